This design comes from an exercise in tuning for small area, a short achievable clock period and few clock cycles on the open sky130 flow, not from production work. At most, simulation tests tie the RTL to the original design; equivalence was not proved. Order is by start time. A run may have started before the one above it ended, and the first run may already hold edits. Not every run is shown, and edits may drop behaviour that the tests do not exercise. Function not checked in runs 2 to 8, 11, 12, 18 to 29, 34 to 38, 43, 52, 54, 55, 57 to 59, 64, 81 and 82: the RTL went through the layout flow alone. The clock cells of runs 35 to 50 come from the design's own scripts or RTL, not from TritonCTS. The clock input has no modelled driver; a real chip could not lean on it and would need a root buffer or a full tree. Power and IR drop assume default switching activity.

<file path="flow/run.sh">
#!/bin/bash
# synth_recipe.tcl (not shown) runs the flow's synth.tcl, then flattens the netlist and writes it again
# the make line also repeats each setting of config.mk as NAME=value (left out here)
make -C /OpenROAD-flow-scripts/flow DESIGN_CONFIG=/design/flow/config.mk WORK_HOME=/design/flow/orfs CLKGATE_MAP_FILE= SYNTH_SCRIPT=/design/flow/synth_recipe.tcl finish
</file>
<file path="flow/constraint.sdc">
create_clock -name core_clock -period 5.5 [get_ports {clk}]
set_input_delay 1.1000 -clock core_clock [delete_from_list [all_inputs] [get_ports {clk}]]
set_output_delay 1.1000 -clock core_clock [all_outputs]
set_load 0.01 [all_outputs]
</file>
<file path="flow/design.v">
module ME(
	clk,
	rst_n,
    block_valid,
	area_valid,
    in_data,
    out_valid,
    out_vector
);
input clk, rst_n, block_valid, area_valid;
input [7:0] in_data;
output logic out_valid;
output logic signed [2:0] out_vector;
logic [7:0] curr_block[0:15];
logic [11:0] sum_array[0:63];
logic out_cnt;
logic IsInvalid;
logic signed [2:0] min_x, min_y;
logic signed [2:0] min_x_t, min_y_t;
logic [11:0] min_num;
logic [3:0] in_cnt;
logic [5:0] abs_cnt;
assign min_x_t = (min_num > sum_array[27])? 2: min_x;
assign min_y_t = (min_num > sum_array[27])? -2: min_y;
assign out_vector = (rst_n && out_valid)? ((out_cnt)? min_y_t: min_x_t): 0;
logic [0:2] x_cnt, y_cnt;
always @(posedge clk) begin
    if(block_valid) begin
        min_num <= 12'b111111111111;
        x_cnt <= 0;
        y_cnt <= 0;
    end
    if(abs_cnt >= 28 && (abs_cnt - 28) % 8 < 5) begin
        if(x_cnt == 4) begin
            y_cnt <= y_cnt + 1;
            x_cnt <= 0;
        end
        else
            x_cnt <= x_cnt + 1;
        if(min_num > sum_array[27]) begin
            min_x <=  x_cnt - 2;
            min_y <=  2 - y_cnt;
            min_num <= sum_array[27];
        end
    end
end
always @(posedge clk, negedge rst_n) begin
    if(!rst_n) begin
        out_valid <= 0;
        IsInvalid <= 0;
        in_cnt <= 0; 
        abs_cnt <= 0;
    end
    else begin
        if(block_valid) begin
            curr_block[in_cnt] <= in_data;
            in_cnt <= in_cnt + 1;
            IsInvalid <= 1;
            sum_array[0] <= 0;
            sum_array[1] <= 0;
            sum_array[2] <= 0;
            sum_array[3] <= 0;
            sum_array[4] <= 0;
            sum_array[5] <= 0;
            sum_array[6] <= 0;
            sum_array[7] <= 0;
            sum_array[8] <= 0;
            sum_array[9] <= 0;
            sum_array[10] <= 0;
            sum_array[11] <= 0;
            sum_array[12] <= 0;
            sum_array[13] <= 0;
            sum_array[14] <= 0;
            sum_array[15] <= 0;
            sum_array[16] <= 0;
            sum_array[17] <= 0;
            sum_array[18] <= 0;
            sum_array[19] <= 0;
            sum_array[20] <= 0;
            sum_array[21] <= 0;
            sum_array[22] <= 0;
            sum_array[23] <= 0;
            sum_array[24] <= 0;
            sum_array[25] <= 0;
            sum_array[26] <= 0;
            sum_array[27] <= 0;
            sum_array[28] <= 0;
            sum_array[29] <= 0;
            sum_array[30] <= 0;
            sum_array[31] <= 0;
            sum_array[32] <= 0;
            sum_array[33] <= 0;
            sum_array[34] <= 0;
            sum_array[35] <= 0;
            sum_array[36] <= 0;
            sum_array[37] <= 0;
            sum_array[38] <= 0;
            sum_array[39] <= 0;
            sum_array[40] <= 0;
            sum_array[41] <= 0;
            sum_array[42] <= 0;
            sum_array[43] <= 0;
            sum_array[44] <= 0;
            sum_array[45] <= 0;
            sum_array[46] <= 0;
            sum_array[47] <= 0;
            sum_array[48] <= 0;
            sum_array[49] <= 0;
            sum_array[50] <= 0;
            sum_array[51] <= 0;
            sum_array[52] <= 0;
            sum_array[53] <= 0;
            sum_array[54] <= 0;
            sum_array[55] <= 0;
            sum_array[56] <= 0;
            sum_array[57] <= 0;
            sum_array[58] <= 0;
            sum_array[59] <= 0;
            sum_array[60] <= 0;
            sum_array[61] <= 0;
            sum_array[62] <= 0;
            sum_array[63] <= 0;
        end
        if(area_valid)begin
            abs_cnt <= abs_cnt + 1;
            sum_array[0] <= (in_data > curr_block[0])? in_data - curr_block[0]: curr_block[0] - in_data;
            sum_array[1] <= sum_array[0] + ((in_data > curr_block[1])? in_data - curr_block[1]: curr_block[1] - in_data);
            sum_array[2] <= sum_array[1] + ((in_data > curr_block[2])? in_data - curr_block[2]: curr_block[2] - in_data);
            sum_array[3] <= sum_array[2] + ((in_data > curr_block[3])? in_data - curr_block[3]: curr_block[3] - in_data);
            sum_array[4] <= sum_array[3];
            sum_array[5] <= sum_array[4];
            sum_array[6] <= sum_array[5];
            sum_array[7] <= sum_array[6];
            sum_array[8] <= sum_array[7] + ((in_data > curr_block[4])? in_data - curr_block[4]: curr_block[4] - in_data);
            sum_array[9] <= sum_array[8] + ((in_data > curr_block[5])? in_data - curr_block[5]: curr_block[5] - in_data);
            sum_array[10] <= sum_array[9] + ((in_data > curr_block[6])? in_data - curr_block[6]: curr_block[6] - in_data);
            sum_array[11] <= sum_array[10] + ((in_data > curr_block[7])? in_data - curr_block[7]: curr_block[7] - in_data);
            sum_array[12] <= sum_array[11];
            sum_array[13] <= sum_array[12];
            sum_array[14] <= sum_array[13];
            sum_array[15] <= sum_array[14];
            sum_array[16] <= sum_array[15] + ((in_data > curr_block[8])? in_data - curr_block[8]: curr_block[8] - in_data);
            sum_array[17] <= sum_array[16] + ((in_data > curr_block[9])? in_data - curr_block[9]: curr_block[9] - in_data);
            sum_array[18] <= sum_array[17] + ((in_data > curr_block[10])? in_data - curr_block[10]: curr_block[10] - in_data);
            sum_array[19] <= sum_array[18] + ((in_data > curr_block[11])? in_data - curr_block[11]: curr_block[11] - in_data);
            sum_array[20] <= sum_array[19];
            sum_array[21] <= sum_array[20];
            sum_array[22] <= sum_array[21];
            sum_array[23] <= sum_array[22];
            sum_array[24] <= sum_array[23] + ((in_data > curr_block[12])? in_data - curr_block[12]: curr_block[12] - in_data);
            sum_array[25] <= sum_array[24] + ((in_data > curr_block[13])? in_data - curr_block[13]: curr_block[13] - in_data);
            sum_array[26] <= sum_array[25] + ((in_data > curr_block[14])? in_data - curr_block[14]: curr_block[14] - in_data);
            sum_array[27] <= sum_array[26] + ((in_data > curr_block[15])? in_data - curr_block[15]: curr_block[15] - in_data);
            sum_array[28] <= sum_array[27];
            sum_array[29] <= sum_array[28];
            sum_array[30] <= sum_array[29];
            sum_array[31] <= sum_array[30];
            sum_array[32] <= sum_array[31];
            sum_array[33] <= sum_array[32];
            sum_array[34] <= sum_array[33];
            sum_array[35] <= sum_array[34];
            sum_array[36] <= sum_array[35];
            sum_array[37] <= sum_array[36];
            sum_array[38] <= sum_array[37];
            sum_array[39] <= sum_array[38];
            sum_array[40] <= sum_array[39];
            sum_array[41] <= sum_array[40];
            sum_array[42] <= sum_array[41];
            sum_array[43] <= sum_array[42];
            sum_array[44] <= sum_array[43];
            sum_array[45] <= sum_array[44];
            sum_array[46] <= sum_array[45];
            sum_array[47] <= sum_array[46];
            sum_array[48] <= sum_array[47];
            sum_array[49] <= sum_array[48];
            sum_array[50] <= sum_array[49];
            sum_array[51] <= sum_array[50];
            sum_array[52] <= sum_array[51];
            sum_array[53] <= sum_array[52];
            sum_array[54] <= sum_array[53];
            sum_array[55] <= sum_array[54];
            sum_array[56] <= sum_array[55];
            sum_array[57] <= sum_array[56];
            sum_array[58] <= sum_array[57];
            sum_array[59] <= sum_array[58];
            sum_array[60] <= sum_array[59];
            sum_array[61] <= sum_array[60];
            sum_array[62] <= sum_array[61];
            sum_array[63] <= sum_array[62];
        end
        if(IsInvalid && !area_valid && !block_valid) begin
            out_valid <= 1;
        end
        if(out_valid) begin
            out_cnt <= out_cnt + 1;
        end
        else begin
            out_cnt <= 0;
        end
        if(out_cnt == 1) begin
            out_valid <= 0;
            IsInvalid <= 0;
        end
    end
end
endmodule
</file>
<file path="flow/config.mk">
export PLATFORM = sky130hd
export DESIGN_NAME = ME
export DESIGN_NICKNAME = ME
export VERILOG_FILES = /design/flow/design.v
export SDC_FILE = /design/flow/constraint.sdc
export NUM_CORES = 8
export LEC_CHECK = 0
export CAP_MARGIN = 20
export CORE_MARGIN = 2
export CORE_UTILIZATION = 40
export SLEW_MARGIN = 20
</file>
==> impl_metrics.json, run 1 <==
{
  "outcome": "finished clean",
  "hold_violations": 0,
  "slowest_delay_ps": 520,
  "first_pass_iters": 5,
  "drive_gt1_frac": 0.0821,
  "start_util": 0.405,
  "synth_top_family_by_area": "adder cells",
  "yosys-top-cells-area": "edfxtp_1 40%, ha_1 16%, and2_1 3.8%, a21o_1 3.1%, a21oi_1 3.1%",
  "min_path_type": "flop to flop",
  "drt.antenna.violating_nets": 0,
  "track_usage": 0.170,
  "syn_area_per_cell_um2": 10.6,
  "synth-simple-area-share": 0.127,
  "fmax_mhz": 205,
  "place.gp.congestion": 0.831,
  "cts.sinks": 498,
  "dp_hpwl_um": 53700,
  "synth_seq_cells": 498,
  "synth_xor_area_frac": 0.0507,
  "ys_warn_count": 3,
  "cap_violations": 0,
  "powerDensity_mw_per_mm2": 335,
  "root_buffer": "clkbuf_16",
  "grt_pass1_vias": 23500,
  "tritoncts": "built",
  "ys_async_sr_fraction": 0.0241,
  "cts_buffers": 59,
  "port_buffers": 15,
  "clock_path_buffers": 3,
  "required_ps": 5880,
  "rsz0062_at_grt": "false",
  "synthAdderAreaFrac": 0.183,
  "grt_pass1_wl_um": 125000,
  "utilization": 0.452,
  "fin_area_mm2": 0.0394,
  "die_x_um": 301,
  "cp.arrival_ps": 5260,
  "vias_per_cell": 5.22,
  "worstSetupPathType": "primary input to flop",
  "vias": 24100,
  "slew_headroom": 0.309,
  "fill_cells": 8142,
  "grt_start_max_net_pins": 130,
  "die_y_um": 301,
  "drtIter0Drc": 1332,
  "synth_nets": 3817,
  "overflow": 0,
  "htreeDepth": 2,
  "area_delta_synth_final_pct": 11.7,
  "fp.coreArea_mm2": 0.0872,
  "path_max_fanout": 13,
  "wire_per_inst_um": 16.6,
  "dp_cells": 4502,
  "syn_area_mm2": 0.0353,
  "num_rows": 108,
  "post_dp_cell_area_mm2": 0.0375,
  "instances_no_fill": 4615,
  "end_kind": "flop",
  "synth_cells": 3317,
  "hold_buffers": 0,
  "ys_seq_area_frac": 0.418,
  "synth_top_cell_area_share": 0.401,
  "final_common_cell": "edfxtp_1",
  "synth_ff_type": "edfxtp_1",
  "clk_latency_ps": 640,
  "postCtsSetupBuffers": 0,
  "synthMuxAreaShare": 0.0299,
  "timing.final.crit_share": 0.886,
  "io_pins": 16,
  "nNetsFinal": 3908,
  "ys_types": 92,
  "worst_ir_drop_vdd_uv": 218,
  "tightest_slew_ps": 1030,
  "finalSetupViolations": 0,
  "crit_chain": "buf_2, clkinvlp_4, buf_12, buf_4, ha_1, nor2b_1, o21ai_0, o21ai_1, a21oi_4, mux2_2, ha_1, a21o_1, a21o_1, a2111oi_0, buf_4, o21a_1, a21oi_1, xor2_1, mux2i_1",
  "slew_violations": 0,
  "yosysTopAreaCell": "edfxtp_1",
  "die_area_mm2": 0.0906,
  "cts.clk_slew.worst_paths_ps": 60,
  "synth-edff-count": 471,
  "cp-start-kind": "primary input",
  "leakage_nw": 16.9,
  "drc": 0,
  "finalWirelength_um": 76800,
  "antenna_found_initial": 0,
  "cts_resized": 0,
  "layout_min_cycle_time_ps": 4870,
  "slowest_stage": "a2111oi_0",
  "mostFrequentLayoutCells": "471 x edfxtp_1, 440 x ha_1, 258 x nor2_1",
  "synth_compound_area_frac": 0.154,
  "finClkSkew_ps": 29.2
}
-- cells in the mapped netlist, types with 7 or more instances --
cell type,instances
inv_1,255
or2_2,9
dfxtp_1,15
mux2i_1,77
clkbuf_1,53
a211oi_1,44
a21o_1,146
o221ai_1,10
o31ai_1,11
edfxtp_1,471
nand2_1,88
nand3b_1,7
a21oi_1,218
xor2_1,85
nor3_1,81
dfrtp_1,12
a211o_1,13
xnor2_1,106
o21ai_0,169
or3_1,12
mux2_2,21
nor2b_1,40
nor3b_1,14
a31oi_1,24
fa_1,47
ha_1,441
or4_1,7
and2_1,214
buf_2,25
o211ai_1,12
clkbuf_2,8
nand2b_1,38
nor2_1,259
nand3_1,22
nand4_1,34
o21bai_1,25
o21a_1,57
a31o_2,8
and3_1,16
-- worst paths after layout --
check                      cells past startpoint               from  slack [ps]                end
max                                           19         in_data[1]         630   sum_array[2][11]
max in group asynchronous                      2              rst_n        4430         abs_cnt[1]
max reg2reg                                   14  curr_block[13][2]        1170  sum_array[25][10]
min reg2reg                                    1         abs_cnt[5]         460         abs_cnt[5]
min                                            1         abs_cnt[5]         460         abs_cnt[5]
min in group asynchronous                      2              rst_n         830          in_cnt[2]
-- cell families after synthesis --
| group | count (synthesis) |
|---|---|
| mux | 101 |
| simple gates | 863 |
| fa+ha+maj | 488 |
| xor+xnor | 196 |
| flops | 498 |
| compound gates | 826 |
| buf+inv | 345 |
-- power breakdown --
| group | total (mW) | internal (mW) | switching [mW] |
|---|---|---|---|
| combinational | 4.35 | 1.93 | 2.42 |
| clock | 3.88 | 2.26 | 1.62 |
| sequential | 4.97 | 4.76 | 0.210 |
| total | 13.2 | 8.96 | 4.24 |
-- cell type report --
| type | instances | area (um2) | area share |
|---|---|---|---|
| Multi-Input combinational cell | 2474 | 19200 | 0.488 |
| Sequential cell | 498 | 14700 | 0.374 |
| Clock buffer | 72 | 1570 | 0.0397 |
| Tap cell | 1155 | 1450 | 0.0367 |
| Timing Repair Buffer | 119 | 1090 | 0.0277 |
| Inverter | 256 | 967 | 0.0245 |
| Clock inverter | 40 | 359 | 0.00911 |
| Antenna cell | 1 | 2.50 | 0.0000635 |
-- state kept, by name, indices dropped and copies added, names as in the netlist --
name / cells
out_cnt: 1
in_cnt: 4
y_cnt: 3
abs_cnt: 6
x_cnt: 3
curr_block: 128
IsInvalid: 1
min_x: 3
sum_array: 333
min_y: 3
out_valid: 1
min_num: 12
-- worst max-delay path: cells and delay by family --
| kind | cells | cell delay (ps) |
|---|---|---|
| buffers and inverters | 5 | 830 |
| xor gates and xnor gates | 1 | 200 |
| muxes | 2 | 510 |
| adders and majority gates | 2 | 630 |
| and+or+nand+nor | 1 | 140 |
| AOI/OAI and AO/OA | 8 | 1820 |
-- metrics by stage --
| step | hold slack (ps) | power [mW] | setup TNS (ps) | setup slack [ps] |
|---|---|---|---|---|
| 6_report | 455 | 13.2 | 0 | 626 |
| 5_1_grt | 496 | 14.1 | 0 | 299 |
| 4_1_cts | 465 | 13.4 | 0 | 614 |
| 3_5_place_dp | 453 | 9.38 | -90.3 | -55.7 |
| 3_3_place_gp | 452 | 9.36 | 0 | 29.4 |
| 2_1_floorplan | 433 | 8.35 | -418520 | -1260 |
-- layer usage --
metal  part of all wire  track usage  wire [um]
met5                  0            0          0
met4              0.022       0.0448       1670
met3              0.036       0.0205       2740
met2               0.46        0.277      35100
met1               0.49        0.239      37300
Testbench counts, summed over its fixed seeds: cycles 42,496.
==> run 2: changes to the inputs <==
==> flow/design.v (replaced) <==
module ME(
    input clk,
    input rst_n,
    input block_valid,
    input area_valid,
    input [7:0] in_data,
    output logic out_valid,
    output logic signed [2:0] out_vector
);
logic [7:0] blk [0:15];
always_ff @(posedge clk)
    if (block_valid) begin
        for (int k = 0; k < 15; k++) blk[k] <= blk[k+1];
        blk[15] <= in_data;
    end
logic [7:0] pix [0:24];
always_ff @(posedge clk) begin
    pix[0] <= in_data;
    for (int d = 1; d < 25; d++) pix[d] <= pix[d-1];
end
function automatic [7:0] absdiff(input [7:0] a, input [7:0] b);
    absdiff = (a > b) ? a - b : b - a;
endfunction
logic [9:0] col [0:3];
always_comb
    for (int j = 0; j < 4; j++)
        col[j] = {2'b0, absdiff(pix[24], blk[j])}    + {2'b0, absdiff(pix[16], blk[4+j])}
               + {2'b0, absdiff(pix[8],  blk[8+j])}  + {2'b0, absdiff(pix[0],  blk[12+j])};
logic [9:0]  colr [0:3];
logic [9:0]  h0;
logic [10:0] h1;
logic [11:0] h2;
always_ff @(posedge clk) begin
    for (int j = 0; j < 4; j++) colr[j] <= col[j];
    h0 <= colr[0];
    h1 <= {1'b0, h0} + {1'b0, colr[1]};
    h2 <= {1'b0, h1} + {2'b0, colr[2]};
end
wire [11:0] sad = h2 + {2'b0, colr[3]};
logic [5:0] idx0, idx1;
logic v0, v1;
always_ff @(posedge clk, negedge rst_n)
    if (!rst_n) begin
        v0 <= 1'b0;
        v1 <= 1'b0;
    end else begin
        v0 <= area_valid;
        v1 <= v0;
    end
always_ff @(posedge clk) begin
    idx0 <= block_valid ? 6'd0 : idx0 + {5'd0, v0};
    idx1 <= idx0;
end
wire win_ok = v1 && idx1[5:3] >= 3'd3 && idx1[2:0] >= 3'd3;
wire first  = idx1 == 6'd27;
wire better = first || sad < min_sad;
logic [11:0] min_sad;
logic signed [2:0] min_x, min_y;
wire [2:0] cur_x = idx1[2:0] - 3'd5;    
wire [2:0] cur_y = 3'd5 - idx1[5:3];    
always_ff @(posedge clk)
    if (win_ok && better) begin
        min_sad <= sad;
        min_x   <= cur_x;
        min_y   <= cur_y;
    end
wire last = v1 && idx1 == 6'd63;
logic second;
always_ff @(posedge clk, negedge rst_n)
    if (!rst_n) begin
        out_valid  <= 1'b0;
        second     <= 1'b0;
        out_vector <= 3'd0;
    end else begin
        second <= 1'b0;
        if (last) begin
            out_valid  <= 1'b1;
            out_vector <= better ? cur_x : min_x;
            second     <= 1'b1;
        end else if (second) begin
            out_vector <= min_y;
        end else begin
            out_valid  <= 1'b0;
            out_vector <= 3'd0;
        end
    end
endmodule
==> run 2 against run 1 <==
Compared with the run above:
- die area down 29%
- combinational power up 53%
- clock skew rose by 6.8 ps
- power up 6.6%
- via count is 32% lower
- critical endpoint is now colr[1][9]
- routed wire length fell by 24%
- first-iteration DRC count fell by 22%
- setup slack worse by 360 ps
- non-clock buffer count decreased by 72
- critical path depth up 1
- maximum frequency decreased by 6.9%
- area after synthesis fell by 29%
- still clean
==> impl_metrics.json, run 2 <==
{
  "outcome": "finished clean",
  "io_pins": 16,
  "buffer_area_frac": 0.0140,
  "slew_headroom": 0.424,
  "finalSetupViolations": 0,
  "synth_commonest_cells": "379 x inv_1, 323 x ha_1, 285 x dfxtp_1",
  "mostFrequentLayoutCells": "379 x inv_1, 323 x ha_1, 284 x dfxtp_1",
  "timing.rr.end": "colr[1][9]",
  "path_max_fanout": 14,
  "hold_end": "pix[16][2]",
  "required_ps": 5950,
  "top_usage_layer": "met2",
  "combinationalPower_mw": 6.65,
  "crit_end": "colr[1][9]",
  "inverters": 379,
  "port_buffers": 15,
  "postCtsSetupBuffers": 0,
  "syn_area_mm2": 0.0250,
  "root_buffer": "clkbuf_16",
  "cts_buffers": 48,
  "cp.arrival_ps": 5690,
  "timing.final.ws_setup_ps": 265,
  "multi_input_area_mm2": 0.0131,
  "synth_seq_cells": 438,
  "crit_buf_inv": 3,
  "reg2reg_setup_slack_ps": 260,
  "hold_violations": 0,
  "leakage_nw": 13.0,
  "final_common_cell": "inv_1",
  "r2r-start": "blk[1][4]",
  "use_met3": 0.0262,
  "yosys-top-cells-area": "dfxtp_1 23%, edfxtp_1 18%, ha_1 16%, fa_1 7.9%, inv_1 5.7%",
  "nClkBuffers": 65,
  "finalSetupTns_ps": 0,
  "p_int_mw": 8.78,
  "use_met1": 0.247,
  "ys_async_sr_fraction": 0.0160,
  "tightest_slew_ps": 859,
  "synth_cells": 2277,
  "timing.final.crit_share": 0.952,
  "nNetsFinal": 2785,
  "pwr-share-seq": 0.294,
  "pwr.group.clock_mw": 3.28,
  "topRoutingLayerUsed": "met4",
  "clockPowerShare": 0.233,
  "drive_gt1_frac": 0.0851,
  "cap_violations": 0,
  "start_util": 0.405,
  "seq_share": 0.368
}
run 2: cell types whose count changed after synthesis, sizes merged, moves of 58 or more:
cell / change
edfxtp: -325
dfxtp: +270
nor2: -217
and2: -197
inv: +124
ha: -118
o21ai: -98
a21oi: -69
a21o: -59
clkbuf: -58
run 2: kinds of logic (layout without fill, tap and decap cells):
kind of cell | after synthesis | count (layout) | synth area share
AOI/OAI and AO/OA | 486 | 486 | 0.131
DFF | 438 | 438 | 0.411
adders and majority gates | 422 | 422 | 0.241
buffers and inverters | 402 | 511 | 0.0639
and+or+nand+nor | 275 | 275 | 0.0541
xor gates and xnor gates | 141 | 141 | 0.0494
muxes | 113 | 113 | 0.0496
run 2: per-stage QoR:
step	instances	total power [mW]
6_report	3223	14.1
5_1_grt	3223	15.1
4_1_cts	3223	14.2
3_5_place_dp	3138	10.8
3_3_place_gp	3138	10.7
2_1_floorplan	2277	9.11
run 2: timing repair:
action | CTS | global route
setup endpoints to repair | 0 | 3
resized for setup | 0 | 4
hold buffers | 0 | 0
==> run 3: changes to the inputs <==
--- a/flow/design.v
+++ b/flow/design.v
@@ -14,28 +14,22 @@
         blk[15] <= in_data;
     end
-logic [7:0] pix [0:24];
-always_ff @(posedge clk) begin
-    pix[0] <= in_data;
-    for (int d = 1; d < 25; d++) pix[d] <= pix[d-1];
-end
+logic [7:0] pix;
+always_ff @(posedge clk) pix <= in_data;
 function automatic [7:0] absdiff(input [7:0] a, input [7:0] b);
     absdiff = (a > b) ? a - b : b - a;
 endfunction
-logic [9:0] col [0:3];
-always_comb
-    for (int j = 0; j < 4; j++)
-        col[j] = {2'b0, absdiff(pix[24], blk[j])}    + {2'b0, absdiff(pix[16], blk[4+j])}
-               + {2'b0, absdiff(pix[8],  blk[8+j])}  + {2'b0, absdiff(pix[0],  blk[12+j])};
-logic [9:0]  colr [0:3];
-logic [9:0]  h0;
-logic [10:0] h1;
-logic [11:0] h2;
-always_ff @(posedge clk) begin
-    for (int j = 0; j < 4; j++) colr[j] <= col[j];
-    h0 <= colr[0];
-    h1 <= {1'b0, h0} + {1'b0, colr[1]};
-    h2 <= {1'b0, h1} + {2'b0, colr[2]};
-end
-wire [11:0] sad = h2 + {2'b0, colr[3]};
+function automatic [11:0] psmask(input integer s);
+    integer n;
+    n = (s / 8) * 4 + ((s % 8) < 3 ? (s % 8) : 3) + 1;    
+    psmask = n == 1 ? 12'h0ff : n == 2 ? 12'h1ff : n <= 4 ? 12'h3ff : n <= 8 ? 12'h7ff : 12'hfff;
+endfunction
+logic [11:0] ps [0:27];
+always_ff @(posedge clk)
+    for (int s = 0; s < 28; s++)
+        if (s % 8 < 4)
+            ps[s] <= ((s == 0 ? 12'd0 : ps[s-1]) + {4'd0, absdiff(pix, blk[(s/8)*4 + s%8])}) & psmask(s);
+        else
+            ps[s] <= ps[s-1];
+wire [11:0] sad = ps[27];
 logic [5:0] idx0, idx1;
 logic v0, v1;
@@ -54,7 +48,7 @@
 wire win_ok = v1 && idx1[5:3] >= 3'd3 && idx1[2:0] >= 3'd3;
 wire first  = idx1 == 6'd27;
+logic [11:0] min_sad;
 wire better = first || sad < min_sad;
-logic [11:0] min_sad;
-logic signed [2:0] min_x, min_y;
+logic [2:0] min_x, min_y;
 wire [2:0] cur_x = idx1[2:0] - 3'd5;    
 wire [2:0] cur_y = 3'd5 - idx1[5:3];    
==> run 3 against run 2 <==
Compared with the run above:
- still clean on timing, DRC and antenna
- sequential power increased by 35%
- synthesized cell count rose by 14%
- flip-flop and latch count rose by 44
- setup slack improved by 630 ps
- largest cell class unchanged
==> impl_metrics.json, run 3 <==
{
  "outcome": "finished clean",
  "multi_input_area_mm2": 0.0150,
  "top_usage_layer": "met2",
  "cap_violations": 0,
  "synth_compound_area_frac": 0.143,
  "nNetsFinal": 3099,
  "cts_resized": 0,
  "postCtsSetupBuffers": 0,
  "timing.rr.end": "ps[10][10]",
  "root_buffer": "clkbuf_16",
  "drc": 0,
  "start_util": 0.405,
  "reg2reg_setup_slack_ps": 900,
  "met3WireLength_um": 2190,
  "use_met3": 0.0202,
  "die_area_mm2": 0.0703,
  "port_buffers": 15,
  "r2r-start": "pix[4]",
  "slew_headroom": 0.363,
  "hold_end": "ps[12][3]",
  "syn_area_mm2": 0.0273,
  "synth_top_family_by_area": "adder cells",
  "hold_buffers": 0,
  "synthAdderAreaFrac": 0.208,
  "cts_buffers": 53,
  "hold_violations": 0,
  "top_register": "ps",
  "leakage_nw": 13.7,
  "required_ps": 5980,
  "final_common_cell": "ha_1",
  "drive_gt1_frac": 0.0747,
  "use_met1": 0.243,
  "crit_buf_inv": 1,
  "crit_start": "pix[4]",
  "io_pins": 16,
  "wire_per_inst_um": 17.1,
  "topRoutingLayerUsed": "met4",
  "ys_async_sr_fraction": 0.0145,
  "synth_commonest_cells": "378 x ha_1, 329 x dfxtp_1, 251 x inv_1",
  "finalSetupViolations": 0,
  "synth_cells": 2598,
  "tightest_slew_ps": 955,
  "synth-simple-area-share": 0.0826,
  "crit_end": "ps[10][10]",
  "synth_seq_cells": 482,
  "yosys-top-cells-area": "dfxtp_1 24%, ha_1 17%, edfxtp_1 16%, xnor2_1 4.8%, a21oi_1 3.9%",
  "path_max_fanout": 16,
  "timing.final.crit_share": 0.837,
  "cp.arrival_ps": 5080
}
-- run 3: changes by cell type after synthesis, moves of 27 or more --
cell     delta
a21oi_1    +63
dfxtp_1    +44
fa_1       -52
ha_1       +55
inv_1     -128
nand2_1    +95
nor2_1     +49
nor2b_1    +27
xnor2_1    +48
xor2_1     +37
-- run 3: power by group --
group          switching, mW  total (mW)  internal [mW]
Clock                   1.51        3.57           2.06
Combinational           3.01        5.61           2.60
Sequential             0.588        5.60           5.01
Total                   5.11        14.8           9.68
-- run 3: layout make-up --
class	count	share of cell area
clock buffers	69	0.0488
clock inverters	29	0.00967
inverters	251	0.0311
multi-input cells	1837	0.495
flip-flops and latches	482	0.368
well taps	873	0.0361
repair buffers	37	0.0109
-- run 3: stage by stage --
| step | std cells | total power [mW] | util |
|---|---|---|---|
| CTS | 3578 | 15.0 | 0.450 |
| global route | 3578 | 15.9 | 0.450 |
| detailed placement | 3480 | 11.3 | 0.424 |
| floorplan | 2598 | 9.90 | - |
| global placement | 3480 | 11.2 | 0.424 |
| finish | 3578 | 14.8 | 0.450 |
==> run 4: changes to the inputs <==
--- a/flow/config.mk
+++ b/flow/config.mk
@@ -6,6 +6,9 @@
 export NUM_CORES = 8
 export LEC_CHECK = 0
+export ABC_CLOCK_PERIOD_IN_PS = 3000
 export CAP_MARGIN = 20
 export CORE_MARGIN = 2
 export CORE_UTILIZATION = 40
+export SETUP_SLACK_MARGIN = 2.5
 export SLEW_MARGIN = 20
+export TNS_END_PERCENT = 100
==> run 4 against run 3 <==
Compared with the run above:
- still clean on timing, DRC and antenna
- area after synthesis unchanged
- non-clock buffer count up 286
- synthesized cell count unchanged
- die area is the same
- clock power about the same
- cell count is 8.0% higher
- power is 22% higher
- utilization up 9.5 points
- via count is 8.9% higher
- clock-buffer cell count down 6
- critical path type unchanged
- largest power group unchanged
- highest routed layer unchanged
==> impl_metrics.json, run 4 <==
{
  "synth_commonest_cells": "378 x ha_1, 329 x dfxtp_1, 251 x inv_1",
  "crit_end": "ps[16][10]",
  "die_area_mm2": 0.0703,
  "drive_gt1_frac": 0.332,
  "slew_headroom": 0.442,
  "cts.clk_slew.worst_paths_ps": 60,
  "cts_buffers": 52,
  "p_total_mw": 18.0,
  "root_buffer": "clkbuf_16",
  "crit_start": "pix[5]",
  "timing.rr.end": "ps[16][10]",
  "syn_area_mm2": 0.0273,
  "port_buffers": 15,
  "reg2reg_setup_slack_ps": 1720,
  "start_util": 0.405,
  "cp.arrival_ps": 4310,
  "ys_async_sr_fraction": 0.0145,
  "post_dp_cell_area_mm2": 0.0290,
  "drt.antenna.violating_nets": 0,
  "synth_top_cell_area_share": 0.242,
  "dp_cells": 3475,
  "hold_end": "ps[14][10]",
  "synth_cells": 2598,
  "grt_start_max_net_pins": 59,
  "cap_violations": 0,
  "num_rows": 95,
  "yosys-top-cells-area": "dfxtp_1 24%, ha_1 17%, edfxtp_1 16%, xnor2_1 4.8%, a21oi_1 3.9%",
  "cts.sinks": 482,
  "synth_seq_cells": 482,
  "outcome": "finished clean",
  "instances_no_fill": 3865,
  "top_register": "ps",
  "leakage_nw": 15.9,
  "tightest_slew_ps": 832,
  "r2r-start": "pix[5]",
  "hold_buffers": 0,
  "tritoncts": "built",
  "path_max_fanout": 5,
  "timing.final.crit_share": 0.688,
  "wire_per_inst_um": 18.6,
  "final_common_cell": "dfxtp_1",
  "hold_violations": 0,
  "cts_resized": 352,
  "required_ps": 6020,
  "nNetsFinal": 3388,
  "finalSetupViolations": 0,
  "postCtsSetupBuffers": 173,
  "io_pins": 16,
  "utilization": 0.545
}
-- run 4: cell counts after synthesis --
No cell type changed its count.
-- run 4: report_power, final --
group          internal (mW)  leakage [nW]  switching (mW)  total, mW
Clock                   2.02         0.855            1.51       3.54
Sequential              5.02          4.28           0.694       5.71
Combinational           4.59          10.8            4.16       8.75
-- run 4: area by class of cell --
cell class	instances	area [um2]
fill	5671	30600
multi-input combinational	1841	18700
sequential	482	11200
timing repair buffer	323	3050
clock buffer	63	1440
tap	873	1090
inverter	251	981
clock inverter	32	285
-- run 4: routing by layer --
metal / global-route usage / vias to the layer above / share of wire
met3: 0.0226 / 143 / 0.028
li1: - / 9841 / -
met4: 0.0709 / 0 / 0.033
met5: 0 / - / 0
met1: 0.248 / 9840 / 0.44
met2: 0.335 / 325 / 0.50
-- run 4: cell families after synthesis --
group                      synth area share
DFF                                   0.409
muxes                                0.0445
and+or+nand+nor                      0.0826
AOI/OAI and AO/OA                     0.143
xor gates and xnor gates             0.0726
adders and majority gates             0.208
buffers and inverters                0.0412
==> run 5: changes to the inputs <==
--- a/flow/design.v
+++ b/flow/design.v
@@ -16,7 +16,13 @@
 logic [7:0] pix;
 always_ff @(posedge clk) pix <= in_data;
-function automatic [7:0] absdiff(input [7:0] a, input [7:0] b);
-    absdiff = (a > b) ? a - b : b - a;
-endfunction
+logic [7:0] adv [0:15];
+logic       adc [0:15];
+always_ff @(posedge clk)
+    for (int k = 0; k < 16; k++) begin
+        logic [8:0] e;
+        e = {1'b0, pix} + {1'b0, ~blk[k]};
+        adv[k] <= e[7:0] ^ {8{~e[8]}};
+        adc[k] <= e[8];
+    end
 function automatic [11:0] psmask(input integer s);
     integer n;
@@ -28,29 +34,33 @@
     for (int s = 0; s < 28; s++)
         if (s % 8 < 4)
-            ps[s] <= ((s == 0 ? 12'd0 : ps[s-1]) + {4'd0, absdiff(pix, blk[(s/8)*4 + s%8])}) & psmask(s);
+            ps[s] <= ((s == 0 ? 12'd0 : ps[s-1]) + {4'd0, adv[(s/8)*4 + s%8]}
+                      + {11'd0, adc[(s/8)*4 + s%8]}) & psmask(s);
         else
             ps[s] <= ps[s-1];
 wire [11:0] sad = ps[27];
-logic [5:0] idx0, idx1;
-logic v0, v1;
+logic [5:0] idx0, idx1, idx2;
+logic v0, v1, v2;
 always_ff @(posedge clk, negedge rst_n)
     if (!rst_n) begin
         v0 <= 1'b0;
         v1 <= 1'b0;
+        v2 <= 1'b0;
     end else begin
         v0 <= area_valid;
         v1 <= v0;
+        v2 <= v1;
     end
 always_ff @(posedge clk) begin
     idx0 <= block_valid ? 6'd0 : idx0 + {5'd0, v0};
     idx1 <= idx0;
+    idx2 <= idx1;
 end
-wire win_ok = v1 && idx1[5:3] >= 3'd3 && idx1[2:0] >= 3'd3;
-wire first  = idx1 == 6'd27;
+wire win_ok = v2 && idx2[5:3] >= 3'd3 && idx2[2:0] >= 3'd3;
+wire first  = idx2 == 6'd27;
 logic [11:0] min_sad;
 wire better = first || sad < min_sad;
 logic [2:0] min_x, min_y;
-wire [2:0] cur_x = idx1[2:0] - 3'd5;    
-wire [2:0] cur_y = 3'd5 - idx1[5:3];    
+wire [2:0] cur_x = idx2[2:0] - 3'd5;    
+wire [2:0] cur_y = 3'd5 - idx2[5:3];    
 always_ff @(posedge clk)
     if (win_ok && better) begin
@@ -59,5 +69,5 @@
         min_y   <= cur_y;
     end
-wire last = v1 && idx1 == 6'd63;
+wire last = v2 && idx2 == 6'd63;
 logic second;
 always_ff @(posedge clk, negedge rst_n)
--- a/flow/config.mk
+++ b/flow/config.mk
@@ -6,9 +6,9 @@
 export NUM_CORES = 8
 export LEC_CHECK = 0
-export ABC_CLOCK_PERIOD_IN_PS = 3000
+export ABC_CLOCK_PERIOD_IN_PS = 2500
 export CAP_MARGIN = 20
 export CORE_MARGIN = 2
 export CORE_UTILIZATION = 40
-export SETUP_SLACK_MARGIN = 2.5
+export SETUP_SLACK_MARGIN = 3.0
 export SLEW_MARGIN = 20
 export TNS_END_PERCENT = 100
==> run 5 against run 4 <==
Compared with the run above:
- worst hold slack got worse by 6.5 ps
- sequential power increased by 25%
- utilization decreased by 8.2 points
- cell count decreased by 8.8%
- routed wire length decreased by 28%
- combinational power decreased by 33%
- flip-flop and latch count increased by 151
- largest power group is now sequential cells
- setup slack improved by 1300 ps
- final area decreased by 13%
- clock-buffer cell count increased by 30
- maximum frequency increased by 53%
- critical path depth decreased by 8
==> impl_metrics.json, run 5 <==
{
  "outcome": "finished clean",
  "top_register": "ps",
  "hold_buffers": 0,
  "synth-simple-area-share": 0.0610,
  "synth_commonest_cells": "479 x dfxtp_1, 287 x inv_1, 252 x ha_1",
  "cp.arrival_ps": 2970,
  "use_met3": 0.0288,
  "ys_async_sr_fraction": 0.0126,
  "io_pins": 16,
  "cts_resized": 14,
  "synth_top_cell_area_share": 0.346,
  "synthAdderAreaFrac": 0.147,
  "required_ps": 6000,
  "path_max_fanout": 8,
  "post_dp_cell_area_mm2": 0.0291,
  "multi_input_area_mm2": 0.0127,
  "synth_top_family_by_area": "adder cells",
  "use_met1": 0.192,
  "fill_cells": 6189,
  "hold_violations": 0,
  "tritoncts": "built",
  "syn_area_mm2": 0.0277,
  "tightest_slew_ps": 994,
  "p_total_mw": 17.6,
  "timing.rr.end": "adv[8][7]",
  "met2_usage": 0.249,
  "start_util": 0.404,
  "topRoutingLayerUsed": "met4",
  "top_usage_layer": "met2",
  "reg2reg_setup_slack_ps": 3030,
  "final_common_cell": "dfxtp_1",
  "nNetsFinal": 2851,
  "cts_buffers": 68,
  "synth_seq_cells": 633,
  "synth_cells": 2435,
  "synth_xor_area_frac": 0.104,
  "root_buffer": "clkbuf_16",
  "cts.sinks": 633,
  "synthMuxAreaShare": 0.00813,
  "dr_wl_met2_um": 24000,
  "hold_end": "ps[14][0]",
  "synth_compound_area_frac": 0.130,
  "cap_violations": 0,
  "met3WireLength_um": 1590,
  "drt.antenna.violating_nets": 0,
  "cts.clk_slew.worst_paths_ps": 60,
  "drive_gt1_frac": 0.0921,
  "die_area_mm2": 0.0714,
  "slew_headroom": 0.337
}
run 5: per-stage QoR:
stage,util,cells
final,0.463,3526
after floorplan,-,2435
after CTS,0.459,3519
after global placement,0.424,3387
after detailed placement,0.424,3387
after global routing,0.463,3526
run 5: how the worst max path moves through the flow:
stage	start	to	slack [ps]
floorplan	min_sad[10]	min_sad[0]	3030
global placement	block_valid	blk[11][4]	2640
detailed placement	min_sad[2]	min_sad[10]	2590
CTS	pix[0]	adv[7][7]	2960
global route	pix[0]	adv[4][7]	2950
finish	pix[0]	adv[8][7]	3030
run 5: power by group:
group / switching [mW] / internal [mW]
logic: 3.07 / 2.81
registers: 0.681 / 6.43
clock network: 1.82 / 2.82
total: 5.58 / 12.1
run 5: area by class of cell:
cell class	instances	area share
well taps	931	0.0367
clock buffers	93	0.0624
multi-input cells	1515	0.399
repair buffers	36	0.0104
inverters	287	0.0339
flip-flops and latches	633	0.447
clock inverters	31	0.0108
run 5: worst reg2reg max path, stage by stage (launching register included):
cell      delay [ps]
dfxtp_4          360
buf_6            160
ha_1             250
fa_2             380
a211o_1          330
nand2_1           70
a21oi_1           90
a211o_1          270
mux2_2           260
o311ai_1         210
==> run 6: changes to the inputs <==
--- a/flow/config.mk
+++ b/flow/config.mk
@@ -6,9 +6,9 @@
 export NUM_CORES = 8
 export LEC_CHECK = 0
-export ABC_CLOCK_PERIOD_IN_PS = 2500
+export ABC_CLOCK_PERIOD_IN_PS = 3000
 export CAP_MARGIN = 20
 export CORE_MARGIN = 2
 export CORE_UTILIZATION = 40
-export SETUP_SLACK_MARGIN = 3.0
+export SETUP_SLACK_MARGIN = 2.5
 export SLEW_MARGIN = 20
 export TNS_END_PERCENT = 100
==> run 6 against run 5 <==
Compared with the run above:
- synthesized cell count unchanged
- first-iteration DRC count increased by 9.5%
- clock skew decreased by 6.6 ps
- die area unchanged
- via count decreased by 0.40%
- worst hold slack improved by 0.52 ps
- maximum frequency decreased by 10%
- flip-flop and latch count unchanged
- non-clock buffer count decreased by 14
- sequential power about the same
- setup slack got worse by 270 ps
- critical endpoint is now adv[5][7]
- largest power group unchanged
==> impl_metrics.json, run 6 <==
{
  "topRoutingLayerUsed": "met4",
  "synth_cells": 2435,
  "pg_seq_mw": 7.13,
  "utilization": 0.458,
  "cp.arrival_ps": 3240,
  "reg2reg_setup_slack_ps": 2750,
  "use_met3": 0.0271,
  "dp_cells": 3388,
  "cap_violations": 0,
  "combinationalPower_mw": 5.80,
  "power.group.top": "sequential cells",
  "outcome": "finished clean",
  "cts_buffers": 68,
  "cts_resized": 1,
  "fill_cells": 6215,
  "synth_seq_cells": 633,
  "nNetsFinal": 2837,
  "hold_end": "ps[21][0]",
  "combPwrFrac": 0.330,
  "p_sw_mw": 5.55,
  "timing.rr.end": "adv[5][7]",
  "pwr.group.clock_mw": 4.64,
  "io_pins": 16,
  "slew_headroom": 0.267,
  "p_sw_frac": 0.316,
  "synth_top_cell_area_share": 0.346,
  "cts.clk_slew.worst_paths_ps": 60,
  "met3WireLength_um": 1700,
  "die_area_mm2": 0.0714,
  "final_common_cell": "dfxtp_1",
  "tightest_slew_ps": 1100,
  "required_ps": 5990,
  "post_dp_cell_area_mm2": 0.0291,
  "hold_violations": 0,
  "instances_no_fill": 3510,
  "met2_usage": 0.244,
  "p_total_mw": 17.6,
  "drive_gt1_frac": 0.0741,
  "p_int_mw": 12.0,
  "root_buffer": "clkbuf_16",
  "drt.antenna.violating_nets": 0,
  "syn_area_mm2": 0.0277,
  "top_usage_layer": "met2",
  "hold_buffers": 0,
  "path_max_fanout": 16,
  "dr_wl_met2_um": 23500,
  "rsz0062_at_grt": "false",
  "pwr-share-seq": 0.406,
  "ys_async_sr_fraction": 0.0126
}
## run 6: cell counts after synthesis
No cell type changed its count.
## run 6: cell type report
cell class                      instances  area [um2]  area share
Clock buffer                           99        2110      0.0672
Clock inverter                         23         228     0.00725
Inverter                              287        1080      0.0343
Multi-Input combinational cell       1515       12500       0.397
Sequential cell                       633       14200       0.451
Tap cell                              931        1160      0.0371
Timing Repair Buffer                   22         200     0.00637
## run 6: cells by family after synthesis
kind of cell / Yosys count / synth area share
fa+ha+maj: 298 / 0.147
buf+inv: 287 / 0.0389
mux: 18 / 0.00813
flops: 633 / 0.511
simple gates: 324 / 0.0610
compound gates: 547 / 0.130
xor+xnor: 328 / 0.104
## run 6: how the worst max path moves through the flow
stage,startpoint,to,depth (start not counted)
3_3_place_gp,pix[0],adv[1][1],9
2_1_floorplan,pix[1],adv[1][1],8
6_report,pix[3],adv[5][7],7
5_1_grt,pix[4],adv[1][7],4
3_5_place_dp,pix[0],adv[1][4],9
4_1_cts,pix[2],adv[3][7],7
## run 6: worst max-delay path, delay by kind of cell (launching register included)
kind	cells	cell delay [ps]
compound gates	4	830
flops	1	1050
simple gates	1	70
mux	1	260
fa+ha+maj	1	420
==> run 7: changes to the inputs <==
--- a/flow/config.mk
+++ b/flow/config.mk
@@ -6,9 +6,9 @@
 export NUM_CORES = 8
 export LEC_CHECK = 0
-export ABC_CLOCK_PERIOD_IN_PS = 3000
+export ABC_CLOCK_PERIOD_IN_PS = 2000
 export CAP_MARGIN = 20
 export CORE_MARGIN = 2
 export CORE_UTILIZATION = 40
-export SETUP_SLACK_MARGIN = 2.5
+export SETUP_SLACK_MARGIN = 3.5
 export SLEW_MARGIN = 20
 export TNS_END_PERCENT = 100
==> run 7 against run 6 <==
Compared with the run above:
- still clean on timing, DRC and antenna
- setup slack improved by 320 ps
- synthesized cell count unchanged
- critical path depth increased by 2
- first-iteration DRC count decreased by 19%
- power increased by 8.8%
- cell count increased by 3.7%
- largest cell class unchanged
- largest power group unchanged
==> impl_metrics.json, run 7 <==
{
  "outcome": "finished clean",
  "cp.arrival_ps": 2910,
  "synth_seq_cells": 633,
  "utilization": 0.501,
  "rsz0062_at_grt": "true",
  "met2_usage": 0.270,
  "final_common_cell": "dfxtp_1",
  "synth_top_cell_area_share": 0.346,
  "ys_async_sr_fraction": 0.0126,
  "dr_wl_met2_um": 27000,
  "slew_headroom": 0.437,
  "antenna_found_initial": 0,
  "die_area_mm2": 0.0714,
  "instances_no_fill": 3641,
  "cts.clk_slew.worst_paths_ps": 60,
  "crit_start": "pix[0]",
  "port_buffers": 15,
  "timing.rr.end": "adv[3][7]",
  "layout_min_cycle_time_ps": 2420,
  "path_max_fanout": 7,
  "dp_cells": 3383,
  "multi_input_area_mm2": 0.0140,
  "syn_area_mm2": 0.0277,
  "min_path_type": "flop to flop",
  "vias_per_cell": 4.78,
  "use_met3": 0.0266,
  "tightest_slew_ps": 834,
  "hold_buffers": 0,
  "hold_violations": 0,
  "post_dp_cell_area_mm2": 0.0292,
  "cap_violations": 0,
  "cts_buffers": 68,
  "seq_area_mm2": 0.0142,
  "hold_end": "ps[20][9]",
  "crit_end": "adv[3][7]",
  "p_total_mw": 19.1,
  "nNetsFinal": 2967,
  "required_ps": 5980,
  "yosys-top-cells-area": "dfxtp_1 35%, edfxtp_1 16%, ha_1 11%, xnor2_1 7.3%, inv_1 3.9%",
  "met3WireLength_um": 1590,
  "io_pins": 16,
  "root_buffer": "clkbuf_16",
  "drive_gt1_frac": 0.230,
  "timing.final.ws_setup_ps": 3080,
  "reg2reg_setup_slack_ps": 3080,
  "fill_cells": 5943,
  "drt.antenna.violating_nets": 0,
  "topRoutingLayerUsed": "met4",
  "top_usage_layer": "met2"
}
==> run 7: final cells by class <==
type,instances,share of cell area
tap,931,0.0339
sequential,633,0.414
multi-input combinational,1515,0.409
clock buffer,91,0.0578
timing repair buffer,152,0.0419
clock inverter,32,0.0128
inverter,287,0.0314
==> run 7: where the power goes <==
part / leakage [nW] / total (mW) / internal [mW] / switching [mW]
Sequential: 5.55 / 7.15 / 6.43 / 0.719
Clock: 1.19 / 4.86 / 3.02 / 1.84
Combinational: 8.07 / 7.10 / 3.57 / 3.53
Total: 14.8 / 19.1 / 13.0 / 6.09
==> run 7: repair_timing <==
item	CTS	global route
gates resized for setup	196	143
endpoints found under the setup margin	248	284
endpoints found under the hold margin	0	0
cloned	0	1
pin swaps	199	164
buffers inserted	87	47
==> run 7: kinds of logic after synthesis <==
logic type	synth area share
flip-flops	0.511
AO/OA/AOI/OAI	0.130
XOR/XNOR	0.104
AND/OR/NAND/NOR	0.0610
adder cells (fa/ha/maj)	0.147
buffers and inverters	0.0389
multiplexers	0.00813
==> run 7: worst max-delay path, stage by stage, from the launching register on <==
cell	delay [ps]
dfxtp_4	370
buf_12	160
ha_4	170
fa_2	350
a211o_1	330
nand2_1	90
a21oi_2	70
a211o_1	230
mux2_4	280
o311ai_4	260
==> run 8: changes to the inputs <==
--- a/flow/config.mk
+++ b/flow/config.mk
@@ -6,9 +6,9 @@
 export NUM_CORES = 8
 export LEC_CHECK = 0
-export ABC_CLOCK_PERIOD_IN_PS = 2000
+export ABC_CLOCK_PERIOD_IN_PS = 2200
 export CAP_MARGIN = 20
 export CORE_MARGIN = 2
 export CORE_UTILIZATION = 40
-export SETUP_SLACK_MARGIN = 3.5
+export SETUP_SLACK_MARGIN = 3.3
 export SLEW_MARGIN = 20
 export TNS_END_PERCENT = 100
==> run 8 against run 7 <==
Compared with the run above:
- clock-buffer cell count down 3
- first-iteration DRC count increased by 37%
- maximum frequency down 0.75%
- die area did not move
- synthesized cell count is the same
- utilization fell by 0.95 points
- area after synthesis unchanged
- via count fell by 0.24%
- sequential power barely moved
- critical path type unchanged
- critical endpoint is now adv[7][7]
- largest power group unchanged
==> impl_metrics.json, run 8 <==
{
  "crit_family": "compound AO/OA/AOI/OAI gates",
  "timing.rr.end": "adv[7][7]",
  "met3WireLength_um": 1770,
  "synth_top_cell_area_share": 0.346,
  "use_met3": 0.0288,
  "path_max_fanout": 7,
  "root_buffer": "clkbuf_16",
  "yosys-top-cells-area": "dfxtp_1 35%, edfxtp_1 16%, ha_1 11%, xnor2_1 7.3%, inv_1 3.9%",
  "min_path_type": "flop to flop",
  "required_ps": 6010,
  "combinationalPower_mw": 6.60,
  "top_usage_layer": "met2",
  "cp.arrival_ps": 2950,
  "cts_resized": 109,
  "p_int_mw": 12.5,
  "vias_per_cell": 4.80,
  "hold_end": "ps[13][2]",
  "cts_buffers": 69,
  "reg2reg_setup_slack_ps": 3060,
  "port_buffers": 15,
  "cp.depth": 10,
  "instances_no_fill": 3617,
  "nNetsFinal": 2941,
  "slowest_delay_ps": 410,
  "slew_headroom": 0.418,
  "crit_buf_inv": 2,
  "outcome": "finished clean",
  "met2_usage": 0.251,
  "postCtsSetupBuffers": 59,
  "combPwrFrac": 0.358,
  "crit_start": "pix[0]",
  "syn_area_mm2": 0.0277,
  "io_pins": 16,
  "pg_seq_mw": 7.13,
  "p_sw_frac": 0.321,
  "dr_wl_met2_um": 25500,
  "crit_chain": "buf_12, buf_6, ha_4, fa_2, a211o_1, nand2_1, a21oi_2, a211o_1, mux2_4, o311ai_2",
  "antenna_found_initial": 0,
  "hold_violations": 0,
  "pwr-share-seq": 0.387,
  "post_dp_cell_area_mm2": 0.0291,
  "tightest_slew_ps": 873,
  "crit_end": "adv[7][7]",
  "layout_min_cycle_time_ps": 2440,
  "path_common_cell": "a211o_1",
  "power.group.top": "sequential cells",
  "hold_buffers": 0,
  "final_common_cell": "dfxtp_1",
  "p_sw_mw": 5.92
}
-- run 8: changes by cell type in the layout (fill, tap and decap cells not counted), sizes merged --
cell	change
inv	+1
clkinv	+2
buf	-27
bufinv	-4
clkinvlp	+7
clkbuf	-3
-- run 8: metrics by stage --
| stage | hold slack, ps | power (mW) | utilization |
|---|---|---|---|
| detailed placement | 312 | 13.1 | 0.425 |
| finish | 317 | 18.4 | 0.492 |
| global placement | 311 | 12.9 | 0.425 |
| CTS | 318 | 18.2 | 0.475 |
| floorplan | 310 | 11.7 | - |
| global route | 322 | 19.7 | 0.492 |
-- run 8: cell type report --
class,instances,area [um2],area share
clock buffers,88,1950,0.0579
clock inverters,38,400,0.0119
inverters,287,1080,0.0319
multi-input cells,1515,13700,0.406
flip-flops and latches,633,14200,0.421
well taps,931,1160,0.0345
repair buffers,125,1250,0.0371
-- run 8: cells by family after synthesis --
group,share of synthesized area
flip-flops,0.511
adder cells (fa/ha/maj),0.147
multiplexers,0.00813
XOR/XNOR,0.104
AND/OR/NAND/NOR,0.0610
AO/OA/AOI/OAI,0.130
buffers and inverters,0.0389
==> run 9: changes to the inputs <==
--- a/flow/design.v
+++ b/flow/design.v
@@ -19,10 +19,6 @@
 logic       adc [0:15];
 always_ff @(posedge clk)
-    for (int k = 0; k < 16; k++) begin
-        logic [8:0] e;
-        e = {1'b0, pix} + {1'b0, ~blk[k]};
-        adv[k] <= e[7:0] ^ {8{~e[8]}};
-        adc[k] <= e[8];
-    end
+    for (int k = 0; k < 16; k++)
+        {adc[k], adv[k]} <= {1'b0, pix} + {1'b0, ~blk[k]};
 function automatic [11:0] psmask(input integer s);
     integer n;
@@ -34,5 +30,6 @@
     for (int s = 0; s < 28; s++)
         if (s % 8 < 4)
-            ps[s] <= ((s == 0 ? 12'd0 : ps[s-1]) + {4'd0, adv[(s/8)*4 + s%8]}
+            ps[s] <= ((s == 0 ? 12'd0 : ps[s-1])
+                      + {4'd0, adv[(s/8)*4 + s%8] ^ {8{~adc[(s/8)*4 + s%8]}}}
                       + {11'd0, adc[(s/8)*4 + s%8]}) & psmask(s);
         else
==> run 9 against run 8 <==
Compared with the run above:
- still clean on timing, DRC and antenna
- global-route usage down 1.1 points
- non-clock buffer count down 88
- routed wire length down 11%
- via count down 8.4%
- sequential power about the same
- synthesized cell count down 3.8%
- sequential share of layout area up 4.2 points
- clock-buffer cell count up 4
==> impl_metrics.json, run 9 <==
{
  "multi_input_gates": 1462,
  "final_common_cell": "dfxtp_1",
  "met2_usage": 0.236,
  "holdWs_ps": 320,
  "cp.arrival_ps": 1110,
  "root_buffer": "clkbuf_16",
  "crit_start": "out_valid",
  "combPwrFrac": 0.354,
  "crit_buf_inv": 1,
  "min_path_type": "flop to flop",
  "tightest_slew_ps": 799,
  "use_met3": 0.0300,
  "multi_input_area_share": 0.387,
  "met3WireLength_um": 1640,
  "hold_violations": 0,
  "io_pins": 16,
  "synth-simple-area-share": 0.0713,
  "layout.cells.largest_class": "registers",
  "utilization": 0.460,
  "seq_share": 0.463,
  "reg2reg_setup_slack_ps": 3390,
  "p_int_mw": 12.3,
  "slowest_delay_ps": 380,
  "top_usage_layer": "met2",
  "cp.depth": 1,
  "dr_wl_met2_um": 22400,
  "nClkBuffers": 92,
  "synth_xor_area_frac": 0.113,
  "timing.rr.end": "ps[11][10]",
  "inverters": 230,
  "synth_compound_area_frac": 0.0999,
  "outcome": "finished clean",
  "synthMuxAreaShare": 0.00917,
  "p_total_mw": 18.2,
  "multi_input_area_mm2": 0.0119,
  "instances_no_fill": 3357,
  "required_ps": 4400,
  "slew_headroom": 0.468,
  "vias_per_cell": 4.74,
  "seq_cells": 633,
  "crit_chain": "buf_2",
  "hold_end": "ps[14][0]",
  "pwr-share-seq": 0.392,
  "seq_area_mm2": 0.0142,
  "p_sw_mw": 5.87,
  "n_tap_cell": 873,
  "crit_family": "flip-flops",
  "buffers": 37,
  "synth_top_family_by_area": "adder cells"
}
-- run 9: changes by cell type after synthesis, sizes merged, moves of 15 or more --
| cell | previous run | this run |
|---|---|---|
| inv | 287 | 230 |
| o21ai | 135 | 111 |
| o41ai | 3 | 19 |
| fa | 46 | 31 |
| xor2 | 97 | 55 |
| o21a | 60 | 19 |
| xnor2 | 231 | 293 |
| nor2b | 58 | 37 |
| nor2 | 98 | 128 |
| nand2 | 78 | 122 |
| buf | 0 | 16 |
| o311ai | 18 | 1 |
| a211o | 31 | 0 |
-- run 9: power by group through the flow --
stage               registers (mW)  logic [mW]  clock network [mW]
detailed placement            7.23        6.16                   0
global placement              7.21        6.05                   0
CTS                           7.15        6.31                4.76
global route                  7.30        7.28                4.96
floorplan                     6.91        5.12                   0
finish                        7.12        6.42                4.62
-- run 9: timing repair --
| action | CTS | global route |
|---|---|---|
| pin swaps | 8 | 19 |
| hold buffers | 0 | 0 |
| setup endpoints to repair | 148 | 145 |
| gates resized for setup | 57 | 59 |
| buffers inserted | 11 | 7 |
-- run 9: worst max path at each step --
stage	end	slack, ps
final	out_valid	3290
after global routing	ps[19][10]	3170
after floorplan	adv[0][6]	3320
after global placement	blk[2][7]	2690
after detailed placement	blk[2][6]	2650
after CTS	out_valid	3250
Testbench counts for the RTL of run 9, summed over its fixed seeds: cycles 43,520.
==> run 10: changes to the inputs <==
--- a/flow/config.mk
+++ b/flow/config.mk
@@ -6,9 +6,9 @@
 export NUM_CORES = 8
 export LEC_CHECK = 0
-export ABC_CLOCK_PERIOD_IN_PS = 2200
+export ABC_CLOCK_PERIOD_IN_PS = 2500
 export CAP_MARGIN = 20
 export CORE_MARGIN = 2
 export CORE_UTILIZATION = 40
-export SETUP_SLACK_MARGIN = 3.3
+export SETUP_SLACK_MARGIN = 3.0
 export SLEW_MARGIN = 20
 export TNS_END_PERCENT = 100
==> run 10 against run 9 <==
Compared with the run above:
- global-route usage rose by 0.064 points
- area after synthesis did not move
- sequential share of layout area rose by 0.37 points
- register-to-register slack got worse by 270 ps
- largest cell class unchanged
- first-iteration DRC count rose by 3.9%
- still clean
- maximum frequency fell by 7.4%
- clock power rose by 0.9%
- sequential power barely moved
- via count fell by 0.46%
- setup slack got worse by 180 ps
- critical endpoint is now ps[17][10]
- power fell by 1.2%
- final area fell by 1.1%
==> impl_metrics.json, run 10 <==
{
  "outcome": "finished clean",
  "tightest_slew_ps": 919,
  "met2_usage": 0.236,
  "grt_pass1_vias": 16300,
  "p_total_mw": 18.0,
  "cp.arrival_ps": 2910,
  "r2r-start": "adc[9]",
  "grt_pass1_wl_um": 81200,
  "slowest_delay_ps": 580,
  "io_pins": 16,
  "vias_per_cell": 4.73,
  "track_usage": 0.144,
  "hold_end": "ps[12][4]",
  "crit_buf_inv": 1,
  "crit_end": "ps[17][10]",
  "met3WireLength_um": 1520,
  "slew_headroom": 0.388,
  "worstSetupPathType": "flop to flop",
  "fmax_mhz": 420,
  "final_common_cell": "dfxtp_1",
  "crit_chain": "xnor2_1, inv_1, fa_1, nor2b_1, o21ai_0, a21boi_0, o21ai_0, nor2_1, xor2_1",
  "use_met3": 0.0267,
  "crit_family": "compound AO/OA/AOI/OAI gates",
  "synth-simple-area-share": 0.0713,
  "worstHoldStart": "ps[11][4]",
  "timing.rr.end": "ps[17][10]",
  "synth_compound_area_frac": 0.0999,
  "crit_start": "adc[9]",
  "synth_xor_area_frac": 0.113,
  "synth_top_family_by_area": "adder cells",
  "required_ps": 6030,
  "start_util": 0.402,
  "reg2reg_setup_slack_ps": 3120,
  "ys_async_sr_fraction": 0.0126,
  "synthMuxAreaShare": 0.00917,
  "multi_input_area_mm2": 0.0117,
  "antenna_found_initial": 0,
  "root_buffer": "clkbuf_16",
  "cp.depth": 9,
  "overflow": 0,
  "synth_nets": 2637,
  "min_path_type": "flop to flop",
  "top_usage_layer": "met2",
  "cts_buffers": 67,
  "hold_buffers": 0,
  "dr_wl_met2_um": 22200,
  "hold_violations": 0,
  "seq_area_mm2": 0.0142,
  "path_max_fanout": 8
}
==> run 10: cell count changes in the layout (fill, tap and decap cells not counted), sizes merged <==
cell         change
buf             -16
bufinv           -1
clkinv           +5
clkbuf           -5
inv              +2
dlygate4sd2      +4
==> run 10: layout make-up <==
class | instances | area share
multi-input combinational | 1462 | 0.385
timing repair buffer | 25 | 0.00729
clock inverter | 36 | 0.0135
tap | 873 | 0.0359
clock buffer | 87 | 0.0631
inverter | 230 | 0.0284
sequential | 633 | 0.467
==> run 10: where the power goes <==
part | switching [mW] | internal, mW
clock network | 1.84 | 2.82
registers | 0.751 | 6.36
logic | 3.22 | 2.96
==> run 10: stage by stage <==
| step | setup slack, ps | hold WS, ps | utilization | cells |
|---|---|---|---|---|
| 6_report | 3120 | 313 | 0.455 | 3346 |
| 5_1_grt | 2950 | 322 | 0.455 | 3346 |
| 4_1_cts | 3030 | 318 | 0.454 | 3342 |
| 3_5_place_dp | 2720 | 312 | 0.419 | 3219 |
| 3_3_place_gp | 2760 | 310 | 0.419 | 3219 |
| 2_1_floorplan | 3010 | 310 | - | 2342 |
==> run 10: what timing repair did <==
action                     4_1_cts  5_1_grt
gates resized for setup          8       16
pin swaps                        0        2
setup endpoints to repair       76       57
setup buffers                    0        4
==> run 11: changes to the inputs <==
--- a/flow/design.v
+++ b/flow/design.v
@@ -15,10 +15,14 @@
     end
 logic [7:0] pix;
-always_ff @(posedge clk) pix <= in_data;
-logic [7:0] adv [0:15];
-logic       adc [0:15];
-always_ff @(posedge clk)
-    for (int k = 0; k < 16; k++)
-        {adc[k], adv[k]} <= {1'b0, pix} + {1'b0, ~blk[k]};
+logic [15:0] gt;
+always_ff @(posedge clk) begin
+    pix <= in_data;
+    for (int k = 0; k < 16; k++) gt[k] <= in_data > blk[k];
+end
+function automatic [11:0] addabs(input [11:0] p, input [7:0] a, input [7:0] b, input g);
+    logic [7:0] m;
+    m = {8{~g}};
+    addabs = p + {4'hf, a ^ m} + {4'h0, ~b ^ m} + 12'd1;
+endfunction
 function automatic [11:0] psmask(input integer s);
     integer n;
@@ -30,34 +34,30 @@
     for (int s = 0; s < 28; s++)
         if (s % 8 < 4)
-            ps[s] <= ((s == 0 ? 12'd0 : ps[s-1])
-                      + {4'd0, adv[(s/8)*4 + s%8] ^ {8{~adc[(s/8)*4 + s%8]}}}
-                      + {11'd0, adc[(s/8)*4 + s%8]}) & psmask(s);
+            ps[s] <= addabs(s == 0 ? 12'd0 : ps[s-1], pix, blk[(s/8)*4 + s%8], gt[(s/8)*4 + s%8])
+                     & psmask(s);
         else
             ps[s] <= ps[s-1];
 wire [11:0] sad = ps[27];
-logic [5:0] idx0, idx1, idx2;
-logic v0, v1, v2;
+logic [5:0] idx0, idx1;
+logic v0, v1;
 always_ff @(posedge clk, negedge rst_n)
     if (!rst_n) begin
         v0 <= 1'b0;
         v1 <= 1'b0;
-        v2 <= 1'b0;
     end else begin
         v0 <= area_valid;
         v1 <= v0;
-        v2 <= v1;
     end
 always_ff @(posedge clk) begin
     idx0 <= block_valid ? 6'd0 : idx0 + {5'd0, v0};
     idx1 <= idx0;
-    idx2 <= idx1;
 end
-wire win_ok = v2 && idx2[5:3] >= 3'd3 && idx2[2:0] >= 3'd3;
-wire first  = idx2 == 6'd27;
+wire win_ok = v1 && idx1[5:3] >= 3'd3 && idx1[2:0] >= 3'd3;
+wire first  = idx1 == 6'd27;
 logic [11:0] min_sad;
 wire better = first || sad < min_sad;
 logic [2:0] min_x, min_y;
-wire [2:0] cur_x = idx2[2:0] - 3'd5;    
-wire [2:0] cur_y = 3'd5 - idx2[5:3];    
+wire [2:0] cur_x = idx1[2:0] - 3'd5;    
+wire [2:0] cur_y = 3'd5 - idx1[5:3];    
 always_ff @(posedge clk)
     if (win_ok && better) begin
@@ -66,5 +66,5 @@
         min_y   <= cur_y;
     end
-wire last = v2 && idx2 == 6'd63;
+wire last = v1 && idx1 == 6'd63;
 logic second;
 always_ff @(posedge clk, negedge rst_n)
==> run 11 against run 10 <==
Compared with the run above:
- still clean on timing, DRC and antenna
- setup slack got worse by 750 ps
- via count rose by 11%
- synthesized cell count rose by 9.8%
- clock skew rose by 1.5 ps
- combinational power rose by 150%
- cell count rose by 11%
- power rose by 38%
- non-clock buffer count rose by 208
- worst hold slack improved by 7.1 ps
- critical path type unchanged
==> impl_metrics.json, run 11 <==
{
  "outcome": "finished clean",
  "hold_buffers": 0,
  "crit_end": "ps[19][9]",
  "io_pins": 16,
  "cts_resized": 189,
  "ys_async_sr_fraction": 0.0141,
  "preCtsSetupSlack_ps": 1840,
  "power.group.top": "combinational logic",
  "pg_seq_mw": 5.89,
  "synth_nets": 3019,
  "p_sw_mw": 9.17,
  "clockNetworkAreaShare": 0.0533,
  "crit_buf_inv": 4,
  "seq_cells": 498,
  "n_tap_cell": 882,
  "p_sw_frac": 0.369,
  "start_util": 0.402,
  "pwr-share-seq": 0.237,
  "fmax_mhz": 319,
  "nClkBuffers": 72,
  "buffers": 233,
  "inverters": 554,
  "grt_pass1_wl_um": 94500,
  "seq_share": 0.340,
  "utilization": 0.498,
  "crit_chain": "buf_12, buf_12, xor2_4, fa_1, inv_2, ha_4, a21o_1, a21oi_2, nor2b_1, o21a_1, o41ai_4, buf_4, o21bai_1, xor2_1",
  "seq_area_mm2": 0.0115,
  "holdWs_ps": 320,
  "buffer_area_frac": 0.0655,
  "layout.cells.largest_class": "multi-input gates",
  "combinationalPower_mw": 15.3,
  "multi_input_area_share": 0.447,
  "cp.arrival_ps": 3600,
  "crit_start": "pix[1]",
  "final_common_cell": "inv_1",
  "overflow": 0,
  "crit_family": "compound AO/OA/AOI/OAI gates",
  "multi_input_area_mm2": 0.0152,
  "cp.depth": 14,
  "dp_cells": 3432,
  "antenna_found_initial": 0,
  "root_buffer": "clkbuf_16",
  "grt_pass1_vias": 18800,
  "slowest_delay_ps": 520,
  "r2r-start": "pix[1]",
  "postCtsSetupBuffers": 153,
  "clockPowerShare": 0.148,
  "p_total_mw": 24.8,
  "vias_per_cell": 4.73
}
run 11: worst reg2reg max path: stages, from the launching register on:
cell and delay, ps:
dfxtp_4 400, buf_12 160, buf_12 130, xor2_4 150
fa_1 520, inv_2 50, ha_4 210, a21o_1 170
a21oi_2 130, nor2b_1 70, o21a_1 230, o41ai_4 400
buf_4 180, o21bai_1 70, xor2_1 140
run 11: per-layer routing:
| layer | vias up | GRT usage | routed length [um] |
|---|---|---|---|
| met3 | 105 | 0.0247 | 2210 |
| li1 | 8698 | - | - |
| met5 | - | 0 | 0 |
| met1 | 8572 | 0.210 | 25900 |
| met4 | 0 | 0.0510 | 1470 |
| met2 | 284 | 0.294 | 29000 |
run 11: cell families after synthesis:
| logic type | count (synthesis) | share of synthesized area |
|---|---|---|
| DFF | 498 | 0.418 |
| and+or+nand+nor | 216 | 0.0425 |
| adders and majority gates | 437 | 0.232 |
| xor gates and xnor gates | 403 | 0.129 |
| muxes | 5 | 0.00182 |
| AOI/OAI and AO/OA | 406 | 0.0918 |
| buffers and inverters | 607 | 0.0859 |
==> run 12: changes to the inputs <==
--- a/flow/config.mk
+++ b/flow/config.mk
@@ -6,9 +6,9 @@
 export NUM_CORES = 8
 export LEC_CHECK = 0
-export ABC_CLOCK_PERIOD_IN_PS = 2500
+export ABC_CLOCK_PERIOD_IN_PS = 2200
 export CAP_MARGIN = 20
 export CORE_MARGIN = 2
 export CORE_UTILIZATION = 40
-export SETUP_SLACK_MARGIN = 3.0
+export SETUP_SLACK_MARGIN = 3.3
 export SLEW_MARGIN = 20
 export TNS_END_PERCENT = 100
==> run 12 against run 11 <==
Compared with the run above:
- still clean on timing, DRC and antenna
- power is 3.2% lower
- sequential power hardly changed
- clock power is 4% higher
- routed wire length is 1.1% lower
- die area stayed put
- critical endpoint is now ps[26][11]
==> impl_metrics.json, run 12 <==
{
  "outcome": "finished clean",
  "p_total_mw": 24.0,
  "synth-simple-area-share": 0.0425,
  "grt_pass1_vias": 18400,
  "io_pins": 16,
  "timing.rr.end": "ps[26][11]",
  "slew_headroom": 0.286,
  "grt_start_max_net_pins": 72,
  "start_util": 0.402,
  "crit_family": "compound AO/OA/AOI/OAI gates",
  "synthMuxAreaShare": 0.00182,
  "ys_async_sr_fraction": 0.0141,
  "finalSetupViolations": 0,
  "overflow": 0,
  "clockPowerShare": 0.159,
  "root_buffer": "clkbuf_16",
  "synth_compound_area_frac": 0.0918,
  "drtIter0Drc": 756,
  "crit_start": "blk[14][1]",
  "p_sw_mw": 8.89,
  "synth_top_family_by_area": "adder cells",
  "timing.final.crit_share": 0.570,
  "p_sw_frac": 0.370,
  "crit_buf_inv": 1,
  "pwr-share-seq": 0.246,
  "slew_violations": 0,
  "vias_per_cell": 4.72,
  "antenna_found_initial": 0,
  "multi_input_area_mm2": 0.0150,
  "fmax_mhz": 319,
  "hold_buffers": 0,
  "seq_area_mm2": 0.0115,
  "combPwrFrac": 0.596,
  "cp.arrival_ps": 3670,
  "crit_chain": "xnor2_2, fa_1, inv_2, ha_4, a21o_1, a21oi_2, nor2b_1, o21a_1, o41a_1, a221o_1, a21oi_2, xnor2_1",
  "preCtsSetupSlack_ps": 1820,
  "first_pass_iters": 5,
  "dp_cells": 3433,
  "crit_end": "ps[26][11]",
  "r2r-start": "blk[14][1]",
  "final_common_cell": "inv_1",
  "holdWs_ps": 321,
  "post_dp_cell_area_mm2": 0.0292,
  "synth_xor_area_frac": 0.129,
  "synthAdderAreaFrac": 0.232,
  "cp.depth": 12,
  "grt_pass1_wl_um": 93200,
  "utilization": 0.496,
  "slowest_delay_ps": 500
}
[run 12: cell counts after synthesis]
No cell type changed its count.
[run 12: power by group through the flow]
stage                     clock network [mW]  logic [mW]  registers, mW
after CTS                               3.91        13.2           5.92
after floorplan                            0        9.14           5.68
after detailed placement                   0        10.8           5.99
after global routing                    4.05        16.0           6.04
final                                   3.81        14.3           5.90
after global placement                     0        10.5           5.98
[run 12: per-layer routing]
| metal | vias up | global-route usage | share of wire |
|---|---|---|---|
| li1 | 8690 | - | - |
| met4 | 0 | 0.0486 | 0.028 |
| met5 | - | 0 | 0 |
| met3 | 117 | 0.0260 | 0.035 |
| met1 | 8491 | 0.210 | 0.45 |
| met2 | 235 | 0.288 | 0.49 |
[run 12: timing repair]
action / 4_1_cts / 5_1_grt
setup buffers: 139 / 39
cloned: 1 / 2
endpoints found under the setup margin: 196 / 175
pin swaps: 131 / 99
gates resized for setup: 205 / 99
[run 12: layout make-up]
cell class	instances	share of cell area
tap	882	0.0326
clock buffer	79	0.0511
clock inverter	22	0.00573
multi-input combinational	1467	0.445
sequential	498	0.341
inverter	554	0.0616
timing repair buffer	213	0.0630
==> run 13: changes to the inputs <==
--- a/flow/design.v
+++ b/flow/design.v
@@ -15,14 +15,10 @@
     end
 logic [7:0] pix;
-logic [15:0] gt;
-always_ff @(posedge clk) begin
-    pix <= in_data;
-    for (int k = 0; k < 16; k++) gt[k] <= in_data > blk[k];
-end
-function automatic [11:0] addabs(input [11:0] p, input [7:0] a, input [7:0] b, input g);
-    logic [7:0] m;
-    m = {8{~g}};
-    addabs = p + {4'hf, a ^ m} + {4'h0, ~b ^ m} + 12'd1;
-endfunction
+always_ff @(posedge clk) pix <= in_data;
+logic [7:0] adv [0:15];
+logic       adc [0:15];
+always_ff @(posedge clk)
+    for (int k = 0; k < 16; k++)
+        {adc[k], adv[k]} <= {1'b0, pix} + {1'b0, ~blk[k]};
 function automatic [11:0] psmask(input integer s);
     integer n;
@@ -34,30 +30,34 @@
     for (int s = 0; s < 28; s++)
         if (s % 8 < 4)
-            ps[s] <= addabs(s == 0 ? 12'd0 : ps[s-1], pix, blk[(s/8)*4 + s%8], gt[(s/8)*4 + s%8])
-                     & psmask(s);
+            ps[s] <= ((s == 0 ? 12'd0 : ps[s-1])
+                      + {4'd0, adv[(s/8)*4 + s%8] ^ {8{~adc[(s/8)*4 + s%8]}}}
+                      + {11'd0, adc[(s/8)*4 + s%8]}) & psmask(s);
         else
             ps[s] <= ps[s-1];
 wire [11:0] sad = ps[27];
-logic [5:0] idx0, idx1;
-logic v0, v1;
+logic [5:0] idx0, idx1, idx2;
+logic v0, v1, v2;
 always_ff @(posedge clk, negedge rst_n)
     if (!rst_n) begin
         v0 <= 1'b0;
         v1 <= 1'b0;
+        v2 <= 1'b0;
     end else begin
         v0 <= area_valid;
         v1 <= v0;
+        v2 <= v1;
     end
 always_ff @(posedge clk) begin
     idx0 <= block_valid ? 6'd0 : idx0 + {5'd0, v0};
     idx1 <= idx0;
+    idx2 <= idx1;
 end
-wire win_ok = v1 && idx1[5:3] >= 3'd3 && idx1[2:0] >= 3'd3;
-wire first  = idx1 == 6'd27;
+wire win_ok = v2 && idx2[5:3] >= 3'd3 && idx2[2:0] >= 3'd3;
+wire first  = idx2 == 6'd27;
 logic [11:0] min_sad;
 wire better = first || sad < min_sad;
 logic [2:0] min_x, min_y;
-wire [2:0] cur_x = idx1[2:0] - 3'd5;    
-wire [2:0] cur_y = 3'd5 - idx1[5:3];    
+wire [2:0] cur_x = idx2[2:0] - 3'd5;    
+wire [2:0] cur_y = 3'd5 - idx2[5:3];    
 always_ff @(posedge clk)
     if (win_ok && better) begin
@@ -66,5 +66,5 @@
         min_y   <= cur_y;
     end
-wire last = v1 && idx1 == 6'd63;
+wire last = v2 && idx2 == 6'd63;
 logic second;
 always_ff @(posedge clk, negedge rst_n)
--- a/flow/config.mk
+++ b/flow/config.mk
@@ -6,9 +6,9 @@
 export NUM_CORES = 8
 export LEC_CHECK = 0
-export ABC_CLOCK_PERIOD_IN_PS = 2200
+export ABC_CLOCK_PERIOD_IN_PS = 2000
 export CAP_MARGIN = 20
 export CORE_MARGIN = 2
 export CORE_UTILIZATION = 40
-export SETUP_SLACK_MARGIN = 3.3
+export SETUP_SLACK_MARGIN = 3.5
 export SLEW_MARGIN = 20
 export TNS_END_PERCENT = 100
==> run 13 against run 12 <==
Compared with the run above:
- clock-buffer cell count grew 10
- non-clock buffer count shrank 71
- clock skew grew 7.3 ps
- register-to-register slack gained 1000 ps
- largest cell class is now registers
- highest routed layer unchanged
==> impl_metrics.json, run 13 <==
{
  "root_buffer": "clkbuf_16",
  "die_area_mm2": 0.0693,
  "area_delta_synth_final_pct": 22.3,
  "crit_chain": "buf_6",
  "synth_xor_area_frac": 0.113,
  "seq_cells": 633,
  "synth_top_family_by_area": "adder cells",
  "postCtsSetupBuffers": 56,
  "cts_resized": 120,
  "outcome": "finished clean",
  "clockNetworkAreaShare": 0.0718,
  "met1Wirelength_um": 24000,
  "preCtsSetupSlack_ps": 2700,
  "slew_violations": 0,
  "multi_input_area_share": 0.395,
  "timing.final.crit_share": 0.400,
  "n_tap_cell": 873,
  "inverters": 230,
  "met2_usage": 0.247,
  "hold_buffers": 0,
  "slew_headroom": 0.531,
  "cp.arrival_ps": 1100,
  "synth-simple-area-share": 0.0713,
  "dr_wl_met2_um": 25300,
  "nClkBuffers": 89,
  "port_buffers": 15,
  "vias_per_cell": 4.77,
  "buffers": 142,
  "use_met1": 0.190,
  "ys_types": 67,
  "grt_pass1_wl_um": 82900,
  "grt_pass1_vias": 16700,
  "track_usage": 0.147,
  "io_pins": 16,
  "multi_input_gates": 1462,
  "buffer_area_frac": 0.0395,
  "start_util": 0.402,
  "ys_async_sr_fraction": 0.0126,
  "fmax_mhz": 455,
  "met3WireLength_um": 1540,
  "grt_start_max_net_pins": 109,
  "antenna_found_initial": 0,
  "top_usage_layer": "met2",
  "seq_area_mm2": 0.0143,
  "multi_input_area_mm2": 0.0130,
  "drtIter0Drc": 730,
  "use_met3": 0.0262,
  "slowest_delay_ps": 380,
  "topRoutingLayerUsed": "met4"
}
-- run 13: metrics by stage --
stage                      util  instance area [um2]  hold WS, ps  power (mW)  std cells
after floorplan               -                27000          310        12.1       2342
after global placement    0.421                28100          310        13.3       3216
after detailed placement  0.421                28100          312        13.5       3216
after CTS                 0.469                31300          325        18.8       3396
after global routing      0.492                32900          330        20.9       3464
final                     0.492                32900          320        19.6       3464
-- run 13: worst paths after layout --
path | startpoint | to | slack, ps | cells after the start
min in group asynchronous | rst_n | v2 | 780 | 1
hold / removal | ps[21][1] | ps[22][1] | 320 | 0
hold reg to reg | ps[21][1] | ps[22][1] | 320 | 0
setup reg to reg | min_sad[7] | min_sad[8] | 3390 | 9
max in group asynchronous | rst_n | out_valid | 4460 | 1
setup / recovery | out_valid | out_valid | 3300 | 1
-- run 13: power by group --
part	total, mW	internal [mW]	switching, mW
clock	4.72	2.84	1.88
sequential	7.18	6.37	0.816
combinational	7.65	3.91	3.74
total	19.6	13.1	6.43
-- run 13: cell families (layout without fill, tap and decap cells) --
logic type               after synthesis  in the layout
flip-flops                           633            633
adder cells (fa/ha/maj)              283            283
buffers and inverters                247            496
AO/OA/AOI/OAI                        408            408
AND/OR/NAND/NOR                      404            404
XOR/XNOR                             348            348
multiplexers                          19             19
Testbench counts for the RTL of run 13, summed over its fixed seeds: cycles 43,520.
==> run 14: changes to the inputs <==
--- a/flow/config.mk
+++ b/flow/config.mk
@@ -6,9 +6,10 @@
 export NUM_CORES = 8
 export LEC_CHECK = 0
-export ABC_CLOCK_PERIOD_IN_PS = 2000
+export ABC_CLOCK_PERIOD_IN_PS = 2200
 export CAP_MARGIN = 20
 export CORE_MARGIN = 2
 export CORE_UTILIZATION = 40
-export SETUP_SLACK_MARGIN = 3.5
+export CTS_BUF_LIST = sky130_fd_sc_hd__clkbuf_8
+export SETUP_SLACK_MARGIN = 3.3
 export SLEW_MARGIN = 20
 export TNS_END_PERCENT = 100
==> run 14 against run 13 <==
Compared with the run above:
- global-route usage down 0.31 points
- utilization down 3.2 points
- critical path depth unchanged
- clock power down 7.0%
- setup slack worse by 90 ps
- power down 8.2%
- worst hold slack worse by 1.5 ps
- final area down 6.5%
- area after synthesis unchanged
- clock skew about the same
- register-to-register slack about the same
- cell count down 0.98%
- critical path type unchanged
- largest cell class unchanged
==> impl_metrics.json, run 14 <==
{
  "outcome": "finished clean",
  "clockPowerShare": 0.244,
  "area_delta_synth_final_pct": 14.4,
  "utilization": 0.460,
  "port_buffers": 15,
  "combPwrFrac": 0.359,
  "syn_area_mm2": 0.0269,
  "timing.final.crit_share": 0.416,
  "die_area_mm2": 0.0693,
  "p_sw_mw": 5.91,
  "vias_per_cell": 4.70,
  "yosysTopAreaCell": "dfxtp_1",
  "io_pins": 16,
  "drtIter0Drc": 688,
  "slew_headroom": 0.463,
  "synth_cells": 2342,
  "hold_buffers": 0,
  "p_int_mw": 12.0,
  "cts_buffers": 103,
  "dp_cells": 3217,
  "synth-simple-area-share": 0.0713,
  "crit_chain": "buf_2",
  "preCtsSetupSlack_ps": 2650,
  "pwr.group.clock_mw": 4.39,
  "ys_types": 67,
  "reg2reg_setup_slack_ps": 3390,
  "combinationalPower_mw": 6.44,
  "fmax_mhz": 437,
  "r2r_cells": 9,
  "holdPathStages": 0,
  "p_sw_frac": 0.329,
  "power.group.top": "sequential cells",
  "post_dp_cell_area_mm2": 0.0280,
  "grt_pass1_wl_um": 81400,
  "pg_seq_mw": 7.13,
  "root_buffer": "clkbuf_8",
  "yosys-top-cells-area": "dfxtp_1 36%, edfxtp_1 16%, ha_1 12%, xnor2_1 9.5%, inv_1 3.2%",
  "instances_no_fill": 3430,
  "synth_top_family_by_area": "adder cells",
  "slew_violations": 0,
  "holdWs_ps": 318,
  "grt_pass1_vias": 16700,
  "cp.arrival_ps": 1190,
  "fin_area_mm2": 0.0307,
  "ys_async_sr_fraction": 0.0126,
  "antenna_found_initial": 0,
  "p_total_mw": 18.0,
  "grt_start_max_net_pins": 81,
  "pwr-share-seq": 0.397
}
-- run 14: cell counts after synthesis --
No cell type changed its count.
-- run 14: cell type report --
| class | count | area [um2] |
|---|---|---|
| flip-flops and latches | 633 | 14200 |
| repair buffers | 38 | 334 |
| fillers | 6124 | 36100 |
| inverters | 230 | 867 |
| clock inverters | 67 | 556 |
| well taps | 873 | 1090 |
| clock buffers | 127 | 1750 |
| multi-input cells | 1462 | 11900 |
-- run 14: path summary, 6_finish.rpt --
check,start,end
worst min register to register,ps[13][2],ps[14][2]
worst max-delay path,out_valid,out_valid
worst min-delay path,ps[13][2],ps[14][2]
worst max register to register,adv[7][0],ps[11][10]
max in group asynchronous,rst_n,second
min in group asynchronous,rst_n,v0
-- run 14: metal layers --
metal	track usage	vias up	wire length, um
li1	-	8216	-
met1	0.186	7568	23400
met2	0.235	222	22600
met3	0.0311	105	1720
met4	0.0519	0	1300
met5	0	-	0
-- run 14: repair_timing --
item	in CTS	in global routing
pin swaps	7	19
setup endpoints to repair	147	89
gates resized for setup	60	56
buffers inserted	10	9
==> run 15: changes to the inputs <==
--- a/flow/config.mk
+++ b/flow/config.mk
@@ -10,5 +10,6 @@
 export CORE_MARGIN = 2
 export CORE_UTILIZATION = 40
-export CTS_BUF_LIST = sky130_fd_sc_hd__clkbuf_8
+export CTS_BUF_LIST = sky130_fd_sc_hd__clkbuf_4
+export CTS_CLUSTER_SIZE = 30
 export SETUP_SLACK_MARGIN = 3.3
 export SLEW_MARGIN = 20
==> run 15 against run 14 <==
Compared with the run above:
- cell count grew 3.1%
- synthesized cell count unchanged
- sequential power about the same
- clock power down 5.0%
- utilization down 0.14 points
- flip-flop and latch count unchanged
- clock skew is 36 ps higher
- via count up 2.5%
- combinational power is essentially flat
- critical path type unchanged
- highest routed layer unchanged
- global-route usage grew 0.47 points
- routed wire length is 2.1% higher
- power is 1.3% lower
==> impl_metrics.json, run 15 <==
{
  "worstHoldStart": "ps[11][4]",
  "met2_usage": 0.239,
  "synth_top_family_by_area": "adder cells",
  "instances_no_fill": 3535,
  "ys_types": 67,
  "yosysTopAreaCell": "dfxtp_1",
  "hold_buffers": 0,
  "cp.arrival_ps": 1490,
  "io_pins": 16,
  "port_buffers": 15,
  "dp_cells": 3217,
  "hold_end": "ps[12][4]",
  "drtIter0Drc": 622,
  "vias_per_cell": 4.67,
  "slew_headroom": 0.461,
  "yosys-top-cells-area": "dfxtp_1 36%, edfxtp_1 16%, ha_1 12%, xnor2_1 9.5%, inv_1 3.2%",
  "antenna_found_initial": 2,
  "pwr.group.clock_mw": 4.17,
  "grt_start_max_net_pins": 81,
  "topRoutingLayerUsed": "met4",
  "pg_seq_mw": 7.12,
  "combPwrFrac": 0.363,
  "pwr-share-seq": 0.402,
  "r2r-start": "adv[4][0]",
  "fmax_mhz": 386,
  "timing.rr.end": "ps[8][10]",
  "p_sw_frac": 0.336,
  "use_met1": 0.185,
  "crit_chain": "buf_2",
  "ys_async_sr_fraction": 0.0126,
  "met3WireLength_um": 2050,
  "outcome": "finished clean",
  "powerDensity_mw_per_mm2": 578,
  "area_delta_synth_final_pct": 14.0,
  "slew_violations": 0,
  "dr_wl_met2_um": 23100,
  "p_int_mw": 11.8,
  "grt_pass1_vias": 17300,
  "timing.final.crit_share": 0.471,
  "crit_start": "out_valid",
  "p_sw_mw": 5.95,
  "grt_pass1_wl_um": 83100,
  "syn_area_mm2": 0.0269,
  "synth_cells": 2342,
  "holdPathStages": 0,
  "use_met3": 0.0414,
  "clockPowerShare": 0.235,
  "power.group.top": "sequential cells",
  "cts_buffers": 160
}
[run 15: cell counts after synthesis]
Identical to the previous run, type by type.
[run 15: what timing repair did]
item | in CTS | in global routing
buffers inserted | 11 | 9
gates resized for setup | 63 | 52
pin swaps | 9 | 21
endpoints found under the setup margin | 150 | 86
[run 15: worst max-delay path by stage]
stage / to / slack (ps)
after floorplan: adv[0][6] / 3320
after global placement: blk[2][7] / 2690
after detailed placement: blk[2][6] / 2650
after CTS: out_valid / 2760
after global routing: out_valid / 2780
final: out_valid / 2910
[run 15: layout make-up]
cell class              instances  area [um2]
fillers                      6193       36200
flip-flops and latches        633       14200
multi-input cells            1462       11900
clock buffers                 242        1820
well taps                     873        1090
inverters                     230         867
clock inverters                50         362
repair buffers                 39         354
diodes                          6        15.0
[run 15: per-stage QoR]
stage / hold WS [ps] / cell area (um2) / util / power, mW / worst slack, ps
after floorplan: 310 / 26900 / - / 12.0 / 3320
after global placement: 310 / 28000 / 0.419 / 13.3 / 2690
after detailed placement: 312 / 28000 / 0.419 / 13.4 / 2650
after CTS: 256 / 30400 / 0.454 / 17.8 / 2760
after global routing: 311 / 30600 / 0.459 / 19.2 / 2780
final: 310 / 30600 / 0.459 / 17.7 / 2910
==> run 16: changes to the inputs <==
--- a/flow/config.mk
+++ b/flow/config.mk
@@ -9,7 +9,5 @@
 export CAP_MARGIN = 20
 export CORE_MARGIN = 2
-export CORE_UTILIZATION = 40
-export CTS_BUF_LIST = sky130_fd_sc_hd__clkbuf_4
-export CTS_CLUSTER_SIZE = 30
+export CORE_UTILIZATION = 60
 export SETUP_SLACK_MARGIN = 3.3
 export SLEW_MARGIN = 20
==> run 16 against run 15 <==
Compared with the run above:
- first-iteration DRC count increased by 41%
- power grew 2.5%
- worst hold slack better by 12 ps
- clock power is 8.9% higher
- synthesized cell count stayed put
- sequential power about the same
- final area fell by 0.65%
- via count is 3.6% lower
- global-route usage increased by 6.8 points
- combinational power about the same
- die area is 33% lower
- still clean
- register-to-register slack got worse by 20 ps
==> impl_metrics.json, run 16 <==
{
  "instances_no_fill": 3085,
  "timing.final.crit_share": 0.397,
  "synth_top_family_by_area": "adder cells",
  "cts_buffers": 67,
  "n_antenna_cell": 0,
  "fill_cells": 3294,
  "clockPowerShare": 0.250,
  "synth_top_cell_area_share": 0.357,
  "timing.final.ws_setup_ps": 3320,
  "crit_end": "out_valid",
  "pg_seq_mw": 7.15,
  "combPwrFrac": 0.356,
  "hold_buffers": 0,
  "grt_pass1_vias": 16000,
  "drtIter0Drc": 877,
  "vias_per_cell": 5.16,
  "clock_path_buffers": 3,
  "port_buffers": 15,
  "p_sw_frac": 0.324,
  "powerDensity_mw_per_mm2": 597,
  "dp_cells": 2937,
  "crit_start": "out_valid",
  "holdWs_ps": 321,
  "yosys-top-cells-area": "dfxtp_1 36%, edfxtp_1 16%, ha_1 12%, xnor2_1 9.5%, inv_1 3.2%",
  "grt_start_max_net_pins": 60,
  "grt_pass1_wl_um": 80900,
  "pwr.group.clock_mw": 4.54,
  "synth_cells": 2342,
  "post_dp_cell_area_mm2": 0.0277,
  "syn_area_mm2": 0.0269,
  "area_delta_synth_final_pct": 13.3,
  "ys_async_sr_fraction": 0.0126,
  "io_pins": 16,
  "antenna_found_initial": 0,
  "p_total_mw": 18.2,
  "pwr-share-seq": 0.394,
  "timing.rr.end": "ps[8][10]",
  "outcome": "finished clean",
  "yosysTopAreaCell": "dfxtp_1",
  "synth_compound_area_frac": 0.0999,
  "power.group.top": "sequential cells",
  "p_int_mw": 12.3,
  "fmax_mhz": 459,
  "r2r-start": "adv[4][0]",
  "fin_area_mm2": 0.0304,
  "slew_headroom": 0.509,
  "p_sw_mw": 5.89,
  "ys_types": 67,
  "cp.arrival_ps": 1080
}
## run 16: repair_timing
item	4_1_cts	5_1_grt
buffers inserted	13	13
pin swaps	8	18
gates resized for setup	65	46
endpoints found under the setup margin	140	94
## run 16: routing by layer
metal | part of all wire | up-vias | track usage
met5 | 0 | - | 0
li1 | - | 8141 | -
met2 | 0.44 | 215 | 0.337
met1 | 0.50 | 7478 | 0.306
met4 | 0.025 | 0 | 0.0738
met3 | 0.035 | 88 | 0.0364
## run 16: layout make-up
type,count,area [um2],area share
Sequential cell,633,14300,0.468
Multi-Input combinational cell,1462,11900,0.391
Clock buffer,100,2080,0.0683
Inverter,230,867,0.0285
Tap cell,592,741,0.0243
Timing Repair Buffer,46,417,0.0137
Clock inverter,22,195,0.00641
## run 16: worst min path at each step
stage / slack, ps / to / startpoint / cells past startpoint
after floorplan: 310 / idx2[0] / idx1[0] / 0
after global placement: 310 / ps[14][0] / ps[13][0] / 0
after detailed placement: 310 / ps[12][8] / ps[11][8] / 0
after CTS: 330 / ps[14][0] / ps[13][0] / 0
after global routing: 330 / ps[23][9] / ps[22][9] / 0
final: 320 / ps[5][3] / ps[4][3] / 0
==> run 17: changes to the inputs <==
--- a/flow/config.mk
+++ b/flow/config.mk
@@ -10,4 +10,6 @@
 export CORE_MARGIN = 2
 export CORE_UTILIZATION = 60
+export CTS_CLUSTER_DIAMETER = 100
+export CTS_CLUSTER_SIZE = 30
 export SETUP_SLACK_MARGIN = 3.3
 export SLEW_MARGIN = 20
==> run 17 against run 16 <==
Compared with the run above:
- still clean on timing, DRC and antenna
- sequential power is essentially flat
- first-iteration DRC count down 4.6%
- power is 13% lower
- register-to-register slack got worse by 20 ps
- die area unchanged
- area after synthesis did not move
- sequential share of layout area rose by 2.4 points
- via count shrank 2.4%
- critical path depth is the same
- critical endpoint unchanged
- largest cell class unchanged
==> impl_metrics.json, run 17 <==
{
  "combPwrFrac": 0.409,
  "use_met1": 0.308,
  "fin_area_mm2": 0.0290,
  "met1Wirelength_um": 24300,
  "tightest_slew_ps": 735,
  "instances_no_fill": 3012,
  "pwr.group.clock_mw": 2.22,
  "clockPowerShare": 0.140,
  "p_sw_mw": 5.45,
  "yosys-top-cells-area": "dfxtp_1 36%, edfxtp_1 16%, ha_1 12%, xnor2_1 9.5%, inv_1 3.2%",
  "powerDensity_mw_per_mm2": 547,
  "antenna_found_initial": 0,
  "synth_top_family_by_area": "adder cells",
  "holdPathStages": 0,
  "cp.arrival_ps": 1110,
  "path_max_fanout": 2,
  "p_sw_frac": 0.344,
  "hold_buffers": 0,
  "port_buffers": 15,
  "met2_usage": 0.328,
  "met3WireLength_um": 1060,
  "die_x_um": 216,
  "timing.final.ws_setup_ps": 3290,
  "grt_pass1_wl_um": 78600,
  "use_met3": 0.0195,
  "slew_headroom": 0.510,
  "dp_cells": 2937,
  "syn_area_mm2": 0.0269,
  "p_total_mw": 15.8,
  "area_delta_synth_final_pct": 7.82,
  "io_pins": 16,
  "dr_wl_met2_um": 21200,
  "ys_types": 67,
  "grt_pass1_vias": 15400,
  "drtIter0Drc": 837,
  "power.group.top": "sequential cells",
  "top_usage_layer": "met2",
  "clock_path_buffers": 3,
  "pwr-share-seq": 0.450,
  "n_antenna_cell": 0,
  "vias_per_cell": 5.16,
  "outcome": "finished clean",
  "ys_async_sr_fraction": 0.0126,
  "p_int_mw": 10.4,
  "timing.final.crit_share": 0.401,
  "pg_seq_mw": 7.13,
  "cts_buffers": 25,
  "post_dp_cell_area_mm2": 0.0277,
  "fmax_mhz": 453
}
-- run 17: final timing paths --
kind	start	to	slack (ps)
min	ps[13][5]	ps[14][5]	330
max reg2reg	adv[3][0]	ps[3][8]	3350
max	out_valid	out_valid	3290
max in group asynchronous	rst_n	out_valid	4470
min in group asynchronous	rst_n	out_vector[1]	780
min reg2reg	ps[13][5]	ps[14][5]	330
-- run 17: cells by family (layout without fill, tap and decap cells) --
logic type | Yosys count | count (layout)
xor gates and xnor gates | 348 | 348
and+or+nand+nor | 404 | 404
adders and majority gates | 283 | 283
muxes | 19 | 19
DFF | 633 | 633
buffers and inverters | 247 | 325
AOI/OAI and AO/OA | 408 | 408
-- run 17: cell type report --
type	count	area (um2)
fillers	3492	15200
flip-flops and latches	633	14300
multi-input cells	1462	11900
inverters	230	867
well taps	592	741
clock buffers	38	674
repair buffers	54	472
clock inverters	3	33.8
-- run 17: repair_timing --
| item | in CTS | in global routing |
|---|---|---|
| pin swaps | 10 | 17 |
| endpoints found under the setup margin | 152 | 98 |
| setup buffers | 18 | 16 |
| gates resized for setup | 70 | 51 |
==> run 18: changes to the inputs <==
==> flow/design.v (replaced) <==
module ME(
    input clk,
    input rst_n,
    input block_valid,
    input area_valid,
    input [7:0] in_data,
    output logic out_valid,
    output logic signed [2:0] out_vector
);
logic [7:0] nblk [0:15];
always_ff @(posedge clk)
    if (block_valid) begin
        for (int k = 0; k < 15; k++) nblk[k] <= nblk[k+1];
        nblk[15] <= ~in_data;
    end
logic [7:0] pix;
always_ff @(posedge clk) pix <= in_data;
logic [7:0] adv [0:15];
logic       adc [0:15];
always_ff @(posedge clk)
    for (int k = 0; k < 16; k++)
        {adc[k], adv[k]} <= {1'b0, pix} + {1'b0, nblk[k]};
function automatic [11:0] psmask(input integer s);
    integer n;
    n = (s / 8) * 4 + ((s % 8) < 3 ? (s % 8) : 3) + 1;    
    psmask = n == 1 ? 12'h0ff : n == 2 ? 12'h1ff : n <= 4 ? 12'h3ff : n <= 8 ? 12'h7ff : 12'hfff;
endfunction
logic [11:0] ps [0:27];
always_ff @(posedge clk)
    for (int s = 0; s < 28; s++)
        if (s % 8 < 4)
            ps[s] <= ((s == 0 ? 12'd0 : ps[s-1])
                      + {4'd0, adv[(s/8)*4 + s%8] ^ {8{~adc[(s/8)*4 + s%8]}}}
                      + {11'd0, adc[(s/8)*4 + s%8]}) & psmask(s);
        else
            ps[s] <= ps[s-1];
wire [11:0] sad = ps[27];
logic [5:0] idx;
logic v0, v1, v2;
always_ff @(posedge clk, negedge rst_n)
    if (!rst_n) begin
        v0 <= 1'b0;
        v1 <= 1'b0;
        v2 <= 1'b0;
    end else begin
        v0 <= area_valid;
        v1 <= v0;
        v2 <= v1;
    end
always_ff @(posedge clk)
    idx <= block_valid ? 6'd0 : idx + {5'd0, v2};
wire win_ok = v2 && idx[5:3] >= 3'd3 && idx[2:0] >= 3'd3;
wire first  = idx == 6'd27;
logic [11:0] nmin;    
wire better = first || sad < ~nmin;
logic [2:0] min_x, min_y;
wire [2:0] cur_x = idx[2:0] - 3'd5;    
wire [2:0] cur_y = 3'd5 - idx[5:3];    
always_ff @(posedge clk)
    if (win_ok && better) begin
        nmin    <= ~sad;
        min_x   <= cur_x;
        min_y   <= cur_y;
    end
wire last = v2 && idx == 6'd63;
logic second;
always_ff @(posedge clk, negedge rst_n)
    if (!rst_n) begin
        out_valid  <= 1'b0;
        second     <= 1'b0;
        out_vector <= 3'd0;
    end else begin
        second    <= last;
        out_valid <= last || second;
        if (last)
            out_vector <= better ? cur_x : min_x;
        else if (second)
            out_vector <= min_y;
        else
            out_vector <= 3'd0;
    end
endmodule
==> run 18 against run 17 <==
Compared with the run above:
- die area shrank 2.0%
- critical path depth is the same
- clock-buffer cell count grew 1
- critical path type unchanged
- final area shrank 1.8%
- non-clock buffer count shrank 10
- combinational power shrank 2%
- clock power shrank 3%
- utilization grew 0.38 points
- still clean on timing, DRC and antenna
- highest routed layer unchanged
==> impl_metrics.json, run 18 <==
{
  "outcome": "finished clean",
  "n_antenna_cell": 0,
  "n_tap_cell": 585,
  "slew_headroom": 0.323,
  "die_x_um": 214,
  "nClkBuffers": 39,
  "combPwrFrac": 0.410,
  "buffers": 44,
  "p_sw_frac": 0.346,
  "multi_input_area_share": 0.431,
  "hold_buffers": 0,
  "p_int_mw": 10.1,
  "top_usage_layer": "met2",
  "port_buffers": 15,
  "seq_cells": 621,
  "powerDensity_mw_per_mm2": 544,
  "vias_per_cell": 5.43,
  "hold_end": "ps[6][5]",
  "timing.rr.end": "adv[14][6]",
  "yosys-top-cells-area": "dfxtp_1 35%, edfxtp_1 17%, ha_1 12%, xnor2_1 8.6%, a21oi_1 2.6%",
  "grt_pass1_vias": 15500,
  "buffer_area_frac": 0.0149,
  "seq_share": 0.492,
  "tightest_slew_ps": 1020,
  "p_total_mw": 15.5,
  "met3WireLength_um": 1160,
  "dp_cells": 2806,
  "use_met3": 0.0215,
  "ys_types": 76,
  "r2r-start": "pix[0]",
  "pwr.group.clock_mw": 2.16,
  "holdPathStages": 0,
  "dr_wl_met2_um": 22600,
  "power.group.top": "sequential cells",
  "path_max_fanout": 1,
  "p_sw_mw": 5.36,
  "clock_path_buffers": 3,
  "met2_usage": 0.362,
  "clockPowerShare": 0.140,
  "antenna_found_initial": 0,
  "timing.final.crit_share": 0.396,
  "timing.final.ws_setup_ps": 3320,
  "multi_input_gates": 1483,
  "ys_async_sr_fraction": 0.0129,
  "cts_buffers": 24,
  "seq_area_mm2": 0.0140,
  "fin_area_mm2": 0.0285,
  "post_dp_cell_area_mm2": 0.0272,
  "fill_cells": 3397
}
run 18: changes by cell type in the layout (fill, tap and decap cells not counted), moves of 16 or more:
| cell | delta |
|---|---|
| inv_1 | -134 |
| a211oi_1 | +16 |
| o21bai_1 | +19 |
| xnor2_1 | -27 |
| o21ai_0 | -43 |
| nand2_1 | -67 |
| a21o_1 | +32 |
| o21ai_1 | +21 |
run 18: repair_timing:
action | 4_1_cts | 5_1_grt
gates resized for setup | 58 | 65
buffers inserted | 4 | 15
endpoints found under the setup margin | 102 | 98
cloned | 0 | 3
pin swaps | 5 | 24
run 18: kinds of logic after synthesis:
family / share of synthesized area
AOI/OAI and AO/OA: 0.124
adders and majority gates: 0.143
xor gates and xnor gates: 0.108
buffers and inverters: 0.0178
muxes: 0.00907
DFF: 0.529
and+or+nand+nor: 0.0687
run 18: worst max-delay path by stage:
stage	startpoint	end	slack [ps]	depth (start not counted)
2_1_floorplan	nmin[6]	min_x[0]	3250	6
3_3_place_gp	block_valid	nblk[8][0]	2870	2
3_5_place_dp	block_valid	nblk[8][1]	2830	2
4_1_cts	out_vector[1]	out_vector[1]	3270	1
5_1_grt	nmin[2]	min_y[1]	3230	8
6_report	out_vector[2]	out_vector[2]	3320	1
==> run 19: changes to the inputs <==
--- a/flow/design.v
+++ b/flow/design.v
@@ -14,26 +14,23 @@
         nblk[15] <= ~in_data;
     end
-logic [7:0] pix;
-always_ff @(posedge clk) pix <= in_data;
+logic [7:0] pix [0:12];
+always_ff @(posedge clk) begin
+    pix[0] <= in_data;
+    for (int d = 1; d < 13; d++) pix[d] <= pix[d-1];
+end
 logic [7:0] adv [0:15];
 logic       adc [0:15];
 always_ff @(posedge clk)
     for (int k = 0; k < 16; k++)
-        {adc[k], adv[k]} <= {1'b0, pix} + {1'b0, nblk[k]};
+        {adc[k], adv[k]} <= {1'b0, pix[12 - 4*(k/4)]} + {1'b0, nblk[k]};
 function automatic [11:0] psmask(input integer s);
-    integer n;
-    n = (s / 8) * 4 + ((s % 8) < 3 ? (s % 8) : 3) + 1;    
-    psmask = n == 1 ? 12'h0ff : n == 2 ? 12'h1ff : n <= 4 ? 12'h3ff : n <= 8 ? 12'h7ff : 12'hfff;
+    psmask = s == 0 ? 12'h0ff : s == 1 ? 12'h1ff : s <= 3 ? 12'h3ff : s <= 7 ? 12'h7ff : 12'hfff;
 endfunction
-logic [11:0] ps [0:27];
+logic [11:0] ps [0:15];
 always_ff @(posedge clk)
-    for (int s = 0; s < 28; s++)
-        if (s % 8 < 4)
-            ps[s] <= ((s == 0 ? 12'd0 : ps[s-1])
-                      + {4'd0, adv[(s/8)*4 + s%8] ^ {8{~adc[(s/8)*4 + s%8]}}}
-                      + {11'd0, adc[(s/8)*4 + s%8]}) & psmask(s);
-        else
-            ps[s] <= ps[s-1];
-wire [11:0] sad = ps[27];
+    for (int s = 0; s < 16; s++)
+        ps[s] <= ((s == 0 ? 12'd0 : ps[s-1])
+                  + {4'd0, adv[s] ^ {8{~adc[s]}}} + {11'd0, adc[s]}) & psmask(s);
+wire [11:0] sad = ps[15];
 logic [5:0] idx;
 logic v0, v1, v2;
==> run 19 against run 18 <==
Compared with the run above:
- still clean on timing, DRC and antenna
- synthesized cell count down 3.2%
- area after synthesis down 4.6%
- sequential share of layout area down 0.40 points
- maximum frequency down 1.5%
- combinational power up 2%
- critical endpoint is now out_vector[1]
- largest cell class unchanged
- cell count down 4.5%
==> impl_metrics.json, run 19 <==
{
  "rsz0062_at_grt": "true",
  "overflow": 0,
  "vias_per_cell": 5.40,
  "nClkBuffers": 39,
  "n_antenna_cell": 0,
  "seq_share": 0.488,
  "seq_area_mm2": 0.0133,
  "crit_start": "out_vector[1]",
  "synth-simple-area-share": 0.0690,
  "seq_cells": 585,
  "slew_headroom": 0.386,
  "n_tap_cell": 532,
  "fill_cells": 3195,
  "yosys-top-cells-area": "dfxtp_1 34%, edfxtp_1 17%, ha_1 13%, xnor2_1 10%, fa_1 2.5%",
  "final_common_cell": "dfxtp_1",
  "synthAdderAreaFrac": 0.150,
  "finalSetupTns_ps": 0,
  "ys_types": 65,
  "mostFrequentLayoutCells": "401 x dfxtp_1, 284 x xnor2_1, 250 x ha_1",
  "tightest_slew_ps": 922,
  "cts_buffers": 23,
  "buffers": 42,
  "layout.cells.largest_class": "registers",
  "top_usage_layer": "met2",
  "postCtsSetupBuffers": 18,
  "die_x_um": 209,
  "buffer_area_frac": 0.0144,
  "met3WireLength_um": 1160,
  "antenna_found_initial": 0,
  "synthMuxAreaShare": 0.00842,
  "synth_ff_type": "dfxtp_1",
  "multi_input_gates": 1443,
  "clock_path_buffers": 3,
  "use_met3": 0.0218,
  "root_buffer": "clkbuf_16",
  "timing.final.ws_setup_ps": 3290,
  "outcome": "finished clean",
  "met2_usage": 0.343,
  "dr_wl_met2_um": 20900,
  "cts_resized": 65,
  "end_kind": "output port",
  "r2r-start": "nmin[8]",
  "synth_xor_area_frac": 0.119,
  "dp_hpwl_um": 33300,
  "path_max_fanout": 1,
  "worst_ir_drop_vdd_uv": 355,
  "synth_top_family_by_area": "adder cells",
  "hold_buffers": 0,
  "grt_pass1_vias": 14600
}
-- run 19: cell types whose count changed after synthesis, sizes merged, moves of 21 or more --
| cell | change |
|---|---|
| dfxtp | -36 |
| o41ai | +25 |
| o21ai | +29 |
| nand2 | +41 |
| xnor2 | +35 |
| xor2 | -21 |
| a21o | -32 |
-- run 19: through the flow --
step           cell area (um2)  instances   util  hold WS, ps  power (mW)
5_1_grt                  27200       2741  0.663          340        15.9
3_5_place_dp             25900       2674  0.630          312        12.3
4_1_cts                  26800       2733  0.653          328        14.6
6_report                 27200       2741  0.663          329        14.8
2_1_floorplan            25200       2146      -          310        11.0
3_3_place_gp             25900       2674  0.630          310        12.2
-- run 19: path summary, 6_finish.rpt --
kind / cells past startpoint / to / slack [ps]
worst max register to register: 7 / nmin[5] / 3350
max in group asynchronous: 1 / v2 / 4450
min in group asynchronous: 1 / out_vector[0] / 790
worst max-delay path: 1 / out_vector[1] / 3290
worst min-delay path: 0 / pix[10][5] / 330
worst min register to register: 0 / pix[10][5] / 330
-- run 19: report_power, final --
part           leakage (nW)  internal (mW)  total, mW  switching [mW]
Combinational          5.68           3.16       6.46            3.30
Clock                 0.314          0.812       2.05            1.24
Sequential             5.16           5.54       6.26           0.720
==> run 20: changes to the inputs <==
--- a/flow/design.v
+++ b/flow/design.v
@@ -14,14 +14,17 @@
         nblk[15] <= ~in_data;
     end
-logic [7:0] pix [0:12];
+logic [7:0] pix [0:11];
 always_ff @(posedge clk) begin
     pix[0] <= in_data;
-    for (int d = 1; d < 13; d++) pix[d] <= pix[d-1];
+    for (int d = 1; d < 12; d++) pix[d] <= pix[d-1];
 end
+function automatic [7:0] pixd(input integer i);
+    pixd = i == 0 ? pix[11] : i == 1 ? pix[7] : i == 2 ? pix[3] : in_data;
+endfunction
 logic [7:0] adv [0:15];
 logic       adc [0:15];
 always_ff @(posedge clk)
     for (int k = 0; k < 16; k++)
-        {adc[k], adv[k]} <= {1'b0, pix[12 - 4*(k/4)]} + {1'b0, nblk[k]};
+        {adc[k], adv[k]} <= {1'b0, pixd(k/4)} + {1'b0, nblk[k]};
 function automatic [11:0] psmask(input integer s);
     psmask = s == 0 ? 12'h0ff : s == 1 ? 12'h1ff : s <= 3 ? 12'h3ff : s <= 7 ? 12'h7ff : 12'hfff;
@@ -34,13 +37,11 @@
 wire [11:0] sad = ps[15];
 logic [5:0] idx;
-logic v0, v1, v2;
+logic v1, v2;
 always_ff @(posedge clk, negedge rst_n)
     if (!rst_n) begin
-        v0 <= 1'b0;
         v1 <= 1'b0;
         v2 <= 1'b0;
     end else begin
-        v0 <= area_valid;
-        v1 <= v0;
+        v1 <= area_valid;
         v2 <= v1;
     end
==> run 20 against run 19 <==
Compared with the run above:
- sequential power shrank 2%
- maximum frequency down 2.6%
- area after synthesis up 0.75%
- utilization is 0.33 points lower
- sequential share of layout area shrank 1.2 points
- synthesized cell count rose by 0.75%
- first-iteration DRC count increased by 8.0%
- final area is 1.1% higher
- power decreased by 1.1%
- non-clock buffer count rose by 3
- critical path type is now flop to flop
==> impl_metrics.json, run 20 <==
{
  "reg2reg_setup_slack_ps": 3230,
  "timing.rr.end": "ps[7][9]",
  "fin_area_mm2": 0.0275,
  "utilization": 0.659,
  "vias_per_cell": 5.50,
  "synth_ff_type": "dfxtp_1",
  "synthMuxAreaShare": 0.00742,
  "multi_input_gates": 1470,
  "finalSetupTns_ps": 0,
  "hold_end": "pix[11][3]",
  "post_dp_cell_area_mm2": 0.0261,
  "buffer_area_frac": 0.0148,
  "slew_headroom": 0.546,
  "nClkBuffers": 39,
  "buffers": 45,
  "overflow": 0,
  "dp_hpwl_um": 34300,
  "yosys-top-cells-area": "dfxtp_1 33%, edfxtp_1 17%, ha_1 12%, xnor2_1 9.0%, a21oi_1 2.7%",
  "worstHoldStart": "pix[10][3]",
  "holdWs_ps": 326,
  "instances_no_fill": 2768,
  "slowest_stage": "dfxtp_4",
  "n_antenna_cell": 0,
  "outcome": "finished clean",
  "r2r_cells": 7,
  "worst_ir_drop_vdd_uv": 304,
  "timing.final.ws_setup_ps": 3230,
  "dp_cells": 2700,
  "ys_types": 70,
  "final_common_cell": "dfxtp_1",
  "hold_buffers": 0,
  "synth_xor_area_frac": 0.113,
  "seq_area_mm2": 0.0131,
  "synth_compound_area_frac": 0.125,
  "root_buffer": "clkbuf_16",
  "r2r-start": "adc[7]",
  "synth_top_family_by_area": "adder cells",
  "mostFrequentLayoutCells": "401 x dfxtp_1, 252 x xnor2_1, 244 x ha_1",
  "p_total_mw": 14.6,
  "layout.cells.largest_class": "registers",
  "fill_cells": 3210,
  "synthAdderAreaFrac": 0.149,
  "synth-simple-area-share": 0.0714,
  "antenna_found_initial": 0,
  "clock_path_buffers": 3,
  "grt_pass1_vias": 15000,
  "cp-start-kind": "flop",
  "tightest_slew_ps": 681,
  "ys_warn_count": 6
}
==> run 20: changes by cell type in the layout (fill, tap and decap cells not counted), sizes merged, moves of 22 or more <==
cell   delta
o41ai    -24
a21o     +28
xor2     +22
o21ai    -35
xnor2    -35
nand2    -51
==> run 20: how the worst max path moves through the flow <==
stage | start | end | slack (ps) | cells past startpoint
after floorplan | in_data[0] | adc[12] | 3020 | 7
after global placement | in_data[0] | adc[12] | 2080 | 8
after detailed placement | in_data[0] | adv[14][6] | 2030 | 8
after CTS | adv[7][0] | ps[7][10] | 3190 | 7
after global routing | adc[7] | ps[7][10] | 3140 | 8
final | adc[7] | ps[7][9] | 3230 | 7
==> run 20: repair_timing <==
action                                  CTS  global route
endpoints found under the setup margin   85            88
setup buffers                             9            17
cloned                                    0             2
resized for setup                        81            90
pin swaps                                19            29
==> run 20: power breakdown <==
group	switching [mW]	internal, mW	total, mW	leakage [nW]
registers	0.655	5.46	6.12	5.08
clock network	1.24	0.811	2.05	0.314
logic	3.34	3.10	6.44	6.15
==> run 20: metal layers <==
metal	vias to the layer above	wire (um)	global-route usage
li1	7748	-	-
met1	7241	22100	0.288
met2	169	22300	0.369
met3	53	920	0.0195
met4	0	876	0.0421
met5	-	0	0
==> run 21: changes to the inputs <==
--- a/flow/design.v
+++ b/flow/design.v
@@ -14,17 +14,14 @@
         nblk[15] <= ~in_data;
     end
-logic [7:0] pix [0:11];
+logic [7:0] pix [0:12];
 always_ff @(posedge clk) begin
     pix[0] <= in_data;
-    for (int d = 1; d < 12; d++) pix[d] <= pix[d-1];
+    for (int d = 1; d < 13; d++) pix[d] <= pix[d-1];
 end
-function automatic [7:0] pixd(input integer i);
-    pixd = i == 0 ? pix[11] : i == 1 ? pix[7] : i == 2 ? pix[3] : in_data;
-endfunction
 logic [7:0] adv [0:15];
 logic       adc [0:15];
 always_ff @(posedge clk)
     for (int k = 0; k < 16; k++)
-        {adc[k], adv[k]} <= {1'b0, pixd(k/4)} + {1'b0, nblk[k]};
+        {adc[k], adv[k]} <= {1'b0, pix[12 - 4*(k/4)]} + {1'b0, nblk[k]};
 function automatic [11:0] psmask(input integer s);
     psmask = s == 0 ? 12'h0ff : s == 1 ? 12'h1ff : s <= 3 ? 12'h3ff : s <= 7 ? 12'h7ff : 12'hfff;
@@ -37,11 +34,13 @@
 wire [11:0] sad = ps[15];
 logic [5:0] idx;
-logic v1, v2;
+logic v0, v1, v2;
 always_ff @(posedge clk, negedge rst_n)
     if (!rst_n) begin
+        v0 <= 1'b0;
         v1 <= 1'b0;
         v2 <= 1'b0;
     end else begin
-        v1 <= area_valid;
+        v0 <= area_valid;
+        v1 <= v0;
         v2 <= v1;
     end
--- a/flow/config.mk
+++ b/flow/config.mk
@@ -9,5 +9,5 @@
 export CAP_MARGIN = 20
 export CORE_MARGIN = 2
-export CORE_UTILIZATION = 60
+export CORE_UTILIZATION = 75
 export CTS_CLUSTER_DIAMETER = 100
 export CTS_CLUSTER_SIZE = 30
==> run 21 against run 20 <==
Compared with the run above:
- worst hold slack improved by 7.5 ps
- flip-flop and latch count rose by 9
- via count rose by 1.5%
- utilization rose by 16 points
- clock skew fell by 10 ps
- area after synthesis fell by 0.75%
- highest routed layer unchanged
==> impl_metrics.json, run 21 <==
{
  "outcome": "finished clean",
  "instances_no_fill": 2676,
  "synth_ff_type": "dfxtp_1",
  "finalSetupTns_ps": 0,
  "pg_seq_mw": 6.25,
  "tightest_slew_ps": 601,
  "clock_path_buffers": 3,
  "synth_commonest_cells": "431 x dfxtp_1, 295 x xnor2_1, 252 x ha_1",
  "n_antenna_cell": 0,
  "dp_hpwl_um": 33500,
  "grt_pass1_vias": 15500,
  "post_dp_cell_area_mm2": 0.0258,
  "slowest_stage": "dfxtp_4",
  "worst_ir_drop_vdd_uv": 375,
  "die_x_um": 187,
  "pwr-share-seq": 0.416,
  "r2r-start": "adc[13]",
  "p_total_mw": 15.0,
  "final_common_cell": "dfxtp_1",
  "ys_types": 65,
  "p_sw_frac": 0.361,
  "cts_resized": 76,
  "fin_area_mm2": 0.0273,
  "utilization": 0.821,
  "yosys-top-cells-area": "dfxtp_1 34%, edfxtp_1 17%, ha_1 13%, xnor2_1 10%, fa_1 2.5%",
  "cts_buffers": 23,
  "dp_cells": 2591,
  "vias_per_cell": 5.77,
  "overflow": 0,
  "timing.rr.end": "ps[13][10]",
  "pwr.group.clock_mw": 2.05,
  "p_int_mw": 9.60,
  "combinationalPower_mw": 6.71,
  "postCtsSetupBuffers": 27,
  "combPwrFrac": 0.447,
  "rsz0062_at_grt": "true",
  "worstHoldStart": "pix[5][7]",
  "drc": 0,
  "antenna_found_initial": 0,
  "timing.final.ws_setup_ps": 3280,
  "reg2reg_setup_slack_ps": 3280,
  "root_buffer": "clkbuf_16",
  "slew_headroom": 0.599,
  "power.group.top": "combinational logic",
  "clockPowerShare": 0.137,
  "cp-start-kind": "flop",
  "p_sw_mw": 5.41,
  "mostFrequentLayoutCells": "403 x dfxtp_1, 279 x xnor2_1, 249 x ha_1",
  "hold_end": "pix[6][7]"
}
[run 21: worst max-delay path by stage]
stage / from / to / slack [ps] / cells past startpoint
2_1_floorplan: adc[13] / ps[13][10] / 3300 / 9
3_3_place_gp: block_valid / nblk[1][1] / 2820 / 2
3_5_place_dp: block_valid / nblk[0][1] / 2760 / 2
4_1_cts: out_valid / out_valid / 3190 / 1
5_1_grt: adc[13] / ps[13][10] / 3200 / 8
6_report: adc[13] / ps[13][10] / 3280 / 8
[run 21: cell families after synthesis]
group / share of synthesized area
AO/OA/AOI/OAI: 0.109
XOR/XNOR: 0.119
adder cells (fa/ha/maj): 0.150
buffers and inverters: 0.0187
flip-flops: 0.526
multiplexers: 0.00842
AND/OR/NAND/NOR: 0.0690
[run 21: per-layer routing]
layer  global-route usage  routed length (um)  vias to the layer above
met5                    0                   0                        -
met4               0.0641                1010                        0
met3               0.0231                1480                       75
met2                0.475               23600                      274
met1                0.349               20700                     7452
li1                     -                   -                     7638
[run 21: area by class of cell]
class / count / area [um2]
Sequential cell: 585 / 13300
Clock inverter: 2 / 25.0
Multi-Input combinational cell: 1443 / 11900
Inverter: 98 / 368
Timing Repair Buffer: 61 / 519
Tap cell: 448 / 561
Clock buffer: 39 / 636
Fill cell: 1908 / 5950
==> run 22: changes to the inputs <==
--- a/flow/config.mk
+++ b/flow/config.mk
@@ -9,7 +9,7 @@
 export CAP_MARGIN = 20
 export CORE_MARGIN = 2
-export CORE_UTILIZATION = 75
-export CTS_CLUSTER_DIAMETER = 100
-export CTS_CLUSTER_SIZE = 30
+export CORE_UTILIZATION = 60
+export CTS_CLUSTER_DIAMETER = 60
+export CTS_CLUSTER_SIZE = 40
 export SETUP_SLACK_MARGIN = 3.3
 export SLEW_MARGIN = 20
==> run 22 against run 21 <==
Compared with the run above:
- still clean
- critical path type is now flop to output port
- via count is 3.5% lower
- synthesized cell count unchanged
- power is 6.8% higher
- critical path depth decreased by 7
- clock-buffer cell count rose by 6
==> impl_metrics.json, run 22 <==
{
  "outcome": "finished clean",
  "cp-start-kind": "flop",
  "crit_start": "out_vector[1]",
  "met1Wirelength_um": 22300,
  "r2r-start": "nmin[8]",
  "root_buffer": "clkbuf_16",
  "utilization": 0.683,
  "ys_types": 65,
  "power.group.top": "combinational logic",
  "mostFrequentLayoutCells": "403 x dfxtp_1, 282 x xnor2_1, 250 x ha_1",
  "clock_path_buffers": 3,
  "p_sw_frac": 0.354,
  "post_dp_cell_area_mm2": 0.0259,
  "rsz0062_at_grt": "true",
  "combPwrFrac": 0.408,
  "pwr.group.clock_mw": 3.23,
  "slowest_stage": "dfrtp_1",
  "cp.depth": 1,
  "synth_top_cell_area_share": 0.343,
  "synth_commonest_cells": "431 x dfxtp_1, 295 x xnor2_1, 252 x ha_1",
  "antenna_found_initial": 0,
  "topRoutingLayerUsed": "met4",
  "p_int_mw": 10.4,
  "dp_cells": 2674,
  "final_common_cell": "dfxtp_1",
  "vias_per_cell": 5.36,
  "yosys-top-cells-area": "dfxtp_1 34%, edfxtp_1 17%, ha_1 13%, xnor2_1 10%, fa_1 2.5%",
  "crit_family": "flip-flops",
  "overflow": 0,
  "slew_headroom": 0.404,
  "crit_buf_inv": 1,
  "instances_no_fill": 2781,
  "die_x_um": 209,
  "timing.final.ws_setup_ps": 3290,
  "finalSetupTns_ps": 0,
  "grt_pass1_vias": 14700,
  "fin_area_mm2": 0.0281,
  "dp_hpwl_um": 33300,
  "pwr-share-seq": 0.391,
  "tightest_slew_ps": 895,
  "combinationalPower_mw": 6.55,
  "worst_ir_drop_vdd_uv": 357,
  "clockPowerShare": 0.201,
  "drc": 0,
  "synth_ff_type": "dfxtp_1",
  "dr_wl_met2_um": 21100,
  "p_total_mw": 16.0,
  "p_sw_mw": 5.68,
  "worstHoldStart": "pix[3][4]"
}
## run 22: cell counts after synthesis
Identical to the previous run, type by type.
## run 22: kinds of logic after synthesis
group | count (synthesis) | share of synthesized area
xor gates and xnor gates | 340 | 0.119
and+or+nand+nor | 373 | 0.0690
DFF | 585 | 0.526
adders and majority gates | 283 | 0.150
AOI/OAI and AO/OA | 427 | 0.109
muxes | 20 | 0.00842
buffers and inverters | 118 | 0.0187
## run 22: final cells by class
cell class	instances	area (um2)
Tap cell	532	666
Multi-Input combinational cell	1443	11900
Clock buffer	45	1060
Fill cell	3075	13000
Sequential cell	585	13300
Inverter	98	368
Clock inverter	25	374
Timing Repair Buffer	53	478
## run 22: final timing paths
path	slack, ps	endpoint
worst max-delay path	3290	out_vector[1]
worst min-delay path	320	pix[4][4]
worst max register to register	3320	out_vector[2]
worst min register to register	320	pix[4][4]
max in group asynchronous	4440	second
min in group asynchronous	800	out_vector[0]
## run 22: what timing repair did
action                                  CTS  global route
pin swaps                                14            30
endpoints found under the setup margin   61            89
gates resized for setup                  61            82
cloned                                    0             1
setup buffers                            25            11
## run 22: metal layers
metal,vias up,global-route usage
met5,-,0
met2,142,0.344
met4,0,0.0589
li1,7674,-
met1,7010,0.295
met3,70,0.0316
==> run 23: changes to the inputs <==
--- a/flow/config.mk
+++ b/flow/config.mk
@@ -10,6 +10,6 @@
 export CORE_MARGIN = 2
 export CORE_UTILIZATION = 60
-export CTS_CLUSTER_DIAMETER = 60
-export CTS_CLUSTER_SIZE = 40
+export CTS_CLUSTER_DIAMETER = 80
+export CTS_CLUSTER_SIZE = 35
 export SETUP_SLACK_MARGIN = 3.3
 export SLEW_MARGIN = 20
==> run 23 against run 22 <==
Compared with the run above:
- area after synthesis unchanged
- flip-flop and latch count unchanged
- sequential share of layout area increased by 0.92 points
- via count down 0.42%
- register-to-register slack improved by 20 ps
- cell count fell by 0.93%
- routed wire length is 1.0% lower
- clock-buffer cell count fell by 17
- utilization shrank 1.3 points
- combinational power hardly changed
- critical path type unchanged
- largest power group unchanged
==> impl_metrics.json, run 23 <==
{
  "outcome": "finished clean",
  "synth-simple-area-share": 0.0690,
  "timing.final.ws_setup_ps": 3260,
  "dp_cells": 2674,
  "top_usage_layer": "met2",
  "yosys-top-cells-area": "dfxtp_1 34%, edfxtp_1 17%, ha_1 13%, xnor2_1 10%, fa_1 2.5%",
  "crit_buf_inv": 1,
  "worst_ir_drop_vdd_uv": 366,
  "p_sw_frac": 0.360,
  "synth_cells": 2146,
  "topRoutingLayerUsed": "met4",
  "dp_hpwl_um": 33300,
  "clockPowerShare": 0.156,
  "use_met1": 0.292,
  "synth_compound_area_frac": 0.109,
  "power.group.top": "combinational logic",
  "final_common_cell": "dfxtp_1",
  "use_met3": 0.0218,
  "instances_no_fill": 2755,
  "post_dp_cell_area_mm2": 0.0259,
  "synth_ff_type": "dfxtp_1",
  "tightest_slew_ps": 892,
  "p_sw_mw": 5.47,
  "cp-start-kind": "flop",
  "ys_types": 65,
  "drc": 0,
  "vias_per_cell": 5.38,
  "met2_usage": 0.346,
  "pwr.group.clock_mw": 2.36,
  "area_delta_synth_final_pct": 9.73,
  "met1Wirelength_um": 22100,
  "die_x_um": 209,
  "first_pass_iters": 5,
  "slowest_stage": "dfrtp_1",
  "hold_buffers": 0,
  "p_total_mw": 15.2,
  "rsz0062_at_grt": "true",
  "antenna_found_initial": 0,
  "pwr-share-seq": 0.413,
  "grt_pass1_vias": 14600,
  "synth_top_family_by_area": "adder cells",
  "synthAdderAreaFrac": 0.150,
  "combPwrFrac": 0.432,
  "seq_area_mm2": 0.0133,
  "dr_wl_met2_um": 21100,
  "p_int_mw": 9.72,
  "fin_area_mm2": 0.0276,
  "root_buffer": "clkbuf_16",
  "synth_commonest_cells": "431 x dfxtp_1, 295 x xnor2_1, 252 x ha_1"
}
run 23: cell counts after synthesis:
No cell type changed its count.
run 23: worst paths after layout:
kind	startpoint	endpoint	slack, ps	cells after the start
min in group asynchronous	rst_n	v1	770	1
hold reg to reg	pix[2][6]	pix[3][6]	330	0
max in group asynchronous	rst_n	v0	4470	1
hold / removal	pix[2][6]	pix[3][6]	330	0
setup reg to reg	adc[13]	ps[13][8]	3340	8
setup / recovery	out_vector[1]	out_vector[1]	3260	1
run 23: per-stage QoR:
step                       util  hold slack (ps)
after floorplan               -              310
after global placement    0.630              310
after detailed placement  0.630              312
after CTS                 0.659              335
after global routing      0.671              343
final                     0.671              332
run 23: layout make-up:
class,count,share of cell area
clock buffers,28,0.0238
clock inverters,18,0.00831
inverters,98,0.0133
multi-input cells,1443,0.431
flip-flops and latches,585,0.482
well taps,532,0.0241
repair buffers,51,0.0172
run 23: what timing repair did:
item | in CTS | in global routing
resized for setup | 65 | 89
cloned | 0 | 1
pin swaps | 15 | 31
endpoints found under the setup margin | 64 | 93
buffers inserted | 22 | 12
==> run 24: changes to the inputs <==
==> flow/flow/run.sh (new file) <==
#!/bin/bash
# Standard layout, with yosys's own carry-lookahead mapping instead of the
# Kogge-Stone one (SYNTH_OPERATIONS_ARGS replaces the default -extra-map).
set -euo pipefail
bash standard.sh SYNTH_OPERATIONS_ARGS=-booth finish > standard_make.log 2>&1
==> flow/standard.sh (new file) <==
#!/bin/bash
# synth_recipe.tcl (not shown) runs the flow's synth.tcl, then flattens the netlist and writes it again
# the make line also repeats each setting of config.mk as NAME=value (left out here)
make -C /OpenROAD-flow-scripts/flow DESIGN_CONFIG=/design/flow/config.mk WORK_HOME=/design/flow/orfs CLKGATE_MAP_FILE= SYNTH_SCRIPT=/design/flow/synth_recipe.tcl "${@:-finish}"
--- a/flow/config.mk
+++ b/flow/config.mk
@@ -10,6 +10,6 @@
 export CORE_MARGIN = 2
 export CORE_UTILIZATION = 60
-export CTS_CLUSTER_DIAMETER = 80
-export CTS_CLUSTER_SIZE = 35
+export CTS_CLUSTER_DIAMETER = 100
+export CTS_CLUSTER_SIZE = 30
 export SETUP_SLACK_MARGIN = 3.3
 export SLEW_MARGIN = 20
removed: flow/run.sh
==> run 24 against run 23 <==
Compared with the run above:
- clock-buffer cell count increased by 12
- clock power fell by 13%
- still clean on timing, DRC and antenna
- via count down 22%
- critical endpoint is now adv[8][7]
- worst hold slack lost 20 ps
==> impl_metrics.json, run 24 <==
{
  "p_total_mw": 13.2,
  "die_x_um": 202,
  "cp-start-kind": "flop",
  "outcome": "finished clean",
  "use_met1": 0.276,
  "hold_buffers": 0,
  "first_pass_iters": 4,
  "timing.final.ws_setup_ps": 3160,
  "multi_input_area_share": 0.406,
  "antenna_found_initial": 0,
  "n_tap_cell": 518,
  "ys_types": 35,
  "vias_per_cell": 4.97,
  "dr_wl_met2_um": 18600,
  "synth_cells": 1691,
  "post_dp_cell_area_mm2": 0.0246,
  "r2r-start": "nblk[8][0]",
  "rsz0062_at_grt": "true",
  "nClkBuffers": 40,
  "crit_buf_inv": 0,
  "root_buffer": "clkbuf_16",
  "seq_area_mm2": 0.0133,
  "cp.depth": 8,
  "met2_usage": 0.325,
  "die_area_mm2": 0.0410,
  "buffers": 107,
  "multi_input_gates": 948,
  "buffer_area_frac": 0.0325,
  "final_common_cell": "dfxtp_1",
  "holdWs_ps": 312,
  "tightest_slew_ps": 816,
  "drc": 0,
  "use_met3": 0.0181,
  "reg2reg_setup_slack_ps": 3160,
  "top_usage_layer": "met2",
  "dp_hpwl_um": 28100,
  "layout.cells.largest_class": "registers",
  "crit_end": "adv[8][7]",
  "fin_area_mm2": 0.0270,
  "utilization": 0.696,
  "synth_ff_type": "dfxtp_1",
  "area_delta_synth_final_pct": 14.2,
  "dp_cells": 2210,
  "yosys-top-cells-area": "dfxtp_1 37%, edfxtp_1 19%, ha_1 13%, fa_1 11%, xnor2_1 5.1%",
  "inverters": 142,
  "timing.rr.end": "adv[8][7]",
  "postCtsSetupBuffers": 44,
  "met1Wirelength_um": 18400,
  "seq_cells": 585
}
## run 24: changes by cell type after synthesis, sizes merged, moves of 25 or more
cell   before  now
a21o       52   77
a21oi     119   34
fa         31  124
inv        98  142
nand2      97   29
nor2      127   15
o21ai     111   33
o41ai      27    0
xnor2     295  137
xor2       45  113
## run 24: report_power, final
part	leakage, nW	internal, mW	total, mW	switching [mW]
registers	5.16	5.52	6.25	0.732
clock network	0.311	0.813	2.06	1.25
logic	6.36	2.51	4.85	2.34
## run 24: cells by family after synthesis
logic type | Yosys count | synth area share
DFF | 585 | 0.559
adders and majority gates | 372 | 0.237
xor gates and xnor gates | 250 | 0.0927
AOI/OAI and AO/OA | 178 | 0.0504
buffers and inverters | 158 | 0.0252
and+or+nand+nor | 130 | 0.0281
muxes | 18 | 0.00763
## run 24: worst min-delay path by stage
stage | from | endpoint | slack (ps) | depth (start not counted)
floorplan | pix[9][0] | pix[10][0] | 310 | 0
global placement | pix[6][5] | pix[7][5] | 310 | 0
detailed placement | pix[10][0] | pix[11][0] | 310 | 0
CTS | pix[7][4] | pix[8][4] | 320 | 0
global route | pix[7][4] | pix[8][4] | 310 | 0
finish | pix[7][4] | pix[8][4] | 310 | 0
==> run 25: changes to the inputs <==
--- a/flow/design.v
+++ b/flow/design.v
@@ -24,15 +24,34 @@
     for (int k = 0; k < 16; k++)
         {adc[k], adv[k]} <= {1'b0, pix[12 - 4*(k/4)]} + {1'b0, nblk[k]};
-function automatic [11:0] psmask(input integer s);
-    psmask = s == 0 ? 12'h0ff : s == 1 ? 12'h1ff : s <= 3 ? 12'h3ff : s <= 7 ? 12'h7ff : 12'hfff;
+logic [3:0] plo [0:15], pmid [0:15], phi [0:15];
+logic       kc1 [0:15], kc2 [0:15];
+function automatic [3:0] himask(input integer s);
+    himask = s == 0 ? 4'h0 : s == 1 ? 4'h1 : s <= 3 ? 4'h3 : s <= 7 ? 4'h7 : 4'hf;
 endfunction
-logic [11:0] ps [0:15];
 always_ff @(posedge clk)
-    for (int s = 0; s < 16; s++)
-        ps[s] <= ((s == 0 ? 12'd0 : ps[s-1])
-                  + {4'd0, adv[s] ^ {8{~adc[s]}}} + {11'd0, adc[s]}) & psmask(s);
-wire [11:0] sad = ps[15];
+    for (int s = 0; s < 16; s++) begin
+        logic [7:0] t;
+        logic [4:0] lo, mid;
+        t = adv[s] ^ {8{~adc[s]}};
+        if (s == 0) begin
+            lo  = {1'b0, t[3:0]} + {4'd0, adc[s]};
+            mid = {1'b0, t[7:4]};
+            phi[s] <= 4'd0;
+            kc2[s] <= 1'b0;
+        end else begin
+            lo  = {1'b0, plo[s-1]}  + {1'b0, t[3:0]} + {4'd0, adc[s]};
+            mid = {1'b0, pmid[s-1]} + {1'b0, t[7:4]} + {4'd0, kc1[s-1]};
+            phi[s] <= (phi[s-1] + {3'd0, kc2[s-1]}) & himask(s);
+            kc2[s] <= mid[4];
+        end
+        plo[s]  <= lo[3:0];
+        kc1[s]  <= lo[4];
+        pmid[s] <= mid[3:0];
+    end
+logic [11:0] sad;
+always_ff @(posedge clk)
+    sad <= {phi[15], pmid[15], plo[15]} + {3'd0, kc2[15], 3'd0, kc1[15], 4'd0};
 logic [5:0] idx;
-logic v0, v1, v2;
+logic v0, v1, v2, v3;
 always_ff @(posedge clk, negedge rst_n)
     if (!rst_n) begin
@@ -40,12 +59,14 @@
         v1 <= 1'b0;
         v2 <= 1'b0;
+        v3 <= 1'b0;
     end else begin
         v0 <= area_valid;
         v1 <= v0;
         v2 <= v1;
+        v3 <= v2;
     end
 always_ff @(posedge clk)
-    idx <= block_valid ? 6'd0 : idx + {5'd0, v2};
-wire win_ok = v2 && idx[5:3] >= 3'd3 && idx[2:0] >= 3'd3;
+    idx <= block_valid ? 6'd0 : idx + {5'd0, v3};
+wire win_ok = v3 && idx[5:3] >= 3'd3 && idx[2:0] >= 3'd3;
 wire first  = idx == 6'd27;
 logic [11:0] nmin;    
@@ -60,5 +81,5 @@
         min_y   <= cur_y;
     end
-wire last = v2 && idx == 6'd63;
+wire last = v3 && idx == 6'd63;
 logic second;
 always_ff @(posedge clk, negedge rst_n)
==> flow/run.sh (new file) <==
#!/bin/bash
# synth_recipe.tcl (not shown) runs the flow's synth.tcl, then flattens the netlist and writes it again
# the make line also repeats each setting of config.mk as NAME=value (left out here)
make -C /OpenROAD-flow-scripts/flow DESIGN_CONFIG=/design/flow/config.mk WORK_HOME=/design/flow/orfs CLKGATE_MAP_FILE= SYNTH_SCRIPT=/design/flow/synth_recipe.tcl finish
removed: flow/flow/run.sh
removed: flow/standard.sh
==> run 25 against run 24 <==
Compared with the run above:
- still clean
- global-route usage decreased by 0.51 points
- setup slack gained 160 ps
- register-to-register slack better by 170 ps
- power shrank 1.2%
- critical path depth down 7
- maximum frequency increased by 7.2%
- highest routed layer unchanged
==> impl_metrics.json, run 25 <==
{
  "outcome": "finished clean",
  "seq_area_mm2": 0.0141,
  "clockPowerShare": 0.168,
  "hold_buffers": 0,
  "num_rows": 74,
  "yosys-top-cells-area": "dfxtp_1 38%, edfxtp_1 18%, ha_1 13%, xnor2_1 8.9%, fa_1 5.0%",
  "fin_area_mm2": 0.0262,
  "die_x_um": 207,
  "root_buffer": "clkbuf_16",
  "pwr.group.clock_mw": 2.18,
  "combPwrFrac": 0.322,
  "utilization": 0.646,
  "power.group.top": "sequential cells",
  "combinationalPower_mw": 4.18,
  "p_total_mw": 13.0,
  "area_delta_synth_final_pct": 6.69,
  "synth_ff_type": "dfxtp_1",
  "final_common_cell": "dfxtp_1",
  "cp-start-kind": "flop",
  "met1Wirelength_um": 18600,
  "timing.rr.end": "out_vector[1]",
  "tightest_slew_ps": 656,
  "holdWs_ps": 329,
  "holdPathStages": 0,
  "reg2reg_setup_slack_ps": 3330,
  "die_area_mm2": 0.0426,
  "slowest_stage": "dfrtp_1",
  "pwr-share-seq": 0.510,
  "r2r-start": "nmin[9]",
  "drc": 0,
  "use_met3": 0.0222,
  "p_int_mw": 9.01,
  "post_dp_cell_area_mm2": 0.0254,
  "worstHoldStart": "pix[6][7]",
  "crit_buf_inv": 1,
  "synth_cells": 1870,
  "p_sw_frac": 0.307,
  "postCtsSetupBuffers": 5,
  "dp_hpwl_um": 28900,
  "antenna_found_initial": 0,
  "hold_end": "pix[7][7]",
  "timing.final.ws_setup_ps": 3320,
  "pg_seq_mw": 6.63,
  "top_usage_layer": "met2",
  "use_met1": 0.256,
  "vias_per_cell": 5.10,
  "rsz0062_at_grt": "true",
  "ys_types": 32,
  "dp_cells": 2402
}
[run 25: cell types whose count changed in the layout (fill, tap and decap cells not counted), moves of 46 or more]
cell	change
a21oi_1	+76
dfxtp_1	+63
buf_4	-79
ha_1	+46
fa_2	-60
xnor2_1	+146
[run 25: final cells by class]
cell class,instances,area share
Clock buffer,43,0.0268
Multi-Input combinational cell,1124,0.388
Timing Repair Buffer,25,0.00853
Sequential cell,627,0.536
Inverter,102,0.0146
Tap cell,532,0.0254
[run 25: worst max-delay path by stage]
| stage | slack, ps | to | depth (start not counted) |
|---|---|---|---|
| detailed placement | 2870 | nblk[0][0] | 2 |
| global route | 3250 | out_vector[1] | 8 |
| finish | 3320 | out_vector[2] | 1 |
| floorplan | 3370 | min_x[0] | 6 |
| CTS | 3270 | out_vector[2] | 1 |
| global placement | 2900 | nblk[1][1] | 2 |
[run 25: cell families (layout without fill, tap and decap cells)]
family                   count (synthesis)  count (layout)  share of synthesized area
AO/OA/AOI/OAI                          298             298                     0.0765
XOR/XNOR                               314             314                      0.112
adder cells (fa/ha/maj)                326             326                      0.184
buffers and inverters                  119             170                     0.0185
flip-flops                             627             627                      0.571
multiplexers                            18              18                    0.00778
AND/OR/NAND/NOR                        168             168                     0.0296
==> run 26: changes to the inputs <==
--- a/flow/design.v
+++ b/flow/design.v
@@ -24,11 +24,11 @@
     for (int k = 0; k < 16; k++)
         {adc[k], adv[k]} <= {1'b0, pix[12 - 4*(k/4)]} + {1'b0, nblk[k]};
-logic [3:0] plo [0:15], pmid [0:15], phi [0:15];
-logic       kc1 [0:15], kc2 [0:15];
+logic [3:0] plo [0:14], pmid [0:14], phi [0:14];
+logic       kc1 [0:14], kc2 [0:14];
 function automatic [3:0] himask(input integer s);
     himask = s == 0 ? 4'h0 : s == 1 ? 4'h1 : s <= 3 ? 4'h3 : s <= 7 ? 4'h7 : 4'hf;
 endfunction
 always_ff @(posedge clk)
-    for (int s = 0; s < 16; s++) begin
+    for (int s = 0; s < 15; s++) begin
         logic [7:0] t;
         logic [4:0] lo, mid;
@@ -51,7 +51,8 @@
 logic [11:0] sad;
 always_ff @(posedge clk)
-    sad <= {phi[15], pmid[15], plo[15]} + {3'd0, kc2[15], 3'd0, kc1[15], 4'd0};
+    sad <= {phi[14], pmid[14], plo[14]} + {3'd0, kc2[14], 3'd0, kc1[14], 4'd0}
+           + {4'd0, adv[15] ^ {8{~adc[15]}}} + {11'd0, adc[15]};
 logic [5:0] idx;
-logic v0, v1, v2, v3;
+logic v0, v1, v2;
 always_ff @(posedge clk, negedge rst_n)
     if (!rst_n) begin
@@ -59,14 +60,12 @@
         v1 <= 1'b0;
         v2 <= 1'b0;
-        v3 <= 1'b0;
     end else begin
         v0 <= area_valid;
         v1 <= v0;
         v2 <= v1;
-        v3 <= v2;
     end
 always_ff @(posedge clk)
-    idx <= block_valid ? 6'd0 : idx + {5'd0, v3};
-wire win_ok = v3 && idx[5:3] >= 3'd3 && idx[2:0] >= 3'd3;
+    idx <= block_valid ? 6'd0 : idx + {5'd0, v2};
+wire win_ok = v2 && idx[5:3] >= 3'd3 && idx[2:0] >= 3'd3;
 wire first  = idx == 6'd27;
 logic [11:0] nmin;    
@@ -81,5 +80,5 @@
         min_y   <= cur_y;
     end
-wire last = v3 && idx == 6'd63;
+wire last = v2 && idx == 6'd63;
 logic second;
 always_ff @(posedge clk, negedge rst_n)
==> run 26 against run 25 <==
Compared with the run above:
- critical path type is now flop to flop
- power is 1.4% higher
- highest routed layer unchanged
- synthesized cell count is 0.96% higher
- still clean
- area after synthesis is 0.66% lower
- maximum frequency is 2.3% lower
- die area is 0.65% lower
==> impl_metrics.json, run 26 <==
{
  "cp-start-kind": "flop",
  "synth_top_family_by_area": "adder cells",
  "synth_compound_area_frac": 0.0769,
  "synth_cells": 1888,
  "combPwrFrac": 0.347,
  "outcome": "finished clean",
  "seq_area_mm2": 0.0138,
  "leakage_nw": 11.3,
  "utilization": 0.654,
  "antenna_found_initial": 0,
  "root_buffer": "clkbuf_16",
  "grt_pass1_wl_um": 64600,
  "n_tap_cell": 525,
  "tightest_slew_ps": 797,
  "die_area_mm2": 0.0424,
  "fin_area_mm2": 0.0262,
  "clockPowerShare": 0.164,
  "num_rows": 73,
  "layout.cells.largest_class": "registers",
  "synthAdderAreaFrac": 0.187,
  "p_total_mw": 13.2,
  "holdWs_ps": 333,
  "vias_per_cell": 5.13,
  "post_dp_cell_area_mm2": 0.0252,
  "yosys-top-cells-area": "dfxtp_1 38%, edfxtp_1 18%, ha_1 14%, xnor2_1 9.2%, fa_1 4.9%",
  "dp_cells": 2413,
  "dp_hpwl_um": 29600,
  "worstHoldStart": "pix[11][3]",
  "buffer_area_frac": 0.00985,
  "hold_buffers": 0,
  "nClkBuffers": 41,
  "clockNetworkAreaShare": 0.0270,
  "n_antenna_cell": 1,
  "synth_ff_type": "dfxtp_1",
  "r2r-start": "adc[15]",
  "p_int_mw": 9.03,
  "die_x_um": 206,
  "seq_cells": 612,
  "p_sw_frac": 0.315,
  "ys_types": 32,
  "final_common_cell": "dfxtp_1",
  "postCtsSetupBuffers": 4,
  "pwr-share-seq": 0.488,
  "rsz0062_at_grt": "true",
  "multi_input_gates": 1143,
  "synth-simple-area-share": 0.0331,
  "synthMuxAreaShare": 0.00773,
  "timing.final.ws_setup_ps": 3270,
  "multi_input_area_share": 0.395
}
-- run 26: routing by layer --
metal / share of wire / global-route usage / up-vias
li1: - / - / 6476
met5: 0 / 0 / -
met4: 0.017 / 0.0342 / 0
met1: 0.47 / 0.259 / 6001
met2: 0.48 / 0.340 / 110
met3: 0.024 / 0.0217 / 37
-- run 26: power by group through the flow --
stage / sequential [mW] / clock (mW) / combinational, mW
4_1_cts: 6.45 / 2.25 / 4.60
3_5_place_dp: 6.54 / 0 / 4.48
5_1_grt: 6.58 / 2.40 / 5.29
6_report: 6.43 / 2.17 / 4.58
3_3_place_gp: 6.54 / 0 / 4.42
2_1_floorplan: 6.30 / 0 / 3.58
-- run 26: path summary, 6_finish.rpt --
kind / endpoint / slack [ps] / cells after the start
max: sad[9] / 3270 / 9
min: pix[12][3] / 330 / 0
max reg2reg: sad[9] / 3270 / 9
min reg2reg: pix[12][3] / 330 / 0
max in group asynchronous: second / 4440 / 1
min in group asynchronous: out_vector[2] / 800 / 1
-- run 26: worst max-delay path, cell delays in order, from the launching register on --
cell and delay (ps):
dfxtp_4 380, xnor2_1 130, ha_1 280, ha_2 190, fa_2 330, a21o_1 170
a21oi_2 180, o21ai_2 110, o41ai_2 230, xnor2_1 160
==> run 27: changes to the inputs <==
--- a/flow/design.v
+++ b/flow/design.v
@@ -24,32 +24,29 @@
     for (int k = 0; k < 16; k++)
         {adc[k], adv[k]} <= {1'b0, pix[12 - 4*(k/4)]} + {1'b0, nblk[k]};
-logic [3:0] plo [0:14], pmid [0:14], phi [0:14];
-logic       kc1 [0:14], kc2 [0:14];
-function automatic [3:0] himask(input integer s);
-    himask = s == 0 ? 4'h0 : s == 1 ? 4'h1 : s <= 3 ? 4'h3 : s <= 7 ? 4'h7 : 4'hf;
+logic [5:0] pd0 [0:14];
+logic [5:0] pd1 [0:14];
+logic       kc1 [0:14];
+function automatic [5:0] topmask(input integer s);
+    integer m, k;
+    m = (255 * (s + 1)) >> 6;
+    k = 0;
+    while (k < m) k = 2 * k + 1;
+    topmask = k;
 endfunction
 always_ff @(posedge clk)
     for (int s = 0; s < 15; s++) begin
-        logic [7:0] t;
-        logic [4:0] lo, mid;
-        t = adv[s] ^ {8{~adc[s]}};
-        if (s == 0) begin
-            lo  = {1'b0, t[3:0]} + {4'd0, adc[s]};
-            mid = {1'b0, t[7:4]};
-            phi[s] <= 4'd0;
-            kc2[s] <= 1'b0;
-        end else begin
-            lo  = {1'b0, plo[s-1]}  + {1'b0, t[3:0]} + {4'd0, adc[s]};
-            mid = {1'b0, pmid[s-1]} + {1'b0, t[7:4]} + {4'd0, kc1[s-1]};
-            phi[s] <= (phi[s-1] + {3'd0, kc2[s-1]}) & himask(s);
-            kc2[s] <= mid[4];
-        end
-        plo[s]  <= lo[3:0];
-        kc1[s]  <= lo[4];
-        pmid[s] <= mid[3:0];
+        logic [11:0] t;
+        logic [6:0] q0;
+        logic [6:0] q1;
+        t = {4'd0, adv[s] ^ {8{~adc[s]}}};
+        q0 = {1'b0, (s == 0 ? 6'd0 : pd0[s-1])} + {1'b0, t[5:0]} + {6'd0, adc[s]};
+        q1 = {1'b0, (s == 0 ? 6'd0 : pd1[s-1])} + {1'b0, t[11:6]} + {6'd0, (s == 0 ? 1'b0 : kc1[s-1])};
+        pd0[s] <= q0[5:0];
+        kc1[s] <= q0[6];
+        pd1[s] <= q1[5:0] & topmask(s);
     end
 logic [11:0] sad;
 always_ff @(posedge clk)
-    sad <= {phi[14], pmid[14], plo[14]} + {3'd0, kc2[14], 3'd0, kc1[14], 4'd0}
+    sad <= {pd1[14], pd0[14]} + ({11'd0, kc1[14]} << 6)
            + {4'd0, adv[15] ^ {8{~adc[15]}}} + {11'd0, adc[15]};
 logic [5:0] idx;
==> run 27 against run 26 <==
Compared with the run above:
- utilization decreased by 1.1 points
- area after synthesis increased by 0.61%
- sequential power decreased by 0.6%
- clock skew decreased by 16 ps
- maximum frequency increased by 0.77%
- final area about the same
- via count increased by 2.1%
- register-to-register slack improved by 20 ps
- non-clock buffer count decreased by 1
- flip-flop and latch count decreased by 12
- critical endpoint is now sad[10]
- highest routed layer unchanged
==> impl_metrics.json, run 27 <==
{
  "pwr-share-seq": 0.473,
  "pwr.group.clock_mw": 2.06,
  "fin_area_mm2": 0.0261,
  "met1Wirelength_um": 19800,
  "topRoutingLayerUsed": "met4",
  "buffer_area_frac": 0.00790,
  "drt.antenna.violating_nets": 0,
  "p_total_mw": 13.5,
  "die_area_mm2": 0.0426,
  "tightest_slew_ps": 884,
  "multi_input_gates": 1189,
  "slowest_delay_ps": 410,
  "use_met3": 0.0216,
  "nClkBuffers": 41,
  "holdWs_ps": 332,
  "root_buffer": "clkbuf_16",
  "seq_cells": 600,
  "n_antenna_cell": 0,
  "antenna_found_initial": 1,
  "clockNetworkAreaShare": 0.0246,
  "die_x_um": 206,
  "dp_hpwl_um": 30700,
  "layout.cells.largest_class": "registers",
  "pg_seq_mw": 6.39,
  "final_common_cell": "dfxtp_1",
  "clockPowerShare": 0.153,
  "post_dp_cell_area_mm2": 0.0253,
  "power.group.top": "sequential cells",
  "vias_per_cell": 5.07,
  "n_tap_cell": 532,
  "utilization": 0.643,
  "use_met1": 0.272,
  "leakage_nw": 11.1,
  "synth_ff_type": "dfxtp_1",
  "met2_usage": 0.335,
  "crit_chain": "xnor2_2, ha_1, ha_1, a21o_1, a21oi_2, nand2b_4, a21oi_2, or4_1, nand4_1",
  "outcome": "finished clean",
  "rsz0062_at_grt": "true",
  "p_sw_frac": 0.332,
  "top_usage_layer": "met2",
  "num_rows": 74,
  "multi_input_area_share": 0.402,
  "slowest_stage": "dfxtp_4",
  "crit_buf_inv": 0,
  "dr_wl_met2_um": 19100,
  "combinationalPower_mw": 5.06,
  "timing.final.ws_setup_ps": 3280,
  "dp_cells": 2493,
  "yosys-top-cells-area": "dfxtp_1 36%, edfxtp_1 18%, ha_1 12%, xnor2_1 10%, fa_1 4.9%"
}
[run 27: cell types whose count changed after synthesis, sizes merged, moves of 14 or more]
cell    change
a21o       -34
a21oi      +16
buf        +14
clkbuf     -14
ha         -26
inv        +40
nor2       +16
o21bai     +18
xnor2      +28
[run 27: kinds of logic after synthesis]
| family | count (synthesis) | synth area share |
|---|---|---|
| fa+ha+maj | 304 | 0.173 |
| xor+xnor | 335 | 0.119 |
| compound gates | 307 | 0.0782 |
| mux | 18 | 0.00880 |
| simple gates | 225 | 0.0423 |
| flops | 600 | 0.550 |
| buf+inv | 173 | 0.0289 |
[run 27: what timing repair did]
item | CTS | global route
hold buffers | 0 | 0
buffers inserted | 6 | 1
setup endpoints to repair | 29 | 74
resized for setup | 28 | 18
cloned | 0 | 0
pin swaps | 10 | 7
[run 27: path summary, 6_finish.rpt]
path	from	endpoint	slack, ps	cells after the start
worst max-delay path	adc[15]	sad[10]	3280	9
worst min register to register	pix[9][1]	pix[10][1]	330	0
worst max register to register	adc[15]	sad[10]	3280	9
min in group asynchronous	rst_n	out_vector[0]	790	1
max in group asynchronous	rst_n	v2	4450	1
worst min-delay path	pix[9][1]	pix[10][1]	330	0
==> run 28: changes to the inputs <==
--- a/flow/design.v
+++ b/flow/design.v
@@ -24,10 +24,10 @@
     for (int k = 0; k < 16; k++)
         {adc[k], adv[k]} <= {1'b0, pix[12 - 4*(k/4)]} + {1'b0, nblk[k]};
-logic [5:0] pd0 [0:14];
-logic [5:0] pd1 [0:14];
+logic [7:0] pd0 [0:14];
+logic [3:0] pd1 [0:14];
 logic       kc1 [0:14];
-function automatic [5:0] topmask(input integer s);
+function automatic [3:0] topmask(input integer s);
     integer m, k;
-    m = (255 * (s + 1)) >> 6;
+    m = (255 * (s + 1)) >> 8;
     k = 0;
     while (k < m) k = 2 * k + 1;
@@ -37,16 +37,16 @@
     for (int s = 0; s < 15; s++) begin
         logic [11:0] t;
-        logic [6:0] q0;
-        logic [6:0] q1;
+        logic [8:0] q0;
+        logic [4:0] q1;
         t = {4'd0, adv[s] ^ {8{~adc[s]}}};
-        q0 = {1'b0, (s == 0 ? 6'd0 : pd0[s-1])} + {1'b0, t[5:0]} + {6'd0, adc[s]};
-        q1 = {1'b0, (s == 0 ? 6'd0 : pd1[s-1])} + {1'b0, t[11:6]} + {6'd0, (s == 0 ? 1'b0 : kc1[s-1])};
-        pd0[s] <= q0[5:0];
-        kc1[s] <= q0[6];
-        pd1[s] <= q1[5:0] & topmask(s);
+        q0 = {1'b0, (s == 0 ? 8'd0 : pd0[s-1])} + {1'b0, t[7:0]} + {8'd0, adc[s]};
+        q1 = {1'b0, (s == 0 ? 4'd0 : pd1[s-1])} + {1'b0, t[11:8]} + {4'd0, (s == 0 ? 1'b0 : kc1[s-1])};
+        pd0[s] <= q0[7:0];
+        kc1[s] <= q0[8];
+        pd1[s] <= q1[3:0] & topmask(s);
     end
 logic [11:0] sad;
 always_ff @(posedge clk)
-    sad <= {pd1[14], pd0[14]} + ({11'd0, kc1[14]} << 6)
+    sad <= {pd1[14], pd0[14]} + ({11'd0, kc1[14]} << 8)
            + {4'd0, adv[15] ^ {8{~adc[15]}}} + {11'd0, adc[15]};
 logic [5:0] idx;
==> run 28 against run 27 <==
Compared with the run above:
- global-route usage decreased by 0.088 points
- clock skew increased by 3.6 ps
- clock power about the same
- clock-buffer cell count unchanged
- final area increased by 1.3%
- synthesized cell count increased by 3.8%
- utilization increased by 0.54 points
- via count increased by 6.2%
- largest cell class unchanged
- worst hold slack improved by 0.60 ps
- combinational power increased by 7.5%
- area after synthesis increased by 1.0%
- critical path depth decreased by 1
==> impl_metrics.json, run 28 <==
{
  "hold_buffers": 0,
  "cts.clk_slew.worst_paths_ps": 110,
  "crit_buf_inv": 2,
  "holdWs_ps": 333,
  "dr_wl_met2_um": 19200,
  "crit_chain": "ha_4, nand2_4, nor2_4, or4b_4, o22ai_4, a211oi_4, buf_12, clkbuf_16",
  "outcome": "finished clean",
  "timing.final.ws_setup_ps": 3220,
  "met1Wirelength_um": 21300,
  "top_usage_layer": "met2",
  "fin_area_mm2": 0.0265,
  "n_antenna_cell": 0,
  "synth_top_family_by_area": "adder cells",
  "hold_end": "pix[8][0]",
  "final_common_cell": "dfxtp_1",
  "p_total_mw": 13.8,
  "topRoutingLayerUsed": "met4",
  "post_dp_cell_area_mm2": 0.0256,
  "r2r_cells": 8,
  "yosys-top-cells-area": "dfxtp_1 36%, edfxtp_1 18%, ha_1 14%, xnor2_1 9.8%, a21oi_1 3.0%",
  "num_rows": 74,
  "use_met3": 0.0233,
  "timing.rr.end": "min_x[0]",
  "worstHoldStart": "pix[7][0]",
  "reg2reg_setup_slack_ps": 3220,
  "use_met1": 0.284,
  "die_x_um": 207,
  "r2r-start": "nmin[9]",
  "slowest_stage": "or4b_4",
  "finalSetupViolations": 0,
  "vias_per_cell": 5.23,
  "synth-simple-area-share": 0.0412,
  "fill_cells": 3169,
  "dp_cells": 2568,
  "synth_xor_area_frac": 0.115,
  "synthMuxAreaShare": 0.00876,
  "holdPathStages": 0,
  "root_buffer": "clkbuf_16",
  "cp.depth": 8,
  "die_area_mm2": 0.0431,
  "vias": 13700,
  "tightest_slew_ps": 874,
  "met2_usage": 0.321,
  "clock_path_buffers": 3,
  "leakage_nw": 11.1,
  "utilization": 0.649,
  "rsz0062_at_grt": "true",
  "slowest_delay_ps": 480,
  "antenna_found_initial": 0
}
## run 28: cell type report
| cell class | instances | share of cell area |
|---|---|---|
| Clock buffer | 41 | 0.0243 |
| Inverter | 105 | 0.0149 |
| Multi-Input combinational cell | 1315 | 0.414 |
| Sequential cell | 600 | 0.511 |
| Tap cell | 532 | 0.0251 |
| Timing Repair Buffer | 24 | 0.0108 |
## run 28: repair_timing
item / CTS / global route
cloned: 0 / 3
endpoints found under the setup margin: 41 / 70
buffers inserted: 1 / 4
gates resized for setup: 25 / 43
pin swaps: 1 / 7
## run 28: worst max-delay path by stage
stage	start	endpoint	slack, ps
final	nmin[9]	min_x[0]	3220
after global routing	nmin[9]	nmin[7]	3160
after CTS	out_vector[0]	out_vector[0]	3220
after detailed placement	block_valid	nblk[3][0]	2870
after global placement	block_valid	nblk[3][0]	2890
after floorplan	nmin[1]	min_x[0]	3370
## run 28: report_power, final
part / switching, mW / total [mW] / internal, mW / leakage, nW
registers: 0.609 / 6.29 / 5.68 / 5.28
clock network: 1.26 / 2.06 / 0.807 / 0.305
logic: 2.83 / 5.44 / 2.61 / 5.53
total: 4.70 / 13.8 / 9.10 / 11.1
==> run 29: changes to the inputs <==
--- a/flow/design.v
+++ b/flow/design.v
@@ -14,20 +14,23 @@
         nblk[15] <= ~in_data;
     end
-logic [7:0] pix [0:12];
+logic [7:0] pix [0:11];
 always_ff @(posedge clk) begin
     pix[0] <= in_data;
-    for (int d = 1; d < 13; d++) pix[d] <= pix[d-1];
+    for (int d = 1; d < 12; d++) pix[d] <= pix[d-1];
 end
+function automatic [7:0] pixd(input integer i);
+    pixd = i == 0 ? pix[11] : i == 1 ? pix[7] : i == 2 ? pix[3] : in_data;
+endfunction
 logic [7:0] adv [0:15];
 logic       adc [0:15];
 always_ff @(posedge clk)
     for (int k = 0; k < 16; k++)
-        {adc[k], adv[k]} <= {1'b0, pix[12 - 4*(k/4)]} + {1'b0, nblk[k]};
-logic [7:0] pd0 [0:14];
-logic [3:0] pd1 [0:14];
+        {adc[k], adv[k]} <= {1'b0, pixd(k/4)} + {1'b0, nblk[k]};
+logic [5:0] pd0 [0:14];
+logic [5:0] pd1 [0:14];
 logic       kc1 [0:14];
-function automatic [3:0] topmask(input integer s);
+function automatic [5:0] topmask(input integer s);
     integer m, k;
-    m = (255 * (s + 1)) >> 8;
+    m = (255 * (s + 1)) >> 6;
     k = 0;
     while (k < m) k = 2 * k + 1;
@@ -37,27 +40,25 @@
     for (int s = 0; s < 15; s++) begin
         logic [11:0] t;
-        logic [8:0] q0;
-        logic [4:0] q1;
+        logic [6:0] q0;
+        logic [6:0] q1;
         t = {4'd0, adv[s] ^ {8{~adc[s]}}};
-        q0 = {1'b0, (s == 0 ? 8'd0 : pd0[s-1])} + {1'b0, t[7:0]} + {8'd0, adc[s]};
-        q1 = {1'b0, (s == 0 ? 4'd0 : pd1[s-1])} + {1'b0, t[11:8]} + {4'd0, (s == 0 ? 1'b0 : kc1[s-1])};
-        pd0[s] <= q0[7:0];
-        kc1[s] <= q0[8];
-        pd1[s] <= q1[3:0] & topmask(s);
+        q0 = {1'b0, (s == 0 ? 6'd0 : pd0[s-1])} + {1'b0, t[5:0]} + {6'd0, adc[s]};
+        q1 = {1'b0, (s == 0 ? 6'd0 : pd1[s-1])} + {1'b0, t[11:6]} + {6'd0, (s == 0 ? 1'b0 : kc1[s-1])};
+        pd0[s] <= q0[5:0];
+        kc1[s] <= q0[6];
+        pd1[s] <= q1[5:0] & topmask(s);
     end
 logic [11:0] sad;
 always_ff @(posedge clk)
-    sad <= {pd1[14], pd0[14]} + ({11'd0, kc1[14]} << 8)
+    sad <= {pd1[14], pd0[14]} + ({11'd0, kc1[14]} << 6)
            + {4'd0, adv[15] ^ {8{~adc[15]}}} + {11'd0, adc[15]};
 logic [5:0] idx;
-logic v0, v1, v2;
+logic v1, v2;
 always_ff @(posedge clk, negedge rst_n)
     if (!rst_n) begin
-        v0 <= 1'b0;
         v1 <= 1'b0;
         v2 <= 1'b0;
     end else begin
-        v0 <= area_valid;
-        v1 <= v0;
+        v1 <= area_valid;
         v2 <= v1;
     end
==> run 29 against run 28 <==
Compared with the run above:
- register-to-register slack better by 60 ps
- still clean on timing, DRC and antenna
- critical path type unchanged
- area after synthesis down 2.3%
- non-clock buffer count up 2
- routed wire length down 5.2%
==> impl_metrics.json, run 29 <==
{
  "outcome": "finished clean",
  "hold_end": "pix[9][6]",
  "die_area_mm2": 0.0421,
  "vias": 13000,
  "p_total_mw": 13.3,
  "slowest_delay_ps": 520,
  "cts.clk_slew.worst_paths_ps": 110,
  "pg_seq_mw": 6.29,
  "worstHoldStart": "pix[8][6]",
  "r2r_cells": 10,
  "synth_top_family_by_area": "adder cells",
  "combPwrFrac": 0.368,
  "synth-simple-area-share": 0.0422,
  "final_common_cell": "dfxtp_1",
  "crit_buf_inv": 1,
  "synthMuxAreaShare": 0.00784,
  "root_buffer": "clkbuf_16",
  "fill_cells": 3128,
  "tightest_slew_ps": 681,
  "rsz0062_at_grt": "true",
  "timing.rr.end": "sad[10]",
  "pwr.group.clock_mw": 2.08,
  "combinationalPower_mw": 4.88,
  "synth_cells": 1955,
  "synth_seq_cells": 591,
  "clockPowerShare": 0.157,
  "yosys-top-cells-area": "dfxtp_1 36%, edfxtp_1 18%, ha_1 13%, xnor2_1 10%, fa_1 4.9%",
  "synth_compound_area_frac": 0.0778,
  "ys_seq_area_frac": 0.549,
  "num_rows": 73,
  "p_sw_frac": 0.329,
  "postCtsSetupBuffers": 4,
  "dp_cells": 2480,
  "p_int_mw": 8.90,
  "cts_resized": 47,
  "slowest_stage": "fa_1",
  "hold_buffers": 0,
  "r2r-start": "adc[15]",
  "pwr-share-seq": 0.475,
  "antenna_found_initial": 2,
  "timing.final.ws_setup_ps": 3280,
  "synth_xor_area_frac": 0.121,
  "holdPathStages": 0,
  "finalSetupViolations": 0,
  "vias_per_cell": 5.12,
  "clock_path_buffers": 3,
  "fin_area_mm2": 0.0261,
  "power.group.top": "sequential cells",
  "p_sw_mw": 4.36
}
## run 29: changes by cell type after synthesis, moves of 15 or more
cell / delta
inv_1: +51
o21ai_0: -39
ha_1: -33
fa_1: +29
a211oi_1: -27
a21oi_1: -19
clkbuf_1: +15
## run 29: area by class of cell
cell class	count	area [um2]	share of cell area
clock buffers	40	639	0.0245
inverters	155	582	0.0223
diodes	1	2.50	0.0000959
well taps	525	657	0.0252
repair buffers	26	215	0.00825
flip-flops and latches	591	13300	0.512
multi-input cells	1192	10600	0.407
clock inverters	2	17.5	0.000671
## run 29: worst max-delay path by stage
stage	startpoint	endpoint	slack [ps]	cells after the start
2_1_floorplan	in_data[0]	adv[13][6]	3110	7
3_3_place_gp	in_data[0]	adv[14][6]	2170	8
3_5_place_dp	in_data[0]	adv[15][6]	2110	8
4_1_cts	adc[15]	sad[11]	3200	10
5_1_grt	adc[15]	sad[11]	3180	9
6_report	adc[15]	sad[10]	3280	10
## run 29: metal layers
metal	up-vias	part of all wire	global-route usage
met2	100	0.48	0.350
met4	0	0.020	0.0424
met1	6160	0.48	0.273
li1	6642	-	-
met3	52	0.023	0.0218
met5	-	0	0
==> run 30: changes to the inputs <==
--- a/flow/design.v
+++ b/flow/design.v
@@ -27,10 +27,12 @@
     for (int k = 0; k < 16; k++)
         {adc[k], adv[k]} <= {1'b0, pixd(k/4)} + {1'b0, nblk[k]};
-logic [5:0] pd0 [0:14];
-logic [5:0] pd1 [0:14];
+logic [3:0] pd0 [0:14];
+logic [3:0] pd1 [0:14];
+logic [3:0] pd2 [0:14];
 logic       kc1 [0:14];
-function automatic [5:0] topmask(input integer s);
+logic       kc2 [0:14];
+function automatic [3:0] topmask(input integer s);
     integer m, k;
-    m = (255 * (s + 1)) >> 6;
+    m = (255 * (s + 1)) >> 8;
     k = 0;
     while (k < m) k = 2 * k + 1;
@@ -40,16 +42,20 @@
     for (int s = 0; s < 15; s++) begin
         logic [11:0] t;
-        logic [6:0] q0;
-        logic [6:0] q1;
+        logic [4:0] q0;
+        logic [4:0] q1;
+        logic [4:0] q2;
         t = {4'd0, adv[s] ^ {8{~adc[s]}}};
-        q0 = {1'b0, (s == 0 ? 6'd0 : pd0[s-1])} + {1'b0, t[5:0]} + {6'd0, adc[s]};
-        q1 = {1'b0, (s == 0 ? 6'd0 : pd1[s-1])} + {1'b0, t[11:6]} + {6'd0, (s == 0 ? 1'b0 : kc1[s-1])};
-        pd0[s] <= q0[5:0];
-        kc1[s] <= q0[6];
-        pd1[s] <= q1[5:0] & topmask(s);
+        q0 = {1'b0, (s == 0 ? 4'd0 : pd0[s-1])} + {1'b0, t[3:0]} + {4'd0, adc[s]};
+        q1 = {1'b0, (s == 0 ? 4'd0 : pd1[s-1])} + {1'b0, t[7:4]} + {4'd0, (s == 0 ? 1'b0 : kc1[s-1])};
+        q2 = {1'b0, (s == 0 ? 4'd0 : pd2[s-1])} + {1'b0, t[11:8]} + {4'd0, (s == 0 ? 1'b0 : kc2[s-1])};
+        pd0[s] <= q0[3:0];
+        kc1[s] <= q0[4];
+        pd1[s] <= q1[3:0];
+        kc2[s] <= q1[4];
+        pd2[s] <= q2[3:0] & topmask(s);
     end
 logic [11:0] sad;
 always_ff @(posedge clk)
-    sad <= {pd1[14], pd0[14]} + ({11'd0, kc1[14]} << 6)
+    sad <= {pd2[14], pd1[14], pd0[14]} + ({11'd0, kc1[14]} << 4) + ({11'd0, kc2[14]} << 8)
            + {4'd0, adv[15] ^ {8{~adc[15]}}} + {11'd0, adc[15]};
 logic [5:0] idx;
==> run 30 against run 29 <==
Compared with the run above:
- still clean
- sequential power is 1% higher
- die area is 0.60% higher
- combinational power is 6.4% lower
- first-iteration DRC count is 4.8% lower
- register-to-register slack hardly changed
- clock-buffer cell count is 3 higher
- area after synthesis is 0.61% higher
- critical endpoint is now sad[7]
- largest power group unchanged
==> impl_metrics.json, run 30 <==
{
  "crit_start": "adc[15]",
  "rsz0062_at_grt": "true",
  "holdPathStages": 0,
  "outcome": "finished clean",
  "antenna_found_initial": 0,
  "postCtsSetupBuffers": 3,
  "met1Wirelength_um": 18700,
  "clock_path_buffers": 3,
  "use_met3": 0.0192,
  "met2_usage": 0.348,
  "r2r-start": "adc[15]",
  "vias": 12500,
  "tightest_slew_ps": 810,
  "topRoutingLayerUsed": "met4",
  "layout_min_cycle_time_ps": 2210,
  "synth_cells": 1873,
  "nNetsFinal": 2244,
  "hold_buffers": 0,
  "crit_end": "sad[7]",
  "finalSetupViolations": 0,
  "top_usage_layer": "met2",
  "min_path_type": "flop to flop",
  "die_area_mm2": 0.0423,
  "timing.final.ws_setup_ps": 3290,
  "fin_area_mm2": 0.0261,
  "final_common_cell": "dfxtp_1",
  "p_total_mw": 13.1,
  "root_buffer": "clkbuf_16",
  "synth_seq_cells": 603,
  "fp.coreArea_mm2": 0.0399,
  "drt.antenna.violating_nets": 0,
  "timing.rr.end": "sad[7]",
  "vias_per_cell": 5.13,
  "num_rows": 73,
  "worstHoldStart": "pix[0][7]",
  "fill_cells": 3053,
  "slowest_delay_ps": 480,
  "use_met1": 0.258,
  "yosys-top-cells-area": "dfxtp_1 37%, edfxtp_1 18%, ha_1 14%, xnor2_1 9.2%, fa_1 4.9%",
  "cts_resized": 45,
  "wire_per_inst_um": 16.0,
  "timing.final.crit_share": 0.402,
  "dp_cells": 2398,
  "n_antenna_cell": 0,
  "utilization": 0.655,
  "ys_seq_area_frac": 0.556,
  "r2r_cells": 9,
  "slowest_stage": "fa_1",
  "hold_end": "pix[1][7]"
}
## run 30: cell count changes in the layout (fill, tap and decap cells not counted), sizes merged, moves of 26 or more
cell | previous run | this run
inv | 157 | 115
a21o | 55 | 94
xnor2 | 284 | 256
ha | 244 | 270
a21oi | 132 | 103
## run 30: worst max-delay path: cells and delay by family (launching register included)
kind / cells / cell delay [ps]
simple gates: 1 / 110
flops: 1 / 420
compound gates: 3 / 490
buf+inv: 1 / 60
fa+ha+maj: 2 / 730
xor+xnor: 2 / 310
## run 30: power by group
part	switching, mW	total (mW)	internal (mW)
Sequential	0.635	6.38	5.75
Clock	1.30	2.17	0.879
Combinational	2.24	4.57	2.33
## run 30: cells by family after synthesis
logic type	after synthesis	synth area share
flip-flops	603	0.556
adder cells (fa/ha/maj)	330	0.188
XOR/XNOR	311	0.112
AO/OA/AOI/OAI	294	0.0821
AND/OR/NAND/NOR	187	0.0339
buffers and inverters	132	0.0224
multiplexers	16	0.00697
## run 30: area by class of cell
cell class	count	area [um2]	share of cell area
tap	525	657	0.0251
inverter	115	432	0.0165
multi-input combinational	1138	10500	0.403
timing repair buffer	20	199	0.00761
sequential	603	13600	0.520
clock inverter	1	30.0	0.00115
clock buffer	43	693	0.0265
Testbench counts for the RTL of run 30, summed over its fixed seeds: cycles 43,008.
==> run 31: changes to the inputs <==
--- a/flow/config.mk
+++ b/flow/config.mk
@@ -12,5 +12,5 @@
 export CTS_CLUSTER_DIAMETER = 100
 export CTS_CLUSTER_SIZE = 30
-export SETUP_SLACK_MARGIN = 3.3
+export SETUP_SLACK_MARGIN = 3.35
 export SLEW_MARGIN = 20
 export TNS_END_PERCENT = 100
==> run 31 against run 30 <==
Compared with the run above:
- global-route usage down 0.11 points
- area after synthesis unchanged
- largest cell class unchanged
- worst hold slack improved by 3.3 ps
- power grew 1.2%
- routed wire length shrank 0.10%
- critical endpoint is now sad[11]
- final area is 0.69% higher
==> impl_metrics.json, run 31 <==
{
  "clockPowerShare": 0.163,
  "pwr-share-seq": 0.481,
  "cts_resized": 52,
  "yosys-top-cells-area": "dfxtp_1 37%, edfxtp_1 18%, ha_1 14%, xnor2_1 9.2%, fa_1 4.9%",
  "wire_per_inst_um": 15.9,
  "timing.rr.end": "sad[11]",
  "slowest_stage": "dfxtp_4",
  "clock_path_buffers": 3,
  "combinationalPower_mw": 4.73,
  "worstHoldStart": "pix[10][7]",
  "fill_cells": 2979,
  "p_sw_frac": 0.319,
  "vias_per_cell": 5.10,
  "pg_seq_mw": 6.39,
  "tightest_slew_ps": 813,
  "synth_top_cell_area_share": 0.369,
  "root_buffer": "clkbuf_16",
  "timing.final.crit_share": 0.410,
  "r2r_cells": 11,
  "slowest_delay_ps": 420,
  "finalSetupViolations": 0,
  "p_total_mw": 13.3,
  "p_sw_mw": 4.23,
  "synth_xor_area_frac": 0.112,
  "ys_seq_area_frac": 0.556,
  "postCtsSetupBuffers": 3,
  "num_rows": 73,
  "nNetsFinal": 2250,
  "synthAdderAreaFrac": 0.188,
  "drt.antenna.violating_nets": 0,
  "synthMuxAreaShare": 0.00697,
  "hold_buffers": 0,
  "outcome": "finished clean",
  "holdPathStages": 0,
  "synth_top_family_by_area": "adder cells",
  "synth_seq_cells": 603,
  "synth-simple-area-share": 0.0339,
  "timing.final.ws_setup_ps": 3240,
  "power.group.top": "sequential cells",
  "die_area_mm2": 0.0423,
  "fin_area_mm2": 0.0263,
  "synth_compound_area_frac": 0.0821,
  "vias": 12500,
  "antenna_found_initial": 0,
  "pwr.group.clock_mw": 2.17,
  "hold_end": "pix[11][7]",
  "min_path_type": "flop to flop",
  "synth_cells": 1873,
  "synth_commonest_cells": "450 x dfxtp_1, 270 x ha_1, 256 x xnor2_1"
}
run 31: per-layer routing:
metal  GRT usage  share of wire
met2       0.342           0.49
met5           0              0
met4      0.0373          0.018
met3      0.0215          0.020
met1       0.261           0.47
run 31: worst max-delay path by stage:
stage | start | end | slack [ps]
2_1_floorplan | in_data[0] | adv[13][6] | 3110
3_3_place_gp | in_data[0] | adv[13][6] | 2190
3_5_place_dp | in_data[0] | adv[14][6] | 2090
4_1_cts | out_vector[1] | out_vector[1] | 3250
5_1_grt | adc[15] | sad[9] | 3140
6_report | adc[15] | sad[11] | 3240
run 31: final cells by class:
| class | instances | area (um2) | share of cell area |
|---|---|---|---|
| clock buffers | 43 | 693 | 0.0263 |
| multi-input cells | 1138 | 10700 | 0.406 |
| repair buffers | 26 | 241 | 0.00918 |
| inverters | 115 | 432 | 0.0164 |
| clock inverters | 1 | 30.0 | 0.00114 |
| well taps | 525 | 657 | 0.0250 |
| flip-flops and latches | 603 | 13600 | 0.516 |
run 31: critical path: cells and delay by family (launching register included):
family                     cells  cell delay [ps]
DFF                            1              420
xor gates and xnor gates       2              280
adders and majority gates      3              810
and+or+nand+nor                1              130
buffers and inverters          1               40
AOI/OAI and AO/OA              4              460
==> run 32: changes to the inputs <==
--- a/flow/config.mk
+++ b/flow/config.mk
@@ -9,8 +9,8 @@
 export CAP_MARGIN = 20
 export CORE_MARGIN = 2
-export CORE_UTILIZATION = 60
+export CORE_UTILIZATION = 70
 export CTS_CLUSTER_DIAMETER = 100
 export CTS_CLUSTER_SIZE = 30
-export SETUP_SLACK_MARGIN = 3.35
+export SETUP_SLACK_MARGIN = 3.3
 export SLEW_MARGIN = 20
 export TNS_END_PERCENT = 100
==> run 32 against run 31 <==
Compared with the run above:
- maximum frequency up 0.65%
- final area down 1.3%
- still clean on timing, DRC and antenna
- global-route usage up 3.2 points
- highest routed layer unchanged
- area after synthesis unchanged
- critical path depth unchanged
- synthesized cell count unchanged
==> impl_metrics.json, run 32 <==
{
  "slowest_delay_ps": 400,
  "die_y_um": 191,
  "slowest_stage": "dfxtp_4",
  "clockPowerShare": 0.165,
  "tightest_slew_ps": 790,
  "synth_compound_area_frac": 0.0821,
  "synth_seq_cells": 603,
  "antenna_found_initial": 0,
  "min_path_type": "flop to flop",
  "synth_commonest_cells": "450 x dfxtp_1, 270 x ha_1, 256 x xnor2_1",
  "crit_buf_inv": 1,
  "synth_top_family_by_area": "adder cells",
  "nNetsFinal": 2245,
  "slew_violations": 0,
  "preCtsSetupSlack_ps": 2140,
  "pg_seq_mw": 6.39,
  "synth_xor_area_frac": 0.112,
  "wire_per_inst_um": 16.6,
  "die_area_mm2": 0.0364,
  "p_sw_mw": 4.17,
  "finalWirelength_um": 39400,
  "synth_top_cell_area_share": 0.369,
  "timing.final.ws_setup_ps": 3260,
  "vias": 12600,
  "fill_cells": 2242,
  "synth_cells": 1873,
  "combinationalPower_mw": 4.55,
  "fin_area_mm2": 0.0260,
  "timing.final.crit_share": 0.407,
  "slew_headroom": 0.473,
  "pwr.group.clock_mw": 2.17,
  "outcome": "finished clean",
  "synth-simple-area-share": 0.0339,
  "synthAdderAreaFrac": 0.188,
  "synthMuxAreaShare": 0.00697,
  "clock_path_buffers": 3,
  "p_total_mw": 13.1,
  "port_buffers": 15,
  "crit_family": "adder cells",
  "drt.antenna.violating_nets": 0,
  "power.group.top": "sequential cells",
  "hold_buffers": 0,
  "ys_seq_area_frac": 0.556,
  "root_buffer": "clkbuf_16",
  "num_rows": 68,
  "yosys-top-cells-area": "dfxtp_1 37%, edfxtp_1 18%, ha_1 14%, xnor2_1 9.2%, fa_1 4.9%",
  "p_sw_frac": 0.318,
  "finalSetupViolations": 0,
  "vias_per_cell": 5.32
}
## run 32: cell counts after synthesis
No cell type changed its count.
## run 32: path summary, 6_finish.rpt
| path | start | endpoint | cells after the start |
|---|---|---|---|
| max | adc[15] | sad[11] | 11 |
| min | pix[9][6] | pix[10][6] | 0 |
| max reg2reg | adc[15] | sad[11] | 11 |
| min reg2reg | pix[9][6] | pix[10][6] | 0 |
| max in group asynchronous | rst_n | v2 | 1 |
| min in group asynchronous | rst_n | out_valid | 1 |
## run 32: cell type report
| type | count | area, um2 | area share |
|---|---|---|---|
| Clock buffer | 43 | 693 | 0.0267 |
| Clock inverter | 1 | 30.0 | 0.00116 |
| Inverter | 115 | 432 | 0.0166 |
| Multi-Input combinational cell | 1138 | 10500 | 0.404 |
| Sequential cell | 603 | 13600 | 0.523 |
| Tap cell | 455 | 569 | 0.0219 |
| Timing Repair Buffer | 21 | 174 | 0.00670 |
## run 32: layer usage
layer / GRT usage / wire, um
met5: 0 / 0
met1: 0.293 / 18100
met4: 0.0408 / 670
met2: 0.415 / 19900
met3: 0.0228 / 735
## run 32: what timing repair did
action,in CTS,in global routing
cloned,0,0
gates resized for setup,36,20
pin swaps,8,6
setup endpoints to repair,54,37
buffers inserted,3,1
==> run 33: changes to the inputs <==
--- a/flow/config.mk
+++ b/flow/config.mk
@@ -9,5 +9,5 @@
 export CAP_MARGIN = 20
 export CORE_MARGIN = 2
-export CORE_UTILIZATION = 70
+export CORE_UTILIZATION = 50
 export CTS_CLUSTER_DIAMETER = 100
 export CTS_CLUSTER_SIZE = 30
==> run 33 against run 32 <==
Compared with the run above:
- still clean
- routed wire length grew 0.97%
- cell count grew 6.6%
- power grew 0.56%
- clock power grew 3%
- non-clock buffer count shrank 2
- utilization shrank 21 points
- clock skew shrank 8.9 ps
- synthesized cell count is the same
- critical endpoint unchanged
==> impl_metrics.json, run 33 <==
{
  "outcome": "finished clean",
  "met2_usage": 0.295,
  "holdPathStages": 0,
  "synthMuxAreaShare": 0.00697,
  "num_rows": 80,
  "min_path_type": "flop to flop",
  "postCtsSetupBuffers": 3,
  "multi_input_gates": 1138,
  "buffer_area_frac": 0.00663,
  "buffers": 19,
  "drt.antenna.violating_nets": 0,
  "p_sw_mw": 4.22,
  "yosys-top-cells-area": "dfxtp_1 37%, edfxtp_1 18%, ha_1 14%, xnor2_1 9.2%, fa_1 4.9%",
  "nNetsFinal": 2243,
  "port_buffers": 15,
  "hold_buffers": 0,
  "fill_cells": 4035,
  "clock_path_buffers": 3,
  "inverters": 115,
  "synth_commonest_cells": "450 x dfxtp_1, 270 x ha_1, 256 x xnor2_1",
  "seq_cells": 603,
  "r2r_cells": 11,
  "finalSetupViolations": 0,
  "r2r-start": "adc[15]",
  "layout.cells.largest_class": "registers",
  "crit_start": "adc[15]",
  "seq_area_mm2": 0.0136,
  "p_sw_frac": 0.320,
  "finalWirelength_um": 39800,
  "ys_seq_area_frac": 0.556,
  "antenna_found_initial": 0,
  "dr_wl_met2_um": 19500,
  "synth-simple-area-share": 0.0339,
  "met3WireLength_um": 617,
  "synthAdderAreaFrac": 0.188,
  "top_usage_layer": "met2",
  "wire_per_inst_um": 15.7,
  "synth_compound_area_frac": 0.0821,
  "synth_cells": 1873,
  "slew_violations": 0,
  "multi_input_area_share": 0.402,
  "timing.rr.end": "sad[11]",
  "use_met3": 0.0172,
  "vias_per_cell": 4.93,
  "slew_headroom": 0.417,
  "crit_end": "sad[11]",
  "topRoutingLayerUsed": "met4",
  "synth_top_family_by_area": "adder cells",
  "hold_end": "pix[10][4]"
}
## run 33: cell counts after synthesis
Identical to the previous run, type by type.
## run 33: logic make-up (layout without fill, tap and decap cells)
kind of cell,after synthesis,count (layout)
flip-flops,603,603
adder cells (fa/ha/maj),330,330
XOR/XNOR,311,311
AO/OA/AOI/OAI,294,294
AND/OR/NAND/NOR,187,187
buffers and inverters,132,177
multiplexers,16,16
## run 33: critical path, cell delays in order, from the launching register on
cell and delay, ps:
dfxtp_4 420, xnor2_2 140, ha_1 280, ha_2 170, inv_2 40, fa_2 340, nor2b_1 120, o21a_1 190
o21ai_4 100, a21oi_2 170, a211oi_2 50, xnor2_1 120
## run 33: stage by stage
step                setup WS (ps)   util  hold slack [ps]  total power, mW
floorplan                    3110      -              310             9.86
global placement             2180  0.529              310             11.0
detailed placement           2160  0.529              312             11.0
CTS                          3220  0.545              327             13.4
global route                 3120  0.547              327             14.3
finish                       3220  0.547              329             13.2
## run 33: power groups by stage
stage / logic (mW) / registers, mW / clock network (mW)
after global routing: 5.30 / 6.52 / 2.47
after floorplan: 3.63 / 6.23 / 0
after detailed placement: 4.54 / 6.49 / 0
after global placement: 4.47 / 6.51 / 0
after CTS: 4.64 / 6.41 / 2.33
final: 4.56 / 6.39 / 2.24
==> run 34: changes to the inputs <==
--- a/flow/design.v
+++ b/flow/design.v
@@ -14,17 +14,29 @@
         nblk[15] <= ~in_data;
     end
-logic [7:0] pix [0:11];
+logic [7:0] pix [0:12];
 always_ff @(posedge clk) begin
     pix[0] <= in_data;
-    for (int d = 1; d < 12; d++) pix[d] <= pix[d-1];
+    for (int d = 1; d < 13; d++) pix[d] <= pix[d-1];
 end
-function automatic [7:0] pixd(input integer i);
-    pixd = i == 0 ? pix[11] : i == 1 ? pix[7] : i == 2 ? pix[3] : in_data;
+function automatic [7:0] cmppix(input integer i);
+    cmppix = i == 0 ? pix[11] : i == 1 ? pix[7] : i == 2 ? pix[3] : in_data;
 endfunction
-logic [7:0] adv [0:15];
-logic       adc [0:15];
+function automatic [7:0] addpix(input integer i);
+    addpix = pix[12 - 4*i];
+endfunction
+logic [15:0] gt, c4;
+logic [7:0]  e15;
 always_ff @(posedge clk)
-    for (int k = 0; k < 16; k++)
-        {adc[k], adv[k]} <= {1'b0, pixd(k/4)} + {1'b0, nblk[k]};
+    for (int k = 0; k < 16; k++) begin
+        logic [7:0] a;
+        logic [8:0] e;
+        logic [4:0] lo;
+        a  = cmppix(k/4);
+        e  = {1'b0, a} + {1'b0, nblk[k]};
+        lo = {1'b0, a[3:0]} + {1'b0, nblk[k][3:0]};
+        gt[k] <= e[8];
+        c4[k] <= lo[4];
+        if (k == 15) e15 <= e[7:0];
+    end
 logic [3:0] pd0 [0:14];
 logic [3:0] pd1 [0:14];
@@ -45,6 +57,11 @@
         logic [4:0] q1;
         logic [4:0] q2;
-        t = {4'd0, adv[s] ^ {8{~adc[s]}}};
-        q0 = {1'b0, (s == 0 ? 4'd0 : pd0[s-1])} + {1'b0, t[3:0]} + {4'd0, adc[s]};
+        logic [7:0] a;
+        logic [3:0] elo, ehi;
+        a = addpix(s/4);
+        elo = a[3:0] + nblk[s][3:0];
+        ehi = a[7:4] + nblk[s][7:4] + {3'd0, c4[s]};
+        t = {4'd0, {ehi, elo} ^ {8{~gt[s]}}};
+        q0 = {1'b0, (s == 0 ? 4'd0 : pd0[s-1])} + {1'b0, t[3:0]} + {4'd0, gt[s]};
         q1 = {1'b0, (s == 0 ? 4'd0 : pd1[s-1])} + {1'b0, t[7:4]} + {4'd0, (s == 0 ? 1'b0 : kc1[s-1])};
         q2 = {1'b0, (s == 0 ? 4'd0 : pd2[s-1])} + {1'b0, t[11:8]} + {4'd0, (s == 0 ? 1'b0 : kc2[s-1])};
@@ -58,5 +75,5 @@
 always_ff @(posedge clk)
     sad <= {pd2[14], pd1[14], pd0[14]} + ({11'd0, kc1[14]} << 4) + ({11'd0, kc2[14]} << 8)
-           + {4'd0, adv[15] ^ {8{~adc[15]}}} + {11'd0, adc[15]};
+           + {4'd0, e15 ^ {8{~gt[15]}}} + {11'd0, gt[15]};
 logic [5:0] idx;
 logic v1, v2;
--- a/flow/config.mk
+++ b/flow/config.mk
@@ -9,5 +9,5 @@
 export CAP_MARGIN = 20
 export CORE_MARGIN = 2
-export CORE_UTILIZATION = 50
+export CORE_UTILIZATION = 60
 export CTS_CLUSTER_DIAMETER = 100
 export CTS_CLUSTER_SIZE = 30
==> run 34 against run 33 <==
Compared with the run above:
- clock skew decreased by 7.2 ps
- final area decreased by 0.25%
- largest power group unchanged
- flip-flop and latch count decreased by 97
- synthesized cell count decreased by 5.4%
- critical endpoint is now kc2[10]
- sequential power decreased by 14%
- critical path depth decreased by 4
- die area decreased by 20%
- highest routed layer unchanged
- setup slack got worse by 51 ps
- routed wire length increased by 1.2%
==> impl_metrics.json, run 34 <==
{
  "port_buffers": 15,
  "yosys-top-cells-area": "dfxtp_1 30%, edfxtp_1 19%, ha_1 18%, fa_1 7.7%, xnor2_1 7.6%",
  "slew_headroom": 0.490,
  "r2r_cells": 7,
  "inverters": 102,
  "utilization": 0.677,
  "finalWirelength_um": 40300,
  "crit_chain": "fa_2, inv_2, fa_1, xor2_2, fa_2, a21o_1, a21o_1",
  "finalSetupViolations": 0,
  "crit_buf_inv": 1,
  "buffer_area_frac": 0.0240,
  "p_total_mw": 12.5,
  "timing.rr.end": "kc2[10]",
  "layout.cells.largest_class": "multi-input gates",
  "multi_input_gates": 1147,
  "seq_area_mm2": 0.0117,
  "clock_path_buffers": 3,
  "pwr.group.clock_mw": 1.88,
  "crit_end": "kc2[10]",
  "combinationalPower_mw": 5.11,
  "top_usage_layer": "met2",
  "p_sw_frac": 0.332,
  "cp.depth": 7,
  "met3WireLength_um": 686,
  "outcome": "finished clean",
  "synth_cells": 1771,
  "nNetsFinal": 2291,
  "p_sw_mw": 4.15,
  "crit_family": "adder cells",
  "slew_violations": 0,
  "power.group.top": "sequential cells",
  "pg_seq_mw": 5.51,
  "holdPathStages": 0,
  "r2r-start": "nblk[10][4]",
  "synth_commonest_cells": "353 x dfxtp_1, 332 x ha_1, 204 x xnor2_1",
  "wire_per_inst_um": 16.9,
  "ys_seq_area_frac": 0.496,
  "timing.final.ws_setup_ps": 3170,
  "hold_buffers": 0,
  "crit_start": "nblk[10][4]",
  "drt.antenna.violating_nets": 0,
  "met2_usage": 0.359,
  "slowest_delay_ps": 440,
  "buffers": 80,
  "seq_cells": 506,
  "postCtsSetupBuffers": 33,
  "dr_wl_met2_um": 19700,
  "vias_per_cell": 5.17,
  "min_path_type": "flop to flop"
}
-- run 34: cell count changes after synthesis, sizes merged, moves of 47 or more --
cell	before	now
a21o	94	156
dfxtp	450	353
ha	270	332
nor2	59	12
xnor2	256	204
xor2	55	108
-- run 34: worst register-to-register path, stage by stage, from the launching register on --
cell	delay (ps)
edfxtp_1	440
fa_2	410
inv_2	80
fa_1	420
xor2_2	180
fa_2	380
a21o_1	170
a21o_1	160
-- run 34: cell families (layout without fill, tap and decap cells) --
group / after synthesis / in the layout / share of synthesized area
mux: 18 / 18 / 0.00837
xor+xnor: 312 / 312 / 0.116
flops: 506 / 506 / 0.496
simple gates: 79 / 80 / 0.0171
fa+ha+maj: 422 / 422 / 0.254
compound gates: 315 / 315 / 0.0884
buf+inv: 119 / 218 / 0.0203
-- run 34: worst min path at each step --
| stage | start | end | slack (ps) |
|---|---|---|---|
| floorplan | kc2[1] | pd2[2] | 310 |
| global placement | kc2[1] | pd2[2] | 310 |
| detailed placement | pix[9][2] | pix[10][2] | 310 |
| CTS | pix[6][2] | pix[7][2] | 330 |
| global route | pix[6][2] | pix[7][2] | 330 |
| finish | pix[6][2] | pix[7][2] | 320 |
==> run 35: changes to the inputs <==
--- a/flow/design.v
+++ b/flow/design.v
@@ -8,10 +8,4 @@
     output logic signed [2:0] out_vector
 );
-logic [7:0] nblk [0:15];
-always_ff @(posedge clk)
-    if (block_valid) begin
-        for (int k = 0; k < 15; k++) nblk[k] <= nblk[k+1];
-        nblk[15] <= ~in_data;
-    end
 logic [7:0] pix [0:12];
 always_ff @(posedge clk) begin
@@ -19,24 +13,17 @@
     for (int d = 1; d < 13; d++) pix[d] <= pix[d-1];
 end
-function automatic [7:0] cmppix(input integer i);
-    cmppix = i == 0 ? pix[11] : i == 1 ? pix[7] : i == 2 ? pix[3] : in_data;
-endfunction
-function automatic [7:0] addpix(input integer i);
-    addpix = pix[12 - 4*i];
-endfunction
-logic [15:0] gt, c4;
-logic [7:0]  e15;
+logic bv;
+always_ff @(posedge clk) bv <= block_valid;
+logic [7:0] nblk [0:15];
 always_ff @(posedge clk)
-    for (int k = 0; k < 16; k++) begin
-        logic [7:0] a;
-        logic [8:0] e;
-        logic [4:0] lo;
-        a  = cmppix(k/4);
-        e  = {1'b0, a} + {1'b0, nblk[k]};
-        lo = {1'b0, a[3:0]} + {1'b0, nblk[k][3:0]};
-        gt[k] <= e[8];
-        c4[k] <= lo[4];
-        if (k == 15) e15 <= e[7:0];
+    if (bv) begin
+        for (int k = 0; k < 15; k++) nblk[k] <= nblk[k+1];
+        nblk[15] <= ~pix[0];
     end
+logic [7:0] adv [0:15];
+logic       adc [0:15];
+always_ff @(posedge clk)
+    for (int k = 0; k < 16; k++)
+        {adc[k], adv[k]} <= {1'b0, pix[12 - 4*(k/4)]} + {1'b0, nblk[k]};
 logic [3:0] pd0 [0:14];
 logic [3:0] pd1 [0:14];
@@ -57,11 +44,6 @@
         logic [4:0] q1;
         logic [4:0] q2;
-        logic [7:0] a;
-        logic [3:0] elo, ehi;
-        a = addpix(s/4);
-        elo = a[3:0] + nblk[s][3:0];
-        ehi = a[7:4] + nblk[s][7:4] + {3'd0, c4[s]};
-        t = {4'd0, {ehi, elo} ^ {8{~gt[s]}}};
-        q0 = {1'b0, (s == 0 ? 4'd0 : pd0[s-1])} + {1'b0, t[3:0]} + {4'd0, gt[s]};
+        t = {4'd0, adv[s] ^ {8{~adc[s]}}};
+        q0 = {1'b0, (s == 0 ? 4'd0 : pd0[s-1])} + {1'b0, t[3:0]} + {4'd0, adc[s]};
         q1 = {1'b0, (s == 0 ? 4'd0 : pd1[s-1])} + {1'b0, t[7:4]} + {4'd0, (s == 0 ? 1'b0 : kc1[s-1])};
         q2 = {1'b0, (s == 0 ? 4'd0 : pd2[s-1])} + {1'b0, t[11:8]} + {4'd0, (s == 0 ? 1'b0 : kc2[s-1])};
@@ -75,17 +57,19 @@
 always_ff @(posedge clk)
     sad <= {pd2[14], pd1[14], pd0[14]} + ({11'd0, kc1[14]} << 4) + ({11'd0, kc2[14]} << 8)
-           + {4'd0, e15 ^ {8{~gt[15]}}} + {11'd0, gt[15]};
+           + {4'd0, adv[15] ^ {8{~adc[15]}}} + {11'd0, adc[15]};
 logic [5:0] idx;
-logic v1, v2;
+logic v0, v1, v2;
 always_ff @(posedge clk, negedge rst_n)
     if (!rst_n) begin
+        v0 <= 1'b0;
         v1 <= 1'b0;
         v2 <= 1'b0;
     end else begin
-        v1 <= area_valid;
+        v0 <= area_valid;
+        v1 <= v0;
         v2 <= v1;
     end
 always_ff @(posedge clk)
-    idx <= block_valid ? 6'd0 : idx + {5'd0, v2};
+    idx <= bv ? 6'd0 : idx + {5'd0, v2};
 wire win_ok = v2 && idx[5:3] >= 3'd3 && idx[2:0] >= 3'd3;
 wire first  = idx == 6'd27;
==> flow/flow/run.sh (new file) <==
#!/bin/bash
# The standard layout, except for clock tree synthesis: after placement
# flow/cts_manual.tcl builds the clock tree (see mcts.tcl), then the
# standard flow continues from it. Each step's output goes to its own log.
set -euo pipefail
here=$(pwd)
bash standard.sh place > make_place.log 2>&1
bash standard.sh run RUN_SCRIPT="$here/flow/cts_manual.tcl" RUN_LOG_NAME_STEM=4_1_cts_manual \
    MCTS_LEAVES=24 MCTS_ROOT=clkinv_16 MCTS_LEAF=clkinv_8 > make_cts.log 2>&1
bash standard.sh finish > make_finish.log 2>&1
==> flow/flow/cts_manual.tcl (new file) <==
# The CTS step of ORFS's cts.tcl, with a two-level clock tree built by
# mcts.tcl in place of TritonCTS: the clock port drives four root
# inverters, each root drives a group of leaf inverters, and each leaf
# drives a cluster of flip-flops. Every flip-flop sees two inversions.
utl::set_metrics_stage "cts__{}"
source $::env(SCRIPTS_DIR)/load.tcl
erase_non_stage_variables cts
load_design 3_place.odb 3_place.sdc

source [file join [file dirname [info script]] mcts.tcl]
set_dont_use $::env(DONT_USE_CELLS)
manual_cts $::env(MCTS_LEAVES) sky130_fd_sc_hd__$::env(MCTS_ROOT) sky130_fd_sc_hd__$::env(MCTS_LEAF) 4
set_propagated_clock [all_clocks]

log_cmd estimate_parasitics -placement
report_clock_latency
set_placement_padding -global \
  -left $::env(CELL_PAD_IN_SITES_DETAIL_PLACEMENT) \
  -right $::env(CELL_PAD_IN_SITES_DETAIL_PLACEMENT)
detailed_placement
log_cmd estimate_parasitics -placement

repair_timing_helper
detailed_placement
check_placement -verbose
report_clock_latency

report_metrics 4 "cts final"
orfs_write_db $::env(RESULTS_DIR)/4_1_cts.odb
orfs_write_sdc $::env(RESULTS_DIR)/4_cts.sdc
==> flow/flow/mcts.tcl (new file) <==
proc outpin {inst} {
  foreach it [$inst getITerms] {
    if {[$it isOutputSignal]} { return $it }
  }
}
# manual two-level clock tree: clk -> root buffer -> K leaf buffers -> flops
proc manual_cts {K rootcell leafcell {R 1}} {
  set db [ord::get_db]
  set block [ord::get_db_block]
  set clknet [$block findNet clk]
  set sinks {}
  foreach it [$clknet getITerms] {
    lappend sinks $it
  }
  # sink locations
  set pts {}
  foreach it $sinks {
    set inst [$it getInst]
    set bb [$inst getBBox]
    lappend pts [list [expr {([$bb xMin]+[$bb xMax])/2}] [expr {([$bb yMin]+[$bb yMax])/2}]]
  }
  set n [llength $pts]
  # k-means init: spread over sorted-by-x/y grid
  set cx {}; set cy {}
  for {set k 0} {$k < $K} {incr k} {
    set p [lindex $pts [expr {($k * $n) / $K}]]
    lappend cx [lindex $p 0]; lappend cy [lindex $p 1]
  }
  # balanced-ish kmeans with capacity
  set cap [expr {int(ceil(double($n) / $K * 1.15))}]
  for {set iter 0} {$iter < 30} {incr iter} {
    set assign {}
    set cnt [lrepeat $K 0]
    # order points by distance to nearest center to make capacity fair
    set order {}
    for {set i 0} {$i < $n} {incr i} {
      set p [lindex $pts $i]
      set best 1e18
      for {set k 0} {$k < $K} {incr k} {
        set d [expr {abs([lindex $p 0]-[lindex $cx $k]) + abs([lindex $p 1]-[lindex $cy $k])}]
        if {$d < $best} {set best $d}
      }
      lappend order [list $i $best]
    }
    set order [lsort -real -index 1 $order]
    set assign [lrepeat $n -1]
    foreach o $order {
      set i [lindex $o 0]
      set p [lindex $pts $i]
      set ds {}
      for {set k 0} {$k < $K} {incr k} {
        lappend ds [list $k [expr {abs([lindex $p 0]-[lindex $cx $k]) + abs([lindex $p 1]-[lindex $cy $k])}]]
      }
      foreach kd [lsort -real -index 1 $ds] {
        set k [lindex $kd 0]
        if {[lindex $cnt $k] < $cap} {
          lset assign $i $k
          lset cnt $k [expr {[lindex $cnt $k] + 1}]
          break
        }
      }
    }
    set sx [lrepeat $K 0.0]; set sy [lrepeat $K 0.0]
    for {set i 0} {$i < $n} {incr i} {
      set k [lindex $assign $i]; set p [lindex $pts $i]
      lset sx $k [expr {[lindex $sx $k] + [lindex $p 0]}]
      lset sy $k [expr {[lindex $sy $k] + [lindex $p 1]}]
    }
    for {set k 0} {$k < $K} {incr k} {
      if {[lindex $cnt $k] > 0} {
        lset cx $k [expr {int([lindex $sx $k] / [lindex $cnt $k])}]
        lset cy $k [expr {int([lindex $sy $k] / [lindex $cnt $k])}]
      }
    }
  }
  puts "manual_cts: $n sinks, $K clusters, sizes $cnt"
  # root buffer at the clock port
  set bterm [$block findBTerm clk]
  set bb [$bterm getBBox]
  set px [expr {([$bb xMin]+[$bb xMax])/2}]; set py [expr {([$bb yMin]+[$bb yMax])/2}]
  # centroid of leaf centers
  set mx 0; set my 0
  for {set k 0} {$k < $K} {incr k} { set mx [expr {$mx + [lindex $cx $k]}]; set my [expr {$my + [lindex $cy $k]}] }
  set mx [expr {$mx / $K}]; set my [expr {$my / $K}]
  set rootm [$db findMaster $rootcell]
  set leafm [$db findMaster $leafcell]
  # group the leaf centers into R groups by angle around their centroid
  set grp {}
  for {set k 0} {$k < $K} {incr k} {
    set ang [expr {atan2([lindex $cy $k]-$my, [lindex $cx $k]-$mx)}]
    lappend grp [list $k $ang]
  }
  set grp [lsort -real -index 1 $grp]
  for {set r 0} {$r < $R} {incr r} { set members($r) {} }
  set idx 0
  foreach g $grp {
    set r [expr {($idx * $R) / $K}]
    lappend members($r) [lindex $g 0]
    incr idx
  }
  for {set r 0} {$r < $R} {incr r} {
    set sx 0; set sy 0
    foreach k $members($r) { set sx [expr {$sx + [lindex $cx $k]}]; set sy [expr {$sy + [lindex $cy $k]}] }
    set nm [llength $members($r)]
    # root sits between the group's centroid and the die centroid
    set rx [expr {($sx / $nm + $mx) / 2}]; set ry [expr {($sy / $nm + $my) / 2}]
    set root [odb::dbInst_create $block $rootm "mcts_root_$r"]
    $root setLocation [expr {int($rx)}] [expr {int($ry)}]
    $root setPlacementStatus PLACED
    set rootnet [odb::dbNet_create $block "mcts_root_net_$r"]
    $rootnet setSigType CLOCK
    [$root findITerm A] connect $clknet
    [outpin $root] connect $rootnet
    foreach k $members($r) {
      set lb [odb::dbInst_create $block $leafm "mcts_leaf_$k"]
      $lb setLocation [lindex $cx $k] [lindex $cy $k]
      $lb setPlacementStatus PLACED
      set ln [odb::dbNet_create $block "mcts_leaf_net_$k"]
      $ln setSigType CLOCK
      [$lb findITerm A] connect $rootnet
      [outpin $lb] connect $ln
      set leafnets($k) $ln
    }
  }
  for {set i 0} {$i < $n} {incr i} {
    set it [lindex $sinks $i]
    $it disconnect
    $it connect $leafnets([lindex $assign $i])
  }
}
==> flow/standard.sh (new file) <==
#!/bin/bash
# synth_recipe.tcl (not shown) runs the flow's synth.tcl, then flattens the netlist and writes it again
# the make line also repeats each setting of config.mk as NAME=value (left out here)
make -C /OpenROAD-flow-scripts/flow DESIGN_CONFIG=/design/flow/config.mk WORK_HOME=/design/flow/orfs CLKGATE_MAP_FILE= SYNTH_SCRIPT=/design/flow/synth_recipe.tcl "${@:-finish}"
==> flow/config.mk (replaced) <==
export PLATFORM = sky130hd
export DESIGN_NAME = ME
export DESIGN_NICKNAME = ME
export VERILOG_FILES = /design/flow/design.v
export SDC_FILE = /design/flow/constraint.sdc
export NUM_CORES = 8
export LEC_CHECK = 0
export ABC_CLOCK_PERIOD_IN_PS = 1900
export CAP_MARGIN = 20
export CORE_MARGIN = 2
export CORE_UTILIZATION = 60
export SETUP_SLACK_MARGIN = 3.6
export SLEW_MARGIN = 20
export TNS_END_PERCENT = 100
removed: flow/run.sh
==> run 35 against run 34 <==
Compared with the run above:
- utilization shrank 0.59 points
- routed wire length grew 3.0%
- flip-flop and latch count grew 107
- critical path depth grew 2
- first-iteration DRC count grew 23%
- die area grew 4.2%
- area after synthesis grew 4.2%
- sequential share of layout area grew 7.1 points
- clock skew grew 30 ps
- global-route usage shrank 1.0 points
- sequential power grew 18%
- maximum frequency grew 0.31%
- critical path type unchanged
- critical endpoint is now sad[10]
- largest cell class is now registers
- largest power group unchanged
==> impl_metrics.json, run 35 <==
{
  "outcome": "finished clean",
  "ys_warn_count": 10,
  "slew_headroom": 0.421,
  "syn_area_mm2": 0.0245,
  "synthMuxAreaShare": 0.00773,
  "holdPathStages": 0,
  "drtIter0Drc": 532,
  "synth_compound_area_frac": 0.0783,
  "synth-simple-area-share": 0.0310,
  "yosys-top-cells-area": "dfxtp_1 38%, edfxtp_1 18%, ha_1 14%, xnor2_1 9.2%, fa_1 4.9%",
  "synth_top_family_by_area": "adder cells",
  "synth_xor_area_frac": 0.111,
  "worstHoldStart": "pix[3][2]",
  "timing.rr.end": "sad[10]",
  "area_delta_synth_final_pct": 9.77,
  "finalWirelength_um": 41500,
  "port_buffers": 15,
  "ys_seq_area_frac": 0.563,
  "die_y_um": 206,
  "crit_start": "adc[15]",
  "synth_cells": 1887,
  "hold_end": "pix[4][2]",
  "crit_end": "sad[10]",
  "end_kind": "flop",
  "min_path_type": "flop to flop",
  "drt.antenna.violating_nets": 0,
  "r2r_cells": 9,
  "r2r-start": "adc[15]",
  "rsz0062_at_grt": "true",
  "slew_violations": 0,
  "cp.arrival_ps": 2490,
  "timing.final.ws_setup_ps": 3180,
  "synth_commonest_cells": "459 x dfxtp_1, 270 x ha_1, 256 x xnor2_1",
  "synth_nets": 2229,
  "p_total_mw": 13.0,
  "vias_per_cell": 5.15,
  "utilization": 0.671,
  "wire_per_inst_um": 16.6,
  "overflow": 0,
  "place.gp.congestion": 0.789,
  "ys_async_sr_fraction": 0.0131,
  "cp-start-kind": "flop",
  "finalSetupViolations": 0,
  "cts.clk_slew.worst_paths_ps": 110,
  "synth-edff-count": 146,
  "nNetsFinal": 2318,
  "yosysTopAreaCell": "dfxtp_1",
  "synth_top_cell_area_share": 0.376,
  "synthAdderAreaFrac": 0.187
}
==> run 35: cell count changes in the layout (fill, tap and decap cells not counted), sizes merged, moves of 17 or more <==
cell	before	now
a21o	156	93
clkbuf	38	0
clkinv	0	28
dfxtp	353	459
fa	90	60
ha	332	270
inv	102	122
nand2	28	59
nor2	12	57
o21ai	32	49
o21bai	3	26
xnor2	204	256
xor2	108	54
==> run 35: worst max-delay path, cell delays in order (launching register included) <==
cell	delay (ps)
dfxtp_4	380
xor2_2	150
fa_1	490
inv_2	50
ha_4	210
o21a_4	210
a2111oi_4	360
o21bai_1	100
a21oi_1	180
xnor2_1	140
==> run 35: where the power goes <==
part           switching (mW)  internal, mW
clock                    1.42         0.245
combinational            2.36          2.48
sequential              0.652          5.83
==> run 35: metal layers <==
layer / global-route usage / vias to the layer above / routed length, um
met2: 0.334 / 91 / 19500
met3: 0.0136 / 40 / 832
met5: 0 / - / 0
met1: 0.280 / 6174 / 20400
met4: 0.0304 / 0 / 672
li1: - / 6555 / -
==> run 35: final cells by class <==
type                            instances  area [um2]
Multi-Input combinational cell       1135       10700
Timing Repair Buffer                   76         656
Inverter                              150         968
Fill cell                            2952       13200
Sequential cell                       613       13900
Tap cell                              525         657
==> run 36: changes to the inputs <==
--- a/flow/design.v
+++ b/flow/design.v
@@ -26,9 +26,9 @@
     for (int k = 0; k < 16; k++)
         {adc[k], adv[k]} <= {1'b0, pix[12 - 4*(k/4)]} + {1'b0, nblk[k]};
-logic [3:0] pd0 [0:14];
-logic [3:0] pd1 [0:14];
-logic [3:0] pd2 [0:14];
-logic       kc1 [0:14];
-logic       kc2 [0:14];
+logic [3:0] pd0 [0:15];
+logic [3:0] pd1 [0:15];
+logic [3:0] pd2 [0:15];
+logic       kc1 [0:15];
+logic       kc2 [0:15];
 function automatic [3:0] topmask(input integer s);
     integer m, k;
@@ -39,5 +39,5 @@
 endfunction
 always_ff @(posedge clk)
-    for (int s = 0; s < 15; s++) begin
+    for (int s = 0; s < 16; s++) begin
         logic [11:0] t;
         logic [4:0] q0;
@@ -54,8 +54,6 @@
         pd2[s] <= q2[3:0] & topmask(s);
     end
-logic [11:0] sad;
-always_ff @(posedge clk)
-    sad <= {pd2[14], pd1[14], pd0[14]} + ({11'd0, kc1[14]} << 4) + ({11'd0, kc2[14]} << 8)
-           + {4'd0, adv[15] ^ {8{~adc[15]}}} + {11'd0, adc[15]};
+wire [11:0] sad_d = {pd2[15], pd1[15], pd0[15]};
+wire [11:0] sad_k = {3'd0, kc2[15], 3'd0, kc1[15], 4'd0};
 logic [5:0] idx;
 logic v0, v1, v2;
@@ -73,16 +71,25 @@
     idx <= bv ? 6'd0 : idx + {5'd0, v2};
 wire win_ok = v2 && idx[5:3] >= 3'd3 && idx[2:0] >= 3'd3;
-wire first  = idx == 6'd27;
-logic [11:0] nmin;    
-wire better = first || sad < ~nmin;
-logic [2:0] min_x, min_y;
 wire [2:0] cur_x = idx[2:0] - 3'd5;    
 wire [2:0] cur_y = 3'd5 - idx[5:3];    
-always_ff @(posedge clk)
-    if (win_ok && better) begin
-        nmin    <= ~sad;
-        min_x   <= cur_x;
-        min_y   <= cur_y;
+logic [11:0] mlag, prev;
+logic        prev_ok, prev_better;
+logic [2:0]  lag_x, lag_y, prev_x, prev_y;
+wire better = win_ok && {1'b0, sad_d} + {1'b0, sad_k} < {1'b0, mlag}
+                     && (!prev_ok || {1'b0, sad_d} + {1'b0, sad_k} < {1'b0, prev});
+always_ff @(posedge clk) begin
+    prev        <= sad_d + sad_k;
+    prev_ok     <= win_ok;
+    prev_better <= better;
+    prev_x      <= cur_x;
+    prev_y      <= cur_y;
+    if (bv)
+        mlag <= 12'hfff;    
+    else if (prev_better) begin
+        mlag  <= prev;
+        lag_x <= prev_x;
+        lag_y <= prev_y;
     end
+end
 wire last = v2 && idx == 6'd63;
 logic second;
@@ -96,7 +103,7 @@
         out_valid <= last || second;
         if (last)
-            out_vector <= better ? cur_x : min_x;
+            out_vector <= better ? cur_x : prev_better ? prev_x : lag_x;
         else if (second)
-            out_vector <= min_y;
+            out_vector <= prev_better ? prev_y : lag_y;
         else
             out_vector <= 3'd0;
==> run 36 against run 35 <==
Compared with the run above:
- utilization shrank 1.6 points
- clock power grew 2%
- setup slack lost 250 ps
- global-route usage grew 0.52 points
- flip-flop and latch count grew 22
- final area grew 2.8%
- highest routed layer unchanged
==> impl_metrics.json, run 36 <==
{
  "outcome": "finished clean",
  "p_sw_frac": 0.349,
  "multi_input_area_share": 0.403,
  "synth_nets": 2399,
  "cp.arrival_ps": 2670,
  "wire_per_inst_um": 16.4,
  "met2_usage": 0.361,
  "met1Wirelength_um": 20300,
  "utilization": 0.655,
  "place.gp.congestion": 0.820,
  "crit_buf_inv": 0,
  "slew_headroom": 0.293,
  "vias_per_cell": 5.07,
  "dr_wl_met2_um": 21400,
  "slowest_delay_ps": 350,
  "n_tap_cell": 539,
  "top_usage_layer": "met2",
  "yosys-top-cells-area": "dfxtp_1 38%, edfxtp_1 16%, ha_1 13%, xnor2_1 9.5%, fa_1 4.8%",
  "inverters": 220,
  "combPwrFrac": 0.365,
  "die_y_um": 211,
  "seq_area_mm2": 0.0142,
  "use_met1": 0.270,
  "use_met3": 0.0159,
  "fill_cells": 3190,
  "met3WireLength_um": 921,
  "syn_area_mm2": 0.0257,
  "rsz0062_at_grt": "true",
  "r2r-start": "pd2[15][0]",
  "p_sw_mw": 4.65,
  "multi_input_area_mm2": 0.0111,
  "crit_chain": "ha_4, and3_4, a31oi_4, xnor2_2, ha_1, a211o_1, o211ai_2, o2111a_2, nand4_4, mux2i_1, o21ai_1",
  "port_buffers": 15,
  "yosysTopAreaCell": "dfxtp_1",
  "synth_cells": 2050,
  "nNetsFinal": 2457,
  "seq_share": 0.513,
  "area_delta_synth_final_pct": 7.43,
  "ys_warn_count": 10,
  "drtIter0Drc": 539,
  "crit_family": "compound AO/OA/AOI/OAI gates",
  "layout.cells.largest_class": "registers",
  "finalWirelength_um": 43400,
  "synth_commonest_cells": "493 x dfxtp_1, 280 x xnor2_1, 276 x ha_1",
  "drt.antenna.violating_nets": 0,
  "ys_seq_area_frac": 0.549,
  "ys_async_sr_fraction": 0.0126,
  "cts.clk_slew.worst_paths_ps": 100,
  "finalSetupViolations": 0
}
-- run 36: cells by family after synthesis --
| family | Yosys count | share of synthesized area |
|---|---|---|
| flops | 635 | 0.549 |
| fa+ha+maj | 337 | 0.182 |
| xor+xnor | 314 | 0.107 |
| compound gates | 287 | 0.0746 |
| simple gates | 240 | 0.0456 |
| buf+inv | 212 | 0.0318 |
| mux | 25 | 0.0104 |
-- run 36: how the worst max path moves through the flow --
stage	from	endpoint	slack (ps)	depth (start not counted)
after global routing	kc1[15]	out_vector[0]	2810	12
after CTS	pd1[15][0]	out_vector[0]	2910	12
after detailed placement	kc1[15]	out_vector[0]	2880	12
after floorplan	pd2[15][0]	out_vector[0]	3120	11
after global placement	pd2[15][0]	out_vector[0]	2930	12
final	pd2[15][0]	out_vector[0]	2930	11
-- run 36: metrics by stage --
stage	hold WS, ps	cells	total power, mW
global placement	310	2585	11.5
floorplan	310	2050	10.1
finish	323	2645	13.3
detailed placement	312	2585	11.6
global route	336	2645	14.5
-- run 36: power by group through the flow --
stage               registers [mW]  logic (mW)  clock network, mW
floorplan                     6.55        3.55                  0
global placement              6.86        4.66                  0
detailed placement            6.85        4.76                  0
CTS                           6.78        4.91               1.79
global route                  6.89        5.61               1.96
finish                        6.75        4.87               1.71
==> run 37: changes to the inputs <==
--- a/flow/design.v
+++ b/flow/design.v
@@ -56,6 +56,8 @@
 wire [11:0] sad_d = {pd2[15], pd1[15], pd0[15]};
 wire [11:0] sad_k = {3'd0, kc2[15], 3'd0, kc1[15], 4'd0};
+logic [11:0] sad;
+always_ff @(posedge clk) sad <= sad_d + sad_k;
 logic [5:0] idx;
-logic v0, v1, v2;
+logic v0, v1, v2, v3;
 always_ff @(posedge clk, negedge rst_n)
     if (!rst_n) begin
@@ -63,12 +65,14 @@
         v1 <= 1'b0;
         v2 <= 1'b0;
+        v3 <= 1'b0;
     end else begin
         v0 <= area_valid;
         v1 <= v0;
         v2 <= v1;
+        v3 <= v2;
     end
 always_ff @(posedge clk)
-    idx <= bv ? 6'd0 : idx + {5'd0, v2};
-wire win_ok = v2 && idx[5:3] >= 3'd3 && idx[2:0] >= 3'd3;
+    idx <= bv ? 6'd0 : idx + {5'd0, v3};
+wire win_ok = v3 && idx[5:3] >= 3'd3 && idx[2:0] >= 3'd3;
 wire [2:0] cur_x = idx[2:0] - 3'd5;    
 wire [2:0] cur_y = 3'd5 - idx[5:3];    
@@ -76,8 +80,7 @@
 logic        prev_ok, prev_better;
 logic [2:0]  lag_x, lag_y, prev_x, prev_y;
-wire better = win_ok && {1'b0, sad_d} + {1'b0, sad_k} < {1'b0, mlag}
-                     && (!prev_ok || {1'b0, sad_d} + {1'b0, sad_k} < {1'b0, prev});
+wire better = win_ok && sad < mlag && (!prev_ok || sad < prev);
 always_ff @(posedge clk) begin
-    prev        <= sad_d + sad_k;
+    prev        <= sad;
     prev_ok     <= win_ok;
     prev_better <= better;
@@ -92,5 +95,5 @@
     end
 end
-wire last = v2 && idx == 6'd63;
+wire last = v3 && idx == 6'd63;
 logic second;
 always_ff @(posedge clk, negedge rst_n)
==> run 37 against run 36 <==
Compared with the run above:
- still clean on timing, DRC and antenna
- first-iteration DRC count fell by 1.9%
- utilization rose by 0.25 points
- setup slack improved by 150 ps
- global-route usage fell by 0.97 points
- sequential power rose by 2%
- area after synthesis barely moved
- highest routed layer unchanged
==> impl_metrics.json, run 37 <==
{
  "ys_seq_area_frac": 0.559,
  "synth_commonest_cells": "505 x dfxtp_1, 276 x ha_1, 269 x xnor2_1",
  "holdWs_ps": 318,
  "synth_ff_type": "dfxtp_1",
  "die_y_um": 211,
  "slew_headroom": 0.456,
  "yosys-top-cells-area": "dfxtp_1 39%, edfxtp_1 16%, ha_1 13%, xnor2_1 9.2%, fa_1 4.8%",
  "drtIter0Drc": 529,
  "mostFrequentLayoutCells": "473 x dfxtp_1, 266 x xnor2_1, 262 x ha_1",
  "cts.clk_slew.worst_paths_ps": 110,
  "place.gp.congestion": 0.768,
  "utilization": 0.657,
  "area_delta_synth_final_pct": 7.92,
  "synthAdderAreaFrac": 0.182,
  "fill_cells": 3204,
  "ys_async_sr_fraction": 0.0139,
  "nNetsFinal": 2439,
  "crit_family": "simple AND/OR/NAND/NOR gates",
  "wire_per_inst_um": 16.0,
  "clk_latency_ps": 240,
  "seq_area_mm2": 0.0144,
  "synthMuxAreaShare": 0.00926,
  "synth_xor_area_frac": 0.107,
  "port_buffers": 15,
  "ys_warn_count": 10,
  "crit_chain": "ha_4, a211oi_2, o21ai_1, or4b_4, or4_4, o31ai_2, o21ai_1",
  "synth_cells": 2025,
  "finClkSkew_ps": 29.4,
  "vias_per_cell": 5.09,
  "finalSetupViolations": 0,
  "path_common_cell": "o21ai_1",
  "synth-simple-area-share": 0.0440,
  "synth_nets": 2374,
  "outcome": "finished clean",
  "cp.arrival_ps": 2530,
  "instances_no_fill": 2627,
  "cp.depth": 7,
  "synth_seq_cells": 648,
  "overflow": 0,
  "synth_compound_area_frac": 0.0727,
  "drt.antenna.violating_nets": 0,
  "syn_area_mm2": 0.0257,
  "rsz0062_at_grt": "true",
  "dp_cells": 2560,
  "finalWirelength_um": 42000,
  "yosysTopAreaCell": "dfxtp_1",
  "crit_buf_inv": 0,
  "multi_input_area_mm2": 0.0111,
  "synth_top_family_by_area": "adder cells"
}
-- run 37: worst paths after layout --
kind | to | slack, ps | start
min in group asynchronous | v3 | 1140 | rst_n
max in group asynchronous | out_vector[2] | 4080 | rst_n
min | pix[12][3] | 320 | pix[11][3]
max reg2reg | out_vector[2] | 3080 | sad[9]
min reg2reg | pix[12][3] | 320 | pix[11][3]
max | out_vector[2] | 3080 | sad[9]
-- run 37: report_power, final --
| group | switching [mW] | total, mW | internal, mW |
|---|---|---|---|
| logic | 2.13 | 4.39 | 2.26 |
| registers | 0.720 | 6.88 | 6.16 |
| clock network | 1.49 | 1.74 | 0.246 |
-- run 37: area by class of cell --
| class | instances | area share |
|---|---|---|
| tap | 539 | 0.0243 |
| multi-input combinational | 1205 | 0.400 |
| timing repair buffer | 56 | 0.0158 |
| sequential | 648 | 0.521 |
| inverter | 179 | 0.0390 |
-- run 37: routing by layer --
layer / share of wire / vias up / track usage
li1: - / 6930 / -
met1: 0.51 / 6277 / 0.284
met2: 0.46 / 113 / 0.314
met3: 0.021 / 41 / 0.0123
met4: 0.018 / 0 / 0.0306
met5: 0 / - / 0
==> run 38: changes to the inputs <==
--- a/flow/flow/run.sh
+++ b/flow/flow/run.sh
@@ -5,5 +5,5 @@
 set -euo pipefail
 here=$(pwd)
-bash standard.sh place > make_place.log 2>&1
+bash standard.sh ADDER_MAP_FILE= place > make_place.log 2>&1
 bash standard.sh run RUN_SCRIPT="$here/flow/cts_manual.tcl" RUN_LOG_NAME_STEM=4_1_cts_manual \
     MCTS_LEAVES=24 MCTS_ROOT=clkinv_16 MCTS_LEAF=clkinv_8 > make_cts.log 2>&1
==> run 38 against run 37 <==
Compared with the run above:
- cell count is 9.6% higher
- highest routed layer unchanged
- first-iteration DRC count up 22%
- final area is 3.1% higher
- critical endpoint is now adc[0]
- critical path type unchanged
- largest power group unchanged
- setup slack lost 99 ps
- worst hold slack better by 9.7 ps
==> impl_metrics.json, run 38 <==
{
  "multi_input_area_mm2": 0.0111,
  "synth_compound_area_frac": 0.0696,
  "synth_ff_type": "dfxtp_1",
  "cts.clk_slew.worst_paths_ps": 110,
  "synth_nets": 2210,
  "syn_area_mm2": 0.0254,
  "utilization": 0.681,
  "synth_xor_area_frac": 0.221,
  "ys_async_sr_fraction": 0.0139,
  "finalWirelength_um": 42300,
  "vias_per_cell": 5.19,
  "ys_warn_count": 10,
  "multi_input_gates": 1413,
  "outcome": "finished clean",
  "ys_seq_area_frac": 0.564,
  "clk_latency_ps": 230,
  "combPwrFrac": 0.321,
  "met3WireLength_um": 866,
  "synthMuxAreaShare": 0.00541,
  "wire_per_inst_um": 14.7,
  "dr_wl_met2_um": 20400,
  "overflow": 0,
  "dp_cells": 2694,
  "instances_no_fill": 2880,
  "multi_input_area_share": 0.390,
  "n_tap_cell": 539,
  "nNetsFinal": 2355,
  "seq_share": 0.508,
  "top_usage_layer": "met2",
  "synthAdderAreaFrac": 0.0583,
  "yosysTopAreaCell": "dfxtp_1",
  "crit_family": "adder cells",
  "crit_buf_inv": 0,
  "rsz0062_at_grt": "true",
  "met1Wirelength_um": 20100,
  "holdWs_ps": 328,
  "finClkSkew_ps": 33.3,
  "layout.cells.largest_class": "registers",
  "drtIter0Drc": 644,
  "drt.antenna.violating_nets": 0,
  "synth_cells": 2198,
  "path_common_cell": "maj3_2",
  "synth_commonest_cells": "534 x xnor2_1, 505 x dfxtp_1, 137 x nand2_1",
  "die_y_um": 210,
  "p_sw_frac": 0.335,
  "clockPowerShare": 0.130,
  "fill_cells": 3194,
  "topRoutingLayerUsed": "met4",
  "slew_headroom": 0.500
}
[run 38: changes by cell type in the layout (fill, tap and decap cells not counted), moves of 44 or more]
| cell | previous run | this run |
|---|---|---|
| a21o_1 | 88 | 4 |
| buf_4 | 41 | 138 |
| fa_1 | 44 | 0 |
| ha_1 | 262 | 0 |
| inv_1 | 145 | 76 |
| maj3_1 | 0 | 74 |
| maj3_2 | 0 | 72 |
| nand2_1 | 67 | 136 |
| xnor2_1 | 266 | 525 |
| xor2_1 | 45 | 108 |
[run 38: power by group through the flow]
stage	combinational, mW	sequential, mW	clock (mW)
after CTS	4.23	7.34	1.82
after global placement	3.96	7.39	0
after global routing	4.81	7.53	1.98
after floorplan	3.57	7.07	0
final	4.29	7.35	1.73
after detailed placement	4.03	7.44	0
[run 38: final timing paths]
path | to | cells after the start | startpoint
max | adc[0] | 7 | nblk[0][0]
min | pix[4][2] | 0 | pix[3][2]
max reg2reg | adc[0] | 7 | nblk[0][0]
min reg2reg | pix[4][2] | 0 | pix[3][2]
max in group asynchronous | second | 1 | rst_n
min in group asynchronous | out_vector[0] | 1 | rst_n
==> run 39: changes to the inputs <==
--- a/flow/design.v
+++ b/flow/design.v
@@ -74,26 +74,29 @@
 always_ff @(posedge clk)
     idx <= bv ? 6'd0 : idx + {5'd0, v3};
-wire win_ok = v3 && idx[5:3] >= 3'd3 && idx[2:0] >= 3'd3;
 wire [2:0] cur_x = idx[2:0] - 3'd5;    
 wire [2:0] cur_y = 3'd5 - idx[5:3];    
-logic [11:0] mlag, prev;
+logic wok, wlast;
+always_ff @(posedge clk) begin
+    wok   <= v2 && (idx + {5'd0, v3}) >= 6'd27 && (idx[2:0] + {2'd0, v3}) >= 3'd3;
+    wlast <= v2 && (idx + {5'd0, v3}) == 6'd63;
+end
+logic [11:0] nmlag, nprev;
 logic        prev_ok, prev_better;
 logic [2:0]  lag_x, lag_y, prev_x, prev_y;
-wire better = win_ok && sad < mlag && (!prev_ok || sad < prev);
+wire better = wok && sad < ~nmlag && (!prev_ok || sad < ~nprev);
 always_ff @(posedge clk) begin
-    prev        <= sad;
-    prev_ok     <= win_ok;
+    nprev       <= ~sad;
+    prev_ok     <= wok;
     prev_better <= better;
     prev_x      <= cur_x;
     prev_y      <= cur_y;
     if (bv)
-        mlag <= 12'hfff;    
+        nmlag <= 12'h000;    
     else if (prev_better) begin
-        mlag  <= prev;
+        nmlag <= nprev;
         lag_x <= prev_x;
         lag_y <= prev_y;
     end
 end
-wire last = v3 && idx == 6'd63;
 logic second;
 always_ff @(posedge clk, negedge rst_n)
@@ -103,7 +106,7 @@
         out_vector <= 3'd0;
     end else begin
-        second    <= last;
-        out_valid <= last || second;
-        if (last)
+        second    <= wlast;
+        out_valid <= wlast || second;
+        if (wlast)
             out_vector <= better ? cur_x : prev_better ? prev_x : lag_x;
         else if (second)
==> run 39 against run 38 <==
Compared with the run above:
- still clean on timing, DRC and antenna
- power up 1.7%
- critical path depth did not move
- cell count rose by 2.6%
- final area up 3.5%
- global-route usage increased by 0.95 points
- synthesized cell count up 2.7%
- worst hold slack worse by 12 ps
- area after synthesis is 1.4% higher
- clock skew decreased by 12 ps
- sequential power up 0.8%
- critical path type unchanged
- critical endpoint unchanged
- largest power group unchanged
==> impl_metrics.json, run 39 <==
{
  "clk_latency_ps": 230,
  "outcome": "finished clean",
  "worstHoldStart": "pix[7][7]",
  "clockPowerShare": 0.128,
  "finalWirelength_um": 45500,
  "multi_input_gates": 1480,
  "synth_nets": 2269,
  "top_usage_layer": "met2",
  "r2r_cells": 7,
  "vias_per_cell": 5.31,
  "combPwrFrac": 0.327,
  "ys_async_sr_fraction": 0.0138,
  "yosys-top-cells-area": "dfxtp_1 39%, xnor2_1 18%, edfxtp_1 16%, maj3_1 5.2%, xor2_1 3.2%",
  "rsz0062_at_grt": "true",
  "utilization": 0.700,
  "met3WireLength_um": 956,
  "crit_buf_inv": 1,
  "met1Wirelength_um": 21600,
  "p_int_mw": 8.99,
  "dr_wl_met2_um": 22200,
  "fill_cells": 3123,
  "synth_ff_type": "dfxtp_1",
  "wire_per_inst_um": 15.4,
  "hold_end": "pix[8][7]",
  "syn_area_mm2": 0.0258,
  "ys_warn_count": 10,
  "synth_cells": 2257,
  "holdPathStages": 0,
  "nNetsFinal": 2431,
  "slew_headroom": 0.327,
  "post_dp_cell_area_mm2": 0.0265,
  "multi_input_area_share": 0.403,
  "timing.rr.end": "adc[0]",
  "ys_seq_area_frac": 0.558,
  "crit_start": "nblk[0][1]",
  "drtIter0Drc": 781,
  "layout.cells.largest_class": "registers",
  "crit_end": "adc[0]",
  "die_y_um": 211,
  "seq_share": 0.493,
  "drt.antenna.violating_nets": 0,
  "path_common_cell": "maj3_2",
  "r2r-start": "nblk[0][1]",
  "yosysTopAreaCell": "dfxtp_1",
  "overflow": 0,
  "dp_hpwl_um": 29300,
  "worst_ir_drop_vdd_uv": 272,
  "cts.clk_slew.worst_paths_ps": 100,
  "cp.depth": 7
}
-- run 39: cell types whose count changed after synthesis, sizes merged, moves of 11 or more --
cell and delta:
inv -17, nor2 +22, o21ai +17, xnor2 +11, xor2 -15, a21oi -25
-- run 39: power groups by stage --
stage | Combinational [mW] | Clock, mW | Sequential, mW
final | 4.45 | 1.74 | 7.41
after global routing | 4.96 | 1.98 | 7.60
after CTS | 4.33 | 1.81 | 7.39
after detailed placement | 4.07 | 0 | 7.50
after global placement | 4.00 | 0 | 7.46
after floorplan | 3.59 | 0 | 7.10
-- run 39: through the flow --
| stage | hold WS, ps | std cells |
|---|---|---|
| after global routing | 324 | 2956 |
| after detailed placement | 312 | 2745 |
| after global placement | 311 | 2745 |
| after floorplan | 310 | 2257 |
| final | 316 | 2956 |
-- run 39: logic make-up after synthesis --
group / count (synthesis) / share of synthesized area
fa+ha+maj: 136 / 0.0529
buf+inv: 127 / 0.0197
compound gates: 294 / 0.0752
mux: 18 / 0.00727
flops: 650 / 0.558
simple gates: 392 / 0.0685
xor+xnor: 640 / 0.218
Testbench counts for the RTL of run 39, summed over its fixed seeds: cycles 44,032.
==> run 40: changes to the inputs <==
--- a/flow/flow/run.sh
+++ b/flow/flow/run.sh
@@ -5,5 +5,5 @@
 set -euo pipefail
 here=$(pwd)
-bash standard.sh ADDER_MAP_FILE= place > make_place.log 2>&1
+bash standard.sh place > make_place.log 2>&1
 bash standard.sh run RUN_SCRIPT="$here/flow/cts_manual.tcl" RUN_LOG_NAME_STEM=4_1_cts_manual \
     MCTS_LEAVES=24 MCTS_ROOT=clkinv_16 MCTS_LEAF=clkinv_8 > make_cts.log 2>&1
==> run 40 against run 39 <==
Compared with the run above:
- global-route usage decreased by 1.2 points
- final area decreased by 6.0%
- die area increased by 0.11%
- via count decreased by 16%
- sequential share of layout area increased by 2.9 points
- setup slack improved by 400 ps
- worst hold slack about the same
- utilization decreased by 5.0 points
- maximum frequency increased by 21%
- clock power about the same
- routed wire length decreased by 10%
- largest power group unchanged
==> impl_metrics.json, run 40 <==
{
  "synth-simple-area-share": 0.0431,
  "r2r-start": "nblk[15][1]",
  "instances_no_fill": 2608,
  "multi_input_gates": 1190,
  "ys_async_sr_fraction": 0.0138,
  "wire_per_inst_um": 15.7,
  "layout.cells.largest_class": "registers",
  "holdWs_ps": 316,
  "clk_latency_ps": 230,
  "utilization": 0.649,
  "worst_ir_drop_vdd_uv": 267,
  "outcome": "finished clean",
  "nNetsFinal": 2410,
  "combPwrFrac": 0.334,
  "met3WireLength_um": 895,
  "drt.antenna.violating_nets": 0,
  "crit_start": "nblk[15][1]",
  "top_usage_layer": "met2",
  "synth_top_family_by_area": "adder cells",
  "yosysTopAreaCell": "dfxtp_1",
  "cts.clk_slew.worst_paths_ps": 110,
  "ys_seq_area_frac": 0.557,
  "synth_ff_type": "dfxtp_1",
  "met1Wirelength_um": 20500,
  "yosys-top-cells-area": "dfxtp_1 39%, edfxtp_1 16%, ha_1 13%, xnor2_1 9.2%, fa_1 4.7%",
  "synth_nets": 2354,
  "clockPowerShare": 0.135,
  "vias_per_cell": 5.04,
  "syn_area_mm2": 0.0258,
  "overflow": 0,
  "p_int_mw": 8.70,
  "die_y_um": 211,
  "slew_headroom": 0.395,
  "r2r_cells": 7,
  "multi_input_area_share": 0.402,
  "rsz0062_at_grt": "true",
  "drtIter0Drc": 452,
  "post_dp_cell_area_mm2": 0.0266,
  "crit_end": "adv[15][7]",
  "cp-start-kind": "flop",
  "synth_xor_area_frac": 0.107,
  "timing.rr.end": "adv[15][7]",
  "synth_cells": 2008,
  "synth_seq_cells": 650,
  "synthMuxAreaShare": 0.0134,
  "dp_cells": 2549,
  "synthAdderAreaFrac": 0.180,
  "dp_hpwl_um": 30500,
  "seq_share": 0.521
}
## run 40: cell count changes in the layout (fill, tap and decap cells not counted), sizes merged, moves of 29 or more
cell,change
a21oi,+29
xnor2,-275
maj3,-136
xor2,-48
nor2b,+42
inv,+85
nand2,-111
a21o,+84
buf,-151
nor2,-39
fa,+61
ha,+273
## run 40: power groups by stage
stage                     sequential [mW]  combinational [mW]  clock, mW
after floorplan                      6.73                3.39          0
after global placement               7.01                4.14          0
after detailed placement             7.01                4.24          0
after CTS                            6.92                4.32       1.83
after global routing                 7.07                5.05       2.00
final                                6.91                4.34       1.76
## run 40: worst min path at each step
stage | from | end | cells past startpoint
6_report | pix[7][2] | pix[8][2] | 0
2_1_floorplan | kc2[1] | pd2[2] | 0
4_1_cts | pix[6][6] | pix[7][6] | 0
5_1_grt | pix[7][2] | pix[8][2] | 0
3_3_place_gp | pix[6][7] | pix[7][7] | 0
3_5_place_dp | pix[10][7] | pix[11][7] | 0
## run 40: critical path: stages (launching register included)
cell and delay [ps]:
edfxtp_1 430, ha_1 290, a21o_1 190, a21oi_2 180
nor2b_1 60, o21a_1 210, o41ai_2 270, xnor2_1 180
==> run 41: changes to the inputs <==
--- a/flow/config.mk
+++ b/flow/config.mk
@@ -10,5 +10,5 @@
 export CORE_MARGIN = 2
 export CORE_UTILIZATION = 60
-export SETUP_SLACK_MARGIN = 3.6
+export SETUP_SLACK_MARGIN = 3.65
 export SLEW_MARGIN = 20
 export TNS_END_PERCENT = 100
==> run 41 against run 40 <==
Compared with the run above:
- first-iteration DRC count increased by 32%
- setup slack got worse by 41 ps
- area after synthesis unchanged
- register-to-register slack got worse by 40 ps
- synthesized cell count unchanged
- die area unchanged
- routed wire length increased by 1.7%
- power about the same
- global-route usage increased by 0.42 points
- maximum frequency decreased by 2.1%
- largest power group unchanged
==> impl_metrics.json, run 41 <==
{
  "outcome": "finished clean",
  "ys_seq_area_frac": 0.557,
  "synth_top_cell_area_share": 0.393,
  "syn_area_mm2": 0.0258,
  "pwr.group.clock_mw": 1.74,
  "tightest_slew_ps": 990,
  "dp_hpwl_um": 30400,
  "p_total_mw": 13.0,
  "hold_end": "pix[7][6]",
  "clk_latency_ps": 230,
  "track_usage": 0.190,
  "rsz0062_at_grt": "true",
  "utilization": 0.655,
  "yosys-top-cells-area": "dfxtp_1 39%, edfxtp_1 16%, ha_1 13%, xnor2_1 9.2%, fa_1 4.7%",
  "slew_violations": 0,
  "end_kind": "flop",
  "nNetsFinal": 2441,
  "r2r-start": "nblk[11][0]",
  "pg_seq_mw": 6.91,
  "drt.antenna.violating_nets": 0,
  "worstHoldStart": "pix[6][6]",
  "post_dp_cell_area_mm2": 0.0266,
  "holdWs_ps": 312,
  "cp-start-kind": "flop",
  "fill_cells": 3265,
  "power.group.top": "sequential cells",
  "wire_per_inst_um": 15.7,
  "holdPathStages": 0,
  "p_int_mw": 8.71,
  "ys_async_sr_fraction": 0.0138,
  "layout_min_cycle_time_ps": 1920,
  "worst_ir_drop_vdd_uv": 257,
  "r2r_cells": 8,
  "crit_end": "adv[11][7]",
  "crit_start": "nblk[11][0]",
  "synth_ff_type": "dfxtp_1",
  "yosysTopAreaCell": "dfxtp_1",
  "clockPowerShare": 0.134,
  "vias_per_cell": 5.07,
  "die_y_um": 211,
  "multi_input_area_mm2": 0.0112,
  "combinationalPower_mw": 4.35,
  "synth_nets": 2354,
  "slew_headroom": 0.339,
  "finClkSkew_ps": 23.5,
  "synth_seq_cells": 650,
  "overflow": 0,
  "drtIter0Drc": 597,
  "timing.rr.end": "adv[11][7]"
}
==> run 41: critical path, cell delays in order, from the launching register on <==
cell and delay (ps):
edfxtp_1 470, ha_2 230, buf_4 130, a21o_1 160
a21oi_2 170, nor2b_1 60, o21a_1 190, o41ai_2 280
xnor2_1 160
==> run 41: cells by family after synthesis <==
group           after synthesis  synth area share
xor+xnor                    315             0.107
fa+ha+maj                   334             0.180
simple gates                223            0.0431
buf+inv                     168            0.0252
mux                          33            0.0134
flops                       650             0.557
compound gates              285            0.0746
==> run 41: metal layers <==
layer,track usage,vias to the layer above,routed length [um]
met5,0,-,0
met4,0.0350,0,954
met3,0.0148,63,1040
met2,0.320,98,19000
met1,0.273,6319,20500
li1,-,6910,-
==> run 41: through the flow <==
| stage | setup WS, ps | instances |
|---|---|---|
| 3_3_place_gp | 3310 | 2549 |
| 6_report | 3580 | 2639 |
| 5_1_grt | 3470 | 2639 |
| 3_5_place_dp | 3300 | 2549 |
| 2_1_floorplan | 3570 | 2008 |
==> run 41: cell type report <==
class                           instances  area share
Timing Repair Buffer                   79      0.0227
Multi-Input combinational cell       1190       0.398
Tap cell                              546      0.0244
Inverter                              174      0.0379
Sequential cell                       650       0.517
==> run 42: changes to the inputs <==
--- a/flow/config.mk
+++ b/flow/config.mk
@@ -10,5 +10,5 @@
 export CORE_MARGIN = 2
 export CORE_UTILIZATION = 60
-export SETUP_SLACK_MARGIN = 3.65
+export SETUP_SLACK_MARGIN = 3.75
 export SLEW_MARGIN = 20
 export TNS_END_PERCENT = 100
==> run 42 against run 41 <==
Compared with the run above:
- critical path type unchanged
- worst hold slack got worse by 8.2 ps
- clock power about the same
- largest power group unchanged
- maximum frequency decreased by 0.49%
- die area unchanged
- highest routed layer unchanged
- power increased by 1.8%
- cell count increased by 2.0%
- clock skew increased by 6.4 ps
==> impl_metrics.json, run 42 <==
{
  "synth_seq_cells": 650,
  "met1Wirelength_um": 20900,
  "finClkSkew_ps": 29.9,
  "timing.final.ws_setup_ps": 3570,
  "die_y_um": 211,
  "top_usage_layer": "met2",
  "ys_seq_area_frac": 0.557,
  "rsz0062_at_grt": "true",
  "tightest_slew_ps": 598,
  "vias_per_cell": 5.06,
  "ys_async_sr_fraction": 0.0138,
  "syn_area_mm2": 0.0258,
  "final_common_cell": "dfxtp_1",
  "end_kind": "flop",
  "hold_end": "pix[6][5]",
  "synth_ff_type": "dfxtp_1",
  "clk_latency_ps": 240,
  "r2r_cells": 7,
  "track_usage": 0.194,
  "post_dp_cell_area_mm2": 0.0266,
  "grt_start_max_net_pins": 60,
  "min_path_type": "flop to flop",
  "area_delta_synth_final_pct": 11.7,
  "utilization": 0.675,
  "fin_area_mm2": 0.0289,
  "dp_hpwl_um": 30900,
  "yosys-top-cells-area": "dfxtp_1 39%, edfxtp_1 16%, ha_1 13%, xnor2_1 9.2%, fa_1 4.7%",
  "slew_headroom": 0.601,
  "synth_top_cell_area_share": 0.393,
  "worst_ir_drop_vdd_uv": 302,
  "yosysTopAreaCell": "dfxtp_1",
  "cp-start-kind": "flop",
  "preCtsSetupSlack_ps": 3460,
  "instances_no_fill": 2692,
  "r2r-start": "nblk[11][1]",
  "dr_wl_met2_um": 20500,
  "wire_per_inst_um": 16.0,
  "dp_cells": 2549,
  "holdWs_ps": 304,
  "layout_min_cycle_time_ps": 1930,
  "met3WireLength_um": 1060,
  "slew_violations": 0,
  "drt.antenna.violating_nets": 0,
  "overflow": 0,
  "p_total_mw": 13.2,
  "outcome": "finished clean",
  "met2_usage": 0.335,
  "ys_warn_count": 10,
  "timing.rr.end": "adv[11][7]"
}
run 42: cell families after synthesis:
kind of cell,after synthesis,share of synthesized area
adders and majority gates,334,0.180
xor gates and xnor gates,315,0.107
buffers and inverters,168,0.0252
AOI/OAI and AO/OA,285,0.0746
muxes,33,0.0134
and+or+nand+nor,223,0.0431
DFF,650,0.557
run 42: worst max-delay path, stage by stage (launching register included):
cell	delay [ps]
edfxtp_1	480
ha_1	320
a21o_1	200
a21oi_2	170
nor2b_1	70
o21a_1	190
o41ai_2	270
xnor2_1	170
run 42: worst max path at each step:
stage                 from          end  slack, ps  depth (start not counted)
6_report       nblk[11][1]   adv[11][7]       3570                          7
5_1_grt        nblk[11][1]   adv[11][7]       3480                          7
4_1_cts        nblk[11][1]   adv[11][7]       3560                          7
3_5_place_dp            bv  nblk[15][3]       3460                          1
3_3_place_gp            bv  nblk[14][5]       3480                          1
2_1_floorplan           bv     lag_x[0]       3570                          3
run 42: power breakdown:
| group | internal, mW | switching, mW |
|---|---|---|
| combinational | 2.43 | 2.13 |
| clock | 0.245 | 1.49 |
| sequential | 6.18 | 0.749 |
run 42: cell type report:
class,count,area [um2]
fill,3175,13900
inverter,174,1070
multi-input combinational,1190,11500
sequential,650,14500
tap,546,683
timing repair buffer,132,1080
==> run 43: changes to the inputs <==
--- a/flow/design.v
+++ b/flow/design.v
@@ -26,12 +26,10 @@
     for (int k = 0; k < 16; k++)
         {adc[k], adv[k]} <= {1'b0, pix[12 - 4*(k/4)]} + {1'b0, nblk[k]};
-logic [3:0] pd0 [0:15];
-logic [3:0] pd1 [0:15];
-logic [3:0] pd2 [0:15];
+logic [5:0] pd0 [0:15];
+logic [5:0] pd1 [0:15];
 logic       kc1 [0:15];
-logic       kc2 [0:15];
-function automatic [3:0] topmask(input integer s);
+function automatic [5:0] topmask(input integer s);
     integer m, k;
-    m = (255 * (s + 1)) >> 8;
+    m = (255 * (s + 1)) >> 6;
     k = 0;
     while (k < m) k = 2 * k + 1;
@@ -41,19 +39,15 @@
     for (int s = 0; s < 16; s++) begin
         logic [11:0] t;
-        logic [4:0] q0;
-        logic [4:0] q1;
-        logic [4:0] q2;
+        logic [6:0] q0;
+        logic [6:0] q1;
         t = {4'd0, adv[s] ^ {8{~adc[s]}}};
-        q0 = {1'b0, (s == 0 ? 4'd0 : pd0[s-1])} + {1'b0, t[3:0]} + {4'd0, adc[s]};
-        q1 = {1'b0, (s == 0 ? 4'd0 : pd1[s-1])} + {1'b0, t[7:4]} + {4'd0, (s == 0 ? 1'b0 : kc1[s-1])};
-        q2 = {1'b0, (s == 0 ? 4'd0 : pd2[s-1])} + {1'b0, t[11:8]} + {4'd0, (s == 0 ? 1'b0 : kc2[s-1])};
-        pd0[s] <= q0[3:0];
-        kc1[s] <= q0[4];
-        pd1[s] <= q1[3:0];
-        kc2[s] <= q1[4];
-        pd2[s] <= q2[3:0] & topmask(s);
+        q0 = {1'b0, (s == 0 ? 6'd0 : pd0[s-1])} + {1'b0, t[5:0]} + {6'd0, adc[s]};
+        q1 = {1'b0, (s == 0 ? 6'd0 : pd1[s-1])} + {1'b0, t[11:6]} + {6'd0, (s == 0 ? 1'b0 : kc1[s-1])};
+        pd0[s] <= q0[5:0];
+        kc1[s] <= q0[6];
+        pd1[s] <= q1[5:0] & topmask(s);
     end
-wire [11:0] sad_d = {pd2[15], pd1[15], pd0[15]};
-wire [11:0] sad_k = {3'd0, kc2[15], 3'd0, kc1[15], 4'd0};
+wire [11:0] sad_d = {pd1[15], pd0[15]};
+wire [11:0] sad_k = {5'd0, kc1[15], 6'd0};
 logic [11:0] sad;
 always_ff @(posedge clk) sad <= sad_d + sad_k;
--- a/flow/config.mk
+++ b/flow/config.mk
@@ -10,5 +10,5 @@
 export CORE_MARGIN = 2
 export CORE_UTILIZATION = 60
-export SETUP_SLACK_MARGIN = 3.75
+export SETUP_SLACK_MARGIN = 3.6
 export SLEW_MARGIN = 20
 export TNS_END_PERCENT = 100
==> run 43 against run 42 <==
Compared with the run above:
- combinational power is 9.8% higher
- utilization is 1.9 points lower
- clock power hardly changed
- routed wire length is 0.33% lower
- cell count is 0.74% higher
- die area hardly changed
- first-iteration DRC count is 21% higher
- area after synthesis hardly changed
- global-route usage hardly changed
==> impl_metrics.json, run 43 <==
{
  "ys_types": 45,
  "crit_buf_inv": 0,
  "hold_end": "pix[7][3]",
  "overflow": 0,
  "crit_family": "compound AO/OA/AOI/OAI gates",
  "outcome": "finished clean",
  "instances_no_fill": 2712,
  "ys_seq_area_frac": 0.548,
  "clk_latency_ps": 220,
  "cp.depth": 7,
  "min_path_type": "flop to flop",
  "drt.antenna.violating_nets": 0,
  "ys_warn_count": 8,
  "fill_cells": 3274,
  "crit_end": "out_vector[2]",
  "synth_seq_cells": 637,
  "crit_start": "sad[11]",
  "cap_violations": 0,
  "holdWs_ps": 325,
  "slew_headroom": 0.568,
  "r2r-start": "sad[11]",
  "grt_start_max_net_pins": 64,
  "vias_per_cell": 5.09,
  "wire_per_inst_um": 15.8,
  "timing.rr.end": "out_vector[2]",
  "dp_cells": 2641,
  "yosysTopAreaCell": "dfxtp_1",
  "layout_min_cycle_time_ps": 1910,
  "end_kind": "flop",
  "first_pass_iters": 6,
  "crit_chain": "ha_4, nand4_4, o21bai_4, a2111oi_4, o31ai_4, o31a_1, o2bb2ai_1",
  "fin_area_mm2": 0.0280,
  "p_total_mw": 13.6,
  "finClkSkew_ps": 28.6,
  "cp-start-kind": "flop",
  "slew_violations": 0,
  "slowest_stage": "dfxtp_4",
  "yosys-top-cells-area": "dfxtp_1 38%, edfxtp_1 16%, ha_1 12%, xnor2_1 10%, fa_1 4.7%",
  "slowest_delay_ps": 380,
  "nNetsFinal": 2487,
  "area_delta_synth_final_pct": 8.60,
  "synth_ff_type": "dfxtp_1",
  "ys_async_sr_fraction": 0.0141,
  "post_dp_cell_area_mm2": 0.0265,
  "dp_hpwl_um": 32200,
  "preCtsSetupSlack_ps": 3400,
  "utilization": 0.655,
  "r2r_cells": 7,
  "worst_ir_drop_vdd_uv": 317
}
## run 43: cell count changes after synthesis, moves of 18 or more
cell | before | now
a21o_1 | 85 | 64
nor2b_1 | 48 | 30
nand2_1 | 35 | 78
inv_1 | 146 | 188
o21bai_1 | 11 | 37
ha_1 | 273 | 246
xnor2_1 | 270 | 295
## run 43: where the power goes
part	switching, mW	internal (mW)
sequential	0.797	6.05
clock	1.48	0.246
combinational	2.45	2.57
## run 43: area by class of cell
class / instances / area, um2 / share of cell area
sequential: 637 / 14300 / 0.508
tap: 546 / 683 / 0.0244
inverter: 216 / 1220 / 0.0436
multi-input combinational: 1253 / 11400 / 0.407
timing repair buffer: 60 / 472 / 0.0168
## run 43: cells by family after synthesis
kind of cell / count (synthesis) / share of synthesized area
flops: 637 / 0.548
xor+xnor: 340 / 0.115
fa+ha+maj: 307 / 0.167
compound gates: 303 / 0.0758
simple gates: 270 / 0.0487
buf+inv: 210 / 0.0328
mux: 33 / 0.0134
## run 43: layer usage
metal  global-route usage  part of all wire  vias to the layer above
met5                    0                 0                        -
li1                     -                 -                     7118
met4               0.0401             0.024                        0
met2                0.334              0.48                       90
met1                0.269              0.48                     6544
met3               0.0147             0.020                       62
==> run 44: changes to the inputs <==
--- a/flow/design.v
+++ b/flow/design.v
@@ -26,10 +26,12 @@
     for (int k = 0; k < 16; k++)
         {adc[k], adv[k]} <= {1'b0, pix[12 - 4*(k/4)]} + {1'b0, nblk[k]};
-logic [5:0] pd0 [0:15];
-logic [5:0] pd1 [0:15];
+logic [3:0] pd0 [0:15];
+logic [3:0] pd1 [0:15];
+logic [3:0] pd2 [0:15];
 logic       kc1 [0:15];
-function automatic [5:0] topmask(input integer s);
+logic       kc2 [0:15];
+function automatic [3:0] topmask(input integer s);
     integer m, k;
-    m = (255 * (s + 1)) >> 6;
+    m = (255 * (s + 1)) >> 8;
     k = 0;
     while (k < m) k = 2 * k + 1;
@@ -39,15 +41,19 @@
     for (int s = 0; s < 16; s++) begin
         logic [11:0] t;
-        logic [6:0] q0;
-        logic [6:0] q1;
+        logic [4:0] q0;
+        logic [4:0] q1;
+        logic [4:0] q2;
         t = {4'd0, adv[s] ^ {8{~adc[s]}}};
-        q0 = {1'b0, (s == 0 ? 6'd0 : pd0[s-1])} + {1'b0, t[5:0]} + {6'd0, adc[s]};
-        q1 = {1'b0, (s == 0 ? 6'd0 : pd1[s-1])} + {1'b0, t[11:6]} + {6'd0, (s == 0 ? 1'b0 : kc1[s-1])};
-        pd0[s] <= q0[5:0];
-        kc1[s] <= q0[6];
-        pd1[s] <= q1[5:0] & topmask(s);
+        q0 = {1'b0, (s == 0 ? 4'd0 : pd0[s-1])} + {1'b0, t[3:0]} + {4'd0, adc[s]};
+        q1 = {1'b0, (s == 0 ? 4'd0 : pd1[s-1])} + {1'b0, t[7:4]} + {4'd0, (s == 0 ? 1'b0 : kc1[s-1])};
+        q2 = {1'b0, (s == 0 ? 4'd0 : pd2[s-1])} + {1'b0, t[11:8]} + {4'd0, (s == 0 ? 1'b0 : kc2[s-1])};
+        pd0[s] <= q0[3:0];
+        kc1[s] <= q0[4];
+        pd1[s] <= q1[3:0];
+        kc2[s] <= q1[4];
+        pd2[s] <= q2[3:0] & topmask(s);
     end
-wire [11:0] sad_d = {pd1[15], pd0[15]};
-wire [11:0] sad_k = {5'd0, kc1[15], 6'd0};
+wire [11:0] sad_d = {pd2[15], pd1[15], pd0[15]};
+wire [11:0] sad_k = {3'd0, kc2[15], 3'd0, kc1[15], 4'd0};
 logic [11:0] sad;
 always_ff @(posedge clk) sad <= sad_d + sad_k;
--- a/flow/config.mk
+++ b/flow/config.mk
@@ -6,4 +6,5 @@
 export NUM_CORES = 8
 export LEC_CHECK = 0
+export ABC_AREA = 1
 export ABC_CLOCK_PERIOD_IN_PS = 1900
 export CAP_MARGIN = 20
==> run 44 against run 43 <==
Compared with the run above:
- register-to-register slack gained 90 ps
- utilization shrank 0.63 points
- flip-flop and latch count grew 13
- sequential share of layout area grew 0.75 points
- clock skew grew 16 ps
- routed wire length grew 0.29%
==> impl_metrics.json, run 44 <==
{
  "met3WireLength_um": 1110,
  "crit_chain": "clkbuf_2",
  "slowest_stage": "dfrtp_1",
  "synth_seq_cells": 650,
  "dp_cells": 2861,
  "slowest_delay_ps": 380,
  "dp_hpwl_um": 32600,
  "grt_start_max_net_pins": 102,
  "area_delta_synth_final_pct": 6.52,
  "slew_violations": 0,
  "hold_end": "pix[7][5]",
  "cp-start-kind": "flop",
  "ys_warn_count": 10,
  "pwr-share-seq": 0.536,
  "combPwrFrac": 0.329,
  "preCtsSetupSlack_ps": 3390,
  "layout_min_cycle_time_ps": 1830,
  "ys_seq_area_frac": 0.547,
  "outcome": "finished clean",
  "worst_ir_drop_vdd_uv": 281,
  "ys_types": 33,
  "synth_ff_type": "dfxtp_1",
  "pg_seq_mw": 6.91,
  "clockPowerShare": 0.134,
  "crit_start": "out_vector[1]",
  "combinationalPower_mw": 4.25,
  "pwr.group.clock_mw": 1.73,
  "p_int_mw": 8.42,
  "wire_per_inst_um": 14.8,
  "yosys-top-cells-area": "dfxtp_1 39%, edfxtp_1 15%, ha_1 13%, xnor2_1 6.2%, xor2_1 4.8%",
  "p_sw_mw": 4.47,
  "first_pass_iters": 5,
  "cp.depth": 1,
  "slew_headroom": 0.574,
  "yosysTopAreaCell": "dfxtp_1",
  "r2r_cells": 8,
  "crit_family": "flip-flops",
  "cap_violations": 0,
  "met1Wirelength_um": 21200,
  "topRoutingLayerUsed": "met4",
  "timing.rr.end": "adv[12][6]",
  "p_sw_frac": 0.346,
  "finClkSkew_ps": 44.9,
  "vias_per_cell": 4.98,
  "overflow": 0,
  "ys_async_sr_fraction": 0.0138,
  "dr_wl_met2_um": 19700,
  "drt.antenna.violating_nets": 0,
  "min_path_type": "flop to flop"
}
==> run 44: cell types whose count changed after synthesis, moves of 36 or more <==
cell      before  now
nand2_1       78  289
inv_1        188  249
xor2_1        45  143
o21bai_1      37    1
a21o_1        64   12
a21oi_1       97  140
nor2_1        85   38
nand3_1       13   86
xnor2_1      295  186
==> run 44: metrics by stage <==
stage	hold slack [ps]	power [mW]	util	cell area [um2]
after floorplan	310	10.1	-	26300
after global placement	310	11.1	0.627	27100
after detailed placement	312	11.2	0.627	27100
after global routing	331	14.0	0.649	28000
final	315	12.9	0.649	28000
==> run 44: cell families after synthesis <==
kind of cell	count (synthesis)	synth area share
adders and majority gates	334	0.176
AOI/OAI and AO/OA	234	0.0480
muxes	15	0.00604
DFF	650	0.547
buffers and inverters	270	0.0409
xor gates and xnor gates	329	0.110
and+or+nand+nor	448	0.0718
==> run 44: area by class of cell <==
type                    instances  area (um2)
fillers                      3455       15200
inverters                     278        1450
multi-input cells            1360       11100
flip-flops and latches        650       14500
well taps                     585         732
repair buffers                 34         285
==> run 44: routing by layer <==
layer / global-route usage / vias up
met5: 0 / -
met4: 0.0424 / 0
met3: 0.0151 / 69
met2: 0.320 / 125
met1: 0.274 / 6783
li1: - / 7510
Testbench counts for the RTL of run 44, summed over its fixed seeds: cycles 44,032.
==> run 45: changes to the inputs <==
--- a/flow/config.mk
+++ b/flow/config.mk
@@ -11,5 +11,5 @@
 export CORE_MARGIN = 2
 export CORE_UTILIZATION = 60
-export SETUP_SLACK_MARGIN = 3.6
+export SETUP_SLACK_MARGIN = 3.7
 export SLEW_MARGIN = 20
 export TNS_END_PERCENT = 100
==> run 45 against run 44 <==
Compared with the run above:
- still clean on timing, DRC and antenna
- global-route usage grew 0.060 points
- area after synthesis is the same
- routed wire length grew 0.87%
- sequential power is essentially flat
- first-iteration DRC count grew 40%
- maximum frequency shrank 0.52%
- cell count grew 0.93%
- power grew 0.93%
- clock power is essentially flat
- final area grew 1.8%
==> impl_metrics.json, run 45 <==
{
  "synth_seq_cells": 650,
  "fill_cells": 3380,
  "wire_per_inst_um": 14.8,
  "slowest_delay_ps": 390,
  "yosysTopAreaCell": "dfxtp_1",
  "layout_min_cycle_time_ps": 1840,
  "outcome": "finished clean",
  "dp_hpwl_um": 32200,
  "ys_seq_area_frac": 0.547,
  "vias_per_cell": 4.98,
  "inverters": 278,
  "multi_input_area_mm2": 0.0113,
  "post_dp_cell_area_mm2": 0.0271,
  "multi_input_gates": 1360,
  "seq_area_mm2": 0.0145,
  "utilization": 0.661,
  "worst_ir_drop_vdd_uv": 244,
  "drt.antenna.violating_nets": 0,
  "drc": 0,
  "ys_warn_count": 10,
  "crit_start": "out_vector[1]",
  "multi_input_area_share": 0.397,
  "slew_violations": 0,
  "finClkSkew_ps": 33.2,
  "io_pins": 16,
  "crit_chain": "buf_6",
  "holdWs_ps": 304,
  "preCtsSetupSlack_ps": 3430,
  "cp-start-kind": "flop",
  "min_path_type": "flop to flop",
  "fin_area_mm2": 0.0285,
  "cap_violations": 0,
  "r2r-start": "pix[0][0]",
  "p_total_mw": 13.0,
  "n_tap_cell": 585,
  "ys_async_sr_fraction": 0.0138,
  "grt_start_max_net_pins": 74,
  "mostFrequentLayoutCells": "474 x dfxtp_1, 276 x nand2_1, 251 x ha_1",
  "seq_cells": 650,
  "layout.cells.largest_class": "registers",
  "seq_share": 0.508,
  "dp_cells": 2862,
  "first_pass_iters": 5,
  "yosys-top-cells-area": "dfxtp_1 39%, edfxtp_1 15%, ha_1 13%, xnor2_1 6.2%, xor2_1 4.8%",
  "ys_types": 33,
  "crit_family": "flip-flops",
  "overflow": 0,
  "slew_headroom": 0.612,
  "slowest_stage": "dfrtp_1"
}
[run 45: power by group]
part / internal [mW] / total (mW) / switching (mW)
clock network: 0.245 / 1.74 / 1.50
registers: 6.17 / 6.90 / 0.728
logic: 2.06 / 4.37 / 2.31
total: 8.47 / 13.0 / 4.53
[run 45: cell families after synthesis]
kind of cell,after synthesis,synth area share
AO/OA/AOI/OAI,234,0.0480
adder cells (fa/ha/maj),334,0.176
buffers and inverters,270,0.0409
AND/OR/NAND/NOR,448,0.0718
flip-flops,650,0.547
XOR/XNOR,329,0.110
multiplexers,15,0.00604
[run 45: per-layer routing]
metal	vias up	part of all wire	global-route usage
met5	-	0	0
met4	0	0.018	0.0287
met3	55	0.022	0.0142
met2	117	0.46	0.327
met1	6877	0.50	0.276
li1	7550	-	-
[run 45: final timing paths]
check	slack, ps	to	cells after the start
worst max-delay path	3660	out_vector[1]	1
worst min-delay path	300	pix[6][3]	0
worst max register to register	3670	adv[15][4]	10
worst min register to register	300	pix[6][3]	0
max in group asynchronous	4090	v3	1
min in group asynchronous	1140	out_vector[0]	1
==> run 46: changes to the inputs <==
--- a/flow/config.mk
+++ b/flow/config.mk
@@ -11,5 +11,5 @@
 export CORE_MARGIN = 2
 export CORE_UTILIZATION = 60
-export SETUP_SLACK_MARGIN = 3.7
+export SETUP_SLACK_MARGIN = 3.55
 export SLEW_MARGIN = 20
 export TNS_END_PERCENT = 100
==> run 46 against run 45 <==
Compared with the run above:
- setup slack lost 88 ps
- final area decreased by 2.9%
- maximum frequency decreased by 4.6%
- routed wire length is 2.3% lower
- critical path type is now flop to flop
- largest power group unchanged
==> impl_metrics.json, run 46 <==
{
  "grt_start_max_net_pins": 81,
  "power.group.top": "sequential cells",
  "slew_violations": 0,
  "hold_end": "pix[12][2]",
  "ys_warn_count": 10,
  "r2r_cells": 4,
  "ys_seq_area_frac": 0.547,
  "mostFrequentLayoutCells": "481 x dfxtp_1, 286 x nand2_1, 270 x ha_1",
  "dp_hpwl_um": 32300,
  "p_sw_frac": 0.346,
  "io_pins": 16,
  "seq_area_mm2": 0.0144,
  "pwr.group.clock_mw": 1.71,
  "synth_seq_cells": 650,
  "yosys-top-cells-area": "dfxtp_1 39%, edfxtp_1 15%, ha_1 13%, xnor2_1 6.2%, xor2_1 4.8%",
  "drc": 0,
  "outcome": "finished clean",
  "synth_cells": 2280,
  "ys_types": 33,
  "powerDensity_mw_per_mm2": 465,
  "fill_cells": 3507,
  "crit_end": "pd1[5][2]",
  "timing.final.crit_share": 0.350,
  "crit_chain": "xnor2_1, fa_1, fa_1, xor2_1",
  "timing.rr.end": "pd1[5][2]",
  "num_rows": 76,
  "clockPowerShare": 0.133,
  "ys_async_sr_fraction": 0.0138,
  "slowest_stage": "dfxtp_1",
  "cp-start-kind": "flop",
  "multi_input_area_mm2": 0.0109,
  "cp.depth": 4,
  "p_int_mw": 8.41,
  "r2r-start": "adc[5]",
  "utilization": 0.642,
  "first_pass_iters": 5,
  "min_path_type": "flop to flop",
  "reg2reg_setup_slack_ps": 3580,
  "slew_headroom": 0.624,
  "pwr-share-seq": 0.537,
  "crit_start": "adc[5]",
  "yosysTopAreaCell": "dfxtp_1",
  "worst_ir_drop_vdd_uv": 234,
  "layout_min_cycle_time_ps": 1920,
  "combinationalPower_mw": 4.24,
  "wire_per_inst_um": 14.7,
  "cap_violations": 0,
  "slowest_delay_ps": 650,
  "tightest_slew_ps": 563
}
==> run 46: cell families after synthesis <==
group / count (synthesis) / synth area share
compound gates: 234 / 0.0480
xor+xnor: 329 / 0.110
fa+ha+maj: 334 / 0.176
buf+inv: 270 / 0.0409
flops: 650 / 0.547
mux: 15 / 0.00604
simple gates: 448 / 0.0718
==> run 46: layer usage <==
metal	track usage	part of all wire	vias to the layer above
met4	0.0352	0.021	0
li1	-	-	7463
met2	0.329	0.46	142
met3	0.0173	0.028	56
met1	0.273	0.49	6705
met5	0	0	-
==> run 46: cell type report <==
type | count | area share
inverters | 278 | 0.0523
repair buffers | 20 | 0.00696
well taps | 585 | 0.0264
multi-input cells | 1360 | 0.393
flip-flops and latches | 650 | 0.521
==> run 46: worst reg2reg max path, cell delays in order, from the launching register on <==
cell     delay (ps)
dfxtp_1         650
xnor2_1         180
fa_1            430
fa_1            420
xor2_1          170
==> run 46: per-stage QoR <==
stage	power, mW	cells	hold WS (ps)	cell area [um2]
2_1_floorplan	10.1	2280	310	26300
3_3_place_gp	11.1	2861	310	27100
3_5_place_dp	11.3	2861	312	27100
5_1_grt	14.0	2893	318	27700
6_report	12.9	2893	311	27700
==> run 47: changes to the inputs <==
--- a/flow/config.mk
+++ b/flow/config.mk
@@ -10,6 +10,6 @@
 export CAP_MARGIN = 20
 export CORE_MARGIN = 2
-export CORE_UTILIZATION = 60
-export SETUP_SLACK_MARGIN = 3.55
+export CORE_UTILIZATION = 50
+export SETUP_SLACK_MARGIN = 3.6
 export SLEW_MARGIN = 20
 export TNS_END_PERCENT = 100
==> run 47 against run 46 <==
Compared with the run above:
- sequential share of layout area down 0.68 points
- flip-flop and latch count unchanged
- area after synthesis unchanged
- clock skew up 10 ps
- clock power up 3%
- maximum frequency down 0.64%
- cell count up 3.9%
- die area up 20%
- power up 1.7%
- critical endpoint is now out_vector[1]
==> impl_metrics.json, run 47 <==
{
  "outcome": "finished clean",
  "yosysTopAreaCell": "dfxtp_1",
  "dp_cells": 2965,
  "cp.depth": 1,
  "worst_ir_drop_vdd_uv": 239,
  "ys_async_sr_fraction": 0.0138,
  "drc": 0,
  "clockPowerShare": 0.134,
  "crit_chain": "buf_2",
  "p_total_mw": 13.1,
  "reg2reg_setup_slack_ps": 3660,
  "slew_violations": 0,
  "power.group.top": "sequential cells",
  "synth_seq_cells": 650,
  "pwr.group.clock_mw": 1.76,
  "slew_headroom": 0.422,
  "timing.final.crit_share": 0.352,
  "min_path_type": "flop to flop",
  "dp_hpwl_um": 36200,
  "hold_violations": 0,
  "slowest_stage": "dfrtp_1",
  "num_rows": 84,
  "dr_wl_met2_um": 22700,
  "met3WireLength_um": 1070,
  "cp-start-kind": "flop",
  "drive_gt1_frac": 0.0664,
  "mostFrequentLayoutCells": "480 x dfxtp_1, 282 x nand2_1, 263 x ha_1",
  "ys_warn_count": 10,
  "p_sw_frac": 0.355,
  "met1Wirelength_um": 21700,
  "io_pins": 16,
  "timing.rr.end": "adc[14]",
  "first_pass_iters": 5,
  "combinationalPower_mw": 4.31,
  "holdWs_ps": 331,
  "yosys-top-cells-area": "dfxtp_1 39%, edfxtp_1 15%, ha_1 13%, xnor2_1 6.2%, xor2_1 4.8%",
  "crit_start": "out_vector[1]",
  "topRoutingLayerUsed": "met4",
  "cap_violations": 0,
  "post_dp_cell_area_mm2": 0.0272,
  "powerDensity_mw_per_mm2": 466,
  "pwr-share-seq": 0.536,
  "wire_per_inst_um": 15.6,
  "r2r_cells": 11,
  "layout_min_cycle_time_ps": 1940,
  "synth_cells": 2280,
  "ys_types": 33,
  "fill_cells": 4447,
  "fin_area_mm2": 0.0281
}
==> run 47: cell counts after synthesis <==
Identical to the previous run, type by type.
==> run 47: layout make-up <==
class                           count  area, um2  share of cell area
Sequential cell                   650      14500               0.515
Multi-Input combinational cell   1360      11100               0.394
Timing Repair Buffer               31        263             0.00935
Inverter                          278       1450              0.0517
Tap cell                          688        861              0.0306
==> run 47: worst min-delay path by stage <==
stage                     startpoint          to  slack [ps]  cells after the start
after global placement     pix[7][6]   pix[8][6]         310                      0
after detailed placement  pix[10][5]  pix[11][5]         310                      0
after global routing      pix[11][0]  pix[12][0]         340                      0
after floorplan               kc2[1]      pd2[2]         310                      0
final                      pix[7][0]   pix[8][0]         330                      0
after CTS                  pix[7][0]   pix[8][0]         330                      0
==> run 47: cell families after synthesis <==
family	count (synthesis)	synth area share
flip-flops	650	0.547
AO/OA/AOI/OAI	234	0.0480
buffers and inverters	270	0.0409
adder cells (fa/ha/maj)	334	0.176
XOR/XNOR	329	0.110
AND/OR/NAND/NOR	448	0.0718
multiplexers	15	0.00604
==> run 47: layer usage <==
metal / track usage / up-vias
met5: 0 / -
met3: 0.0127 / 51
met1: 0.232 / 6762
met2: 0.300 / 126
li1: - / 7488
met4: 0.0452 / 0
==> run 48: changes to the inputs <==
--- a/flow/config.mk
+++ b/flow/config.mk
@@ -10,5 +10,5 @@
 export CAP_MARGIN = 20
 export CORE_MARGIN = 2
-export CORE_UTILIZATION = 50
+export CORE_UTILIZATION = 70
 export SETUP_SLACK_MARGIN = 3.6
 export SLEW_MARGIN = 20
==> run 48 against run 47 <==
Compared with the run above:
- still clean on timing, DRC and antenna
- sequential share of layout area increased by 0.43 points
- utilization rose by 21 points
- combinational power shrank 2%
- first-iteration DRC count is 10% higher
- final area down 0.82%
- die area is 28% lower
==> impl_metrics.json, run 48 <==
{
  "synth_compound_area_frac": 0.0480,
  "hold_end": "pix[3][6]",
  "multi_input_area_mm2": 0.0110,
  "clockPowerShare": 0.133,
  "powerDensity_mw_per_mm2": 461,
  "synthAdderAreaFrac": 0.176,
  "worst_ir_drop_vdd_uv": 293,
  "synth_seq_cells": 650,
  "ys_seq_area_frac": 0.547,
  "r2r_cells": 9,
  "timing.final.crit_share": 0.354,
  "synthMuxAreaShare": 0.00604,
  "pwr-share-seq": 0.539,
  "post_dp_cell_area_mm2": 0.0269,
  "outcome": "finished clean",
  "synth_cells": 2280,
  "p_sw_frac": 0.345,
  "crit_start": "pix[0][0]",
  "slew_headroom": 0.613,
  "ys_async_sr_fraction": 0.0138,
  "num_rows": 71,
  "slew_violations": 0,
  "synth_top_family_by_area": "adder cells",
  "yosysTopAreaCell": "dfxtp_1",
  "cap_violations": 0,
  "dp_hpwl_um": 32800,
  "hold_violations": 0,
  "cp-start-kind": "flop",
  "ys_types": 33,
  "worstHoldStart": "pix[2][6]",
  "min_path_type": "flop to flop",
  "ys_warn_count": 10,
  "synth-simple-area-share": 0.0718,
  "holdPathStages": 0,
  "dp_cells": 2750,
  "io_pins": 16,
  "layout_min_cycle_time_ps": 1950,
  "mostFrequentLayoutCells": "479 x dfxtp_1, 281 x nand2_1, 261 x ha_1",
  "fmax_mhz": 513,
  "area_delta_synth_final_pct": 5.90,
  "p_total_mw": 12.9,
  "seq_area_mm2": 0.0145,
  "drc": 0,
  "fin_area_mm2": 0.0279,
  "antenna_found_initial": 0,
  "fill_cells": 2498,
  "timing.rr.end": "adv[12][6]",
  "synth_xor_area_frac": 0.110,
  "reg2reg_setup_slack_ps": 3550
}
==> run 48: layer usage <==
metal | global-route usage | part of all wire
met1 | 0.306 | 0.47
met2 | 0.391 | 0.48
met3 | 0.0162 | 0.028
met4 | 0.0443 | 0.023
met5 | 0 | 0
==> run 48: area by class of cell <==
type | count | share of cell area
inverters | 278 | 0.0521
multi-input cells | 1360 | 0.396
flip-flops and latches | 650 | 0.519
well taps | 474 | 0.0213
repair buffers | 38 | 0.0113
==> run 48: critical path, stage by stage, from the launching register on <==
cell and delay, ps:
dfxtp_4 390, buf_4 130, ha_4 130, inv_1 50
fa_2 340, nand3b_1 160, nand2_1 90, a21oi_1 70
o21ai_1 220, xor2_1 270
==> run 48: power groups by stage <==
stage | Combinational, mW | Clock (mW) | Sequential, mW
global placement | 4.00 | 0 | 7.01
CTS | 4.25 | 1.77 | 6.94
global route | 4.91 | 1.94 | 7.06
detailed placement | 4.19 | 0 | 7.03
finish | 4.22 | 1.71 | 6.92
floorplan | 3.36 | 0 | 6.73
==> run 49: changes to the inputs <==
--- a/flow/flow/run.sh
+++ b/flow/flow/run.sh
@@ -7,4 +7,4 @@
 bash standard.sh place > make_place.log 2>&1
 bash standard.sh run RUN_SCRIPT="$here/flow/cts_manual.tcl" RUN_LOG_NAME_STEM=4_1_cts_manual \
-    MCTS_LEAVES=24 MCTS_ROOT=clkinv_16 MCTS_LEAF=clkinv_8 > make_cts.log 2>&1
+    MCTS_LEAVES=20 MCTS_ROOT=clkinv_16 MCTS_LEAF=clkinv_16 > make_cts.log 2>&1
 bash standard.sh finish > make_finish.log 2>&1
--- a/flow/config.mk
+++ b/flow/config.mk
@@ -10,5 +10,5 @@
 export CAP_MARGIN = 20
 export CORE_MARGIN = 2
-export CORE_UTILIZATION = 70
+export CORE_UTILIZATION = 60
 export SETUP_SLACK_MARGIN = 3.6
 export SLEW_MARGIN = 20
==> run 49 against run 48 <==
Compared with the run above:
- synthesized cell count did not move
- global-route usage fell by 3.1 points
- flip-flop and latch count did not move
- critical path depth fell by 1
- still clean
- clock power rose by 15%
==> impl_metrics.json, run 49 <==
{
  "r2r_cells": 8,
  "layout_min_cycle_time_ps": 1850,
  "timing.final.crit_share": 0.337,
  "timing.rr.end": "adv[3][6]",
  "hold_end": "pix[2][2]",
  "met1Wirelength_um": 21200,
  "p_int_mw": 8.50,
  "area_delta_synth_final_pct": 6.68,
  "r2r-start": "pix[12][0]",
  "hold_violations": 0,
  "reg2reg_setup_slack_ps": 3650,
  "worstHoldStart": "pix[1][2]",
  "mostFrequentLayoutCells": "478 x dfxtp_1, 279 x nand2_1, 263 x ha_1",
  "met2_usage": 0.322,
  "powerDensity_mw_per_mm2": 467,
  "crit_family": "adder cells",
  "cap_violations": 0,
  "synth_top_family_by_area": "adder cells",
  "fmax_mhz": 540,
  "slew_violations": 0,
  "top_usage_layer": "met2",
  "crit_chain": "ha_1, inv_1, fa_1, o211ai_2, nand2_1, a21oi_2, nor2_1, xnor2_1",
  "drc": 0,
  "yosysTopAreaCell": "dfxtp_1",
  "pwr-share-seq": 0.527,
  "synth_compound_area_frac": 0.0480,
  "use_met1": 0.275,
  "crit_buf_inv": 1,
  "io_pins": 16,
  "synthMuxAreaShare": 0.00604,
  "ys_async_sr_fraction": 0.0138,
  "slew_headroom": 0.573,
  "synth_cells": 2280,
  "antenna_found_initial": 0,
  "p_total_mw": 13.1,
  "outcome": "finished clean",
  "min_path_type": "flop to flop",
  "dp_hpwl_um": 32600,
  "slowest_delay_ps": 410,
  "synthAdderAreaFrac": 0.176,
  "synth_xor_area_frac": 0.110,
  "dr_wl_met2_um": 19700,
  "num_rows": 76,
  "holdPathStages": 0,
  "topRoutingLayerUsed": "met4",
  "synth_seq_cells": 650,
  "ys_seq_area_frac": 0.547,
  "worst_ir_drop_vdd_uv": 271,
  "slowest_stage": "fa_1"
}
-- run 49: cell counts after synthesis --
No cell type changed its count.
-- run 49: cell type report --
class                      count  area (um2)
fill                        3452       15100
inverter                     274        1660
multi-input combinational   1360       11000
sequential                   650       14500
tap                          585         732
timing repair buffer          25         218
-- run 49: power by group through the flow --
stage	Combinational, mW	Sequential, mW	Clock [mW]
after global placement	4.08	7.02	0
after CTS	4.27	6.94	2.06
final	4.23	6.91	1.97
after global routing	4.95	7.06	2.25
after floorplan	3.36	6.73	0
after detailed placement	4.20	7.02	0
-- run 49: worst max path at each step --
stage	start	endpoint	cells past startpoint
floorplan	bv	lag_x[0]	2
global placement	pix[0][1]	adv[12][6]	7
detailed placement	pix[0][1]	adv[15][6]	7
CTS	out_vector[1]	out_vector[1]	1
global route	nblk[10][0]	adc[10]	11
finish	pix[12][0]	adv[3][6]	8
-- run 49: metrics by stage --
| step | instance area, um2 | cells | setup slack [ps] |
|---|---|---|---|
| floorplan | 26300 | 2280 | 3610 |
| global placement | 27100 | 2861 | 3450 |
| detailed placement | 27100 | 2861 | 3390 |
| global route | 28100 | 2894 | 3530 |
| finish | 28100 | 2894 | 3650 |
==> run 50: changes to the inputs <==
--- a/flow/flow/run.sh
+++ b/flow/flow/run.sh
@@ -7,4 +7,4 @@
 bash standard.sh place > make_place.log 2>&1
 bash standard.sh run RUN_SCRIPT="$here/flow/cts_manual.tcl" RUN_LOG_NAME_STEM=4_1_cts_manual \
-    MCTS_LEAVES=20 MCTS_ROOT=clkinv_16 MCTS_LEAF=clkinv_16 > make_cts.log 2>&1
+    MCTS_LEAVES=28 MCTS_ROOT=clkinv_16 MCTS_LEAF=clkinv_8 > make_cts.log 2>&1
 bash standard.sh finish > make_finish.log 2>&1
==> run 50 against run 49 <==
Compared with the run above:
- synthesized cell count did not move
- sequential power barely moved
- area after synthesis did not move
- clock skew fell by 13 ps
- flip-flop and latch count did not move
- worst hold slack got worse by 25 ps
- die area did not move
- power fell by 1.3%
- final area fell by 0.32%
- cell count rose by 0.38%
- global-route usage barely moved
- routed wire length barely moved
- critical endpoint unchanged
- largest cell class unchanged
- largest power group unchanged
==> impl_metrics.json, run 50 <==
{
  "outcome": "finished clean",
  "instances_no_fill": 2905,
  "mostFrequentLayoutCells": "478 x dfxtp_1, 280 x nand2_1, 262 x ha_1",
  "hold_violations": 0,
  "multi_input_gates": 1360,
  "crit_buf_inv": 1,
  "antenna_found_initial": 0,
  "drc": 0,
  "crit_chain": "ha_1, inv_1, fa_1, o211ai_2, nand2_1, a21oi_2, nor2_1, xnor2_1",
  "preCtsSetupSlack_ps": 3390,
  "holdPathStages": 0,
  "cap_violations": 0,
  "yosysTopAreaCell": "dfxtp_1",
  "synth_compound_area_frac": 0.0480,
  "fin_area_mm2": 0.0280,
  "synth_cells": 2280,
  "fmax_mhz": 539,
  "timing.rr.end": "adv[3][6]",
  "ys_seq_area_frac": 0.547,
  "synthAdderAreaFrac": 0.176,
  "hold_end": "pix[10][7]",
  "min_path_type": "flop to flop",
  "multi_input_area_mm2": 0.0110,
  "synth_xor_area_frac": 0.110,
  "layout.cells.largest_class": "registers",
  "p_total_mw": 12.9,
  "timing.final.crit_share": 0.337,
  "io_pins": 16,
  "pwr.group.clock_mw": 1.80,
  "synth_seq_cells": 650,
  "combinationalPower_mw": 4.23,
  "post_dp_cell_area_mm2": 0.0271,
  "multi_input_area_share": 0.394,
  "crit_family": "adder cells",
  "ys_async_sr_fraction": 0.0138,
  "n_tap_cell": 585,
  "dp_hpwl_um": 32600,
  "p_int_mw": 8.44,
  "worst_ir_drop_vdd_uv": 247,
  "timing.final.ws_setup_ps": 3640,
  "layout_min_cycle_time_ps": 1860,
  "powerDensity_mw_per_mm2": 463,
  "slowest_stage": "fa_1",
  "seq_cells": 650,
  "num_rows": 76,
  "r2r-start": "pix[12][0]",
  "worstHoldStart": "pix[9][7]",
  "seq_share": 0.517,
  "synthMuxAreaShare": 0.00604
}
[run 50: cell families (layout without fill, tap and decap cells)]
family / count (synthesis) / count (layout)
buffers and inverters: 270 / 310
flip-flops: 650 / 650
multiplexers: 15 / 15
AO/OA/AOI/OAI: 234 / 234
adder cells (fa/ha/maj): 334 / 334
XOR/XNOR: 329 / 329
AND/OR/NAND/NOR: 448 / 448
[run 50: routing by layer]
| layer | up-vias | GRT usage | share of wire |
|---|---|---|---|
| met2 | 113 | 0.322 | 0.46 |
| li1 | 7503 | - | - |
| met4 | 0 | 0.0421 | 0.025 |
| met3 | 62 | 0.0145 | 0.023 |
| met1 | 6747 | 0.273 | 0.49 |
| met5 | - | 0 | 0 |
[run 50: stage by stage]
step,utilization,hold WS (ps)
floorplan,-,310
global placement,0.627,310
detailed placement,0.627,312
global route,0.648,303
finish,0.648,303
[run 50: worst max-delay path by stage]
stage / start / endpoint / slack, ps / depth (start not counted)
final: pix[12][0] / adv[3][6] / 3640 / 8
after global placement: pix[0][1] / adv[12][6] / 3450 / 7
after global routing: pix[12][0] / adc[1] / 3500 / 11
after CTS: out_vector[1] / out_vector[1] / 3520 / 1
after detailed placement: pix[0][1] / adv[15][6] / 3390 / 7
after floorplan: bv / lag_x[0] / 3610 / 2
==> run 51: changes to the inputs <==
==> flow/design.v: back to that of run 30 <==
==> flow/run.sh (new file) <==
#!/bin/bash
# synth_recipe.tcl (not shown) runs the flow's synth.tcl, then flattens the netlist and writes it again
# the make line also repeats each setting of config.mk as NAME=value (left out here)
make -C /OpenROAD-flow-scripts/flow DESIGN_CONFIG=/design/flow/config.mk WORK_HOME=/design/flow/orfs CLKGATE_MAP_FILE= SYNTH_SCRIPT=/design/flow/synth_recipe.tcl finish
--- a/flow/config.mk
+++ b/flow/config.mk
@@ -7,9 +7,11 @@
 export LEC_CHECK = 0
 export ABC_AREA = 1
-export ABC_CLOCK_PERIOD_IN_PS = 1900
+export ABC_CLOCK_PERIOD_IN_PS = 2200
 export CAP_MARGIN = 20
 export CORE_MARGIN = 2
 export CORE_UTILIZATION = 60
-export SETUP_SLACK_MARGIN = 3.6
+export CTS_CLUSTER_DIAMETER = 100
+export CTS_CLUSTER_SIZE = 30
+export SETUP_SLACK_MARGIN = 3.3
 export SLEW_MARGIN = 20
 export TNS_END_PERCENT = 100
removed: flow/flow/run.sh
removed: flow/flow/cts_manual.tcl
removed: flow/flow/mcts.tcl
removed: flow/standard.sh
==> run 51 against run 50 <==
Compared with the run above:
- critical path depth shrank 7
- power is 2.6% higher
- first-iteration DRC count up 8.3%
- cell count decreased by 7.8%
- sequential share of layout area decreased by 0.78 points
- highest routed layer unchanged
==> impl_metrics.json, run 51 <==
{
  "dr_wl_met2_um": 20200,
  "io_pins": 16,
  "synth_seq_cells": 603,
  "outcome": "finished clean",
  "antenna_found_initial": 0,
  "cap_violations": 0,
  "topRoutingLayerUsed": "met4",
  "crit_buf_inv": 1,
  "crit_chain": "buf_2",
  "crit_start": "out_valid",
  "met2_usage": 0.346,
  "overflow": 0,
  "r2r-start": "adc[15]",
  "instances_no_fill": 2679,
  "met1Wirelength_um": 20200,
  "drc": 0,
  "min_path_type": "flop to flop",
  "powerDensity_mw_per_mm2": 498,
  "crit_family": "flip-flops",
  "multi_input_gates": 1312,
  "met3WireLength_um": 1060,
  "p_total_mw": 13.3,
  "hold_end": "pix[11][7]",
  "seq_cells": 603,
  "hold_violations": 0,
  "crit_end": "out_valid",
  "layout_min_cycle_time_ps": 2190,
  "cp.depth": 1,
  "num_rows": 74,
  "dp_hpwl_um": 31900,
  "timing.rr.end": "sad[9]",
  "ys_seq_area_frac": 0.542,
  "worstHoldStart": "pix[10][7]",
  "multi_input_area_share": 0.409,
  "timing.final.crit_share": 0.397,
  "ys_async_sr_fraction": 0.0116,
  "yosysTopAreaCell": "dfxtp_1",
  "n_tap_cell": 532,
  "top_usage_layer": "met2",
  "layout.cells.largest_class": "registers",
  "use_met3": 0.0210,
  "synth_cells": 2097,
  "holdWs_ps": 335,
  "utilization": 0.650,
  "worst_ir_drop_vdd_uv": 327,
  "mostFrequentLayoutCells": "448 x dfxtp_1, 260 x ha_1, 179 x a21oi_1",
  "slowest_stage": "dfrtp_1",
  "use_met1": 0.272,
  "nClkBuffers": 42
}
-- run 51: cell types whose count changed after synthesis, sizes merged, moves of 23 or more --
| cell | previous run | this run |
|---|---|---|
| nand2 | 291 | 171 |
| nand4 | 6 | 29 |
| dfxtp | 507 | 450 |
| a21oi | 141 | 184 |
| inv | 250 | 165 |
| o21ai | 70 | 31 |
| nand3 | 86 | 129 |
-- run 51: metrics by stage --
step | instance area, um2 | setup slack, ps
2_1_floorplan | 25100 | 3250
4_1_cts | 26600 | 3280
3_3_place_gp | 25900 | 2230
6_report | 26700 | 3310
5_1_grt | 26700 | 3240
3_5_place_dp | 25900 | 2230
-- run 51: report_power, final --
group          total [mW]  switching, mW  leakage [nW]  internal [mW]
registers            6.41          0.647          5.30           5.76
logic                4.71           2.53          6.04           2.18
clock network        2.16           1.31         0.335          0.855
-- run 51: logic make-up after synthesis --
kind of cell    Yosys count  synth area share
xor+xnor                337             0.118
flops                   603             0.542
buf+inv                 182            0.0296
simple gates            384            0.0689
compound gates          246            0.0527
mux                      15           0.00639
fa+ha+maj               330             0.183
-- run 51: timing repair --
item | 4_1_cts | 5_1_grt
gates cloned | 0 | 0
setup endpoints to repair | 54 | 37
pin swaps | 0 | 9
resized for setup | 27 | 20
setup buffers | 2 | 4
Testbench counts for the RTL of run 51, summed over its fixed seeds: cycles 43,008.
==> run 52: changes to the inputs <==
--- a/flow/design.v
+++ b/flow/design.v
@@ -27,12 +27,10 @@
     for (int k = 0; k < 16; k++)
         {adc[k], adv[k]} <= {1'b0, pixd(k/4)} + {1'b0, nblk[k]};
-logic [3:0] pd0 [0:14];
-logic [3:0] pd1 [0:14];
-logic [3:0] pd2 [0:14];
+logic [5:0] pd0 [0:14];
+logic [5:0] pd1 [0:14];
 logic       kc1 [0:14];
-logic       kc2 [0:14];
-function automatic [3:0] topmask(input integer s);
+function automatic [5:0] topmask(input integer s);
     integer m, k;
-    m = (255 * (s + 1)) >> 8;
+    m = (255 * (s + 1)) >> 6;
     k = 0;
     while (k < m) k = 2 * k + 1;
@@ -42,20 +40,16 @@
     for (int s = 0; s < 15; s++) begin
         logic [11:0] t;
-        logic [4:0] q0;
-        logic [4:0] q1;
-        logic [4:0] q2;
+        logic [6:0] q0;
+        logic [6:0] q1;
         t = {4'd0, adv[s] ^ {8{~adc[s]}}};
-        q0 = {1'b0, (s == 0 ? 4'd0 : pd0[s-1])} + {1'b0, t[3:0]} + {4'd0, adc[s]};
-        q1 = {1'b0, (s == 0 ? 4'd0 : pd1[s-1])} + {1'b0, t[7:4]} + {4'd0, (s == 0 ? 1'b0 : kc1[s-1])};
-        q2 = {1'b0, (s == 0 ? 4'd0 : pd2[s-1])} + {1'b0, t[11:8]} + {4'd0, (s == 0 ? 1'b0 : kc2[s-1])};
-        pd0[s] <= q0[3:0];
-        kc1[s] <= q0[4];
-        pd1[s] <= q1[3:0];
-        kc2[s] <= q1[4];
-        pd2[s] <= q2[3:0] & topmask(s);
+        q0 = {1'b0, (s == 0 ? 6'd0 : pd0[s-1])} + {1'b0, t[5:0]} + {6'd0, adc[s]};
+        q1 = {1'b0, (s == 0 ? 6'd0 : pd1[s-1])} + {1'b0, t[11:6]} + {6'd0, (s == 0 ? 1'b0 : kc1[s-1])};
+        pd0[s] <= q0[5:0];
+        kc1[s] <= q0[6];
+        pd1[s] <= q1[5:0] & topmask(s);
     end
 logic [11:0] sad;
 always_ff @(posedge clk)
-    sad <= {pd2[14], pd1[14], pd0[14]} + ({11'd0, kc1[14]} << 4) + ({11'd0, kc2[14]} << 8)
+    sad <= {pd1[14], pd0[14]} + ({11'd0, kc1[14]} << 6)
            + {4'd0, adv[15] ^ {8{~adc[15]}}} + {11'd0, adc[15]};
 logic [5:0] idx;
==> run 52 against run 51 <==
Compared with the run above:
- still clean
- area after synthesis grew 1.1%
- die area grew 1.1%
- synthesized cell count grew 5.6%
- first-iteration DRC count grew 21%
- cell count grew 4.5%
- register-to-register slack gained 60 ps
- clock skew shrank 23 ps
- flip-flop and latch count shrank 12
- clock-buffer cell count shrank 3
- combinational power grew 11%
- sequential power shrank 1%
- largest power group unchanged
==> impl_metrics.json, run 52 <==
{
  "outcome": "finished clean",
  "cts_resized": 31,
  "hold_violations": 0,
  "worst_ir_drop_vdd_uv": 271,
  "timing.final.crit_share": 0.395,
  "utilization": 0.645,
  "timing.rr.end": "sad[10]",
  "cap_violations": 0,
  "grt_start_max_net_pins": 135,
  "layout.cells.largest_class": "registers",
  "multi_input_gates": 1370,
  "yosysTopAreaCell": "dfxtp_1",
  "ys_async_sr_fraction": 0.0118,
  "instances_no_fill": 2800,
  "n_tap_cell": 539,
  "crit_buf_inv": 1,
  "nClkBuffers": 39,
  "fin_area_mm2": 0.0269,
  "seq_cells": 591,
  "path_max_fanout": 1,
  "tritoncts": "built",
  "dp_hpwl_um": 32600,
  "synth_seq_cells": 591,
  "multi_input_area_share": 0.415,
  "final_common_cell": "dfxtp_1",
  "holdWs_ps": 328,
  "cp.depth": 1,
  "mostFrequentLayoutCells": "426 x dfxtp_1, 236 x inv_1, 236 x ha_1",
  "layout_min_cycle_time_ps": 2180,
  "slowest_stage": "dfrtp_1",
  "worstHoldStart": "pix[9][5]",
  "preCtsSetupSlack_ps": 2280,
  "crit_family": "flip-flops",
  "r2r-start": "adc[15]",
  "ys_seq_area_frac": 0.526,
  "crit_start": "out_vector[2]",
  "die_area_mm2": 0.0439,
  "fmax_mhz": 460,
  "first_pass_iters": 5,
  "timing.final.ws_setup_ps": 3320,
  "min_path_type": "flop to flop",
  "crit_chain": "buf_2",
  "drc": 0,
  "antenna_found_initial": 0,
  "synth_commonest_cells": "438 x dfxtp_1, 244 x ha_1, 238 x inv_1",
  "num_rows": 75,
  "post_dp_cell_area_mm2": 0.0261,
  "powerDensity_mw_per_mm2": 506,
  "crit_end": "out_vector[2]"
}
## run 52: cell count changes after synthesis, sizes merged, moves of 18 or more
cell / change
a21o: +29
a21oi: -21
ha: -26
inv: +73
nand3: -18
nor2: +23
## run 52: worst reg2reg max path, cell delays in order, from the launching register on
cell and delay, ps:
dfxtp_4 410, buf_6 140, xnor2_2 180, ha_1 270, ha_1 350, a21o_1 190, a22oi_1 160, nand3_1 130
xor2_1 150
## run 52: kinds of logic (layout without fill, tap and decap cells)
group	count (synthesis)	after routing	synth area share
compound gates	278	278	0.0642
xor+xnor	363	363	0.127
fa+ha+maj	304	304	0.168
buf+inv	254	299	0.0401
flops	591	591	0.526
mux	1	1	0.000445
other cells	0	1	0
simple gates	424	424	0.0739
## run 52: routing by layer
layer  routed length [um]  GRT usage  vias up  share of wire
li1                     -          -     7442              -
met2                19700      0.339      141           0.46
met3                  983     0.0205       42          0.023
met5                    0          0        -              0
met1                21700      0.295     6753           0.50
met4                  750     0.0382        0          0.017
## run 52: power breakdown
group | switching (mW) | internal [mW]
clock | 1.26 | 0.807
combinational | 2.80 | 2.44
sequential | 0.699 | 5.63
==> run 53: changes to the inputs <==
--- a/flow/design.v
+++ b/flow/design.v
@@ -27,29 +27,44 @@
     for (int k = 0; k < 16; k++)
         {adc[k], adv[k]} <= {1'b0, pixd(k/4)} + {1'b0, nblk[k]};
-logic [5:0] pd0 [0:14];
-logic [5:0] pd1 [0:14];
+logic [3:0] pd0 [0:14];
+logic [3:0] pd1 [0:14];
+logic [3:0] pd2 [0:14];
 logic       kc1 [0:14];
-function automatic [5:0] topmask(input integer s);
+logic       kc2 [0:14];
+function automatic [3:0] topmask(input integer s);
     integer m, k;
-    m = (255 * (s + 1)) >> 6;
+    m = (255 * (s + 1)) >> 8;
     k = 0;
     while (k < m) k = 2 * k + 1;
     topmask = k;
 endfunction
+function automatic [4:0] radd4(input [3:0] a, input [3:0] b, input ci);
+    logic c;
+    c = ci;
+    for (int i = 0; i < 4; i++) begin
+        radd4[i] = a[i] ^ b[i] ^ c;
+        c = (a[i] & b[i]) | (c & (a[i] ^ b[i]));
+    end
+    radd4[4] = c;
+endfunction
 always_ff @(posedge clk)
     for (int s = 0; s < 15; s++) begin
         logic [11:0] t;
-        logic [6:0] q0;
-        logic [6:0] q1;
+        logic [4:0] q0;
+        logic [4:0] q1;
+        logic [4:0] q2;
         t = {4'd0, adv[s] ^ {8{~adc[s]}}};
-        q0 = {1'b0, (s == 0 ? 6'd0 : pd0[s-1])} + {1'b0, t[5:0]} + {6'd0, adc[s]};
-        q1 = {1'b0, (s == 0 ? 6'd0 : pd1[s-1])} + {1'b0, t[11:6]} + {6'd0, (s == 0 ? 1'b0 : kc1[s-1])};
-        pd0[s] <= q0[5:0];
-        kc1[s] <= q0[6];
-        pd1[s] <= q1[5:0] & topmask(s);
+        q0 = radd4((s == 0 ? 4'd0 : pd0[s-1]), t[3:0], adc[s]);
+        q1 = radd4((s == 0 ? 4'd0 : pd1[s-1]), t[7:4], (s == 0 ? 1'b0 : kc1[s-1]));
+        q2 = radd4((s == 0 ? 4'd0 : pd2[s-1]), t[11:8], (s == 0 ? 1'b0 : kc2[s-1]));
+        pd0[s] <= q0[3:0];
+        kc1[s] <= q0[4];
+        pd1[s] <= q1[3:0];
+        kc2[s] <= q1[4];
+        pd2[s] <= q2[3:0] & topmask(s);
     end
 logic [11:0] sad;
 always_ff @(posedge clk)
-    sad <= {pd1[14], pd0[14]} + ({11'd0, kc1[14]} << 6)
+    sad <= {pd2[14], pd1[14], pd0[14]} + ({11'd0, kc1[14]} << 4) + ({11'd0, kc2[14]} << 8)
            + {4'd0, adv[15] ^ {8{~adc[15]}}} + {11'd0, adc[15]};
 logic [5:0] idx;
--- a/flow/config.mk
+++ b/flow/config.mk
@@ -6,5 +6,4 @@
 export NUM_CORES = 8
 export LEC_CHECK = 0
-export ABC_AREA = 1
 export ABC_CLOCK_PERIOD_IN_PS = 2200
 export CAP_MARGIN = 20
==> run 53 against run 52 <==
Compared with the run above:
- register-to-register slack got worse by 180 ps
- sequential power about the same
- setup slack got worse by 89 ps
- cell count shrank 16%
- clock power up 5%
- critical path type is now flop to flop
- largest power group unchanged
==> impl_metrics.json, run 53 <==
{
  "yosysTopAreaCell": "dfxtp_1",
  "synth_commonest_cells": "450 x dfxtp_1, 209 x inv_1, 195 x ha_1",
  "dp_hpwl_um": 27000,
  "crit_family": "adder cells",
  "r2r-start": "adc[15]",
  "fmax_mhz": 442,
  "synth-simple-area-share": 0.0285,
  "min_path_type": "flop to flop",
  "slowest_stage": "dfxtp_4",
  "top_usage_layer": "met2",
  "crit_chain": "xnor2_4, ha_1, ha_2, inv_2, fa_2, inv_1, a21o_1, a21oi_4, buf_4, buf_4, buf_4, xnor2_2",
  "crit_end": "sad[5]",
  "hold_violations": 0,
  "topRoutingLayerUsed": "met4",
  "outcome": "finished clean",
  "vias": 11600,
  "required_ps": 5960,
  "timing.rr.end": "sad[5]",
  "synthMuxAreaShare": 0.00688,
  "slew_violations": 0,
  "crit_buf_inv": 5,
  "worst_ir_drop_vdd_uv": 342,
  "mostFrequentLayoutCells": "430 x dfxtp_1, 190 x inv_1, 179 x ha_1",
  "synth_xor_area_frac": 0.0922,
  "crit_start": "adc[15]",
  "first_pass_iters": 4,
  "drc": 0,
  "cts_resized": 75,
  "ys_async_sr_fraction": 0.0116,
  "cp.depth": 12,
  "cp-start-kind": "flop",
  "instances_no_fill": 2352,
  "layout_min_cycle_time_ps": 2260,
  "die_area_mm2": 0.0407,
  "cap_violations": 0,
  "worstHoldStart": "pix[6][1]",
  "vias_per_cell": 4.92,
  "num_rows": 72,
  "drive_gt1_frac": 0.121,
  "synthAdderAreaFrac": 0.203,
  "met3WireLength_um": 897,
  "synth_seq_cells": 603,
  "timing.final.crit_share": 0.412,
  "synth_compound_area_frac": 0.0547,
  "powerDensity_mw_per_mm2": 487,
  "grt_start_max_net_pins": 89,
  "tritoncts": "built",
  "met2_usage": 0.340,
  "final_common_cell": "dfxtp_1"
}
## run 53: changes by cell type after synthesis, sizes merged, moves of 15 or more
cell	change
o41ai	+16
buf	-15
fa	+56
nand4	-44
o211ai	-16
nor3	+16
clkbuf	+16
ha	-49
mux2i	+15
nand2	-130
nand3	-100
xor2	-102
a21oi	-90
inv	-29
## run 53: stage by stage
stage          hold slack [ps]  setup WS (ps)  power [mW]  utilization  area (um2)
2_1_floorplan              310           3110        8.82            -       23700
3_3_place_gp               310           2180        9.93        0.631       24400
3_5_place_dp               312           2120        9.98        0.631       24400
4_1_cts                    332           3200        12.4        0.657       25400
5_1_grt                    335           3170        13.7        0.669       25800
6_report                   328           3240        12.6        0.669       25800
## run 53: report_power, final
group,switching (mW),internal (mW)
registers,0.562,5.75
clock network,1.29,0.880
logic,2.12,1.98
## run 53: cell type report
type	instances	area (um2)
Inverter	209	785
Clock inverter	1	30.0
Fill cell	2816	12800
Timing Repair Buffer	57	500
Multi-Input combinational cell	921	9560
Clock buffer	43	693
Tap cell	518	648
Sequential cell	603	13600
Testbench counts for the RTL of run 53, summed over its fixed seeds: cycles 43,008.
==> run 54: changes to the inputs <==
--- a/flow/design.v
+++ b/flow/design.v
@@ -64,8 +64,20 @@
         pd2[s] <= q2[3:0] & topmask(s);
     end
+logic [11:0] r14;
+always_comb begin
+    logic c;
+    logic [4:0] q;
+    r14[3:0] = pd0[14];
+    c = 1'b0;
+    q = radd4(pd1[14], {3'd0, kc1[14]}, c);
+    r14[7:4] = q[3:0];
+    c = q[4];
+    q = radd4(pd2[14], {3'd0, kc2[14]}, c);
+    r14[11:8] = q[3:0];
+    c = q[4];
+end
 logic [11:0] sad;
 always_ff @(posedge clk)
-    sad <= {pd2[14], pd1[14], pd0[14]} + ({11'd0, kc1[14]} << 4) + ({11'd0, kc2[14]} << 8)
-           + {4'd0, adv[15] ^ {8{~adc[15]}}} + {11'd0, adc[15]};
+    sad <= r14 + {4'd0, adv[15] ^ {8{~adc[15]}}} + {11'd0, adc[15]};
 logic [5:0] idx;
 logic v1, v2;
--- a/flow/config.mk
+++ b/flow/config.mk
@@ -6,4 +6,5 @@
 export NUM_CORES = 8
 export LEC_CHECK = 0
+export ABC_AREA = 1
 export ABC_CLOCK_PERIOD_IN_PS = 2200
 export CAP_MARGIN = 20
==> run 54 against run 53 <==
Compared with the run above:
- power is 0.68% lower
- die area rose by 3.6%
- area after synthesis is 3.7% higher
- via count is 10% higher
- critical endpoint is now pd1[7][3]
- worst hold slack better by 2.3 ps
==> impl_metrics.json, run 54 <==
{
  "outcome": "finished clean",
  "synthAdderAreaFrac": 0.194,
  "required_ps": 5980,
  "vias": 12800,
  "drive_gt1_frac": 0.0878,
  "worstHoldStart": "pix[8][2]",
  "crit_family": "adder cells",
  "synth_seq_cells": 603,
  "layout_min_cycle_time_ps": 2320,
  "post_dp_cell_area_mm2": 0.0252,
  "synth_compound_area_frac": 0.0483,
  "slowest_stage": "fa_2",
  "first_pass_iters": 5,
  "cp-start-kind": "flop",
  "timing.final.crit_share": 0.422,
  "path_common_cell": "fa_2",
  "ys_async_sr_fraction": 0.0116,
  "vias_per_cell": 4.94,
  "num_rows": 73,
  "slew_violations": 0,
  "synth-simple-area-share": 0.0456,
  "seq_area_mm2": 0.0136,
  "p_total_mw": 12.5,
  "synthMuxAreaShare": 0.00648,
  "instances_no_fill": 2586,
  "holdWs_ps": 331,
  "dp_cells": 2525,
  "fmax_mhz": 431,
  "timing.rr.end": "pd1[7][3]",
  "mostFrequentLayoutCells": "433 x dfxtp_1, 353 x inv_1, 181 x ha_1",
  "grt_start_max_net_pins": 64,
  "hold_violations": 0,
  "crit_buf_inv": 1,
  "hold_buffers": 0,
  "reg2reg_setup_slack_ps": 3180,
  "powerDensity_mw_per_mm2": 476,
  "fill_cells": 3051,
  "synth_xor_area_frac": 0.0889,
  "cp.depth": 6,
  "final_common_cell": "dfxtp_1",
  "r2r-start": "adc[7]",
  "multi_input_area_mm2": 0.00963,
  "yosysTopAreaCell": "dfxtp_1",
  "timing.final.ws_setup_ps": 3180,
  "die_area_mm2": 0.0422,
  "tritoncts": "built",
  "crit_chain": "xor2_1, fa_2, fa_2, fa_2, fa_2, inv_1",
  "fin_area_mm2": 0.0263,
  "crit_end": "pd1[7][3]"
}
## run 54: timing repair
| item | CTS | global route |
|---|---|---|
| setup endpoints to repair | 74 | 51 |
| resized for setup | 78 | 16 |
| setup buffers | 14 | 5 |
| endpoints found under the hold margin | 0 | 0 |
| pin swaps | 10 | 9 |
## run 54: area by class of cell
| cell class | count | share of cell area |
|---|---|---|
| repair buffers | 36 | 0.0115 |
| clock inverters | 1 | 0.00114 |
| well taps | 525 | 0.0250 |
| inverters | 357 | 0.0511 |
| multi-input cells | 1023 | 0.367 |
| clock buffers | 41 | 0.0261 |
| flip-flops and latches | 603 | 0.518 |
## run 54: report_power, final
group | total, mW | internal, mW | leakage [nW] | switching (mW)
sequential | 6.29 | 5.76 | 5.31 | 0.532
combinational | 4.05 | 1.78 | 6.26 | 2.26
clock | 2.17 | 0.873 | 0.338 | 1.29
total | 12.5 | 8.41 | 11.9 | 4.09
## run 54: routing by layer
metal,GRT usage,part of all wire
met1,0.291,0.49
met2,0.332,0.46
met3,0.0211,0.029
met4,0.0403,0.019
met5,0,0
==> run 55: changes to the inputs <==
--- a/flow/config.mk
+++ b/flow/config.mk
@@ -6,5 +6,4 @@
 export NUM_CORES = 8
 export LEC_CHECK = 0
-export ABC_AREA = 1
 export ABC_CLOCK_PERIOD_IN_PS = 2200
 export CAP_MARGIN = 20
==> run 55 against run 54 <==
Compared with the run above:
- still clean on timing, DRC and antenna
- global-route usage is 0.46 points lower
- utilization is 0.93 points higher
- clock-buffer cell count is 2 higher
- synthesized cell count is 8.2% lower
- critical path depth is 6 higher
- flip-flop and latch count stayed put
- highest routed layer unchanged
==> impl_metrics.json, run 55 <==
{
  "hold_violations": 0,
  "r2r_cells": 12,
  "seq_share": 0.526,
  "yosysTopAreaCell": "dfxtp_1",
  "layout_min_cycle_time_ps": 2380,
  "final_common_cell": "dfxtp_1",
  "inverters": 278,
  "holdWs_ps": 329,
  "buffer_area_frac": 0.0122,
  "topRoutingLayerUsed": "met4",
  "fill_cells": 2876,
  "grt_start_max_net_pins": 92,
  "finClkSkew_ps": 35.9,
  "fmax_mhz": 420,
  "seq_cells": 603,
  "multi_input_area_share": 0.369,
  "first_pass_iters": 6,
  "seq_area_mm2": 0.0136,
  "multi_input_area_mm2": 0.00955,
  "hold_buffers": 0,
  "synth_seq_cells": 603,
  "n_tap_cell": 518,
  "vias_per_cell": 4.88,
  "crit_end": "sad[11]",
  "buffers": 40,
  "nClkBuffers": 43,
  "fin_area_mm2": 0.0259,
  "cp-start-kind": "flop",
  "num_rows": 72,
  "drive_gt1_frac": 0.107,
  "timing.rr.end": "sad[11]",
  "post_dp_cell_area_mm2": 0.0248,
  "p_total_mw": 12.5,
  "mostFrequentLayoutCells": "428 x dfxtp_1, 275 x inv_1, 177 x ha_1",
  "crit_chain": "ha_4, ha_4, ha_4, ha_4, fa_2, ha_4, ha_4, xnor2_4, nor2_1, o21ai_1, nand2_1, a311oi_2",
  "layout.cells.largest_class": "registers",
  "met1Wirelength_um": 17700,
  "vias": 11800,
  "use_met1": 0.260,
  "timing.final.ws_setup_ps": 3120,
  "reg2reg_setup_slack_ps": 3120,
  "dp_cells": 2355,
  "required_ps": 5990,
  "outcome": "finished clean",
  "use_met3": 0.0210,
  "slew_violations": 0,
  "instances_no_fill": 2424,
  "slowest_stage": "dfxtp_2",
  "timing.final.crit_share": 0.432
}
-- run 55: changes by cell type after synthesis, sizes merged, moves of 26 or more --
cell and delta:
nand2 -86, inv -78, a21oi -75, xnor2 +66, xor2 -66, nand3 -45
nor2 +41, a21o +30, o21ai +27, nand4 -26
-- run 55: logic make-up after synthesis --
group | share of synthesized area
multiplexers | 0.00853
buffers and inverters | 0.0470
XOR/XNOR | 0.0911
AND/OR/NAND/NOR | 0.0364
AO/OA/AOI/OAI | 0.0468
adder cells (fa/ha/maj) | 0.199
flip-flops | 0.571
-- run 55: repair_timing --
item	CTS	global route
pin swaps	14	11
resized for setup	66	33
cloned	1	1
buffers inserted	16	7
setup endpoints to repair	86	71
-- run 55: power breakdown --
part / switching (mW) / total, mW / internal (mW)
logic: 2.14 / 4.06 / 1.92
registers: 0.520 / 6.27 / 5.75
clock network: 1.31 / 2.19 / 0.880
-- run 55: worst max-delay path: cells and delay by family, from the launching register on --
family                     cells  cell delay (ps)
adders and majority gates      7             1290
xor gates and xnor gates       1              150
DFF                            1              350
and+or+nand+nor                2              160
AOI/OAI and AO/OA              2              330
==> run 56: changes to the inputs <==
--- a/flow/design.v
+++ b/flow/design.v
@@ -64,20 +64,8 @@
         pd2[s] <= q2[3:0] & topmask(s);
     end
-logic [11:0] r14;
-always_comb begin
-    logic c;
-    logic [4:0] q;
-    r14[3:0] = pd0[14];
-    c = 1'b0;
-    q = radd4(pd1[14], {3'd0, kc1[14]}, c);
-    r14[7:4] = q[3:0];
-    c = q[4];
-    q = radd4(pd2[14], {3'd0, kc2[14]}, c);
-    r14[11:8] = q[3:0];
-    c = q[4];
-end
 logic [11:0] sad;
 always_ff @(posedge clk)
-    sad <= r14 + {4'd0, adv[15] ^ {8{~adc[15]}}} + {11'd0, adc[15]};
+    sad <= {pd2[14], pd1[14], pd0[14]} + ({11'd0, kc1[14]} << 4) + ({11'd0, kc2[14]} << 8)
+           + {4'd0, adv[15] ^ {8{~adc[15]}}} + {11'd0, adc[15]};
 logic [5:0] idx;
 logic v1, v2;
--- a/flow/config.mk
+++ b/flow/config.mk
@@ -6,4 +6,5 @@
 export NUM_CORES = 8
 export LEC_CHECK = 0
+export ABC_AREA = 1
 export ABC_CLOCK_PERIOD_IN_PS = 2200
 export CAP_MARGIN = 20
==> run 56 against run 55 <==
Compared with the run above:
- synthesized cell count rose by 5.2%
- via count rose by 5.4%
- cell count rose by 4.1%
- combinational power fell by 5.7%
- non-clock buffer count fell by 1
- first-iteration DRC count rose by 13%
- clock-buffer cell count fell by 1
- sequential share of layout area fell by 0.10 points
- global-route usage fell by 0.096 points
- maximum frequency rose by 8.6%
- setup slack improved by 190 ps
- critical endpoint is now sad[9]
==> impl_metrics.json, run 56 <==
{
  "outcome": "finished clean",
  "first_pass_iters": 5,
  "slowest_stage": "fa_1",
  "timing.rr.end": "sad[9]",
  "drtIter0Drc": 549,
  "crit_end": "sad[9]",
  "met1Wirelength_um": 18000,
  "cp.depth": 11,
  "synth_compound_area_frac": 0.0373,
  "final_common_cell": "dfxtp_1",
  "met3WireLength_um": 925,
  "p_total_mw": 12.3,
  "fmax_mhz": 457,
  "crit_chain": "xor2_2, fa_1, inv_1, ha_4, nand2_4, nor3_4, nor2_2, nor2_2, nand2_1, nand3_1, nand2_1",
  "reg2reg_setup_slack_ps": 3310,
  "synth_xor_area_frac": 0.0888,
  "mostFrequentLayoutCells": "433 x dfxtp_1, 257 x inv_1, 184 x ha_1",
  "io_pins": 16,
  "layout_min_cycle_time_ps": 2190,
  "r2r_cells": 11,
  "num_rows": 73,
  "hold_buffers": 0,
  "vias_per_cell": 4.94,
  "n_antenna_cell": 0,
  "grt_start_max_net_pins": 134,
  "synthMuxAreaShare": 0.00631,
  "worst_ir_drop_vdd_uv": 342,
  "crit_family": "adder cells",
  "hold_violations": 0,
  "crit_buf_inv": 1,
  "timing.final.crit_share": 0.398,
  "cap_violations": 0,
  "instances_no_fill": 2523,
  "timing.final.ws_setup_ps": 3310,
  "synth_seq_cells": 603,
  "slew_violations": 0,
  "cp-start-kind": "flop",
  "drive_gt1_frac": 0.0886,
  "synth_top_family_by_area": "adder cells",
  "finClkSkew_ps": 34.1,
  "yosysTopAreaCell": "dfxtp_1",
  "dr_wl_met2_um": 19200,
  "fill_cells": 3007,
  "synthAdderAreaFrac": 0.199,
  "dp_cells": 2457,
  "synth-simple-area-share": 0.0563,
  "vias": 12500,
  "holdWs_ps": 331,
  "topRoutingLayerUsed": "met4"
}
-- run 56: metrics by stage --
| step | utilization | instance area, um2 |
|---|---|---|
| 2_1_floorplan | - | 24100 |
| 3_3_place_gp | 0.628 | 24800 |
| 3_5_place_dp | 0.628 | 24800 |
| 4_1_cts | 0.649 | 25700 |
| 5_1_grt | 0.656 | 26000 |
| 6_report | 0.656 | 26000 |
-- run 56: what timing repair did --
action | CTS | global route
setup buffers | 11 | 12
endpoints found under the setup margin | 79 | 48
gates resized for setup | 56 | 80
pin swaps | 1 | 17
-- run 56: layout make-up --
type | instances | area (um2) | share of cell area
well taps | 525 | 657 | 0.0253
clock inverters | 1 | 30.0 | 0.00116
clock buffers | 42 | 689 | 0.0266
inverters | 276 | 1040 | 0.0399
multi-input cells | 1037 | 9600 | 0.370
flip-flops and latches | 603 | 13600 | 0.525
repair buffers | 39 | 318 | 0.0122
-- run 56: routing by layer --
layer | up-vias | track usage
met4 | 0 | 0.0388
li1 | 6355 | -
met3 | 53 | 0.0225
met5 | - | 0
met1 | 5948 | 0.265
met2 | 117 | 0.342
-- run 56: power breakdown --
part / total (mW) / internal, mW / switching, mW
registers: 6.32 / 5.76 / 0.567
clock network: 2.17 / 0.877 / 1.30
logic: 3.83 / 1.73 / 2.11
Testbench counts for the RTL of run 56, summed over its fixed seeds: cycles 43,008.
==> run 57: changes to the inputs <==
--- a/flow/design.v
+++ b/flow/design.v
@@ -14,17 +14,14 @@
         nblk[15] <= ~in_data;
     end
-logic [7:0] pix [0:11];
+logic [7:0] pix [0:12];
 always_ff @(posedge clk) begin
     pix[0] <= in_data;
-    for (int d = 1; d < 12; d++) pix[d] <= pix[d-1];
+    for (int d = 1; d < 13; d++) pix[d] <= pix[d-1];
 end
-function automatic [7:0] pixd(input integer i);
-    pixd = i == 0 ? pix[11] : i == 1 ? pix[7] : i == 2 ? pix[3] : in_data;
-endfunction
 logic [7:0] adv [0:15];
 logic       adc [0:15];
-always_ff @(posedge clk)
+always_comb
     for (int k = 0; k < 16; k++)
-        {adc[k], adv[k]} <= {1'b0, pixd(k/4)} + {1'b0, nblk[k]};
+        {adc[k], adv[k]} = {1'b0, pix[12 - 4*(k/4)]} + {1'b0, nblk[k]};
 logic [3:0] pd0 [0:14];
 logic [3:0] pd1 [0:14];
@@ -39,13 +36,4 @@
     topmask = k;
 endfunction
-function automatic [4:0] radd4(input [3:0] a, input [3:0] b, input ci);
-    logic c;
-    c = ci;
-    for (int i = 0; i < 4; i++) begin
-        radd4[i] = a[i] ^ b[i] ^ c;
-        c = (a[i] & b[i]) | (c & (a[i] ^ b[i]));
-    end
-    radd4[4] = c;
-endfunction
 always_ff @(posedge clk)
     for (int s = 0; s < 15; s++) begin
@@ -55,7 +43,7 @@
         logic [4:0] q2;
         t = {4'd0, adv[s] ^ {8{~adc[s]}}};
-        q0 = radd4((s == 0 ? 4'd0 : pd0[s-1]), t[3:0], adc[s]);
-        q1 = radd4((s == 0 ? 4'd0 : pd1[s-1]), t[7:4], (s == 0 ? 1'b0 : kc1[s-1]));
-        q2 = radd4((s == 0 ? 4'd0 : pd2[s-1]), t[11:8], (s == 0 ? 1'b0 : kc2[s-1]));
+        q0 = {1'b0, (s == 0 ? 4'd0 : pd0[s-1])} + {1'b0, t[3:0]} + {4'd0, adc[s]};
+        q1 = {1'b0, (s == 0 ? 4'd0 : pd1[s-1])} + {1'b0, t[7:4]} + {4'd0, (s == 0 ? 1'b0 : kc1[s-1])};
+        q2 = {1'b0, (s == 0 ? 4'd0 : pd2[s-1])} + {1'b0, t[11:8]} + {4'd0, (s == 0 ? 1'b0 : kc2[s-1])};
         pd0[s] <= q0[3:0];
         kc1[s] <= q0[4];
@@ -69,12 +57,12 @@
            + {4'd0, adv[15] ^ {8{~adc[15]}}} + {11'd0, adc[15]};
 logic [5:0] idx;
-logic v1, v2;
+logic v0, v2;
 always_ff @(posedge clk, negedge rst_n)
     if (!rst_n) begin
-        v1 <= 1'b0;
+        v0 <= 1'b0;
         v2 <= 1'b0;
     end else begin
-        v1 <= area_valid;
-        v2 <= v1;
+        v0 <= area_valid;
+        v2 <= v0;
     end
 always_ff @(posedge clk)
--- a/flow/config.mk
+++ b/flow/config.mk
@@ -13,5 +13,5 @@
 export CTS_CLUSTER_DIAMETER = 100
 export CTS_CLUSTER_SIZE = 30
-export SETUP_SLACK_MARGIN = 3.3
+export SETUP_SLACK_MARGIN = 3.05
 export SLEW_MARGIN = 20
 export TNS_END_PERCENT = 100
==> run 57 against run 56 <==
Compared with the run above:
- still clean
- flip-flop and latch count shrank 136
- critical path depth grew 2
- non-clock buffer count grew 134
- sequential power shrank 19%
- clock-buffer cell count shrank 11
- area after synthesis shrank 1.3%
- maximum frequency shrank 29%
- worst hold slack lost 14 ps
- register-to-register slack lost 900 ps
- critical endpoint unchanged
==> impl_metrics.json, run 57 <==
{
  "timing.rr.end": "sad[9]",
  "synth-simple-area-share": 0.146,
  "vias": 16300,
  "synth_xor_area_frac": 0.0785,
  "num_rows": 72,
  "clockPowerShare": 0.130,
  "synth-edff-count": 146,
  "drtIter0Drc": 710,
  "worst_ir_drop_vdd_uv": 329,
  "grt_start_max_net_pins": 55,
  "crit_end": "sad[9]",
  "cp.depth": 13,
  "finClkSkew_ps": 25.4,
  "met2_usage": 0.443,
  "pwr-share-seq": 0.371,
  "reg2reg_setup_slack_ps": 2410,
  "first_pass_iters": 5,
  "p_total_mw": 13.7,
  "dp_cells": 2939,
  "use_met3": 0.0183,
  "slowest_stage": "fa_2",
  "drive_gt1_frac": 0.299,
  "crit_buf_inv": 1,
  "hold_buffers": 0,
  "yosys-top-cells-area": "dfxtp_1 27%, edfxtp_1 19%, ha_1 14%, nand2_1 7.6%, inv_1 5.9%",
  "instances_no_fill": 3128,
  "met1Wirelength_um": 22400,
  "met3WireLength_um": 1230,
  "topRoutingLayerUsed": "met4",
  "p_sw_mw": 5.13,
  "crit_chain": "ha_1, nand2_1, o21ai_4, nand2_2, nand2_4, buf_6, xor2_1, ha_1, fa_2, nand3_2, nand2_2, a211o_1, xor2_1",
  "combPwrFrac": 0.499,
  "io_pins": 16,
  "timing.final.ws_setup_ps": 2410,
  "outcome": "finished clean",
  "utilization": 0.759,
  "vias_per_cell": 5.22,
  "yosysTopAreaCell": "dfxtp_1",
  "synthAdderAreaFrac": 0.193,
  "synth_compound_area_frac": 0.0628,
  "synth_top_family_by_area": "adder cells",
  "dr_wl_met2_um": 26100,
  "holdWs_ps": 317,
  "n_antenna_cell": 0,
  "fmax_mhz": 323,
  "fin_area_mm2": 0.0295,
  "timing.final.crit_share": 0.562,
  "slew_violations": 0,
  "top_usage_layer": "met2"
}
==> run 57: cell families after synthesis <==
group / after synthesis
buf+inv: 386
xor+xnor: 201
flops: 467
compound gates: 261
simple gates: 760
fa+ha+maj: 329
==> run 57: worst min path at each step <==
stage,cells after the start,to
3_5_place_dp,0,pix[11][5]
2_1_floorplan,0,pix[12][0]
5_1_grt,0,pix[4][7]
6_report,0,pix[4][3]
4_1_cts,0,pix[4][3]
3_3_place_gp,0,pix[7][2]
==> run 57: layout make-up <==
| type | instances | area, um2 |
|---|---|---|
| fillers | 2587 | 9350 |
| multi-input cells | 1551 | 14200 |
| well taps | 518 | 648 |
| flip-flops and latches | 467 | 10900 |
| clock buffers | 31 | 520 |
| inverters | 385 | 1470 |
| repair buffers | 173 | 1670 |
| clock inverters | 3 | 50.0 |
==> run 57: power groups by stage <==
stage               Clock, mW  Combinational, mW  Sequential, mW
finish                   1.78               6.85            5.09
global route             1.94               7.68            5.17
CTS                      1.81               5.86            5.03
detailed placement          0               4.80            5.05
global placement            0               4.65            5.06
floorplan                   0               3.75            4.88
==> run 57: repair_timing <==
item,CTS,global route
setup buffers,110,45
endpoints found under the setup margin,131,138
resized for setup,312,297
pin swaps,158,213
==> run 58: changes to the inputs <==
--- a/flow/design.v
+++ b/flow/design.v
@@ -36,4 +36,13 @@
     topmask = k;
 endfunction
+function automatic [4:0] radd4(input [3:0] a, input [3:0] b, input ci);
+    logic c;
+    c = ci;
+    for (int i = 0; i < 4; i++) begin
+        radd4[i] = a[i] ^ b[i] ^ c;
+        c = (a[i] & b[i]) | (c & (a[i] ^ b[i]));
+    end
+    radd4[4] = c;
+endfunction
 always_ff @(posedge clk)
     for (int s = 0; s < 15; s++) begin
@@ -43,7 +52,7 @@
         logic [4:0] q2;
         t = {4'd0, adv[s] ^ {8{~adc[s]}}};
-        q0 = {1'b0, (s == 0 ? 4'd0 : pd0[s-1])} + {1'b0, t[3:0]} + {4'd0, adc[s]};
-        q1 = {1'b0, (s == 0 ? 4'd0 : pd1[s-1])} + {1'b0, t[7:4]} + {4'd0, (s == 0 ? 1'b0 : kc1[s-1])};
-        q2 = {1'b0, (s == 0 ? 4'd0 : pd2[s-1])} + {1'b0, t[11:8]} + {4'd0, (s == 0 ? 1'b0 : kc2[s-1])};
+        q0 = radd4((s == 0 ? 4'd0 : pd0[s-1]), t[3:0], adc[s]);
+        q1 = radd4((s == 0 ? 4'd0 : pd1[s-1]), t[7:4], (s == 0 ? 1'b0 : kc1[s-1]));
+        q2 = radd4((s == 0 ? 4'd0 : pd2[s-1]), t[11:8], (s == 0 ? 1'b0 : kc2[s-1]));
         pd0[s] <= q0[3:0];
         kc1[s] <= q0[4];
==> run 58 against run 57 <==
Compared with the run above:
- sequential share of layout area up 4.4 points
- clock-buffer cell count down 1
- clock skew down 6.9 ps
- area after synthesis down 6.2%
- flip-flop and latch count unchanged
- power down 17%
- setup slack worse by 100 ps
- maximum frequency down 3.2%
- cell count down 13%
- final area down 11%
- first-iteration DRC count down 0.99%
- global-route usage down 1.0 points
- largest cell class unchanged
==> impl_metrics.json, run 58 <==
{
  "first_pass_iters": 5,
  "hold_buffers": 0,
  "holdWs_ps": 330,
  "yosysTopAreaCell": "dfxtp_1",
  "met1Wirelength_um": 19600,
  "synth-edff-count": 146,
  "pg_seq_mw": 5.04,
  "p_sw_mw": 3.97,
  "timing.final.crit_share": 0.581,
  "finClkSkew_ps": 18.5,
  "combPwrFrac": 0.407,
  "vias_per_cell": 5.14,
  "met3WireLength_um": 1170,
  "slew_violations": 0,
  "use_met3": 0.0187,
  "clockPowerShare": 0.149,
  "top_usage_layer": "met2",
  "worst_ir_drop_vdd_uv": 288,
  "seq_area_mm2": 0.0109,
  "topRoutingLayerUsed": "met4",
  "io_pins": 16,
  "multi_input_area_mm2": 0.0116,
  "yosys-top-cells-area": "dfxtp_1 28%, edfxtp_1 20%, ha_1 11%, fa_1 10%, inv_1 5.9%",
  "instances_no_fill": 2707,
  "outcome": "finished clean",
  "timing.rr.end": "pd1[14][3]",
  "utilization": 0.721,
  "dp_cells": 2546,
  "p_total_mw": 11.3,
  "power.group.top": "sequential cells",
  "cp.depth": 14,
  "crit_chain": "buf_4, ha_4, inv_1, fa_2, o21ai_4, xor2_2, xnor2_2, fa_2, inv_2, fa_1, inv_1, fa_2, inv_2, fa_1",
  "cts.clk_slew.worst_paths_ps": 110,
  "drtIter0Drc": 703,
  "timing.final.ws_setup_ps": 2310,
  "num_rows": 70,
  "cap_violations": 0,
  "fin_area_mm2": 0.0263,
  "clk_latency_ps": 550,
  "crit_buf_inv": 5,
  "holdPathStages": 0,
  "fill_cells": 2638,
  "met2_usage": 0.420,
  "pwr-share-seq": 0.444,
  "fmax_mhz": 313,
  "pwr.group.clock_mw": 1.69,
  "n_antenna_cell": 0,
  "grt_start_max_net_pins": 68,
  "slowest_stage": "dfxtp_4"
}
[run 58: cells by family after synthesis]
logic type / after synthesis / synth area share
xor gates and xnor gates: 164 / 0.0647
buffers and inverters: 366 / 0.0623
and+or+nand+nor: 554 / 0.116
adders and majority gates: 310 / 0.214
AOI/OAI and AO/OA: 200 / 0.0549
DFF: 467 / 0.489
[run 58: worst max path at each step]
stage                          from          to  slack [ps]
after detailed placement  pix[0][1]  pd1[13][3]        2140
after global routing      pix[0][0]     sad[10]        2160
after floorplan           pix[4][0]   pd1[9][3]        2550
final                     pix[0][0]  pd1[14][3]        2310
after CTS                 pix[0][0]  pd1[13][3]        2360
after global placement    pix[8][1]   pd1[7][3]        2130
[run 58: what timing repair did]
item / in CTS / in global routing
setup buffers: 86 / 42
setup endpoints to repair: 123 / 116
pin swaps: 37 / 36
resized for setup: 166 / 110
[run 58: cell type report]
cell class | count | share of cell area
Tap cell | 468 | 0.0222
Sequential cell | 467 | 0.414
Clock buffer | 30 | 0.0200
Inverter | 365 | 0.0535
Clock inverter | 3 | 0.000855
Timing Repair Buffer | 146 | 0.0485
Multi-Input combinational cell | 1228 | 0.441
==> run 59: changes to the inputs <==
--- a/flow/config.mk
+++ b/flow/config.mk
@@ -13,5 +13,5 @@
 export CTS_CLUSTER_DIAMETER = 100
 export CTS_CLUSTER_SIZE = 30
-export SETUP_SLACK_MARGIN = 3.05
+export SETUP_SLACK_MARGIN = 3.2
 export SLEW_MARGIN = 20
 export TNS_END_PERCENT = 100
==> run 59 against run 58 <==
Compared with the run above:
- still clean
- worst hold slack barely moved
- combinational power increased by 4%
- final area increased by 1.7%
- flip-flop and latch count is the same
- sequential power hardly changed
- first-iteration DRC count shrank 10%
- non-clock buffer count is 4 higher
- utilization grew 1.3 points
- power up 1.8%
- critical path depth is 2 higher
- largest power group unchanged
==> impl_metrics.json, run 59 <==
{
  "outcome": "finished clean",
  "die_x_um": 196,
  "timing.final.crit_share": 0.574,
  "use_met3": 0.0209,
  "crit_buf_inv": 5,
  "synth_xor_area_frac": 0.0647,
  "end_kind": "flop",
  "met2_usage": 0.420,
  "drc": 0,
  "timing.final.ws_setup_ps": 2340,
  "hold_buffers": 0,
  "crit_chain": "ha_4, inv_2, fa_2, inv_2, nand3_2, nand2_2, nand4_1, nand2_4, xnor2_2, fa_2, inv_2, fa_2, inv_2, fa_2, inv_2, fa_2",
  "p_total_mw": 11.6,
  "rsz0062_at_grt": "true",
  "die_area_mm2": 0.0385,
  "utilization": 0.734,
  "vias_per_cell": 5.15,
  "io_pins": 16,
  "synth-edff-count": 146,
  "first_pass_iters": 6,
  "finClkSkew_ps": 22.5,
  "ys_async_sr_fraction": 0.0150,
  "cap_violations": 0,
  "fmax_mhz": 317,
  "dp_cells": 2545,
  "holdWs_ps": 330,
  "grt_start_max_net_pins": 74,
  "worst_ir_drop_vdd_uv": 331,
  "synth_commonest_cells": "350 x inv_1, 340 x nand2_1, 314 x dfxtp_1",
  "yosysTopAreaCell": "dfxtp_1",
  "synth_top_family_by_area": "adder cells",
  "dr_wl_met2_um": 22600,
  "clk_latency_ps": 550,
  "num_rows": 70,
  "instances_no_fill": 2711,
  "yosys-top-cells-area": "dfxtp_1 28%, edfxtp_1 20%, ha_1 11%, fa_1 10%, inv_1 5.9%",
  "synthMuxAreaShare": 0,
  "synth_compound_area_frac": 0.0549,
  "synthAdderAreaFrac": 0.214,
  "met3WireLength_um": 1440,
  "cts.clk_slew.worst_paths_ps": 120,
  "fin_area_mm2": 0.0268,
  "fill_cells": 2547,
  "n_antenna_cell": 0,
  "slowest_stage": "edfxtp_1",
  "synth-simple-area-share": 0.116,
  "top_usage_layer": "met2",
  "holdPathStages": 0,
  "drtIter0Drc": 632
}
## run 59: layout make-up
type,count,area [um2],area share
multi-input combinational,1228,11900,0.445
sequential,467,10900,0.407
inverter,365,1420,0.0529
timing repair buffer,150,1410,0.0527
tap,468,586,0.0219
clock buffer,30,517,0.0193
clock inverter,3,28.8,0.00107
## run 59: repair_timing
| action | 4_1_cts | 5_1_grt |
|---|---|---|
| hold endpoints to repair | 0 | 0 |
| setup buffers | 88 | 45 |
| setup endpoints to repair | 155 | 141 |
| pin swaps | 37 | 51 |
| resized for setup | 188 | 152 |
## run 59: worst max-delay path by stage
stage,from,to,slack (ps),cells after the start
after floorplan,pix[4][0],pd1[9][3],2550,16
after global placement,pix[8][1],pd1[7][3],2150,15
after detailed placement,pix[8][1],pd1[7][3],2140,15
after CTS,pix[0][0],sad[9],2350,15
after global routing,pix[8][0],pd1[7][3],2240,16
final,nblk[9][0],pd1[9][3],2340,16
## run 59: kinds of logic after synthesis
family          Yosys count
xor+xnor                164
fa+ha+maj               310
flops                   467
compound gates          200
simple gates            554
buf+inv                 366
## run 59: where the power goes
part           internal, mW  switching, mW  leakage [nW]  total (mW)
registers              4.55          0.506          4.16        5.05
logic                  2.24           2.56          7.60        4.80
clock network         0.670           1.03         0.263        1.70
==> run 60: changes to the inputs <==
--- a/flow/design.v
+++ b/flow/design.v
@@ -14,14 +14,17 @@
         nblk[15] <= ~in_data;
     end
-logic [7:0] pix [0:12];
+logic [7:0] pix [0:11];
 always_ff @(posedge clk) begin
     pix[0] <= in_data;
-    for (int d = 1; d < 13; d++) pix[d] <= pix[d-1];
+    for (int d = 1; d < 12; d++) pix[d] <= pix[d-1];
 end
+function automatic [7:0] pixd(input integer i);
+    pixd = i == 0 ? pix[11] : i == 1 ? pix[7] : i == 2 ? pix[3] : in_data;
+endfunction
 logic [7:0] adv [0:15];
 logic       adc [0:15];
-always_comb
+always_ff @(posedge clk)
     for (int k = 0; k < 16; k++)
-        {adc[k], adv[k]} = {1'b0, pix[12 - 4*(k/4)]} + {1'b0, nblk[k]};
+        {adc[k], adv[k]} <= {1'b0, pixd(k/4)} + {1'b0, nblk[k]};
 logic [3:0] pd0 [0:14];
 logic [3:0] pd1 [0:14];
@@ -66,12 +69,12 @@
            + {4'd0, adv[15] ^ {8{~adc[15]}}} + {11'd0, adc[15]};
 logic [5:0] idx;
-logic v0, v2;
+logic v1, v2;
 always_ff @(posedge clk, negedge rst_n)
     if (!rst_n) begin
-        v0 <= 1'b0;
+        v1 <= 1'b0;
         v2 <= 1'b0;
     end else begin
-        v0 <= area_valid;
-        v2 <= v0;
+        v1 <= area_valid;
+        v2 <= v1;
     end
 always_ff @(posedge clk)
--- a/flow/config.mk
+++ b/flow/config.mk
@@ -10,8 +10,8 @@
 export CAP_MARGIN = 20
 export CORE_MARGIN = 2
-export CORE_UTILIZATION = 60
+export CORE_UTILIZATION = 55
 export CTS_CLUSTER_DIAMETER = 100
 export CTS_CLUSTER_SIZE = 30
-export SETUP_SLACK_MARGIN = 3.2
+export SETUP_SLACK_MARGIN = 3.3
 export SLEW_MARGIN = 20
 export TNS_END_PERCENT = 100
==> run 60 against run 59 <==
Compared with the run above:
- clock skew rose by 13 ps
- routed wire length down 11%
- register-to-register slack gained 1000 ps
- maximum frequency up 43%
- clock power rose by 29%
==> impl_metrics.json, run 60 <==
{
  "pwr-share-seq": 0.512,
  "die_area_mm2": 0.0453,
  "cp.depth": 5,
  "slowest_stage": "clkdlybuf4s50_1",
  "pg_seq_mw": 6.31,
  "met2_usage": 0.329,
  "top_usage_layer": "met2",
  "fill_cells": 3515,
  "drc": 0,
  "combPwrFrac": 0.311,
  "synth-edff-count": 146,
  "outcome": "finished clean",
  "grt_start_max_net_pins": 134,
  "pwr.group.clock_mw": 2.19,
  "clk_latency_ps": 600,
  "power.group.top": "sequential cells",
  "seq_area_mm2": 0.0136,
  "holdWs_ps": 327,
  "layout.cells.largest_class": "registers",
  "combinationalPower_mw": 3.83,
  "timing.final.crit_share": 0.401,
  "yosys-top-cells-area": "dfxtp_1 38%, edfxtp_1 18%, ha_1 10%, fa_1 9.7%, xor2_1 5.0%",
  "multi_input_area_share": 0.367,
  "drtIter0Drc": 518,
  "p_int_mw": 8.33,
  "crit_chain": "clkdlybuf4s50_1, ha_1, a21oi_1, nand3_1, xor2_1",
  "crit_buf_inv": 1,
  "synth_compound_area_frac": 0.0373,
  "inverters": 276,
  "fin_area_mm2": 0.0260,
  "die_x_um": 213,
  "finClkSkew_ps": 35.1,
  "io_pins": 16,
  "synth_commonest_cells": "450 x dfxtp_1, 274 x inv_1, 195 x ha_1",
  "n_antenna_cell": 0,
  "synth_xor_area_frac": 0.0888,
  "ys_async_sr_fraction": 0.0116,
  "use_met3": 0.0209,
  "buffer_area_frac": 0.0127,
  "buffers": 40,
  "yosysTopAreaCell": "dfxtp_1",
  "holdPathStages": 0,
  "end_kind": "flop",
  "clockNetworkAreaShare": 0.0277,
  "cts.clk_slew.worst_paths_ps": 110,
  "nClkBuffers": 41,
  "first_pass_iters": 5,
  "seq_cells": 603,
  "multi_input_area_mm2": 0.00953
}
[run 60: metal layers]
metal  up-vias  wire [um]
met5         -          0
met4         0        835
met3        49       1060
met2       113      20000
met1      5984      18400
li1       6352          -
[run 60: what timing repair did]
| item | 4_1_cts | 5_1_grt |
|---|---|---|
| pin swaps | 3 | 19 |
| setup buffers | 14 | 10 |
| hold buffers | 0 | 0 |
| gates resized for setup | 60 | 54 |
| setup endpoints to repair | 79 | 48 |
[run 60: how the worst max path moves through the flow]
stage	startpoint	to	slack [ps]
2_1_floorplan	in_data[0]	adv[12][6]	3230
4_1_cts	out_vector[1]	out_vector[1]	3290
6_report	in_data[6]	adv[12][7]	3290
3_5_place_dp	in_data[0]	adv[12][6]	2270
3_3_place_gp	in_data[0]	adv[12][6]	2270
5_1_grt	adc[15]	sad[9]	3200
[run 60: per-stage QoR]
| stage | total power, mW | util | setup slack (ps) | cells |
|---|---|---|---|---|
| global route | 13.4 | 0.603 | 3200 | 2584 |
| detailed placement | 10.1 | 0.578 | 2270 | 2517 |
| global placement | 10.1 | 0.578 | 2270 | 2517 |
| CTS | 12.4 | 0.599 | 3290 | 2574 |
| floorplan | 8.88 | - | 3230 | 1933 |
| finish | 12.3 | 0.603 | 3290 | 2584 |
Testbench counts for the RTL of run 60, summed over its fixed seeds: cycles 43,008.
==> run 61: changes to the inputs <==
--- a/flow/config.mk
+++ b/flow/config.mk
@@ -10,5 +10,5 @@
 export CAP_MARGIN = 20
 export CORE_MARGIN = 2
-export CORE_UTILIZATION = 55
+export CORE_UTILIZATION = 65
 export CTS_CLUSTER_DIAMETER = 100
 export CTS_CLUSTER_SIZE = 30
==> run 61 against run 60 <==
Compared with the run above:
- critical path type is now flop to flop
- largest power group unchanged
- worst hold slack worse by 18 ps
- clock-buffer cell count is 1 higher
- utilization grew 11 points
- critical path depth up 6
- combinational power is 2% higher
==> impl_metrics.json, run 61 <==
{
  "dr_wl_met2_um": 19700,
  "die_area_mm2": 0.0384,
  "first_pass_iters": 5,
  "multi_input_area_mm2": 0.00963,
  "outcome": "finished clean",
  "grt_start_max_net_pins": 121,
  "crit_buf_inv": 1,
  "nClkBuffers": 42,
  "mostFrequentLayoutCells": "435 x dfxtp_1, 256 x inv_1, 183 x ha_1",
  "instances_no_fill": 2468,
  "multi_input_area_share": 0.372,
  "topRoutingLayerUsed": "met4",
  "finClkSkew_ps": 31.4,
  "combPwrFrac": 0.316,
  "fill_cells": 2579,
  "seq_cells": 603,
  "preCtsSetupSlack_ps": 2310,
  "synth-edff-count": 146,
  "io_pins": 16,
  "pwr-share-seq": 0.511,
  "drc": 0,
  "crit_chain": "xnor2_1, ha_1, ha_2, inv_1, fa_2, nor3_4, nor2_2, nor2_2, nand2_1, nand3_1, nand2_1",
  "dp_cells": 2400,
  "end_kind": "flop",
  "met2_usage": 0.379,
  "met1Wirelength_um": 17800,
  "ys_async_sr_fraction": 0.0116,
  "buffer_area_frac": 0.0126,
  "clockPowerShare": 0.173,
  "timing.final.ws_setup_ps": 3310,
  "timing.final.crit_share": 0.398,
  "buffers": 40,
  "utilization": 0.711,
  "clk_latency_ps": 580,
  "drt.antenna.violating_nets": 0,
  "slowest_stage": "fa_2",
  "die_x_um": 196,
  "fin_area_mm2": 0.0259,
  "clockNetworkAreaShare": 0.0276,
  "yosys-top-cells-area": "dfxtp_1 38%, edfxtp_1 18%, ha_1 10%, fa_1 9.7%, xor2_1 5.0%",
  "drtIter0Drc": 546,
  "hold_buffers": 0,
  "post_dp_cell_area_mm2": 0.0248,
  "cts.clk_slew.worst_paths_ps": 110,
  "cp.arrival_ps": 2660,
  "use_met3": 0.0230,
  "rsz0062_at_grt": "true",
  "met3WireLength_um": 964,
  "n_antenna_cell": 0
}
-- run 61: cell counts after synthesis --
Identical to the previous run, type by type.
-- run 61: worst paths after layout --
kind	start	end	slack, ps	cells after the start
setup / recovery	adc[15]	sad[9]	3310	11
hold / removal	pix[4][3]	pix[5][3]	310	0
setup reg to reg	adc[15]	sad[9]	3310	11
hold reg to reg	pix[4][3]	pix[5][3]	310	0
max in group asynchronous	rst_n	second	4490	1
min in group asynchronous	rst_n	out_vector[2]	780	1
-- run 61: timing repair --
| item | in CTS | in global routing |
|---|---|---|
| gates resized for setup | 56 | 70 |
| pin swaps | 1 | 23 |
| setup buffers | 12 | 12 |
| endpoints found under the setup margin | 79 | 48 |
-- run 61: logic make-up after synthesis --
logic type / after synthesis / synth area share
and+or+nand+nor: 303 / 0.0563
xor gates and xnor gates: 243 / 0.0888
muxes: 15 / 0.00631
AOI/OAI and AO/OA: 165 / 0.0373
DFF: 603 / 0.566
adders and majority gates: 311 / 0.199
buffers and inverters: 293 / 0.0468
-- run 61: power by group through the flow --
stage	Combinational (mW)	Sequential [mW]	Clock (mW)
floorplan	2.66	6.22	0
global placement	3.46	6.45	0
detailed placement	3.53	6.46	0
CTS	3.68	6.34	2.21
global route	4.62	6.44	2.36
finish	3.91	6.32	2.14
==> run 62: changes to the inputs <==
--- a/flow/config.mk
+++ b/flow/config.mk
@@ -10,8 +10,8 @@
 export CAP_MARGIN = 20
 export CORE_MARGIN = 2
-export CORE_UTILIZATION = 65
+export CORE_UTILIZATION = 60
 export CTS_CLUSTER_DIAMETER = 100
 export CTS_CLUSTER_SIZE = 30
-export SETUP_SLACK_MARGIN = 3.3
+export SETUP_SLACK_MARGIN = 3.25
 export SLEW_MARGIN = 20
 export TNS_END_PERCENT = 100
==> run 62 against run 61 <==
Compared with the run above:
- routed wire length up 0.79%
- cell count up 2.4%
- first-iteration DRC count down 9.0%
- flip-flop and latch count unchanged
- area after synthesis unchanged
- final area about the same
- still clean on timing, DRC and antenna
- synthesized cell count unchanged
- register-to-register slack about the same
- global-route usage down 1.3 points
- worst hold slack better by 17 ps
- die area up 8.2%
==> impl_metrics.json, run 62 <==
{
  "clk_latency_ps": 580,
  "synthAdderAreaFrac": 0.199,
  "utilization": 0.655,
  "dp_cells": 2457,
  "topRoutingLayerUsed": "met4",
  "timing.final.ws_setup_ps": 3300,
  "synth-edff-count": 146,
  "met2_usage": 0.354,
  "timing.final.crit_share": 0.400,
  "drc": 0,
  "synth-simple-area-share": 0.0563,
  "rsz0062_at_grt": "true",
  "met3WireLength_um": 937,
  "grt_start_max_net_pins": 73,
  "cts_buffers": 24,
  "first_pass_iters": 4,
  "drive_gt1_frac": 0.0719,
  "dr_wl_met2_um": 19500,
  "crit_buf_inv": 1,
  "outcome": "finished clean",
  "clockPowerShare": 0.176,
  "slowest_stage": "fa_2",
  "mostFrequentLayoutCells": "433 x dfxtp_1, 267 x inv_1, 187 x ha_1",
  "synth_compound_area_frac": 0.0373,
  "finClkSkew_ps": 31.5,
  "drtIter0Drc": 497,
  "io_pins": 16,
  "postCtsSetupBuffers": 7,
  "drt.antenna.violating_nets": 0,
  "fin_area_mm2": 0.0259,
  "pwr-share-seq": 0.517,
  "n_antenna_cell": 0,
  "post_dp_cell_area_mm2": 0.0248,
  "use_met3": 0.0234,
  "synth_cells": 1933,
  "hold_buffers": 0,
  "synthMuxAreaShare": 0.00631,
  "multi_input_area_mm2": 0.00952,
  "crit_chain": "clkdlybuf4s15_2, ha_4, fa_2, nand3_2, nand3_2, a21oi_1, nor2_1, nor2_1, xnor2_1",
  "die_area_mm2": 0.0416,
  "met1Wirelength_um": 18500,
  "yosys-top-cells-area": "dfxtp_1 38%, edfxtp_1 18%, ha_1 10%, fa_1 9.7%, xor2_1 5.0%",
  "preCtsSetupSlack_ps": 2230,
  "cts.clk_slew.worst_paths_ps": 120,
  "synth_most_common_cell": "dfxtp_1",
  "cp.arrival_ps": 2720,
  "synth_xor_area_frac": 0.0888,
  "combPwrFrac": 0.308,
  "synth_top_family_by_area": "adder cells"
}
[run 62: final cells by class]
| type | count | area share |
|---|---|---|
| well taps | 525 | 0.0254 |
| clock inverters | 2 | 0.00179 |
| inverters | 276 | 0.0400 |
| flip-flops and latches | 603 | 0.526 |
| multi-input cells | 1037 | 0.367 |
| repair buffers | 43 | 0.0139 |
| clock buffers | 42 | 0.0258 |
[run 62: final timing paths]
| kind | cells after the start | slack (ps) | start | end |
|---|---|---|---|---|
| worst min register to register | 0 | 330 | pix[6][5] | pix[7][5] |
| worst max-delay path | 9 | 3300 | in_data[0] | adv[12][6] |
| worst min-delay path | 0 | 330 | pix[6][5] | pix[7][5] |
| min in group asynchronous | 1 | 760 | rst_n | second |
| max in group asynchronous | 1 | 4520 | rst_n | v2 |
| worst max register to register | 11 | 3310 | adc[15] | sad[9] |
[run 62: power groups by stage]
stage / combinational [mW] / clock, mW / sequential [mW]
after CTS: 3.63 / 2.23 / 6.36
after global routing: 4.48 / 2.38 / 6.46
after floorplan: 2.63 / 0 / 6.22
final: 3.76 / 2.15 / 6.32
after detailed placement: 3.51 / 0 / 6.46
after global placement: 3.45 / 0 / 6.47
==> run 63: changes to the inputs <==
--- a/flow/config.mk
+++ b/flow/config.mk
@@ -13,5 +13,5 @@
 export CTS_CLUSTER_DIAMETER = 100
 export CTS_CLUSTER_SIZE = 30
-export SETUP_SLACK_MARGIN = 3.25
+export SETUP_SLACK_MARGIN = 3.35
 export SLEW_MARGIN = 20
 export TNS_END_PERCENT = 100
==> run 63 against run 62 <==
Compared with the run above:
- clock-buffer cell count grew 1
- cell count did not move
- first-iteration DRC count fell by 6.4%
- clock power increased by 3%
- power increased by 2.9%
- global-route usage barely moved
- synthesized cell count unchanged
- combinational power grew 7.4%
- final area is 0.92% higher
- worst hold slack about the same
- sequential share of layout area is 0.47 points lower
- maximum frequency up 0.50%
==> impl_metrics.json, run 63 <==
{
  "drc": 0,
  "die_area_mm2": 0.0416,
  "synthMuxAreaShare": 0.00631,
  "r2r-start": "adc[5]",
  "cp.arrival_ps": 1090,
  "io_pins": 16,
  "topRoutingLayerUsed": "met4",
  "fin_area_mm2": 0.0261,
  "met1Wirelength_um": 18800,
  "finClkSkew_ps": 31.6,
  "first_pass_iters": 4,
  "synth_xor_area_frac": 0.0888,
  "pwr-share-seq": 0.503,
  "met2_usage": 0.354,
  "crit_buf_inv": 1,
  "clk_latency_ps": 580,
  "multi_input_area_share": 0.372,
  "clockNetworkAreaShare": 0.0285,
  "grt_start_max_net_pins": 79,
  "synth_top_family_by_area": "adder cells",
  "n_tap_cell": 525,
  "hold_buffers": 0,
  "rsz0062_at_grt": "true",
  "timing.final.ws_setup_ps": 3310,
  "preCtsSetupSlack_ps": 2180,
  "multi_input_area_mm2": 0.00973,
  "seq_cells": 603,
  "synth_most_common_cell": "dfxtp_1",
  "multi_input_gates": 1037,
  "post_dp_cell_area_mm2": 0.0248,
  "dr_wl_met2_um": 19800,
  "layout.cells.largest_class": "registers",
  "buffers": 43,
  "synth_compound_area_frac": 0.0373,
  "utilization": 0.661,
  "cts.clk_slew.worst_paths_ps": 120,
  "synth_cells": 1933,
  "cp.depth": 1,
  "buffer_area_frac": 0.0134,
  "use_met3": 0.0214,
  "n_antenna_cell": 0,
  "worstHoldStart": "kc2[1]",
  "synthAdderAreaFrac": 0.199,
  "mostFrequentLayoutCells": "432 x dfxtp_1, 249 x inv_1, 181 x ha_1",
  "crit_chain": "buf_6",
  "yosys-top-cells-area": "dfxtp_1 38%, edfxtp_1 18%, ha_1 10%, fa_1 9.7%, xor2_1 5.0%",
  "r2r_cells": 8,
  "slowest_stage": "dfrtp_1",
  "outcome": "finished clean"
}
==> run 63: cell types whose count changed in the layout (fill, tap and decap cells not counted), moves of 5 or more <==
cell	previous run	this run
fa_1	98	79
fa_2	18	37
inv_1	267	249
inv_2	9	26
xor2_1	136	128
xor2_2	1	9
ha_1	187	181
ha_4	7	12
==> run 63: power by group through the flow <==
stage	Combinational, mW	Sequential [mW]	Clock, mW
final	4.04	6.33	2.22
after CTS	3.89	6.34	2.29
after global routing	4.74	6.45	2.44
after global placement	3.55	6.47	0
after detailed placement	3.60	6.47	0
after floorplan	2.67	6.22	0
==> run 63: worst paths after layout <==
check,to,slack [ps]
worst max-delay path,out_vector[1],3310
worst min-delay path,pd2[2],330
worst max register to register,pd1[5][3],3340
worst min register to register,pd2[2],330
max in group asynchronous,out_vector[2],4520
min in group asynchronous,second,760
==> run 63: what timing repair did <==
item | in CTS | in global routing
setup buffers | 18 | 8
endpoints found under the setup margin | 91 | 55
gates cloned | 0 | 0
resized for setup | 75 | 86
pin swaps | 11 | 33
==> run 64: changes to the inputs <==
==> flow/design.v: back to that of run 34 <==
--- a/flow/config.mk
+++ b/flow/config.mk
@@ -13,5 +13,5 @@
 export CTS_CLUSTER_DIAMETER = 100
 export CTS_CLUSTER_SIZE = 30
-export SETUP_SLACK_MARGIN = 3.35
+export SETUP_SLACK_MARGIN = 3.3
 export SLEW_MARGIN = 20
 export TNS_END_PERCENT = 100
==> run 64 against run 63 <==
Compared with the run above:
- maximum frequency is 4.2% lower
- flip-flop and latch count down 97
- utilization is 1.8 points higher
- sequential power fell by 12%
- critical path type is now flop to flop
- still clean
- via count up 9.3%
- clock-buffer cell count down 7
- final area grew 3.0%
==> impl_metrics.json, run 64 <==
{
  "outcome": "finished clean",
  "top_register": "nblk",
  "topRoutingLayerUsed": "met4",
  "n_antenna_cell": 0,
  "grt_pass1_wl_um": 70500,
  "grt_pass1_vias": 14200,
  "met2_usage": 0.356,
  "hold_end": "pix[3][1]",
  "fill_cells": 2940,
  "synth_cells": 1989,
  "vias_per_cell": 5.26,
  "synth_most_common_cell": "dfxtp_1",
  "die_area_mm2": 0.0417,
  "use_met1": 0.296,
  "drc": 0,
  "ys_async_sr_fraction": 0.0138,
  "end_kind": "flop",
  "post_dp_cell_area_mm2": 0.0247,
  "mostFrequentLayoutCells": "333 x dfxtp_1, 297 x ha_1, 153 x xor2_1",
  "use_met3": 0.0166,
  "r2r-start": "nblk[13][4]",
  "timing.final.ws_setup_ps": 3210,
  "finClkSkew_ps": 15.6,
  "cp.arrival_ps": 2750,
  "grt_start_max_net_pins": 71,
  "worstHoldStart": "pix[2][1]",
  "timing.rr.end": "pd1[13][1]",
  "r2r_cells": 7,
  "ys_types": 35,
  "met1Wirelength_um": 20600,
  "rsz0062_at_grt": "true",
  "utilization": 0.679,
  "tightest_slew_ps": 769,
  "crit_end": "pd1[13][1]",
  "fp.coreArea_mm2": 0.0396,
  "worst_ir_drop_vdd_uv": 314,
  "cts.clk_slew.worst_paths_ps": 110,
  "preCtsSetupSlack_ps": 2420,
  "drtIter0Drc": 536,
  "reg2reg_setup_slack_ps": 3210,
  "holdPathStages": 0,
  "syn_area_mm2": 0.0240,
  "io_pins": 16,
  "clk_latency_ps": 550,
  "first_pass_iters": 4,
  "finalWirelength_um": 42700,
  "dr_wl_met2_um": 20600,
  "yosys-top-cells-area": "dfxtp_1 29%, edfxtp_1 18%, ha_1 17%, fa_1 7.5%, xor2_1 6.2%",
  "fin_area_mm2": 0.0269
}
run 64: report_power, final:
group | total [mW] | switching [mW] | internal (mW) | leakage, nW
combinational | 5.41 | 2.80 | 2.61 | 6.99
sequential | 5.56 | 0.663 | 4.90 | 4.49
clock | 1.85 | 1.10 | 0.756 | 0.289
run 64: layout make-up:
type                       count  area, um2  share of cell area
multi-input combinational   1303      12800               0.474
sequential                   506      11700               0.433
tap                          525        657              0.0244
timing repair buffer          83        654              0.0243
clock buffer                  36        602              0.0223
inverter                     157        589              0.0219
run 64: kinds of logic after synthesis:
family / after synthesis / share of synthesized area
xor gates and xnor gates: 334 / 0.122
muxes: 13 / 0.00604
DFF: 506 / 0.484
adders and majority gates: 422 / 0.248
and+or+nand+nor: 323 / 0.0589
AOI/OAI and AO/OA: 211 / 0.0506
buffers and inverters: 180 / 0.0312
run 64: timing repair:
action,in CTS,in global routing
hold buffers,0,0
resized for setup,149,129
endpoints found under the setup margin,102,104
buffers inserted,35,31
pin swaps,70,104
run 64: critical path, stage by stage, from the launching register on:
cell and delay [ps]:
edfxtp_1 440, fa_2 370, inv_2 80, fa_2 450
xnor2_2 150, buf_4 160, fa_2 520, inv_1 30
==> run 65: changes to the inputs <==
==> flow/design.v: back to that of run 53 <==
--- a/flow/config.mk
+++ b/flow/config.mk
@@ -8,10 +8,10 @@
 export ABC_AREA = 1
 export ABC_CLOCK_PERIOD_IN_PS = 2200
-export CAP_MARGIN = 20
+export CAP_MARGIN = 5
 export CORE_MARGIN = 2
 export CORE_UTILIZATION = 60
 export CTS_CLUSTER_DIAMETER = 100
 export CTS_CLUSTER_SIZE = 30
-export SETUP_SLACK_MARGIN = 3.3
-export SLEW_MARGIN = 20
+export SETUP_SLACK_MARGIN = 3.35
+export SLEW_MARGIN = 5
 export TNS_END_PERCENT = 100
==> run 65 against run 64 <==
Compared with the run above:
- clock-buffer cell count up 7
- synthesized cell count down 2.8%
- power down 1.8%
- flip-flop and latch count up 97
- global-route usage down 0.80 points
- critical endpoint is now out_vector[1]
- still clean on timing, DRC and antenna
- routed wire length down 5.7%
- worst hold slack worse by 4.8 ps
- first-iteration DRC count down 13%
- via count down 8.5%
- largest power group unchanged
- setup slack better by 97 ps
==> impl_metrics.json, run 65 <==
{
  "outcome": "finished clean",
  "timing.rr.end": "pd1[5][3]",
  "preCtsSetupSlack_ps": 2180,
  "pwr.group.clock_mw": 2.22,
  "combPwrFrac": 0.321,
  "pg_seq_mw": 6.33,
  "crit_family": "flip-flops",
  "grt_pass1_wl_um": 65300,
  "die_area_mm2": 0.0416,
  "n_antenna_cell": 0,
  "synth_most_common_cell": "dfxtp_1",
  "first_pass_iters": 4,
  "ys_async_sr_fraction": 0.0116,
  "synthMuxAreaShare": 0.00631,
  "syn_area_mm2": 0.0240,
  "clockPowerShare": 0.177,
  "mostFrequentLayoutCells": "432 x dfxtp_1, 249 x inv_1, 181 x ha_1",
  "holdPathStages": 0,
  "met1Wirelength_um": 18800,
  "p_int_mw": 8.50,
  "grt_pass1_vias": 13100,
  "io_pins": 16,
  "post_dp_cell_area_mm2": 0.0248,
  "slowest_delay_ps": 400,
  "tightest_slew_ps": 803,
  "finalWirelength_um": 40200,
  "p_sw_frac": 0.325,
  "rsz0062_at_grt": "true",
  "clk_latency_ps": 580,
  "timing.final.ws_setup_ps": 3310,
  "worst_ir_drop_vdd_uv": 301,
  "r2r-start": "adc[5]",
  "finClkSkew_ps": 31.6,
  "end_kind": "output port",
  "p_sw_mw": 4.09,
  "slowest_stage": "dfrtp_1",
  "combinationalPower_mw": 4.04,
  "utilization": 0.661,
  "hold_end": "pd2[2]",
  "grt_start_max_net_pins": 79,
  "fin_area_mm2": 0.0261,
  "dr_wl_met2_um": 19800,
  "crit_chain": "buf_6",
  "worstHoldStart": "kc2[1]",
  "synth_cells": 1933,
  "synth_top_family_by_area": "adder cells",
  "cp.depth": 1,
  "crit_end": "out_vector[1]",
  "ys_types": 29
}
-- run 65: cell types whose count changed in the layout (fill, tap and decap cells not counted), sizes merged, moves of 34 or more --
cell | previous run | this run
ha | 332 | 195
inv | 157 | 276
dfxtp | 353 | 450
xnor2 | 163 | 106
nand3 | 117 | 77
buf | 72 | 34
xor2 | 171 | 137
-- run 65: kinds of logic (layout without fill, tap and decap cells) --
kind of cell	Yosys count	count (layout)
AO/OA/AOI/OAI	165	165
XOR/XNOR	243	243
adder cells (fa/ha/maj)	311	311
buffers and inverters	293	363
flip-flops	603	603
multiplexers	15	15
AND/OR/NAND/NOR	303	303
-- run 65: area by class of cell --
class,count,area [um2]
fill,3047,13400
clock buffer,43,714
timing repair buffer,43,350
clock inverter,1,30.0
inverter,276,1040
sequential,603,13600
tap,525,657
multi-input combinational,1037,9730
-- run 65: metal layers --
layer	track usage	vias to the layer above
li1	-	6346
met1	0.268	6056
met2	0.354	117
met3	0.0214	47
met4	0.0401	0
met5	0	-
-- run 65: repair_timing --
item                                    4_1_cts  5_1_grt
buffers inserted                             18        8
resized for setup                            75       86
hold buffers                                  0        0
pin swaps                                    11       33
endpoints found under the setup margin       91       55
Testbench counts for the RTL of run 65, summed over its fixed seeds: cycles 43,008.
==> run 66: changes to the inputs <==
--- a/flow/config.mk
+++ b/flow/config.mk
@@ -8,10 +8,11 @@
 export ABC_AREA = 1
 export ABC_CLOCK_PERIOD_IN_PS = 2200
-export CAP_MARGIN = 5
+export CAP_MARGIN = 20
 export CORE_MARGIN = 2
 export CORE_UTILIZATION = 60
 export CTS_CLUSTER_DIAMETER = 100
 export CTS_CLUSTER_SIZE = 30
+export GPL_TIMING_DRIVEN = 0
 export SETUP_SLACK_MARGIN = 3.35
-export SLEW_MARGIN = 5
+export SLEW_MARGIN = 20
 export TNS_END_PERCENT = 100
==> run 66 against run 65 <==
Compared with the run above:
- clock skew increased by 0.85 ps
- flip-flop and latch count unchanged
- synthesized cell count unchanged
- routed wire length shrank 0.60%
- still clean on timing, DRC and antenna
- largest cell class unchanged
- cell count increased by 0.71%
- setup slack got worse by 4.5 ps
- non-clock buffer count increased by 17
- largest power group unchanged
- die area unchanged
- highest routed layer is now met5
==> impl_metrics.json, run 66 <==
{
  "outcome": "finished clean",
  "top_usage_layer": "met2",
  "drc": 0,
  "worst_ir_drop_vdd_uv": 314,
  "finClkSkew_ps": 32.4,
  "r2r-start": "adc[6]",
  "first_pass_iters": 4,
  "holdPathStages": 0,
  "timing.final.ws_setup_ps": 3310,
  "p_sw_frac": 0.325,
  "p_total_mw": 12.7,
  "grt_pass1_vias": 13200,
  "use_met1": 0.258,
  "synth_most_common_cell": "dfxtp_1",
  "hold_end": "pix[10][5]",
  "p_sw_mw": 4.11,
  "mostFrequentLayoutCells": "435 x dfxtp_1, 241 x inv_1, 178 x ha_1",
  "crit_family": "adder cells",
  "rsz0062_at_grt": "true",
  "hold_buffers": 0,
  "grt_pass1_wl_um": 65100,
  "slew_violations": 0,
  "slowest_stage": "fa_1",
  "num_rows": 73,
  "ys_async_sr_fraction": 0.0116,
  "crit_end": "pd1[6][3]",
  "clk_latency_ps": 570,
  "pwr.group.clock_mw": 2.17,
  "finalWirelength_um": 40000,
  "tightest_slew_ps": 525,
  "slowest_delay_ps": 400,
  "end_kind": "flop",
  "ys_types": 29,
  "die_area_mm2": 0.0416,
  "cp.depth": 9,
  "met2_usage": 0.350,
  "syn_area_mm2": 0.0240,
  "cts.sinks": 603,
  "combPwrFrac": 0.331,
  "dr_wl_met2_um": 19800,
  "clockPowerShare": 0.171,
  "p_int_mw": 8.54,
  "crit_chain": "buf_8, xor2_2, fa_2, inv_2, fa_2, inv_1, fa_2, inv_2, fa_1",
  "synth_cells": 1933,
  "pg_seq_mw": 6.30,
  "preCtsSetupSlack_ps": 1950,
  "timing.rr.end": "pd1[6][3]",
  "use_met3": 0.0222,
  "combinationalPower_mw": 4.19
}
-- run 66: cell counts after synthesis --
No cell type changed its count.
-- run 66: cell type report --
type,count,area [um2]
fillers,2892,13100
clock buffers,42,689
inverters,276,1040
clock inverters,1,30.0
flip-flops and latches,603,13600
repair buffers,43,372
diodes,2,5.00
well taps,525,657
multi-input cells,1037,9900
plain buffers,17,216
-- run 66: timing repair --
action,4_1_cts,5_1_grt
gates cloned,0,0
pin swaps,36,24
setup endpoints to repair,75,42
buffers inserted,19,8
resized for setup,165,49
hold endpoints to repair,0,0
-- run 66: stage by stage --
step | area (um2) | setup TNS (ps) | util
after floorplan | 24100 | 0 | -
after global placement | 24900 | -207490 | 0.630
after detailed placement | 25000 | 0 | 0.631
after CTS | 26200 | 0 | 0.663
after global routing | 26500 | 0 | 0.670
final | 26500 | 0 | 0.670
-- run 66: kinds of logic after synthesis --
kind of cell,count (synthesis),share of synthesized area
compound gates,165,0.0373
xor+xnor,243,0.0888
buf+inv,293,0.0468
simple gates,303,0.0563
mux,15,0.00631
flops,603,0.566
fa+ha+maj,311,0.199
==> run 67: changes to the inputs <==
--- a/flow/config.mk
+++ b/flow/config.mk
@@ -13,5 +13,5 @@
 export CTS_CLUSTER_DIAMETER = 100
 export CTS_CLUSTER_SIZE = 30
-export GPL_TIMING_DRIVEN = 0
+export GPL_ROUTABILITY_DRIVEN = 0
 export SETUP_SLACK_MARGIN = 3.35
 export SLEW_MARGIN = 20
==> run 67 against run 66 <==
Compared with the run above:
- clock skew fell by 0.85 ps
- sequential share of layout area rose by 0.84 points
- routed wire length is 0.61% higher
- largest power group unchanged
- critical path depth fell by 8
- flip-flop and latch count unchanged
- setup slack improved by 4.5 ps
- worst hold slack worse by 2.4 ps
- clock-buffer cell count grew 1
- synthesized cell count unchanged
- area after synthesis unchanged
- non-clock buffer count down 17
- sequential power about the same
==> impl_metrics.json, run 67 <==
{
  "grt_pass1_wl_um": 65300,
  "timing.rr.end": "pd1[5][3]",
  "pwr.group.clock_mw": 2.22,
  "synth_cells": 1933,
  "fin_area_mm2": 0.0261,
  "post_dp_cell_area_mm2": 0.0248,
  "rsz0062_at_grt": "true",
  "tightest_slew_ps": 803,
  "slowest_stage": "dfrtp_1",
  "tritoncts": "built",
  "combinationalPower_mw": 4.04,
  "die_area_mm2": 0.0416,
  "crit_family": "flip-flops",
  "met2_usage": 0.354,
  "finClkSkew_ps": 31.6,
  "first_pass_iters": 4,
  "n_antenna_cell": 0,
  "outcome": "finished clean",
  "mostFrequentLayoutCells": "432 x dfxtp_1, 249 x inv_1, 181 x ha_1",
  "num_rows": 73,
  "pg_seq_mw": 6.33,
  "timing.final.ws_setup_ps": 3310,
  "drc": 0,
  "cts.sinks": 603,
  "dr_wl_met2_um": 19800,
  "p_int_mw": 8.50,
  "r2r-start": "adc[5]",
  "clockPowerShare": 0.177,
  "crit_chain": "buf_6",
  "slowest_delay_ps": 400,
  "finalWirelength_um": 40200,
  "grt_pass1_vias": 13100,
  "slew_violations": 0,
  "p_sw_mw": 4.09,
  "combPwrFrac": 0.321,
  "p_total_mw": 12.6,
  "crit_end": "out_vector[1]",
  "ys_async_sr_fraction": 0.0116,
  "vias_per_cell": 4.97,
  "preCtsSetupSlack_ps": 2180,
  "synth_most_common_cell": "dfxtp_1",
  "clk_latency_ps": 580,
  "p_sw_frac": 0.325,
  "cp.depth": 1,
  "end_kind": "output port",
  "ys_types": 29,
  "finalSetupTns_ps": 0,
  "use_met1": 0.268,
  "utilization": 0.661
}
run 67: final cells by class:
cell class / count / area (um2)
fillers: 3047 / 13400
inverters: 276 / 1040
well taps: 525 / 657
multi-input cells: 1037 / 9730
repair buffers: 43 / 350
flip-flops and latches: 603 / 13600
clock buffers: 43 / 714
clock inverters: 1 / 30.0
run 67: worst min-delay path by stage:
stage	start	endpoint	slack, ps	depth (start not counted)
3_3_place_gp	pix[4][7]	pix[5][7]	310	0
2_1_floorplan	kc2[1]	pd2[2]	310	0
5_1_grt	pix[6][1]	pix[7][1]	330	0
6_report	kc2[1]	pd2[2]	330	0
3_5_place_dp	pix[9][4]	pix[10][4]	310	0
4_1_cts	pix[6][1]	pix[7][1]	330	0
run 67: repair_timing:
item | CTS | global route
pin swaps | 11 | 33
resized for setup | 75 | 86
setup endpoints to repair | 91 | 55
buffers inserted | 18 | 8
run 67: kinds of logic after synthesis:
group / after synthesis / share of synthesized area
DFF: 603 / 0.566
adders and majority gates: 311 / 0.199
and+or+nand+nor: 303 / 0.0563
buffers and inverters: 293 / 0.0468
xor gates and xnor gates: 243 / 0.0888
AOI/OAI and AO/OA: 165 / 0.0373
muxes: 15 / 0.00631
==> run 68: changes to the inputs <==
--- a/flow/config.mk
+++ b/flow/config.mk
@@ -13,5 +13,5 @@
 export CTS_CLUSTER_DIAMETER = 100
 export CTS_CLUSTER_SIZE = 30
-export GPL_ROUTABILITY_DRIVEN = 0
+export PLACE_DENSITY = 0.7
 export SETUP_SLACK_MARGIN = 3.35
 export SLEW_MARGIN = 20
==> run 68 against run 67 <==
Compared with the run above:
- register-to-register slack better by 30 ps
- area after synthesis unchanged
- critical path type unchanged
- final area down 0.45%
- still clean
- maximum frequency up 0.14%
- non-clock buffer count down 3
- worst hold slack worse by 1.7 ps
- clock power down 2%
- setup slack better by 3.1 ps
- global-route usage down 0.30 points
==> impl_metrics.json, run 68 <==
{
  "clockNetworkAreaShare": 0.0276,
  "multi_input_gates": 1037,
  "crit_chain": "buf_6",
  "vias_per_cell": 5.00,
  "finClkSkew_ps": 24.7,
  "p_sw_mw": 4.05,
  "utilization": 0.658,
  "clk_latency_ps": 570,
  "power.group.top": "sequential cells",
  "met2_usage": 0.338,
  "fill_cells": 2939,
  "combPwrFrac": 0.316,
  "finalSetupTns_ps": 0,
  "rsz0062_at_grt": "true",
  "end_kind": "output port",
  "use_met1": 0.274,
  "multi_input_area_share": 0.370,
  "nClkBuffers": 42,
  "tightest_slew_ps": 916,
  "preCtsSetupSlack_ps": 2240,
  "ys_async_sr_fraction": 0.0116,
  "inverters": 276,
  "met1Wirelength_um": 18900,
  "slew_headroom": 0.390,
  "fp.coreArea_mm2": 0.0395,
  "tritoncts": "built",
  "n_antenna_cell": 0,
  "p_int_mw": 8.40,
  "holdPathStages": 0,
  "dr_wl_met2_um": 19200,
  "seq_share": 0.524,
  "drive_gt1_frac": 0.0915,
  "ys_types": 29,
  "buffer_area_frac": 0.0134,
  "yosysTopAreaCell": "dfxtp_1",
  "crit_family": "flip-flops",
  "multi_input_area_mm2": 0.00964,
  "pwr.group.clock_mw": 2.18,
  "grt_pass1_wl_um": 65000,
  "synth_most_common_cell": "dfxtp_1",
  "die_area_mm2": 0.0416,
  "buffers": 40,
  "cts.clk_slew.worst_paths_ps": 110,
  "clockPowerShare": 0.175,
  "slowest_delay_ps": 400,
  "outcome": "finished clean",
  "drc": 0,
  "num_rows": 73,
  "synth_seq_cells": 603,
  "ys_seq_area_frac": 0.566,
  "drtIter0Drc": 584,
  "postCtsSetupBuffers": 24,
  "layout.cells.largest_class": "registers",
  "cp.depth": 1,
  "cts.sinks": 603,
  "grt_pass1_vias": 12900,
  "seq_cells": 603,
  "n_tap_cell": 525,
  "mostFrequentLayoutCells": "433 x dfxtp_1, 255 x inv_1, 183 x ha_1",
  "timing.final.ws_setup_ps": 3310,
  "slowest_stage": "dfrtp_1",
  "finalWirelength_um": 39700,
  "p_sw_frac": 0.325,
  "die_x_um": 204,
  "cts_resized": 66,
  "combinationalPower_mw": 3.93,
  "slew_violations": 0,
  "seq_area_mm2": 0.0136,
  "first_pass_iters": 7,
  "pg_seq_mw": 6.34,
  "layout_min_cycle_time_ps": 2190
}
## run 68: final timing paths
| path | start | endpoint | slack (ps) |
|---|---|---|---|
| min reg2reg | pix[2][6] | pix[3][6] | 320 |
| max reg2reg | adv[11][4] | pd1[11][3] | 3370 |
| max in group asynchronous | rst_n | second | 4520 |
| min in group asynchronous | rst_n | out_valid | 760 |
| max | out_vector[2] | out_vector[2] | 3310 |
| min | pix[2][6] | pix[3][6] | 320 |
## run 68: stage by stage
| step | cell area [um2] | hold WS (ps) | power, mW |
|---|---|---|---|
| final | 26000 | 325 | 12.5 |
| after global routing | 26000 | 324 | 13.5 |
| after CTS | 25800 | 327 | 12.5 |
| after detailed placement | 24800 | 312 | 10.1 |
| after global placement | 24800 | 311 | 10.0 |
| after floorplan | 24100 | 310 | 8.89 |
## run 68: kinds of logic after synthesis
family / share of synthesized area
and+or+nand+nor: 0.0563
xor gates and xnor gates: 0.0888
buffers and inverters: 0.0468
DFF: 0.566
muxes: 0.00631
AOI/OAI and AO/OA: 0.0373
adders and majority gates: 0.199
==> run 69: changes to the inputs <==
--- a/flow/config.mk
+++ b/flow/config.mk
@@ -13,6 +13,6 @@
 export CTS_CLUSTER_DIAMETER = 100
 export CTS_CLUSTER_SIZE = 30
-export PLACE_DENSITY = 0.7
-export SETUP_SLACK_MARGIN = 3.35
+export PLACE_DENSITY = 0.75
+export SETUP_SLACK_MARGIN = 3.3
 export SLEW_MARGIN = 20
 export TNS_END_PERCENT = 100
==> run 69 against run 68 <==
Compared with the run above:
- power barely moved
- clock skew rose by 5.4 ps
- register-to-register slack got worse by 30 ps
- cell count barely moved
- worst hold slack improved by 1.6 ps
- via count rose by 0.99%
- flip-flop and latch count did not move
- area after synthesis did not move
- utilization fell by 0.22 points
- die area did not move
==> impl_metrics.json, run 69 <==
{
  "ys_seq_area_frac": 0.566,
  "end_kind": "output port",
  "slew_violations": 0,
  "drtIter0Drc": 550,
  "hold_end": "pix[10][7]",
  "ys_async_sr_fraction": 0.0116,
  "postCtsSetupBuffers": 15,
  "grt_pass1_vias": 13800,
  "drc": 0,
  "worstHoldStart": "pix[9][7]",
  "finClkSkew_ps": 30.1,
  "n_antenna_cell": 0,
  "finalSetupTns_ps": 0,
  "utilization": 0.656,
  "p_sw_mw": 4.06,
  "mostFrequentLayoutCells": "434 x dfxtp_1, 259 x inv_1, 186 x ha_1",
  "r2r-start": "adc[15]",
  "crit_start": "out_valid",
  "tightest_slew_ps": 714,
  "p_int_mw": 8.40,
  "crit_chain": "buf_2",
  "yosysTopAreaCell": "dfxtp_1",
  "clk_latency_ps": 580,
  "tritoncts": "built",
  "rsz0062_at_grt": "true",
  "slowest_delay_ps": 370,
  "finalWirelength_um": 39800,
  "met1Wirelength_um": 17100,
  "synth_most_common_cell": "dfxtp_1",
  "holdPathStages": 0,
  "cts.sinks": 603,
  "pg_seq_mw": 6.32,
  "crit_end": "out_valid",
  "slowest_stage": "dfrtp_1",
  "clockPowerShare": 0.173,
  "timing.rr.end": "sad[8]",
  "fp.coreArea_mm2": 0.0395,
  "use_met1": 0.250,
  "num_rows": 73,
  "die_x_um": 204,
  "vias_per_cell": 5.05,
  "grt_pass1_wl_um": 66300,
  "synth_seq_cells": 603,
  "combPwrFrac": 0.320,
  "power.group.top": "sequential cells",
  "met2_usage": 0.368,
  "outcome": "finished clean",
  "ys_types": 29,
  "cp.depth": 1
}
==> run 69: cell counts after synthesis <==
No cell type changed its count.
==> run 69: layout make-up <==
| type | instances | area [um2] |
|---|---|---|
| inverters | 276 | 1040 |
| repair buffers | 41 | 338 |
| clock inverters | 2 | 46.3 |
| fillers | 2820 | 13600 |
| well taps | 525 | 657 |
| multi-input cells | 1037 | 9580 |
| flip-flops and latches | 603 | 13600 |
| clock buffers | 40 | 661 |
==> run 69: metrics by stage <==
| stage | std cells | instance area [um2] | setup slack [ps] | hold slack, ps | power, mW |
|---|---|---|---|---|---|
| final | 2524 | 25900 | 3320 | 327 | 12.5 |
| after global routing | 2524 | 25900 | 3190 | 337 | 13.5 |
| after CTS | 2515 | 25700 | 3280 | 331 | 12.4 |
| after detailed placement | 2458 | 24800 | 2210 | 312 | 10.1 |
| after global placement | 2458 | 24800 | 2330 | 310 | 9.97 |
| after floorplan | 1933 | 24100 | 3230 | 310 | 8.88 |
==> run 69: logic make-up after synthesis <==
family / Yosys count / share of synthesized area
fa+ha+maj: 311 / 0.199
mux: 15 / 0.00631
simple gates: 303 / 0.0563
compound gates: 165 / 0.0373
buf+inv: 293 / 0.0468
xor+xnor: 243 / 0.0888
flops: 603 / 0.566
==> run 70: changes to the inputs <==
--- a/flow/config.mk
+++ b/flow/config.mk
@@ -13,5 +13,5 @@
 export CTS_CLUSTER_DIAMETER = 100
 export CTS_CLUSTER_SIZE = 30
-export PLACE_DENSITY = 0.75
+export PLACE_DENSITY = 0.65
 export SETUP_SLACK_MARGIN = 3.3
 export SLEW_MARGIN = 20
==> run 70 against run 69 <==
Compared with the run above:
- still clean
- final area hardly changed
- register-to-register slack lost 20 ps
- sequential power is essentially flat
- first-iteration DRC count fell by 3.6%
- maximum frequency fell by 0.15%
- sequential share of layout area is essentially flat
- critical path type is now flop to flop
- largest power group unchanged
==> impl_metrics.json, run 70 <==
{
  "post_dp_cell_area_mm2": 0.0248,
  "tightest_slew_ps": 985,
  "layout.cells.largest_class": "registers",
  "seq_share": 0.525,
  "drc": 0,
  "synth_most_common_cell": "dfxtp_1",
  "multi_input_area_mm2": 0.00958,
  "die_x_um": 204,
  "dp_cells": 2458,
  "multi_input_gates": 1037,
  "cp.depth": 11,
  "outcome": "finished clean",
  "nClkBuffers": 43,
  "met2_usage": 0.356,
  "finalWirelength_um": 39900,
  "multi_input_area_share": 0.369,
  "clockNetworkAreaShare": 0.0279,
  "seq_area_mm2": 0.0136,
  "buffer_area_frac": 0.0127,
  "finalSetupTns_ps": 0,
  "r2r-start": "adc[15]",
  "tritoncts": "built",
  "num_rows": 73,
  "fill_cells": 3024,
  "fp.coreArea_mm2": 0.0395,
  "grt_pass1_vias": 13100,
  "vias_per_cell": 5.03,
  "slew_violations": 0,
  "crit_end": "sad[9]",
  "postCtsSetupBuffers": 13,
  "rsz0062_at_grt": "true",
  "seq_cells": 603,
  "cts.sinks": 603,
  "buffers": 41,
  "ys_async_sr_fraction": 0.0116,
  "instances_no_fill": 2526,
  "holdWs_ps": 337,
  "end_kind": "flop",
  "slowest_delay_ps": 430,
  "clk_latency_ps": 580,
  "p_total_mw": 12.4,
  "crit_start": "adc[15]",
  "worstHoldStart": "pix[5][7]",
  "met1Wirelength_um": 18400,
  "preCtsSetupSlack_ps": 2230,
  "timing.rr.end": "sad[9]",
  "crit_chain": "xnor2_1, ha_1, ha_4, inv_1, fa_2, nor3_4, nor2_2, nor2_2, nand2_1, nand3_1, nand2_1",
  "n_tap_cell": 525,
  "utilization": 0.656
}
run 70: changes by cell type in the layout (fill, tap and decap cells not counted), moves of 2 or more:
cell	delta
ha_4	+4
ha_1	-3
a21oi_1	+2
clkbuf_1	+2
clkdlybuf4s50_1	-2
dlymetal6s2s_1	+2
fa_1	+2
fa_2	-2
o21ai_2	-2
run 70: power breakdown:
group	switching, mW	internal [mW]	total, mW
combinational	2.15	1.77	3.92
sequential	0.559	5.76	6.32
clock	1.31	0.880	2.19
run 70: logic make-up (layout without fill, tap and decap cells):
kind of cell / after synthesis / in the layout / share of synthesized area
multiplexers: 15 / 15 / 0.00631
buffers and inverters: 293 / 361 / 0.0468
XOR/XNOR: 243 / 243 / 0.0888
AND/OR/NAND/NOR: 303 / 303 / 0.0563
adder cells (fa/ha/maj): 311 / 311 / 0.199
flip-flops: 603 / 603 / 0.566
AO/OA/AOI/OAI: 165 / 165 / 0.0373
run 70: worst min path at each step:
stage	endpoint	slack (ps)	cells past startpoint
2_1_floorplan	pd2[2]	310	0
3_3_place_gp	pix[5][5]	310	0
3_5_place_dp	pd2[2]	310	0
4_1_cts	pix[7][5]	340	0
5_1_grt	pix[5][0]	340	0
6_report	pix[6][7]	340	0
==> run 71: changes to the inputs <==
--- a/flow/config.mk
+++ b/flow/config.mk
@@ -14,5 +14,5 @@
 export CTS_CLUSTER_SIZE = 30
 export PLACE_DENSITY = 0.65
-export SETUP_SLACK_MARGIN = 3.3
+export SETUP_SLACK_MARGIN = 3.35
 export SLEW_MARGIN = 20
 export TNS_END_PERCENT = 100
==> run 71 against run 70 <==
Compared with the run above:
- still clean
- area after synthesis unchanged
- first-iteration DRC count up 3.8%
- utilization up 0.22 points
- synthesized cell count unchanged
- combinational power up 1%
- critical path depth up 1
- global-route usage about the same
==> impl_metrics.json, run 71 <==
{
  "cp.depth": 12,
  "finalSetupTns_ps": 0,
  "track_usage": 0.199,
  "synth_compound_area_frac": 0.0373,
  "holdPathStages": 0,
  "grt_pass1_vias": 13200,
  "ys_async_sr_fraction": 0.0116,
  "rsz0062_at_grt": "true",
  "synth_top_family_by_area": "adder cells",
  "instances_no_fill": 2524,
  "cts.sinks": 603,
  "holdWs_ps": 295,
  "worstHoldStart": "pix[4][6]",
  "crit_chain": "xor2_2, fa_1, inv_2, ha_4, nand2_4, nor3_4, nor2_2, nor2_2, nand2_2, nand2_1, nand2_1, nand2_1",
  "nNetsFinal": 2305,
  "synth_xor_area_frac": 0.0888,
  "synth-simple-area-share": 0.0563,
  "fp.coreArea_mm2": 0.0395,
  "outcome": "finished clean",
  "preCtsSetupSlack_ps": 2290,
  "drc": 0,
  "finClkSkew_ps": 43.4,
  "end_kind": "flop",
  "synthAdderAreaFrac": 0.199,
  "clk_latency_ps": 610,
  "crit_buf_inv": 1,
  "finalWirelength_um": 39700,
  "fill_cells": 2991,
  "p_total_mw": 12.4,
  "tritoncts": "built",
  "post_dp_cell_area_mm2": 0.0248,
  "slowest_delay_ps": 520,
  "crit_start": "adc[15]",
  "yosysTopAreaCell": "dfxtp_1",
  "vias_per_cell": 4.98,
  "path_common_cell": "nand2_1",
  "dp_cells": 2458,
  "die_x_um": 204,
  "synth_most_common_cell": "dfxtp_1",
  "num_rows": 73,
  "tightest_slew_ps": 677,
  "finalSetupViolations": 0,
  "synthMuxAreaShare": 0.00631,
  "utilization": 0.658,
  "slew_violations": 0,
  "ys_types": 29,
  "synth-edff-count": 146,
  "antenna_found_initial": 0,
  "r2r-start": "adc[15]"
}
run 71: power by group:
group | internal [mW] | switching, mW
registers | 5.76 | 0.561
logic | 1.80 | 2.16
clock network | 0.852 | 1.31
total | 8.40 | 4.03
run 71: layer usage:
metal	GRT usage	up-vias	share of wire
li1	-	6354	-
met1	0.260	6013	0.45
met2	0.355	142	0.50
met3	0.0246	63	0.025
met4	0.0472	0	0.024
met5	0	-	0
run 71: timing repair:
action,4_1_cts,5_1_grt
pin swaps,16,14
gates resized for setup,92,63
buffers inserted,15,8
endpoints found under the setup margin,86,49
run 71: path summary, 6_finish.rpt:
kind / end / slack [ps]
min in group asynchronous: second / 770
min reg2reg: pix[5][6] / 300
max reg2reg: sad[9] / 3260
max in group asynchronous: out_vector[1] / 4500
min: pix[5][6] / 300
max: sad[9] / 3260
run 71: layout make-up:
cell class,count,area (um2),share of cell area
multi-input combinational,1037,9690,0.372
tap,525,657,0.0252
inverter,276,1040,0.0398
timing repair buffer,40,322,0.0123
clock buffer,41,664,0.0255
sequential,603,13600,0.523
clock inverter,2,46.3,0.00178
==> run 72: changes to the inputs <==
--- a/flow/config.mk
+++ b/flow/config.mk
@@ -13,6 +13,6 @@
 export CTS_CLUSTER_DIAMETER = 100
 export CTS_CLUSTER_SIZE = 30
-export PLACE_DENSITY = 0.65
-export SETUP_SLACK_MARGIN = 3.35
+export PLACE_DENSITY = 0.8
+export SETUP_SLACK_MARGIN = 3.3
 export SLEW_MARGIN = 20
 export TNS_END_PERCENT = 100
==> run 72 against run 71 <==
Compared with the run above:
- area after synthesis is the same
- critical path type unchanged
- highest routed layer unchanged
- global-route usage decreased by 0.23 points
- combinational power down 1%
- still clean
==> impl_metrics.json, run 72 <==
{
  "synth_most_common_cell": "dfxtp_1",
  "slew_violations": 0,
  "crit_start": "adc[5]",
  "num_rows": 73,
  "met2_usage": 0.362,
  "crit_end": "pd1[5][3]",
  "finClkSkew_ps": 36.9,
  "crit_buf_inv": 3,
  "vias_per_cell": 5.10,
  "tightest_slew_ps": 812,
  "use_met1": 0.245,
  "nNetsFinal": 2304,
  "finalSetupViolations": 0,
  "timing.rr.end": "pd1[5][3]",
  "path_common_cell": "fa_1",
  "dr_wl_met2_um": 20400,
  "end_kind": "flop",
  "ys_types": 29,
  "slowest_delay_ps": 400,
  "instances_no_fill": 2523,
  "use_met3": 0.0226,
  "p_sw_frac": 0.324,
  "finalWirelength_um": 39500,
  "met3WireLength_um": 1260,
  "cts.sinks": 603,
  "clockPowerShare": 0.175,
  "tritoncts": "built",
  "reg2reg_setup_slack_ps": 3300,
  "r2r-start": "adc[5]",
  "post_dp_cell_area_mm2": 0.0248,
  "met1Wirelength_um": 16700,
  "p_int_mw": 8.37,
  "clk_latency_ps": 580,
  "preCtsSetupSlack_ps": 2260,
  "p_sw_mw": 4.01,
  "finalSetupTns_ps": 0,
  "utilization": 0.656,
  "holdPathStages": 0,
  "combPwrFrac": 0.315,
  "die_x_um": 204,
  "yosysTopAreaCell": "dfxtp_1",
  "top_usage_layer": "met2",
  "dp_cells": 2458,
  "crit_chain": "xor2_1, fa_1, inv_1, fa_2, inv_1, fa_1, inv_2, fa_1",
  "holdWs_ps": 328,
  "outcome": "finished clean",
  "hold_end": "pix[11][7]",
  "rsz0062_at_grt": "true",
  "grt_pass1_vias": 13600
}
-- run 72: cell counts after synthesis --
Identical to the previous run, type by type.
-- run 72: cells by family (layout without fill, tap and decap cells) --
logic type      after synthesis  count (layout)  share of synthesized area
xor+xnor                    243             243                     0.0888
simple gates                303             303                     0.0563
flops                       603             603                      0.566
mux                          15              15                    0.00631
fa+ha+maj                   311             311                      0.199
compound gates              165             165                     0.0373
buf+inv                     293             358                     0.0468
-- run 72: what timing repair did --
action	CTS	global route
endpoints found under the hold margin	0	0
setup endpoints to repair	75	47
pin swaps	6	22
setup buffers	13	9
resized for setup	66	55
-- run 72: power by group through the flow --
| stage | clock network, mW | registers, mW | logic (mW) |
|---|---|---|---|
| finish | 2.17 | 6.31 | 3.91 |
| global route | 2.38 | 6.44 | 4.59 |
| CTS | 2.22 | 6.33 | 3.82 |
| detailed placement | 0 | 6.45 | 3.62 |
| global placement | 0 | 6.44 | 3.48 |
| floorplan | 0 | 6.22 | 2.66 |
-- run 72: final cells by class --
cell class | instances | area (um2)
Sequential cell | 603 | 13600
Fill cell | 2794 | 13600
Multi-Input combinational cell | 1037 | 9580
Inverter | 276 | 1040
Clock buffer | 42 | 689
Tap cell | 525 | 657
Timing Repair Buffer | 39 | 313
Clock inverter | 1 | 30.0
==> run 73: changes to the inputs <==
--- a/flow/config.mk
+++ b/flow/config.mk
@@ -13,6 +13,6 @@
 export CTS_CLUSTER_DIAMETER = 100
 export CTS_CLUSTER_SIZE = 30
-export PLACE_DENSITY = 0.8
-export SETUP_SLACK_MARGIN = 3.3
+export PLACE_DENSITY = 0.65
+export SETUP_SLACK_MARGIN = 3.4
 export SLEW_MARGIN = 20
 export TNS_END_PERCENT = 100
==> run 73 against run 72 <==
Compared with the run above:
- first-iteration DRC count down 14%
- highest routed layer unchanged
- register-to-register slack better by 90 ps
- global-route usage up 0.31 points
- critical path depth down 7
- routed wire length up 0.36%
- critical endpoint is now out_vector[1]
- combinational power up 3%
- power up 1.3%
- maximum frequency up 0.90%
- clock skew down 4.7 ps
- final area up 0.90%
- utilization up 0.59 points
==> impl_metrics.json, run 73 <==
{
  "met1Wirelength_um": 18000,
  "power.group.top": "sequential cells",
  "die_x_um": 204,
  "combPwrFrac": 0.322,
  "holdPathStages": 0,
  "synthAdderAreaFrac": 0.199,
  "reg2reg_setup_slack_ps": 3390,
  "synthMuxAreaShare": 0.00631,
  "yosysTopAreaCell": "dfxtp_1",
  "rsz0062_at_grt": "true",
  "dr_wl_met2_um": 19700,
  "tritoncts": "built",
  "slew_violations": 0,
  "clockPowerShare": 0.174,
  "finalWirelength_um": 39600,
  "pg_seq_mw": 6.33,
  "synth_most_common_cell": "dfxtp_1",
  "nNetsFinal": 2305,
  "p_int_mw": 8.50,
  "crit_chain": "buf_6",
  "slowest_delay_ps": 390,
  "timing.rr.end": "sad[9]",
  "p_sw_mw": 4.05,
  "seq_area_mm2": 0.0136,
  "finalSetupTns_ps": 0,
  "r2r-start": "adv[15][4]",
  "combinationalPower_mw": 4.04,
  "p_sw_frac": 0.323,
  "synth-simple-area-share": 0.0563,
  "instances_no_fill": 2524,
  "clk_latency_ps": 580,
  "post_dp_cell_area_mm2": 0.0249,
  "synth_top_family_by_area": "adder cells",
  "postCtsSetupBuffers": 21,
  "crit_buf_inv": 1,
  "fill_cells": 3015,
  "hold_buffers": 0,
  "end_kind": "output port",
  "cts_resized": 92,
  "vias_per_cell": 5.00,
  "finalSetupViolations": 0,
  "outcome": "finished clean",
  "num_rows": 73,
  "cts.sinks": 603,
  "dp_cells": 2458,
  "preCtsSetupSlack_ps": 2170,
  "tightest_slew_ps": 833,
  "multi_input_area_mm2": 0.00978,
  "ys_types": 29
}
[run 73: cell counts after synthesis]
Identical to the previous run, type by type.
[run 73: worst max-delay path by stage]
stage | depth (start not counted) | startpoint | to | slack [ps]
after floorplan | 8 | in_data[0] | adv[12][6] | 3230
after global placement | 9 | in_data[0] | adv[12][6] | 2240
after CTS | 1 | out_vector[1] | out_vector[1] | 3280
after global routing | 11 | adc[15] | sad[9] | 3240
after detailed placement | 9 | in_data[0] | adv[12][6] | 2170
final | 1 | out_vector[1] | out_vector[1] | 3320
[run 73: cell type report]
cell class,instances,area share
Inverter,276,0.0396
Timing Repair Buffer,40,0.0124
Multi-Input combinational cell,1037,0.374
Sequential cell,603,0.521
Clock buffer,42,0.0267
Tap cell,525,0.0251
Clock inverter,1,0.00115
[run 73: worst register-to-register path, delay by kind of cell (launching register included)]
| family | cells | cell delay [ps] |
|---|---|---|
| compound gates | 2 | 240 |
| xor+xnor | 1 | 190 |
| fa+ha+maj | 2 | 800 |
| buf+inv | 1 | 50 |
| flops | 1 | 370 |
| simple gates | 5 | 360 |
[run 73: routing by layer]
layer	global-route usage	vias to the layer above
li1	-	6341
met2	0.355	154
met4	0.0516	0
met5	0	-
met3	0.0204	54
met1	0.263	6059
==> run 74: changes to the inputs <==
--- a/flow/config.mk
+++ b/flow/config.mk
@@ -13,6 +13,6 @@
 export CTS_CLUSTER_DIAMETER = 100
 export CTS_CLUSTER_SIZE = 30
-export PLACE_DENSITY = 0.65
-export SETUP_SLACK_MARGIN = 3.4
+export PLACE_DENSITY = 0.75
+export SETUP_SLACK_MARGIN = 3.35
 export SLEW_MARGIN = 20
 export TNS_END_PERCENT = 100
==> run 74 against run 73 <==
Compared with the run above:
- sequential power barely moved
- global-route usage fell by 0.10 points
- clock power barely moved
- routed wire length rose by 0.68%
- area after synthesis did not move
- flip-flop and latch count did not move
- critical endpoint unchanged
- largest power group unchanged
- highest routed layer unchanged
==> impl_metrics.json, run 74 <==
{
  "outcome": "finished clean",
  "fill_cells": 2824,
  "buffers": 41,
  "synth_cells": 1933,
  "n_tap_cell": 525,
  "clockPowerShare": 0.173,
  "combinationalPower_mw": 4.10,
  "p_int_mw": 8.50,
  "yosysTopAreaCell": "dfxtp_1",
  "nNetsFinal": 2306,
  "ys_seq_area_frac": 0.566,
  "synth_most_common_cell": "dfxtp_1",
  "cp-start-kind": "flop",
  "clockNetworkAreaShare": 0.0277,
  "num_rows": 73,
  "use_met1": 0.248,
  "tightest_slew_ps": 1060,
  "wire_per_inst_um": 15.8,
  "crit_buf_inv": 1,
  "use_met3": 0.0204,
  "vias_per_cell": 5.11,
  "syn_area_per_cell_um2": 12.4,
  "utilization": 0.661,
  "crit_chain": "buf_2",
  "multi_input_area_mm2": 0.00977,
  "area_delta_synth_final_pct": 9.07,
  "slowest_delay_ps": 390,
  "inverters": 276,
  "yosys-top-cells-area": "dfxtp_1 38%, edfxtp_1 18%, ha_1 10%, fa_1 9.7%, xor2_1 5.0%",
  "tritoncts": "built",
  "multi_input_gates": 1037,
  "power.group.top": "sequential cells",
  "hold_buffers": 0,
  "die_y_um": 204,
  "pg_seq_mw": 6.33,
  "vias": 12900,
  "rsz0062_at_grt": "true",
  "seq_share": 0.521,
  "synth-edff-count": 146,
  "buffer_area_frac": 0.0129,
  "slew_violations": 0,
  "finalSetupTns_ps": 0,
  "end_kind": "output port",
  "combPwrFrac": 0.325,
  "cts_buffers": 24,
  "mostFrequentLayoutCells": "432 x dfxtp_1, 249 x inv_1, 181 x ha_1",
  "p_sw_mw": 4.12,
  "nClkBuffers": 42,
  "dr_wl_met2_um": 20600,
  "multi_input_area_share": 0.374,
  "drt.antenna.violating_nets": 0,
  "seq_area_mm2": 0.0136,
  "top_usage_layer": "met2",
  "synth_ff_type": "dfxtp_1",
  "die_x_um": 204,
  "topRoutingLayerUsed": "met4",
  "ys_types": 29,
  "finalSetupViolations": 0,
  "overflow": 0,
  "seq_cells": 603,
  "layout.cells.largest_class": "registers",
  "postCtsSetupBuffers": 21,
  "met1Wirelength_um": 17300,
  "cts.sinks": 603,
  "leakage_nw": 11.6,
  "finalWirelength_um": 39900,
  "p_sw_frac": 0.327,
  "cts_resized": 98,
  "met2_usage": 0.367,
  "clk_latency_ps": 580,
  "grt_pass1_vias": 13700
}
[run 74: cell counts after synthesis]
Identical to the previous run, type by type.
[run 74: cell families after synthesis]
logic type / count (synthesis) / synth area share
flops: 603 / 0.566
fa+ha+maj: 311 / 0.199
simple gates: 303 / 0.0563
buf+inv: 293 / 0.0468
xor+xnor: 243 / 0.0888
compound gates: 165 / 0.0373
mux: 15 / 0.00631
[run 74: stage by stage]
step	cell area [um2]	std cells	power (mW)	setup slack, ps
final	26200	2526	12.6	3300
after global routing	26200	2526	13.6	3240
after CTS	25900	2523	12.6	3260
after detailed placement	24800	2458	10.1	2240
after global placement	24800	2458	9.95	2320
after floorplan	24100	1933	8.89	3230
[run 74: final timing paths]
kind                                     from             to  slack, ps  depth (start not counted)
worst max-delay path            out_vector[1]  out_vector[1]       3300                          1
worst min-delay path                pix[4][2]      pix[5][2]        330                          0
worst max register to register        adc[15]         sad[9]       3350                         11
worst min register to register      pix[4][2]      pix[5][2]        330                          0
max in group asynchronous               rst_n             v1       4520                          1
min in group asynchronous               rst_n  out_vector[1]        760                          1
==> run 75: changes to the inputs <==
--- a/flow/config.mk
+++ b/flow/config.mk
@@ -13,5 +13,5 @@
 export CTS_CLUSTER_DIAMETER = 100
 export CTS_CLUSTER_SIZE = 30
-export PLACE_DENSITY = 0.75
+export PLACE_DENSITY = 0.8
 export SETUP_SLACK_MARGIN = 3.35
 export SLEW_MARGIN = 20
==> run 75 against run 74 <==
Compared with the run above:
- worst hold slack gained 9.1 ps
- sequential share of layout area is essentially flat
- maximum frequency grew 1.0%
- flip-flop and latch count is the same
- final area is essentially flat
- clock-buffer cell count is the same
- non-clock buffer count is the same
- first-iteration DRC count grew 21%
- clock power is essentially flat
- via count is essentially flat
- critical path type unchanged
- largest cell class unchanged
==> impl_metrics.json, run 75 <==
{
  "outcome": "finished clean",
  "reg2reg_setup_slack_ps": 3370,
  "r2r_cells": 8,
  "holdPathStages": 0,
  "vias_per_cell": 5.11,
  "hold_end": "pix[2][7]",
  "synthMuxAreaShare": 0.00631,
  "cp-start-kind": "flop",
  "synth-edff-count": 146,
  "die_x_um": 204,
  "utilization": 0.662,
  "mostFrequentLayoutCells": "431 x dfxtp_1, 246 x inv_1, 181 x ha_1",
  "synth_xor_area_frac": 0.0888,
  "clk_latency_ps": 580,
  "rsz0062_at_grt": "true",
  "instances_no_fill": 2525,
  "hold_buffers": 0,
  "crit_start": "out_vector[0]",
  "synth_ff_type": "dfxtp_1",
  "synth-simple-area-share": 0.0563,
  "p_total_mw": 12.7,
  "grt_pass1_vias": 13800,
  "wire_per_inst_um": 16.0,
  "end_kind": "output port",
  "synth_cells": 1933,
  "finalWirelength_um": 40500,
  "yosys-top-cells-area": "dfxtp_1 38%, edfxtp_1 18%, ha_1 10%, fa_1 9.7%, xor2_1 5.0%",
  "finalSetupTns_ps": 0,
  "cts_buffers": 24,
  "die_y_um": 204,
  "finalSetupViolations": 0,
  "synth_compound_area_frac": 0.0373,
  "crit_end": "out_vector[0]",
  "vias": 12900,
  "fin_area_mm2": 0.0262,
  "cts.sinks": 603,
  "r2r-start": "adc[6]",
  "postCtsSetupBuffers": 22,
  "synth_most_common_cell": "dfxtp_1",
  "overflow": 0,
  "crit_buf_inv": 1,
  "cp.depth": 1,
  "crit_chain": "buf_6",
  "leakage_nw": 11.6,
  "worstHoldStart": "pix[1][7]",
  "fill_cells": 2690,
  "tritoncts": "built",
  "tightest_slew_ps": 796,
  "syn_area_per_cell_um2": 12.4
}
==> run 75: cell count changes in the layout (fill, tap and decap cells not counted), moves of 3 or more <==
cell and delta:
inv_1 -3, inv_2 +3, xor2_1 -3, xnor2_1 +3, ha_4 -3, ha_2 +3
==> run 75: layout make-up <==
type | count | area, um2 | share of cell area
Clock buffer | 42 | 721 | 0.0275
Clock inverter | 1 | 30.0 | 0.00115
Inverter | 276 | 1040 | 0.0396
Multi-Input combinational cell | 1037 | 9740 | 0.372
Sequential cell | 603 | 13600 | 0.521
Tap cell | 525 | 657 | 0.0251
Timing Repair Buffer | 41 | 349 | 0.0133
==> run 75: metal layers <==
| layer | up-vias | GRT usage | share of wire |
|---|---|---|---|
| li1 | 6348 | - | - |
| met1 | 6275 | 0.245 | 0.42 |
| met2 | 205 | 0.377 | 0.52 |
| met3 | 73 | 0.0220 | 0.028 |
| met4 | 0 | 0.0537 | 0.026 |
| met5 | - | 0 | 0 |
==> run 75: report_power, final <==
group	total [mW]	leakage, nW	switching [mW]	internal (mW)
combinational	4.16	5.92	2.27	1.89
clock	2.21	0.357	1.30	0.916
sequential	6.33	5.31	0.574	5.76
total	12.7	11.6	4.14	8.56
==> run 76: changes to the inputs <==
--- a/flow/config.mk
+++ b/flow/config.mk
@@ -13,6 +13,6 @@
 export CTS_CLUSTER_DIAMETER = 100
 export CTS_CLUSTER_SIZE = 30
-export PLACE_DENSITY = 0.8
-export SETUP_SLACK_MARGIN = 3.35
+export PLACE_DENSITY = 0.75
+export SETUP_SLACK_MARGIN = 3.4
 export SLEW_MARGIN = 20
 export TNS_END_PERCENT = 100
==> run 76 against run 75 <==
Compared with the run above:
- final area shrank 0.41%
- routed wire length shrank 0.94%
- maximum frequency shrank 0.24%
- power shrank 1.6%
- highest routed layer unchanged
- sequential power is essentially flat
- global-route usage shrank 0.18 points
- utilization shrank 0.27 points
- synthesized cell count is the same
- first-iteration DRC count shrank 13%
- critical endpoint is now pd1[14][3]
- combinational power shrank 4%
- still clean on timing, DRC and antenna
==> impl_metrics.json, run 76 <==
{
  "clockPowerShare": 0.175,
  "synth_most_common_cell": "dfxtp_1",
  "pwr-share-seq": 0.507,
  "met3WireLength_um": 1120,
  "overflow": 0,
  "p_int_mw": 8.42,
  "vias_per_cell": 5.06,
  "crit_family": "adder cells",
  "crit_chain": "xor2_4, fa_2, inv_2, fa_2, inv_2, fa_2, inv_2, fa_1",
  "syn_area_per_cell_um2": 12.4,
  "die_x_um": 204,
  "dr_wl_met2_um": 20700,
  "cp-start-kind": "flop",
  "combPwrFrac": 0.318,
  "top_usage_layer": "met2",
  "yosys-top-cells-area": "dfxtp_1 38%, edfxtp_1 18%, ha_1 10%, fa_1 9.7%, xor2_1 5.0%",
  "r2r-start": "adv[14][4]",
  "p_total_mw": 12.5,
  "wire_per_inst_um": 15.9,
  "use_met3": 0.0217,
  "synth_compound_area_frac": 0.0373,
  "cts.sinks": 603,
  "grt_pass1_vias": 13600,
  "r2r_cells": 8,
  "mostFrequentLayoutCells": "433 x dfxtp_1, 245 x inv_1, 183 x ha_1",
  "crit_end": "pd1[14][3]",
  "finalSetupViolations": 0,
  "topRoutingLayerUsed": "met4",
  "crit_buf_inv": 3,
  "synthMuxAreaShare": 0.00631,
  "finClkSkew_ps": 32.7,
  "clk_latency_ps": 580,
  "synth_ff_type": "dfxtp_1",
  "cts_buffers": 24,
  "synth-simple-area-share": 0.0563,
  "worstHoldStart": "pix[5][3]",
  "outcome": "finished clean",
  "use_met1": 0.249,
  "leakage_nw": 11.5,
  "reg2reg_setup_slack_ps": 3310,
  "fin_area_mm2": 0.0261,
  "holdPathStages": 0,
  "crit_start": "adv[14][4]",
  "synth_cells": 1933,
  "cp.depth": 8,
  "finalSetupTns_ps": 0,
  "end_kind": "flop",
  "hold_end": "pix[6][3]",
  "synth-edff-count": 146
}
run 76: cells by family (layout without fill, tap and decap cells):
family	count (synthesis)	count (layout)
simple gates	303	303
buf+inv	293	357
fa+ha+maj	311	311
flops	603	603
xor+xnor	243	243
compound gates	165	165
mux	15	15
run 76: final cells by class:
cell class | instances | area [um2]
clock buffer | 42 | 699
clock inverter | 1 | 30.0
fill | 2849 | 13500
inverter | 276 | 1040
multi-input combinational | 1037 | 9710
sequential | 603 | 13600
tap | 525 | 657
timing repair buffer | 38 | 293
run 76: repair_timing:
item | CTS | global route
hold buffers | 0 | 0
buffers inserted | 20 | 1
endpoints found under the setup margin | 103 | 58
gates resized for setup | 102 | 53
pin swaps | 24 | 34
endpoints found under the hold margin | 0 | 0
run 76: power groups by stage:
stage / Clock (mW) / Combinational (mW) / Sequential, mW
2_1_floorplan: 0 / 2.71 / 6.23
3_5_place_dp: 0 / 3.69 / 6.46
6_report: 2.19 / 3.98 / 6.33
3_3_place_gp: 0 / 3.54 / 6.45
5_1_grt: 2.38 / 4.65 / 6.45
4_1_cts: 2.24 / 3.96 / 6.33
==> run 77: changes to the inputs <==
--- a/flow/config.mk
+++ b/flow/config.mk
@@ -13,5 +13,5 @@
 export CTS_CLUSTER_DIAMETER = 100
 export CTS_CLUSTER_SIZE = 30
-export PLACE_DENSITY = 0.75
+export PLACE_DENSITY = 0.8
 export SETUP_SLACK_MARGIN = 3.4
 export SLEW_MARGIN = 20
==> run 77 against run 76 <==
Compared with the run above:
- worst hold slack improved by 2.5 ps
- setup slack got worse by 10 ps
- die area stayed put
- final area grew 0.42%
- first-iteration DRC count rose by 4.0%
- critical path type is now flop to output port
- largest cell class unchanged
- largest power group unchanged
- highest routed layer unchanged
==> impl_metrics.json, run 77 <==
{
  "nNetsFinal": 2305,
  "syn_area_per_cell_um2": 12.4,
  "worst_ir_drop_vdd_uv": 348,
  "final_common_cell": "dfxtp_1",
  "synth-simple-area-share": 0.0563,
  "leakage_nw": 11.6,
  "synth_compound_area_frac": 0.0373,
  "synth_most_common_cell": "dfxtp_1",
  "ys_types": 29,
  "crit_family": "flip-flops",
  "hold_violations": 0,
  "p_int_mw": 8.54,
  "grt_pass1_vias": 14300,
  "synthMuxAreaShare": 0.00631,
  "p_total_mw": 12.8,
  "die_x_um": 204,
  "pg_seq_mw": 6.34,
  "end_kind": "output port",
  "ys_seq_area_frac": 0.566,
  "dp_cells": 2458,
  "combinationalPower_mw": 4.24,
  "power.group.top": "sequential cells",
  "wire_per_inst_um": 16.6,
  "finClkSkew_ps": 35.6,
  "pwr.group.clock_mw": 2.19,
  "finalSetupTns_ps": 0,
  "cts.sinks": 603,
  "fin_area_mm2": 0.0262,
  "vias_per_cell": 5.15,
  "finalSetupViolations": 0,
  "mostFrequentLayoutCells": "429 x dfxtp_1, 245 x inv_1, 181 x ha_1",
  "synth-edff-count": 146,
  "overflow": 0,
  "slew_violations": 0,
  "combPwrFrac": 0.332,
  "cp-start-kind": "flop",
  "outcome": "finished clean",
  "hold_buffers": 0,
  "synth_ff_type": "dfxtp_1",
  "yosys-top-cells-area": "dfxtp_1 38%, edfxtp_1 18%, ha_1 10%, fa_1 9.7%, xor2_1 5.0%",
  "p_sw_mw": 4.23,
  "pwr-share-seq": 0.496,
  "clockPowerShare": 0.172,
  "vias": 13000,
  "worstSetupPathType": "flop to output port",
  "crit_chain": "buf_2",
  "clk_latency_ps": 590,
  "synth_cells": 1933,
  "crit_buf_inv": 1
}
[run 77: logic make-up after synthesis]
kind of cell,count (synthesis)
fa+ha+maj,311
buf+inv,293
mux,15
compound gates,165
simple gates,303
flops,603
xor+xnor,243
[run 77: path summary, 6_finish.rpt]
path / start / end / slack (ps) / cells after the start
max: out_valid / out_valid / 3300 / 1
min: pix[8][7] / pix[9][7] / 330 / 0
max reg2reg: adc[15] / sad[9] / 3350 / 12
min reg2reg: pix[8][7] / pix[9][7] / 330 / 0
max in group asynchronous: rst_n / out_vector[0] / 4510 / 1
min in group asynchronous: rst_n / out_vector[1] / 760 / 1
[run 77: timing repair]
action | CTS | global route
resized for setup | 119 | 50
pin swaps | 28 | 29
buffers inserted | 21 | 2
endpoints found under the setup margin | 106 | 42
[run 77: metal layers]
metal,GRT usage,wire length [um]
met4,0.0592,1160
met1,0.251,17400
met2,0.397,22100
met5,0,0
met3,0.0242,1180
[run 77: cell type report]
cell class              count  area (um2)
clock buffers              43         694
clock inverters             1        30.0
fillers                  2729       13400
inverters                 276        1040
multi-input cells        1037        9790
flip-flops and latches    603       13600
well taps                 525         657
repair buffers             40         327
==> run 78: changes to the inputs <==
--- a/flow/config.mk
+++ b/flow/config.mk
@@ -12,7 +12,7 @@
 export CORE_UTILIZATION = 60
 export CTS_CLUSTER_DIAMETER = 100
-export CTS_CLUSTER_SIZE = 30
-export PLACE_DENSITY = 0.8
-export SETUP_SLACK_MARGIN = 3.4
+export CTS_CLUSTER_SIZE = 24
+export PLACE_DENSITY = 0.7
+export SETUP_SLACK_MARGIN = 3.35
 export SLEW_MARGIN = 20
 export TNS_END_PERCENT = 100
==> run 78 against run 77 <==
Compared with the run above:
- area after synthesis did not move
- critical path depth did not move
- utilization fell by 0.088 points
- sequential share of layout area barely moved
- routed wire length fell by 5.7%
- largest cell class unchanged
==> impl_metrics.json, run 78 <==
{
  "use_met3": 0.0242,
  "leakage_nw": 11.6,
  "pg_seq_mw": 6.34,
  "dr_wl_met2_um": 18900,
  "top_usage_layer": "met2",
  "vias": 12600,
  "met3WireLength_um": 1030,
  "synth_most_common_cell": "dfxtp_1",
  "wire_per_inst_um": 15.6,
  "nNetsFinal": 2309,
  "dp_cells": 2457,
  "worst_ir_drop_vdd_uv": 274,
  "hold_end": "pix[3][6]",
  "p_total_mw": 12.6,
  "ys_seq_area_frac": 0.566,
  "r2r_cells": 11,
  "reg2reg_setup_slack_ps": 3350,
  "clockPowerShare": 0.186,
  "vias_per_cell": 4.99,
  "hold_violations": 0,
  "yosys-top-cells-area": "dfxtp_1 38%, edfxtp_1 18%, ha_1 10%, fa_1 9.7%, xor2_1 5.0%",
  "pwr.group.clock_mw": 2.34,
  "r2r-start": "adc[15]",
  "end_kind": "output port",
  "fin_area_mm2": 0.0261,
  "outcome": "finished clean",
  "crit_family": "flip-flops",
  "use_met1": 0.272,
  "grt_pass1_vias": 12900,
  "synth_cells": 1933,
  "finalSetupViolations": 0,
  "crit_chain": "buf_6",
  "combPwrFrac": 0.312,
  "finalSetupTns_ps": 0,
  "fill_cells": 2935,
  "cts.sinks": 603,
  "met2_usage": 0.336,
  "worstHoldStart": "pix[2][6]",
  "overflow": 0,
  "p_sw_mw": 4.08,
  "die_x_um": 204,
  "power.group.top": "sequential cells",
  "syn_area_per_cell_um2": 12.4,
  "slew_violations": 0,
  "synth_ff_type": "dfxtp_1",
  "final_common_cell": "dfxtp_1",
  "pwr-share-seq": 0.502,
  "topRoutingLayerUsed": "met4",
  "combinationalPower_mw": 3.94
}
run 78: worst max path at each step:
stage | slack, ps | start | to
2_1_floorplan | 3230 | in_data[0] | adv[12][6]
3_3_place_gp | 2290 | in_data[0] | adv[12][6]
3_5_place_dp | 2240 | in_data[0] | adv[12][6]
4_1_cts | 3260 | out_vector[2] | out_vector[2]
5_1_grt | 3240 | adc[15] | sad[9]
6_report | 3310 | out_vector[2] | out_vector[2]
run 78: timing repair:
action,4_1_cts,5_1_grt
pin swaps,9,10
setup buffers,23,0
cloned,0,0
setup endpoints to repair,81,31
gates resized for setup,65,74
hold buffers,0,0
run 78: area by class of cell:
class	instances	area, um2	area share
Inverter	276	1040	0.0396
Timing Repair Buffer	39	343	0.0131
Sequential cell	603	13600	0.521
Multi-Input combinational cell	1037	9630	0.368
Tap cell	525	657	0.0251
Clock inverter	1	30.0	0.00115
Clock buffer	52	812	0.0311
run 78: logic make-up after synthesis:
kind of cell,after synthesis,synth area share
buffers and inverters,293,0.0468
AND/OR/NAND/NOR,303,0.0563
flip-flops,603,0.566
multiplexers,15,0.00631
XOR/XNOR,243,0.0888
AO/OA/AOI/OAI,165,0.0373
adder cells (fa/ha/maj),311,0.199
==> run 79: changes to the inputs <==
--- a/flow/config.mk
+++ b/flow/config.mk
@@ -12,5 +12,5 @@
 export CORE_UTILIZATION = 60
 export CTS_CLUSTER_DIAMETER = 100
-export CTS_CLUSTER_SIZE = 24
+export CTS_CLUSTER_SIZE = 27
 export PLACE_DENSITY = 0.7
 export SETUP_SLACK_MARGIN = 3.35
==> run 79 against run 78 <==
Compared with the run above:
- setup slack got worse by 6.9 ps
- first-iteration DRC count increased by 6.3%
- routed wire length increased by 0.51%
- worst hold slack improved by 5.3 ps
- register-to-register slack about the same
- cell count decreased by 0.12%
- flip-flop and latch count unchanged
- critical path depth unchanged
- area after synthesis unchanged
==> impl_metrics.json, run 79 <==
{
  "outcome": "finished clean",
  "slew_headroom": 0.421,
  "timing.final.crit_share": 0.400,
  "rsz0062_at_grt": "true",
  "synth_nets": 2256,
  "leakage_nw": 11.6,
  "fin_area_mm2": 0.0261,
  "r2r-start": "adc[15]",
  "die_area_mm2": 0.0416,
  "synth_xor_area_frac": 0.0888,
  "synth_cells": 1933,
  "syn_area_per_cell_um2": 12.4,
  "die_x_um": 204,
  "ys_warn_count": 10,
  "end_kind": "output port",
  "synth_compound_area_frac": 0.0373,
  "worst_ir_drop_vdd_uv": 336,
  "synth-edff-count": 146,
  "crit_end": "out_vector[2]",
  "crit_family": "flip-flops",
  "crit_chain": "buf_6",
  "overflow": 0,
  "hold_end": "pix[7][7]",
  "finalSetupViolations": 0,
  "wire_per_inst_um": 15.7,
  "yosysTopAreaCell": "dfxtp_1",
  "hold_violations": 0,
  "nNetsFinal": 2308,
  "yosys-top-cells-area": "dfxtp_1 38%, edfxtp_1 18%, ha_1 10%, fa_1 9.7%, xor2_1 5.0%",
  "crit_start": "out_vector[2]",
  "synth_top_family_by_area": "adder cells",
  "reg2reg_setup_slack_ps": 3360,
  "ys_seq_area_frac": 0.566,
  "preCtsSetupSlack_ps": 2240,
  "synthAdderAreaFrac": 0.199,
  "p_total_mw": 12.6,
  "worstHoldStart": "pix[6][7]",
  "finalSetupTns_ps": 0,
  "fill_cells": 2943,
  "synth-simple-area-share": 0.0563,
  "grt_pass1_vias": 12900,
  "holdWs_ps": 329,
  "dp_cells": 2457,
  "synth_most_common_cell": "dfxtp_1",
  "slew_violations": 0,
  "final_common_cell": "dfxtp_1",
  "r2r_cells": 11,
  "synth_ff_type": "dfxtp_1",
  "synthMuxAreaShare": 0.00631
}
[run 79: layout make-up]
class,count,area [um2],area share
flip-flops and latches,603,13600,0.522
multi-input cells,1037,9660,0.370
inverters,276,1040,0.0397
clock buffers,47,751,0.0288
well taps,525,657,0.0252
repair buffers,41,354,0.0136
clock inverters,1,20.0,0.000767
[run 79: repair_timing]
item,in CTS,in global routing
setup endpoints to repair,81,32
pin swaps,10,10
setup buffers,24,1
gates resized for setup,64,80
[run 79: logic make-up after synthesis]
| logic type | Yosys count |
|---|---|
| AND/OR/NAND/NOR | 303 |
| AO/OA/AOI/OAI | 165 |
| XOR/XNOR | 243 |
| multiplexers | 15 |
| buffers and inverters | 293 |
| flip-flops | 603 |
| adder cells (fa/ha/maj) | 311 |
[run 79: report_power, final]
part	internal [mW]	switching (mW)
Clock	0.944	1.32
Combinational	1.78	2.18
Sequential	5.76	0.580
[run 79: layer usage]
metal,up-vias,global-route usage,part of all wire
met5,-,0,0
li1,6366,-,-
met3,50,0.0239,0.023
met1,6060,0.272,0.48
met4,0,0.0425,0.019
met2,131,0.337,0.48
==> run 80: changes to the inputs <==
--- a/flow/config.mk
+++ b/flow/config.mk
@@ -12,5 +12,5 @@
 export CORE_UTILIZATION = 60
 export CTS_CLUSTER_DIAMETER = 100
-export CTS_CLUSTER_SIZE = 27
+export CTS_CLUSTER_SIZE = 33
 export PLACE_DENSITY = 0.7
 export SETUP_SLACK_MARGIN = 3.35
==> run 80 against run 79 <==
Compared with the run above:
- clock power fell by 8%
- sequential share of layout area rose by 0.29 points
- via count fell by 0.33%
- global-route usage fell by 0.18 points
- routed wire length fell by 0.74%
- worst hold slack improved by 4.6 ps
- utilization fell by 0.35 points
- largest power group unchanged
- clock skew rose by 3.3 ps
- flip-flop and latch count did not move
- largest cell class unchanged
- still clean
- setup slack improved by 5.6 ps
- die area did not move
==> impl_metrics.json, run 80 <==
{
  "outcome": "finished clean",
  "synth-edff-count": 146,
  "p_total_mw": 12.4,
  "met2_usage": 0.334,
  "postCtsSetupBuffers": 24,
  "met3WireLength_um": 943,
  "crit_family": "flip-flops",
  "preCtsSetupSlack_ps": 2240,
  "cts_resized": 64,
  "topRoutingLayerUsed": "met4",
  "die_x_um": 204,
  "final_common_cell": "dfxtp_1",
  "use_met3": 0.0236,
  "end_kind": "output port",
  "hold_violations": 0,
  "worst_ir_drop_vdd_uv": 274,
  "worstHoldStart": "pix[5][5]",
  "finalSetupTns_ps": 0,
  "rsz0062_at_grt": "true",
  "fin_area_mm2": 0.0260,
  "nNetsFinal": 2303,
  "drt.antenna.violating_nets": 0,
  "reg2reg_setup_slack_ps": 3350,
  "synth_cells": 1933,
  "synth_nets": 2256,
  "holdWs_ps": 333,
  "met1Wirelength_um": 18800,
  "slew_violations": 0,
  "synth_most_common_cell": "dfxtp_1",
  "synth_ff_type": "dfxtp_1",
  "r2r-start": "adv[15][4]",
  "hold_end": "pix[6][5]",
  "leakage_nw": 11.6,
  "r2r_cells": 11,
  "crit_start": "out_vector[2]",
  "syn_area_per_cell_um2": 12.4,
  "grt_pass1_vias": 12800,
  "die_area_mm2": 0.0416,
  "crit_end": "out_vector[2]",
  "ys_seq_area_frac": 0.566,
  "dp_cells": 2457,
  "ys_warn_count": 10,
  "yosysTopAreaCell": "dfxtp_1",
  "top_usage_layer": "met2",
  "dr_wl_met2_um": 19000,
  "fill_cells": 2960,
  "use_met1": 0.272,
  "crit_chain": "buf_6",
  "finalSetupViolations": 0
}
==> run 80: cell counts after synthesis <==
No cell type changed its count.
==> run 80: report_power, final <==
| part | total, mW | internal, mW | leakage, nW | switching, mW |
|---|---|---|---|---|
| combinational | 3.94 | 1.77 | 5.93 | 2.17 |
| sequential | 6.34 | 5.76 | 5.31 | 0.579 |
| clock | 2.09 | 0.810 | 0.316 | 1.28 |
| total | 12.4 | 8.33 | 11.6 | 4.03 |
==> run 80: logic make-up after synthesis <==
family / Yosys count / synth area share
buffers and inverters: 293 / 0.0468
flip-flops: 603 / 0.566
adder cells (fa/ha/maj): 311 / 0.199
AND/OR/NAND/NOR: 303 / 0.0563
AO/OA/AOI/OAI: 165 / 0.0373
multiplexers: 15 / 0.00631
XOR/XNOR: 243 / 0.0888
==> run 80: area by class of cell <==
class / instances / area [um2] / share of cell area
inverter: 276 / 1040 / 0.0399
clock inverter: 3 / 28.8 / 0.00111
tap: 525 / 657 / 0.0253
sequential: 603 / 13600 / 0.525
clock buffer: 37 / 628 / 0.0242
multi-input combinational: 1037 / 9640 / 0.371
timing repair buffer: 40 / 349 / 0.0134
==> run 81: changes to the inputs <==
--- a/flow/design.v
+++ b/flow/design.v
@@ -14,11 +14,18 @@
         nblk[15] <= ~in_data;
     end
-logic [7:0] pix [0:11];
+logic [7:0] pix [0:18];
 always_ff @(posedge clk) begin
     pix[0] <= in_data;
-    for (int d = 1; d < 12; d++) pix[d] <= pix[d-1];
+    for (int d = 1; d < 19; d++) pix[d] <= pix[d-1];
 end
-function automatic [7:0] pixd(input integer i);
-    pixd = i == 0 ? pix[11] : i == 1 ? pix[7] : i == 2 ? pix[3] : in_data;
+function automatic integer adage(input integer k);
+    integer i, j, s;
+    i = k / 4;
+    j = k % 4;
+    s = i < 3 ? 2 * i + j / 2 : (j < 2 ? 6 : j + 5);    
+    adage = 19 + s - 8 * i - j;
+endfunction
+function automatic [7:0] pixa(input integer age);
+    pixa = age == 0 ? in_data : pix[age - 1];
 endfunction
 logic [7:0] adv [0:15];
@@ -26,13 +33,11 @@
 always_ff @(posedge clk)
     for (int k = 0; k < 16; k++)
-        {adc[k], adv[k]} <= {1'b0, pixd(k/4)} + {1'b0, nblk[k]};
-logic [3:0] pd0 [0:14];
-logic [3:0] pd1 [0:14];
-logic [3:0] pd2 [0:14];
-logic       kc1 [0:14];
-logic       kc2 [0:14];
+        {adc[k], adv[k]} <= {1'b0, pixa(adage(k))} + {1'b0, nblk[k]};
+logic [3:0] d0 [0:7], d1 [0:7], d2 [0:7];
+logic       k1 [0:7], k2 [0:7];
 function automatic [3:0] topmask(input integer s);
-    integer m, k;
-    m = (255 * (s + 1)) >> 8;
+    integer n, m, k;
+    n = s < 7 ? 2 * (s + 1) : 15;      
+    m = (255 * n) >> 8;
     k = 0;
     while (k < m) k = 2 * k + 1;
@@ -49,22 +54,32 @@
 endfunction
 always_ff @(posedge clk)
-    for (int s = 0; s < 15; s++) begin
-        logic [11:0] t;
-        logic [4:0] q0;
-        logic [4:0] q1;
-        logic [4:0] q2;
-        t = {4'd0, adv[s] ^ {8{~adc[s]}}};
-        q0 = radd4((s == 0 ? 4'd0 : pd0[s-1]), t[3:0], adc[s]);
-        q1 = radd4((s == 0 ? 4'd0 : pd1[s-1]), t[7:4], (s == 0 ? 1'b0 : kc1[s-1]));
-        q2 = radd4((s == 0 ? 4'd0 : pd2[s-1]), t[11:8], (s == 0 ? 1'b0 : kc2[s-1]));
-        pd0[s] <= q0[3:0];
-        kc1[s] <= q0[4];
-        pd1[s] <= q1[3:0];
-        kc2[s] <= q1[4];
-        pd2[s] <= q2[3:0] & topmask(s);
+    for (int s = 0; s < 8; s++) begin
+        logic [7:0] x, ta, tb, fs, fc;
+        logic [4:0] q0, q1;
+        logic [3:0] q2;
+        x = s == 0 ? 8'd0 : {d1[s-1], d0[s-1]};
+        if (s < 7) begin
+            ta = adv[2*s] ^ {8{~adc[2*s]}};
+            tb = adv[2*s+1] ^ {8{~adc[2*s+1]}};
+            fs = x ^ ta ^ tb;
+            fc = (x & ta) | (x & tb) | (ta & tb);
+            q0 = {1'b0, fs[3:0]} + {1'b0, fc[2:0], adc[2*s]} + {4'd0, adc[2*s+1]};
+            q1 = {1'b0, fs[7:4]} + {1'b0, fc[6:3]} + {4'd0, s == 0 ? 1'b0 : k1[s-1]};
+            q2 = (s == 0 ? 4'd0 : d2[s-1]) + {3'd0, fc[7]} + {3'd0, s == 0 ? 1'b0 : k2[s-1]};
+        end else begin
+            ta = adv[14] ^ {8{~adc[14]}};
+            q0 = radd4(x[3:0], ta[3:0], adc[14]);
+            q1 = radd4(x[7:4], ta[7:4], k1[s-1]);
+            q2 = d2[s-1] + {3'd0, k2[s-1]};
+        end
+        d0[s] <= q0[3:0];
+        k1[s] <= q0[4];
+        d1[s] <= q1[3:0];
+        k2[s] <= q1[4];
+        d2[s] <= q2 & topmask(s);
     end
 logic [11:0] sad;
 always_ff @(posedge clk)
-    sad <= {pd2[14], pd1[14], pd0[14]} + ({11'd0, kc1[14]} << 4) + ({11'd0, kc2[14]} << 8)
+    sad <= {d2[7], d1[7], d0[7]} + ({11'd0, k1[7]} << 4) + ({11'd0, k2[7]} << 8)
            + {4'd0, adv[15] ^ {8{~adc[15]}}} + {11'd0, adc[15]};
 logic [5:0] idx;
--- a/flow/config.mk
+++ b/flow/config.mk
@@ -12,5 +12,5 @@
 export CORE_UTILIZATION = 60
 export CTS_CLUSTER_DIAMETER = 100
-export CTS_CLUSTER_SIZE = 33
+export CTS_CLUSTER_SIZE = 30
 export PLACE_DENSITY = 0.7
 export SETUP_SLACK_MARGIN = 3.35
==> run 81 against run 80 <==
Compared with the run above:
- maximum frequency is 0.39% higher
- area after synthesis hardly changed
- global-route usage is 0.58 points higher
- routed wire length is 5.3% higher
- power is 14% higher
- synthesized cell count is 4.8% higher
- register-to-register slack worse by 30 ps
==> impl_metrics.json, run 81 <==
{
  "multi_input_area_share": 0.399,
  "ys_warn_count": 10,
  "p_total_mw": 14.1,
  "p_sw_mw": 5.15,
  "fin_area_mm2": 0.0265,
  "p_sw_frac": 0.365,
  "clockPowerShare": 0.145,
  "power.group.top": "combinational logic",
  "drt.antenna.violating_nets": 0,
  "crit_family": "flip-flops",
  "seq_cells": 572,
  "final_common_cell": "dfxtp_1",
  "p_int_mw": 8.98,
  "multi_input_area_mm2": 0.0106,
  "finalSetupTns_ps": 0,
  "nNetsFinal": 2427,
  "synth_cells": 2025,
  "dp_cells": 2550,
  "nClkBuffers": 39,
  "pwr-share-seq": 0.404,
  "leakage_nw": 11.9,
  "die_x_um": 204,
  "outcome": "finished clean",
  "combPwrFrac": 0.452,
  "syn_area_per_cell_um2": 11.8,
  "ys_seq_area_frac": 0.540,
  "met3WireLength_um": 789,
  "fill_cells": 2928,
  "holdWs_ps": 302,
  "hold_end": "pix[4][6]",
  "dr_wl_met2_um": 21200,
  "buffer_area_frac": 0.0178,
  "use_met1": 0.247,
  "worstHoldStart": "pix[3][6]",
  "clockNetworkAreaShare": 0.0253,
  "pg_seq_mw": 5.70,
  "hold_violations": 0,
  "pwr.group.clock_mw": 2.05,
  "layout.cells.largest_class": "registers",
  "synth-edff-count": 146,
  "die_area_mm2": 0.0416,
  "end_kind": "output port",
  "n_tap_cell": 525,
  "buffers": 57,
  "synth_nets": 2362,
  "rsz0062_at_grt": "true",
  "postCtsSetupBuffers": 27,
  "worst_ir_drop_vdd_uv": 342,
  "top_usage_layer": "met2"
}
## run 81: changes by cell type after synthesis, moves of 10 or more
cell	previous run	this run
xor2_1	137	186
ha_1	195	219
nand2_1	135	156
xnor2_1	106	84
inv_1	274	291
nand3_1	77	93
dfxtp_1	450	419
a21oi_1	127	155
fa_1	116	106
mux2i_1	14	1
## run 81: worst max path at each step
| stage | slack, ps | from | cells past startpoint | end |
|---|---|---|---|---|
| floorplan | 3250 | in_data[0] | 8 | adv[15][6] |
| global placement | 2420 | in_data[0] | 9 | adv[15][6] |
| detailed placement | 2340 | in_data[0] | 9 | adv[13][6] |
| CTS | 3290 | out_vector[0] | 1 | out_vector[0] |
| global route | 3240 | adc[15] | 10 | sad[9] |
| finish | 3320 | out_vector[0] | 1 | out_vector[0] |
## run 81: cell families (layout without fill, tap and decap cells)
| kind of cell | after synthesis | count (layout) | synth area share |
|---|---|---|---|
| xor+xnor | 270 | 270 | 0.0986 |
| flops | 572 | 572 | 0.540 |
| simple gates | 336 | 336 | 0.0617 |
| mux | 2 | 2 | 0.000887 |
| fa+ha+maj | 325 | 325 | 0.203 |
| buf+inv | 310 | 391 | 0.0494 |
| compound gates | 210 | 210 | 0.0469 |
==> run 82: changes to the inputs <==
--- a/flow/config.mk
+++ b/flow/config.mk
@@ -6,5 +6,4 @@
 export NUM_CORES = 8
 export LEC_CHECK = 0
-export ABC_AREA = 1
 export ABC_CLOCK_PERIOD_IN_PS = 2200
 export CAP_MARGIN = 20
==> run 82 against run 81 <==
Compared with the run above:
- register-to-register slack got worse by 70 ps
- sequential share of layout area is 0.35 points higher
- largest power group unchanged
- clock skew is 6.2 ps higher
- power is essentially flat
- still clean
- utilization is 1.1 points higher
- critical path type is now flop to flop
- clock power is essentially flat
- setup slack worse by 71 ps
==> impl_metrics.json, run 82 <==
{
  "outcome": "finished clean",
  "holdWs_ps": 326,
  "buffers": 75,
  "leakage_nw": 11.5,
  "top_usage_layer": "met2",
  "ys_seq_area_frac": 0.549,
  "die_area_mm2": 0.0409,
  "first_pass_iters": 4,
  "final_common_cell": "dfxtp_1",
  "r2r_cells": 11,
  "multi_input_area_share": 0.398,
  "timing.final.crit_share": 0.410,
  "synth_xor_area_frac": 0.102,
  "p_total_mw": 14.1,
  "synth_nets": 2180,
  "crit_family": "compound AO/OA/AOI/OAI gates",
  "drt.antenna.violating_nets": 0,
  "buffer_area_frac": 0.0237,
  "met3WireLength_um": 753,
  "hold_violations": 0,
  "synth_compound_area_frac": 0.0656,
  "fill_cells": 2838,
  "n_tap_cell": 518,
  "multi_input_area_mm2": 0.0105,
  "rsz0062_at_grt": "true",
  "ys_warn_count": 10,
  "synth-edff-count": 146,
  "finalSetupTns_ps": 0,
  "postCtsSetupBuffers": 42,
  "synth_top_family_by_area": "adder cells",
  "slowest_stage": "dfxtp_4",
  "end_kind": "flop",
  "synthAdderAreaFrac": 0.206,
  "dp_hpwl_um": 28700,
  "die_x_um": 202,
  "seq_cells": 572,
  "synthMuxAreaShare": 0.00133,
  "synth_cells": 1843,
  "dp_cells": 2360,
  "worst_ir_drop_vdd_uv": 309,
  "dr_wl_met2_um": 20600,
  "nNetsFinal": 2262,
  "use_met1": 0.231,
  "hold_end": "pix[15][4]",
  "nClkBuffers": 40,
  "layout.cells.largest_class": "registers",
  "syn_area_per_cell_um2": 12.8,
  "worstHoldStart": "pix[14][4]",
  "clockNetworkAreaShare": 0.0255
}
-- run 82: cell types whose count changed after synthesis, moves of 30 or more --
cell     delta
inv_1      -60
nand4_1    -30
nand3_1    -82
nand2_1    -96
xor2_1     -82
a21oi_1    -73
xnor2_1    +86
a21o_1     +42
-- run 82: how the worst max path moves through the flow --
stage / endpoint / slack [ps] / start / cells past startpoint
2_1_floorplan: adv[14][6] / 3110 / in_data[0] / 7
3_3_place_gp: adv[14][6] / 2270 / in_data[0] / 8
3_5_place_dp: adv[15][7] / 2260 / in_data[1] / 7
4_1_cts: sad[11] / 3250 / adc[15] / 11
5_1_grt: sad[11] / 3150 / adc[15] / 11
6_report: sad[11] / 3240 / adc[15] / 11
-- run 82: per-stage QoR --
stage | worst slack, ps | area [um2]
after floorplan | 3110 | 24000
after global placement | 2270 | 24600
after detailed placement | 2260 | 24600
after CTS | 3250 | 25800
after global routing | 3150 | 26300
final | 3240 | 26300
-- run 82: power breakdown --
part | switching [mW] | internal [mW] | total (mW) | leakage, nW
sequential | 0.452 | 5.26 | 5.71 | 5.05
combinational | 3.17 | 3.21 | 6.38 | 6.15
clock | 1.23 | 0.815 | 2.05 | 0.315
==> run 83: changes to the inputs <==
==> flow/design.v: back to that of run 53 <==
--- a/flow/config.mk
+++ b/flow/config.mk
@@ -6,6 +6,9 @@
 export NUM_CORES = 8
 export LEC_CHECK = 0
+export ABC_AREA = 1
 export ABC_CLOCK_PERIOD_IN_PS = 2200
 export CAP_MARGIN = 20
+export CELL_PAD_IN_SITES_DETAIL_PLACEMENT = 0
+export CELL_PAD_IN_SITES_GLOBAL_PLACEMENT = 1
 export CORE_MARGIN = 2
 export CORE_UTILIZATION = 60
==> run 83 against run 82 <==
Compared with the run above:
- still clean on timing, DRC and antenna
- flip-flop and latch count rose by 31
- global-route usage rose by 0.78 points
- setup slack improved by 59 ps
- non-clock buffer count fell by 36
- die area rose by 1.6%
- clock skew fell by 1.0 ps
- combinational power fell by 39%
- synthesized cell count rose by 4.9%
- first-iteration DRC count rose by 65%
- critical path depth rose by 2
- power fell by 13%
- sequential share of layout area rose by 2.9 points
- critical endpoint is now sad[9]
==> impl_metrics.json, run 83 <==
{
  "synth_xor_area_frac": 0.0888,
  "crit_end": "sad[9]",
  "crit_start": "adc[15]",
  "synth_commonest_cells": "450 x dfxtp_1, 274 x inv_1, 195 x ha_1",
  "synth_nets": 2256,
  "power.group.top": "sequential cells",
  "final_common_cell": "dfxtp_1",
  "synthAdderAreaFrac": 0.199,
  "holdWs_ps": 326,
  "ys_warn_count": 10,
  "cp.depth": 13,
  "die_area_mm2": 0.0416,
  "rsz0062_at_grt": "true",
  "drt.antenna.violating_nets": 0,
  "first_pass_iters": 5,
  "p_sw_mw": 4.00,
  "p_sw_frac": 0.324,
  "timing.final.crit_share": 0.399,
  "die_x_um": 204,
  "dp_cells": 2458,
  "r2r_cells": 13,
  "synth-edff-count": 146,
  "combPwrFrac": 0.313,
  "pwr.group.clock_mw": 2.17,
  "worst_ir_drop_vdd_uv": 293,
  "pwr-share-seq": 0.512,
  "synth_top_family_by_area": "adder cells",
  "synth_ff_type": "dfxtp_1",
  "start_util": 0.606,
  "synth_compound_area_frac": 0.0373,
  "end_kind": "flop",
  "outcome": "finished clean",
  "crit_family": "adder cells",
  "dp_hpwl_um": 29600,
  "hold_end": "pix[6][4]",
  "synth_cells": 1933,
  "clockPowerShare": 0.175,
  "preCtsSetupSlack_ps": 2250,
  "leakage_nw": 11.6,
  "synthMuxAreaShare": 0.00631,
  "postCtsSetupBuffers": 22,
  "p_int_mw": 8.35,
  "fin_area_mm2": 0.0260,
  "worstHoldStart": "pix[5][4]",
  "p_total_mw": 12.3,
  "synth_seq_cells": 603,
  "pg_seq_mw": 6.32,
  "combinationalPower_mw": 3.86,
  "fill_cells": 2963
}
==> run 83: changes by cell type in the layout (fill, tap and decap cells not counted), moves of 36 or more <==
cell	delta
a21o_1	-47
a21oi_1	+74
nand2_1	+71
xnor2_1	-46
inv_1	+36
nand3_1	+61
xor2_1	+41
==> run 83: area by class of cell <==
class,count,area [um2],area share
Tap cell,525,657,0.0253
Inverter,276,1040,0.0398
Timing Repair Buffer,39,319,0.0123
Clock inverter,2,46.3,0.00178
Clock buffer,42,668,0.0257
Multi-Input combinational cell,1037,9650,0.371
Sequential cell,603,13600,0.524
==> run 83: worst register-to-register path, cell delays in order, from the launching register on <==
cell     delay (ps)
dfxtp_4         390
xor2_2          160
fa_1            520
inv_2            50
ha_4            220
buf_6           120
a21oi_4         130
o21ai_2          80
nor2_1          120
nor2_2           50
nand2_1          70
nand2_1          50
nand2_1          70
nand2_1          50
==> run 83: per-layer routing <==
metal / GRT usage / wire, um / part of all wire / vias to the layer above
li1: - / - / - / 6338
met1: 0.266 / 18500 / 0.46 / 6056
met2: 0.363 / 20000 / 0.50 / 120
met3: 0.0218 / 952 / 0.024 / 42
met4: 0.0370 / 783 / 0.019 / 0
met5: 0 / 0 / 0 / -
Testbench counts for the RTL of run 83, summed over its fixed seeds: cycles 43,008.
==> run 84: changes to the inputs <==
--- a/flow/config.mk
+++ b/flow/config.mk
@@ -9,6 +9,4 @@
 export ABC_CLOCK_PERIOD_IN_PS = 2200
 export CAP_MARGIN = 20
-export CELL_PAD_IN_SITES_DETAIL_PLACEMENT = 0
-export CELL_PAD_IN_SITES_GLOBAL_PLACEMENT = 1
 export CORE_MARGIN = 2
 export CORE_UTILIZATION = 60
@@ -18,3 +16,3 @@
 export SETUP_SLACK_MARGIN = 3.35
 export SLEW_MARGIN = 20
-export TNS_END_PERCENT = 100
+export TNS_END_PERCENT = 50
==> run 84 against run 83 <==
Compared with the run above:
- largest cell class unchanged
- die area did not move
- cell count increased by 0.24%
- register-to-register slack gained 30 ps
- clock power barely moved
- clock skew is 3.6 ps higher
- critical path type is now flop to output port
- synthesized cell count stayed put
- clock-buffer cell count stayed put
- highest routed layer unchanged
==> impl_metrics.json, run 84 <==
{
  "seq_share": 0.523,
  "synth-edff-count": 146,
  "start_util": 0.606,
  "crit_family": "flip-flops",
  "synth_ff_type": "dfxtp_1",
  "nClkBuffers": 42,
  "outcome": "finished clean",
  "finalSetupViolations": 0,
  "multi_input_area_mm2": 0.00963,
  "dp_hpwl_um": 28400,
  "worst_ir_drop_vdd_uv": 324,
  "top_usage_layer": "met2",
  "synth_seq_cells": 603,
  "vias_per_cell": 5.00,
  "die_area_mm2": 0.0416,
  "htreeDepth": 1,
  "leakage_nw": 11.6,
  "multi_input_area_share": 0.370,
  "worstSetupPathType": "flop to output port",
  "n_tap_cell": 525,
  "met3WireLength_um": 1010,
  "synth_cells": 1933,
  "met1Wirelength_um": 18000,
  "dr_wl_met2_um": 18700,
  "use_met1": 0.267,
  "end_kind": "output port",
  "layout.cells.largest_class": "registers",
  "timing.final.crit_share": 0.396,
  "fill_cells": 2911,
  "first_pass_iters": 4,
  "preCtsSetupSlack_ps": 2230,
  "met2_usage": 0.335,
  "die_x_um": 204,
  "holdWs_ps": 331,
  "postCtsSetupBuffers": 10,
  "seq_cells": 603,
  "seq_area_mm2": 0.0136,
  "ys_types": 29,
  "final_common_cell": "dfxtp_1",
  "ys_warn_count": 10,
  "synth_commonest_cells": "450 x dfxtp_1, 274 x inv_1, 195 x ha_1",
  "dp_cells": 2457,
  "multi_input_gates": 1037,
  "buffer_area_frac": 0.0146,
  "synth_nets": 2256,
  "buffers": 46,
  "use_met3": 0.0217,
  "crit_chain": "buf_2",
  "drt.antenna.violating_nets": 0
}
## run 84: cell counts after synthesis
No cell type changed its count.
## run 84: worst paths after layout
kind | end | start | slack (ps) | cells after the start
hold reg to reg | pix[5][2] | pix[4][2] | 330 | 0
min in group asynchronous | v2 | rst_n | 780 | 1
setup / recovery | out_vector[1] | out_vector[1] | 3320 | 1
max in group asynchronous | out_vector[1] | rst_n | 4490 | 1
setup reg to reg | sad[9] | adc[15] | 3330 | 11
hold / removal | pix[5][2] | pix[4][2] | 330 | 0
## run 84: per-stage QoR
step	utilization	area, um2	total power [mW]
after floorplan	-	24000	8.84
after global placement	0.626	24800	9.89
after detailed placement	0.626	24800	10.0
after CTS	0.648	25600	12.3
after global routing	0.659	26100	13.5
final	0.659	26100	12.4
## run 84: kinds of logic (layout without fill, tap and decap cells)
logic type / after synthesis / in the layout / share of synthesized area
flops: 603 / 603 / 0.566
fa+ha+maj: 311 / 311 / 0.199
simple gates: 303 / 303 / 0.0563
buf+inv: 293 / 365 / 0.0468
xor+xnor: 243 / 243 / 0.0888
compound gates: 165 / 165 / 0.0373
mux: 15 / 15 / 0.00631
## run 84: report_power, final
part | internal, mW | switching (mW)
sequential | 5.76 | 0.568
combinational | 1.77 | 2.15
clock | 0.876 | 1.28
==> run 85: changes to the inputs <==
--- a/flow/config.mk
+++ b/flow/config.mk
@@ -9,4 +9,6 @@
 export ABC_CLOCK_PERIOD_IN_PS = 2200
 export CAP_MARGIN = 20
+export CELL_PAD_IN_SITES_DETAIL_PLACEMENT = 0
+export CELL_PAD_IN_SITES_GLOBAL_PLACEMENT = 0
 export CORE_MARGIN = 2
 export CORE_UTILIZATION = 60
@@ -16,3 +18,3 @@
 export SETUP_SLACK_MARGIN = 3.35
 export SLEW_MARGIN = 20
-export TNS_END_PERCENT = 50
+export TNS_END_PERCENT = 100
==> run 85 against run 84 <==
Compared with the run above:
- final area down 0.10%
- routed wire length up 2.4%
- combinational power about the same
- still clean on timing, DRC and antenna
- critical endpoint is now out_vector[2]
- setup slack worse by 6.4 ps
- utilization down 0.067 points
- clock power about the same
==> impl_metrics.json, run 85 <==
{
  "wire_per_inst_um": 15.7,
  "met2_usage": 0.338,
  "dp_cells": 2457,
  "crit_family": "flip-flops",
  "synthMuxAreaShare": 0.00631,
  "preCtsSetupSlack_ps": 2240,
  "final_common_cell": "dfxtp_1",
  "die_x_um": 204,
  "end_kind": "output port",
  "yosysTopAreaCell": "dfxtp_1",
  "crit_chain": "buf_6",
  "grt_start_max_net_pins": 134,
  "synthAdderAreaFrac": 0.199,
  "nNetsFinal": 2305,
  "htreeDepth": 1,
  "die_area_mm2": 0.0416,
  "pg_seq_mw": 6.34,
  "met1Wirelength_um": 18900,
  "use_met1": 0.274,
  "fp.coreArea_mm2": 0.0395,
  "clockPowerShare": 0.175,
  "timing.final.crit_share": 0.398,
  "grt_pass1_wl_um": 65000,
  "synth_top_family_by_area": "adder cells",
  "use_met3": 0.0199,
  "p_total_mw": 12.5,
  "synth_nets": 2256,
  "synth_ff_type": "dfxtp_1",
  "ys_types": 29,
  "cts_buffers": 24,
  "synth_cells": 1933,
  "cp.arrival_ps": 1090,
  "pwr.group.clock_mw": 2.18,
  "met3WireLength_um": 906,
  "cts.sinks": 603,
  "combinationalPower_mw": 3.93,
  "synth_seq_cells": 603,
  "dp_hpwl_um": 28900,
  "slowest_delay_ps": 400,
  "fmax_mhz": 457,
  "first_pass_iters": 7,
  "holdWs_ps": 325,
  "worstSetupPathType": "flop to output port",
  "power.group.top": "sequential cells",
  "start_util": 0.606,
  "leakage_nw": 11.6,
  "p_int_mw": 8.40,
  "ys_warn_count": 10,
  "antenna_found_initial": 0,
  "utilization": 0.658,
  "io_pins": 16,
  "synth_compound_area_frac": 0.0373,
  "vias_per_cell": 5.00,
  "finalSetupViolations": 0,
  "synth_xor_area_frac": 0.0888,
  "rsz0062_at_grt": "true",
  "p_sw_frac": 0.325,
  "combPwrFrac": 0.316,
  "top_usage_layer": "met2",
  "drt.antenna.violating_nets": 0,
  "post_dp_cell_area_mm2": 0.0248,
  "fin_area_mm2": 0.0260,
  "fill_cells": 2939,
  "synth-edff-count": 146,
  "synth_commonest_cells": "450 x dfxtp_1, 274 x inv_1, 195 x ha_1",
  "pwr-share-seq": 0.509,
  "p_sw_mw": 4.05,
  "dr_wl_met2_um": 19200,
  "outcome": "finished clean",
  "worst_ir_drop_vdd_uv": 241,
  "synth-simple-area-share": 0.0563
}
run 85: cell counts after synthesis:
No cell type changed its count.
run 85: repair_timing:
item | in CTS | in global routing
buffers inserted | 24 | 0
setup endpoints to repair | 81 | 32
resized for setup | 66 | 75
pin swaps | 9 | 9
run 85: cell type report:
class	instances	area (um2)	share of cell area
clock buffers	42	689	0.0265
clock inverters	2	28.8	0.00111
inverters	276	1040	0.0398
multi-input cells	1037	9640	0.370
flip-flops and latches	603	13600	0.524
well taps	525	657	0.0252
repair buffers	40	349	0.0134
run 85: cell families after synthesis:
kind of cell / after synthesis
buf+inv: 293
mux: 15
fa+ha+maj: 311
compound gates: 165
xor+xnor: 243
simple gates: 303
flops: 603
run 85: path summary, 6_finish.rpt:
path                                      end  depth (start not counted)           from  slack, ps
worst max-delay path            out_vector[2]                          1  out_vector[2]       3310
worst min-delay path                pix[3][6]                          0      pix[2][6]        320
worst max register to register     pd1[11][3]                          8     adv[11][4]       3370
worst min register to register      pix[3][6]                          0      pix[2][6]        320
max in group asynchronous              second                          1          rst_n       4520
min in group asynchronous           out_valid                          1          rst_n        760
==> run 86: changes to the inputs <==
--- a/flow/config.mk
+++ b/flow/config.mk
@@ -9,6 +9,4 @@
 export ABC_CLOCK_PERIOD_IN_PS = 2200
 export CAP_MARGIN = 20
-export CELL_PAD_IN_SITES_DETAIL_PLACEMENT = 0
-export CELL_PAD_IN_SITES_GLOBAL_PLACEMENT = 0
 export CORE_MARGIN = 2
 export CORE_UTILIZATION = 60
@@ -16,4 +14,5 @@
 export CTS_CLUSTER_SIZE = 30
 export PLACE_DENSITY = 0.7
+export PLACE_DENSITY_LB_ADDON = 0.1
 export SETUP_SLACK_MARGIN = 3.35
 export SLEW_MARGIN = 20
==> run 86 against run 85 <==
Compared with the run above:
- clock power is essentially flat
- combinational power rose by 1%
- critical path depth unchanged
- non-clock buffer count up 2
- first-iteration DRC count decreased by 29%
- die area is the same
- cell count hardly changed
- critical endpoint unchanged
- clock-buffer cell count unchanged
- still clean
- area after synthesis unchanged
==> impl_metrics.json, run 86 <==
{
  "met1Wirelength_um": 17500,
  "die_x_um": 204,
  "worstHoldStart": "pix[6][5]",
  "met3WireLength_um": 971,
  "nNetsFinal": 2307,
  "r2r-start": "adc[15]",
  "crit_family": "flip-flops",
  "die_area_mm2": 0.0416,
  "multi_input_area_mm2": 0.00971,
  "finalSetupViolations": 0,
  "cts.sinks": 603,
  "synth_seq_cells": 603,
  "cp.arrival_ps": 1070,
  "antenna_found_initial": 0,
  "synth_cells": 1933,
  "dp_hpwl_um": 29100,
  "timing.rr.end": "sad[9]",
  "synth_commonest_cells": "450 x dfxtp_1, 274 x inv_1, 195 x ha_1",
  "outcome": "finished clean",
  "drt.antenna.violating_nets": 0,
  "seq_area_mm2": 0.0136,
  "first_pass_iters": 5,
  "cts_buffers": 24,
  "end_kind": "output port",
  "fill_cells": 2959,
  "synth_nets": 2256,
  "ys_warn_count": 10,
  "fp.coreArea_mm2": 0.0395,
  "reg2reg_setup_slack_ps": 3340,
  "worst_ir_drop_vdd_uv": 256,
  "leakage_nw": 11.6,
  "crit_chain": "buf_2",
  "wire_per_inst_um": 15.6,
  "synth_ff_type": "dfxtp_1",
  "preCtsSetupSlack_ps": 2160,
  "crit_start": "out_vector[2]",
  "holdPathStages": 0,
  "dr_wl_met2_um": 20200,
  "rsz0062_at_grt": "true",
  "cts_resized": 96,
  "start_util": 0.606,
  "postCtsSetupBuffers": 22,
  "p_total_mw": 12.5,
  "timing.final.crit_share": 0.395,
  "ys_types": 29,
  "worstSetupPathType": "flop to output port",
  "final_common_cell": "dfxtp_1",
  "crit_end": "out_vector[2]",
  "r2r_cells": 11
}
## run 86: metal layers
layer,vias up,GRT usage
met5,-,0
met4,0,0.0422
met3,57,0.0231
met2,140,0.362
met1,6134,0.259
li1,6350,-
## run 86: kinds of logic after synthesis
logic type | share of synthesized area
and+or+nand+nor | 0.0563
xor gates and xnor gates | 0.0888
adders and majority gates | 0.199
AOI/OAI and AO/OA | 0.0373
buffers and inverters | 0.0468
muxes | 0.00631
DFF | 0.566
## run 86: metrics by stage
step	util	instances	area (um2)	hold WS (ps)
final	0.659	2526	26100	334
after global routing	0.659	2526	26100	342
after CTS	0.654	2524	25900	336
after detailed placement	0.628	2459	24800	312
after global placement	0.628	2459	24800	311
after floorplan	-	1933	24100	310
## run 86: area by class of cell
type | count | area share
multi-input combinational | 1037 | 0.372
inverter | 276 | 0.0397
timing repair buffer | 42 | 0.0130
clock buffer | 42 | 0.0264
sequential | 603 | 0.522
tap | 525 | 0.0252
clock inverter | 1 | 0.00115
## run 86: where the power goes
group	internal [mW]	switching, mW
registers	5.76	0.563
clock network	0.877	1.29
logic	1.81	2.17
total	8.44	4.02

[re-timing with driven ports]
Ports are ideal in the flow. The routed layouts listed here were re-timed in OpenROAD. Step 1, drivers: a clkbuf_16 drives clk and a buf_2 each remaining input, both assumed. Step 2 moves the port delays by t, midway between the first and last clock arrival at a register: inputs arrive t later, outputs are due t later. That takes back most of the time a late clock gives input paths. a / b / c = ideal ports / drivers / drivers and shift; a / b = the first two.
run | shift t [ns] | setup WS [ns] | worst setup path at the end | clock arrival spread, ns | slew at the worst register clock pin (ns)
run 1 | 0.693 | 0.626 / 0.673 / -0.020 | input to register | 0.031 / 0.031 | 0.06 / 0.06
run 2 | 0.633 | 0.265 / 0.265 / 0.265 | register to register | 0.038 / 0.037 | 0.07 / 0.07
run 3 | 0.667 | 0.896 / 0.896 / 0.896 | register to register | 0.030 / 0.030 | 0.07 / 0.07
run 4 | 0.651 | 1.717 / 1.717 / 1.717 | register to register | 0.020 / 0.021 | 0.07 / 0.07
run 5 | 0.646 | 3.026 / 3.026 / 2.590 | input to register | 0.026 / 0.026 | 0.06 / 0.06
run 6 | 0.643 | 2.752 / 2.752 / 2.752 | register to register | 0.019 / 0.019 | 0.06 / 0.06
run 7 | 0.639 | 3.075 / 3.075 / 3.025 | input to register | 0.022 / 0.022 | 0.07 / 0.07
run 8 | 0.653 | 3.057 / 3.057 / 2.764 | input to register | 0.032 / 0.032 | 0.07 / 0.07
run 9 | 0.651 | 3.293 / 3.233 / 2.829 | input to register | 0.017 / 0.017 | 0.06 / 0.06
run 10 | 0.655 | 3.117 / 3.082 / 2.632 | input to register | 0.030 / 0.031 | 0.06 / 0.06
run 11 | 0.647 | 2.369 / 2.369 / 2.369 | register to register | 0.027 / 0.026 | 0.07 / 0.07
run 12 | 0.665 | 2.366 / 2.366 / 2.366 | register to register | 0.015 / 0.015 | 0.07 / 0.07
run 13 | 0.653 | 3.300 / 3.240 / 2.963 | input to register | 0.023 / 0.023 | 0.07 / 0.07
run 14 | 0.728 | 3.210 / 3.153 / 2.627 | input to register | 0.026 / 0.025 | 0.06 / 0.06
run 15 | 1.019 | 2.911 / 2.851 / 2.645 | input to register | 0.071 / 0.070 | 0.07 / 0.07
run 16 | 0.634 | 3.319 / 3.261 / 3.015 | input to register | 0.032 / 0.032 | 0.07 / 0.07
run 17 | 0.631 | 3.294 / 3.234 / 3.005 | input to register | 0.040 / 0.040 | 0.12 / 0.12
run 18 | 0.631 | 3.320 / 3.263 / 2.834 | input to register | 0.024 / 0.024 | 0.11 / 0.11
run 19 | 0.625 | 3.286 / 3.230 / 3.218 | input to register | 0.024 / 0.025 | 0.11 / 0.11
run 20 | 0.625 | 3.228 / 3.228 / 2.769 | input to register | 0.031 / 0.031 | 0.12 / 0.12
run 21 | 0.612 | 3.282 / 3.276 / 2.949 | input to register | 0.020 / 0.020 | 0.11 / 0.11
run 22 | 0.621 | 3.292 / 3.237 / 3.225 | input to register | 0.028 / 0.028 | 0.10 / 0.10
run 23 | 0.641 | 3.264 / 3.208 / 3.210 | input to register | 0.023 / 0.024 | 0.12 / 0.12
run 24 | 0.611 | 3.162 / 3.162 / 2.879 | input to register | 0.024 / 0.024 | 0.11 / 0.11
run 25 | 0.623 | 3.318 / 3.263 / 2.870 | input to register | 0.020 / 0.020 | 0.11 / 0.11
run 26 | 0.625 | 3.267 / 3.244 / 2.895 | input to register | 0.027 / 0.027 | 0.12 / 0.12
run 27 | 0.622 | 3.284 / 3.261 / 2.758 | input to register | 0.013 / 0.014 | 0.11 / 0.11
run 28 | 0.620 | 3.223 / 3.198 / 2.880 | input to register | 0.015 / 0.016 | 0.11 / 0.11
run 29 | 0.624 | 3.280 / 3.254 / 2.780 | input to register | 0.028 / 0.028 | 0.12 / 0.12
run 30 | 0.623 | 3.291 / 3.240 / 2.784 | input to register | 0.042 / 0.042 | 0.12 / 0.12
run 31 | 0.630 | 3.245 / 3.233 / 2.806 | input to register | 0.036 / 0.036 | 0.11 / 0.11
run 32 | 0.607 | 3.259 / 3.259 / 2.778 | input to register | 0.039 / 0.040 | 0.12 / 0.12
run 33 | 0.639 | 3.225 / 3.225 / 2.773 | input to register | 0.033 / 0.033 | 0.12 / 0.12
run 34 | 0.591 | 3.174 / 3.174 / 2.758 | input to register | 0.023 / 0.023 | 0.12 / 0.12
run 35 | 0.431 | 3.181 / 3.181 / 3.181 | register to register | 0.051 / 0.050 | 0.11 / 0.11
run 36 | 0.448 | 2.932 / 2.931 / 2.931 | register to register | 0.031 / 0.031 | 0.10 / 0.10
run 37 | 0.443 | 3.083 / 3.083 / 3.083 | register to register | 0.036 / 0.036 | 0.11 / 0.11
run 38 | 0.440 | 2.985 / 2.985 / 2.985 | register to register | 0.039 / 0.040 | 0.11 / 0.11
run 39 | 0.448 | 3.211 / 3.211 / 3.211 | register to register | 0.023 / 0.023 | 0.11 / 0.11
run 40 | 0.440 | 3.616 / 3.452 / 3.616 | register to register | 0.038 / 0.038 | 0.11 / 0.11
run 41 | 0.441 | 3.575 / 3.445 / 3.575 | register to register | 0.028 / 0.029 | 0.11 / 0.11
run 42 | 0.444 | 3.566 / 3.449 / 3.566 | register to register | 0.035 / 0.035 | 0.11 / 0.11
run 43 | 0.441 | 3.587 / 3.469 / 3.587 | register to register | 0.038 / 0.039 | 0.11 / 0.11
run 44 | 0.443 | 3.674 / 3.449 / 3.674 | register to register | 0.047 / 0.048 | 0.12 / 0.12
run 45 | 0.445 | 3.664 / 3.439 / 3.674 | register to register | 0.034 / 0.034 | 0.11 / 0.11
run 46 | 0.439 | 3.576 / 3.449 / 3.576 | register to register | 0.034 / 0.034 | 0.11 / 0.11
run 47 | 0.446 | 3.564 / 3.338 / 3.662 | register to register | 0.040 / 0.040 | 0.11 / 0.11
run 48 | 0.440 | 3.551 / 3.448 / 3.550 | register to register | 0.030 / 0.030 | 0.11 / 0.11
run 49 | 0.466 | 3.649 / 3.440 / 3.647 | register to register | 0.045 / 0.047 | 0.09 / 0.09
run 50 | 0.449 | 3.644 / 3.455 / 3.644 | register to register | 0.045 / 0.045 | 0.10 / 0.10
run 51 | 0.633 | 3.314 / 3.256 / 2.797 | input to register | 0.038 / 0.038 | 0.11 / 0.11
run 52 | 0.625 | 3.325 / 3.267 / 2.783 | input to register | 0.022 / 0.023 | 0.12 / 0.12
run 53 | 0.607 | 3.236 / 3.236 / 2.797 | input to register | 0.036 / 0.036 | 0.11 / 0.11
run 54 | 0.623 | 3.179 / 3.179 / 2.767 | input to register | 0.047 / 0.047 | 0.12 / 0.12
run 55 | 0.615 | 3.122 / 3.122 / 2.753 | input to register | 0.038 / 0.038 | 0.11 / 0.11
run 56 | 0.613 | 3.311 / 3.268 / 2.760 | input to register | 0.043 / 0.043 | 0.11 / 0.11
run 57 | 0.599 | 2.409 / 2.409 / 2.409 | register to register | 0.029 / 0.029 | 0.13 / 0.13
run 58 | 0.597 | 2.307 / 2.307 / 2.307 | register to register | 0.023 / 0.022 | 0.12 / 0.12
run 59 | 0.591 | 2.343 / 2.343 / 2.343 | register to register | 0.022 / 0.023 | 0.12 / 0.12
run 60 | 0.641 | 3.293 / 3.274 / 2.685 | input to register | 0.037 / 0.037 | 0.12 / 0.12
run 61 | 0.618 | 3.309 / 3.278 / 2.807 | input to register | 0.033 / 0.032 | 0.11 / 0.11
run 62 | 0.628 | 3.299 / 3.268 / 2.706 | input to register | 0.040 / 0.040 | 0.12 / 0.12
run 63 | 0.623 | 3.310 / 3.254 / 2.805 | input to register | 0.032 / 0.032 | 0.12 / 0.12
run 64 | 0.597 | 3.213 / 3.213 / 2.813 | input to register | 0.019 / 0.019 | 0.11 / 0.11
run 65 | 0.623 | 3.310 / 3.254 / 2.805 | input to register | 0.032 / 0.032 | 0.12 / 0.12
run 66 | 0.618 | 3.305 / 3.264 / 2.772 | input to register | 0.040 / 0.040 | 0.12 / 0.12
run 67 | 0.623 | 3.310 / 3.254 / 2.805 | input to register | 0.032 / 0.032 | 0.12 / 0.12
run 68 | 0.617 | 3.313 / 3.255 / 2.855 | input to register | 0.026 / 0.027 | 0.11 / 0.11
run 69 | 0.627 | 3.320 / 3.263 / 2.765 | input to register | 0.037 / 0.037 | 0.12 / 0.12
run 70 | 0.617 | 3.317 / 3.270 / 2.787 | input to register | 0.038 / 0.039 | 0.12 / 0.12
run 71 | 0.637 | 3.260 / 3.260 / 2.823 | input to register | 0.043 / 0.043 | 0.12 / 0.12
run 72 | 0.617 | 3.300 / 3.263 / 2.747 | input to register | 0.037 / 0.037 | 0.11 / 0.11
run 73 | 0.617 | 3.319 / 3.264 / 2.839 | input to register | 0.032 / 0.033 | 0.11 / 0.11
run 74 | 0.620 | 3.296 / 3.243 / 2.808 | input to register | 0.034 / 0.034 | 0.12 / 0.12
run 75 | 0.628 | 3.319 / 3.261 / 2.754 | input to register | 0.022 / 0.022 | 0.11 / 0.11
run 76 | 0.618 | 3.314 / 3.269 / 2.876 | input to register | 0.032 / 0.032 | 0.12 / 0.12
run 77 | 0.623 | 3.303 / 3.248 / 2.835 | input to register | 0.038 / 0.037 | 0.12 / 0.12
run 78 | 0.635 | 3.308 / 3.250 / 2.816 | input to register | 0.025 / 0.024 | 0.10 / 0.10
run 79 | 0.633 | 3.301 / 3.245 / 2.809 | input to register | 0.023 / 0.023 | 0.11 / 0.11
run 80 | 0.619 | 3.307 / 3.252 / 2.845 | input to register | 0.025 / 0.025 | 0.12 / 0.12
run 81 | 0.609 | 3.315 / 3.259 / 2.786 | input to register | 0.033 / 0.033 | 0.12 / 0.12
run 82 | 0.599 | 3.244 / 3.244 / 2.856 | input to register | 0.041 / 0.041 | 0.12 / 0.12
run 83 | 0.635 | 3.303 / 3.262 / 2.808 | input to register | 0.038 / 0.039 | 0.12 / 0.12
run 84 | 0.619 | 3.319 / 3.264 / 2.763 | input to register | 0.039 / 0.039 | 0.11 / 0.11
run 85 | 0.617 | 3.313 / 3.255 / 2.855 | input to register | 0.026 / 0.027 | 0.11 / 0.11
run 86 | 0.613 | 3.327 / 3.273 / 2.844 | input to register | 0.034 / 0.034 | 0.11 / 0.11
With both steps, setup timing fails in run 1, where it was met with ideal ports. The setup slack of run 1, which loses most, moves by +0.047 ns with the drivers and by -0.646 ns with both steps.
